Background: an optimization exercise with open tools, aiming at small area. Do not read the settings as production practice.
RTL that was checked went through simulation tests only; none was proved equivalent to the original.
Order is by start time. A run may have started before the one above it ended, and the first run may already hold edits.
Not every run is shown, and edits may drop behaviour that the tests do not exercise.
No functional check of the RTL was part of runs 2 to 4, 6, 12, 13, 15, 23 and 37.
Power and IR drop assume default switching activity.

`flow/config.mk`:
```
export PLATFORM = sky130hd
export DESIGN_NAME = WaveGenerator
export DESIGN_NICKNAME = WaveGenerator
export VERILOG_FILES = /design/flow/design.v
export SDC_FILE = /design/flow/constraint.sdc
export NUM_CORES = 4
export LEC_CHECK = 0
export CAP_MARGIN = 20
export CORE_MARGIN = 2
export CORE_UTILIZATION = 40
export SLEW_MARGIN = 20
```
`flow/constraint.sdc`:
```
create_clock -name core_clock -period 6.0 [get_ports {clk}]
set_input_delay 1.2000 -clock core_clock [delete_from_list [all_inputs] [get_ports {clk}]]
set_output_delay 1.2000 -clock core_clock [all_outputs]
set_load 0.01 [all_outputs]
```
`flow/design.v`:
```
module NCO #(N = 32)(
  input clk,                  
  input rst,                  
  input [N-1:0] ctrl,         
  output reg [15:0] sin_out   
);
reg [N-1:0] phase;
always @(posedge clk) begin
  if (rst)
    phase <= {N{1'b0}};
  else
    phase <= phase + ctrl;
end
reg [5:0] sin_lut_sel;
reg [15:0] sin_lut_val;
always @(*) begin
  sin_lut_sel <= phase[N-2] ? ~(phase[N-3:N-8]-1'b1) : phase[N-3:N-8];
  if (phase[N-2] & ~|phase[N-3:N-8]) begin
    sin_out <= phase[N-1] ? 16'b10000000_00000001 : 16'b01111111_11111111;
  end else begin
    sin_out <= phase[N-1] ? (~sin_lut_val+1'b1) : sin_lut_val;    
  end
  case(sin_lut_sel)
    6'h00 : sin_lut_val <= 16'h0000;
    6'h01 : sin_lut_val <= 16'h0324;
    6'h02 : sin_lut_val <= 16'h0648;
    6'h03 : sin_lut_val <= 16'h096A;
    6'h04 : sin_lut_val <= 16'h0C8C;
    6'h05 : sin_lut_val <= 16'h0FAB;
    6'h06 : sin_lut_val <= 16'h12C8;
    6'h07 : sin_lut_val <= 16'h15E2;
    6'h08 : sin_lut_val <= 16'h18F9;
    6'h09 : sin_lut_val <= 16'h1C0B;
    6'h0A : sin_lut_val <= 16'h1F1A;
    6'h0B : sin_lut_val <= 16'h2223;
    6'h0C : sin_lut_val <= 16'h2528;
    6'h0D : sin_lut_val <= 16'h2826;
    6'h0E : sin_lut_val <= 16'h2B1F;
    6'h0F : sin_lut_val <= 16'h2E11;
    6'h10 : sin_lut_val <= 16'h30FB;
    6'h11 : sin_lut_val <= 16'h33DF;
    6'h12 : sin_lut_val <= 16'h36BA;
    6'h13 : sin_lut_val <= 16'h398C;
    6'h14 : sin_lut_val <= 16'h3C56;
    6'h15 : sin_lut_val <= 16'h3F17;
    6'h16 : sin_lut_val <= 16'h41CE;
    6'h17 : sin_lut_val <= 16'h447A;
    6'h18 : sin_lut_val <= 16'h471C;
    6'h19 : sin_lut_val <= 16'h49B4;
    6'h1A : sin_lut_val <= 16'h4C3F;
    6'h1B : sin_lut_val <= 16'h4EBF;
    6'h1C : sin_lut_val <= 16'h5133;
    6'h1D : sin_lut_val <= 16'h539B;
    6'h1E : sin_lut_val <= 16'h55F5;
    6'h1F : sin_lut_val <= 16'h5842;
    6'h20 : sin_lut_val <= 16'h5A82;
    6'h21 : sin_lut_val <= 16'h5CB3;
    6'h22 : sin_lut_val <= 16'h5ED7;
    6'h23 : sin_lut_val <= 16'h60EB;
    6'h24 : sin_lut_val <= 16'h62F1;
    6'h25 : sin_lut_val <= 16'h64E8;
    6'h26 : sin_lut_val <= 16'h66CF;
    6'h27 : sin_lut_val <= 16'h68A6;
    6'h28 : sin_lut_val <= 16'h6A6D;
    6'h29 : sin_lut_val <= 16'h6C23;
    6'h2A : sin_lut_val <= 16'h6DC9;
    6'h2B : sin_lut_val <= 16'h6F5E;
    6'h2C : sin_lut_val <= 16'h70E2;
    6'h2D : sin_lut_val <= 16'h7254;
    6'h2E : sin_lut_val <= 16'h73B5;
    6'h2F : sin_lut_val <= 16'h7504;
    6'h30 : sin_lut_val <= 16'h7641;
    6'h31 : sin_lut_val <= 16'h776B;
    6'h32 : sin_lut_val <= 16'h7884;
    6'h33 : sin_lut_val <= 16'h7989;
    6'h34 : sin_lut_val <= 16'h7A7C;
    6'h35 : sin_lut_val <= 16'h7B5C;
    6'h36 : sin_lut_val <= 16'h7C29;
    6'h37 : sin_lut_val <= 16'h7CE3;
    6'h38 : sin_lut_val <= 16'h7D89;
    6'h39 : sin_lut_val <= 16'h7E1D;
    6'h3A : sin_lut_val <= 16'h7E9C;
    6'h3B : sin_lut_val <= 16'h7F09;
    6'h3C : sin_lut_val <= 16'h7F61;
    6'h3D : sin_lut_val <= 16'h7FA6;
    6'h3E : sin_lut_val <= 16'h7FD8;
    6'h3F : sin_lut_val <= 16'h7FF5;
  endcase
end
endmodule
module Chirp #(N = 32)(
  input clk,
  input rst,
  input [7:0] delay,           
  input reverse,               
  input [N-1:0] min_ctrl,      
  input [N-1:0] max_ctrl,      
  input [N-1:0] inc_rate,      
  input [N-1:0] div_rate,      
  output reg nco_reset,        
  output reg [N-1:0] nco_ctrl  
);
wire [N-1:0] stt_ctrl;
wire [N-1:0] end_ctrl;
wire end_flag;
assign stt_ctrl = reverse ? max_ctrl : min_ctrl;
assign end_ctrl = reverse ? min_ctrl : max_ctrl;
assign end_flag = reverse ? (nco_ctrl <= end_ctrl) : (nco_ctrl >= end_ctrl);
reg [N-1:0] rate_count;
reg [7:0] delay_count;
always @(posedge clk) begin
  if (rst) begin
    rate_count <= {N{1'b0}};
    delay_count <= 4'b0;
    nco_reset <= 1'b1;
    nco_ctrl <= {N{1'b0}};
  end else begin
    if (end_flag) begin
      nco_ctrl <= stt_ctrl;
      rate_count <= rate_count + 1'b1;
    end else if (rate_count >= div_rate) begin
      nco_ctrl <= reverse ? nco_ctrl - inc_rate : nco_ctrl + inc_rate;
      rate_count <= {N{1'b0}};
    end else
      rate_count <= rate_count + 1'b1;
    if (end_flag) begin
      if (delay_count >= delay)
        delay_count <= 8'b0;
      else
        delay_count <= delay_count + 1'b1;
    end
    nco_reset <= |delay_count;
  end
end
endmodule
module WaveGenerator #(N = 32, M = 16)(
  input clk,
  input rst,
  input chirp_reverse,             
  input [7:0] chirp_delay,         
  input [N-1:0] chirp_min_ctrl,    
  input [N-1:0] chirp_max_ctrl,    
  input [N-1:0] chirp_inc_rate,    
  input [N-1:0] chirp_div_rate,    
  output reg [M-1:0] waveform     
);
reg nco_reset;
reg [N-1:0] nco_ctrl;
wire chirp_nco_reset;
wire [N-1:0] chirp_nco_ctrl;
wire [15:0] sin_out;
always @(posedge clk) begin
  nco_ctrl <= chirp_nco_ctrl;
  nco_reset <= chirp_nco_reset;
  waveform <= sin_out;
end
NCO #(.N(N)) NCO0 (
  .clk     ( clk       ),  
  .rst     ( nco_reset ),  
  .ctrl    ( nco_ctrl  ),  
  .sin_out ( sin_out   )  
);
Chirp #(.N(N)) Chirp0 (
  .clk       ( clk             ),  
  .rst       ( rst             ),  
  .delay     ( chirp_delay     ),  
  .reverse   ( chirp_reverse   ),  
  .min_ctrl  ( chirp_min_ctrl  ),  
  .max_ctrl  ( chirp_max_ctrl  ),  
  .inc_rate  ( chirp_inc_rate  ),  
  .div_rate  ( chirp_div_rate  ),  
  .nco_reset ( chirp_nco_reset ),  
  .nco_ctrl  ( chirp_nco_ctrl  )   
);
endmodule
```
`flow/run.sh`:
```
#!/bin/bash
# synth_recipe.tcl (not shown) runs the flow's synth.tcl, then flattens the netlist and writes it again
# the make line also repeats each setting of config.mk as NAME=value (left out here)
make -C /OpenROAD-flow-scripts/flow DESIGN_CONFIG=/design/flow/config.mk WORK_HOME=/design/flow/orfs CLKGATE_MAP_FILE= SYNTH_SCRIPT=/design/flow/synth_recipe.tcl finish
```
==> summary.md, run 1 <==
| Metric | Value |
|---|---|
| Largest net degree at the start of global routing | `62` |
| CTS tree | `done` |
| Overall Global Routing Usage | `20.8%` |
| Synthesized instance count | `1686` |
| First-pass GRT wire length | `60700 microns` |
| Post-Synthesis Mean Instance Area | `7.98 sq um` |
| Hold EP | `nco_reset$_DFF_P_` |
| Starting density of the core | `40.3%` |
| Hold buffers post-CTS | `0` |
| Worst-path clk slew | `0.06 ns` |
| R2r setup slk | `1.12 ns` |
| Minimum clock period after layout | `5.25 ns` |
| Largest area contributor in the netlist | `dfxtp_1` |
| TritonRoute pass-1 iters | `8` |
| Final Hold Viols | `0` |
| Critical Path Start | `chirp_inc_rate[9]` |
| Most frequent cell after synthesis | `nor2_1` |
| CP Max Fanout | `5` |
| Final TNS setup | `0 ns` |
| Kind of critical path | `in -> reg` |
| WL/cell | `16.3 microns` |
| Synth warn | `3` |
| Power share of the combinational group | `47.1%` |
| Critical path cell sequence | `clkdlybuf4s50_1 -> or4_1 -> nor3_1 -> nand3_1 -> nor2_1 -> a31oi_1 -> xnor2_1 -> ha_1 -> a21o_1 -> a31o_2 -> a221oi_1 -> a31oi_1 -> or2_2 -> o311ai_0 -> mux2i_1 -> o211a_1` |
| Core area | `0.0334 sq mm` |
| Root Buffer | `clkbuf_16` |
| Mapped Area | `0.0135 sq mm` |
| Max clock buf depth | `2` |
| Initial antenna violation count | `0` |
| Reg2reg path depth | `17` |
| Post-synth EDFFs | `0` |
| CTS Buf Count | `17` |
| Gr ovfl total | `0` |
| Setup violators final | `0` |
| Post-CTS setup buffers | `0` |
| Power Dens Cells | `292 mW/mm^2` |
| Share of Yosys cell area claimed by the top area cell type | `22.9%` |
| FMAX | `191 MHz` |
| Crit path DAT | `5.57 ns` |
| Die width | `187 microns` |
| Prevailing post-synth register cell | `dfxtp_1` |
| Synth top cells by count | `nor2_1, ha_1, dfxtp_1` |
| Syn_nets | `1982` |
| Final antenna-violating net count | `0` |
| CP required | `6.32 ns` |
| Yosys reg bits | `154` |
| Sequential share of the synthesized area | `22.9%` |
| Worst Skew | `0.0111 ns` |
| Dpl hpwl | `28400 microns` |
| HP Start | `Chirp0.nco_reset$_SDFF_PP1_` |
| Worst-margin pin slew | `0.951 ns` |
| CP max stage delay | `0.58 ns` |
| Fin nets | `2104` |
| Reg-to-Reg End | `waveform[13]$_DFF_P_` |
| DR iter-0 viols | `1044` |
| Post-synth ARST share | `0%` |
| Layout fillers | `3302` |
| Maximum Capacitance Violations | `0` |
| CP Capture Type | `register` |
| Sw frac | `38.7%` |
| Core Util, Final | `48.2%` |
| Most used cell, CP | `a31oi_1` |
| Setup crit start kind | `input port` |
| Multi-input logic area | `0.00967 sq mm` |
| Synth top area cells | `dfxtp_1, ha_1, mux2i_1` |
| Post-synthesis cell type count | `86` |
| Rows | `67` |
| Max transition margin | `36.6%` |
| Drt total wl | `36900 microns` |
| Via density | `5.60` |
| Layout cells sized above 1 | `5.11%` |
| Worst-skew pair later-pin latency | `0.43 ns` |
| P_leak | `0.00679 uW` |
| Crit-path slowest cell | `or4_1` |
| Sequential Power Share | `27.7%` |
| Diode count | `0` |
| Number of global-route vias before repair | `12100` |
| HP Class | `reg -> reg` |
| Hold Crit Depth | `0` |
| Via count | `12700` |
| DRC | `0` |
| Die height | `187 microns` |
| GPL Wtd Cong | `0.907` |
| Sink Count | `154` |
| H-tree depth | `4` |
| Reg-to-Reg Start | `NCO0.phase[25]$_SDFF_PP0_` |
| Die area | `0.0351 sq mm` |
| Internal | `2880 uW` |
| # IOs | `155` |
| Max VDD drop | `216 uV` |
| RSZ-0062 raised after global routing | `no` |
| WHS | `0.333 ns` |
| Max-slew violation count | `0` |
| Area Overhead vs Synth | `19.4%` |
| Final worst path period share | `87.4%` |
| P_sw | `1810 uW` |
| Reg area | `0.00308 sq mm` |
| Resized Gates After CTS | `0` |
| Outcome | `timing/DRC/antenna clean` |
| Clock power share | `25.2%` |
| IO Port Bufs | `154` |
critical path: cells and delay by family:
family	cells	cell delay [ns]
buf+inv	1	0.46
simple gates	5	1.43
mux	1	0.15
fa+ha+maj	1	0.35
compound gates	7	1.81
xor+xnor	1	0.16
cell usage in the layout (no fill, tap or decap), types with 24 or more instances in the layout:
cell type and n:
nor2_1 163, ha_1 155, dfxtp_1 154, clkdlybuf4s50_1 153, nand2_1 115, a21oi_1 109, inv_1 90, a211oi_1 77
xnor2_1 75, o21ai_0 68, mux2i_1 67, nand3_1 51, nor3_1 49, a21o_1 44, nor2b_1 40, xor2_1 40
buf_4 25, a31oi_1 24
area by class of cell:
type,instances,area share [%]
sequential,154,19.2
clock inverter,13,1.34
inverter,94,2.20
multi-input combinational,1361,60.1
clock buffer,19,2.69
tap,448,3.49
timing repair buffer,180,10.9
cell families after synthesis:
group | synth area share [%]
XOR/XNOR | 7.79
buffers and inverters | 5.42
AND/OR/NAND/NOR | 19.3
multiplexers | 5.40
AO/OA/AOI/OAI | 24.4
flip-flops | 22.9
adder cells (fa/ha/maj) | 14.7
per-layer routing:
| metal | GRT usage (%) | up-vias | wire [microns] |
|---|---|---|---|
| met1 | 29.0 | 5859 | 18000 |
| met2 | 34.0 | 374 | 16600 |
| met4 | 5.69 | 0 | 669 |
| met5 | 0 | - | 0 |
| li1 | - | 6423 | - |
| met3 | 2.53 | 45 | 1640 |
worst max-delay path by stage:
| stage | slack [ns] | to |
|---|---|---|
| after floorplan | 0.67 | Chirp0.nco_ctrl[9]$_SDFFE_PP0P_ |
| after global placement | 0.41 | Chirp0.nco_ctrl[29]$_SDFFE_PP0P_ |
| after detailed placement | 0.34 | Chirp0.nco_ctrl[29]$_SDFFE_PP0P_ |
| after CTS | 0.79 | Chirp0.nco_ctrl[29]$_SDFFE_PP0P_ |
| after global routing | 0.38 | Chirp0.nco_ctrl[29]$_SDFFE_PP0P_ |
| final | 0.75 | Chirp0.nco_ctrl[29]$_SDFFE_PP0P_ |
flip-flops by register name, summed over array words and instances, names as in the netlist:
| name | flops |
|---|---|
| Chirp0.delay_count | 8 |
| Chirp0.nco_ctrl | 32 |
| Chirp0.nco_reset | 1 |
| Chirp0.rate_count | 32 |
| NCO0.phase | 32 |
| nco_ctrl | 32 |
| nco_reset | 1 |
| waveform | 16 |
through the flow:
stage,worst slack [ns],cell area [sq um],std cells,total power [uW]
after floorplan,0.672,13500,1686,2890
after global placement,0.414,15400,2237,3470
after detailed placement,0.340,15400,2237,3500
after CTS,0.793,16100,2269,4690
after global routing,0.379,16100,2269,5010
final,0.755,16100,2269,4690
power groups by stage:
stage	Sequential, uW	Clock [uW]	Combinational (uW)
floorplan	1290	0	1600
CTS	1300	1210	2180
finish	1300	1180	2210
detailed placement	1320	0	2170
global route	1320	1250	2440
global placement	1320	0	2150
==> inputs of run 2 (changes only) <==
==> flow/design.v (replaced) <==
module NCO #(N = 32)(
  input clk,
  input rst,                  
  input [N-1:0] ctrl,         
  output reg [15:0] sin_out   
);
reg [N-1:0] phase;
reg [7:0] ph1, ph2;
always @(posedge clk) begin
  if (rst)
    phase <= {N{1'b0}};
  else
    phase <= phase + ctrl;
  ph1 <= phase[N-1:N-8];
  ph2 <= ph1;
end
reg [5:0] sin_lut_sel;
reg [15:0] sin_lut_val;
always @(*) begin
  sin_lut_sel = ph2[6] ? ~(ph2[5:0]-1'b1) : ph2[5:0];
  if (ph2[6] & ~|ph2[5:0]) begin
    sin_out = ph2[7] ? 16'b10000000_00000001 : 16'b01111111_11111111;
  end else begin
    sin_out = ph2[7] ? (~sin_lut_val+1'b1) : sin_lut_val;
  end
  case(sin_lut_sel)
    6'h00 : sin_lut_val = 16'h0000;
    6'h01 : sin_lut_val = 16'h0324;
    6'h02 : sin_lut_val = 16'h0648;
    6'h03 : sin_lut_val = 16'h096A;
    6'h04 : sin_lut_val = 16'h0C8C;
    6'h05 : sin_lut_val = 16'h0FAB;
    6'h06 : sin_lut_val = 16'h12C8;
    6'h07 : sin_lut_val = 16'h15E2;
    6'h08 : sin_lut_val = 16'h18F9;
    6'h09 : sin_lut_val = 16'h1C0B;
    6'h0A : sin_lut_val = 16'h1F1A;
    6'h0B : sin_lut_val = 16'h2223;
    6'h0C : sin_lut_val = 16'h2528;
    6'h0D : sin_lut_val = 16'h2826;
    6'h0E : sin_lut_val = 16'h2B1F;
    6'h0F : sin_lut_val = 16'h2E11;
    6'h10 : sin_lut_val = 16'h30FB;
    6'h11 : sin_lut_val = 16'h33DF;
    6'h12 : sin_lut_val = 16'h36BA;
    6'h13 : sin_lut_val = 16'h398C;
    6'h14 : sin_lut_val = 16'h3C56;
    6'h15 : sin_lut_val = 16'h3F17;
    6'h16 : sin_lut_val = 16'h41CE;
    6'h17 : sin_lut_val = 16'h447A;
    6'h18 : sin_lut_val = 16'h471C;
    6'h19 : sin_lut_val = 16'h49B4;
    6'h1A : sin_lut_val = 16'h4C3F;
    6'h1B : sin_lut_val = 16'h4EBF;
    6'h1C : sin_lut_val = 16'h5133;
    6'h1D : sin_lut_val = 16'h539B;
    6'h1E : sin_lut_val = 16'h55F5;
    6'h1F : sin_lut_val = 16'h5842;
    6'h20 : sin_lut_val = 16'h5A82;
    6'h21 : sin_lut_val = 16'h5CB3;
    6'h22 : sin_lut_val = 16'h5ED7;
    6'h23 : sin_lut_val = 16'h60EB;
    6'h24 : sin_lut_val = 16'h62F1;
    6'h25 : sin_lut_val = 16'h64E8;
    6'h26 : sin_lut_val = 16'h66CF;
    6'h27 : sin_lut_val = 16'h68A6;
    6'h28 : sin_lut_val = 16'h6A6D;
    6'h29 : sin_lut_val = 16'h6C23;
    6'h2A : sin_lut_val = 16'h6DC9;
    6'h2B : sin_lut_val = 16'h6F5E;
    6'h2C : sin_lut_val = 16'h70E2;
    6'h2D : sin_lut_val = 16'h7254;
    6'h2E : sin_lut_val = 16'h73B5;
    6'h2F : sin_lut_val = 16'h7504;
    6'h30 : sin_lut_val = 16'h7641;
    6'h31 : sin_lut_val = 16'h776B;
    6'h32 : sin_lut_val = 16'h7884;
    6'h33 : sin_lut_val = 16'h7989;
    6'h34 : sin_lut_val = 16'h7A7C;
    6'h35 : sin_lut_val = 16'h7B5C;
    6'h36 : sin_lut_val = 16'h7C29;
    6'h37 : sin_lut_val = 16'h7CE3;
    6'h38 : sin_lut_val = 16'h7D89;
    6'h39 : sin_lut_val = 16'h7E1D;
    6'h3A : sin_lut_val = 16'h7E9C;
    6'h3B : sin_lut_val = 16'h7F09;
    6'h3C : sin_lut_val = 16'h7F61;
    6'h3D : sin_lut_val = 16'h7FA6;
    6'h3E : sin_lut_val = 16'h7FD8;
    6'h3F : sin_lut_val = 16'h7FF5;
  endcase
end
endmodule
module Chirp #(N = 32)(
  input clk,
  input rst,
  input [7:0] delay,           
  input reverse,               
  input [N-1:0] min_ctrl,      
  input [N-1:0] max_ctrl,      
  input [N-1:0] inc_rate,      
  input [N-1:0] div_rate,      
  output reg nco_reset,        
  output reg [N-1:0] nco_ctrl  
);
wire [N-1:0] stt_ctrl;
wire [N-1:0] end_ctrl;
wire end_flag;
assign stt_ctrl = reverse ? max_ctrl : min_ctrl;
assign end_ctrl = reverse ? min_ctrl : max_ctrl;
assign end_flag = reverse ? (nco_ctrl <= end_ctrl) : (nco_ctrl >= end_ctrl);
reg [N-1:0] rate_count;
reg [7:0] delay_count;
always @(posedge clk) begin
  if (rst) begin
    rate_count <= {N{1'b0}};
    delay_count <= 4'b0;
    nco_reset <= 1'b1;
    nco_ctrl <= {N{1'b0}};
  end else begin
    if (end_flag) begin
      nco_ctrl <= stt_ctrl;
      rate_count <= rate_count + 1'b1;
    end else if (rate_count >= div_rate) begin
      nco_ctrl <= reverse ? nco_ctrl - inc_rate : nco_ctrl + inc_rate;
      rate_count <= {N{1'b0}};
    end else
      rate_count <= rate_count + 1'b1;
    if (end_flag) begin
      if (delay_count >= delay)
        delay_count <= 8'b0;
      else
        delay_count <= delay_count + 1'b1;
    end
    nco_reset <= |delay_count;
  end
end
endmodule
module WaveGenerator #(N = 32, M = 16)(
  input clk,
  input rst,
  input chirp_reverse,             
  input [7:0] chirp_delay,         
  input [N-1:0] chirp_min_ctrl,    
  input [N-1:0] chirp_max_ctrl,    
  input [N-1:0] chirp_inc_rate,    
  input [N-1:0] chirp_div_rate,    
  output [M-1:0] waveform          
);
wire chirp_nco_reset;
wire [N-1:0] chirp_nco_ctrl;
NCO #(.N(N)) NCO0 (
  .clk     ( clk             ),
  .rst     ( chirp_nco_reset ),
  .ctrl    ( chirp_nco_ctrl  ),
  .sin_out ( waveform        )
);
Chirp #(.N(N)) Chirp0 (
  .clk       ( clk             ),
  .rst       ( rst             ),
  .delay     ( chirp_delay     ),
  .reverse   ( chirp_reverse   ),
  .min_ctrl  ( chirp_min_ctrl  ),
  .max_ctrl  ( chirp_max_ctrl  ),
  .inc_rate  ( chirp_inc_rate  ),
  .div_rate  ( chirp_div_rate  ),
  .nco_reset ( chirp_nco_reset ),
  .nco_ctrl  ( chirp_nco_ctrl  )
);
endmodule
==> flow/flow/run.sh (new file) <==
#!/bin/bash
# Standard layout flow, unchanged.
bash standard.sh > standard.log 2>&1
==> flow/standard.sh (new file) <==
#!/bin/bash
# synth_recipe.tcl (not shown) runs the flow's synth.tcl, then flattens the netlist and writes it again
# the make line also repeats each setting of config.mk as NAME=value (left out here)
make -C /OpenROAD-flow-scripts/flow DESIGN_CONFIG=/design/flow/config.mk WORK_HOME=/design/flow/orfs CLKGATE_MAP_FILE= SYNTH_SCRIPT=/design/flow/synth_recipe.tcl "${@:-finish}"
removed: flow/run.sh
==> summary.md, run 2 <==
| Metric | Value |
|---|---|
| Gr busiest metal | `met2 (unchanged)` |
| Adder-Cell Fraction of Synth Area | `14.4% (was 14.7%)` |
| Most frequent cells in the layout | `clkdlybuf4s50_1, ha_1, nor2_1 (was nor2_1, ha_1, dfxtp_1)` |
| Reg-to-Reg Start | `Chirp0.nco_ctrl[1]$_SDFFE_PP0P_ (was NCO0.phase[25]$_SDFF_PP0_)` |
| Placed Area | `0.0156 sq mm (was 0.0154 sq mm)` |
| Met1 usage | `30.1% (was 29.0%)` |
| R2r setup slk | `2.51 ns (was 1.12 ns)` |
| Largest family of logic cells by synthesized area | `compound AO/OA/AOI/OAI gates (unchanged)` |
| IO Port Bufs | `154 (unchanged)` |
| Synth Area in Simple Gates | `21.3% (was 19.3%)` |
| Final Hold Viols | `0 (unchanged)` |
| Max VDD drop | `191 uV (was 216 uV)` |
| DRC | `0 (unchanged)` |
| Top flop regs | `Chirp0.nco_ctrl: 32 flops, Chirp0.rate_count: 32 flops, NCO0.phase: 32 flops` |
| Prevailing post-synth register cell | `dfxtp_1 (unchanged)` |
| Final WS setup | `0.274 ns (was 0.755 ns)` |
| Post-synth ARST share | `0% (unchanged)` |
| Setup crit start kind | `register (was input port)` |
| Die area | `0.0351 sq mm (about the same)` |
| Multi-input logic area | `0.0103 sq mm (was 0.00967 sq mm)` |
| Sequential share of the synthesized area | `18.0% (was 22.9%)` |
| Max transition margin | `39.7% (was 36.6%)` |
| Hold EP | `NCO0.ph2[0]$_DFF_P_ (was nco_reset$_DFF_P_)` |
| Drt total wl | `40000 microns (was 36900 microns)` |
| Overall Global Routing Usage | `22.4% (was 20.8%)` |
| Placed insts | `2306 (was 2237)` |
| Number of global-route vias before repair | `12600 (was 12100)` |
| Met2 usage | `37.5% (was 34.0%)` |
| Largest area contributor in the netlist | `dfxtp_1 (unchanged)` |
| Minimum clock period after layout | `5.73 ns (was 5.25 ns)` |
| Synthesized instance count | `1740 (was 1686)` |
| HP Start | `NCO0.ph1[0]$_DFF_P_ (was Chirp0.nco_reset$_SDFF_PP1_)` |
| TritonRoute pass-1 iters | `5 (was 8)` |
| Die width | `187 microns (about the same)` |
| Met3 Usage GRT | `2.78% (was 2.53%)` |
| Fin nets | `2180 (was 2104)` |
| Gr ovfl total | `0 (unchanged)` |
| CP Max Fanout | `9 (was 5)` |
| First-pass GRT wire length | `64600 microns (was 60700 microns)` |
| Hold Crit Depth | `0 (unchanged)` |
| Post-synthesis cell type count | `104 (was 86)` |
| Sink Count | `121 (was 154)` |
| Syn_nets | `2033 (was 1982)` |
| CTS tree | `done (unchanged)` |
| Max-slew violation count | `0 (unchanged)` |
| RSZ-0062 raised after global routing | `yes (was no)` |
| Fraction of synthesized area in multiplexers | `5.48% (was 5.40%)` |
| Final antenna-violating net count | `0 (unchanged)` |
| Outcome | `timing/DRC/antenna clean (unchanged)` |
| Worst-margin pin slew | `0.903 ns (was 0.951 ns)` |
| Crit path DAT | `4.53 ns (was 5.57 ns)` |
| Commonest non-fill, non-tap cell in the layout | `clkdlybuf4s50_1 (was nor2_1)` |
| Reg-to-Reg End | `Chirp0.nco_ctrl[31]$_SDFFE_PP0P_ (was waveform[13]$_DFF_P_)` |
| Reg area | `0.00242 sq mm (was 0.00308 sq mm)` |
| Yosys reg bits | `121 (was 154)` |
| WL/cell | `17.0 microns (was 16.3 microns)` |
| Core area | `0.0334 sq mm (unchanged)` |
| Synth top area cells | `dfxtp_1, ha_1, xnor2_1 (was dfxtp_1, ha_1, mux2i_1)` |
| Worst-skew pair later-pin latency | `0.43 ns (about the same)` |
| Post-Synth XOR/XNOR Area | `7.17% (was 7.79%)` |
| P_leak | `0.00703 uW (was 0.00679 uW)` |
| Reg2reg path depth | `12 (was 17)` |
| Starting density of the core | `40.4% (was 40.3%)` |
| Maximum Capacitance Violations | `0 (unchanged)` |
| Synth Area in Compound Gates | `27.9% (was 24.4%)` |
| GPL Wtd Cong | `0.924 (was 0.907)` |
| Max clock buf depth | `2 (unchanged)` |
| Layout fillers | `3368 (was 3302)` |
| Diode count | `0 (unchanged)` |
| Final worst path period share | `95.4% (was 87.4%)` |
| DR iter-0 viols | `969 (was 1044)` |
| WHS | `0.325 ns (was 0.333 ns)` |
| Largest net degree at the start of global routing | `49 (was 62)` |
| Layout cells sized above 1 | `7.74% (was 5.11%)` |
| Synth warn | `2 (was 3)` |
| Via density | `5.72 (was 5.60)` |
| Rows | `67 (unchanged)` |
| CP required | `4.80 ns (was 6.32 ns)` |
| Kind of critical path | `reg -> out (was in -> reg)` |
| Post-synth EDFFs | `0 (unchanged)` |
| Mapped Area | `0.0135 sq mm (about the same)` |
| Post-Synthesis Mean Instance Area | `7.74 sq um (was 7.98 sq um)` |
| H-tree depth | `4 (unchanged)` |
| Synth top cells by count | `ha_1, nor2_1, a21oi_1 (was nor2_1, ha_1, dfxtp_1)` |
| # IOs | `155 (unchanged)` |
| Place WS | `0.318 ns (was 0.340 ns)` |
| CTS Buf Count | `17 (unchanged)` |
| Die height | `187 microns (about the same)` |
| Share of Yosys cell area claimed by the top area cell type | `18.0% (was 22.9%)` |
| Non-filler cells, final | `2347 (was 2269)` |
| Initial antenna violation count | `0 (unchanged)` |
| Final Cell Area | `0.0163 sq mm (was 0.0161 sq mm)` |
| HP Class | `reg -> reg (unchanged)` |
| Worst Skew | `0.0178 ns (was 0.0111 ns)` |
| CP Capture Type | `output port (was register)` |
| Setup violators final | `0 (unchanged)` |
| Worst-path clk slew | `0.05 ns (was 0.06 ns)` |
| Dpl hpwl | `31100 microns (was 28400 microns)` |
| Power Dens Cells | `331 mW/mm^2 (was 292 mW/mm^2)` |
| FMAX | `175 MHz (was 191 MHz)` |
| Via count | `13400 (was 12700)` |
| Most frequent cell after synthesis | `ha_1 (was nor2_1)` |
| Area Overhead vs Synth | `20.9% (was 19.4%)` |
| Root Buffer | `clkbuf_16 (unchanged)` |
[run 2: final cells by class]
type                            count  share of cell area, %
Timing Repair Buffer              218                   12.5
Tap cell                          448                   3.44
Multi-Input combinational cell   1430                   63.3
Sequential cell                   121                   14.9
Clock inverter                      8                  0.569
Clock buffer                       23                   3.06
Inverter                           99                   2.28
[run 2: how the worst max path moves through the flow]
| stage | start | to | slack [ns] | cells after the start |
|---|---|---|---|---|
| finish | NCO0.ph2[0]$_DFF_P_ | waveform[7] | 0.27 | 16 |
| global route | NCO0.ph2[0]$_DFF_P_ | waveform[7] | -0.02 | 16 |
| CTS | NCO0.ph2[0]$_DFF_P_ | waveform[14] | 0.14 | 16 |
| detailed placement | chirp_inc_rate[2] | Chirp0.nco_ctrl[27]$_SDFFE_PP0P_ | 0.32 | 20 |
| global placement | chirp_inc_rate[2] | Chirp0.nco_ctrl[30]$_SDFFE_PP0P_ | 0.42 | 17 |
| floorplan | chirp_reverse | Chirp0.nco_ctrl[14]$_SDFFE_PP0P_ | 0.67 | 16 |
[run 2: metal layers]
metal	part of all wire, %	vias up
met3	5.2	49
met1	47	6253
met4	1.6	0
met5	0	-
met2	46	379
li1	-	6745
[run 2: timing repair]
action	4_1_cts	5_1_grt
buffers inserted	0	10
hold endpoints to repair	0	0
endpoints found under the setup margin	0	10
hold buffers	0	0
resized for setup	0	7
[run 2: logic make-up (layout without fill, tap and decap cells)]
kind of cell    after synthesis  in the layout
compound gates              532            532
xor+xnor                    108            108
fa+ha+maj                   154            154
buf+inv                     189            348
flops                       121            121
mux                          73             73
simple gates                563            563
[run 2: critical path, cell delays in order (launching register included)]
cell             delay [ns]
dfxtp_1                0.32
inv_1                  0.11
ha_1                   0.39
nand2_1                0.06
o21ai_0                0.22
inv_1                  0.13
ha_2                   0.27
or2_2                  0.39
nor3_1                 0.17
a311oi_1               0.09
o2111ai_1              0.23
nand3_1                0.15
a31oi_4                0.30
nand2_2                0.14
o41ai_2                0.38
xnor2_1                0.17
clkdlybuf4s50_1        0.56
[run 2: power breakdown]
part	internal (uW)	total (uW)	switching (uW)
logic	1470	3360	1890
registers	904	1000	99.8
clock network	660	1030	368
[run 2: per-stage QoR]
step	total power (uW)	utilization [%]	TNS [ns]
final	5390	48.8	0
after global placement	4210	46.6	0
after global routing	5780	48.8	-0.0234
after CTS	5290	48.4	0
after detailed placement	4240	46.6	0
after floorplan	3250	-	0
==> inputs of run 3 (changes only) <==
--- a/flow/design.v
+++ b/flow/design.v
@@ -6,2 +6,14 @@
 );
+function automatic [N-1:0] add;
+  input [N-1:0] a, b;
+  integer i;
+  reg c;
+  begin
+    c = 1'b0;
+    for (i = 0; i < N; i = i + 1) begin
+      add[i] = a[i] ^ b[i] ^ c;
+      c = (a[i] & b[i]) | (c & (a[i] ^ b[i]));
+    end
+  end
+endfunction
 reg [N-1:0] phase;
@@ -12,3 +24,3 @@
   else
-    phase <= phase + ctrl;
+    phase <= add(phase, ctrl);
   ph1 <= phase[N-1:N-8];
@@ -105,10 +117,44 @@
 );
-wire [N-1:0] stt_ctrl;
-wire [N-1:0] end_ctrl;
-wire end_flag;
-assign stt_ctrl = reverse ? max_ctrl : min_ctrl;
-assign end_ctrl = reverse ? min_ctrl : max_ctrl;
-assign end_flag = reverse ? (nco_ctrl <= end_ctrl) : (nco_ctrl >= end_ctrl);
+function automatic ge;
+  input [N-1:0] a, b;
+  integer i;
+  reg c;
+  begin
+    c = 1'b1;
+    for (i = 0; i < N; i = i + 1)
+      c = (a[i] & ~b[i]) | (c & ~(a[i] ^ b[i]));
+    ge = c;
+  end
+endfunction
+function automatic [N-1:0] add;
+  input [N-1:0] a, b;
+  input ci;
+  integer i;
+  reg c;
+  begin
+    c = ci;
+    for (i = 0; i < N; i = i + 1) begin
+      add[i] = a[i] ^ b[i] ^ c;
+      c = (a[i] & b[i]) | (c & (a[i] ^ b[i]));
+    end
+  end
+endfunction
+function automatic [N-1:0] inc;
+  input [N-1:0] a;
+  integer i;
+  reg c;
+  begin
+    c = 1'b1;
+    for (i = 0; i < N; i = i + 1) begin
+      inc[i] = a[i] ^ c;
+      c = c & a[i];
+    end
+  end
+endfunction
+wire [N-1:0] stt_ctrl = reverse ? max_ctrl : min_ctrl;
+wire end_flag = reverse ? ge(min_ctrl, nco_ctrl) : ge(nco_ctrl, max_ctrl);
 reg [N-1:0] rate_count;
 reg [7:0] delay_count;
+wire step = ge(rate_count, div_rate);
+wire [N-1:0] nco_step = add(nco_ctrl, inc_rate ^ {N{reverse}}, reverse);
 always @(posedge clk) begin
@@ -116,3 +162,3 @@
     rate_count <= {N{1'b0}};
-    delay_count <= 4'b0;
+    delay_count <= 8'b0;
     nco_reset <= 1'b1;
@@ -122,8 +168,8 @@
       nco_ctrl <= stt_ctrl;
-      rate_count <= rate_count + 1'b1;
-    end else if (rate_count >= div_rate) begin
-      nco_ctrl <= reverse ? nco_ctrl - inc_rate : nco_ctrl + inc_rate;
+      rate_count <= inc(rate_count);
+    end else if (step) begin
+      nco_ctrl <= nco_step;
       rate_count <= {N{1'b0}};
     end else
-      rate_count <= rate_count + 1'b1;
+      rate_count <= inc(rate_count);
     if (end_flag) begin
==> flow/flow/run.sh (replaced) <==
#!/bin/bash
# Standard ORFS layout, with two changes:
#  - synthesis maps logic with an area-oriented ABC script (flow/abc.script)
#    and leaves adders as plain logic (no full/half-adder cells); registers
#    are the standard synthesis's (same passes up to mapping, same names)
#  - ports are buffered with the smallest buffer
set -u
W=$(pwd)
export MY_ABC_SCRIPT=$W/flow/abc.script
export MY_ABC_D=${MY_ABC_D:-4000}
export MY_NO_FA=1
bash standard.sh SYNTH_SCRIPT=$W/flow/my_synth.tcl \
  BUFFER_PORTS_ARGS="-buffer_cell sky130_fd_sc_hd__buf_1" finish > standard.log 2>&1
==> flow/flow/abc.script (new file) <==
strash
dch
map {D}
topo
stime -c
==> flow/flow/my_synth.tcl (new file) <==
proc synth {args} { yosys synth -nofsm -noshare {*}$args }
if { [info exists ::env(MY_ABC_SCRIPT)] && $::env(MY_ABC_SCRIPT) ne "" } {
  proc abc {args} {
    set i [lsearch -exact $args -script]
    if { $i >= 0 } { set args [lreplace $args $i [expr {$i + 1}] -script $::env(MY_ABC_SCRIPT)] }
    set i [lsearch -exact $args -D]
    if { $i >= 0 && [info exists ::env(MY_ABC_D)] } { set args [lreplace $args $i [expr {$i + 1}] -D $::env(MY_ABC_D)] }
    puts "my abc: $args"
    yosys abc {*}$args
  }
}
if { [info exists ::env(MY_NO_FA)] && $::env(MY_NO_FA) eq "1" } {
  proc extract_fa {args} { puts "extract_fa skipped" }
}
source $::env(SCRIPTS_DIR)/synth.tcl
# left out here: clear keep_hierarchy, flatten, clean up, hide names made inside functions, write 1_2_yosys.v
==> summary.md, run 3 <==
| Metric | Value |
|---|---|
| WL/cell | `14.3 microns (was 17.0 microns)` |
| WHS | `0.324 ns (was 0.325 ns)` |
| Synthesized instance count | `1344 (was 1740)` |
| Core area | `0.0212 sq mm (was 0.0334 sq mm)` |
| Dpl hpwl | `20000 microns (was 31100 microns)` |
| Yosys reg bits | `121 (unchanged)` |
| Prevailing post-synth register cell | `dfxtp_1 (unchanged)` |
| CP required | `6.35 ns (was 4.80 ns)` |
| Gr busiest metal | `met2 (unchanged)` |
| Share of Yosys cell area claimed by the top area cell type | `27.9% (was 18.0%)` |
| CP Max Fanout | `7 (was 9)` |
| Setup crit end | `Chirp0.nco_ctrl[6]$_SDFFE_PP0P_ (was waveform[7])` |
| R2r setup slk | `0.35 ns (was 2.51 ns)` |
| Max VDD drop | `177 uV (was 191 uV)` |
| Post-synth ARST share | `0% (unchanged)` |
| Initial antenna violation count | `3 (was 0)` |
| Met2 usage | `41.5% (was 37.5%)` |
| CP max stage delay | `0.17 ns (was 0.56 ns)` |
| Via density | `5.29 (was 5.72)` |
| Layout cells sized above 1 | `17.5% (was 7.74%)` |
| Via count | `10500 (was 13400)` |
| Final Hold Viols | `0 (unchanged)` |
| Reg area | `0.00242 sq mm (unchanged)` |
| Drt total wl | `28200 microns (was 40000 microns)` |
| Worst-path clk slew | `0.06 ns (was 0.05 ns)` |
| Synth top area cells | `dfxtp_1, nor2_1, clkinv_1 (was dfxtp_1, ha_1, xnor2_1)` |
| Met3 Usage GRT | `4.67% (was 2.78%)` |
| Reg-to-Reg Start | `Chirp0.nco_ctrl[1]$_SDFFE_PP0P_ (unchanged)` |
| Sequential share of the synthesized area | `27.9% (was 18.0%)` |
| Synth top cells by count | `nor2_1, clkinv_1, nand2_1 (was ha_1, nor2_1, a21oi_1)` |
| Synth warn | `2 (unchanged)` |
| Final antenna-violating net count | `0 (unchanged)` |
| Max clock buf depth | `2 (unchanged)` |
| Critical Path Start | `chirp_reverse (was NCO0.ph2[0]$_DFF_P_)` |
| First-pass GRT wire length | `44200 microns (was 64600 microns)` |
| Multi-input logic area | `0.00588 sq mm (was 0.0103 sq mm)` |
| H-tree depth | `4 (unchanged)` |
| Hold buffers post-CTS | `0 (unchanged)` |
| Rows | `53 (was 67)` |
| FMAX | `171 MHz (was 175 MHz)` |
| HP Class | `reg -> reg (unchanged)` |
| Sink Count | `121 (unchanged)` |
| Maximum Capacitance Violations | `0 (unchanged)` |
| Minimum clock period after layout | `5.85 ns (was 5.73 ns)` |
| Most frequent cells in the layout | `nor2_1, clkinv_1, buf_4 (was clkdlybuf4s50_1, ha_1, nor2_1)` |
| Final WS setup | `0.154 ns (was 0.274 ns)` |
| Starting density of the core | `41.1% (was 40.4%)` |
| Overall Global Routing Usage | `24.2% (was 22.4%)` |
| Layout fillers | `2095 (was 3368)` |
| Place WS | `-0.682 ns (was 0.318 ns)` |
| Post-synthesis cell type count | `33 (was 104)` |
| P_leak | `0.00445 uW (was 0.00703 uW)` |
| Worst-skew pair later-pin latency | `0.42 ns (was 0.43 ns)` |
| Most used cell, CP | `buf_4 (was inv_1)` |
| Syn_nets | `1483 (was 2033)` |
| Core Util, Final | `56.1% (was 48.8%)` |
| Worst-margin pin slew | `0.886 ns (was 0.903 ns)` |
| CTS Buf Count | `17 (unchanged)` |
| Post-synth EDFFs | `0 (unchanged)` |
| Top flop regs | `Chirp0.nco_ctrl: 32 flops, Chirp0.rate_count: 32 flops, NCO0.phase: 32 flops (unchanged)` |
| Die area | `0.0229 sq mm (was 0.0351 sq mm)` |
| Kind of critical path | `in -> reg (was reg -> out)` |
| TritonRoute pass-1 iters | `7 (was 5)` |
| Reg2reg path depth | `40 (was 12)` |
| Die width | `151 microns (was 187 microns)` |
| Largest area contributor in the netlist | `dfxtp_1 (unchanged)` |
| CP Capture Type | `register (was output port)` |
| Crit-path slowest cell | `o21ai_4 (was clkdlybuf4s50_1)` |
| DR iter-0 viols | `585 (was 969)` |
| Final worst path period share | `97.4% (was 95.4%)` |
| DRC | `0 (unchanged)` |
| Number of global-route vias before repair | `9447 (was 12600)` |
| Worst Skew | `0.0122 ns (was 0.0178 ns)` |
| Root Buffer | `clkbuf_16 (unchanged)` |
| Setup violators final | `0 (unchanged)` |
| Post-Synthesis Mean Instance Area | `6.47 sq um (was 7.74 sq um)` |
| CTS tree | `done (unchanged)` |
| Outcome | `timing/DRC/antenna clean (unchanged)` |
| Final Cell Area | `0.0119 sq mm (was 0.0163 sq mm)` |
| Die height | `151 microns (was 187 microns)` |
| Gr ovfl total | `0 (unchanged)` |
| Fin nets | `1827 (was 2180)` |
| Most frequent cell after synthesis | `nor2_1 (was ha_1)` |
| Crit path DAT | `6.20 ns (was 4.53 ns)` |
| GPL Wtd Cong | `0.939 (was 0.924)` |
| Power Dens Cells | `271 mW/mm^2 (was 331 mW/mm^2)` |
| Setup crit start kind | `input port (was register)` |
| Largest net degree at the start of global routing | `35 (was 49)` |
| Max transition margin | `40.6% (was 39.7%)` |
| Reg-to-Reg End | `Chirp0.nco_ctrl[6]$_SDFFE_PP0P_ (was Chirp0.nco_ctrl[31]$_SDFFE_PP0P_)` |
| Max-slew violation count | `0 (unchanged)` |
| Met1 usage | `29.2% (was 30.1%)` |
| Placed Area | `0.0104 sq mm (was 0.0156 sq mm)` |
| IO Port Bufs | `154 (unchanged)` |
| Commonest non-fill, non-tap cell in the layout | `nor2_1 (was clkdlybuf4s50_1)` |
| Mapped Area | `0.00869 sq mm (was 0.0135 sq mm)` |
| Area Overhead vs Synth | `36.6% (was 20.9%)` |
| # IOs | `155 (unchanged)` |
==> run 3: cell count changes after synthesis, sizes merged, moves of 47 or more <==
cell,before,now
a21o,54,6
inv,98,0
ha,152,0
mux2i,67,0
clkinv,1,199
clkbuf,51,0
nor2,145,219
and2,47,0
==> run 3: layout make-up <==
| class | instances | area share (%) |
|---|---|---|
| Antenna cell | 1 | 0.0211 |
| Multi-Input combinational cell | 1024 | 49.5 |
| Tap cell | 275 | 2.90 |
| Inverter | 199 | 6.45 |
| Timing Repair Buffer | 325 | 16.1 |
| Sequential cell | 121 | 20.4 |
| Clock inverter | 15 | 0.970 |
| Clock buffer | 17 | 3.58 |
==> run 3: per-stage QoR <==
stage | instances | setup TNS [ns] | total power, uW
after global routing | 1976 | -0.463 | 3410
after detailed placement | 1868 | -17.32 | 2060
after CTS | 1971 | -0.00405 | 3140
final | 1977 | 0 | 3220
after floorplan | 1344 | -6.08 | 1650
after global placement | 1868 | -16.98 | 2050
==> run 3: worst min path at each step <==
| stage | to | slack (ns) | startpoint | cells after the start |
|---|---|---|---|---|
| 3_3_place_gp | NCO0.ph2[5]$_DFF_P_ | 0.31 | NCO0.ph1[5]$_DFF_P_ | 0 |
| 2_1_floorplan | NCO0.ph2[0]$_DFF_P_ | 0.31 | NCO0.ph1[0]$_DFF_P_ | 0 |
| 6_report | NCO0.ph2[6]$_DFF_P_ | 0.32 | NCO0.ph1[6]$_DFF_P_ | 0 |
| 3_5_place_dp | NCO0.ph2[0]$_DFF_P_ | 0.31 | NCO0.ph1[0]$_DFF_P_ | 0 |
| 5_1_grt | NCO0.ph2[6]$_DFF_P_ | 0.33 | NCO0.ph1[6]$_DFF_P_ | 0 |
| 4_1_cts | NCO0.ph2[0]$_DFF_P_ | 0.33 | NCO0.ph1[0]$_DFF_P_ | 0 |
==> run 3: repair_timing <==
action,in CTS,in global routing
setup buffers,71,10
resized for setup,24,76
pin swaps,17,45
endpoints found under the setup margin,8,77
==> run 3: metal layers <==
metal / up-vias / part of all wire (%)
met5: - / 0.092
met1: 4705 / 42
met3: 70 / 6.5
li1: 5325 / -
met2: 358 / 48
met4: 4 / 3.1
==> run 3: critical path: cells and delay by family <==
kind | cells | cell delay [ns]
buf+inv | 32 | 3.87
compound gates | 7 | 0.87
xor+xnor | 1 | 0.14
simple gates | 1 | 0.06
==> run 3: logic make-up (layout without fill, tap and decap cells) <==
group	after synthesis	count (layout)	share of synthesized area, %
AND/OR/NAND/NOR	459	459	21.2
AO/OA/AOI/OAI	457	457	31.4
buffers and inverters	199	556	8.60
flip-flops	121	121	27.9
XOR/XNOR	107	107	10.8
adder cells (fa/ha/maj)	1	1	0.115
other	0	1	0
==> run 3: report_power, final <==
part	total, uW	switching [uW]	internal, uW
logic	1330	757	577
clock network	940	406	534
registers	941	65.6	875
total	3220	1230	1990
==> inputs of run 4 (changes only) <==
==> flow/run.sh (new file) <==
#!/bin/bash
# synth_recipe.tcl (not shown) runs the flow's synth.tcl, then flattens the netlist and writes it again
# the make line also repeats each setting of config.mk as NAME=value (left out here)
make -C /OpenROAD-flow-scripts/flow DESIGN_CONFIG=/design/flow/config.mk WORK_HOME=/design/flow/orfs CLKGATE_MAP_FILE= SYNTH_SCRIPT=/design/flow/synth_recipe.tcl finish
removed: flow/flow/run.sh
removed: flow/flow/abc.script
removed: flow/flow/my_synth.tcl
removed: flow/standard.sh
==> summary.md, run 4 <==
| Metric | Value |
|---|---|
| Synth top cells by count | `ha_1, inv_1, dfxtp_1 (was nor2_1, clkinv_1, nand2_1)` |
| Final Power | `5270 uW (was 3220 uW)` |
| Fin nets | `1836 (was 1827)` |
| Mapped Area | `0.0115 sq mm (was 0.00869 sq mm)` |
| Maximum Capacitance Violations | `0 (unchanged)` |
| Number of global-route vias before repair | `10300 (was 9447)` |
| Max clock buf depth | `2 (unchanged)` |
| P_leak | `0.00631 uW (was 0.00445 uW)` |
| Post-synth EDFFs | `0 (unchanged)` |
| DRC | `0 (unchanged)` |
| HP Start | `NCO0.ph1[5]$_DFF_P_ (was NCO0.ph1[6]$_DFF_P_)` |
| Yosys reg bits | `121 (unchanged)` |
| Initial antenna violation count | `0 (was 3)` |
| Layout cells sized above 1 | `17.9% (was 17.5%)` |
| Prevailing post-synth register cell | `dfxtp_1 (unchanged)` |
| GPL Wtd Cong | `0.891 (was 0.939)` |
| HP Class | `reg -> reg (unchanged)` |
| Drt total wl | `31300 microns (was 28200 microns)` |
| Worst-path clk slew | `0.06 ns (about the same)` |
| Via count | `10200 (was 10500)` |
| Most used cell, CP | `fa_2 (was buf_4)` |
| Non-filler cells, final | `1884 (was 1977)` |
| Hold buffers post-CTS | `0 (unchanged)` |
| Layout check faults | `setup timing` |
| Max-slew violation count | `0 (unchanged)` |
| CP Capture Type | `register (unchanged)` |
| Starting density of the core | `40.4% (was 41.1%)` |
| Diode count | `0 (was 1)` |
| Syn_nets | `1667 (was 1483)` |
| CTS tree | `done (unchanged)` |
| Post-synthesis cell type count | `82 (was 33)` |
| Worst Skew | `0.0107 ns (was 0.0122 ns)` |
| Kind of critical path | `reg -> reg (was in -> reg)` |
| Layout fillers | `2679 (was 2095)` |
| Final WS setup | `-6.23 ns (was 0.154 ns)` |
| Setup crit start kind | `register (was input port)` |
| Minimum clock period after layout | `12.23 ns (was 5.85 ns)` |
| Overall Global Routing Usage | `21.1% (was 24.2%)` |
| WL/cell | `16.6 microns (was 14.3 microns)` |
| Worst-skew pair later-pin latency | `0.41 ns (was 0.42 ns)` |
| Hold Crit Depth | `0 (unchanged)` |
| CTS Buf Count | `17 (unchanged)` |
| IO Port Bufs | `154 (unchanged)` |
| Reg-to-Reg End | `NCO0.phase[31]$_SDFF_PP0_ (was Chirp0.nco_ctrl[6]$_SDFFE_PP0P_)` |
| Core area | `0.0285 sq mm (was 0.0212 sq mm)` |
| Dpl hpwl | `23900 microns (was 20000 microns)` |
| H-tree depth | `4 (unchanged)` |
| Share of Yosys cell area claimed by the top area cell type | `21.1% (was 27.9%)` |
| Outcome | `failed layout checks (was timing/DRC/antenna clean)` |
| CP required | `6.28 ns (was 6.35 ns)` |
| Largest area contributor in the netlist | `dfxtp_1 (unchanged)` |
| CP max stage delay | `0.39 ns (was 0.17 ns)` |
| Crit-path slowest cell | `fa_2 (was o21ai_4)` |
| Final worst path period share | `204% (was 97.4%)` |
| Rows | `62 (was 53)` |
| Synth top area cells | `dfxtp_1, ha_1, fa_1 (was dfxtp_1, nor2_1, clkinv_1)` |
| Post-Synthesis Mean Instance Area | `8.72 sq um (was 6.47 sq um)` |
| Post-synth ARST share | `0% (unchanged)` |
| Sink Count | `121 (unchanged)` |
| Most frequent cell after synthesis | `ha_1 (was nor2_1)` |
| Synth warn | `2 (unchanged)` |
| Commonest non-fill, non-tap cell in the layout | `clkdlybuf4s50_1 (was nor2_1)` |
| Max VDD drop | `193 uV (was 177 uV)` |
| FMAX | `81.8 MHz (was 171 MHz)` |
| Via density | `5.43 (was 5.29)` |
| TritonRoute pass-1 iters | `5 (was 7)` |
| Die width | `174 microns (was 151 microns)` |
| Die height | `174 microns (was 151 microns)` |
| Top flop regs | `Chirp0.nco_ctrl: 32 flops, Chirp0.rate_count: 32 flops, NCO0.phase: 32 flops (unchanged)` |
| Largest net degree at the start of global routing | `65 (was 35)` |
| # IOs | `155 (unchanged)` |
| CP Max Fanout | `2 (was 7)` |
| Synthesized instance count | `1318 (was 1344)` |
| Max transition margin | `35.0% (was 40.6%)` |
| DR iter-0 viols | `859 (was 585)` |
| Crit path DAT | `12.50 ns (was 6.20 ns)` |
| Most frequent cells in the layout | `clkdlybuf4s50_1, inv_1, dfxtp_1 (was nor2_1, clkinv_1, buf_4)` |
| First-pass GRT wire length | `52400 microns (was 44200 microns)` |
| Hold EP | `NCO0.ph2[5]$_DFF_P_ (was NCO0.ph2[6]$_DFF_P_)` |
| Setup violators final | `37 (was 0)` |
| Sequential share of the synthesized area | `21.1% (was 27.9%)` |
| Reg2reg path depth | `34 (was 40)` |
| Final antenna-violating net count | `0 (unchanged)` |
| Gr ovfl total | `0 (unchanged)` |
| Placed insts | `1851 (was 1868)` |
| Worst-margin pin slew | `0.974 ns (was 0.886 ns)` |
| Area Overhead vs Synth | `30.2% (was 36.6%)` |
| RSZ-0062 raised after global routing | `yes` |
| R2r setup slk | `-6.23 ns (was 0.35 ns)` |
| Final Hold Viols | `0 (unchanged)` |
| Die area | `0.0301 sq mm (was 0.0229 sq mm)` |
| Reg-to-Reg Start | `Chirp0.nco_ctrl[0]$_SDFFE_PP0P_ (was Chirp0.nco_ctrl[1]$_SDFFE_PP0P_)` |
| Power Dens Cells | `352 mW/mm^2 (was 271 mW/mm^2)` |
| Root Buffer | `clkbuf_16 (unchanged)` |
[run 4: changes by cell type after synthesis, moves of 64 or more]
| cell | change |
|---|---|
| clkinv_1 | -199 |
| ha_1 | +150 |
| nor2_1 | -145 |
| inv_1 | +123 |
| a21oi_1 | -82 |
| o21ai_0 | -64 |
| a211oi_1 | +70 |
| nand2_1 | -131 |
[run 4: timing repair]
| item | CTS | global route |
|---|---|---|
| cloned | 0 | 0 |
| gates resized for setup | 28 | 36 |
| setup endpoints to repair | 44 | 45 |
| buffers inserted | 0 | 1 |
| pin swaps | 5 | 2 |
[run 4: through the flow]
stage | area [sq um] | TNS, ns | hold WS, ns | worst slack, ns | utilization [%]
4_1_cts | 14700 | -123.38 | 0.323 | -6.33 | 51.7
5_1_grt | 15000 | -131.11 | 0.334 | -6.61 | 52.6
2_1_floorplan | 11800 | -127.31 | 0.310 | -6.42 | -
6_report | 15000 | -122.49 | 0.323 | -6.23 | 52.6
3_3_place_gp | 14000 | -137.12 | 0.313 | -6.83 | 49.3
3_5_place_dp | 14000 | -139.41 | 0.312 | -6.93 | 49.3
[run 4: metal layers]
metal	routed length (microns)	part of all wire (%)	global-route usage, %
met5	0	0	0
met1	14600	47	28.7
met3	1490	4.8	3.33
met4	546	1.7	5.90
met2	14700	47	34.9
[run 4: worst max-delay path by stage]
stage | cells past startpoint | to | from | slack [ns]
2_1_floorplan | 40 | Chirp0.nco_ctrl[31]$_SDFFE_PP0P_ | chirp_reverse | -6.42
3_3_place_gp | 38 | Chirp0.nco_ctrl[31]$_SDFFE_PP0P_ | chirp_inc_rate[0] | -6.83
3_5_place_dp | 37 | Chirp0.nco_ctrl[30]$_SDFFE_PP0P_ | chirp_inc_rate[0] | -6.93
4_1_cts | 34 | NCO0.phase[31]$_SDFF_PP0_ | Chirp0.nco_ctrl[0]$_SDFFE_PP0P_ | -6.33
5_1_grt | 34 | NCO0.phase[31]$_SDFF_PP0_ | Chirp0.nco_ctrl[0]$_SDFFE_PP0P_ | -6.61
6_report | 34 | NCO0.phase[31]$_SDFF_PP0_ | Chirp0.nco_ctrl[0]$_SDFFE_PP0P_ | -6.23
[run 4: final cells by class]
class                      count  area (sq um)  share of cell area (%)
clock buffer                  17           425                    2.84
timing repair buffer         237          2170                    14.5
tap                          384           480                    3.21
inverter                     126           475                    3.18
multi-input combinational    984          8750                    58.5
sequential                   121          2430                    16.2
clock inverter                15           235                    1.57
[run 4: worst max-delay path, delay by kind of cell, from the launching register on]
family / cells / cell delay [ns]
adder cells (fa/ha/maj): 31 / 11.40
flip-flops: 1 / 0.33
AND/OR/NAND/NOR: 1 / 0.05
XOR/XNOR: 2 / 0.28
[run 4: cells by family (layout without fill, tap and decap cells)]
logic type	after synthesis	after routing	synth area share (%)
compound gates	360	360	21.9
simple gates	317	317	14.9
buf+inv	213	395	7.27
fa+ha+maj	210	210	26.8
flops	121	121	21.1
xor+xnor	53	53	4.10
mux	44	44	3.97
[run 4: power breakdown]
| group | leakage, uW | switching (uW) | internal, uW | total [uW] |
|---|---|---|---|---|
| registers | 0.000990 | 143 | 924 | 1070 |
| logic | 0.00500 | 1650 | 1410 | 3060 |
| clock network | 0.000316 | 398 | 746 | 1140 |
| total | 0.00631 | 2190 | 3080 | 5270 |
==> inputs of run 5 (changes only) <==
--- a/flow/design.v
+++ b/flow/design.v
@@ -1,2 +1,2 @@
-module NCO #(N = 32)(
+module NCO #(N = 32, B = 8)(
   input clk,
@@ -8,9 +8,20 @@
   input [N-1:0] a, b;
-  integer i;
-  reg c;
-  begin
+  integer i, k;
+  reg c, G, P;
+  reg [N-1:0] g, p;
+  begin
+    g = a & b;
+    p = a ^ b;
     c = 1'b0;
-    for (i = 0; i < N; i = i + 1) begin
-      add[i] = a[i] ^ b[i] ^ c;
-      c = (a[i] & b[i]) | (c & (a[i] ^ b[i]));
+    for (k = 0; k < N; k = k + B) begin
+      G = 1'b0; P = 1'b1;
+      for (i = k; i < k + B; i = i + 1) begin
+        G = g[i] | (p[i] & G);
+        P = P & p[i];
+      end
+      for (i = k; i < k + B; i = i + 1) begin
+        add[i] = p[i] ^ c;
+        c = g[i] | (p[i] & c);
+      end
+      c = G | (P & c);
     end
@@ -105,3 +116,3 @@
 endmodule
-module Chirp #(N = 32)(
+module Chirp #(N = 32, B = 8)(
   input clk,
@@ -119,8 +130,14 @@
   input [N-1:0] a, b;
-  integer i;
-  reg c;
+  integer i, k;
+  reg c, G, T;
   begin
     c = 1'b1;
-    for (i = 0; i < N; i = i + 1)
-      c = (a[i] & ~b[i]) | (c & ~(a[i] ^ b[i]));
+    for (k = 0; k < N; k = k + B) begin
+      G = 1'b0; T = 1'b1;
+      for (i = k; i < k + B; i = i + 1) begin
+        G = (a[i] & ~b[i]) | ((a[i] | ~b[i]) & G);
+        T = T & (a[i] | ~b[i]);
+      end
+      c = G | (T & c);
+    end
     ge = c;
@@ -131,9 +148,20 @@
   input ci;
-  integer i;
-  reg c;
-  begin
+  integer i, k;
+  reg c, G, P;
+  reg [N-1:0] g, p;
+  begin
+    g = a & b;
+    p = a ^ b;
     c = ci;
-    for (i = 0; i < N; i = i + 1) begin
-      add[i] = a[i] ^ b[i] ^ c;
-      c = (a[i] & b[i]) | (c & (a[i] ^ b[i]));
+    for (k = 0; k < N; k = k + B) begin
+      G = 1'b0; P = 1'b1;
+      for (i = k; i < k + B; i = i + 1) begin
+        G = g[i] | (p[i] & G);
+        P = P & p[i];
+      end
+      for (i = k; i < k + B; i = i + 1) begin
+        add[i] = p[i] ^ c;
+        c = g[i] | (p[i] & c);
+      end
+      c = G | (P & c);
     end
@@ -143,9 +171,13 @@
   input [N-1:0] a;
-  integer i;
-  reg c;
+  integer i, k;
+  reg c, P;
   begin
     c = 1'b1;
-    for (i = 0; i < N; i = i + 1) begin
-      inc[i] = a[i] ^ c;
-      c = c & a[i];
+    for (k = 0; k < N; k = k + B) begin
+      P = &a[k +: B];
+      for (i = k; i < k + B; i = i + 1) begin
+        inc[i] = a[i] ^ c;
+        c = c & a[i];
+      end
+      c = P & c;
     end
==> flow/flow/run.sh (new file) <==
#!/bin/bash
# Standard ORFS layout, with these changes:
#  - synthesis maps logic with an area-oriented ABC script (flow/abc.script)
#    and leaves adders as plain logic (no full/half-adder cells); registers
#    are the standard synthesis's (same passes up to mapping, same names)
#  - ports are buffered with the smallest buffer
set -u
W=$(pwd)
export MY_ABC_SCRIPT=$W/flow/abc.script
export MY_NO_FA=1
bash standard.sh SYNTH_SCRIPT=$W/flow/my_synth.tcl \
  BUFFER_PORTS_ARGS="-buffer_cell sky130_fd_sc_hd__buf_1" finish > standard.log 2>&1
==> flow/flow/abc.script (new file) <==
strash
dch
amap
topo
stime -c
==> flow/flow/my_synth.tcl (new file) <==
proc synth {args} { yosys synth -nofsm -noshare {*}$args }
if { [info exists ::env(MY_ABC_SCRIPT)] && $::env(MY_ABC_SCRIPT) ne "" } {
  proc abc {args} {
    set i [lsearch -exact $args -script]
    if { $i >= 0 } { set args [lreplace $args $i [expr {$i + 1}] -script $::env(MY_ABC_SCRIPT)] }
    set i [lsearch -exact $args -D]
    if { $i >= 0 && [info exists ::env(MY_ABC_D)] } { set args [lreplace $args $i [expr {$i + 1}] -D $::env(MY_ABC_D)] }
    puts "my abc: $args"
    yosys abc {*}$args
  }
}
if { [info exists ::env(MY_NO_FA)] && $::env(MY_NO_FA) eq "1" } {
  proc extract_fa {args} { puts "extract_fa skipped" }
}
source $::env(SCRIPTS_DIR)/synth.tcl
# left out here: clear keep_hierarchy, flatten, clean up, hide names made inside functions, write 1_2_yosys.v
==> flow/standard.sh (new file) <==
#!/bin/bash
# synth_recipe.tcl (not shown) runs the flow's synth.tcl, then flattens the netlist and writes it again
# the make line also repeats each setting of config.mk as NAME=value (left out here)
make -C /OpenROAD-flow-scripts/flow DESIGN_CONFIG=/design/flow/config.mk WORK_HOME=/design/flow/orfs CLKGATE_MAP_FILE= SYNTH_SCRIPT=/design/flow/synth_recipe.tcl "${@:-finish}"
removed: flow/run.sh
==> summary.md, run 5 <==
| Metric | Value |
|---|---|
| Outcome | `failed layout checks (unchanged)` |
| Layout check faults | `setup timing (unchanged)` |
| Hold EP | `NCO0.ph2[2]$_DFF_P_ (was NCO0.ph2[5]$_DFF_P_)` |
| Commonest non-fill, non-tap cell in the layout | `buf_4 (was clkdlybuf4s50_1)` |
| TritonRoute pass-1 iters | `6 (was 5)` |
| Met3 WL post-DR | `4870 microns (was 1490 microns)` |
| Reg-to-Reg End | `NCO0.phase[2]$_SDFF_PP0_ (was NCO0.phase[31]$_SDFF_PP0_)` |
| Prevailing post-synth register cell | `dfxtp_1 (unchanged)` |
| Hold buffers post-CTS | `0 (unchanged)` |
| Max clock buf depth | `2 (unchanged)` |
| Starting density of the core | `40.8% (was 40.4%)` |
| Syn_nets | `1401 (was 1667)` |
| Post-Synthesis Mean Instance Area | `6.56 sq um (was 8.72 sq um)` |
| Core area | `0.0203 sq mm (was 0.0285 sq mm)` |
| Via count | `13500 (was 10200)` |
| HP Start | `NCO0.ph1[2]$_DFF_P_ (was NCO0.ph1[5]$_DFF_P_)` |
| Worst Skew | `0.0208 ns (was 0.0107 ns)` |
| Kind of critical path | `reg -> reg (unchanged)` |
| Most used cell, CP | `buf_4 (was fa_2)` |
| CP Max Fanout | `3 (was 2)` |
| Reg2reg path depth | `58 (was 34)` |
| Hold Crit Depth | `0 (unchanged)` |
| Most frequent cell after synthesis | `nor2_1 (was ha_1)` |
| Setup crit start kind | `register (unchanged)` |
| Most frequent cells in the layout | `buf_4, nor2_1, buf_1 (was clkdlybuf4s50_1, inv_1, dfxtp_1)` |
| Minimum clock period after layout | `7.93 ns (was 12.23 ns)` |
| Synth warn | `2 (unchanged)` |
| CP max stage delay | `0.37 ns (was 0.39 ns)` |
| Mapped Area | `0.00828 sq mm (was 0.0115 sq mm)` |
| Area Overhead vs Synth | `70.3% (was 30.2%)` |
| First-pass GRT wire length | `67100 microns (was 52400 microns)` |
| Setup violators final | `26 (was 37)` |
| Worst-margin pin slew | `0.726 ns (was 0.974 ns)` |
| Critical Path Start | `Chirp0.nco_ctrl[1]$_SDFFE_PP0P_ (was Chirp0.nco_ctrl[0]$_SDFFE_PP0P_)` |
| Gr ovfl total | `0 (unchanged)` |
| Synth top area cells | `dfxtp_1, nor2_1, a21oi_1 (was dfxtp_1, ha_1, fa_1)` |
| FMAX | `126 MHz (was 81.8 MHz)` |
| Max VDD drop | `166 uV (was 193 uV)` |
| Root Buffer | `clkbuf_16 (unchanged)` |
| CP required | `6.32 ns (was 6.28 ns)` |
| Initial antenna violation count | `1 (was 0)` |
| Final worst path period share | `132% (was 204%)` |
| Die height | `148 microns (was 174 microns)` |
| Non-filler cells, final | `2199 (was 1884)` |
| Yosys reg bits | `121 (unchanged)` |
| Placed insts | `1816 (was 1851)` |
| Overall Global Routing Usage | `38.1% (was 21.1%)` |
| Fin nets | `2054 (was 1836)` |
| Metal-1 WL | `15500 microns (was 14600 microns)` |
| Via density | `6.12 (was 5.43)` |
| Maximum Capacitance Violations | `0 (unchanged)` |
| H-tree depth | `4 (unchanged)` |
| R2r setup slk | `-1.93 ns (was -6.23 ns)` |
| Post-synthesis cell type count | `51 (was 82)` |
| Sink Count | `121 (unchanged)` |
| Post-synth ARST share | `0% (unchanged)` |
| Largest net degree at the start of global routing | `33 (was 65)` |
| Drt total wl | `42500 microns (was 31300 microns)` |
| GPL Wtd Cong | `0.912 (was 0.891)` |
| Met2 WL post-DR | `18600 microns (was 14700 microns)` |
| CTS Buf Count | `17 (unchanged)` |
| Final WS setup | `-1.93 ns (was -6.23 ns)` |
| Max transition margin | `51.3% (was 35.0%)` |
| Layout cells sized above 1 | `34.8% (was 17.9%)` |
| RSZ-0062 raised after global routing | `yes (unchanged)` |
| DRC | `0 (unchanged)` |
| Post-synth EDFFs | `0 (unchanged)` |
| Worst-path clk slew | `0.07 ns (was 0.06 ns)` |
| Max-slew violation count | `0 (unchanged)` |
| Crit-path slowest cell | `dfxtp_4 (was fa_2)` |
| Share of Yosys cell area claimed by the top area cell type | `29.3% (was 21.1%)` |
| Reg-to-Reg Start | `Chirp0.nco_ctrl[1]$_SDFFE_PP0P_ (was Chirp0.nco_ctrl[0]$_SDFFE_PP0P_)` |
| IO Port Bufs | `154 (unchanged)` |
| Synth top cells by count | `nor2_1, a21oi_1, clkinv_1 (was ha_1, inv_1, dfxtp_1)` |
| Final Hold Viols | `0 (unchanged)` |
| Largest area contributor in the netlist | `dfxtp_1 (unchanged)` |
| # IOs | `155 (unchanged)` |
| DR iter-0 viols | `1407 (was 859)` |
| Sequential share of the synthesized area | `29.3% (was 21.1%)` |
| Number of global-route vias before repair | `13500 (was 10300)` |
| Core Util, Final | `69.4% (was 52.6%)` |
| P_leak | `0.00568 uW (was 0.00631 uW)` |
| Top flop regs | `Chirp0.nco_ctrl: 32 flops, Chirp0.rate_count: 32 flops, NCO0.phase: 32 flops (unchanged)` |
| Final antenna-violating net count | `0 (unchanged)` |
| CTS tree | `done (unchanged)` |
| WL/cell | `19.3 microns (was 16.6 microns)` |
| Die width | `148 microns (was 174 microns)` |
| Worst-skew pair later-pin latency | `0.45 ns (was 0.41 ns)` |
| Rows | `52 (was 62)` |
| Dpl hpwl | `19900 microns (was 23900 microns)` |
| Crit path DAT | `8.25 ns (was 12.50 ns)` |
| Power Dens Cells | `234 mW/mm^2 (was 352 mW/mm^2)` |
| HP Class | `reg -> reg (unchanged)` |
| CP Capture Type | `register (unchanged)` |
| Top sig layer | `met4 (unchanged)` |
| Die area | `0.0219 sq mm (was 0.0301 sq mm)` |
| Synthesized instance count | `1262 (was 1318)` |
run 5: cell types whose count changed after synthesis, sizes merged, moves of 62 or more:
cell	delta
a21oi	+71
clkinv	+131
ha	-150
clkbuf	-62
inv	-126
nand2	+82
nor2	+202
run 5: kinds of logic (layout without fill, tap and decap cells):
| family | after synthesis | count (layout) | share of synthesized area, % |
|---|---|---|---|
| AOI/OAI and AO/OA | 527 | 527 | 40.6 |
| and+or+nand+nor | 483 | 483 | 24.2 |
| buffers and inverters | 131 | 797 | 5.94 |
| other | 0 | 1 | 0 |
| DFF | 121 | 121 | 29.3 |
run 5: where the power goes:
part           switching, uW  internal, uW  leakage (uW)
Clock                    471           600      0.000289
Combinational            776           500       0.00440
Sequential              76.8           871      0.000989
run 5: layout make-up:
type	instances	area, sq um
clock buffers	18	439
multi-input cells	1010	5910
well taps	270	338
repair buffers	634	4300
fillers	1594	6200
diodes	1	2.50
flip-flops and latches	121	2430
inverters	131	523
clock inverters	14	150
run 5: critical path, delay by kind of cell (launching register included):
| kind | cells | cell delay, ns |
|---|---|---|
| buffers and inverters | 53 | 6.67 |
| AOI/OAI and AO/OA | 3 | 0.64 |
| DFF | 1 | 0.37 |
| and+or+nand+nor | 2 | 0.12 |
run 5: stage by stage:
step                hold slack (ns)  total power [uW]  instance area, sq um  TNS (ns)  setup slack (ns)
floorplan                     0.310              1570                  8370     -6.32             -1.09
global placement              0.310              1930                 10300    -18.66             -1.74
detailed placement            0.312              1940                 10300    -22.30             -1.86
CTS                           0.328              3100                 14200    -19.86             -1.23
global route                  0.333              3430                 14100    -33.80             -2.09
finish                        0.325              3300                 14100    -25.40             -1.93
run 5: what timing repair did:
item / 4_1_cts / 5_1_grt
cloned: 0 / 0
resized for setup: 69 / 135
setup endpoints to repair: 25 / 46
setup buffers: 430 / 65
pin swaps: 37 / 58
run 5: worst max-delay path by stage:
stage	slack, ns	endpoint
floorplan	-1.09	Chirp0.nco_ctrl[31]$_SDFFE_PP0P_
global placement	-1.74	Chirp0.nco_ctrl[31]$_SDFFE_PP0P_
detailed placement	-1.86	Chirp0.nco_ctrl[31]$_SDFFE_PP0P_
CTS	-1.23	Chirp0.nco_ctrl[31]$_SDFFE_PP0P_
global route	-2.09	NCO0.phase[31]$_SDFF_PP0_
finish	-1.93	NCO0.phase[2]$_SDFF_PP0_
run 5: metal layers:
layer	global-route usage [%]	up-vias
li1	-	5995
met1	43.2	5934
met2	61.5	1124
met3	11.2	409
met4	26.9	0
met5	0	-
==> inputs of run 6 (changes only) <==
--- a/flow/design.v
+++ b/flow/design.v
@@ -1,2 +1,2 @@
-module NCO #(N = 32, B = 8)(
+module NCO #(N = 32)(
   input clk,
@@ -8,20 +8,9 @@
   input [N-1:0] a, b;
-  integer i, k;
-  reg c, G, P;
-  reg [N-1:0] g, p;
-  begin
-    g = a & b;
-    p = a ^ b;
+  integer i;
+  reg c;
+  begin
     c = 1'b0;
-    for (k = 0; k < N; k = k + B) begin
-      G = 1'b0; P = 1'b1;
-      for (i = k; i < k + B; i = i + 1) begin
-        G = g[i] | (p[i] & G);
-        P = P & p[i];
-      end
-      for (i = k; i < k + B; i = i + 1) begin
-        add[i] = p[i] ^ c;
-        c = g[i] | (p[i] & c);
-      end
-      c = G | (P & c);
+    for (i = 0; i < N; i = i + 1) begin
+      add[i] = a[i] ^ b[i] ^ c;
+      c = (a[i] & b[i]) | (c & (a[i] ^ b[i]));
     end
@@ -116,3 +105,3 @@
 endmodule
-module Chirp #(N = 32, B = 8)(
+module Chirp #(N = 32)(
   input clk,
@@ -130,14 +119,8 @@
   input [N-1:0] a, b;
-  integer i, k;
-  reg c, G, T;
+  integer i;
+  reg c;
   begin
     c = 1'b1;
-    for (k = 0; k < N; k = k + B) begin
-      G = 1'b0; T = 1'b1;
-      for (i = k; i < k + B; i = i + 1) begin
-        G = (a[i] & ~b[i]) | ((a[i] | ~b[i]) & G);
-        T = T & (a[i] | ~b[i]);
-      end
-      c = G | (T & c);
-    end
+    for (i = 0; i < N; i = i + 1)
+      c = (a[i] & ~b[i]) | (c & ~(a[i] ^ b[i]));
     ge = c;
@@ -148,20 +131,9 @@
   input ci;
-  integer i, k;
-  reg c, G, P;
-  reg [N-1:0] g, p;
-  begin
-    g = a & b;
-    p = a ^ b;
+  integer i;
+  reg c;
+  begin
     c = ci;
-    for (k = 0; k < N; k = k + B) begin
-      G = 1'b0; P = 1'b1;
-      for (i = k; i < k + B; i = i + 1) begin
-        G = g[i] | (p[i] & G);
-        P = P & p[i];
-      end
-      for (i = k; i < k + B; i = i + 1) begin
-        add[i] = p[i] ^ c;
-        c = g[i] | (p[i] & c);
-      end
-      c = G | (P & c);
+    for (i = 0; i < N; i = i + 1) begin
+      add[i] = a[i] ^ b[i] ^ c;
+      c = (a[i] & b[i]) | (c & (a[i] ^ b[i]));
     end
@@ -171,13 +143,9 @@
   input [N-1:0] a;
-  integer i, k;
-  reg c, P;
+  integer i;
+  reg c;
   begin
     c = 1'b1;
-    for (k = 0; k < N; k = k + B) begin
-      P = &a[k +: B];
-      for (i = k; i < k + B; i = i + 1) begin
-        inc[i] = a[i] ^ c;
-        c = c & a[i];
-      end
-      c = P & c;
+    for (i = 0; i < N; i = i + 1) begin
+      inc[i] = a[i] ^ c;
+      c = c & a[i];
     end
==> summary.md, run 6 <==
| Metric | Value |
|---|---|
| Outcome | `failed layout checks (unchanged)` |
| Layout check faults | `setup timing (unchanged)` |
| Synthesized instance count | `1295 (was 1262)` |
| IO Port Bufs | `154 (unchanged)` |
| WL/cell | `14.5 microns (was 19.3 microns)` |
| Largest area contributor in the netlist | `dfxtp_1 (unchanged)` |
| Top flop regs | `Chirp0.nco_ctrl: 32 flops, Chirp0.rate_count: 32 flops, NCO0.phase: 32 flops (unchanged)` |
| Most frequent cell after synthesis | `nor2_1 (unchanged)` |
| Die height | `148 microns (about the same)` |
| Worst-path clk slew | `0.06 ns (was 0.07 ns)` |
| Top sig layer | `met4 (unchanged)` |
| Max-slew violation count | `0 (unchanged)` |
| DRC | `0 (unchanged)` |
| FMAX | `126 MHz (about the same)` |
| Metal-1 WL | `13000 microns (was 15500 microns)` |
| Synth top area cells | `dfxtp_1, nor2_1, a21oi_1 (unchanged)` |
| Synth warn | `2 (unchanged)` |
| Starting density of the core | `40.9% (was 40.8%)` |
| Die width | `148 microns (about the same)` |
| CP max stage delay | `0.25 ns (was 0.37 ns)` |
| Yosys reg bits | `121 (unchanged)` |
| Core Util, Final | `66.8% (was 69.4%)` |
| Via density | `5.42 (was 6.12)` |
| First-pass GRT wire length | `47300 microns (was 67100 microns)` |
| Met2 WL post-DR | `15100 microns (was 18600 microns)` |
| Synth top cells by count | `nor2_1, a21oi_1, clkinv_1 (unchanged)` |
| Share of Yosys cell area claimed by the top area cell type | `29.1% (was 29.3%)` |
| RSZ-0062 raised after global routing | `yes (unchanged)` |
| Most used cell, CP | `a21oi_1 (was buf_4)` |
| Sequential share of the synthesized area | `29.1% (was 29.3%)` |
| GPL Wtd Cong | `0.918 (was 0.912)` |
| Worst-skew pair later-pin latency | `0.42 ns (was 0.45 ns)` |
| Max VDD drop | `178 uV (was 166 uV)` |
| Worst-margin pin slew | `1.00 ns (was 0.726 ns)` |
| # IOs | `155 (unchanged)` |
| Placed insts | `1942 (was 1816)` |
| Power Dens Cells | `242 mW/mm^2 (was 234 mW/mm^2)` |
| Setup violators final | `81 (was 26)` |
| Drt total wl | `30100 microns (was 42500 microns)` |
| Crit path DAT | `8.30 ns (was 8.25 ns)` |
| DR iter-0 viols | `540 (was 1407)` |
| Final antenna-violating net count | `0 (unchanged)` |
| Core area | `0.0204 sq mm (was 0.0203 sq mm)` |
| Post-synth EDFFs | `0 (unchanged)` |
| Maximum Capacitance Violations | `0 (unchanged)` |
| Final WS setup | `-1.96 ns (was -1.93 ns)` |
| P_leak | `0.00490 uW (was 0.00568 uW)` |
| Max clock buf depth | `2 (unchanged)` |
| Hold buffers post-CTS | `0 (unchanged)` |
| Prevailing post-synth register cell | `dfxtp_1 (unchanged)` |
| Area Overhead vs Synth | `63.2% (was 70.3%)` |
| Met3 WL post-DR | `1500 microns (was 4870 microns)` |
| CTS Buf Count | `17 (unchanged)` |
| Final Cell Area | `0.0136 sq mm (was 0.0141 sq mm)` |
| WHS | `0.320 ns (was 0.325 ns)` |
| Number of global-route vias before repair | `10400 (was 13500)` |
| Mapped Area | `0.00834 sq mm (was 0.00828 sq mm)` |
| Final TNS setup | `-143.56 ns (was -25.40 ns)` |
| Most frequent cells in the layout | `buf_4, nor2_1, buf_1 (unchanged)` |
| Post-synthesis cell type count | `40 (was 51)` |
| Diode count | `0 (was 1)` |
| Max transition margin | `32.9% (was 51.3%)` |
| Largest net degree at the start of global routing | `50 (was 33)` |
| CP Capture Type | `register (unchanged)` |
| Commonest non-fill, non-tap cell in the layout | `buf_4 (unchanged)` |
| Crit-path slowest cell | `a221o_1 (was dfxtp_4)` |
| Post-Synthesis Mean Instance Area | `6.44 sq um (was 6.56 sq um)` |
| TritonRoute pass-1 iters | `6 (unchanged)` |
| Dpl hpwl | `19600 microns (was 19900 microns)` |
| Kind of critical path | `in -> reg (was reg -> reg)` |
| Fin nets | `1933 (was 2054)` |
| CP Max Fanout | `3 (unchanged)` |
| Final worst path period share | `133% (was 132%)` |
| CP required | `6.35 ns (was 6.32 ns)` |
| Die area | `0.0220 sq mm (was 0.0219 sq mm)` |
| Sink Count | `121 (unchanged)` |
| Via count | `11200 (was 13500)` |
| CTS tree | `done (unchanged)` |
| Setup crit start kind | `input port (was register)` |
| Worst Skew | `0.0152 ns (was 0.0208 ns)` |
| Non-filler cells, final | `2076 (was 2199)` |
| Final Hold Viols | `0 (unchanged)` |
| HP Class | `reg -> reg (unchanged)` |
| Placed Area | `0.0113 sq mm (was 0.0103 sq mm)` |
| Post-synth ARST share | `0% (unchanged)` |
| Syn_nets | `1434 (was 1401)` |
| Layout cells sized above 1 | `32.7% (was 34.8%)` |
| Initial antenna violation count | `0 (was 1)` |
| Overall Global Routing Usage | `26.1% (was 38.1%)` |
| Gr ovfl total | `0 (unchanged)` |
| Root Buffer | `clkbuf_16 (unchanged)` |
| Minimum clock period after layout | `7.96 ns (was 7.93 ns)` |
| H-tree depth | `4 (unchanged)` |
| Rows | `52 (unchanged)` |
==> run 6: cell types whose count changed after synthesis, moves of 7 or more <==
cell      before  now
a211oi_1      55   77
a21oi_1      133  162
a22oi_1       20    9
nor2_1       276  306
nor2b_1       14    6
nor3_1        23   16
o211ai_1      14   28
o21bai_1       3   11
o22ai_1       44   29
o32ai_1       12    5
or2_0         18    7
or3_1          9    1
==> run 6: repair_timing <==
action                                  in CTS  in global routing
pin swaps                                   16                 23
endpoints found under the setup margin      91                100
gates resized for setup                    109                130
buffers inserted                            78                 27
cloned                                       5                  1
==> run 6: path summary, 6_finish.rpt <==
check,end,start,cells after the start,slack [ns]
worst min-delay path,NCO0.ph2[2]$_DFF_P_,NCO0.ph1[2]$_DFF_P_,0,0.32
worst max register to register,NCO0.phase[31]$_SDFF_PP0_,Chirp0.nco_ctrl[1]$_SDFFE_PP0P_,64,-1.88
worst max-delay path,Chirp0.delay_count[7]$_SDFFE_PP0P_,chirp_min_ctrl[0],61,-1.96
worst min register to register,NCO0.ph2[2]$_DFF_P_,NCO0.ph1[2]$_DFF_P_,0,0.32
==> run 6: routing by layer <==
layer,global-route usage [%],vias up
li1,-,5776
met1,32.0,5114
met2,46.8,307
met3,4.29,49
met4,8.00,0
met5,0,-
==> run 6: power by group <==
group          total, uW  internal (uW)  leakage [uW]  switching (uW)
Combinational       1320            571       0.00363             750
Sequential           944            874      0.000990            69.8
Clock               1020            630      0.000274             392
Total               3290           2080       0.00490            1210
==> run 6: critical path: cells and delay by family <==
family	cells	cell delay (ns)
buf+inv	1	0.07
simple gates	19	1.96
compound gates	41	5.07
==> run 6: final cells by class <==
| cell class | instances | area (sq um) |
|---|---|---|
| repair inverters | 2 | 46.3 |
| fillers | 1840 | 6760 |
| inverters | 136 | 584 |
| clock inverters | 11 | 123 |
| flip-flops and latches | 121 | 2430 |
| repair buffers | 475 | 3160 |
| well taps | 270 | 338 |
| multi-input cells | 1041 | 6460 |
| clock buffers | 20 | 457 |
==> run 6: cell families after synthesis <==
logic type	count (synthesis)	share of synthesized area [%]
AOI/OAI and AO/OA	562	42.4
and+or+nand+nor	476	22.4
DFF	121	29.1
buffers and inverters	136	6.12
==> run 6: stage by stage <==
step	power, uW	worst slack (ns)
after floorplan	1610	-1.97
after global routing	3480	-2.62
after global placement	2050	-2.49
final	3290	-1.96
after CTS	3210	-1.97
after detailed placement	2070	-2.52
==> inputs of run 7 (changes only) <==
--- a/flow/design.v
+++ b/flow/design.v
@@ -1,2 +1,2 @@
-module NCO #(N = 32)(
+module NCO #(N = 32, B = 8)(
   input clk,
@@ -8,9 +8,20 @@
   input [N-1:0] a, b;
-  integer i;
-  reg c;
-  begin
+  integer i, k;
+  reg c, G, P;
+  reg [N-1:0] g, p;
+  begin
+    g = a & b;
+    p = a ^ b;
     c = 1'b0;
-    for (i = 0; i < N; i = i + 1) begin
-      add[i] = a[i] ^ b[i] ^ c;
-      c = (a[i] & b[i]) | (c & (a[i] ^ b[i]));
+    for (k = 0; k < N; k = k + B) begin
+      G = 1'b0; P = 1'b1;
+      for (i = k; i < k + B; i = i + 1) begin
+        G = g[i] | (p[i] & G);
+        P = P & p[i];
+      end
+      for (i = k; i < k + B; i = i + 1) begin
+        add[i] = p[i] ^ c;
+        c = g[i] | (p[i] & c);
+      end
+      c = G | (P & c);
     end
@@ -105,3 +116,3 @@
 endmodule
-module Chirp #(N = 32)(
+module Chirp #(N = 32, B = 8)(
   input clk,
@@ -119,8 +130,14 @@
   input [N-1:0] a, b;
-  integer i;
-  reg c;
+  integer i, k;
+  reg c, G, T;
   begin
     c = 1'b1;
-    for (i = 0; i < N; i = i + 1)
-      c = (a[i] & ~b[i]) | (c & ~(a[i] ^ b[i]));
+    for (k = 0; k < N; k = k + B) begin
+      G = 1'b0; T = 1'b1;
+      for (i = k; i < k + B; i = i + 1) begin
+        G = (a[i] & ~b[i]) | ((a[i] | ~b[i]) & G);
+        T = T & (a[i] | ~b[i]);
+      end
+      c = G | (T & c);
+    end
     ge = c;
@@ -131,9 +148,20 @@
   input ci;
-  integer i;
-  reg c;
-  begin
+  integer i, k;
+  reg c, G, P;
+  reg [N-1:0] g, p;
+  begin
+    g = a & b;
+    p = a ^ b;
     c = ci;
-    for (i = 0; i < N; i = i + 1) begin
-      add[i] = a[i] ^ b[i] ^ c;
-      c = (a[i] & b[i]) | (c & (a[i] ^ b[i]));
+    for (k = 0; k < N; k = k + B) begin
+      G = 1'b0; P = 1'b1;
+      for (i = k; i < k + B; i = i + 1) begin
+        G = g[i] | (p[i] & G);
+        P = P & p[i];
+      end
+      for (i = k; i < k + B; i = i + 1) begin
+        add[i] = p[i] ^ c;
+        c = g[i] | (p[i] & c);
+      end
+      c = G | (P & c);
     end
@@ -143,9 +171,13 @@
   input [N-1:0] a;
-  integer i;
-  reg c;
+  integer i, k;
+  reg c, P;
   begin
     c = 1'b1;
-    for (i = 0; i < N; i = i + 1) begin
-      inc[i] = a[i] ^ c;
-      c = c & a[i];
+    for (k = 0; k < N; k = k + B) begin
+      P = &a[k +: B];
+      for (i = k; i < k + B; i = i + 1) begin
+        inc[i] = a[i] ^ c;
+        c = c & a[i];
+      end
+      c = P & c;
     end
==> flow/flow/abc.script (replaced) <==
strash
dch
map -D 5000
topo
stime -c
==> summary.md, run 7 <==
| Metric | Value |
|---|---|
| Sequential share of the synthesized area | `27.1% (was 29.1%)` |
| Layout fillers | `2359 (was 1840)` |
| Syn_nets | `1583 (was 1434)` |
| CP Max Fanout | `3 (unchanged)` |
| Setup violators final | `0 (was 81)` |
| Max-slew violation count | `0 (unchanged)` |
| Root Buffer | `clkbuf_16 (unchanged)` |
| Reg-to-Reg End | `NCO0.phase[31]$_SDFF_PP0_ (unchanged)` |
| Top flop regs | `Chirp0.nco_ctrl: 32 flops, Chirp0.rate_count: 32 flops, NCO0.phase: 32 flops (unchanged)` |
| Kind of critical path | `in -> reg (unchanged)` |
| CTS Buf Count | `17 (unchanged)` |
| Crit path DAT | `5.93 ns (was 8.30 ns)` |
| Final worst path period share | `93.0% (was 133%)` |
| Rows | `54 (was 52)` |
| Final Cell Area | `0.0112 sq mm (was 0.0136 sq mm)` |
| Hold EP | `NCO0.ph2[0]$_DFF_P_ (was NCO0.ph2[2]$_DFF_P_)` |
| Drt total wl | `26800 microns (was 30100 microns)` |
| Fin nets | `1817 (was 1933)` |
| CP Capture Type | `register (unchanged)` |
| Max transition margin | `42.2% (was 32.9%)` |
| Multi-input logic area | `0.00597 sq mm (was 0.00646 sq mm)` |
| R2r setup slk | `0.68 ns (was -1.88 ns)` |
| Synth top cells by count | `nand2_1, nor2_1, clkinv_1 (was nor2_1, a21oi_1, clkinv_1)` |
| Share of Yosys cell area claimed by the top area cell type | `27.1% (was 29.1%)` |
| Synthesized instance count | `1444 (was 1295)` |
| P_leak | `0.00430 uW (was 0.00490 uW)` |
| Core area | `0.0219 sq mm (was 0.0204 sq mm)` |
| Final TNS setup | `0 ns (was -143.56 ns)` |
| Minimum clock period after layout | `5.58 ns (was 7.96 ns)` |
| Overall Global Routing Usage | `22.3% (was 26.1%)` |
| HP Class | `reg -> reg (unchanged)` |
| Final Hold Viols | `0 (unchanged)` |
| IO Port Bufs | `154 (unchanged)` |
| Largest area contributor in the netlist | `dfxtp_1 (unchanged)` |
| Starting density of the core | `40.8% (was 40.9%)` |
| Via count | `10300 (was 11200)` |
| Post-synth ARST share | `0% (unchanged)` |
| Mapped Area | `0.00893 sq mm (was 0.00834 sq mm)` |
| Post-synthesis cell type count | `34 (was 40)` |
| Die height | `153 microns (was 148 microns)` |
| Crit-path slowest cell | `a21o_2 (was a221o_1)` |
| Die width | `153 microns (was 148 microns)` |
| Synth top area cells | `dfxtp_1, nand2_1, nor2_1 (was dfxtp_1, nor2_1, a21oi_1)` |
| Post-synth EDFFs | `0 (unchanged)` |
| Via density | `5.20 (was 5.42)` |
| Commonest non-fill, non-tap cell in the layout | `nand2_1 (was buf_4)` |
| FMAX | `179 MHz (was 126 MHz)` |
| TritonRoute pass-1 iters | `8 (was 6)` |
| HP Start | `NCO0.ph1[0]$_DFF_P_ (was NCO0.ph1[2]$_DFF_P_)` |
| Worst-path clk slew | `0.06 ns (about the same)` |
| Worst Skew | `0.00749 ns (was 0.0152 ns)` |
| Sink Count | `121 (unchanged)` |
| Post-Synthesis Mean Instance Area | `6.19 sq um (was 6.44 sq um)` |
| CTS tree | `done (unchanged)` |
| Area Overhead vs Synth | `25.1% (was 63.2%)` |
| Reg2reg path depth | `62 (was 64)` |
| Worst Path Buf+Inv | `1 (unchanged)` |
| CP delay by family, top | `simple AND/OR/NAND/NOR gates (was compound AO/OA/AOI/OAI gates)` |
| # IOs | `155 (unchanged)` |
| Most used cell, CP | `nand2_1 (was a21oi_1)` |
| Outcome | `timing/DRC/antenna clean (was failed layout checks)` |
| CP required | `6.35 ns (about the same)` |
| Synth warn | `2 (unchanged)` |
| WL/cell | `13.6 microns (was 14.5 microns)` |
| Most frequent cell after synthesis | `nand2_1 (was nor2_1)` |
| DRC | `0 (unchanged)` |
| GPL Wtd Cong | `0.927 (was 0.918)` |
| Reg-to-Reg Start | `NCO0.phase[1]$_SDFF_PP0_ (was Chirp0.nco_ctrl[1]$_SDFFE_PP0P_)` |
| Largest net degree at the start of global routing | `49 (was 50)` |
| Setup crit start kind | `input port (unchanged)` |
| Reg area | `0.00243 sq mm (about the same)` |
| Gr ovfl total | `0 (unchanged)` |
| Most frequent cells in the layout | `nand2_1, nor2_1, clkinv_1 (was buf_4, nor2_1, buf_1)` |
| Hold Crit Depth | `0 (unchanged)` |
| Prevailing post-synth register cell | `dfxtp_1 (unchanged)` |
| Dpl hpwl | `20200 microns (was 19600 microns)` |
| H-tree depth | `4 (unchanged)` |
| Yosys reg bits | `121 (unchanged)` |
| CP max stage delay | `0.24 ns (was 0.25 ns)` |
| Layout cells sized above 1 | `11.4% (was 32.7%)` |
| Die area | `0.0235 sq mm (was 0.0220 sq mm)` |
| Initial antenna violation count | `4 (was 0)` |
| Max VDD drop | `177 uV (was 178 uV)` |
| Power Dens Cells | `281 mW/mm^2 (was 242 mW/mm^2)` |
| Number of global-route vias before repair | `9313 (was 10400)` |
| Final antenna-violating net count | `0 (unchanged)` |
| Maximum Capacitance Violations | `0 (unchanged)` |
| First-pass GRT wire length | `43800 microns (was 47300 microns)` |
| Max clock buf depth | `2 (unchanged)` |
| Worst-skew pair later-pin latency | `0.42 ns (about the same)` |
| Worst-margin pin slew | `0.857 ns (was 1.00 ns)` |
| Placed Area | `0.0103 sq mm (was 0.0113 sq mm)` |
| DR iter-0 viols | `429 (was 540)` |
## run 7: cell count changes in the layout (fill, tap and decap cells not counted), moves of 32 or more
| cell | delta |
|---|---|
| clkinv_1 | +84 |
| nand3_1 | +59 |
| buf_4 | -242 |
| nand2_2 | +33 |
| a21oi_2 | -38 |
| xnor2_1 | +34 |
| a211oi_2 | -45 |
| nand2_1 | +138 |
| nor2_2 | -41 |
| nor3b_1 | +32 |
| xor2_1 | +51 |
## run 7: worst max-delay path by stage
stage / end / slack, ns / depth (start not counted) / from
after global routing: Chirp0.nco_ctrl[31]$_SDFFE_PP0P_ / -0.08 / 63 / chirp_inc_rate[1]
final: Chirp0.nco_ctrl[31]$_SDFFE_PP0P_ / 0.42 / 62 / chirp_inc_rate[1]
after CTS: NCO0.phase[31]$_SDFF_PP0_ / 0.008 / 63 / Chirp0.nco_ctrl[0]$_SDFFE_PP0P_
after global placement: Chirp0.nco_ctrl[31]$_SDFFE_PP0P_ / -0.09 / 62 / chirp_reverse
after floorplan: Chirp0.rate_count[31]$_SDFF_PP0_ / 0.27 / 17 / chirp_min_ctrl[1]
after detailed placement: Chirp0.nco_ctrl[31]$_SDFFE_PP0P_ / -0.18 / 62 / chirp_reverse
## run 7: routing by layer
metal | GRT usage, % | up-vias | share of wire [%]
li1 | - | 5359 | -
met1 | 28.1 | 4526 | 44
met2 | 38.2 | 313 | 47
met3 | 4.99 | 49 | 6.4
met4 | 6.42 | 4 | 2.0
met5 | 0 | - | 0.10
## run 7: layout make-up
class / instances / area share (%)
multi-input cells: 1113 / 53.4
clock buffers: 17 / 3.81
flip-flops and latches: 121 / 21.7
diodes: 2 / 0.0448
repair buffers: 215 / 9.45
well taps: 280 / 3.14
inverters: 210 / 7.05
clock inverters: 15 / 1.35
## run 7: cell families after synthesis
logic type	synth area share (%)
AND/OR/NAND/NOR	33.1
AO/OA/AOI/OAI	22.4
buffers and inverters	8.82
flip-flops	27.1
XOR/XNOR	8.63
## run 7: what timing repair did
| action | 4_1_cts | 5_1_grt |
|---|---|---|
| pin swaps | 0 | 40 |
| gates resized for setup | 2 | 97 |
| buffers inserted | 0 | 7 |
| hold buffers | 0 | 0 |
| setup endpoints to repair | 1 | 15 |
## run 7: per-stage QoR
| stage | instances | hold slack, ns | total power (uW) | worst slack (ns) | utilization [%] |
|---|---|---|---|---|---|
| after floorplan | 1444 | 0.310 | 1720 | 0.267 | - |
| after global placement | 1932 | 0.310 | 2100 | -0.0861 | 47.0 |
| after detailed placement | 1932 | 0.312 | 2100 | -0.175 | 47.0 |
| after CTS | 1964 | 0.325 | 3110 | 0.00800 | 49.6 |
| after global routing | 1972 | 0.329 | 3360 | -0.0803 | 51.0 |
| final | 1973 | 0.324 | 3140 | 0.420 | 51.0 |
## run 7: power breakdown
part	switching [uW]	internal [uW]
Sequential	75.6	882
Combinational	734	448
Clock	388	610
Total	1200	1940
==> inputs of run 8 (changes only) <==
--- a/flow/design.v
+++ b/flow/design.v
@@ -169,3 +169,3 @@
 endfunction
-function automatic [N-1:0] inc;
+function automatic [N-1:0] dec;
   input [N-1:0] a;
@@ -176,6 +176,6 @@
     for (k = 0; k < N; k = k + B) begin
-      P = &a[k +: B];
-      for (i = k; i < k + B; i = i + 1) begin
-        inc[i] = a[i] ^ c;
-        c = c & a[i];
+      P = ~|a[k +: B];
+      for (i = k; i < k + B; i = i + 1) begin
+        dec[i] = a[i] ^ c;
+        c = c & ~a[i];
       end
@@ -187,5 +187,5 @@
 wire end_flag = reverse ? ge(min_ctrl, nco_ctrl) : ge(nco_ctrl, max_ctrl);
-reg [N-1:0] rate_count;
+reg [N-1:0] rate_count_n;     
 reg [7:0] delay_count;
-wire step = ge(rate_count, div_rate);
+wire step = ge(~div_rate, rate_count_n);
 wire [N-1:0] nco_step = add(nco_ctrl, inc_rate ^ {N{reverse}}, reverse);
@@ -193,3 +193,3 @@
   if (rst) begin
-    rate_count <= {N{1'b0}};
+    rate_count_n <= {N{1'b1}};
     delay_count <= 8'b0;
@@ -200,8 +200,8 @@
       nco_ctrl <= stt_ctrl;
-      rate_count <= inc(rate_count);
+      rate_count_n <= dec(rate_count_n);
     end else if (step) begin
       nco_ctrl <= nco_step;
-      rate_count <= {N{1'b0}};
+      rate_count_n <= {N{1'b1}};
     end else
-      rate_count <= inc(rate_count);
+      rate_count_n <= dec(rate_count_n);
     if (end_flag) begin
==> flow/flow/abc.script (replaced) <==
strash
ifraig
dch
map -D 5000
topo
stime -c
--- a/flow/config.mk
+++ b/flow/config.mk
@@ -10,2 +10,3 @@
 export CORE_UTILIZATION = 40
+export CTS_BUF_LIST = sky130_fd_sc_hd__clkbuf_4 sky130_fd_sc_hd__clkbuf_8
 export SLEW_MARGIN = 20
==> summary.md, run 8 <==
| Metric | Value |
|---|---|
| Outcome | `timing/DRC/antenna clean (unchanged)` |
| Minimum clock period after layout | `5.63 ns (was 5.58 ns)` |
| Core area | `0.0216 sq mm (was 0.0219 sq mm)` |
| DR iter-0 viols | `416 (was 429)` |
| DRC | `0 (unchanged)` |
| CP delay by family, top | `simple AND/OR/NAND/NOR gates (unchanged)` |
| Largest net degree at the start of global routing | `51 (was 49)` |
| Setup violators final | `0 (unchanged)` |
| GPL Wtd Cong | `0.951 (was 0.927)` |
| Post-synth EDFFs | `0 (unchanged)` |
| Post-Synth XOR/XNOR Area | `6.92% (was 8.63%)` |
| Multi-input logic area | `0.00586 sq mm (was 0.00597 sq mm)` |
| Worst-margin pin slew | `0.863 ns (was 0.857 ns)` |
| Worst Path Buf+Inv | `3 (was 1)` |
| First-pass GRT wire length | `42000 microns (was 43800 microns)` |
| Via density | `5.26 (was 5.20)` |
| Reg-to-Reg Start | `Chirp0.rate_count_n[1]$_SDFF_PP1_ (was NCO0.phase[1]$_SDFF_PP0_)` |
| CP Capture Type | `register (unchanged)` |
| Non-filler cells, final | `1930 (was 1973)` |
| Fraction of synthesized area in multiplexers | `0% (unchanged)` |
| Commonest non-fill, non-tap cell in the layout | `nand2_1 (unchanged)` |
| Synth top area cells | `dfxtp_1, nand2_1, clkinv_1 (was dfxtp_1, nand2_1, nor2_1)` |
| Prevailing post-synth register cell | `dfxtp_1 (unchanged)` |
| Synth Area in Simple Gates | `30.5% (was 33.1%)` |
| CTS tree | `done (unchanged)` |
| WHS | `0.328 ns (was 0.324 ns)` |
| Die area | `0.0230 sq mm (was 0.0235 sq mm)` |
| TritonRoute pass-1 iters | `5 (was 8)` |
| Die height | `152 microns (was 153 microns)` |
| Layout fillers | `2278 (was 2359)` |
| Syn_nets | `1540 (was 1583)` |
| CP required | `6.37 ns (was 6.35 ns)` |
| HP Start | `NCO0.ph1[2]$_DFF_P_ (was NCO0.ph1[0]$_DFF_P_)` |
| Most frequent cell after synthesis | `nand2_1 (unchanged)` |
| Max transition margin | `42.1% (was 42.2%)` |
| Worst Skew | `0.0209 ns (was 0.00749 ns)` |
| Via count | `10200 (was 10300)` |
| IO Port Bufs | `154 (unchanged)` |
| P_leak | `0.00428 uW (was 0.00430 uW)` |
| CTS Buf Count | `17 (unchanged)` |
| Final antenna-violating net count | `0 (unchanged)` |
| RSZ-0062 raised after global routing | `yes` |
| Kind of critical path | `in -> reg (unchanged)` |
| Hold Crit Depth | `0 (unchanged)` |
| Most frequent cells in the layout | `nand2_1, clkinv_1, buf_1 (was nand2_1, nor2_1, clkinv_1)` |
| Reg2reg path depth | `44 (was 62)` |
| Placed insts | `1886 (was 1932)` |
| Maximum Capacitance Violations | `0 (unchanged)` |
| Power Dens Cells | `246 mW/mm^2 (was 281 mW/mm^2)` |
| Starting density of the core | `40.4% (was 40.8%)` |
| Share of Yosys cell area claimed by the top area cell type | `27.7% (was 27.1%)` |
| Adder-Cell Fraction of Synth Area | `0.344% (was 0%)` |
| Post-Synthesis Mean Instance Area | `6.24 sq um (was 6.19 sq um)` |
| Synthesized instance count | `1401 (was 1444)` |
| Layout cells sized above 1 | `12.0% (was 11.4%)` |
| Post-synthesis cell type count | `36 (was 34)` |
| Crit path depth | `60 (was 62)` |
| Top flop regs | `Chirp0.nco_ctrl: 32 flops, Chirp0.rate_count_n: 32 flops, NCO0.phase: 32 flops (was Chirp0.nco_ctrl: 32 flops, Chirp0.rate_count: 32 flops, NCO0.phase: 32 flops)` |
| Max clock buf depth | `2 (unchanged)` |
| # IOs | `155 (unchanged)` |
| Reg area | `0.00243 sq mm (about the same)` |
| Area Overhead vs Synth | `23.6% (was 25.1%)` |
| Sink Count | `121 (unchanged)` |
| CP Max Fanout | `7 (was 3)` |
| Rows | `54 (unchanged)` |
| Crit path DAT | `6.00 ns (was 5.93 ns)` |
| Initial antenna violation count | `2 (was 4)` |
| CP max stage delay | `0.21 ns (was 0.24 ns)` |
| Root Buffer | `clkbuf_8 (was clkbuf_16)` |
| HP Class | `reg -> reg (unchanged)` |
| Reg-to-Reg End | `Chirp0.rate_count_n[31]$_SDFF_PP1_ (was NCO0.phase[31]$_SDFF_PP0_)` |
| Post-synth ARST share | `0% (unchanged)` |
| Hold buffers post-CTS | `0 (unchanged)` |
| R2r setup slk | `0.68 ns (about the same)` |
| Die width | `152 microns (was 153 microns)` |
| WL/cell | `13.6 microns (about the same)` |
| Overall Global Routing Usage | `22.6% (was 22.3%)` |
| Worst-skew pair later-pin latency | `0.44 ns (was 0.42 ns)` |
| Max VDD drop | `127 uV (was 177 uV)` |
| Sequential share of the synthesized area | `27.7% (was 27.1%)` |
| Max-slew violation count | `0 (unchanged)` |
| Synth warn | `2 (unchanged)` |
| Fin nets | `1774 (was 1817)` |
| Hold EP | `NCO0.ph2[2]$_DFF_P_ (was NCO0.ph2[0]$_DFF_P_)` |
| Drt total wl | `26200 microns (was 26800 microns)` |
| FMAX | `178 MHz (was 179 MHz)` |
| Yosys reg bits | `121 (unchanged)` |
| Largest area contributor in the netlist | `dfxtp_1 (unchanged)` |
| Mapped Area | `0.00874 sq mm (was 0.00893 sq mm)` |
| Number of global-route vias before repair | `9093 (was 9313)` |
| Synth Area in Compound Gates | `26.7% (was 22.4%)` |
| Synth top cells by count | `nand2_1, clkinv_1, nor2_1 (was nand2_1, nor2_1, clkinv_1)` |
| Final worst path period share | `93.8% (was 93.0%)` |
| Most used cell, CP | `nand2_1 (unchanged)` |
| Dpl hpwl | `19700 microns (was 20200 microns)` |
| Final Cell Area | `0.0108 sq mm (was 0.0112 sq mm)` |
| Setup crit start kind | `input port (unchanged)` |
| Largest family of logic cells by synthesized area | `simple AND/OR/NAND/NOR gates (unchanged)` |
| Worst-path clk slew | `0.09 ns (was 0.06 ns)` |
| Crit-path slowest cell | `a21o_2 (unchanged)` |
| H-tree depth | `4 (unchanged)` |
| Placed Area | `0.0101 sq mm (was 0.0103 sq mm)` |
| Gr ovfl total | `0 (unchanged)` |
| Final Hold Viols | `0 (unchanged)` |
[run 8: cell count changes after synthesis, sizes merged, moves of 19 or more]
cell    previous run  this run
a21oi            100        81
clkinv           210       181
nand2            293       355
nand3             63        92
nor2             231       144
nor3              47        16
nor3b             33         0
o21ai             76       110
[run 8: per-stage QoR]
stage / setup TNS, ns / utilization, % / power, uW / worst slack, ns
CTS: 0 / 48.5 / 2640 / 0.0275
global placement: -0.0469 / 46.5 / 1860 / -0.0469
floorplan: 0 / - / 1540 / 0.111
finish: 0 / 49.9 / 2650 / 0.375
detailed placement: -0.187 / 46.5 / 1860 / -0.126
global route: -0.391 / 49.9 / 2850 / -0.167
[run 8: kinds of logic (layout without fill, tap and decap cells)]
family	count (synthesis)	after routing
compound gates	381	381
flops	121	121
other cells	0	2
buf+inv	181	428
simple gates	646	646
xor+xnor	69	69
fa+ha+maj	3	3
[run 8: layer usage]
layer / part of all wire [%] / vias to the layer above / GRT usage (%)
met5: 0 / - / 0
met4: 2.3 / 0 / 8.61
met3: 5.3 / 47 / 3.77
met2: 47 / 258 / 38.7
met1: 45 / 4549 / 28.3
li1: - / 5305 / -
[run 8: cell type report]
type	count	share of cell area, %
Multi-Input combinational cell	1099	54.2
Timing Repair Buffer	215	9.89
Inverter	181	6.29
Antenna cell	2	0.0464
Sequential cell	121	22.5
Tap cell	280	3.24
Clock inverter	15	1.63
Clock buffer	17	2.17
[run 8: power breakdown]
group,switching [uW],total (uW),internal [uW]
Combinational,596,962,365
Clock,377,763,386
Sequential,65.1,930,865
Total,1040,2650,1620
[run 8: worst reg2reg max path, delay by kind of cell, from the launching register on]
kind / cells / cell delay, ns
and+or+nand+nor: 30 / 3.83
buffers and inverters: 12 / 0.84
DFF: 1 / 0.35
AOI/OAI and AO/OA: 2 / 0.20
[run 8: worst max-delay path by stage]
stage / from / to / slack, ns
2_1_floorplan: chirp_reverse / Chirp0.nco_ctrl[31]$_SDFFE_PP0P_ / 0.11
3_3_place_gp: chirp_reverse / Chirp0.nco_ctrl[31]$_SDFFE_PP0P_ / -0.05
3_5_place_dp: chirp_reverse / Chirp0.nco_ctrl[31]$_SDFFE_PP0P_ / -0.13
4_1_cts: Chirp0.rate_count_n[1]$_SDFF_PP1_ / Chirp0.rate_count_n[31]$_SDFF_PP1_ / 0.03
5_1_grt: chirp_inc_rate[1] / Chirp0.nco_ctrl[31]$_SDFFE_PP0P_ / -0.17
6_report: chirp_reverse / Chirp0.nco_ctrl[31]$_SDFFE_PP0P_ / 0.37
[run 8: what timing repair did]
item / in CTS / in global routing
pin swaps: 1 / 23
setup endpoints to repair: 1 / 14
gates cloned: 0 / 0
gates resized for setup: 1 / 92
buffers inserted: 1 / 9
==> inputs of run 9 (changes only) <==
--- a/flow/config.mk
+++ b/flow/config.mk
@@ -7,3 +7,3 @@
 export LEC_CHECK = 0
-export CAP_MARGIN = 20
+export CAP_MARGIN = 0
 export CORE_MARGIN = 2
@@ -11,2 +11,2 @@
 export CTS_BUF_LIST = sky130_fd_sc_hd__clkbuf_4 sky130_fd_sc_hd__clkbuf_8
-export SLEW_MARGIN = 20
+export SLEW_MARGIN = 0
==> summary.md, run 9 <==
| Metric | Value |
|---|---|
| Met2 usage | `38.7% (unchanged)` |
| DR iter-0 viols | `415 (was 416)` |
| Starting density of the core | `40.4% (unchanged)` |
| CTS Buf Count | `17 (unchanged)` |
| Minimum clock period after layout | `5.63 ns (about the same)` |
| HP Start | `NCO0.ph1[2]$_DFF_P_ (unchanged)` |
| RSZ-0062 raised after global routing | `yes (unchanged)` |
| Largest area contributor in the netlist | `dfxtp_1 (unchanged)` |
| Area Overhead vs Synth | `23.6% (about the same)` |
| Sequential Power Share | `35.0% (about the same)` |
| Reg2reg path depth | `44 (unchanged)` |
| Worst-skew pair later-pin latency | `0.44 ns (about the same)` |
| Setup crit start kind | `input port (unchanged)` |
| Final worst path period share | `93.8% (about the same)` |
| Synth top cells by count | `nand2_1, clkinv_1, nor2_1 (unchanged)` |
| P_sw | `1040 uW (about the same)` |
| Power share of the combinational group | `36.2% (about the same)` |
| Dpl hpwl | `19700 microns (unchanged)` |
| # IOs | `155 (unchanged)` |
| CP max stage delay | `0.21 ns (about the same)` |
| Maximum Capacitance Violations | `0 (unchanged)` |
| Prevailing post-synth register cell | `dfxtp_1 (unchanged)` |
| Met3 Usage GRT | `3.77% (unchanged)` |
| Worst Skew | `0.0210 ns (was 0.0209 ns)` |
| Die width | `152 microns (unchanged)` |
| First-pass GRT wire length | `42000 microns (unchanged)` |
| Placed Area | `0.0101 sq mm (unchanged)` |
| WL/cell | `13.6 microns (about the same)` |
| Number of global-route vias before repair | `9093 (unchanged)` |
| Outcome | `timing/DRC/antenna clean (unchanged)` |
| CP Max Fanout | `7 (unchanged)` |
| TritonRoute pass-1 iters | `5 (unchanged)` |
| Synth top area cells | `dfxtp_1, nand2_1, clkinv_1 (unchanged)` |
| Mapped Area | `0.00874 sq mm (unchanged)` |
| FMAX | `178 MHz (about the same)` |
| Drt total wl | `26200 microns (about the same)` |
| Most frequent cells in the layout | `nand2_1, clkinv_1, buf_1 (unchanged)` |
| Yosys reg bits | `121 (unchanged)` |
| Initial antenna violation count | `2 (unchanged)` |
| Clock power share | `28.8% (was 28.7%)` |
| Gr ovfl total | `0 (unchanged)` |
| Met1 usage | `28.3% (unchanged)` |
| Fin nets | `1774 (unchanged)` |
| Max-slew violation count | `0 (unchanged)` |
| Synthesized instance count | `1401 (unchanged)` |
| Die height | `152 microns (unchanged)` |
| Hold EP | `NCO0.ph2[2]$_DFF_P_ (unchanged)` |
| Via density | `5.27 (was 5.26)` |
| Overall Global Routing Usage | `22.6% (unchanged)` |
| Root Buffer | `clkbuf_8 (unchanged)` |
| Final antenna-violating net count | `0 (unchanged)` |
| HP Class | `reg -> reg (unchanged)` |
| Max clock buf depth | `2 (unchanged)` |
| Internal | `1620 uW (about the same)` |
| Post-synthesis cell type count | `36 (unchanged)` |
| CTS tree | `done (unchanged)` |
| Final Cell Area | `0.0108 sq mm (about the same)` |
| Top flop regs | `Chirp0.nco_ctrl: 32 flops, Chirp0.rate_count_n: 32 flops, NCO0.phase: 32 flops (unchanged)` |
| Sequential share of the synthesized area | `27.7% (unchanged)` |
| CP Capture Type | `register (unchanged)` |
| Most used cell, CP | `nand2_1 (unchanged)` |
| Commonest non-fill, non-tap cell in the layout | `nand2_1 (unchanged)` |
| Max transition margin | `33.7% (was 42.1%)` |
| DRC | `0 (unchanged)` |
| Syn_nets | `1540 (unchanged)` |
| CP required | `6.37 ns (about the same)` |
| Post-synth ARST share | `0% (unchanged)` |
| Rows | `54 (unchanged)` |
| Post-Synthesis Mean Instance Area | `6.24 sq um (unchanged)` |
| Via count | `10200 (about the same)` |
| Sink Count | `121 (unchanged)` |
| Die area | `0.0230 sq mm (unchanged)` |
| P_leak | `0.00428 uW (unchanged)` |
| GPL Wtd Cong | `0.951 (unchanged)` |
| Final Hold Viols | `0 (unchanged)` |
| Worst-path clk slew | `0.09 ns (about the same)` |
| Crit-path slowest cell | `a21o_2 (unchanged)` |
| Sw frac | `39.1% (about the same)` |
| Most frequent cell after synthesis | `nand2_1 (unchanged)` |
| Core area | `0.0216 sq mm (unchanged)` |
| Synth warn | `2 (unchanged)` |
| Hold buffers post-CTS | `0 (unchanged)` |
| IO Port Bufs | `154 (unchanged)` |
| H-tree depth | `4 (unchanged)` |
| Final Power | `2650 uW (about the same)` |
| Worst-margin pin slew | `0.970 ns (was 0.863 ns)` |
| Reg-to-Reg End | `Chirp0.rate_count_n[31]$_SDFF_PP1_ (unchanged)` |
| Hold Crit Depth | `0 (unchanged)` |
| R2r setup slk | `0.67 ns (was 0.68 ns)` |
| Share of Yosys cell area claimed by the top area cell type | `27.7% (unchanged)` |
| Reg-to-Reg Start | `Chirp0.rate_count_n[1]$_SDFF_PP1_ (unchanged)` |
| Max VDD drop | `128 uV (was 127 uV)` |
| Crit path DAT | `6.00 ns (about the same)` |
| Kind of critical path | `in -> reg (unchanged)` |
| Gr busiest metal | `met2 (unchanged)` |
| Power Dens Cells | `246 mW/mm^2 (about the same)` |
| Post-synth EDFFs | `0 (unchanged)` |
| Setup violators final | `0 (unchanged)` |
| Layout cells sized above 1 | `12.0% (unchanged)` |
| Largest net degree at the start of global routing | `51 (unchanged)` |
[run 9: area by class of cell]
class                           count  area (sq um)
Antenna cell                        2          5.00
Tap cell                          280           350
Fill cell                        2279         10800
Inverter                          181           679
Clock inverter                     15           176
Clock buffer                       17           234
Multi-Input combinational cell   1099          5850
Sequential cell                   121          2430
Timing Repair Buffer              215          1070
[run 9: worst max-delay path by stage]
stage / start / end / slack, ns / cells after the start
floorplan: chirp_reverse / Chirp0.nco_ctrl[31]$_SDFFE_PP0P_ / 0.11 / 59
global placement: chirp_reverse / Chirp0.nco_ctrl[31]$_SDFFE_PP0P_ / -0.05 / 61
detailed placement: chirp_reverse / Chirp0.nco_ctrl[31]$_SDFFE_PP0P_ / -0.13 / 61
CTS: Chirp0.rate_count_n[1]$_SDFF_PP1_ / Chirp0.rate_count_n[31]$_SDFF_PP1_ / 0.03 / 44
global route: chirp_inc_rate[1] / Chirp0.nco_ctrl[31]$_SDFFE_PP0P_ / -0.17 / 61
finish: chirp_reverse / Chirp0.nco_ctrl[31]$_SDFFE_PP0P_ / 0.37 / 60
[run 9: per-stage QoR]
stage               worst slack, ns  setup TNS, ns  util, %  hold slack (ns)  std cells
floorplan                     0.111              0        -            0.310       1401
global placement            -0.0469        -0.0469     46.5            0.311       1886
detailed placement           -0.126         -0.187     46.5            0.312       1886
CTS                          0.0275              0     48.5            0.328       1919
global route                 -0.167         -0.391     49.9            0.336       1929
finish                        0.372              0     49.9            0.328       1930
[run 9: repair_timing]
action                     CTS  global route
hold endpoints to repair     0             0
resized for setup            1            92
setup endpoints to repair    1            14
setup buffers                1             9
pin swaps                    1            23
[run 9: cell families (layout without fill, tap and decap cells)]
| group | count (synthesis) | after routing | synth area share, % |
|---|---|---|---|
| xor+xnor | 69 | 69 | 6.92 |
| fa+ha+maj | 3 | 3 | 0.344 |
| buf+inv | 181 | 428 | 7.78 |
| compound gates | 381 | 381 | 26.7 |
| simple gates | 646 | 646 | 30.5 |
| other cells | 0 | 2 | 0 |
| flops | 121 | 121 | 27.7 |
[run 9: power by group through the flow]
stage / Sequential [uW] / Clock (uW) / Combinational [uW]
finish: 930 / 764 / 961
floorplan: 930 / 0 / 614
CTS: 929 / 788 / 920
global placement: 946 / 0 / 913
detailed placement: 947 / 0 / 916
global route: 941 / 824 / 1090
[run 9: worst max-delay path, delay by kind of cell]
kind | cells | cell delay, ns
simple gates | 49 | 3.05
compound gates | 6 | 0.96
buf+inv | 3 | 0.41
xor+xnor | 2 | 0.37
[run 9: metal layers]
metal	wire (microns)	vias to the layer above
met5	0	-
met4	578	0
met3	1400	44
met2	12500	263
met1	11800	4554
li1	-	5304
==> inputs of run 10 (changes only) <==
==> flow/flow/abc.script (replaced) <==
strash
ifraig
dch
map -D 4500
topo
stime -c
--- a/flow/config.mk
+++ b/flow/config.mk
@@ -7,3 +7,3 @@
 export LEC_CHECK = 0
-export CAP_MARGIN = 0
+export CAP_MARGIN = 20
 export CORE_MARGIN = 2
@@ -11,2 +11,2 @@
 export CTS_BUF_LIST = sky130_fd_sc_hd__clkbuf_4 sky130_fd_sc_hd__clkbuf_8
-export SLEW_MARGIN = 0
+export SLEW_MARGIN = 20
==> summary.md, run 10 <==
| Metric | Value |
|---|---|
| Outcome | `timing/DRC/antenna clean (unchanged)` |
| Hold EP | `NCO0.ph2[1]$_DFF_P_ (was NCO0.ph2[2]$_DFF_P_)` |
| Worst-margin pin slew | `1.01 ns (was 0.970 ns)` |
| Largest net degree at the start of global routing | `51 (unchanged)` |
| Share of Yosys cell area claimed by the top area cell type | `27.8% (was 27.7%)` |
| Via density | `5.35 (was 5.27)` |
| Placed Area | `0.0101 sq mm (about the same)` |
| Sink Count | `121 (unchanged)` |
| Final TNS setup | `0 ns (unchanged)` |
| Rows | `53 (was 54)` |
| GPL Wtd Cong | `0.911 (was 0.951)` |
| Fin nets | `1767 (was 1774)` |
| HP Start | `NCO0.ph1[1]$_DFF_P_ (was NCO0.ph1[2]$_DFF_P_)` |
| Sw frac | `38.7% (was 39.1%)` |
| Reg-to-Reg End | `Chirp0.nco_ctrl[7]$_SDFFE_PP0P_ (was Chirp0.rate_count_n[31]$_SDFF_PP1_)` |
| Clock power share | `29.4% (was 28.8%)` |
| Reg-to-Reg Start | `Chirp0.nco_ctrl[1]$_SDFFE_PP0P_ (was Chirp0.rate_count_n[1]$_SDFF_PP1_)` |
| DRC | `0 (unchanged)` |
| Power Dens Cells | `250 mW/mm^2 (was 246 mW/mm^2)` |
| Maximum Capacitance Violations | `0 (unchanged)` |
| Overall Global Routing Usage | `23.2% (was 22.6%)` |
| Reg2reg path depth | `45 (was 44)` |
| Die width | `152 microns (about the same)` |
| Mapped Area | `0.00871 sq mm (was 0.00874 sq mm)` |
| First-pass GRT wire length | `43000 microns (was 42000 microns)` |
| Sequential share of the synthesized area | `27.8% (was 27.7%)` |
| Yosys reg bits | `121 (unchanged)` |
| Core area | `0.0212 sq mm (was 0.0216 sq mm)` |
| CP Capture Type | `register (unchanged)` |
| Number of global-route vias before repair | `9135 (was 9093)` |
| Layout fillers | `2189 (was 2279)` |
| Most used cell, CP | `buf_4 (was nand2_1)` |
| Worst-path clk slew | `0.09 ns (about the same)` |
| IO Port Bufs | `154 (unchanged)` |
| Worst Path Buf+Inv | `28 (was 3)` |
| CP Max Fanout | `3 (was 7)` |
| Final Hold Viols | `0 (unchanged)` |
| Synthesized instance count | `1349 (was 1401)` |
| Synth top area cells | `dfxtp_1, nand2_1, o21ai_0 (was dfxtp_1, nand2_1, clkinv_1)` |
| Commonest non-fill, non-tap cell in the layout | `nand2_1 (unchanged)` |
| Max-slew violation count | `0 (unchanged)` |
| Starting density of the core | `41.0% (was 40.4%)` |
| Minimum clock period after layout | `5.83 ns (was 5.63 ns)` |
| DR iter-0 viols | `569 (was 415)` |
| Drt total wl | `26800 microns (was 26200 microns)` |
| Area Overhead vs Synth | `28.5% (was 23.6%)` |
| Synth warn | `2 (unchanged)` |
| Top flop regs | `Chirp0.nco_ctrl: 32 flops, Chirp0.rate_count_n: 32 flops, NCO0.phase: 32 flops (unchanged)` |
| # IOs | `155 (unchanged)` |
| Synth top cells by count | `nand2_1, clkinv_1, nor2_1 (unchanged)` |
| Largest area contributor in the netlist | `dfxtp_1 (unchanged)` |
| Final antenna-violating net count | `0 (unchanged)` |
| Crit-path slowest cell | `xor2_1 (was a21o_2)` |
| Max transition margin | `31.1% (was 33.7%)` |
| Dpl hpwl | `19600 microns (was 19700 microns)` |
| Max clock buf depth | `2 (unchanged)` |
| Post-synthesis cell type count | `36 (unchanged)` |
| Gr ovfl total | `0 (unchanged)` |
| Worst Skew | `0.0203 ns (was 0.0210 ns)` |
| Hold buffers post-CTS | `0 (unchanged)` |
| Root Buffer | `clkbuf_8 (unchanged)` |
| Most frequent cell after synthesis | `nand2_1 (unchanged)` |
| H-tree depth | `4 (unchanged)` |
| Syn_nets | `1488 (was 1540)` |
| P_leak | `0.00427 uW (was 0.00428 uW)` |
| Die height | `152 microns (about the same)` |
| Worst-skew pair later-pin latency | `0.46 ns (was 0.44 ns)` |
| Power share of the combinational group | `37.6% (was 36.2%)` |
| Sequential Power Share | `33.0% (was 35.0%)` |
| Prevailing post-synth register cell | `dfxtp_1 (unchanged)` |
| Setup crit start kind | `input port (unchanged)` |
| CP max stage delay | `0.17 ns (was 0.21 ns)` |
| Internal | `1720 uW (was 1620 uW)` |
| Final Cell Area | `0.0112 sq mm (was 0.0108 sq mm)` |
| P_sw | `1080 uW (was 1040 uW)` |
| WL/cell | `14.0 microns (was 13.6 microns)` |
| HP Class | `reg -> reg (unchanged)` |
| Crit path DAT | `6.20 ns (was 6.00 ns)` |
| Core Util, Final | `52.7% (was 49.9%)` |
| Die area | `0.0230 sq mm (about the same)` |
| Post-synth EDFFs | `0 (unchanged)` |
| Kind of critical path | `in -> reg (unchanged)` |
| CTS Buf Count | `17 (unchanged)` |
| Hold Crit Depth | `0 (unchanged)` |
| FMAX | `172 MHz (was 178 MHz)` |
| R2r setup slk | `0.59 ns (was 0.67 ns)` |
| Setup violators final | `0 (unchanged)` |
| Final worst path period share | `97.1% (was 93.8%)` |
| CTS tree | `done (unchanged)` |
| Max VDD drop | `128 uV (about the same)` |
| Layout cells sized above 1 | `15.1% (was 12.0%)` |
| Via count | `10200 (about the same)` |
| Post-Synthesis Mean Instance Area | `6.46 sq um (was 6.24 sq um)` |
| Post-synth ARST share | `0% (unchanged)` |
| Initial antenna violation count | `1 (was 2)` |
| CP required | `6.37 ns (about the same)` |
| TritonRoute pass-1 iters | `5 (unchanged)` |
| CP delay by family, top | `buffers and inverters (was simple AND/OR/NAND/NOR gates)` |
| Most frequent cells in the layout | `nand2_1, clkinv_1, nor2_1 (was nand2_1, clkinv_1, buf_1)` |
-- run 10: changes by cell type in the layout (fill, tap and decap cells not counted), moves of 6 or more --
| cell | delta |
|---|---|
| o21bai_2 | +7 |
| a21oi_2 | +17 |
| nor2_1 | +28 |
| nand2_1 | -93 |
| xor2_1 | +15 |
| o21ai_0 | +17 |
| a21boi_0 | +11 |
| a21o_2 | +6 |
| nand3_1 | -41 |
| nand2_2 | -20 |
| buf_4 | +46 |
-- run 10: timing repair --
action,4_1_cts,5_1_grt
resized for setup,26,68
setup buffers,43,5
endpoints found under the setup margin,7,18
pin swaps,28,39
-- run 10: power by group through the flow --
stage          Clock [uW]  Sequential, uW  Combinational, uW
6_report              822             925               1050
5_1_grt               882             935               1170
4_1_cts               846             924               1010
3_5_place_dp            0             942                920
3_3_place_gp            0             942                916
2_1_floorplan           0             929                608
-- run 10: worst max path at each step --
stage	to	startpoint	slack, ns	depth (start not counted)
after floorplan	Chirp0.nco_ctrl[31]$_SDFFE_PP0P_	chirp_reverse	0.02	40
after global placement	Chirp0.nco_ctrl[31]$_SDFFE_PP0P_	chirp_reverse	-0.64	41
after detailed placement	Chirp0.nco_ctrl[31]$_SDFFE_PP0P_	chirp_reverse	-0.87	41
after CTS	Chirp0.nco_ctrl[31]$_SDFFE_PP0P_	chirp_reverse	-0.1	41
after global routing	Chirp0.nco_ctrl[31]$_SDFFE_PP0P_	chirp_reverse	-0.02	42
final	Chirp0.nco_ctrl[7]$_SDFFE_PP0P_	chirp_reverse	0.17	45
-- run 10: routing by layer --
| layer | vias up | routed length (microns) | global-route usage [%] |
|---|---|---|---|
| li1 | 5264 | - | - |
| met1 | 4608 | 11900 | 29.8 |
| met2 | 322 | 12500 | 39.0 |
| met3 | 53 | 1570 | 3.98 |
| met4 | 0 | 756 | 8.80 |
| met5 | - | 0 | 0 |
-- run 10: per-stage QoR --
stage / setup WS, ns / power [uW] / std cells / hold WS [ns]
after global routing: -0.0238 / 2990 / 1916 / 0.336
final: 0.174 / 2800 / 1917 / 0.329
after detailed placement: -0.866 / 1860 / 1841 / 0.312
after CTS: -0.0958 / 2780 / 1916 / 0.330
after global placement: -0.643 / 1860 / 1841 / 0.310
after floorplan: 0.0206 / 1540 / 1349 / 0.310
-- run 10: logic make-up after synthesis --
group / synth area share, %
adders and majority gates: 0.345
DFF: 27.8
and+or+nand+nor: 24.1
AOI/OAI and AO/OA: 31.5
buffers and inverters: 7.59
xor gates and xnor gates: 8.65
-- run 10: layout make-up --
| cell class | count | area (sq um) | area share (%) |
|---|---|---|---|
| Multi-Input combinational cell | 1052 | 5910 | 52.8 |
| Inverter | 176 | 661 | 5.90 |
| Antenna cell | 1 | 2.50 | 0.0224 |
| Timing Repair Buffer | 260 | 1410 | 12.6 |
| Sequential cell | 121 | 2420 | 21.7 |
| Clock buffer | 17 | 234 | 2.09 |
| Tap cell | 275 | 344 | 3.07 |
| Clock inverter | 15 | 205 | 1.83 |
==> inputs of run 11 (changes only) <==
==> flow/flow/abc.script (replaced) <==
strash
ifraig
dch
map -D 5000
topo
stime -c
--- a/flow/config.mk
+++ b/flow/config.mk
@@ -11,2 +11,3 @@
 export CTS_BUF_LIST = sky130_fd_sc_hd__clkbuf_4 sky130_fd_sc_hd__clkbuf_8
+export GPL_TIMING_DRIVEN = 0
 export SLEW_MARGIN = 20
==> summary.md, run 11 <==
| Metric | Value |
|---|---|
| Area Overhead vs Synth | `29.2% (was 28.5%)` |
| CP Capture Type | `register (unchanged)` |
| CTS Buf Count | `17 (unchanged)` |
| Largest net degree at the start of global routing | `52 (was 51)` |
| Most frequent cells in the layout | `nand2_1, clkinv_1, buf_1 (was nand2_1, clkinv_1, nor2_1)` |
| Sink Count | `121 (unchanged)` |
| Layout cells sized above 1 | `16.4% (was 15.1%)` |
| Core Util, Final | `52.2% (was 52.7%)` |
| Final Power | `2730 uW (was 2800 uW)` |
| DR iter-0 viols | `455 (was 569)` |
| Gr ovfl total | `0 (unchanged)` |
| Most used cell, CP | `buf_4 (unchanged)` |
| Initial antenna violation count | `2 (was 1)` |
| Yosys reg bits | `121 (unchanged)` |
| Max transition margin | `32.7% (was 31.1%)` |
| Final worst path period share | `97.6% (was 97.1%)` |
| Outcome | `timing/DRC/antenna clean (unchanged)` |
| CP max stage delay | `0.15 ns (was 0.17 ns)` |
| Fin nets | `1811 (was 1767)` |
| Via count | `10500 (was 10200)` |
| GPL Wtd Cong | `0.915 (was 0.911)` |
| H-tree depth | `4 (unchanged)` |
| CP Max Fanout | `6 (was 3)` |
| Die height | `152 microns (about the same)` |
| Prevailing post-synth register cell | `dfxtp_1 (unchanged)` |
| Largest area contributor in the netlist | `dfxtp_1 (unchanged)` |
| Post-synth ARST share | `0% (unchanged)` |
| Worst-margin pin slew | `0.999 ns (was 1.01 ns)` |
| Reg-to-Reg End | `Chirp0.nco_ctrl[2]$_SDFFE_PP0P_ (was Chirp0.nco_ctrl[7]$_SDFFE_PP0P_)` |
| Hold buffers post-CTS | `0 (unchanged)` |
| Post-Synthesis Mean Instance Area | `6.24 sq um (was 6.46 sq um)` |
| Top flop regs | `Chirp0.nco_ctrl: 32 flops, Chirp0.rate_count_n: 32 flops, NCO0.phase: 32 flops (unchanged)` |
| Worst Skew | `0.0142 ns (was 0.0203 ns)` |
| Dpl hpwl | `19200 microns (was 19600 microns)` |
| # IOs | `155 (unchanged)` |
| Final antenna-violating net count | `0 (unchanged)` |
| Metal-1 WL | `12300 microns (was 11900 microns)` |
| Most frequent cell after synthesis | `nand2_1 (unchanged)` |
| WL/cell | `14.2 microns (was 14.0 microns)` |
| Worst-path clk slew | `0.07 ns (was 0.09 ns)` |
| First-pass GRT wire length | `45000 microns (was 43000 microns)` |
| Placed Area | `0.00980 sq mm (was 0.0101 sq mm)` |
| IO Port Bufs | `154 (unchanged)` |
| Post-synthesis cell type count | `36 (unchanged)` |
| DRC | `0 (unchanged)` |
| Commonest non-fill, non-tap cell in the layout | `nand2_1 (unchanged)` |
| Top sig layer | `met4 (unchanged)` |
| Overall Global Routing Usage | `24.3% (was 23.2%)` |
| Met2 WL post-DR | `13500 microns (was 12500 microns)` |
| R2r setup slk | `0.52 ns (was 0.59 ns)` |
| CTS tree | `done (unchanged)` |
| Starting density of the core | `40.4% (was 41.0%)` |
| Mapped Area | `0.00874 sq mm (was 0.00871 sq mm)` |
| Synth warn | `2 (unchanged)` |
| Layout fillers | `2256 (was 2189)` |
| Core area | `0.0216 sq mm (was 0.0212 sq mm)` |
| Reg2reg path depth | `41 (was 45)` |
| Reg-to-Reg Start | `Chirp0.nco_ctrl[1]$_SDFFE_PP0P_ (unchanged)` |
| Critical Path Start | `chirp_reverse (unchanged)` |
| Max-slew violation count | `0 (unchanged)` |
| Kind of critical path | `in -> reg (unchanged)` |
| CP required | `6.30 ns (was 6.37 ns)` |
| TritonRoute pass-1 iters | `5 (unchanged)` |
| FMAX | `171 MHz (was 172 MHz)` |
| Minimum clock period after layout | `5.85 ns (was 5.83 ns)` |
| Drt total wl | `28000 microns (was 26800 microns)` |
| Via density | `5.34 (was 5.35)` |
| P_leak | `0.00450 uW (was 0.00427 uW)` |
| Synth top cells by count | `nand2_1, clkinv_1, nor2_1 (unchanged)` |
| Final WS setup | `0.145 ns (was 0.174 ns)` |
| Setup crit end | `Chirp0.nco_ctrl[2]$_SDFFE_PP0P_ (was Chirp0.nco_ctrl[7]$_SDFFE_PP0P_)` |
| HP Class | `reg -> reg (unchanged)` |
| Die width | `152 microns (about the same)` |
| Sequential share of the synthesized area | `27.7% (was 27.8%)` |
| Post-synth EDFFs | `0 (unchanged)` |
| Met3 WL post-DR | `1390 microns (was 1570 microns)` |
| Power Dens Cells | `241 mW/mm^2 (was 250 mW/mm^2)` |
| Syn_nets | `1540 (was 1488)` |
| Synthesized instance count | `1401 (was 1349)` |
| Setup crit start kind | `input port (unchanged)` |
| Maximum Capacitance Violations | `0 (unchanged)` |
| Die area | `0.0230 sq mm (about the same)` |
| Setup violators final | `0 (unchanged)` |
| Final Cell Area | `0.0113 sq mm (was 0.0112 sq mm)` |
| Worst-skew pair later-pin latency | `0.43 ns (was 0.46 ns)` |
| Place WS | `-1.55 ns (was -0.866 ns)` |
| Crit-path slowest cell | `o21ai_2 (was xor2_1)` |
| Number of global-route vias before repair | `9595 (was 9135)` |
| Max clock buf depth | `2 (unchanged)` |
| Final TNS setup | `0 ns (unchanged)` |
| Root Buffer | `clkbuf_8 (unchanged)` |
| Max VDD drop | `114 uV (was 128 uV)` |
| Synth top area cells | `dfxtp_1, nand2_1, clkinv_1 (was dfxtp_1, nand2_1, o21ai_0)` |
| Share of Yosys cell area claimed by the top area cell type | `27.7% (was 27.8%)` |
| Final Hold Viols | `0 (unchanged)` |
| Rows | `54 (was 53)` |
| RSZ-0062 raised after global routing | `yes` |
| Crit path DAT | `6.16 ns (was 6.20 ns)` |
[run 11: changes by cell type after synthesis, sizes merged, moves of 10 or more]
cell	before	now
nand2	242	355
o21ai	134	110
nand3	49	92
nor2	172	144
a21oi	103	81
a21boi	12	2
xor2	54	37
[run 11: report_power, final]
| group | switching [uW] | internal [uW] | total [uW] |
|---|---|---|---|
| Sequential | 65.8 | 865 | 931 |
| Clock | 334 | 393 | 727 |
| Combinational | 638 | 430 | 1070 |
[run 11: per-stage QoR]
step	cells	hold WS, ns
3_5_place_dp	1842	0.312
4_1_cts	1959	0.325
3_3_place_gp	1835	0.312
5_1_grt	1966	0.329
6_report	1967	0.329
2_1_floorplan	1401	0.310
[run 11: area by class of cell]
| type | instances | area (sq um) | area share (%) |
|---|---|---|---|
| Multi-Input combinational cell | 1099 | 5980 | 53.0 |
| Sequential cell | 121 | 2430 | 21.5 |
| Tap cell | 280 | 350 | 3.10 |
| Inverter | 181 | 687 | 6.08 |
| Timing Repair Buffer | 252 | 1450 | 12.8 |
| Clock inverter | 12 | 125 | 1.11 |
| Clock buffer | 20 | 269 | 2.38 |
| Antenna cell | 2 | 5.00 | 0.0443 |
[run 11: kinds of logic after synthesis]
group | after synthesis | synth area share [%]
and+or+nand+nor | 646 | 30.5
AOI/OAI and AO/OA | 381 | 26.7
buffers and inverters | 181 | 7.78
DFF | 121 | 27.7
xor gates and xnor gates | 69 | 6.92
adders and majority gates | 3 | 0.344
[run 11: critical path, delay by kind of cell]
kind | cells | cell delay (ns)
buf+inv | 37 | 4.47
simple gates | 2 | 0.14
compound gates | 2 | 0.23
xor+xnor | 1 | 0.14
[run 11: worst min path at each step]
stage / startpoint / to / cells past startpoint
2_1_floorplan: NCO0.ph1[0]$_DFF_P_ / NCO0.ph2[0]$_DFF_P_ / 0
3_3_place_gp: NCO0.ph1[6]$_DFF_P_ / NCO0.ph2[6]$_DFF_P_ / 0
3_5_place_dp: NCO0.ph1[0]$_DFF_P_ / NCO0.ph2[0]$_DFF_P_ / 0
4_1_cts: NCO0.ph1[0]$_DFF_P_ / NCO0.ph2[0]$_DFF_P_ / 0
5_1_grt: NCO0.ph1[1]$_DFF_P_ / NCO0.ph2[1]$_DFF_P_ / 0
6_report: NCO0.ph1[7]$_DFF_P_ / NCO0.ph2[7]$_DFF_P_ / 0
[run 11: per-layer routing]
layer  global-route usage [%]  vias up
met2                     41.8      290
met1                     29.9     4767
met5                        0        -
met3                     4.31       64
li1                         -     5386
met4                     10.0        0
[run 11: what timing repair did]
action | 4_1_cts | 5_1_grt
cloned | 2 | 0
pin swaps | 14 | 25
resized for setup | 35 | 98
endpoints found under the setup margin | 15 | 29
buffers inserted | 84 | 17
==> inputs of run 12 (changes only) <==
--- a/flow/design.v
+++ b/flow/design.v
@@ -39,77 +39,74 @@
 end
-reg [5:0] sin_lut_sel;
-reg [15:0] sin_lut_val;
+wire [6:0] sin_lut_sel = ph2[6] ? (7'd64 - {1'b0, ph2[5:0]}) : {1'b0, ph2[5:0]};
+reg [14:0] sin_lut_val;
 always @(*) begin
-  sin_lut_sel = ph2[6] ? ~(ph2[5:0]-1'b1) : ph2[5:0];
-  if (ph2[6] & ~|ph2[5:0]) begin
-    sin_out = ph2[7] ? 16'b10000000_00000001 : 16'b01111111_11111111;
-  end else begin
-    sin_out = ph2[7] ? (~sin_lut_val+1'b1) : sin_lut_val;
-  end
   case(sin_lut_sel)
-    6'h00 : sin_lut_val = 16'h0000;
-    6'h01 : sin_lut_val = 16'h0324;
-    6'h02 : sin_lut_val = 16'h0648;
-    6'h03 : sin_lut_val = 16'h096A;
-    6'h04 : sin_lut_val = 16'h0C8C;
-    6'h05 : sin_lut_val = 16'h0FAB;
-    6'h06 : sin_lut_val = 16'h12C8;
-    6'h07 : sin_lut_val = 16'h15E2;
-    6'h08 : sin_lut_val = 16'h18F9;
-    6'h09 : sin_lut_val = 16'h1C0B;
-    6'h0A : sin_lut_val = 16'h1F1A;
-    6'h0B : sin_lut_val = 16'h2223;
-    6'h0C : sin_lut_val = 16'h2528;
-    6'h0D : sin_lut_val = 16'h2826;
-    6'h0E : sin_lut_val = 16'h2B1F;
-    6'h0F : sin_lut_val = 16'h2E11;
-    6'h10 : sin_lut_val = 16'h30FB;
-    6'h11 : sin_lut_val = 16'h33DF;
-    6'h12 : sin_lut_val = 16'h36BA;
-    6'h13 : sin_lut_val = 16'h398C;
-    6'h14 : sin_lut_val = 16'h3C56;
-    6'h15 : sin_lut_val = 16'h3F17;
-    6'h16 : sin_lut_val = 16'h41CE;
-    6'h17 : sin_lut_val = 16'h447A;
-    6'h18 : sin_lut_val = 16'h471C;
-    6'h19 : sin_lut_val = 16'h49B4;
-    6'h1A : sin_lut_val = 16'h4C3F;
-    6'h1B : sin_lut_val = 16'h4EBF;
-    6'h1C : sin_lut_val = 16'h5133;
-    6'h1D : sin_lut_val = 16'h539B;
-    6'h1E : sin_lut_val = 16'h55F5;
-    6'h1F : sin_lut_val = 16'h5842;
-    6'h20 : sin_lut_val = 16'h5A82;
-    6'h21 : sin_lut_val = 16'h5CB3;
-    6'h22 : sin_lut_val = 16'h5ED7;
-    6'h23 : sin_lut_val = 16'h60EB;
-    6'h24 : sin_lut_val = 16'h62F1;
-    6'h25 : sin_lut_val = 16'h64E8;
-    6'h26 : sin_lut_val = 16'h66CF;
-    6'h27 : sin_lut_val = 16'h68A6;
-    6'h28 : sin_lut_val = 16'h6A6D;
-    6'h29 : sin_lut_val = 16'h6C23;
-    6'h2A : sin_lut_val = 16'h6DC9;
-    6'h2B : sin_lut_val = 16'h6F5E;
-    6'h2C : sin_lut_val = 16'h70E2;
-    6'h2D : sin_lut_val = 16'h7254;
-    6'h2E : sin_lut_val = 16'h73B5;
-    6'h2F : sin_lut_val = 16'h7504;
-    6'h30 : sin_lut_val = 16'h7641;
-    6'h31 : sin_lut_val = 16'h776B;
-    6'h32 : sin_lut_val = 16'h7884;
-    6'h33 : sin_lut_val = 16'h7989;
-    6'h34 : sin_lut_val = 16'h7A7C;
-    6'h35 : sin_lut_val = 16'h7B5C;
-    6'h36 : sin_lut_val = 16'h7C29;
-    6'h37 : sin_lut_val = 16'h7CE3;
-    6'h38 : sin_lut_val = 16'h7D89;
-    6'h39 : sin_lut_val = 16'h7E1D;
-    6'h3A : sin_lut_val = 16'h7E9C;
-    6'h3B : sin_lut_val = 16'h7F09;
-    6'h3C : sin_lut_val = 16'h7F61;
-    6'h3D : sin_lut_val = 16'h7FA6;
-    6'h3E : sin_lut_val = 16'h7FD8;
-    6'h3F : sin_lut_val = 16'h7FF5;
+    7'd0 : sin_lut_val = 15'h0000;
+    7'd1 : sin_lut_val = 15'h0324;
+    7'd2 : sin_lut_val = 15'h0648;
+    7'd3 : sin_lut_val = 15'h096A;
+    7'd4 : sin_lut_val = 15'h0C8C;
+    7'd5 : sin_lut_val = 15'h0FAB;
+    7'd6 : sin_lut_val = 15'h12C8;
+    7'd7 : sin_lut_val = 15'h15E2;
+    7'd8 : sin_lut_val = 15'h18F9;
+    7'd9 : sin_lut_val = 15'h1C0B;
+    7'd10 : sin_lut_val = 15'h1F1A;
+    7'd11 : sin_lut_val = 15'h2223;
+    7'd12 : sin_lut_val = 15'h2528;
+    7'd13 : sin_lut_val = 15'h2826;
+    7'd14 : sin_lut_val = 15'h2B1F;
+    7'd15 : sin_lut_val = 15'h2E11;
+    7'd16 : sin_lut_val = 15'h30FB;
+    7'd17 : sin_lut_val = 15'h33DF;
+    7'd18 : sin_lut_val = 15'h36BA;
+    7'd19 : sin_lut_val = 15'h398C;
+    7'd20 : sin_lut_val = 15'h3C56;
+    7'd21 : sin_lut_val = 15'h3F17;
+    7'd22 : sin_lut_val = 15'h41CE;
+    7'd23 : sin_lut_val = 15'h447A;
+    7'd24 : sin_lut_val = 15'h471C;
+    7'd25 : sin_lut_val = 15'h49B4;
+    7'd26 : sin_lut_val = 15'h4C3F;
+    7'd27 : sin_lut_val = 15'h4EBF;
+    7'd28 : sin_lut_val = 15'h5133;
+    7'd29 : sin_lut_val = 15'h539B;
+    7'd30 : sin_lut_val = 15'h55F5;
+    7'd31 : sin_lut_val = 15'h5842;
+    7'd32 : sin_lut_val = 15'h5A82;
+    7'd33 : sin_lut_val = 15'h5CB3;
+    7'd34 : sin_lut_val = 15'h5ED7;
+    7'd35 : sin_lut_val = 15'h60EB;
+    7'd36 : sin_lut_val = 15'h62F1;
+    7'd37 : sin_lut_val = 15'h64E8;
+    7'd38 : sin_lut_val = 15'h66CF;
+    7'd39 : sin_lut_val = 15'h68A6;
+    7'd40 : sin_lut_val = 15'h6A6D;
+    7'd41 : sin_lut_val = 15'h6C23;
+    7'd42 : sin_lut_val = 15'h6DC9;
+    7'd43 : sin_lut_val = 15'h6F5E;
+    7'd44 : sin_lut_val = 15'h70E2;
+    7'd45 : sin_lut_val = 15'h7254;
+    7'd46 : sin_lut_val = 15'h73B5;
+    7'd47 : sin_lut_val = 15'h7504;
+    7'd48 : sin_lut_val = 15'h7641;
+    7'd49 : sin_lut_val = 15'h776B;
+    7'd50 : sin_lut_val = 15'h7884;
+    7'd51 : sin_lut_val = 15'h7989;
+    7'd52 : sin_lut_val = 15'h7A7C;
+    7'd53 : sin_lut_val = 15'h7B5C;
+    7'd54 : sin_lut_val = 15'h7C29;
+    7'd55 : sin_lut_val = 15'h7CE3;
+    7'd56 : sin_lut_val = 15'h7D89;
+    7'd57 : sin_lut_val = 15'h7E1D;
+    7'd58 : sin_lut_val = 15'h7E9C;
+    7'd59 : sin_lut_val = 15'h7F09;
+    7'd60 : sin_lut_val = 15'h7F61;
+    7'd61 : sin_lut_val = 15'h7FA6;
+    7'd62 : sin_lut_val = 15'h7FD8;
+    7'd63 : sin_lut_val = 15'h7FF5;
+    7'd64 : sin_lut_val = 15'h7FFF;
+    default : sin_lut_val = 15'h0000;
   endcase
+  sin_out = ph2[7] ? -{1'b0, sin_lut_val} : {1'b0, sin_lut_val};
 end
@@ -169,2 +166,24 @@
 endfunction
+function automatic [N-1:0] add_cs;
+  input [N-1:0] a, b;
+  input ci;
+  integer i;
+  reg c, c0, c1;
+  reg [N-1:0] g, p;
+  begin
+    g = a & b;
+    p = a ^ b;
+    c = ci;
+    for (i = 0; i < N/2; i = i + 1) begin
+      add_cs[i] = p[i] ^ c;
+      c = g[i] | (p[i] & c);
+    end
+    c0 = 1'b0; c1 = 1'b1;
+    for (i = N/2; i < N; i = i + 1) begin
+      add_cs[i] = p[i] ^ (c ? c1 : c0);
+      c0 = g[i] | (p[i] & c0);
+      c1 = g[i] | (p[i] & c1);
+    end
+  end
+endfunction
 function automatic [N-1:0] dec;
@@ -190,3 +209,3 @@
 wire step = ge(~div_rate, rate_count_n);
-wire [N-1:0] nco_step = add(nco_ctrl, inc_rate ^ {N{reverse}}, reverse);
+wire [N-1:0] nco_step = add_cs(nco_ctrl, inc_rate ^ {N{reverse}}, reverse);
 always @(posedge clk) begin
--- a/flow/config.mk
+++ b/flow/config.mk
@@ -11,3 +11,2 @@
 export CTS_BUF_LIST = sky130_fd_sc_hd__clkbuf_4 sky130_fd_sc_hd__clkbuf_8
-export GPL_TIMING_DRIVEN = 0
 export SLEW_MARGIN = 20
==> summary.md, run 12 <==
| Metric | Value |
|---|---|
| Max transition margin | `36.6% (was 32.7%)` |
| Top flop regs | `Chirp0.nco_ctrl: 32 flops, Chirp0.rate_count_n: 32 flops, NCO0.phase: 32 flops (unchanged)` |
| Largest area contributor in the netlist | `dfxtp_1 (unchanged)` |
| Setup violators final | `8 (was 0)` |
| FMAX | `148 MHz (was 171 MHz)` |
| Internal | `1800 uW (was 1690 uW)` |
| Commonest non-fill, non-tap cell in the layout | `nand2_1 (unchanged)` |
| Worst Skew | `0.0157 ns (was 0.0142 ns)` |
| Outcome | `failed layout checks (was timing/DRC/antenna clean)` |
| Hold EP | `NCO0.ph2[2]$_DFF_P_ (was NCO0.ph2[7]$_DFF_P_)` |
| Place WS | `-1.24 ns (was -1.55 ns)` |
| Overall Global Routing Usage | `28.3% (was 24.3%)` |
| Worst Path Buf+Inv | `32 (was 37)` |
| First-pass GRT wire length | `51600 microns (was 45000 microns)` |
| Number of global-route vias before repair | `10700 (was 9595)` |
| Crit path DAT | `7.08 ns (was 6.16 ns)` |
| Maximum Capacitance Violations | `0 (unchanged)` |
| Kind of critical path | `in -> reg (unchanged)` |
| Synth top cells by count | `nand2_1, clkinv_1, nor2_1 (unchanged)` |
| Most frequent cells in the layout | `nand2_1, buf_4, clkinv_1 (was nand2_1, clkinv_1, buf_1)` |
| HP Start | `NCO0.ph1[2]$_DFF_P_ (was NCO0.ph1[7]$_DFF_P_)` |
| Post-synth ARST share | `0% (unchanged)` |
| Setup crit start kind | `input port (unchanged)` |
| CTS Buf Count | `17 (unchanged)` |
| R2r setup slk | `-0.16 ns (was 0.52 ns)` |
| Die height | `151 microns (was 152 microns)` |
| Worst-skew pair later-pin latency | `0.45 ns (was 0.43 ns)` |
| CP delay by family, top | `buffers and inverters (unchanged)` |
| Layout check faults | `setup timing` |
| Final Hold Viols | `0 (unchanged)` |
| Max clock buf depth | `2 (unchanged)` |
| Post-synthesis cell type count | `35 (was 36)` |
| Met3 WL post-DR | `2400 microns (was 1390 microns)` |
| Drt total wl | `31800 microns (was 28000 microns)` |
| P_sw | `1090 uW (was 1040 uW)` |
| DRC | `0 (unchanged)` |
| Final worst path period share | `113% (was 97.6%)` |
| Prevailing post-synth register cell | `dfxtp_1 (unchanged)` |
| Via density | `5.45 (was 5.34)` |
| Dpl hpwl | `19600 microns (was 19200 microns)` |
| Worst-path clk slew | `0.08 ns (was 0.07 ns)` |
| HP Class | `reg -> reg (unchanged)` |
| CP max stage delay | `0.20 ns (was 0.15 ns)` |
| Sink Count | `121 (unchanged)` |
| Placed Area | `0.0102 sq mm (was 0.00980 sq mm)` |
| Core area | `0.0212 sq mm (was 0.0216 sq mm)` |
| CTS tree | `done (unchanged)` |
| Final Cell Area | `0.0123 sq mm (was 0.0113 sq mm)` |
| H-tree depth | `4 (unchanged)` |
| RSZ-0062 raised after global routing | `yes (unchanged)` |
| Minimum clock period after layout | `6.76 ns (was 5.85 ns)` |
| CP required | `6.32 ns (was 6.30 ns)` |
| Worst-margin pin slew | `0.945 ns (was 0.999 ns)` |
| WL/cell | `15.5 microns (was 14.2 microns)` |
| TritonRoute pass-1 iters | `5 (unchanged)` |
| Final WS setup | `-0.763 ns (was 0.145 ns)` |
| Rows | `53 (was 54)` |
| Syn_nets | `1501 (was 1540)` |
| Reg2reg path depth | `48 (was 41)` |
| DR iter-0 viols | `628 (was 455)` |
| Final Power | `2890 uW (was 2730 uW)` |
| Met2 WL post-DR | `14900 microns (was 13500 microns)` |
| Reg-to-Reg End | `Chirp0.nco_ctrl[8]$_SDFFE_PP0P_ (was Chirp0.nco_ctrl[2]$_SDFFE_PP0P_)` |
| Critical Path Start | `chirp_reverse (unchanged)` |
| Final antenna-violating net count | `0 (unchanged)` |
| Most used cell, CP | `buf_4 (unchanged)` |
| Post-synth EDFFs | `0 (unchanged)` |
| IO Port Bufs | `154 (unchanged)` |
| Sequential Power Share | `31.8% (was 34.1%)` |
| Synth warn | `2 (unchanged)` |
| Area Overhead vs Synth | `41.2% (was 29.2%)` |
| Max-slew violation count | `0 (unchanged)` |
| Power share of the combinational group | `40.6% (was 39.2%)` |
| Hold Crit Depth | `0 (unchanged)` |
| Layout cells sized above 1 | `23.7% (was 16.4%)` |
| Mapped Area | `0.00868 sq mm (was 0.00874 sq mm)` |
| Yosys reg bits | `121 (unchanged)` |
| Synthesized instance count | `1362 (was 1401)` |
| Starting density of the core | `41.0% (was 40.4%)` |
| Sequential share of the synthesized area | `27.9% (was 27.7%)` |
| Sw frac | `37.8% (was 38.1%)` |
| Gr ovfl total | `0 (unchanged)` |
| Fin nets | `1906 (was 1811)` |
| CP Capture Type | `register (unchanged)` |
| Initial antenna violation count | `2 (unchanged)` |
| Die area | `0.0229 sq mm (was 0.0230 sq mm)` |
| # IOs | `155 (unchanged)` |
| Share of Yosys cell area claimed by the top area cell type | `27.9% (was 27.7%)` |
| P_leak | `0.00500 uW (was 0.00450 uW)` |
| Max VDD drop | `178 uV (was 114 uV)` |
| Post-Synthesis Mean Instance Area | `6.37 sq um (was 6.24 sq um)` |
| Reg-to-Reg Start | `Chirp0.nco_ctrl[1]$_SDFFE_PP0P_ (unchanged)` |
| Root Buffer | `clkbuf_8 (unchanged)` |
| Power Dens Cells | `236 mW/mm^2 (was 241 mW/mm^2)` |
| Synth top area cells | `dfxtp_1, nand2_1, clkinv_1 (unchanged)` |
| Hold buffers post-CTS | `0 (unchanged)` |
| Largest net degree at the start of global routing | `52 (unchanged)` |
| Clock power share | `27.6% (was 26.7%)` |
| Top sig layer | `met4 (unchanged)` |
| Non-filler cells, final | `2057 (was 1967)` |
| Most frequent cell after synthesis | `nand2_1 (unchanged)` |
| Metal-1 WL | `13000 microns (was 12300 microns)` |
| Via count | `11200 (was 10500)` |
| Crit-path slowest cell | `xor2_2 (was o21ai_2)` |
| GPL Wtd Cong | `0.919 (was 0.915)` |
| CP Max Fanout | `5 (was 6)` |
| Placed insts | `1861 (was 1842)` |
| Final TNS setup | `-3.55 ns (was 0 ns)` |
| Die width | `151 microns (was 152 microns)` |
## run 12: cell types whose count changed after synthesis, moves of 12 or more
cell | previous run | this run
a21oi_1 | 81 | 115
a22oi_1 | 26 | 39
a31oi_1 | 38 | 21
clkinv_1 | 181 | 164
nand2_1 | 355 | 304
nand3_1 | 92 | 74
o211ai_1 | 37 | 19
xor2_1 | 37 | 49
## run 12: what timing repair did
item	4_1_cts	5_1_grt
pin swaps	22	60
buffers inserted	179	28
resized for setup	24	112
setup endpoints to repair	6	39
## run 12: layout make-up
type                            count  area, sq um
Antenna cell                        2         5.00
Fill cell                        2064         8900
Sequential cell                   121         2420
Clock buffer                       18          248
Tap cell                          275          344
Inverter                          164          619
Multi-Input combinational cell   1077         6040
Clock inverter                     14          174
Timing Repair Buffer              386         2390
## run 12: logic make-up (layout without fill, tap and decap cells)
logic type	Yosys count	after routing	synth area share [%]
buffers and inverters	164	582	7.09
other	0	2	0
flip-flops	121	121	27.9
XOR/XNOR	82	82	8.27
AND/OR/NAND/NOR	595	595	28.8
AO/OA/AOI/OAI	395	395	27.3
multiplexers	2	2	0.259
adder cells (fa/ha/maj)	3	3	0.346
## run 12: layer usage
metal / up-vias / global-route usage [%]
li1: 5537 / -
met1: 5049 / 33.2
met2: 491 / 47.1
met3: 137 / 6.75
met4: 0 / 16.2
met5: - / 0
## run 12: worst max path at each step
| stage | endpoint | cells after the start |
|---|---|---|
| after global placement | Chirp0.nco_ctrl[31]$_SDFFE_PP0P_ | 54 |
| final | Chirp0.nco_ctrl[8]$_SDFFE_PP0P_ | 49 |
| after CTS | Chirp0.nco_ctrl[8]$_SDFFE_PP0P_ | 50 |
| after global routing | Chirp0.nco_ctrl[31]$_SDFFE_PP0P_ | 54 |
| after floorplan | Chirp0.nco_ctrl[31]$_SDFFE_PP0P_ | 53 |
| after detailed placement | Chirp0.nco_ctrl[31]$_SDFFE_PP0P_ | 54 |
## run 12: metrics by stage
stage | hold slack [ns] | util (%)
global placement | 0.310 | 48.2
finish | 0.326 | 57.9
CTS | 0.325 | 57.0
global route | 0.343 | 57.9
floorplan | 0.310 | -
detailed placement | 0.312 | 48.2
## run 12: power by group through the flow
stage | Combinational (uW) | Sequential, uW | Clock (uW)
after floorplan | 581 | 924 | 0
after global placement | 876 | 934 | 0
after detailed placement | 879 | 936 | 0
after CTS | 1110 | 918 | 806
after global routing | 1290 | 929 | 845
final | 1170 | 920 | 797
==> inputs of run 13 (changes only) <==
--- a/flow/design.v
+++ b/flow/design.v
@@ -166,24 +166,2 @@
 endfunction
-function automatic [N-1:0] add_cs;
-  input [N-1:0] a, b;
-  input ci;
-  integer i;
-  reg c, c0, c1;
-  reg [N-1:0] g, p;
-  begin
-    g = a & b;
-    p = a ^ b;
-    c = ci;
-    for (i = 0; i < N/2; i = i + 1) begin
-      add_cs[i] = p[i] ^ c;
-      c = g[i] | (p[i] & c);
-    end
-    c0 = 1'b0; c1 = 1'b1;
-    for (i = N/2; i < N; i = i + 1) begin
-      add_cs[i] = p[i] ^ (c ? c1 : c0);
-      c0 = g[i] | (p[i] & c0);
-      c1 = g[i] | (p[i] & c1);
-    end
-  end
-endfunction
 function automatic [N-1:0] dec;
@@ -209,3 +187,3 @@
 wire step = ge(~div_rate, rate_count_n);
-wire [N-1:0] nco_step = add_cs(nco_ctrl, inc_rate ^ {N{reverse}}, reverse);
+wire [N-1:0] nco_step = add(nco_ctrl, inc_rate ^ {N{reverse}}, reverse);
 always @(posedge clk) begin
==> summary.md, run 13 <==
| Metric | Value |
|---|---|
| TritonRoute pass-1 iters | `7 (was 5)` |
| Reg2reg path depth | `48 (unchanged)` |
| DRC | `0 (unchanged)` |
| Outcome | `failed layout checks (unchanged)` |
| Most frequent cell after synthesis | `nand2_1 (unchanged)` |
| Layout cells sized above 1 | `22.0% (was 23.7%)` |
| Most used cell, CP | `buf_4 (unchanged)` |
| Gr ovfl total | `0 (unchanged)` |
| HP Start | `NCO0.ph1[1]$_DFF_P_ (was NCO0.ph1[2]$_DFF_P_)` |
| Post-synth EDFFs | `0 (unchanged)` |
| Largest family of logic cells by synthesized area | `simple AND/OR/NAND/NOR gates (unchanged)` |
| Die area | `0.0229 sq mm (about the same)` |
| Minimum clock period after layout | `6.77 ns (was 6.76 ns)` |
| First-pass GRT wire length | `50300 microns (was 51600 microns)` |
| Overall Global Routing Usage | `27.4% (was 28.3%)` |
| Starting density of the core | `41.1% (was 41.0%)` |
| Synth top cells by count | `nand2_1, clkinv_1, nor2_1 (unchanged)` |
| Adder-Cell Fraction of Synth Area | `0.345% (was 0.346%)` |
| Largest area contributor in the netlist | `dfxtp_1 (unchanged)` |
| Hold buffers post-CTS | `0 (unchanged)` |
| Largest net degree at the start of global routing | `45 (was 52)` |
| Crit path DAT | `7.11 ns (was 7.08 ns)` |
| CP Max Fanout | `4 (was 5)` |
| Non-filler cells, final | `2094 (was 2057)` |
| Max clock buf depth | `2 (unchanged)` |
| Syn_nets | `1507 (was 1501)` |
| Maximum Capacitance Violations | `0 (unchanged)` |
| Synth top area cells | `dfxtp_1, nand2_1, clkinv_1 (unchanged)` |
| GPL Wtd Cong | `0.923 (was 0.919)` |
| P_leak | `0.00517 uW (was 0.00500 uW)` |
| Commonest non-fill, non-tap cell in the layout | `nand2_1 (unchanged)` |
| Synth Area in Simple Gates | `29.1% (was 28.8%)` |
| Synthesized instance count | `1368 (was 1362)` |
| CTS Buf Count | `17 (unchanged)` |
| Initial antenna violation count | `2 (unchanged)` |
| WL/cell | `15.3 microns (was 15.5 microns)` |
| CTS tree | `done (unchanged)` |
| # IOs | `155 (unchanged)` |
| Max transition margin | `32.8% (was 36.6%)` |
| Core area | `0.0212 sq mm (unchanged)` |
| Dpl hpwl | `19600 microns (about the same)` |
| Power Dens Cells | `250 mW/mm^2 (was 236 mW/mm^2)` |
| Top flop regs | `Chirp0.nco_ctrl: 32 flops, Chirp0.rate_count_n: 32 flops, NCO0.phase: 32 flops (unchanged)` |
| Die width | `151 microns (about the same)` |
| Setup violators final | `11 (was 8)` |
| Via count | `11300 (was 11200)` |
| Placed insts | `1852 (was 1861)` |
| Final worst path period share | `113% (about the same)` |
| Post-synth ARST share | `0% (unchanged)` |
| Max-slew violation count | `0 (unchanged)` |
| Worst-path clk slew | `0.10 ns (was 0.08 ns)` |
| Drt total wl | `32000 microns (was 31800 microns)` |
| Post-synthesis cell type count | `36 (was 35)` |
| Hold Crit Depth | `0 (unchanged)` |
| Final antenna-violating net count | `0 (unchanged)` |
| Die height | `151 microns (about the same)` |
| Setup crit start kind | `input port (unchanged)` |
| DR iter-0 viols | `574 (was 628)` |
| Worst Skew | `0.0189 ns (was 0.0157 ns)` |
| Final Power | `3100 uW (was 2890 uW)` |
| Post-Synth XOR/XNOR Area | `8.66% (was 8.27%)` |
| Via density | `5.42 (was 5.45)` |
| Kind of critical path | `in -> reg (unchanged)` |
| Share of Yosys cell area claimed by the top area cell type | `27.8% (was 27.9%)` |
| Rows | `53 (unchanged)` |
| Reg-to-Reg Start | `Chirp0.nco_ctrl[1]$_SDFFE_PP0P_ (unchanged)` |
| Sink Count | `121 (unchanged)` |
| Post-Synthesis Mean Instance Area | `6.36 sq um (was 6.37 sq um)` |
| R2r setup slk | `-0.25 ns (was -0.16 ns)` |
| Fraction of synthesized area in multiplexers | `0.360% (was 0.259%)` |
| H-tree depth | `4 (unchanged)` |
| Final WS setup | `-0.770 ns (was -0.763 ns)` |
| Sequential share of the synthesized area | `27.8% (was 27.9%)` |
| RSZ-0062 raised after global routing | `yes (unchanged)` |
| Prevailing post-synth register cell | `dfxtp_1 (unchanged)` |
| CP Capture Type | `register (unchanged)` |
| Hold EP | `NCO0.ph2[1]$_DFF_P_ (was NCO0.ph2[2]$_DFF_P_)` |
| Layout check faults | `setup timing (unchanged)` |
| Most frequent cells in the layout | `nand2_1, buf_4, clkinv_1 (unchanged)` |
| Worst-skew pair later-pin latency | `0.46 ns (was 0.45 ns)` |
| Area Overhead vs Synth | `42.8% (was 41.2%)` |
| Synth Area in Compound Gates | `26.4% (was 27.3%)` |
| Root Buffer | `clkbuf_8 (unchanged)` |
| IO Port Bufs | `154 (unchanged)` |
| Yosys reg bits | `121 (unchanged)` |
| Crit-path slowest cell | `xor2_2 (unchanged)` |
| Max VDD drop | `142 uV (was 178 uV)` |
| Number of global-route vias before repair | `10900 (was 10700)` |
| HP Class | `reg -> reg (unchanged)` |
| Final Hold Viols | `0 (unchanged)` |
| Mapped Area | `0.00870 sq mm (was 0.00868 sq mm)` |
| Synth warn | `2 (unchanged)` |
| Reg-to-Reg End | `Chirp0.nco_ctrl[4]$_SDFFE_PP0P_ (was Chirp0.nco_ctrl[8]$_SDFFE_PP0P_)` |
| Fin nets | `1943 (was 1906)` |
| CP max stage delay | `0.20 ns (about the same)` |
| CP required | `6.34 ns (was 6.32 ns)` |
| Core Util, Final | `58.7% (was 57.9%)` |
| FMAX | `148 MHz (about the same)` |
| Worst-margin pin slew | `0.983 ns (was 0.945 ns)` |
run 13: area by class of cell:
class                   count  area (sq um)
fillers                  2020          8730
clock inverters            15           150
flip-flops and latches    121          2420
inverters                 169           634
clock buffers              17           234
multi-input cells        1078          5970
repair buffers            417          2660
diodes                      2          5.00
well taps                 275           344
run 13: cell families (layout without fill, tap and decap cells):
family,count (synthesis),in the layout
AND/OR/NAND/NOR,604,604
multiplexers,3,3
other,0,2
flip-flops,121,121
AO/OA/AOI/OAI,382,382
XOR/XNOR,86,86
adder cells (fa/ha/maj),3,3
buffers and inverters,169,618
run 13: repair_timing:
action,4_1_cts,5_1_grt
setup endpoints to repair,6,25
pin swaps,25,43
setup buffers,214,37
gates resized for setup,26,85
run 13: worst max path at each step:
stage / startpoint / to / slack, ns
finish: chirp_reverse / Chirp0.nco_ctrl[4]$_SDFFE_PP0P_ / -0.77
global route: chirp_reverse / Chirp0.nco_ctrl[31]$_SDFFE_PP0P_ / -1.04
CTS: chirp_inc_rate[1] / Chirp0.nco_ctrl[12]$_SDFFE_PP0P_ / -0.24
detailed placement: chirp_reverse / Chirp0.nco_ctrl[31]$_SDFFE_PP0P_ / -1.21
global placement: chirp_reverse / Chirp0.nco_ctrl[31]$_SDFFE_PP0P_ / -1.08
floorplan: chirp_reverse / Chirp0.nco_ctrl[31]$_SDFFE_PP0P_ / -0.31
run 13: worst max-delay path, delay by kind of cell:
family                    cells  cell delay [ns]
xor gates and xnor gates      2             0.35
buffers and inverters        38             4.69
and+or+nand+nor               5             0.49
AOI/OAI and AO/OA             4             0.36
run 13: metrics by stage:
step                      hold slack (ns)  setup WS (ns)  TNS, ns  cell area (sq um)
after CTS                           0.331         -0.244    -1.81              12200
after global placement              0.311          -1.08    -4.86              10100
final                               0.329         -0.770    -5.28              12400
after detailed placement            0.313          -1.21    -5.78              10100
after floorplan                     0.310         -0.313   -0.600               8740
after global routing                0.334          -1.04    -7.79              12400
run 13: metal layers:
metal	vias to the layer above	track usage [%]	wire length [microns]
li1	5594	-	-
met2	468	47.7	15400
met5	-	0	0
met1	5136	31.2	12900
met3	150	5.51	2130
met4	0	15.7	1600
run 13: power by group:
group	switching [uW]	leakage, uW	internal, uW	total [uW]
clock network	414	0.000188	310	724
logic	792	0.00399	649	1440
registers	65.8	0.000990	870	936
total	1270	0.00517	1830	3100
==> inputs of run 14 (changes only) <==
==> flow/design.v: back to that of run 8 <==
--- a/flow/flow/run.sh
+++ b/flow/flow/run.sh
@@ -11,2 +11,4 @@
 bash standard.sh SYNTH_SCRIPT=$W/flow/my_synth.tcl \
-  BUFFER_PORTS_ARGS="-buffer_cell sky130_fd_sc_hd__buf_1" finish > standard.log 2>&1
+  BUFFER_PORTS_ARGS="-buffer_cell sky130_fd_sc_hd__buf_1" \
+  SETUP_MOVE_SEQUENCE=unbuffer,sizeup,swap,clone \
+  RECOVER_POWER=100 finish > standard.log 2>&1
--- a/flow/flow/my_synth.tcl
+++ b/flow/flow/my_synth.tcl
@@ -8,3 +8,13 @@
     puts "my abc: $args"
-    yosys abc {*}$args
+    if { [info exists ::env(MY_ABC_KEEP_SCRIPT)] && [info exists ::env(SYNTH_KEEP_MODULES)] } {
+      set kargs $args
+      set i [lsearch -exact $kargs -script]
+      set kargs [lreplace $kargs $i [expr {$i + 1}] -script $::env(MY_ABC_KEEP_SCRIPT)]
+      foreach m $::env(SYNTH_KEEP_MODULES) {
+        yosys abc {*}$kargs $m
+      }
+      yosys abc {*}$args $::env(DESIGN_NAME)
+    } else {
+      yosys abc {*}$args
+    }
   }
==> summary.md, run 14 <==
| Metric | Value |
|---|---|
| Crit path DAT | `5.97 ns (was 7.11 ns)` |
| Top flop regs | `Chirp0.nco_ctrl: 32 flops, Chirp0.rate_count_n: 32 flops, NCO0.phase: 32 flops (unchanged)` |
| TritonRoute pass-1 iters | `5 (was 7)` |
| Maximum Capacitance Violations | `0 (unchanged)` |
| Die width | `152 microns (was 151 microns)` |
| Drt total wl | `26100 microns (was 32000 microns)` |
| Area Overhead vs Synth | `22.8% (was 42.8%)` |
| CP max stage delay | `0.20 ns (about the same)` |
| RSZ-0062 raised after global routing | `yes (unchanged)` |
| Most frequent cell after synthesis | `nand2_1 (unchanged)` |
| Most frequent cells in the layout | `nand2_1, clkinv_1, buf_1 (was nand2_1, buf_4, clkinv_1)` |
| CP delay by family, top | `simple AND/OR/NAND/NOR gates (was buffers and inverters)` |
| Final Hold Viols | `0 (unchanged)` |
| Worst-margin pin slew | `0.874 ns (was 0.983 ns)` |
| Max VDD drop | `127 uV (was 142 uV)` |
| Reg-to-Reg End | `Chirp0.rate_count_n[31]$_SDFF_PP1_ (was Chirp0.nco_ctrl[4]$_SDFFE_PP0P_)` |
| Post-synthesis cell type count | `36 (unchanged)` |
| H-tree depth | `4 (unchanged)` |
| CP required | `6.38 ns (was 6.34 ns)` |
| Power Dens Cells | `246 mW/mm^2 (was 250 mW/mm^2)` |
| CTS Buf Count | `17 (unchanged)` |
| Largest net degree at the start of global routing | `51 (was 45)` |
| Starting density of the core | `40.4% (was 41.1%)` |
| Layout cells sized above 1 | `11.7% (was 22.0%)` |
| Post-synth ARST share | `0% (unchanged)` |
| DRC | `0 (unchanged)` |
| Final worst path period share | `93.2% (was 113%)` |
| Crit-path slowest cell | `xor2_1 (was xor2_2)` |
| Prevailing post-synth register cell | `dfxtp_1 (unchanged)` |
| Reg-to-Reg Start | `Chirp0.rate_count_n[1]$_SDFF_PP1_ (was Chirp0.nco_ctrl[1]$_SDFFE_PP0P_)` |
| Max-slew violation count | `0 (unchanged)` |
| Final TNS setup | `0 ns (was -5.28 ns)` |
| Synth top area cells | `dfxtp_1, nand2_1, clkinv_1 (unchanged)` |
| Reg2reg path depth | `44 (was 48)` |
| Sink Count | `121 (unchanged)` |
| Die area | `0.0230 sq mm (was 0.0229 sq mm)` |
| Final antenna-violating net count | `0 (unchanged)` |
| Share of Yosys cell area claimed by the top area cell type | `27.7% (was 27.8%)` |
| Commonest non-fill, non-tap cell in the layout | `nand2_1 (unchanged)` |
| Worst Path Buf+Inv | `3 (was 38)` |
| Worst Skew | `0.0208 ns (was 0.0189 ns)` |
| Synth warn | `2 (unchanged)` |
| Fin nets | `1764 (was 1943)` |
| WL/cell | `13.6 microns (was 15.3 microns)` |
| HP Class | `reg -> reg (unchanged)` |
| CP Capture Type | `register (unchanged)` |
| Via count | `10100 (was 11300)` |
| Overall Global Routing Usage | `22.6% (was 27.4%)` |
| Syn_nets | `1540 (was 1507)` |
| Hold Crit Depth | `0 (unchanged)` |
| Worst-path clk slew | `0.09 ns (was 0.10 ns)` |
| Largest area contributor in the netlist | `dfxtp_1 (unchanged)` |
| IO Port Bufs | `154 (unchanged)` |
| Max clock buf depth | `2 (unchanged)` |
| Mapped Area | `0.00874 sq mm (was 0.00870 sq mm)` |
| Worst-skew pair later-pin latency | `0.44 ns (was 0.46 ns)` |
| Root Buffer | `clkbuf_8 (unchanged)` |
| FMAX | `179 MHz (was 148 MHz)` |
| First-pass GRT wire length | `42000 microns (was 50300 microns)` |
| Synth top cells by count | `nand2_1, clkinv_1, nor2_1 (unchanged)` |
| Dpl hpwl | `19700 microns (was 19600 microns)` |
| CP Max Fanout | `7 (was 4)` |
| Minimum clock period after layout | `5.59 ns (was 6.77 ns)` |
| Hold EP | `NCO0.ph2[2]$_DFF_P_ (was NCO0.ph2[1]$_DFF_P_)` |
| Via density | `5.28 (was 5.42)` |
| CTS tree | `done (unchanged)` |
| R2r setup slk | `0.68 ns (was -0.25 ns)` |
| Yosys reg bits | `121 (unchanged)` |
| Most used cell, CP | `nand2_1 (was buf_4)` |
| Initial antenna violation count | `2 (unchanged)` |
| Post-CTS setup buffers | `0 (was 214)` |
| Kind of critical path | `in -> reg (unchanged)` |
| DR iter-0 viols | `421 (was 574)` |
| HP Start | `NCO0.ph1[2]$_DFF_P_ (was NCO0.ph1[1]$_DFF_P_)` |
| Post-synth EDFFs | `0 (unchanged)` |
| Number of global-route vias before repair | `9074 (was 10900)` |
| Setup violators final | `0 (was 11)` |
| Post-Synthesis Mean Instance Area | `6.24 sq um (was 6.36 sq um)` |
| Die height | `152 microns (was 151 microns)` |
| Sequential share of the synthesized area | `27.7% (was 27.8%)` |
| Synthesized instance count | `1401 (was 1368)` |
| Placed Area | `0.0101 sq mm (about the same)` |
| Gr ovfl total | `0 (unchanged)` |
| Rows | `54 (was 53)` |
| Max transition margin | `41.4% (was 32.8%)` |
| Setup crit start kind | `input port (unchanged)` |
| Critical Path Start | `chirp_reverse (unchanged)` |
| Core area | `0.0216 sq mm (was 0.0212 sq mm)` |
| # IOs | `155 (unchanged)` |
| Final Cell Area | `0.0107 sq mm (was 0.0124 sq mm)` |
| P_leak | `0.00424 uW (was 0.00517 uW)` |
| Outcome | `timing/DRC/antenna clean (was failed layout checks)` |
| GPL Wtd Cong | `0.951 (was 0.923)` |
[run 14: cell count changes in the layout (fill, tap and decap cells not counted), moves of 12 or more]
cell and change:
a21oi_1 -12, buf_4 -194, buf_6 -19, nand2_1 +43, nand3_1 +35, nand3b_1 -18, nor2_1 -22, xor2_1 -13
[run 14: cell type report]
cell class	count	area (sq um)
well taps	280	350
flip-flops and latches	121	2430
clock inverters	15	176
repair buffers	205	992
diodes	2	5.00
multi-input cells	1099	5870
fillers	2280	10900
clock buffers	17	234
inverters	181	679
[run 14: per-stage QoR]
stage	util, %	power (uW)	worst slack [ns]	hold WS (ns)	std cells
CTS	48.5	2640	0.0152	0.328	1918
detailed placement	46.5	1860	-0.126	0.312	1886
floorplan	-	1540	0.111	0.310	1401
finish	49.6	2640	0.406	0.328	1920
global route	49.6	2840	-0.193	0.336	1919
global placement	46.5	1860	-0.0469	0.311	1886
[run 14: logic make-up after synthesis]
group	synth area share, %
AO/OA/AOI/OAI	26.7
XOR/XNOR	6.92
adder cells (fa/ha/maj)	0.344
buffers and inverters	7.78
flip-flops	27.7
AND/OR/NAND/NOR	30.5
[run 14: per-layer routing]
metal	wire length [microns]	GRT usage, %	part of all wire, %	vias up
met5	0	0	0	-
met4	637	8.61	2.4	0
met3	1400	3.77	5.4	49
met2	12300	38.8	47	285
met1	11700	28.3	45	4514
li1	-	-	-	5291
[run 14: timing repair]
item	in CTS	in global routing
hold buffers	0	0
setup endpoints to repair	1	14
gates resized for setup	2	95
pin swaps	1	24
[run 14: worst reg2reg max path, delay by kind of cell, from the launching register on]
family	cells	cell delay, ns
buffers and inverters	12	0.83
and+or+nand+nor	30	3.82
AOI/OAI and AO/OA	2	0.20
DFF	1	0.35
[run 14: where the power goes]
part / internal (uW) / switching (uW)
registers: 865 / 65.1
clock network: 385 / 378
logic: 357 / 593
total: 1610 / 1040
[run 14: worst max path at each step]
| stage | slack (ns) | cells after the start | endpoint |
|---|---|---|---|
| after floorplan | 0.11 | 59 | Chirp0.nco_ctrl[31]$_SDFFE_PP0P_ |
| after CTS | 0.02 | 44 | Chirp0.rate_count_n[31]$_SDFF_PP1_ |
| after global placement | -0.05 | 61 | Chirp0.nco_ctrl[31]$_SDFFE_PP0P_ |
| final | 0.41 | 60 | Chirp0.nco_ctrl[31]$_SDFFE_PP0P_ |
| after global routing | -0.19 | 61 | Chirp0.nco_ctrl[31]$_SDFFE_PP0P_ |
| after detailed placement | -0.13 | 61 | Chirp0.nco_ctrl[31]$_SDFFE_PP0P_ |
==> inputs of run 15 (changes only) <==
==> flow/design.v: back to that of run 13 <==
==> summary.md, run 15 <==
| Metric | Value |
|---|---|
| Largest area contributor in the netlist | `dfxtp_1 (unchanged)` |
| Worst-skew pair later-pin latency | `0.46 ns (was 0.44 ns)` |
| Layout cells sized above 1 | `10.3% (was 11.7%)` |
| Worst-margin pin slew | `1.08 ns (was 0.874 ns)` |
| Setup crit start kind | `input port (unchanged)` |
| Outcome | `failed layout checks (was timing/DRC/antenna clean)` |
| Largest net degree at the start of global routing | `45 (was 51)` |
| Yosys reg bits | `121 (unchanged)` |
| Power Dens Cells | `255 mW/mm^2 (was 246 mW/mm^2)` |
| Max transition margin | `27.7% (was 41.4%)` |
| Overall Global Routing Usage | `22.5% (was 22.6%)` |
| Via count | `9959 (was 10100)` |
| CTS Buf Count | `17 (unchanged)` |
| Post-synth ARST share | `0% (unchanged)` |
| Sink Count | `121 (unchanged)` |
| Die height | `151 microns (was 152 microns)` |
| Worst Skew | `0.0196 ns (was 0.0208 ns)` |
| Commonest non-fill, non-tap cell in the layout | `nand2_1 (unchanged)` |
| Place WS | `-1.21 ns (was -0.126 ns)` |
| Minimum clock period after layout | `6.12 ns (was 5.59 ns)` |
| Reg-to-Reg End | `NCO0.phase[31]$_SDFF_PP0_ (was Chirp0.rate_count_n[31]$_SDFF_PP1_)` |
| Crit-path slowest cell | `xnor2_4 (was xor2_1)` |
| HP Class | `reg -> reg (unchanged)` |
| Final WS setup | `-0.121 ns (was 0.406 ns)` |
| Final Hold Viols | `0 (unchanged)` |
| Post-synth EDFFs | `0 (unchanged)` |
| Most frequent cells in the layout | `nand2_1, clkinv_1, nor2_1 (was nand2_1, clkinv_1, buf_1)` |
| GPL Wtd Cong | `0.923 (was 0.951)` |
| WL/cell | `13.7 microns (was 13.6 microns)` |
| Worst-path clk slew | `0.07 ns (was 0.09 ns)` |
| # IOs | `155 (unchanged)` |
| Power share of the combinational group | `39.3% (was 35.9%)` |
| Internal | `1580 uW (was 1610 uW)` |
| Via density | `5.28 (about the same)` |
| Setup crit end | `Chirp0.nco_ctrl[31]$_SDFFE_PP0P_ (unchanged)` |
| Final TNS setup | `-0.168 ns (was 0 ns)` |
| Most used cell, CP | `nand2_2 (was nand2_1)` |
| Layout check faults | `setup timing` |
| Final antenna-violating net count | `0 (unchanged)` |
| CP required | `6.38 ns (about the same)` |
| Post-synthesis cell type count | `36 (unchanged)` |
| P_leak | `0.00416 uW (was 0.00424 uW)` |
| First-pass GRT wire length | `41700 microns (was 42000 microns)` |
| Core Util, Final | `50.6% (was 49.6%)` |
| Drt total wl | `25800 microns (was 26100 microns)` |
| Maximum Capacitance Violations | `0 (unchanged)` |
| Hold buffers post-CTS | `0 (unchanged)` |
| Die area | `0.0229 sq mm (was 0.0230 sq mm)` |
| Top flop regs | `Chirp0.nco_ctrl: 32 flops, Chirp0.rate_count_n: 32 flops, NCO0.phase: 32 flops (unchanged)` |
| Reg2reg path depth | `61 (was 44)` |
| Kind of critical path | `in -> reg (unchanged)` |
| Prevailing post-synth register cell | `dfxtp_1 (unchanged)` |
| Core area | `0.0212 sq mm (was 0.0216 sq mm)` |
| Die width | `151 microns (was 152 microns)` |
| CP Capture Type | `register (unchanged)` |
| Mapped Area | `0.00870 sq mm (was 0.00874 sq mm)` |
| Synth warn | `2 (unchanged)` |
| Post-Synthesis Mean Instance Area | `6.36 sq um (was 6.24 sq um)` |
| FMAX | `163 MHz (was 179 MHz)` |
| CP max stage delay | `0.20 ns (about the same)` |
| Syn_nets | `1507 (was 1540)` |
| P_sw | `1140 uW (was 1040 uW)` |
| CP Max Fanout | `4 (was 7)` |
| Synthesized instance count | `1368 (was 1401)` |
| TritonRoute pass-1 iters | `5 (unchanged)` |
| Most frequent cell after synthesis | `nand2_1 (unchanged)` |
| Dpl hpwl | `19600 microns (was 19700 microns)` |
| Reg-to-Reg Start | `Chirp0.nco_ctrl[1]$_SDFFE_PP0P_ (was Chirp0.rate_count_n[1]$_SDFF_PP1_)` |
| Crit path DAT | `6.50 ns (was 5.97 ns)` |
| Sequential share of the synthesized area | `27.8% (was 27.7%)` |
| Initial antenna violation count | `2 (unchanged)` |
| Starting density of the core | `41.1% (was 40.4%)` |
| R2r setup slk | `0.38 ns (was 0.68 ns)` |
| Root Buffer | `clkbuf_8 (unchanged)` |
| H-tree depth | `4 (unchanged)` |
| Setup violators final | `2 (was 0)` |
| CTS tree | `done (unchanged)` |
| Clock power share | `26.5% (was 28.9%)` |
| DRC | `0 (unchanged)` |
| DR iter-0 viols | `409 (was 421)` |
| Area Overhead vs Synth | `23.0% (was 22.8%)` |
| Final worst path period share | `102% (was 93.2%)` |
| Synth top cells by count | `nand2_1, clkinv_1, nor2_1 (unchanged)` |
| Sw frac | `41.9% (was 39.2%)` |
| Rows | `53 (was 54)` |
| Gr ovfl total | `0 (unchanged)` |
| IO Port Bufs | `154 (unchanged)` |
| Number of global-route vias before repair | `9189 (was 9074)` |
| Max-slew violation count | `0 (unchanged)` |
| Sequential Power Share | `34.2% (was 35.2%)` |
| Synth top area cells | `dfxtp_1, nand2_1, clkinv_1 (unchanged)` |
| HP Start | `NCO0.ph1[1]$_DFF_P_ (was NCO0.ph1[2]$_DFF_P_)` |
| Max clock buf depth | `2 (unchanged)` |
| Layout fillers | `2272 (was 2280)` |
| Fin nets | `1735 (was 1764)` |
| RSZ-0062 raised after global routing | `yes (unchanged)` |
| Share of Yosys cell area claimed by the top area cell type | `27.8% (was 27.7%)` |
| Critical Path Start | `chirp_reverse (unchanged)` |
| Max VDD drop | `139 uV (was 127 uV)` |
## run 15: final cells by class
| cell class | instances | area [sq um] | area share, % |
|---|---|---|---|
| well taps | 275 | 344 | 3.22 |
| clock buffers | 17 | 234 | 2.19 |
| repair buffers | 209 | 1000 | 9.37 |
| multi-input cells | 1078 | 5900 | 55.2 |
| clock inverters | 15 | 150 | 1.40 |
| diodes | 1 | 2.50 | 0.0234 |
| inverters | 169 | 634 | 5.93 |
| flip-flops and latches | 121 | 2420 | 22.7 |
## run 15: cell families after synthesis
logic type               Yosys count  share of synthesized area (%)
AND/OR/NAND/NOR                  604                           29.1
AO/OA/AOI/OAI                    382                           26.4
buffers and inverters            169                           7.29
flip-flops                       121                           27.8
XOR/XNOR                          86                           8.66
multiplexers                       3                          0.360
adder cells (fa/ha/maj)            3                          0.345
## run 15: power by group through the flow
stage	Sequential (uW)	Clock, uW	Combinational [uW]
after floorplan	939	0	680
after global placement	951	0	1020
after detailed placement	953	0	1020
after CTS	935	742	1040
after global routing	946	770	1200
final	934	722	1070
## run 15: routing by layer
| metal | vias to the layer above | part of all wire [%] | track usage, % | routed length [microns] |
|---|---|---|---|---|
| met1 | 4470 | 44 | 27.0 | 11300 |
| met4 | 0 | 2.6 | 8.13 | 677 |
| met3 | 49 | 5.6 | 4.13 | 1460 |
| met2 | 258 | 48 | 40.1 | 12400 |
| met5 | - | 0 | 0 | 0 |
| li1 | 5182 | - | - | - |
## run 15: what timing repair did
item                                    in CTS  in global routing
endpoints found under the setup margin       6                 13
gates resized for setup                     18                 63
pin swaps                                   23                 26
buffers inserted                             0                  0
endpoints found under the hold margin        0                  0
## run 15: critical path, delay by kind of cell
family | cells | cell delay (ns)
and+or+nand+nor | 35 | 2.99
xor gates and xnor gates | 2 | 0.36
AOI/OAI and AO/OA | 18 | 1.84
buffers and inverters | 1 | 0.11
## run 15: through the flow
stage | hold WS [ns] | std cells | cell area (sq um) | total power [uW]
2_1_floorplan | 0.310 | 1368 | 8740 | 1620
3_3_place_gp | 0.311 | 1852 | 10100 | 1970
3_5_place_dp | 0.313 | 1852 | 10100 | 1980
4_1_cts | 0.331 | 1884 | 10500 | 2720
5_1_grt | 0.334 | 1884 | 10700 | 2920
6_report | 0.329 | 1885 | 10700 | 2730
## run 15: worst min path at each step
stage | cells after the start | slack [ns] | end
after floorplan | 0 | 0.31 | NCO0.ph2[0]$_DFF_P_
after global placement | 0 | 0.31 | NCO0.ph2[1]$_DFF_P_
after detailed placement | 0 | 0.31 | NCO0.ph2[1]$_DFF_P_
after CTS | 0 | 0.33 | NCO0.ph2[1]$_DFF_P_
after global routing | 0 | 0.33 | NCO0.ph2[0]$_DFF_P_
final | 0 | 0.33 | NCO0.ph2[1]$_DFF_P_
==> inputs of run 16 (changes only) <==
==> flow/design.v: back to that of run 8 <==
==> flow/flow/abc.script (replaced) <==
strash
ifraig
dch
map -D 5000
topo
upsize -c
dnsize -c
topo
stime -c
==> summary.md, run 16 <==
| Metric | Value |
|---|---|
| Outcome | `timing/DRC/antenna clean (was failed layout checks)` |
| Dpl hpwl | `19700 microns (was 19600 microns)` |
| Overall Global Routing Usage | `22.1% (was 22.5%)` |
| WL/cell | `13.9 microns (was 13.7 microns)` |
| Final Hold Viols | `0 (unchanged)` |
| Sequential Power Share | `35.9% (was 34.2%)` |
| Kind of critical path | `in -> reg (unchanged)` |
| Post-CTS setup buffers | `0 (unchanged)` |
| Final antenna-violating net count | `0 (unchanged)` |
| CTS tree | `done (unchanged)` |
| Met3 WL post-DR | `1420 microns (was 1460 microns)` |
| Via density | `5.30 (was 5.28)` |
| Core area | `0.0218 sq mm (was 0.0212 sq mm)` |
| R2r setup slk | `0.63 ns (was 0.38 ns)` |
| Synth top cells by count | `nand2_1, clkinv_1, nor2_1 (unchanged)` |
| Synth top area cells | `dfxtp_1, nand2_1, clkinv_1 (unchanged)` |
| Syn_nets | `1540 (was 1507)` |
| Area Overhead vs Synth | `19.3% (was 23.0%)` |
| Internal | `1540 uW (was 1580 uW)` |
| FMAX | `181 MHz (was 163 MHz)` |
| Worst Skew | `0.0187 ns (was 0.0196 ns)` |
| Initial antenna violation count | `1 (was 2)` |
| Post-synth EDFFs | `0 (unchanged)` |
| Layout cells sized above 1 | `13.6% (was 10.3%)` |
| CP Capture Type | `register (unchanged)` |
| Die width | `153 microns (was 151 microns)` |
| Top flop regs | `Chirp0.nco_ctrl: 32 flops, Chirp0.rate_count_n: 32 flops, NCO0.phase: 32 flops (unchanged)` |
| Sw frac | `40.6% (was 41.9%)` |
| Rows | `54 (was 53)` |
| Yosys reg bits | `121 (unchanged)` |
| Crit-path slowest cell | `xor2_1 (was xnor2_4)` |
| WHS | `0.328 ns (was 0.329 ns)` |
| Worst-margin pin slew | `0.902 ns (was 1.08 ns)` |
| Max clock buf depth | `2 (unchanged)` |
| H-tree depth | `4 (unchanged)` |
| Minimum clock period after layout | `5.53 ns (was 6.12 ns)` |
| Final TNS setup | `0 ns (was -0.168 ns)` |
| DRC | `0 (unchanged)` |
| Setup violators final | `0 (was 2)` |
| Synthesized instance count | `1401 (was 1368)` |
| Commonest non-fill, non-tap cell in the layout | `nand2_1 (unchanged)` |
| Root Buffer | `clkbuf_8 (unchanged)` |
| Sequential share of the synthesized area | `27.2% (was 27.8%)` |
| Die area | `0.0234 sq mm (was 0.0229 sq mm)` |
| IO Port Bufs | `154 (unchanged)` |
| Worst-path clk slew | `0.08 ns (was 0.07 ns)` |
| Top sig layer | `met4 (unchanged)` |
| CP max stage delay | `0.22 ns (was 0.20 ns)` |
| DR iter-0 viols | `473 (was 409)` |
| Clock power share | `27.9% (was 26.5%)` |
| Max transition margin | `39.5% (was 27.7%)` |
| Power Dens Cells | `244 mW/mm^2 (was 255 mW/mm^2)` |
| Gr ovfl total | `0 (unchanged)` |
| Post-Synthesis Mean Instance Area | `6.35 sq um (was 6.36 sq um)` |
| Starting density of the core | `40.8% (was 41.1%)` |
| CP required | `6.38 ns (about the same)` |
| Max-slew violation count | `0 (unchanged)` |
| Metal-1 WL | `11900 microns (was 11300 microns)` |
| Met2 WL post-DR | `12300 microns (was 12400 microns)` |
| Sink Count | `121 (unchanged)` |
| Post-synth ARST share | `0% (unchanged)` |
| Drt total wl | `26200 microns (was 25800 microns)` |
| Maximum Capacitance Violations | `0 (unchanged)` |
| P_leak | `0.00411 uW (was 0.00416 uW)` |
| Most frequent cell after synthesis | `nand2_1 (unchanged)` |
| Die height | `153 microns (was 151 microns)` |
| Via count | `10000 (was 9959)` |
| First-pass GRT wire length | `43500 microns (was 41700 microns)` |
| Final worst path period share | `92.2% (was 102%)` |
| CP Max Fanout | `9 (was 4)` |
| Number of global-route vias before repair | `9294 (was 9189)` |
| HP Class | `reg -> reg (unchanged)` |
| Max VDD drop | `129 uV (was 139 uV)` |
| Worst-skew pair later-pin latency | `0.45 ns (was 0.46 ns)` |
| GPL Wtd Cong | `0.957 (was 0.923)` |
| Power share of the combinational group | `36.2% (was 39.3%)` |
| Mapped Area | `0.00889 sq mm (was 0.00870 sq mm)` |
| Most frequent cells in the layout | `nand2_1, clkinv_1, buf_1 (was nand2_1, clkinv_1, nor2_1)` |
| Post-synthesis cell type count | `43 (was 36)` |
| Crit path DAT | `5.91 ns (was 6.50 ns)` |
| Fin nets | `1734 (was 1735)` |
| CTS Buf Count | `17 (unchanged)` |
| # IOs | `155 (unchanged)` |
| Largest area contributor in the netlist | `dfxtp_1 (unchanged)` |
| P_sw | `1050 uW (was 1140 uW)` |
| Share of Yosys cell area claimed by the top area cell type | `27.2% (was 27.8%)` |
| Most used cell, CP | `nand2_2 (unchanged)` |
| Synth warn | `2 (unchanged)` |
| Largest net degree at the start of global routing | `51 (was 45)` |
| Prevailing post-synth register cell | `dfxtp_1 (unchanged)` |
| Setup crit start kind | `input port (unchanged)` |
| TritonRoute pass-1 iters | `5 (unchanged)` |
## run 16: cell types whose count changed after synthesis, moves of 6 or more
| cell | delta |
|---|---|
| a21oi_1 | -18 |
| a22oi_1 | -7 |
| a31oi_1 | +9 |
| clkinv_1 | +12 |
| nand2_1 | -9 |
| nand2_2 | +45 |
| nand3_1 | +30 |
| nand3b_1 | -18 |
| nor2_1 | -11 |
| o211ai_1 | +8 |
| o21ai_0 | -8 |
| o22ai_1 | +7 |
| or2_2 | +6 |
| xor2_1 | -14 |
## run 16: final timing paths
kind                                                      start                          endpoint  cells past startpoint
worst max-delay path                              chirp_reverse  Chirp0.nco_ctrl[31]$_SDFFE_PP0P_                     59
worst min-delay path                        NCO0.ph1[3]$_DFF_P_               NCO0.ph2[3]$_DFF_P_                      0
worst max register to register  Chirp0.nco_ctrl[0]$_SDFFE_PP0P_         NCO0.phase[31]$_SDFF_PP0_                     62
worst min register to register              NCO0.ph1[3]$_DFF_P_               NCO0.ph2[3]$_DFF_P_                      0
## run 16: critical path: cells and delay by family
family	cells	cell delay (ns)
and+or+nand+nor	49	3.07
AOI/OAI and AO/OA	6	0.95
xor gates and xnor gates	2	0.41
buffers and inverters	2	0.29
## run 16: per-layer routing
metal	up-vias	global-route usage [%]
li1	5220	-
met1	4456	28.1
met2	285	37.6
met3	43	4.08
met4	0	7.41
met5	-	0
## run 16: kinds of logic (layout without fill, tap and decap cells)
kind of cell	after synthesis	after routing	share of synthesized area [%]
adder cells (fa/ha/maj)	3	3	0.338
AND/OR/NAND/NOR	646	646	31.5
flip-flops	121	121	27.2
AO/OA/AOI/OAI	381	381	26.5
other	0	1	0
buffers and inverters	181	388	7.64
XOR/XNOR	69	69	6.80
## run 16: area by class of cell
cell class                      count  area, sq um
Antenna cell                        1         2.50
Clock buffer                       17          234
Clock inverter                     15          151
Fill cell                        2295        11200
Inverter                          181          682
Multi-Input combinational cell   1099         6010
Sequential cell                   121         2430
Tap cell                          280          350
Timing Repair Buffer              175          743
## run 16: stage by stage
stage	total power (uW)	setup WS (ns)	std cells	area, sq um	utilization (%)
after floorplan	1580	0.471	1401	8890	-
after global placement	1860	0.0981	1856	9990	45.8
after detailed placement	1860	-0.0493	1856	9990	45.8
after CTS	2590	0.0699	1888	10400	47.6
after global routing	2790	-0.0711	1889	10600	48.6
final	2590	0.467	1889	10600	48.6
## run 16: timing repair
| item | CTS | global route |
|---|---|---|
| pin swaps | 7 | 38 |
| cloned | 0 | 0 |
| setup endpoints to repair | 2 | 12 |
| gates resized for setup | 8 | 89 |
| hold buffers | 0 | 0 |
## run 16: power groups by stage
stage                     sequential, uW  clock [uW]  combinational [uW]
after floorplan                      930           0                 645
after global placement               946           0                 913
after detailed placement             948           0                 915
after CTS                            929         745                 920
after global routing                 942         784                1060
final                                930         724                 937
==> inputs of run 17 (changes only) <==
--- a/flow/flow/run.sh
+++ b/flow/flow/run.sh
@@ -11,4 +11,2 @@
 bash standard.sh SYNTH_SCRIPT=$W/flow/my_synth.tcl \
-  BUFFER_PORTS_ARGS="-buffer_cell sky130_fd_sc_hd__buf_1" \
-  SETUP_MOVE_SEQUENCE=unbuffer,sizeup,swap,clone \
-  RECOVER_POWER=100 finish > standard.log 2>&1
+  BUFFER_PORTS_ARGS="-buffer_cell sky130_fd_sc_hd__buf_1" finish > standard.log 2>&1
==> summary.md, run 17 <==
| Metric | Value |
|---|---|
| DR iter-0 viols | `475 (was 473)` |
| CP Max Fanout | `9 (unchanged)` |
| Via count | `10000 (about the same)` |
| Worst-margin pin slew | `0.897 ns (was 0.902 ns)` |
| First-pass GRT wire length | `43500 microns (unchanged)` |
| WHS | `0.328 ns (about the same)` |
| Synth warn | `2 (unchanged)` |
| Setup crit start kind | `input port (unchanged)` |
| Largest area contributor in the netlist | `dfxtp_1 (unchanged)` |
| Post-synthesis cell type count | `43 (unchanged)` |
| Post-synth ARST share | `0% (unchanged)` |
| Most frequent cells in the layout | `nand2_1, clkinv_1, buf_1 (unchanged)` |
| HP Start | `NCO0.ph1[3]$_DFF_P_ (unchanged)` |
| WL/cell | `13.9 microns (about the same)` |
| Synth top area cells | `dfxtp_1, nand2_1, clkinv_1 (unchanged)` |
| Final Hold Viols | `0 (unchanged)` |
| Number of global-route vias before repair | `9305 (was 9294)` |
| Overall Global Routing Usage | `22.1% (unchanged)` |
| Die height | `153 microns (unchanged)` |
| Syn_nets | `1540 (unchanged)` |
| Most frequent cell after synthesis | `nand2_1 (unchanged)` |
| Max VDD drop | `128 uV (was 129 uV)` |
| Critical Path Start | `chirp_reverse (unchanged)` |
| Worst-skew pair later-pin latency | `0.45 ns (about the same)` |
| Outcome | `timing/DRC/antenna clean (unchanged)` |
| RSZ-0062 raised after global routing | `yes` |
| Kind of critical path | `in -> reg (unchanged)` |
| Synthesized instance count | `1401 (unchanged)` |
| Non-filler cells, final | `1893 (was 1889)` |
| H-tree depth | `4 (unchanged)` |
| Sequential share of the synthesized area | `27.2% (unchanged)` |
| Dpl hpwl | `19700 microns (unchanged)` |
| Max clock buf depth | `2 (unchanged)` |
| Maximum Capacitance Violations | `0 (unchanged)` |
| # IOs | `155 (unchanged)` |
| CP required | `6.37 ns (was 6.38 ns)` |
| Crit-path slowest cell | `xor2_1 (unchanged)` |
| Drt total wl | `26200 microns (about the same)` |
| Placed insts | `1856 (unchanged)` |
| Power Dens Cells | `245 mW/mm^2 (was 244 mW/mm^2)` |
| Die area | `0.0234 sq mm (unchanged)` |
| Crit path DAT | `5.93 ns (was 5.91 ns)` |
| Mapped Area | `0.00889 sq mm (unchanged)` |
| DRC | `0 (unchanged)` |
| Reg area | `0.00243 sq mm (unchanged)` |
| Minimum clock period after layout | `5.56 ns (was 5.53 ns)` |
| Max transition margin | `39.8% (was 39.5%)` |
| Rows | `54 (unchanged)` |
| Area Overhead vs Synth | `18.9% (was 19.3%)` |
| Root Buffer | `clkbuf_8 (unchanged)` |
| Final antenna-violating net count | `0 (unchanged)` |
| Top flop regs | `Chirp0.nco_ctrl: 32 flops, Chirp0.rate_count_n: 32 flops, NCO0.phase: 32 flops (unchanged)` |
| Hold buffers post-CTS | `0 (unchanged)` |
| Largest net degree at the start of global routing | `51 (unchanged)` |
| Gr ovfl total | `0 (unchanged)` |
| Setup violators final | `0 (unchanged)` |
| Fin nets | `1738 (was 1734)` |
| CP max stage delay | `0.22 ns (about the same)` |
| Share of Yosys cell area claimed by the top area cell type | `27.2% (unchanged)` |
| P_leak | `0.00410 uW (was 0.00411 uW)` |
| Via density | `5.30 (about the same)` |
| GPL Wtd Cong | `0.957 (unchanged)` |
| CTS Buf Count | `17 (unchanged)` |
| CTS tree | `done (unchanged)` |
| Die width | `153 microns (unchanged)` |
| Final worst path period share | `92.6% (was 92.2%)` |
| Worst-path clk slew | `0.08 ns (about the same)` |
| Yosys reg bits | `121 (unchanged)` |
| HP Class | `reg -> reg (unchanged)` |
| Most used cell, CP | `nand2_2 (unchanged)` |
| Prevailing post-synth register cell | `dfxtp_1 (unchanged)` |
| Initial antenna violation count | `1 (unchanged)` |
| Worst Skew | `0.0181 ns (was 0.0187 ns)` |
| Post-synth EDFFs | `0 (unchanged)` |
| FMAX | `180 MHz (was 181 MHz)` |
| Max-slew violation count | `0 (unchanged)` |
| Multi-input logic area | `0.00596 sq mm (was 0.00601 sq mm)` |
| CP Capture Type | `register (unchanged)` |
| Core area | `0.0218 sq mm (unchanged)` |
| Commonest non-fill, non-tap cell in the layout | `nand2_1 (unchanged)` |
| IO Port Bufs | `154 (unchanged)` |
| Reg-to-Reg Start | `Chirp0.rate_count_n[0]$_SDFF_PP1_ (was Chirp0.nco_ctrl[0]$_SDFFE_PP0P_)` |
| Post-Synthesis Mean Instance Area | `6.35 sq um (unchanged)` |
| Synth top cells by count | `nand2_1, clkinv_1, nor2_1 (unchanged)` |
| Starting density of the core | `40.8% (unchanged)` |
| Layout cells sized above 1 | `12.4% (was 13.6%)` |
| Layout fillers | `2294 (was 2295)` |
| Sink Count | `121 (unchanged)` |
| TritonRoute pass-1 iters | `5 (unchanged)` |
-- run 17: cell counts after synthesis --
No cell type changed its count.
-- run 17: cell type report --
| cell class | count | share of cell area, % |
|---|---|---|
| diodes | 1 | 0.0237 |
| repair buffers | 179 | 7.30 |
| well taps | 280 | 3.31 |
| multi-input cells | 1099 | 56.3 |
| clock buffers | 17 | 2.21 |
| flip-flops and latches | 121 | 23.0 |
| inverters | 181 | 6.42 |
| clock inverters | 15 | 1.43 |
-- run 17: repair_timing --
item / CTS / global route
endpoints found under the hold margin: 0 / 0
setup endpoints to repair: 2 / 12
setup buffers: 1 / 3
gates resized for setup: 3 / 68
pin swaps: 2 / 13
-- run 17: kinds of logic (layout without fill, tap and decap cells) --
family / Yosys count / count (layout) / synth area share (%)
buffers and inverters: 181 / 392 / 7.64
flip-flops: 121 / 121 / 27.2
other: 0 / 1 / 0
AO/OA/AOI/OAI: 381 / 381 / 26.5
AND/OR/NAND/NOR: 646 / 646 / 31.5
adder cells (fa/ha/maj): 3 / 3 / 0.338
XOR/XNOR: 69 / 69 / 6.80
-- run 17: metrics by stage --
| step | setup TNS (ns) | power [uW] | cell area, sq um | utilization, % | setup slack, ns |
|---|---|---|---|---|---|
| after CTS | 0 | 2590 | 10400 | 47.6 | 0.000137 |
| after global placement | 0 | 1860 | 9990 | 45.8 | 0.0981 |
| after global routing | -0.201 | 2780 | 10600 | 48.5 | -0.126 |
| after floorplan | 0 | 1580 | 8890 | - | 0.471 |
| after detailed placement | -0.0731 | 1860 | 9990 | 45.8 | -0.0493 |
| final | 0 | 2590 | 10600 | 48.5 | 0.443 |
-- run 17: final timing paths --
check                                       endpoint  slack, ns  cells past startpoint
setup / recovery    Chirp0.nco_ctrl[31]$_SDFFE_PP0P_       0.44                     59
setup reg to reg  Chirp0.rate_count_n[31]$_SDFF_PP1_       0.69                     44
hold / removal                   NCO0.ph2[3]$_DFF_P_       0.33                      0
hold reg to reg                  NCO0.ph2[3]$_DFF_P_       0.33                      0
-- run 17: critical path: cells and delay by family --
kind	cells	cell delay [ns]
and+or+nand+nor	49	3.07
AOI/OAI and AO/OA	6	0.96
xor gates and xnor gates	2	0.41
buffers and inverters	2	0.29
-- run 17: power breakdown --
group	leakage (uW)	internal, uW	switching [uW]
registers	0.000990	865	65.1
clock network	0.000187	341	382
logic	0.00292	334	601
total	0.00410	1540	1050
-- run 17: per-layer routing --
metal	vias to the layer above	GRT usage, %	routed length, microns
li1	5226	-	-
met3	39	4.08	1360
met4	0	7.41	569
met1	4477	28.1	12000
met5	-	0	0
met2	298	37.6	12300
==> inputs of run 18 (changes only) <==
--- a/flow/flow/run.sh
+++ b/flow/flow/run.sh
@@ -11,2 +11,3 @@
 bash standard.sh SYNTH_SCRIPT=$W/flow/my_synth.tcl \
-  BUFFER_PORTS_ARGS="-buffer_cell sky130_fd_sc_hd__buf_1" finish > standard.log 2>&1
+  BUFFER_PORTS_ARGS="-buffer_cell sky130_fd_sc_hd__buf_1" \
+  CTS_ARGS="-sink_clustering_enable -repair_clock_nets -dont_use_dummy_load -buf_list sky130_fd_sc_hd__clkbuf_8" finish > standard.log 2>&1
==> summary.md, run 18 <==
| Metric | Value |
|---|---|
| Most frequent cells in the layout | `nand2_1, clkinv_1, buf_1 (unchanged)` |
| H-tree depth | `4 (unchanged)` |
| Setup violators final | `0 (unchanged)` |
| Largest family of logic cells by synthesized area | `simple AND/OR/NAND/NOR gates (unchanged)` |
| CTS Buf Count | `17 (unchanged)` |
| CP Capture Type | `register (unchanged)` |
| Kind of critical path | `in -> reg (unchanged)` |
| Commonest non-fill, non-tap cell in the layout | `nand2_1 (unchanged)` |
| Max transition margin | `41.2% (was 39.8%)` |
| Syn_nets | `1540 (unchanged)` |
| Fin nets | `1739 (was 1738)` |
| Max VDD drop | `127 uV (was 128 uV)` |
| Gr ovfl total | `0 (unchanged)` |
| Max clock buf depth | `2 (unchanged)` |
| WL/cell | `13.8 microns (was 13.9 microns)` |
| Met2 usage | `37.2% (was 37.6%)` |
| Final Hold Viols | `0 (unchanged)` |
| Met1 usage | `28.1% (about the same)` |
| Max-slew violation count | `0 (unchanged)` |
| Final antenna-violating net count | `0 (unchanged)` |
| FMAX | `179 MHz (was 180 MHz)` |
| Synth warn | `2 (unchanged)` |
| Number of global-route vias before repair | `9218 (was 9305)` |
| Die height | `153 microns (unchanged)` |
| Place WS | `-0.0493 ns (unchanged)` |
| Most used cell, CP | `nand2_2 (unchanged)` |
| GPL Wtd Cong | `0.957 (unchanged)` |
| Synthesized instance count | `1401 (unchanged)` |
| Maximum Capacitance Violations | `0 (unchanged)` |
| Drt total wl | `26000 microns (was 26200 microns)` |
| Final Cell Area | `0.0104 sq mm (was 0.0106 sq mm)` |
| Synth top cells by count | `nand2_1, clkinv_1, nor2_1 (unchanged)` |
| CTS tree | `done (unchanged)` |
| DRC | `0 (unchanged)` |
| Prevailing post-synth register cell | `dfxtp_1 (unchanged)` |
| Post-synth EDFFs | `0 (unchanged)` |
| Mapped Area | `0.00889 sq mm (unchanged)` |
| Core Util, Final | `47.8% (was 48.5%)` |
| Yosys reg bits | `121 (unchanged)` |
| Rows | `54 (unchanged)` |
| Crit path DAT | `5.93 ns (about the same)` |
| Reg2reg path depth | `44 (unchanged)` |
| Synth top area cells | `dfxtp_1, nand2_1, clkinv_1 (unchanged)` |
| Overall Global Routing Usage | `22.0% (was 22.1%)` |
| Worst-path clk slew | `0.06 ns (was 0.08 ns)` |
| Worst-skew pair later-pin latency | `0.45 ns (about the same)` |
| RSZ-0062 raised after global routing | `yes (unchanged)` |
| Post-synth ARST share | `0% (unchanged)` |
| First-pass GRT wire length | `43200 microns (was 43500 microns)` |
| Hold buffers post-CTS | `0 (unchanged)` |
| Sequential share of the synthesized area | `27.2% (unchanged)` |
| Setup crit start kind | `input port (unchanged)` |
| Top flop regs | `Chirp0.nco_ctrl: 32 flops, Chirp0.rate_count_n: 32 flops, NCO0.phase: 32 flops (unchanged)` |
| P_leak | `0.00404 uW (was 0.00410 uW)` |
| Largest net degree at the start of global routing | `51 (unchanged)` |
| Final WS setup | `0.416 ns (was 0.443 ns)` |
| # IOs | `155 (unchanged)` |
| Placed Area | `0.00999 sq mm (unchanged)` |
| Root Buffer | `clkbuf_8 (unchanged)` |
| Via density | `5.30 (about the same)` |
| Sink Count | `121 (unchanged)` |
| Largest area contributor in the netlist | `dfxtp_1 (unchanged)` |
| Core area | `0.0218 sq mm (unchanged)` |
| Synth Area in Compound Gates | `26.5% (unchanged)` |
| CP max stage delay | `0.22 ns (about the same)` |
| Die width | `153 microns (unchanged)` |
| HP Class | `reg -> reg (unchanged)` |
| Most frequent cell after synthesis | `nand2_1 (unchanged)` |
| Dpl hpwl | `19700 microns (unchanged)` |
| DR iter-0 viols | `458 (was 475)` |
| Area Overhead vs Synth | `17.2% (was 18.9%)` |
| Post-Synthesis Mean Instance Area | `6.35 sq um (unchanged)` |
| IO Port Bufs | `154 (unchanged)` |
| CP required | `6.35 ns (was 6.37 ns)` |
| Power Dens Cells | `229 mW/mm^2 (was 245 mW/mm^2)` |
| Worst Skew | `0.0388 ns (was 0.0181 ns)` |
| Gr busiest metal | `met2 (unchanged)` |
| Minimum clock period after layout | `5.58 ns (was 5.56 ns)` |
| Final worst path period share | `93.1% (was 92.6%)` |
| Post-synthesis cell type count | `43 (unchanged)` |
| Post-Synth XOR/XNOR Area | `6.80% (unchanged)` |
| TritonRoute pass-1 iters | `4 (was 5)` |
| CP Max Fanout | `9 (unchanged)` |
| Crit-path slowest cell | `xor2_1 (unchanged)` |
| Outcome | `timing/DRC/antenna clean (unchanged)` |
| Worst-margin pin slew | `0.877 ns (was 0.897 ns)` |
| WHS | `0.323 ns (was 0.328 ns)` |
| Layout cells sized above 1 | `11.4% (was 12.4%)` |
| Initial antenna violation count | `1 (unchanged)` |
| Share of Yosys cell area claimed by the top area cell type | `27.2% (unchanged)` |
| Synth Area in Simple Gates | `31.5% (unchanged)` |
| Via count | `9963 (was 10000)` |
| Met3 Usage GRT | `3.88% (was 4.08%)` |
| Adder-Cell Fraction of Synth Area | `0.338% (unchanged)` |
| Fraction of synthesized area in multiplexers | `0% (unchanged)` |
| Final TNS setup | `0 ns (unchanged)` |
| Die area | `0.0234 sq mm (unchanged)` |
| Hold Crit Depth | `0 (unchanged)` |
| Starting density of the core | `40.8% (unchanged)` |
==> run 18: final cells by class <==
class                   instances  area [sq um]
inverters                     181           679
multi-input cells            1099          5950
flip-flops and latches        121          2430
fillers                      2303         11400
diodes                          1          2.50
clock buffers                  17           234
repair buffers                180           779
well taps                     280           350
==> run 18: where the power goes <==
| group | internal [uW] | switching, uW |
|---|---|---|
| sequential | 866 | 65.1 |
| clock | 248 | 278 |
| combinational | 335 | 599 |
==> run 18: per-stage QoR <==
step,instances,power [uW]
6_report,1879,2390
5_1_grt,1879,2580
4_1_cts,1874,2400
3_5_place_dp,1856,1860
3_3_place_gp,1856,1860
2_1_floorplan,1401,1580
==> run 18: path summary, 6_finish.rpt <==
path / slack, ns / to / start
worst max-delay path: 0.42 / Chirp0.nco_ctrl[31]$_SDFFE_PP0P_ / chirp_reverse
worst min-delay path: 0.32 / NCO0.ph2[5]$_DFF_P_ / NCO0.ph1[5]$_DFF_P_
worst max register to register: 0.68 / Chirp0.rate_count_n[31]$_SDFF_PP1_ / Chirp0.rate_count_n[0]$_SDFF_PP1_
worst min register to register: 0.32 / NCO0.ph2[5]$_DFF_P_ / NCO0.ph1[5]$_DFF_P_
==> run 18: logic make-up after synthesis <==
group           after synthesis
simple gates                646
compound gates              381
buf+inv                     181
flops                       121
xor+xnor                     69
fa+ha+maj                     3
==> run 18: what timing repair did <==
action                     CTS  global route
gates resized for setup      3            64
pin swaps                    2            12
setup endpoints to repair    1            12
buffers inserted             1             4
==> run 18: critical path, delay by kind of cell <==
family,cells,cell delay [ns]
buffers and inverters,2,0.29
AO/OA/AOI/OAI,6,0.96
XOR/XNOR,2,0.41
AND/OR/NAND/NOR,49,3.08
==> run 18: routing by layer <==
metal,share of wire [%],vias to the layer above
met1,46,4427
met5,0,-
met2,47,282
met4,2.2,0
met3,5.4,47
li1,-,5207
==> inputs of run 19 (changes only) <==
--- a/flow/flow/run.sh
+++ b/flow/flow/run.sh
@@ -12,2 +12,2 @@
   BUFFER_PORTS_ARGS="-buffer_cell sky130_fd_sc_hd__buf_1" \
-  CTS_ARGS="-sink_clustering_enable -repair_clock_nets -dont_use_dummy_load -buf_list sky130_fd_sc_hd__clkbuf_8" finish > standard.log 2>&1
+  CTS_ARGS="-sink_clustering_enable -repair_clock_nets -dont_use_dummy_load -buf_list sky130_fd_sc_hd__clkbuf_8 -sink_clustering_size 30 -sink_clustering_max_diameter 200" finish > standard.log 2>&1
==> summary.md, run 19 <==
| Metric | Value |
|---|---|
| # IOs | `155 (unchanged)` |
| GPL Wtd Cong | `0.957 (unchanged)` |
| Die area | `0.0234 sq mm (unchanged)` |
| Die width | `153 microns (unchanged)` |
| Crit-path slowest cell | `xor2_1 (unchanged)` |
| Post-synth ARST share | `0% (unchanged)` |
| Most frequent cell after synthesis | `nand2_1 (unchanged)` |
| Initial antenna violation count | `1 (unchanged)` |
| CP max stage delay | `0.22 ns (about the same)` |
| Gr ovfl total | `0 (unchanged)` |
| FMAX | `179 MHz (unchanged)` |
| Clock power share | `22.0% (about the same)` |
| Max clock buf depth | `2 (unchanged)` |
| Most used cell, CP | `nand2_2 (unchanged)` |
| Core Util, Final | `47.8% (unchanged)` |
| Layout fillers | `2303 (unchanged)` |
| Final worst path period share | `93.1% (unchanged)` |
| Fin nets | `1739 (unchanged)` |
| Setup crit start kind | `input port (unchanged)` |
| DRC | `0 (unchanged)` |
| Post-synthesis cell type count | `43 (unchanged)` |
| Max VDD drop | `127 uV (unchanged)` |
| Largest net degree at the start of global routing | `51 (unchanged)` |
| CP Max Fanout | `9 (unchanged)` |
| Rows | `54 (unchanged)` |
| Top flop regs | `Chirp0.nco_ctrl: 32 flops, Chirp0.rate_count_n: 32 flops, NCO0.phase: 32 flops (unchanged)` |
| Number of global-route vias before repair | `9218 (unchanged)` |
| CP required | `6.35 ns (about the same)` |
| Synth warn | `2 (unchanged)` |
| Setup violators final | `0 (unchanged)` |
| Power share of the combinational group | `39.0% (about the same)` |
| Layout cells sized above 1 | `11.4% (unchanged)` |
| Final Cell Area | `0.0104 sq mm (unchanged)` |
| Via density | `5.30 (unchanged)` |
| CTS tree | `done (unchanged)` |
| IO Port Bufs | `154 (unchanged)` |
| Drt total wl | `26000 microns (unchanged)` |
| CTS Buf Count | `17 (unchanged)` |
| Final Hold Viols | `0 (unchanged)` |
| Met2 usage | `37.2% (unchanged)` |
| Power Dens Cells | `229 mW/mm^2 (unchanged)` |
| Max-slew violation count | `0 (unchanged)` |
| First-pass GRT wire length | `43200 microns (unchanged)` |
| Internal | `1450 uW (unchanged)` |
| Final antenna-violating net count | `0 (unchanged)` |
| Overall Global Routing Usage | `22.0% (unchanged)` |
| Die height | `153 microns (unchanged)` |
| Crit path DAT | `5.93 ns (about the same)` |
| TritonRoute pass-1 iters | `4 (unchanged)` |
| Sequential share of the synthesized area | `27.2% (unchanged)` |
| Outcome | `timing/DRC/antenna clean (unchanged)` |
| Gr busiest metal | `met2 (unchanged)` |
| Via count | `9963 (unchanged)` |
| R2r setup slk | `0.68 ns (about the same)` |
| P_sw | `941 uW (unchanged)` |
| Hold buffers post-CTS | `0 (unchanged)` |
| Sw frac | `39.4% (unchanged)` |
| Met1 usage | `28.1% (unchanged)` |
| Most frequent cells in the layout | `nand2_1, clkinv_1, buf_1 (unchanged)` |
| Maximum Capacitance Violations | `0 (unchanged)` |
| Commonest non-fill, non-tap cell in the layout | `nand2_1 (unchanged)` |
| Placed Area | `0.00999 sq mm (unchanged)` |
| Post-synth EDFFs | `0 (unchanged)` |
| Starting density of the core | `40.8% (unchanged)` |
| Worst-skew pair later-pin latency | `0.45 ns (about the same)` |
| CP Capture Type | `register (unchanged)` |
| Minimum clock period after layout | `5.58 ns (unchanged)` |
| Core area | `0.0218 sq mm (unchanged)` |
| Met3 Usage GRT | `3.88% (unchanged)` |
| Mapped Area | `0.00889 sq mm (unchanged)` |
| Synth top area cells | `dfxtp_1, nand2_1, clkinv_1 (unchanged)` |
| Area Overhead vs Synth | `17.2% (unchanged)` |
| P_leak | `0.00404 uW (unchanged)` |
| WHS | `0.323 ns (unchanged)` |
| Synthesized instance count | `1401 (unchanged)` |
| RSZ-0062 raised after global routing | `yes (unchanged)` |
| Sink Count | `121 (unchanged)` |
| Kind of critical path | `in -> reg (unchanged)` |
| DR iter-0 viols | `458 (unchanged)` |
| Worst Skew | `0.0388 ns (unchanged)` |
| Root Buffer | `clkbuf_8 (unchanged)` |
| Dpl hpwl | `19700 microns (unchanged)` |
| Largest area contributor in the netlist | `dfxtp_1 (unchanged)` |
| Share of Yosys cell area claimed by the top area cell type | `27.2% (unchanged)` |
| Sequential Power Share | `39.0% (about the same)` |
| H-tree depth | `4 (unchanged)` |
| Worst-margin pin slew | `0.877 ns (unchanged)` |
| Syn_nets | `1540 (unchanged)` |
| WL/cell | `13.8 microns (unchanged)` |
| Prevailing post-synth register cell | `dfxtp_1 (unchanged)` |
| Synth top cells by count | `nand2_1, clkinv_1, nor2_1 (unchanged)` |
| Post-Synthesis Mean Instance Area | `6.35 sq um (unchanged)` |
| Worst-path clk slew | `0.06 ns (about the same)` |
| Yosys reg bits | `121 (unchanged)` |
| HP Class | `reg -> reg (unchanged)` |
| Max transition margin | `41.2% (unchanged)` |
[run 19: cell counts in the layout (fill, tap and decap cells not counted)]
Identical to the previous run, type by type.
[run 19: path summary, 6_finish.rpt]
path,from,endpoint,cells past startpoint
worst max register to register,Chirp0.rate_count_n[0]$_SDFF_PP1_,Chirp0.rate_count_n[31]$_SDFF_PP1_,44
worst min register to register,NCO0.ph1[5]$_DFF_P_,NCO0.ph2[5]$_DFF_P_,0
worst min-delay path,NCO0.ph1[5]$_DFF_P_,NCO0.ph2[5]$_DFF_P_,0
worst max-delay path,chirp_reverse,Chirp0.nco_ctrl[31]$_SDFFE_PP0P_,59
[run 19: kinds of logic after synthesis]
family / after synthesis / synth area share (%)
compound gates: 381 / 26.5
xor+xnor: 69 / 6.80
fa+ha+maj: 3 / 0.338
buf+inv: 181 / 7.64
flops: 121 / 27.2
simple gates: 646 / 31.5
[run 19: layout make-up]
type                       count  area [sq um]  share of cell area (%)
tap                          280           350                    3.36
timing repair buffer         180           779                    7.48
antenna                        1          2.50                  0.0240
inverter                     181           679                    6.52
sequential                   121          2430                    23.3
clock buffer                  17           234                    2.24
multi-input combinational   1099          5950                    57.1
[run 19: repair_timing]
action	in CTS	in global routing
endpoints found under the hold margin	0	0
endpoints found under the setup margin	1	12
gates resized for setup	3	64
pin swaps	2	12
setup buffers	1	4
[run 19: layer usage]
metal / up-vias / part of all wire (%)
li1: 5207 / -
met1: 4427 / 46
met2: 282 / 47
met3: 47 / 5.4
met4: 0 / 2.2
met5: - / 0
[run 19: stage by stage]
stage	instances	power [uW]	worst slack, ns	setup TNS [ns]
2_1_floorplan	1401	1580	0.471	0
3_3_place_gp	1856	1860	0.0981	0
6_report	1879	2390	0.416	0
4_1_cts	1874	2400	0.0289	0
5_1_grt	1879	2580	-0.0713	-0.124
3_5_place_dp	1856	1860	-0.0493	-0.0731
[run 19: power by group through the flow]
stage	sequential (uW)	clock (uW)	combinational [uW]
2_1_floorplan	930	0	645
3_3_place_gp	946	0	913
3_5_place_dp	948	0	915
4_1_cts	931	550	918
5_1_grt	942	582	1060
6_report	931	526	934
[run 19: critical path: cells and delay by family]
family / cells / cell delay, ns
AND/OR/NAND/NOR: 49 / 3.08
XOR/XNOR: 2 / 0.41
buffers and inverters: 2 / 0.29
AO/OA/AOI/OAI: 6 / 0.96
==> inputs of run 20 (changes only) <==
--- a/flow/flow/run.sh
+++ b/flow/flow/run.sh
@@ -12,2 +12,2 @@
   BUFFER_PORTS_ARGS="-buffer_cell sky130_fd_sc_hd__buf_1" \
-  CTS_ARGS="-sink_clustering_enable -repair_clock_nets -dont_use_dummy_load -buf_list sky130_fd_sc_hd__clkbuf_8 -sink_clustering_size 30 -sink_clustering_max_diameter 200" finish > standard.log 2>&1
+  CTS_ARGS="-sink_clustering_enable -repair_clock_nets -dont_use_dummy_load -buf_list sky130_fd_sc_hd__clkbuf_8 -sink_buffer_max_cap_derate 1.0" finish > standard.log 2>&1
==> summary.md, run 20 <==
| Metric | Value |
|---|---|
| Worst Skew | `0.0388 ns (unchanged)` |
| CTS Buf Count | `17 (unchanged)` |
| IO Port Bufs | `154 (unchanged)` |
| Post-synth EDFFs | `0 (unchanged)` |
| Reg2reg path depth | `44 (unchanged)` |
| Sw frac | `39.4% (unchanged)` |
| FMAX | `179 MHz (unchanged)` |
| Final antenna-violating net count | `0 (unchanged)` |
| Max-slew violation count | `0 (unchanged)` |
| Place WS | `-0.0493 ns (unchanged)` |
| Reg-to-Reg End | `Chirp0.rate_count_n[31]$_SDFF_PP1_ (unchanged)` |
| P_leak | `0.00404 uW (unchanged)` |
| CP max stage delay | `0.22 ns (about the same)` |
| R2r setup slk | `0.68 ns (about the same)` |
| Initial antenna violation count | `1 (unchanged)` |
| Drt total wl | `26000 microns (unchanged)` |
| Root Buffer | `clkbuf_8 (unchanged)` |
| Setup crit start kind | `input port (unchanged)` |
| CP Max Fanout | `9 (unchanged)` |
| Maximum Capacitance Violations | `0 (unchanged)` |
| Final worst path period share | `93.1% (unchanged)` |
| Die area | `0.0234 sq mm (unchanged)` |
| Power share of the combinational group | `39.0% (about the same)` |
| Metal-1 WL | `11900 microns (unchanged)` |
| Via density | `5.30 (unchanged)` |
| Syn_nets | `1540 (unchanged)` |
| CTS tree | `done (unchanged)` |
| Synth warn | `2 (unchanged)` |
| HP Start | `NCO0.ph1[5]$_DFF_P_ (unchanged)` |
| Commonest non-fill, non-tap cell in the layout | `nand2_1 (unchanged)` |
| Area Overhead vs Synth | `17.2% (unchanged)` |
| Reg area | `0.00243 sq mm (unchanged)` |
| Starting density of the core | `40.8% (unchanged)` |
| Most frequent cell after synthesis | `nand2_1 (unchanged)` |
| Power Dens Cells | `229 mW/mm^2 (unchanged)` |
| H-tree depth | `4 (unchanged)` |
| Layout cells sized above 1 | `11.4% (unchanged)` |
| Max VDD drop | `127 uV (unchanged)` |
| DR iter-0 viols | `458 (unchanged)` |
| Mapped Area | `0.00889 sq mm (unchanged)` |
| Synthesized instance count | `1401 (unchanged)` |
| Final Hold Viols | `0 (unchanged)` |
| Most used cell, CP | `nand2_2 (unchanged)` |
| Minimum clock period after layout | `5.58 ns (unchanged)` |
| Worst-skew pair later-pin latency | `0.45 ns (about the same)` |
| Synth top area cells | `dfxtp_1, nand2_1, clkinv_1 (unchanged)` |
| Core area | `0.0218 sq mm (unchanged)` |
| Layout fillers | `2303 (unchanged)` |
| Most frequent cells in the layout | `nand2_1, clkinv_1, buf_1 (unchanged)` |
| Fin nets | `1739 (unchanged)` |
| Synth top cells by count | `nand2_1, clkinv_1, nor2_1 (unchanged)` |
| Dpl hpwl | `19700 microns (unchanged)` |
| Kind of critical path | `in -> reg (unchanged)` |
| TritonRoute pass-1 iters | `4 (unchanged)` |
| Placed Area | `0.00999 sq mm (unchanged)` |
| Setup violators final | `0 (unchanged)` |
| Multi-input logic area | `0.00595 sq mm (unchanged)` |
| Post-synthesis cell type count | `43 (unchanged)` |
| Hold EP | `NCO0.ph2[5]$_DFF_P_ (unchanged)` |
| Final WS setup | `0.416 ns (unchanged)` |
| Sink Count | `121 (unchanged)` |
| Die height | `153 microns (unchanged)` |
| GPL Wtd Cong | `0.957 (unchanged)` |
| Crit-path slowest cell | `xor2_1 (unchanged)` |
| RSZ-0062 raised after global routing | `yes (unchanged)` |
| Overall Global Routing Usage | `22.0% (unchanged)` |
| # IOs | `155 (unchanged)` |
| Sequential Power Share | `39.0% (about the same)` |
| Met3 WL post-DR | `1410 microns (unchanged)` |
| Worst-margin pin slew | `0.877 ns (unchanged)` |
| Outcome | `timing/DRC/antenna clean (unchanged)` |
| Crit path DAT | `5.93 ns (about the same)` |
| Die width | `153 microns (unchanged)` |
| Met2 WL post-DR | `12200 microns (unchanged)` |
| Worst-path clk slew | `0.06 ns (about the same)` |
| Share of Yosys cell area claimed by the top area cell type | `27.2% (unchanged)` |
| Max transition margin | `41.2% (unchanged)` |
| Internal | `1450 uW (unchanged)` |
| WHS | `0.323 ns (unchanged)` |
| Largest net degree at the start of global routing | `51 (unchanged)` |
| DRC | `0 (unchanged)` |
| Reg-to-Reg Start | `Chirp0.rate_count_n[0]$_SDFF_PP1_ (unchanged)` |
| Hold Crit Depth | `0 (unchanged)` |
| Clock power share | `22.0% (about the same)` |
| First-pass GRT wire length | `43200 microns (unchanged)` |
| Prevailing post-synth register cell | `dfxtp_1 (unchanged)` |
| Largest area contributor in the netlist | `dfxtp_1 (unchanged)` |
| CP Capture Type | `register (unchanged)` |
| Max clock buf depth | `2 (unchanged)` |
| Gr ovfl total | `0 (unchanged)` |
| Via count | `9963 (unchanged)` |
| Final Cell Area | `0.0104 sq mm (unchanged)` |
| P_sw | `941 uW (unchanged)` |
| Rows | `54 (unchanged)` |
| Yosys reg bits | `121 (unchanged)` |
| HP Class | `reg -> reg (unchanged)` |
| Number of global-route vias before repair | `9218 (unchanged)` |
| CP required | `6.35 ns (about the same)` |
| Top sig layer | `met4 (unchanged)` |
| WL/cell | `13.8 microns (unchanged)` |
| Post-Synthesis Mean Instance Area | `6.35 sq um (unchanged)` |
| Post-synth ARST share | `0% (unchanged)` |
| Sequential share of the synthesized area | `27.2% (unchanged)` |
| Top flop regs | `Chirp0.nco_ctrl: 32 flops, Chirp0.rate_count_n: 32 flops, NCO0.phase: 32 flops (unchanged)` |
==> run 20: cell counts after synthesis <==
Identical to the previous run, type by type.
==> run 20: layer usage <==
| metal | up-vias | GRT usage [%] |
|---|---|---|
| met3 | 47 | 3.88 |
| met2 | 282 | 37.2 |
| met4 | 0 | 7.67 |
| met5 | - | 0 |
| li1 | 5207 | - |
| met1 | 4427 | 28.1 |
==> run 20: critical path: cells and delay by family <==
kind,cells,cell delay (ns)
xor gates and xnor gates,2,0.41
buffers and inverters,2,0.29
AOI/OAI and AO/OA,6,0.96
and+or+nand+nor,49,3.08
==> run 20: logic make-up (layout without fill, tap and decap cells) <==
logic type                 after synthesis  after routing  share of synthesized area [%]
and+or+nand+nor                        646            646                           31.5
adders and majority gates                3              3                          0.338
xor gates and xnor gates                69             69                           6.80
buffers and inverters                  181            378                           7.64
other                                    0              1                              0
DFF                                    121            121                           27.2
AOI/OAI and AO/OA                      381            381                           26.5
==> run 20: what timing repair did <==
action,CTS,global route
gates resized for setup,3,64
setup buffers,1,4
pin swaps,2,12
hold buffers,0,0
setup endpoints to repair,1,12
endpoints found under the hold margin,0,0
==> run 20: through the flow <==
stage	util [%]	TNS (ns)	power, uW	cells
2_1_floorplan	-	0	1580	1401
3_3_place_gp	45.8	0	1860	1856
3_5_place_dp	45.8	-0.0731	1860	1856
4_1_cts	46.9	0	2400	1874
5_1_grt	47.8	-0.124	2580	1879
6_report	47.8	0	2390	1879
==> run 20: area by class of cell <==
| class | instances | share of cell area [%] |
|---|---|---|
| multi-input cells | 1099 | 57.1 |
| repair buffers | 180 | 7.48 |
| well taps | 280 | 3.36 |
| inverters | 181 | 6.52 |
| clock buffers | 17 | 2.24 |
| flip-flops and latches | 121 | 23.3 |
| diodes | 1 | 0.0240 |
==> run 20: power by group through the flow <==
stage          Clock, uW  Sequential [uW]  Combinational (uW)
6_report             526              931                 934
5_1_grt              582              942                1060
4_1_cts              550              931                 918
3_5_place_dp           0              948                 915
2_1_floorplan          0              930                 645
3_3_place_gp           0              946                 913
==> run 20: worst max path at each step <==
| stage | startpoint | to | cells past startpoint | slack (ns) |
|---|---|---|---|---|
| 3_3_place_gp | chirp_reverse | Chirp0.nco_ctrl[31]$_SDFFE_PP0P_ | 59 | 0.1 |
| 4_1_cts | Chirp0.rate_count_n[1]$_SDFF_PP1_ | Chirp0.rate_count_n[31]$_SDFF_PP1_ | 44 | 0.03 |
| 6_report | chirp_reverse | Chirp0.nco_ctrl[31]$_SDFFE_PP0P_ | 59 | 0.42 |
| 5_1_grt | Chirp0.nco_ctrl[0]$_SDFFE_PP0P_ | NCO0.phase[31]$_SDFF_PP0_ | 62 | -0.07 |
| 2_1_floorplan | chirp_reverse | Chirp0.nco_ctrl[31]$_SDFFE_PP0P_ | 59 | 0.47 |
| 3_5_place_dp | chirp_reverse | Chirp0.nco_ctrl[31]$_SDFFE_PP0P_ | 59 | -0.05 |
==> inputs of run 21 (changes only) <==
--- a/flow/flow/run.sh
+++ b/flow/flow/run.sh
@@ -12,2 +12,3 @@
   BUFFER_PORTS_ARGS="-buffer_cell sky130_fd_sc_hd__buf_1" \
-  CTS_ARGS="-sink_clustering_enable -repair_clock_nets -dont_use_dummy_load -buf_list sky130_fd_sc_hd__clkbuf_8 -sink_buffer_max_cap_derate 1.0" finish > standard.log 2>&1
+  CTS_ARGS="-sink_clustering_enable -repair_clock_nets -dont_use_dummy_load -buf_list sky130_fd_sc_hd__clkbuf_8" \
+  RECOVER_POWER=100 finish > standard.log 2>&1
==> summary.md, run 21 <==
| Metric | Value |
|---|---|
| Mapped Area | `0.00889 sq mm (unchanged)` |
| Area Overhead vs Synth | `17.2% (unchanged)` |
| Setup crit start kind | `input port (unchanged)` |
| TritonRoute pass-1 iters | `4 (unchanged)` |
| Rows | `54 (unchanged)` |
| FMAX | `179 MHz (unchanged)` |
| WL/cell | `13.8 microns (unchanged)` |
| Overall Global Routing Usage | `22.0% (unchanged)` |
| Synth top cells by count | `nand2_1, clkinv_1, nor2_1 (unchanged)` |
| CP Capture Type | `register (unchanged)` |
| CTS Buf Count | `17 (unchanged)` |
| Crit-path slowest cell | `xor2_1 (unchanged)` |
| CP max stage delay | `0.22 ns (about the same)` |
| Setup violators final | `0 (unchanged)` |
| Root Buffer | `clkbuf_8 (unchanged)` |
| Synthesized instance count | `1401 (unchanged)` |
| Post-synthesis cell type count | `43 (unchanged)` |
| CP required | `6.35 ns (about the same)` |
| Fin nets | `1739 (unchanged)` |
| HP Class | `reg -> reg (unchanged)` |
| Most frequent cells in the layout | `nand2_1, clkinv_1, buf_1 (unchanged)` |
| CTS tree | `done (unchanged)` |
| Worst-path clk slew | `0.06 ns (about the same)` |
| Final Hold Viols | `0 (unchanged)` |
| RSZ-0062 raised after global routing | `yes (unchanged)` |
| Worst Skew | `0.0388 ns (unchanged)` |
| Worst-margin pin slew | `0.877 ns (unchanged)` |
| Max-slew violation count | `0 (unchanged)` |
| Crit path DAT | `5.93 ns (about the same)` |
| Layout cells sized above 1 | `11.4% (unchanged)` |
| GPL Wtd Cong | `0.957 (unchanged)` |
| Yosys reg bits | `121 (unchanged)` |
| Die width | `153 microns (unchanged)` |
| Prevailing post-synth register cell | `dfxtp_1 (unchanged)` |
| Syn_nets | `1540 (unchanged)` |
| DR iter-0 viols | `458 (unchanged)` |
| DRC | `0 (unchanged)` |
| Final TNS setup | `0 ns (unchanged)` |
| Power Dens Cells | `229 mW/mm^2 (unchanged)` |
| Worst Path Buf+Inv | `2 (unchanged)` |
| Max VDD drop | `127 uV (unchanged)` |
| Most used cell, CP | `nand2_2 (unchanged)` |
| Die height | `153 microns (unchanged)` |
| Outcome | `timing/DRC/antenna clean (unchanged)` |
| Post-synth ARST share | `0% (unchanged)` |
| Synth warn | `2 (unchanged)` |
| Dpl hpwl | `19700 microns (unchanged)` |
| Post-synth EDFFs | `0 (unchanged)` |
| Via density | `5.30 (unchanged)` |
| H-tree depth | `4 (unchanged)` |
| Commonest non-fill, non-tap cell in the layout | `nand2_1 (unchanged)` |
| Via count | `9963 (unchanged)` |
| Most frequent cell after synthesis | `nand2_1 (unchanged)` |
| Core area | `0.0218 sq mm (unchanged)` |
| Placed Area | `0.00999 sq mm (unchanged)` |
| Hold buffers post-CTS | `0 (unchanged)` |
| Largest area contributor in the netlist | `dfxtp_1 (unchanged)` |
| Share of Yosys cell area claimed by the top area cell type | `27.2% (unchanged)` |
| Sequential share of the synthesized area | `27.2% (unchanged)` |
| Maximum Capacitance Violations | `0 (unchanged)` |
| CP Max Fanout | `9 (unchanged)` |
| Placed insts | `1856 (unchanged)` |
| Max clock buf depth | `2 (unchanged)` |
| IO Port Bufs | `154 (unchanged)` |
| Layout fillers | `2303 (unchanged)` |
| Max transition margin | `41.2% (unchanged)` |
| Minimum clock period after layout | `5.58 ns (unchanged)` |
| Worst-skew pair later-pin latency | `0.45 ns (about the same)` |
| Final antenna-violating net count | `0 (unchanged)` |
| Gr ovfl total | `0 (unchanged)` |
| # IOs | `155 (unchanged)` |
| Final worst path period share | `93.1% (unchanged)` |
| Number of global-route vias before repair | `9218 (unchanged)` |
| Top flop regs | `Chirp0.nco_ctrl: 32 flops, Chirp0.rate_count_n: 32 flops, NCO0.phase: 32 flops (unchanged)` |
| Synth top area cells | `dfxtp_1, nand2_1, clkinv_1 (unchanged)` |
| CP delay by family, top | `simple AND/OR/NAND/NOR gates (unchanged)` |
| First-pass GRT wire length | `43200 microns (unchanged)` |
| Die area | `0.0234 sq mm (unchanged)` |
| WHS | `0.323 ns (unchanged)` |
| Largest net degree at the start of global routing | `51 (unchanged)` |
| Non-filler cells, final | `1879 (unchanged)` |
| Final Cell Area | `0.0104 sq mm (unchanged)` |
| Sink Count | `121 (unchanged)` |
| Starting density of the core | `40.8% (unchanged)` |
| Drt total wl | `26000 microns (unchanged)` |
| Kind of critical path | `in -> reg (unchanged)` |
| Initial antenna violation count | `1 (unchanged)` |
| P_leak | `0.00404 uW (unchanged)` |
| Post-Synthesis Mean Instance Area | `6.35 sq um (unchanged)` |
## run 21: cell counts after synthesis
No cell type changed its count.
## run 21: path summary, 6_finish.rpt
check,end,from,cells past startpoint,slack (ns)
min,NCO0.ph2[5]$_DFF_P_,NCO0.ph1[5]$_DFF_P_,0,0.32
max reg2reg,Chirp0.rate_count_n[31]$_SDFF_PP1_,Chirp0.rate_count_n[0]$_SDFF_PP1_,44,0.68
min reg2reg,NCO0.ph2[5]$_DFF_P_,NCO0.ph1[5]$_DFF_P_,0,0.32
max,Chirp0.nco_ctrl[31]$_SDFFE_PP0P_,chirp_reverse,59,0.42
## run 21: per-layer routing
metal | vias to the layer above | GRT usage [%] | routed length [microns]
met5 | - | 0 | 0
met4 | 0 | 7.67 | 564
met3 | 47 | 3.88 | 1410
met2 | 282 | 37.2 | 12200
met1 | 4427 | 28.1 | 11900
li1 | 5207 | - | -
## run 21: power breakdown
part / switching (uW) / internal (uW)
logic: 599 / 335
registers: 65.1 / 866
clock network: 278 / 248
total: 941 / 1450
## run 21: kinds of logic (layout without fill, tap and decap cells)
kind of cell / Yosys count / after routing / share of synthesized area, %
adder cells (fa/ha/maj): 3 / 3 / 0.338
AO/OA/AOI/OAI: 381 / 381 / 26.5
AND/OR/NAND/NOR: 646 / 646 / 31.5
other: 0 / 1 / 0
buffers and inverters: 181 / 378 / 7.64
flip-flops: 121 / 121 / 27.2
XOR/XNOR: 69 / 69 / 6.80
## run 21: timing repair
item	4_1_cts	5_1_grt
buffers inserted	1	4
endpoints found under the setup margin	1	12
pin swaps	2	12
gates resized for setup	3	64
gates cloned	0	0
## run 21: area by class of cell
type	instances	area, sq um	area share (%)
clock buffer	17	234	2.24
timing repair buffer	180	779	7.48
tap	280	350	3.36
antenna	1	2.50	0.0240
sequential	121	2430	23.3
multi-input combinational	1099	5950	57.1
inverter	181	679	6.52
## run 21: stage by stage
stage / util (%) / power [uW] / setup WS [ns]
floorplan: - / 1580 / 0.471
global placement: 45.8 / 1860 / 0.0981
detailed placement: 45.8 / 1860 / -0.0493
CTS: 46.9 / 2400 / 0.0289
global route: 47.8 / 2580 / -0.0713
finish: 47.8 / 2390 / 0.416
==> inputs of run 22 (changes only) <==
--- a/flow/flow/run.sh
+++ b/flow/flow/run.sh
@@ -12,3 +12,2 @@
   BUFFER_PORTS_ARGS="-buffer_cell sky130_fd_sc_hd__buf_1" \
-  CTS_ARGS="-sink_clustering_enable -repair_clock_nets -dont_use_dummy_load -buf_list sky130_fd_sc_hd__clkbuf_8" \
-  RECOVER_POWER=100 finish > standard.log 2>&1
+  CTS_ARGS="-sink_clustering_enable -repair_clock_nets -dont_use_dummy_load -buf_list sky130_fd_sc_hd__clkbuf_8" finish > standard.log 2>&1
--- a/flow/config.mk
+++ b/flow/config.mk
@@ -10,3 +10,3 @@
 export CORE_UTILIZATION = 40
-export CTS_BUF_LIST = sky130_fd_sc_hd__clkbuf_4 sky130_fd_sc_hd__clkbuf_8
+export GPL_TIMING_DRIVEN = 0
 export SLEW_MARGIN = 20
==> summary.md, run 22 <==
| Metric | Value |
|---|---|
| Outcome | `timing/DRC/antenna clean (unchanged)` |
| CP Max Fanout | `8 (was 9)` |
| Max transition margin | `27.7% (was 41.2%)` |
| Crit path DAT | `6.10 ns (was 5.93 ns)` |
| Number of global-route vias before repair | `9267 (was 9218)` |
| Largest family of logic cells by synthesized area | `simple AND/OR/NAND/NOR gates (unchanged)` |
| CP Capture Type | `register (unchanged)` |
| Setup crit start kind | `input port (unchanged)` |
| Fraction of synthesized area in multiplexers | `0% (unchanged)` |
| Max VDD drop | `127 uV (about the same)` |
| First-pass GRT wire length | `42900 microns (was 43200 microns)` |
| Synth top area cells | `dfxtp_1, nand2_1, clkinv_1 (unchanged)` |
| Worst Path Buf+Inv | `1 (was 2)` |
| Top flop regs | `Chirp0.nco_ctrl: 32 flops, Chirp0.rate_count_n: 32 flops, NCO0.phase: 32 flops (unchanged)` |
| CP required | `6.36 ns (was 6.35 ns)` |
| Die height | `153 microns (unchanged)` |
| Synthesized instance count | `1401 (unchanged)` |
| Core area | `0.0218 sq mm (unchanged)` |
| Crit-path slowest cell | `a21o_4 (was xor2_1)` |
| Power Dens Cells | `227 mW/mm^2 (was 229 mW/mm^2)` |
| Final TNS setup | `0 ns (unchanged)` |
| Largest area contributor in the netlist | `dfxtp_1 (unchanged)` |
| Final antenna-violating net count | `0 (unchanged)` |
| Most used cell, CP | `nand2_2 (unchanged)` |
| Kind of critical path | `in -> reg (unchanged)` |
| Final worst path period share | `95.6% (was 93.1%)` |
| Adder-Cell Fraction of Synth Area | `0.338% (unchanged)` |
| Rows | `54 (unchanged)` |
| HP Class | `reg -> reg (unchanged)` |
| Via density | `5.39 (was 5.30)` |
| Placed insts | `1841 (was 1856)` |
| Synth Area in Simple Gates | `31.5% (unchanged)` |
| Commonest non-fill, non-tap cell in the layout | `nand2_1 (unchanged)` |
| WL/cell | `14.1 microns (was 13.8 microns)` |
| Most frequent cells in the layout | `nand2_1, clkinv_1, buf_1 (unchanged)` |
| Prevailing post-synth register cell | `dfxtp_1 (unchanged)` |
| Mapped Area | `0.00889 sq mm (unchanged)` |
| Post-synthesis cell type count | `43 (unchanged)` |
| Layout cells sized above 1 | `12.3% (was 11.4%)` |
| CTS tree | `done (unchanged)` |
| Overall Global Routing Usage | `21.7% (was 22.0%)` |
| Worst Skew | `0.0397 ns (was 0.0388 ns)` |
| Final Power | `2430 uW (was 2390 uW)` |
| Worst-skew pair later-pin latency | `0.45 ns (about the same)` |
| Gr ovfl total | `0 (unchanged)` |
| GPL Wtd Cong | `0.924 (was 0.957)` |
| Max clock buf depth | `2 (unchanged)` |
| Place WS | `-0.897 ns (was -0.0493 ns)` |
| RSZ-0062 raised after global routing | `yes (unchanged)` |
| Most frequent cell after synthesis | `nand2_1 (unchanged)` |
| Max-slew violation count | `0 (unchanged)` |
| IO Port Bufs | `154 (unchanged)` |
| Post-Synthesis Mean Instance Area | `6.35 sq um (unchanged)` |
| Final WS setup | `0.264 ns (was 0.416 ns)` |
| Post-Synth XOR/XNOR Area | `6.80% (unchanged)` |
| Synth warn | `2 (unchanged)` |
| Yosys reg bits | `121 (unchanged)` |
| Worst-margin pin slew | `1.07 ns (was 0.877 ns)` |
| Synth Area in Compound Gates | `26.5% (unchanged)` |
| Final Hold Viols | `0 (unchanged)` |
| Syn_nets | `1540 (unchanged)` |
| Layout fillers | `2357 (was 2303)` |
| Post-synth ARST share | `0% (unchanged)` |
| Core Util, Final | `49.0% (was 47.8%)` |
| Sink Count | `121 (unchanged)` |
| Maximum Capacitance Violations | `0 (unchanged)` |
| H-tree depth | `4 (unchanged)` |
| CTS Buf Count | `17 (unchanged)` |
| Setup violators final | `0 (unchanged)` |
| Hold buffers post-CTS | `0 (unchanged)` |
| Worst-path clk slew | `0.07 ns (was 0.06 ns)` |
| Post-synth EDFFs | `0 (unchanged)` |
| DR iter-0 viols | `517 (was 458)` |
| Dpl hpwl | `19500 microns (was 19700 microns)` |
| # IOs | `155 (unchanged)` |
| Die width | `153 microns (unchanged)` |
| Area Overhead vs Synth | `20.1% (was 17.2%)` |
| Largest net degree at the start of global routing | `52 (was 51)` |
| Sequential share of the synthesized area | `27.2% (unchanged)` |
| Drt total wl | `26600 microns (was 26000 microns)` |
| CP max stage delay | `0.22 ns (about the same)` |
| Root Buffer | `clkbuf_8 (unchanged)` |
| DRC | `0 (unchanged)` |
| TritonRoute pass-1 iters | `5 (was 4)` |
| Share of Yosys cell area claimed by the top area cell type | `27.2% (unchanged)` |
| Die area | `0.0234 sq mm (unchanged)` |
| Fin nets | `1749 (was 1739)` |
| FMAX | `174 MHz (was 179 MHz)` |
| Initial antenna violation count | `1 (unchanged)` |
| Starting density of the core | `40.8% (unchanged)` |
| P_leak | `0.00418 uW (was 0.00404 uW)` |
| Non-filler cells, final | `1889 (was 1879)` |
| CP delay by family, top | `simple AND/OR/NAND/NOR gates (unchanged)` |
| Minimum clock period after layout | `5.74 ns (was 5.58 ns)` |
| Via count | `10200 (was 9963)` |
| Synth top cells by count | `nand2_1, clkinv_1, nor2_1 (unchanged)` |
==> run 22: cell types whose count changed in the layout (fill, tap and decap cells not counted), sizes merged <==
| cell | delta |
|---|---|
| bufbuf | +1 |
| inv | +1 |
| clkinv | -3 |
| buf | +9 |
| clkinvlp | +2 |
==> run 22: per-stage QoR <==
stage               hold WS [ns]  instance area [sq um]
floorplan                  0.310                   8890
global placement           0.310                   9820
detailed placement         0.312                   9940
CTS                        0.320                  10200
global route               0.328                  10700
finish                     0.321                  10700
==> run 22: path summary, 6_finish.rpt <==
check	start	endpoint	slack [ns]	cells past startpoint
setup / recovery	chirp_reverse	Chirp0.nco_ctrl[31]$_SDFFE_PP0P_	0.26	60
hold / removal	NCO0.ph1[1]$_DFF_P_	NCO0.ph2[1]$_DFF_P_	0.32	0
setup reg to reg	Chirp0.nco_ctrl[1]$_SDFFE_PP0P_	Chirp0.nco_ctrl[31]$_SDFFE_PP0P_	0.63	59
hold reg to reg	NCO0.ph1[1]$_DFF_P_	NCO0.ph2[1]$_DFF_P_	0.32	0
==> run 22: timing repair <==
action                     4_1_cts  5_1_grt
resized for setup                8       76
gates cloned                     1        2
pin swaps                        0       21
setup buffers                    0       28
setup endpoints to repair       15       27
hold endpoints to repair         0        0
==> run 22: logic make-up (layout without fill, tap and decap cells) <==
| logic type | after synthesis | after routing |
|---|---|---|
| buffers and inverters | 181 | 388 |
| other | 0 | 1 |
| AO/OA/AOI/OAI | 381 | 381 |
| AND/OR/NAND/NOR | 646 | 646 |
| flip-flops | 121 | 121 |
| XOR/XNOR | 69 | 69 |
| adder cells (fa/ha/maj) | 3 | 3 |
==> run 22: report_power, final <==
part	switching [uW]	internal [uW]	total (uW)
combinational	614	354	969
clock	280	248	528
sequential	64.2	866	930
==> run 22: area by class of cell <==
| class | count | area, sq um | share of cell area (%) |
|---|---|---|---|
| antenna | 1 | 2.50 | 0.0234 |
| clock buffer | 17 | 234 | 2.19 |
| inverter | 181 | 692 | 6.48 |
| multi-input combinational | 1099 | 6000 | 56.1 |
| sequential | 121 | 2430 | 22.7 |
| tap | 280 | 350 | 3.28 |
| timing repair buffer | 190 | 981 | 9.18 |
==> run 22: routing by layer <==
metal  global-route usage (%)  routed length (microns)  up-vias
li1                         -                        -     5239
met1                     27.2                    11900     4622
met2                     37.7                    12700      269
met3                     3.86                     1430       49
met4                     7.36                      627        0
met5                        0                        0        -
==> run 22: worst register-to-register path: cells and delay by family (launching register included) <==
family / cells / cell delay [ns]
DFF: 1 / 0.42
xor gates and xnor gates: 1 / 0.22
and+or+nand+nor: 50 / 3.28
AOI/OAI and AO/OA: 7 / 1.13
buffers and inverters: 1 / 0.26
==> inputs of run 23 (changes only) <==
--- a/flow/design.v
+++ b/flow/design.v
@@ -1,2 +1,2 @@
-module NCO #(N = 32, B = 8)(
+module NCO #(N = 32, B = 4)(
   input clk,
@@ -116,3 +116,3 @@
 endmodule
-module Chirp #(N = 32, B = 8)(
+module Chirp #(N = 32, B = 4)(
   input clk,
--- a/flow/config.mk
+++ b/flow/config.mk
@@ -10,3 +10,3 @@
 export CORE_UTILIZATION = 40
-export GPL_TIMING_DRIVEN = 0
+export CTS_BUF_LIST = sky130_fd_sc_hd__clkbuf_4 sky130_fd_sc_hd__clkbuf_8
 export SLEW_MARGIN = 20
==> summary.md, run 23 <==
| Metric | Value |
|---|---|
| HP Class | `reg -> reg (unchanged)` |
| CTS Buf Count | `17 (unchanged)` |
| Synth top area cells | `dfxtp_1, nand2_1, clkinv_1 (unchanged)` |
| DR iter-0 viols | `538 (was 517)` |
| Final TNS setup | `-0.0316 ns (was 0 ns)` |
| Die area | `0.0231 sq mm (was 0.0234 sq mm)` |
| Final antenna-violating net count | `0 (unchanged)` |
| Die width | `152 microns (was 153 microns)` |
| Initial antenna violation count | `2 (was 1)` |
| Die height | `152 microns (was 153 microns)` |
| Gr ovfl total | `0 (unchanged)` |
| Metal-1 WL | `11900 microns (about the same)` |
| Most frequent cell after synthesis | `nand2_1 (unchanged)` |
| FMAX | `166 MHz (was 174 MHz)` |
| RSZ-0062 raised after global routing | `yes (unchanged)` |
| Fin nets | `1760 (was 1749)` |
| Final worst path period share | `101% (was 95.6%)` |
| Crit-path slowest cell | `xor2_1 (was a21o_4)` |
| Via count | `10000 (was 10200)` |
| Kind of critical path | `in -> reg (unchanged)` |
| GPL Wtd Cong | `0.955 (was 0.924)` |
| Max VDD drop | `95.4 uV (was 127 uV)` |
| CP required | `6.34 ns (was 6.36 ns)` |
| Sequential share of the synthesized area | `27.6% (was 27.2%)` |
| Maximum Capacitance Violations | `0 (unchanged)` |
| Post-synth ARST share | `0% (unchanged)` |
| Prevailing post-synth register cell | `dfxtp_1 (unchanged)` |
| Commonest non-fill, non-tap cell in the layout | `nand2_1 (unchanged)` |
| Area Overhead vs Synth | `22.9% (was 20.1%)` |
| Most frequent cells in the layout | `nand2_1, clkinv_1, buf_1 (unchanged)` |
| Core Util, Final | `49.7% (was 49.0%)` |
| Final Hold Viols | `0 (unchanged)` |
| Critical Path Start | `chirp_reverse (unchanged)` |
| Setup violators final | `1 (was 0)` |
| Met2 WL post-DR | `11900 microns (was 12700 microns)` |
| Top sig layer | `met4 (unchanged)` |
| Layout cells sized above 1 | `12.5% (was 12.3%)` |
| CTS tree | `done (unchanged)` |
| TritonRoute pass-1 iters | `6 (was 5)` |
| Starting density of the core | `40.5% (was 40.8%)` |
| Max transition margin | `41.8% (was 27.7%)` |
| Setup crit start kind | `input port (unchanged)` |
| Reg-to-Reg Start | `Chirp0.nco_ctrl[1]$_SDFFE_PP0P_ (unchanged)` |
| Largest net degree at the start of global routing | `38 (was 52)` |
| Worst-skew pair later-pin latency | `0.44 ns (was 0.45 ns)` |
| CP Max Fanout | `4 (was 8)` |
| HP Start | `NCO0.ph1[3]$_DFF_P_ (was NCO0.ph1[1]$_DFF_P_)` |
| Layout fillers | `2246 (was 2357)` |
| Root Buffer | `clkbuf_8 (unchanged)` |
| Synthesized instance count | `1359 (was 1401)` |
| Synth top cells by count | `nand2_1, clkinv_1, nor2_1 (unchanged)` |
| P_leak | `0.00412 uW (was 0.00418 uW)` |
| Yosys reg bits | `121 (unchanged)` |
| Met3 WL post-DR | `1740 microns (was 1430 microns)` |
| Max clock buf depth | `2 (unchanged)` |
| Top flop regs | `Chirp0.nco_ctrl: 32 flops, Chirp0.rate_count_n: 32 flops, NCO0.phase: 32 flops (unchanged)` |
| CP Capture Type | `register (unchanged)` |
| WL/cell | `13.7 microns (was 14.1 microns)` |
| Layout check faults | `setup timing` |
| Syn_nets | `1498 (was 1540)` |
| Power Dens Cells | `222 mW/mm^2 (was 227 mW/mm^2)` |
| Worst Skew | `0.0401 ns (was 0.0397 ns)` |
| # IOs | `155 (unchanged)` |
| Share of Yosys cell area claimed by the top area cell type | `27.6% (was 27.2%)` |
| Sink Count | `121 (unchanged)` |
| H-tree depth | `4 (unchanged)` |
| Via density | `5.28 (was 5.39)` |
| Mapped Area | `0.00878 sq mm (was 0.00889 sq mm)` |
| Most used cell, CP | `nand2_2 (unchanged)` |
| Rows | `54 (unchanged)` |
| First-pass GRT wire length | `43100 microns (was 42900 microns)` |
| Drt total wl | `26100 microns (was 26600 microns)` |
| Worst-margin pin slew | `0.868 ns (was 1.07 ns)` |
| Number of global-route vias before repair | `9289 (was 9267)` |
| Outcome | `failed layout checks (was timing/DRC/antenna clean)` |
| Overall Global Routing Usage | `22.1% (was 21.7%)` |
| Synth warn | `2 (unchanged)` |
| Max-slew violation count | `0 (unchanged)` |
| IO Port Bufs | `154 (unchanged)` |
| Minimum clock period after layout | `6.03 ns (was 5.74 ns)` |
| Hold buffers post-CTS | `0 (unchanged)` |
| Worst-path clk slew | `0.06 ns (was 0.07 ns)` |
| Dpl hpwl | `19200 microns (was 19500 microns)` |
| Post-synth EDFFs | `0 (unchanged)` |
| Largest area contributor in the netlist | `dfxtp_1 (unchanged)` |
| Crit path DAT | `6.37 ns (was 6.10 ns)` |
| Core area | `0.0217 sq mm (was 0.0218 sq mm)` |
| DRC | `0 (unchanged)` |
| Post-synthesis cell type count | `43 (unchanged)` |
| CP max stage delay | `0.23 ns (was 0.22 ns)` |
| Final WS setup | `-0.0316 ns (was 0.264 ns)` |
| Post-Synthesis Mean Instance Area | `6.46 sq um (was 6.35 sq um)` |
run 23: cell types whose count changed in the layout (fill, tap and decap cells not counted), sizes merged, moves of 7 or more:
cell / change
buf: +54
nand3: -36
o21ai: +12
nand2: -44
nor2: +10
a21oi: +8
nand3b: +15
inv: -8
xor2: +13
clkinv: -7
run 23: kinds of logic (layout without fill, tap and decap cells):
family,count (synthesis),after routing,synth area share (%)
buffers and inverters,164,424,7.01
xor gates and xnor gates,82,82,8.18
and+or+nand+nor,590,590,28.6
adders and majority gates,2,2,0.228
AOI/OAI and AO/OA,400,400,28.3
other,0,2,0
DFF,121,121,27.6
run 23: metrics by stage:
| step | setup WS (ns) | instance area, sq um | hold WS [ns] | power [uW] | cells |
|---|---|---|---|---|---|
| 3_3_place_gp | -0.425 | 10100 | 0.311 | 1780 | 1837 |
| 6_report | -0.0316 | 10800 | 0.317 | 2400 | 1901 |
| 4_1_cts | -0.0143 | 10600 | 0.315 | 2380 | 1892 |
| 5_1_grt | -0.392 | 10800 | 0.329 | 2560 | 1900 |
| 3_5_place_dp | -0.564 | 10100 | 0.312 | 1790 | 1837 |
| 2_1_floorplan | -0.0878 | 8790 | 0.310 | 1500 | 1359 |
run 23: path summary, 6_finish.rpt:
check | cells after the start | slack, ns | endpoint
hold / removal | 0 | 0.32 | NCO0.ph2[3]$_DFF_P_
hold reg to reg | 0 | 0.32 | NCO0.ph2[3]$_DFF_P_
setup / recovery | 51 | -0.03 | Chirp0.nco_ctrl[31]$_SDFFE_PP0P_
setup reg to reg | 50 | 0.40 | Chirp0.nco_ctrl[31]$_SDFFE_PP0P_
run 23: critical path: cells and delay by family:
family / cells / cell delay (ns)
buf+inv: 1 / 0.12
xor+xnor: 2 / 0.39
compound gates: 22 / 2.53
simple gates: 26 / 2.10
run 23: timing repair:
| action | CTS | global route |
|---|---|---|
| setup endpoints to repair | 2 | 12 |
| resized for setup | 7 | 38 |
| pin swaps | 7 | 12 |
| gates cloned | 0 | 0 |
| setup buffers | 38 | 12 |
run 23: layout make-up:
| type | instances | area [sq um] | share of cell area, % |
|---|---|---|---|
| Multi-Input combinational cell | 1074 | 5890 | 54.6 |
| Clock buffer | 17 | 234 | 2.17 |
| Inverter | 164 | 616 | 5.71 |
| Timing Repair Buffer | 243 | 1260 | 11.7 |
| Tap cell | 280 | 350 | 3.25 |
| Sequential cell | 121 | 2430 | 22.5 |
| Antenna cell | 2 | 5.00 | 0.0464 |
run 23: metal layers:
layer	track usage, %	up-vias
met5	0	-
met4	7.65	0
met3	5.29	50
met2	36.9	320
met1	27.8	4461
li1	-	5207
run 23: power breakdown:
group | switching (uW) | internal [uW]
sequential | 62.0 | 862
combinational | 568 | 377
clock | 281 | 248
==> inputs of run 24 (changes only) <==
--- a/flow/design.v
+++ b/flow/design.v
@@ -1,2 +1,2 @@
-module NCO #(N = 32, B = 4)(
+module NCO #(N = 32, B = 8)(
   input clk,
@@ -116,3 +116,3 @@
 endmodule
-module Chirp #(N = 32, B = 4)(
+module Chirp #(N = 32, B = 8)(
   input clk,
--- a/flow/config.mk
+++ b/flow/config.mk
@@ -10,3 +10,2 @@
 export CORE_UTILIZATION = 40
-export CTS_BUF_LIST = sky130_fd_sc_hd__clkbuf_4 sky130_fd_sc_hd__clkbuf_8
 export SLEW_MARGIN = 20
==> summary.md, run 24 <==
| Metric | Value |
|---|---|
| Placed Area | `0.00999 sq mm (was 0.0101 sq mm)` |
| Final Hold Viols | `0 (unchanged)` |
| Synth Area in Simple Gates | `31.5% (was 28.6%)` |
| WHS | `0.323 ns (was 0.317 ns)` |
| Reg-to-Reg Start | `Chirp0.rate_count_n[0]$_SDFF_PP1_ (was Chirp0.nco_ctrl[1]$_SDFFE_PP0P_)` |
| Via density | `5.30 (was 5.28)` |
| Worst-skew pair later-pin latency | `0.45 ns (was 0.44 ns)` |
| Area Overhead vs Synth | `17.2% (was 22.9%)` |
| CTS Buf Count | `17 (unchanged)` |
| Multi-input logic area | `0.00595 sq mm (was 0.00589 sq mm)` |
| Most used cell, CP | `nand2_2 (unchanged)` |
| Most frequent cells in the layout | `nand2_1, clkinv_1, buf_1 (unchanged)` |
| Via count | `9963 (was 10000)` |
| Syn_nets | `1540 (was 1498)` |
| FMAX | `179 MHz (was 166 MHz)` |
| Commonest non-fill, non-tap cell in the layout | `nand2_1 (unchanged)` |
| Power Dens Cells | `229 mW/mm^2 (was 222 mW/mm^2)` |
| Max clock buf depth | `2 (unchanged)` |
| Post-synth EDFFs | `0 (unchanged)` |
| Largest net degree at the start of global routing | `51 (was 38)` |
| Final Power | `2390 uW (was 2400 uW)` |
| Yosys reg bits | `121 (unchanged)` |
| HP Class | `reg -> reg (unchanged)` |
| Outcome | `timing/DRC/antenna clean (was failed layout checks)` |
| Layout cells sized above 1 | `11.4% (was 12.5%)` |
| Reg area | `0.00243 sq mm (about the same)` |
| Critical Path Start | `chirp_reverse (unchanged)` |
| H-tree depth | `4 (unchanged)` |
| Synth warn | `2 (unchanged)` |
| Final worst path period share | `93.1% (was 101%)` |
| TritonRoute pass-1 iters | `4 (was 6)` |
| Synthesized instance count | `1401 (was 1359)` |
| Synth top cells by count | `nand2_1, clkinv_1, nor2_1 (unchanged)` |
| Place WS | `-0.0493 ns (was -0.564 ns)` |
| Number of global-route vias before repair | `9218 (was 9289)` |
| Post-Synth XOR/XNOR Area | `6.80% (was 8.18%)` |
| CP required | `6.35 ns (was 6.34 ns)` |
| RSZ-0062 raised after global routing | `yes (unchanged)` |
| Drt total wl | `26000 microns (was 26100 microns)` |
| CP max stage delay | `0.22 ns (was 0.23 ns)` |
| IO Port Bufs | `154 (unchanged)` |
| Final antenna-violating net count | `0 (unchanged)` |
| Prevailing post-synth register cell | `dfxtp_1 (unchanged)` |
| Initial antenna violation count | `1 (was 2)` |
| Synth top area cells | `dfxtp_1, nand2_1, clkinv_1 (unchanged)` |
| Post-synthesis cell type count | `43 (unchanged)` |
| Final Cell Area | `0.0104 sq mm (was 0.0108 sq mm)` |
| Adder-Cell Fraction of Synth Area | `0.338% (was 0.228%)` |
| Post-synth ARST share | `0% (unchanged)` |
| Core area | `0.0218 sq mm (was 0.0217 sq mm)` |
| CP Capture Type | `register (unchanged)` |
| P_leak | `0.00404 uW (was 0.00412 uW)` |
| Die height | `153 microns (was 152 microns)` |
| Fin nets | `1739 (was 1760)` |
| Maximum Capacitance Violations | `0 (unchanged)` |
| Top flop regs | `Chirp0.nco_ctrl: 32 flops, Chirp0.rate_count_n: 32 flops, NCO0.phase: 32 flops (unchanged)` |
| DRC | `0 (unchanged)` |
| Worst Skew | `0.0388 ns (was 0.0401 ns)` |
| GPL Wtd Cong | `0.957 (was 0.955)` |
| Most frequent cell after synthesis | `nand2_1 (unchanged)` |
| CTS tree | `done (unchanged)` |
| Sequential share of the synthesized area | `27.2% (was 27.6%)` |
| Setup violators final | `0 (was 1)` |
| Post-Synthesis Mean Instance Area | `6.35 sq um (was 6.46 sq um)` |
| Fraction of synthesized area in multiplexers | `0% (unchanged)` |
| Crit path DAT | `5.93 ns (was 6.37 ns)` |
| Largest area contributor in the netlist | `dfxtp_1 (unchanged)` |
| Final WS setup | `0.416 ns (was -0.0316 ns)` |
| Minimum clock period after layout | `5.58 ns (was 6.03 ns)` |
| Max transition margin | `41.2% (was 41.8%)` |
| Setup crit start kind | `input port (unchanged)` |
| Max-slew violation count | `0 (unchanged)` |
| Final TNS setup | `0 ns (was -0.0316 ns)` |
| Largest family of logic cells by synthesized area | `simple AND/OR/NAND/NOR gates (unchanged)` |
| Max VDD drop | `127 uV (was 95.4 uV)` |
| Synth Area in Compound Gates | `26.5% (was 28.3%)` |
| # IOs | `155 (unchanged)` |
| Layout fillers | `2303 (was 2246)` |
| Kind of critical path | `in -> reg (unchanged)` |
| Die width | `153 microns (was 152 microns)` |
| Sink Count | `121 (unchanged)` |
| First-pass GRT wire length | `43200 microns (was 43100 microns)` |
| Overall Global Routing Usage | `22.0% (was 22.1%)` |
| Root Buffer | `clkbuf_8 (unchanged)` |
| Gr ovfl total | `0 (unchanged)` |
| DR iter-0 viols | `458 (was 538)` |
| Die area | `0.0234 sq mm (was 0.0231 sq mm)` |
| Starting density of the core | `40.8% (was 40.5%)` |
| CP Max Fanout | `9 (was 4)` |
| WL/cell | `13.8 microns (was 13.7 microns)` |
| Share of Yosys cell area claimed by the top area cell type | `27.2% (was 27.6%)` |
| Worst-path clk slew | `0.06 ns (about the same)` |
| Worst-margin pin slew | `0.877 ns (was 0.868 ns)` |
| Dpl hpwl | `19700 microns (was 19200 microns)` |
| Crit-path slowest cell | `xor2_1 (unchanged)` |
| Hold buffers post-CTS | `0 (unchanged)` |
| Rows | `54 (unchanged)` |
| Mapped Area | `0.00889 sq mm (was 0.00878 sq mm)` |
| HP Start | `NCO0.ph1[5]$_DFF_P_ (was NCO0.ph1[3]$_DFF_P_)` |
[run 24: cell types whose count changed after synthesis, moves of 13 or more]
cell	delta
nand3_1	+36
nand2_2	+29
clkinv_1	+17
nand3b_1	-14
nand2_1	+13
xor2_1	-13
[run 24: critical path: cells and delay by family]
kind,cells,cell delay (ns)
and+or+nand+nor,49,3.08
AOI/OAI and AO/OA,6,0.96
xor gates and xnor gates,2,0.41
buffers and inverters,2,0.29
[run 24: per-stage QoR]
stage          util, %  cells
2_1_floorplan        -   1401
3_3_place_gp      45.8   1856
3_5_place_dp      45.8   1856
4_1_cts           46.9   1874
5_1_grt           47.8   1879
6_report          47.8   1879
[run 24: layout make-up]
class | count | share of cell area, %
Antenna cell | 1 | 0.0240
Clock buffer | 17 | 2.24
Inverter | 181 | 6.52
Multi-Input combinational cell | 1099 | 57.1
Sequential cell | 121 | 23.3
Tap cell | 280 | 3.36
Timing Repair Buffer | 180 | 7.48
[run 24: final timing paths]
kind / cells past startpoint / slack (ns) / end
hold / removal: 0 / 0.32 / NCO0.ph2[5]$_DFF_P_
setup reg to reg: 44 / 0.68 / Chirp0.rate_count_n[31]$_SDFF_PP1_
setup / recovery: 59 / 0.42 / Chirp0.nco_ctrl[31]$_SDFFE_PP0P_
hold reg to reg: 0 / 0.32 / NCO0.ph2[5]$_DFF_P_
[run 24: metal layers]
| layer | vias up | global-route usage, % | share of wire [%] |
|---|---|---|---|
| met5 | - | 0 | 0 |
| met4 | 0 | 7.67 | 2.2 |
| met3 | 47 | 3.88 | 5.4 |
| li1 | 5207 | - | - |
| met1 | 4427 | 28.1 | 46 |
| met2 | 282 | 37.2 | 47 |
[run 24: report_power, final]
group | switching (uW) | total (uW) | leakage (uW) | internal (uW)
clock | 278 | 526 | 0.000122 | 248
combinational | 599 | 934 | 0.00293 | 335
sequential | 65.1 | 931 | 0.000989 | 866
total | 941 | 2390 | 0.00404 | 1450
[run 24: timing repair]
item | CTS | global route
setup buffers | 1 | 4
gates resized for setup | 3 | 64
pin swaps | 2 | 12
endpoints found under the setup margin | 1 | 12
[run 24: cells by family (layout without fill, tap and decap cells)]
logic type,Yosys count,in the layout
AOI/OAI and AO/OA,381,381
DFF,121,121
and+or+nand+nor,646,646
buffers and inverters,181,378
adders and majority gates,3,3
xor gates and xnor gates,69,69
other,0,1
==> inputs of run 25 (changes only) <==
--- a/flow/config.mk
+++ b/flow/config.mk
@@ -9,3 +9,3 @@
 export CORE_MARGIN = 2
-export CORE_UTILIZATION = 40
+export CORE_UTILIZATION = 52
 export SLEW_MARGIN = 20
==> summary.md, run 25 <==
| Metric | Value |
|---|---|
| CTS tree | `done (unchanged)` |
| Fin nets | `1744 (was 1739)` |
| Largest family of logic cells by synthesized area | `simple AND/OR/NAND/NOR gates (unchanged)` |
| Final worst path period share | `94.2% (was 93.1%)` |
| Internal | `1460 uW (was 1450 uW)` |
| Die width | `135 microns (was 153 microns)` |
| Post-synth EDFFs | `0 (unchanged)` |
| Power share of the combinational group | `39.4% (was 39.0%)` |
| Sequential share of the synthesized area | `27.2% (unchanged)` |
| Top flop regs | `Chirp0.nco_ctrl: 32 flops, Chirp0.rate_count_n: 32 flops, NCO0.phase: 32 flops (unchanged)` |
| Outcome | `timing/DRC/antenna clean (unchanged)` |
| WHS | `0.323 ns (about the same)` |
| Max clock buf depth | `2 (unchanged)` |
| Worst-path clk slew | `0.05 ns (was 0.06 ns)` |
| Reg-to-Reg End | `Chirp0.rate_count_n[31]$_SDFF_PP1_ (unchanged)` |
| Layout fillers | `1721 (was 2303)` |
| Overall Global Routing Usage | `26.8% (was 22.0%)` |
| Placed Area | `0.00987 sq mm (was 0.00999 sq mm)` |
| Layout cells sized above 1 | `10.9% (was 11.4%)` |
| Synth top area cells | `dfxtp_1, nand2_1, clkinv_1 (unchanged)` |
| Commonest non-fill, non-tap cell in the layout | `nand2_1 (unchanged)` |
| CP Max Fanout | `3 (was 9)` |
| Clock power share | `21.7% (was 22.0%)` |
| Synth Area in Simple Gates | `31.5% (unchanged)` |
| FMAX | `177 MHz (was 179 MHz)` |
| Starting density of the core | `53.4% (was 40.8%)` |
| Adder-Cell Fraction of Synth Area | `0.338% (unchanged)` |
| Largest net degree at the start of global routing | `51 (unchanged)` |
| Worst-margin pin slew | `0.908 ns (was 0.877 ns)` |
| Setup crit start kind | `input port (unchanged)` |
| Setup violators final | `0 (unchanged)` |
| DRC | `0 (unchanged)` |
| Syn_nets | `1540 (unchanged)` |
| Worst Path Buf+Inv | `1 (was 2)` |
| Crit-path slowest cell | `a21o_4 (was xor2_1)` |
| Die area | `0.0182 sq mm (was 0.0234 sq mm)` |
| Synth Area in Compound Gates | `26.5% (unchanged)` |
| Final Cell Area | `0.0104 sq mm (about the same)` |
| Reg-to-Reg Start | `Chirp0.rate_count_n[0]$_SDFF_PP1_ (unchanged)` |
| Mapped Area | `0.00889 sq mm (unchanged)` |
| Crit path DAT | `5.99 ns (was 5.93 ns)` |
| CP required | `6.33 ns (was 6.35 ns)` |
| Final Hold Viols | `0 (unchanged)` |
| HP Start | `NCO0.ph1[3]$_DFF_P_ (was NCO0.ph1[5]$_DFF_P_)` |
| Most frequent cell after synthesis | `nand2_1 (unchanged)` |
| Synth warn | `2 (unchanged)` |
| Hold EP | `NCO0.ph2[3]$_DFF_P_ (was NCO0.ph2[5]$_DFF_P_)` |
| Final antenna-violating net count | `0 (unchanged)` |
| Yosys reg bits | `121 (unchanged)` |
| CTS Buf Count | `17 (unchanged)` |
| Post-Synth XOR/XNOR Area | `6.80% (unchanged)` |
| Synth top cells by count | `nand2_1, clkinv_1, nor2_1 (unchanged)` |
| Dpl hpwl | `18700 microns (was 19700 microns)` |
| Sw frac | `39.1% (was 39.4%)` |
| Synthesized instance count | `1401 (unchanged)` |
| Post-synthesis cell type count | `43 (unchanged)` |
| Gr ovfl total | `0 (unchanged)` |
| CP delay by family, top | `simple AND/OR/NAND/NOR gates (unchanged)` |
| CP Capture Type | `register (unchanged)` |
| H-tree depth | `4 (unchanged)` |
| Core area | `0.0166 sq mm (was 0.0218 sq mm)` |
| Max VDD drop | `154 uV (was 127 uV)` |
| IO Port Bufs | `154 (unchanged)` |
| Maximum Capacitance Violations | `0 (unchanged)` |
| P_sw | `938 uW (was 941 uW)` |
| Most used cell, CP | `nand2_2 (unchanged)` |
| Post-synth ARST share | `0% (unchanged)` |
| # IOs | `155 (unchanged)` |
| Root Buffer | `clkbuf_8 (unchanged)` |
| Worst-skew pair later-pin latency | `0.44 ns (was 0.45 ns)` |
| GPL Wtd Cong | `0.963 (was 0.957)` |
| Initial antenna violation count | `1 (unchanged)` |
| Max transition margin | `39.5% (was 41.2%)` |
| Reg2reg path depth | `44 (unchanged)` |
| P_leak | `0.00408 uW (was 0.00404 uW)` |
| First-pass GRT wire length | `40200 microns (was 43200 microns)` |
| HP Class | `reg -> reg (unchanged)` |
| Post-Synthesis Mean Instance Area | `6.35 sq um (unchanged)` |
| Largest area contributor in the netlist | `dfxtp_1 (unchanged)` |
| Fraction of synthesized area in multiplexers | `0% (unchanged)` |
| Worst Skew | `0.0359 ns (was 0.0388 ns)` |
| TritonRoute pass-1 iters | `5 (was 4)` |
| Via count | `9994 (was 9963)` |
| Most frequent cells in the layout | `nand2_1, clkinv_1, buf_1 (unchanged)` |
| CP max stage delay | `0.21 ns (was 0.22 ns)` |
| Max-slew violation count | `0 (unchanged)` |
| Die height | `135 microns (was 153 microns)` |
| Sequential Power Share | `38.9% (was 39.0%)` |
| Final Power | `2400 uW (was 2390 uW)` |
| DR iter-0 viols | `755 (was 458)` |
| Sink Count | `121 (unchanged)` |
| Drt total wl | `24900 microns (was 26000 microns)` |
| Number of global-route vias before repair | `8757 (was 9218)` |
| Minimum clock period after layout | `5.65 ns (was 5.58 ns)` |
| Area Overhead vs Synth | `17.1% (was 17.2%)` |
| R2r setup slk | `0.52 ns (was 0.68 ns)` |
| Power Dens Cells | `230 mW/mm^2 (was 229 mW/mm^2)` |
| WL/cell | `13.7 microns (was 13.8 microns)` |
| RSZ-0062 raised after global routing | `yes (unchanged)` |
| Hold Crit Depth | `0 (unchanged)` |
| Rows | `47 (was 54)` |
| Via density | `5.48 (was 5.30)` |
| Prevailing post-synth register cell | `dfxtp_1 (unchanged)` |
| Share of Yosys cell area claimed by the top area cell type | `27.2% (unchanged)` |
| Kind of critical path | `in -> reg (unchanged)` |
| Core Util, Final | `62.6% (was 47.8%)` |
run 25: layer usage:
metal | GRT usage [%] | wire length (microns) | vias to the layer above
met5 | 0 | 0 | -
met1 | 34.2 | 11100 | 4401
li1 | - | - | 5212
met3 | 3.90 | 1380 | 52
met4 | 9.82 | 603 | 0
met2 | 46.1 | 11900 | 329
run 25: stage by stage:
stage	std cells	setup WS (ns)	setup TNS [ns]
finish	1824	0.347	0
global route	1823	-0.0844	-0.152
CTS	1807	0.00681	0
detailed placement	1790	-0.107	-0.187
global placement	1790	0.0606	0
floorplan	1401	0.471	0
run 25: cells by family after synthesis:
logic type,after synthesis
adder cells (fa/ha/maj),3
flip-flops,121
XOR/XNOR,69
AND/OR/NAND/NOR,646
AO/OA/AOI/OAI,381
buffers and inverters,181
run 25: power groups by stage:
| stage | clock, uW | sequential (uW) | combinational, uW |
|---|---|---|---|
| after floorplan | 0 | 930 | 645 |
| after global placement | 0 | 947 | 893 |
| after detailed placement | 0 | 949 | 898 |
| after CTS | 538 | 933 | 902 |
| after global routing | 571 | 945 | 1050 |
| final | 520 | 934 | 946 |
run 25: area by class of cell:
type,instances,area (sq um),share of cell area [%]
Clock buffer,17,234,2.25
Antenna cell,1,2.50,0.0240
Multi-Input combinational cell,1099,5960,57.3
Inverter,181,679,6.52
Sequential cell,121,2430,23.3
Timing Repair Buffer,185,835,8.01
Tap cell,220,275,2.64
run 25: worst max-delay path by stage:
| stage | start | endpoint | slack [ns] | cells after the start |
|---|---|---|---|---|
| finish | chirp_inc_rate[1] | Chirp0.nco_ctrl[31]$_SDFFE_PP0P_ | 0.35 | 60 |
| global route | chirp_inc_rate[1] | Chirp0.nco_ctrl[31]$_SDFFE_PP0P_ | -0.08 | 60 |
| CTS | Chirp0.rate_count_n[1]$_SDFF_PP1_ | Chirp0.rate_count_n[31]$_SDFF_PP1_ | 0.007 | 44 |
| detailed placement | chirp_reverse | Chirp0.nco_ctrl[31]$_SDFFE_PP0P_ | -0.11 | 60 |
| global placement | chirp_reverse | Chirp0.nco_ctrl[31]$_SDFFE_PP0P_ | 0.06 | 60 |
| floorplan | chirp_reverse | Chirp0.nco_ctrl[31]$_SDFFE_PP0P_ | 0.47 | 59 |
run 25: timing repair:
item / 4_1_cts / 5_1_grt
pin swaps: 1 / 20
hold buffers: 0 / 0
buffers inserted: 0 / 16
gates resized for setup: 2 / 62
endpoints found under the setup margin: 1 / 11
endpoints found under the hold margin: 0 / 0
==> inputs of run 26 (changes only) <==
--- a/flow/config.mk
+++ b/flow/config.mk
@@ -9,3 +9,3 @@
 export CORE_MARGIN = 2
-export CORE_UTILIZATION = 52
+export CORE_UTILIZATION = 30
 export SLEW_MARGIN = 20
==> summary.md, run 26 <==
| Metric | Value |
|---|---|
| Worst Path Buf+Inv | `2 (was 1)` |
| Number of global-route vias before repair | `9068 (was 8757)` |
| Root Buffer | `clkbuf_8 (unchanged)` |
| Die height | `176 microns (was 135 microns)` |
| Worst-margin pin slew | `1.01 ns (was 0.908 ns)` |
| Worst-skew pair later-pin latency | `0.43 ns (was 0.44 ns)` |
| First-pass GRT wire length | `43400 microns (was 40200 microns)` |
| Final Cell Area | `0.0107 sq mm (was 0.0104 sq mm)` |
| Mapped Area | `0.00889 sq mm (unchanged)` |
| Reg-to-Reg Start | `Chirp0.rate_count_n[0]$_SDFF_PP1_ (unchanged)` |
| CP Capture Type | `register (unchanged)` |
| Max clock buf depth | `2 (unchanged)` |
| Hold EP | `NCO0.ph2[3]$_DFF_P_ (unchanged)` |
| HP Class | `reg -> reg (unchanged)` |
| Fin nets | `1750 (was 1744)` |
| Core Util, Final | `36.3% (was 62.6%)` |
| Most frequent cells in the layout | `nand2_1, clkinv_1, buf_1 (unchanged)` |
| Synth top area cells | `dfxtp_1, nand2_1, clkinv_1 (unchanged)` |
| Placed insts | `1963 (was 1790)` |
| Layout cells sized above 1 | `11.4% (was 10.9%)` |
| FMAX | `175 MHz (was 177 MHz)` |
| Syn_nets | `1540 (unchanged)` |
| Worst Skew | `0.0274 ns (was 0.0359 ns)` |
| Minimum clock period after layout | `5.72 ns (was 5.65 ns)` |
| Worst-path clk slew | `0.07 ns (was 0.05 ns)` |
| Rows | `63 (was 47)` |
| CP Max Fanout | `3 (unchanged)` |
| Maximum Capacitance Violations | `0 (unchanged)` |
| HP Start | `NCO0.ph1[3]$_DFF_P_ (unchanged)` |
| WHS | `0.301 ns (was 0.323 ns)` |
| Gr ovfl total | `0 (unchanged)` |
| Dpl hpwl | `20800 microns (was 18700 microns)` |
| TritonRoute pass-1 iters | `6 (was 5)` |
| Max transition margin | `31.2% (was 39.5%)` |
| DR iter-0 viols | `498 (was 755)` |
| DRC | `0 (unchanged)` |
| Sink Count | `121 (unchanged)` |
| Setup violators final | `0 (unchanged)` |
| CP required | `6.28 ns (was 6.33 ns)` |
| Max VDD drop | `87.6 uV (was 154 uV)` |
| Largest area contributor in the netlist | `dfxtp_1 (unchanged)` |
| RSZ-0062 raised after global routing | `yes (unchanged)` |
| Via density | `5.01 (was 5.48)` |
| Yosys reg bits | `121 (unchanged)` |
| Kind of critical path | `in -> reg (unchanged)` |
| Synth top cells by count | `nand2_1, clkinv_1, nor2_1 (unchanged)` |
| # IOs | `155 (unchanged)` |
| GPL Wtd Cong | `0.910 (was 0.963)` |
| IO Port Bufs | `154 (unchanged)` |
| Area Overhead vs Synth | `20.1% (was 17.1%)` |
| Final worst path period share | `95.3% (was 94.2%)` |
| CP delay by family, top | `simple AND/OR/NAND/NOR gates (unchanged)` |
| CTS Buf Count | `17 (unchanged)` |
| Crit-path slowest cell | `xor2_1 (was a21o_4)` |
| Most used cell, CP | `nand2_2 (unchanged)` |
| Max-slew violation count | `0 (unchanged)` |
| CP max stage delay | `0.22 ns (was 0.21 ns)` |
| Final TNS setup | `0 ns (unchanged)` |
| Synthesized instance count | `1401 (unchanged)` |
| P_leak | `0.00411 uW (was 0.00408 uW)` |
| Share of Yosys cell area claimed by the top area cell type | `27.2% (unchanged)` |
| Largest net degree at the start of global routing | `51 (unchanged)` |
| Top flop regs | `Chirp0.nco_ctrl: 32 flops, Chirp0.rate_count_n: 32 flops, NCO0.phase: 32 flops (unchanged)` |
| Crit path DAT | `6.00 ns (was 5.99 ns)` |
| Reg-to-Reg End | `Chirp0.rate_count_n[31]$_SDFF_PP1_ (unchanged)` |
| Final Hold Viols | `0 (unchanged)` |
| Most frequent cell after synthesis | `nand2_1 (unchanged)` |
| Via count | `10000 (was 9994)` |
| Drt total wl | `27000 microns (was 24900 microns)` |
| Setup crit start kind | `input port (unchanged)` |
| CTS tree | `done (unchanged)` |
| Synth warn | `2 (unchanged)` |
| Non-filler cells, final | `2001 (was 1824)` |
| Sequential share of the synthesized area | `27.2% (unchanged)` |
| Initial antenna violation count | `3 (was 1)` |
| Post-synth EDFFs | `0 (unchanged)` |
| Commonest non-fill, non-tap cell in the layout | `nand2_1 (unchanged)` |
| R2r setup slk | `0.56 ns (was 0.52 ns)` |
| Post-synth ARST share | `0% (unchanged)` |
| Post-synthesis cell type count | `43 (unchanged)` |
| H-tree depth | `4 (unchanged)` |
| Power Dens Cells | `228 mW/mm^2 (was 230 mW/mm^2)` |
| Post-Synthesis Mean Instance Area | `6.35 sq um (unchanged)` |
| WL/cell | `13.5 microns (was 13.7 microns)` |
| Die area | `0.0310 sq mm (was 0.0182 sq mm)` |
| Core area | `0.0294 sq mm (was 0.0166 sq mm)` |
| Overall Global Routing Usage | `17.0% (was 26.8%)` |
| Outcome | `timing/DRC/antenna clean (unchanged)` |
| Final antenna-violating net count | `0 (unchanged)` |
| Starting density of the core | `30.2% (was 53.4%)` |
| Placed Area | `0.0101 sq mm (was 0.00987 sq mm)` |
| Prevailing post-synth register cell | `dfxtp_1 (unchanged)` |
| Hold Crit Depth | `0 (unchanged)` |
| Reg2reg path depth | `44 (unchanged)` |
| Die width | `176 microns (was 135 microns)` |
[run 26: cell counts after synthesis]
Identical to the previous run, type by type.
[run 26: layout make-up]
cell class / instances / area [sq um]
flip-flops and latches: 121 / 2430
inverters: 181 / 679
diodes: 2 / 5.00
well taps: 390 / 488
multi-input cells: 1099 / 5960
clock buffers: 17 / 234
repair buffers: 191 / 886
fillers: 3208 / 18700
[run 26: cells by family after synthesis]
family / share of synthesized area, %
buf+inv: 7.64
flops: 27.2
fa+ha+maj: 0.338
compound gates: 26.5
xor+xnor: 6.80
simple gates: 31.5
[run 26: how the worst max path moves through the flow]
stage | slack, ns | endpoint | depth (start not counted) | from
after floorplan | 0.47 | Chirp0.nco_ctrl[31]$_SDFFE_PP0P_ | 59 | chirp_reverse
after CTS | 0.02 | NCO0.phase[31]$_SDFF_PP0_ | 61 | Chirp0.nco_ctrl[0]$_SDFFE_PP0P_
final | 0.28 | Chirp0.nco_ctrl[30]$_SDFFE_PP0P_ | 60 | chirp_inc_rate[1]
after detailed placement | -0.07 | Chirp0.nco_ctrl[31]$_SDFFE_PP0P_ | 59 | chirp_reverse
after global placement | 0.11 | Chirp0.nco_ctrl[31]$_SDFFE_PP0P_ | 57 | chirp_reverse
after global routing | -0.11 | Chirp0.nco_ctrl[31]$_SDFFE_PP0P_ | 60 | chirp_inc_rate[1]
[run 26: metal layers]
metal	track usage (%)	vias up	part of all wire (%)
li1	-	5240	-
met1	22.4	4458	47
met2	28.0	275	45
met3	3.23	47	5.6
met4	5.65	2	2.1
met5	0	-	0.041
[run 26: report_power, final]
| group | switching, uW | internal (uW) | leakage, uW |
|---|---|---|---|
| Combinational | 614 | 353 | 0.00300 |
| Sequential | 64.9 | 866 | 0.000990 |
| Clock | 286 | 249 | 0.000122 |
[run 26: timing repair]
item | 4_1_cts | 5_1_grt
endpoints found under the hold margin | 0 | 0
gates resized for setup | 2 | 66
buffers inserted | 2 | 17
hold buffers | 0 | 0
pin swaps | 8 | 38
endpoints found under the setup margin | 1 | 11
[run 26: stage by stage]
step / power (uW) / setup slack [ns]
final: 2430 / 0.283
after global routing: 2620 / -0.113
after CTS: 2410 / 0.0219
after detailed placement: 1870 / -0.0697
after global placement: 1860 / 0.114
after floorplan: 1580 / 0.471
==> inputs of run 27 (changes only) <==
--- a/flow/flow/run.sh
+++ b/flow/flow/run.sh
@@ -12,2 +12,3 @@
   BUFFER_PORTS_ARGS="-buffer_cell sky130_fd_sc_hd__buf_1" \
-  CTS_ARGS="-sink_clustering_enable -repair_clock_nets -dont_use_dummy_load -buf_list sky130_fd_sc_hd__clkbuf_8" finish > standard.log 2>&1
+  CTS_ARGS="-sink_clustering_enable -repair_clock_nets -dont_use_dummy_load -buf_list sky130_fd_sc_hd__clkbuf_8" \
+  GPL_KEEP_OVERFLOW=0 finish > standard.log 2>&1
--- a/flow/config.mk
+++ b/flow/config.mk
@@ -9,3 +9,3 @@
 export CORE_MARGIN = 2
-export CORE_UTILIZATION = 30
+export CORE_UTILIZATION = 40
 export SLEW_MARGIN = 20
==> summary.md, run 27 <==
| Metric | Value |
|---|---|
| Outcome | `timing/DRC/antenna clean (unchanged)` |
| DR iter-0 viols | `475 (was 498)` |
| Hold Crit Depth | `0 (unchanged)` |
| Minimum clock period after layout | `5.83 ns (was 5.72 ns)` |
| P_leak | `0.00415 uW (was 0.00411 uW)` |
| Root Buffer | `clkbuf_8 (unchanged)` |
| Core area | `0.0218 sq mm (was 0.0294 sq mm)` |
| Most frequent cells in the layout | `nand2_1, clkinv_1, buf_1 (unchanged)` |
| Metal-1 WL | `12100 microns (was 12800 microns)` |
| Final Cell Area | `0.0107 sq mm (about the same)` |
| WL/cell | `14.0 microns (was 13.5 microns)` |
| Sequential share of the synthesized area | `27.2% (unchanged)` |
| Synthesized instance count | `1401 (unchanged)` |
| Dpl hpwl | `19500 microns (was 20800 microns)` |
| Multi-input logic area | `0.00596 sq mm (about the same)` |
| Area Overhead vs Synth | `20.0% (was 20.1%)` |
| Synth top cells by count | `nand2_1, clkinv_1, nor2_1 (unchanged)` |
| Prevailing post-synth register cell | `dfxtp_1 (unchanged)` |
| Synth warn | `2 (unchanged)` |
| CTS tree | `done (unchanged)` |
| Die height | `153 microns (was 176 microns)` |
| Starting density of the core | `40.8% (was 30.2%)` |
| Post-synthesis cell type count | `43 (unchanged)` |
| Hold EP | `NCO0.ph2[0]$_DFF_P_ (was NCO0.ph2[3]$_DFF_P_)` |
| Number of global-route vias before repair | `9274 (was 9068)` |
| Met2 WL post-DR | `12600 microns (was 12100 microns)` |
| Worst-skew pair later-pin latency | `0.44 ns (was 0.43 ns)` |
| Final antenna-violating net count | `0 (unchanged)` |
| CP Capture Type | `register (unchanged)` |
| Kind of critical path | `in -> reg (unchanged)` |
| WHS | `0.325 ns (was 0.301 ns)` |
| Top sig layer | `met4 (was met5)` |
| Power Dens Cells | `227 mW/mm^2 (was 228 mW/mm^2)` |
| Placed Area | `0.00995 sq mm (was 0.0101 sq mm)` |
| Syn_nets | `1540 (unchanged)` |
| Max-slew violation count | `0 (unchanged)` |
| Via density | `5.30 (was 5.01)` |
| Power share of the combinational group | `39.7% (was 39.8%)` |
| Max transition margin | `29.4% (was 31.2%)` |
| Initial antenna violation count | `0 (was 3)` |
| Synth top area cells | `dfxtp_1, nand2_1, clkinv_1 (unchanged)` |
| Diode count | `0 (was 2)` |
| Yosys reg bits | `121 (unchanged)` |
| Internal | `1470 uW (about the same)` |
| Max clock buf depth | `2 (unchanged)` |
| Setup violators final | `0 (unchanged)` |
| Rows | `54 (was 63)` |
| Reg area | `0.00243 sq mm (unchanged)` |
| Clock power share | `21.8% (was 22.0%)` |
| Reg2reg path depth | `44 (unchanged)` |
| CP max stage delay | `0.23 ns (was 0.22 ns)` |
| Max VDD drop | `118 uV (was 87.6 uV)` |
| Post-synth ARST share | `0% (unchanged)` |
| Crit path DAT | `6.13 ns (was 6.00 ns)` |
| Mapped Area | `0.00889 sq mm (unchanged)` |
| Hold buffers post-CTS | `0 (unchanged)` |
| IO Port Bufs | `154 (unchanged)` |
| Most used cell, CP | `nand2_2 (unchanged)` |
| Drt total wl | `26500 microns (was 27000 microns)` |
| Overall Global Routing Usage | `21.7% (was 17.0%)` |
| Worst-margin pin slew | `1.03 ns (was 1.01 ns)` |
| Via count | `10000 (about the same)` |
| DRC | `0 (unchanged)` |
| Commonest non-fill, non-tap cell in the layout | `nand2_1 (unchanged)` |
| Share of Yosys cell area claimed by the top area cell type | `27.2% (unchanged)` |
| Post-synth EDFFs | `0 (unchanged)` |
| Reg-to-Reg Start | `Chirp0.rate_count_n[0]$_SDFF_PP1_ (unchanged)` |
| GPL Wtd Cong | `0.956 (was 0.910)` |
| Die area | `0.0234 sq mm (was 0.0310 sq mm)` |
| HP Start | `NCO0.ph1[0]$_DFF_P_ (was NCO0.ph1[3]$_DFF_P_)` |
| Post-Synthesis Mean Instance Area | `6.35 sq um (unchanged)` |
| Final Hold Viols | `0 (unchanged)` |
| Setup crit start kind | `input port (unchanged)` |
| TritonRoute pass-1 iters | `7 (was 6)` |
| Sequential Power Share | `38.5% (was 38.3%)` |
| R2r setup slk | `0.64 ns (was 0.56 ns)` |
| H-tree depth | `4 (unchanged)` |
| Most frequent cell after synthesis | `nand2_1 (unchanged)` |
| Largest area contributor in the netlist | `dfxtp_1 (unchanged)` |
| CP required | `6.29 ns (was 6.28 ns)` |
| Sink Count | `121 (unchanged)` |
| Layout fillers | `2349 (was 3208)` |
| Sw frac | `39.4% (was 39.6%)` |
| Layout cells sized above 1 | `12.0% (was 11.4%)` |
| Worst Skew | `0.0399 ns (was 0.0274 ns)` |
| Maximum Capacitance Violations | `0 (unchanged)` |
| Fin nets | `1751 (was 1750)` |
| FMAX | `171 MHz (was 175 MHz)` |
| Crit-path slowest cell | `a21o_4 (was xor2_1)` |
| CP Max Fanout | `7 (was 3)` |
| Met3 WL post-DR | `1260 microns (was 1520 microns)` |
| First-pass GRT wire length | `42800 microns (was 43400 microns)` |
| CTS Buf Count | `17 (unchanged)` |
| HP Class | `reg -> reg (unchanged)` |
| Final worst path period share | `97.2% (was 95.3%)` |
| Reg-to-Reg End | `Chirp0.rate_count_n[31]$_SDFF_PP1_ (unchanged)` |
| Largest net degree at the start of global routing | `52 (was 51)` |
| P_sw | `953 uW (was 965 uW)` |
| RSZ-0062 raised after global routing | `yes (unchanged)` |
| Worst-path clk slew | `0.05 ns (was 0.07 ns)` |
| Top flop regs | `Chirp0.nco_ctrl: 32 flops, Chirp0.rate_count_n: 32 flops, NCO0.phase: 32 flops (unchanged)` |
| Die width | `153 microns (was 176 microns)` |
| # IOs | `155 (unchanged)` |
| Gr ovfl total | `0 (unchanged)` |
## run 27: cell counts after synthesis
No cell type changed its count.
## run 27: layout make-up
type | instances | share of cell area, %
Clock buffer | 17 | 2.19
Inverter | 181 | 6.47
Multi-Input combinational cell | 1099 | 55.9
Sequential cell | 121 | 22.7
Tap cell | 280 | 3.28
Timing Repair Buffer | 192 | 9.42
## run 27: per-layer routing
layer / vias to the layer above / track usage (%)
met5: - / 0
met4: 0 / 7.50
met3: 44 / 3.54
met2: 262 / 36.7
met1: 4480 / 27.9
li1: 5227 / -
## run 27: cells by family after synthesis
logic type / count (synthesis) / share of synthesized area [%]
simple gates: 646 / 31.5
compound gates: 381 / 26.5
buf+inv: 181 / 7.64
flops: 121 / 27.2
xor+xnor: 69 / 6.80
fa+ha+maj: 3 / 0.338
## run 27: power by group through the flow
stage	clock (uW)	combinational (uW)	sequential, uW
3_5_place_dp	0	902	947
2_1_floorplan	0	645	930
3_3_place_gp	0	893	947
5_1_grt	581	1080	942
4_1_cts	551	908	930
6_report	528	960	931
## run 27: what timing repair did
| action | 4_1_cts | 5_1_grt |
|---|---|---|
| resized for setup | 7 | 67 |
| setup buffers | 0 | 29 |
| endpoints found under the hold margin | 0 | 0 |
| gates cloned | 0 | 3 |
| setup endpoints to repair | 14 | 23 |
| pin swaps | 0 | 30 |
## run 27: how the worst max path moves through the flow
| stage | cells after the start | slack [ns] | startpoint | to |
|---|---|---|---|---|
| 2_1_floorplan | 59 | 0.47 | chirp_reverse | Chirp0.nco_ctrl[31]$_SDFFE_PP0P_ |
| 3_3_place_gp | 9 | -4.51 | chirp_reverse | Chirp0.rate_count_n[31]$_SDFF_PP1_ |
| 3_5_place_dp | 61 | -0.69 | chirp_reverse | Chirp0.nco_ctrl[31]$_SDFFE_PP0P_ |
| 4_1_cts | 44 | 0.01 | Chirp0.rate_count_n[1]$_SDFF_PP1_ | Chirp0.rate_count_n[31]$_SDFF_PP1_ |
| 5_1_grt | 61 | -0.23 | chirp_reverse | Chirp0.nco_ctrl[31]$_SDFFE_PP0P_ |
| 6_report | 61 | 0.17 | chirp_reverse | Chirp0.nco_ctrl[30]$_SDFFE_PP0P_ |
## run 27: critical path, delay by kind of cell
family / cells / cell delay [ns]
and+or+nand+nor: 49 / 3.16
xor gates and xnor gates: 2 / 0.37
AOI/OAI and AO/OA: 7 / 1.02
buffers and inverters: 3 / 0.38
## run 27: per-stage QoR
stage | cells | power (uW) | setup WS (ns) | util [%] | setup TNS [ns]
6_report | 1890 | 2420 | 0.167 | 48.9 | 0
3_3_place_gp | 1835 | 1840 | -4.51 | 45.0 | -271.59
4_1_cts | 1858 | 2390 | 0.0145 | 46.7 | 0
3_5_place_dp | 1841 | 1850 | -0.692 | 45.6 | -4.28
5_1_grt | 1890 | 2600 | -0.229 | 48.9 | -0.600
2_1_floorplan | 1401 | 1580 | 0.471 | - | 0
==> inputs of run 28 (changes only) <==
==> flow/flow/abc.script (replaced) <==
strash
ifraig
dch
map -D 4900
topo
upsize -c
dnsize -c
topo
stime -c
==> summary.md, run 28 <==
| Metric | Value |
|---|---|
| Synthesized instance count | `1387 (was 1401)` |
| Most frequent cell after synthesis | `nand2_1 (unchanged)` |
| Crit-path slowest cell | `o21ai_2 (was a21o_4)` |
| Fin nets | `1730 (was 1751)` |
| DRC | `0 (unchanged)` |
| Gr ovfl total | `0 (unchanged)` |
| RSZ-0062 raised after global routing | `yes (unchanged)` |
| Largest net degree at the start of global routing | `52 (unchanged)` |
| Max clock buf depth | `2 (unchanged)` |
| Sequential share of the synthesized area | `27.3% (was 27.2%)` |
| Root Buffer | `clkbuf_8 (unchanged)` |
| Crit path DAT | `5.89 ns (was 6.13 ns)` |
| First-pass GRT wire length | `41900 microns (was 42800 microns)` |
| Top sig layer | `met5 (was met4)` |
| IO Port Bufs | `154 (unchanged)` |
| Drt total wl | `25800 microns (was 26500 microns)` |
| Core Util, Final | `48.5% (was 48.9%)` |
| Number of global-route vias before repair | `8816 (was 9274)` |
| Die height | `153 microns (about the same)` |
| Worst-path clk slew | `0.05 ns (about the same)` |
| Met2 WL post-DR | `11900 microns (was 12600 microns)` |
| Synth warn | `2 (unchanged)` |
| Minimum clock period after layout | `5.55 ns (was 5.83 ns)` |
| H-tree depth | `4 (unchanged)` |
| TritonRoute pass-1 iters | `5 (was 7)` |
| Worst Skew | `0.0286 ns (was 0.0399 ns)` |
| Hold buffers post-CTS | `0 (unchanged)` |
| CTS Buf Count | `17 (unchanged)` |
| Area Overhead vs Synth | `19.2% (was 20.0%)` |
| Final TNS setup | `0 ns (unchanged)` |
| Post-synth EDFFs | `0 (unchanged)` |
| Overall Global Routing Usage | `21.4% (was 21.7%)` |
| Final Cell Area | `0.0106 sq mm (was 0.0107 sq mm)` |
| Kind of critical path | `in -> reg (unchanged)` |
| # IOs | `155 (unchanged)` |
| Final worst path period share | `92.5% (was 97.2%)` |
| Layout cells sized above 1 | `10.9% (was 12.0%)` |
| Power Dens Cells | `227 mW/mm^2 (about the same)` |
| Top flop regs | `Chirp0.nco_ctrl: 32 flops, Chirp0.rate_count_n: 32 flops, NCO0.phase: 32 flops (unchanged)` |
| Die width | `153 microns (about the same)` |
| Rows | `54 (unchanged)` |
| Placed Area | `0.00993 sq mm (was 0.00995 sq mm)` |
| CTS tree | `done (unchanged)` |
| Max VDD drop | `122 uV (was 118 uV)` |
| Die area | `0.0234 sq mm (about the same)` |
| Final Hold Viols | `0 (unchanged)` |
| Post-synth ARST share | `0% (unchanged)` |
| Most frequent cells in the layout | `nand2_1, clkinv_1, buf_1 (unchanged)` |
| Maximum Capacitance Violations | `0 (unchanged)` |
| Share of Yosys cell area claimed by the top area cell type | `27.3% (was 27.2%)` |
| Mapped Area | `0.00888 sq mm (was 0.00889 sq mm)` |
| Worst-margin pin slew | `0.847 ns (was 1.03 ns)` |
| Diode count | `0 (unchanged)` |
| Via count | `9846 (was 10000)` |
| CP required | `6.34 ns (was 6.29 ns)` |
| Setup crit start kind | `input port (unchanged)` |
| WL/cell | `13.8 microns (was 14.0 microns)` |
| Outcome | `timing/DRC/antenna clean (unchanged)` |
| Setup violators final | `0 (unchanged)` |
| Largest area contributor in the netlist | `dfxtp_1 (unchanged)` |
| DR iter-0 viols | `469 (was 475)` |
| Via density | `5.27 (was 5.30)` |
| Max transition margin | `43.1% (was 29.4%)` |
| HP Class | `reg -> reg (unchanged)` |
| Sink Count | `121 (unchanged)` |
| GPL Wtd Cong | `0.910 (was 0.956)` |
| Post-synthesis cell type count | `45 (was 43)` |
| P_leak | `0.00411 uW (was 0.00415 uW)` |
| Met3 WL post-DR | `1070 microns (was 1260 microns)` |
| Synth top area cells | `dfxtp_1, nand2_1, clkinv_1 (unchanged)` |
| Yosys reg bits | `121 (unchanged)` |
| Final antenna-violating net count | `0 (unchanged)` |
| Core area | `0.0218 sq mm (unchanged)` |
| Most used cell, CP | `nand2_2 (unchanged)` |
| FMAX | `180 MHz (was 171 MHz)` |
| Starting density of the core | `40.7% (was 40.8%)` |
| Dpl hpwl | `19300 microns (was 19500 microns)` |
| Prevailing post-synth register cell | `dfxtp_1 (unchanged)` |
| CP Capture Type | `register (unchanged)` |
| Max-slew violation count | `0 (unchanged)` |
| Synth top cells by count | `nand2_1, clkinv_1, nor2_1 (unchanged)` |
| CP Max Fanout | `7 (unchanged)` |
| Commonest non-fill, non-tap cell in the layout | `nand2_1 (unchanged)` |
| CP max stage delay | `0.20 ns (was 0.23 ns)` |
| Metal-1 WL | `12300 microns (was 12100 microns)` |
| Initial antenna violation count | `1 (was 0)` |
| Worst-skew pair later-pin latency | `0.44 ns (about the same)` |
| Syn_nets | `1526 (was 1540)` |
| Post-Synthesis Mean Instance Area | `6.40 sq um (was 6.35 sq um)` |
==> run 28: cell types whose count changed in the layout (fill, tap and decap cells not counted), sizes merged, moves of 2 or more <==
cell	delta
nor2	+2
a21boi	+2
o21ai	+4
inv	+3
buf	-8
a21oi	+5
clkinv	-7
xor2	+5
nand3	-12
nand2	-18
==> run 28: worst paths after layout <==
kind,startpoint,endpoint,slack (ns),cells past startpoint
setup / recovery,chirp_reverse,Chirp0.nco_ctrl[31]$_SDFFE_PP0P_,0.45,58
hold / removal,NCO0.ph1[0]$_DFF_P_,NCO0.ph2[0]$_DFF_P_,0.32,0
setup reg to reg,Chirp0.rate_count_n[1]$_SDFF_PP1_,Chirp0.rate_count_n[31]$_SDFF_PP1_,0.64,44
hold reg to reg,NCO0.ph1[0]$_DFF_P_,NCO0.ph2[0]$_DFF_P_,0.32,0
==> run 28: critical path, delay by kind of cell <==
kind	cells	cell delay, ns
compound gates	9	1.27
simple gates	45	2.79
buf+inv	2	0.25
xor+xnor	2	0.34
==> run 28: repair_timing <==
item / CTS / global route
gates cloned: 0 / 3
hold endpoints to repair: 0 / 0
setup buffers: 0 / 21
pin swaps: 2 / 18
resized for setup: 5 / 54
endpoints found under the setup margin: 13 / 20
==> run 28: layout make-up <==
type | count | area (sq um)
fill | 2281 | 11200
multi-input combinational | 1090 | 5940
sequential | 121 | 2420
timing repair buffer | 185 | 957
inverter | 176 | 669
tap | 280 | 350
clock buffer | 17 | 234
==> run 28: logic make-up after synthesis <==
group                      after synthesis  share of synthesized area [%]
AOI/OAI and AO/OA                      392                           27.4
xor gates and xnor gates                74                           7.30
adders and majority gates                4                          0.451
buffers and inverters                  176                           7.44
DFF                                    121                           27.3
and+or+nand+nor                        620                           30.2
==> run 28: report_power, final <==
group | leakage, uW | switching, uW | internal (uW)
clock network | 0.000122 | 279 | 248
logic | 0.00300 | 601 | 341
registers | 0.000989 | 66.4 | 866
total | 0.00411 | 946 | 1460
==> run 28: through the flow <==
stage               setup WS [ns]  power (uW)  hold WS [ns]  instances
CTS                        0.0131        2380         0.325       1844
floorplan                   0.589        1570         0.310       1387
global placement            -4.38        1830         0.310       1821
global route               -0.122        2580         0.330       1869
finish                      0.451        2400         0.324       1869
detailed placement         -0.587        1840         0.312       1827
==> run 28: layer usage <==
metal	up-vias	GRT usage [%]
li1	5197	-
met1	4397	28.1
met2	213	35.9
met3	37	3.60
met4	2	6.61
met5	-	0
==> inputs of run 29 (changes only) <==
--- a/flow/flow/run.sh
+++ b/flow/flow/run.sh
@@ -12,3 +12,2 @@
   BUFFER_PORTS_ARGS="-buffer_cell sky130_fd_sc_hd__buf_1" \
-  CTS_ARGS="-sink_clustering_enable -repair_clock_nets -dont_use_dummy_load -buf_list sky130_fd_sc_hd__clkbuf_8" \
-  GPL_KEEP_OVERFLOW=0 finish > standard.log 2>&1
+  CTS_ARGS="-sink_clustering_enable -repair_clock_nets -dont_use_dummy_load -buf_list sky130_fd_sc_hd__clkbuf_8 -sink_clustering_buffer sky130_fd_sc_hd__clkbuf_4" finish > standard.log 2>&1
==> flow/flow/abc.script (replaced) <==
strash
ifraig
dch
map -D 5000
topo
upsize -c
dnsize -c
topo
stime -c
==> summary.md, run 29 <==
| Metric | Value |
|---|---|
| CTS tree | `done (unchanged)` |
| Die width | `153 microns (about the same)` |
| Most frequent cell after synthesis | `nand2_1 (unchanged)` |
| Most frequent cells in the layout | `nand2_1, clkinv_1, buf_1 (unchanged)` |
| GPL Wtd Cong | `0.957 (was 0.910)` |
| Final worst path period share | `93.1% (was 92.5%)` |
| Hold buffers post-CTS | `0 (unchanged)` |
| Post-synth EDFFs | `0 (unchanged)` |
| Largest net degree at the start of global routing | `51 (was 52)` |
| Sequential share of the synthesized area | `27.2% (was 27.3%)` |
| DR iter-0 viols | `458 (was 469)` |
| Max VDD drop | `127 uV (was 122 uV)` |
| Most used cell, CP | `nand2_2 (unchanged)` |
| Final TNS setup | `0 ns (unchanged)` |
| Fin nets | `1739 (was 1730)` |
| Setup violators final | `0 (unchanged)` |
| Via count | `9963 (was 9846)` |
| TritonRoute pass-1 iters | `4 (was 5)` |
| Synth warn | `2 (unchanged)` |
| RSZ-0062 raised after global routing | `yes (unchanged)` |
| Post-Synthesis Mean Instance Area | `6.35 sq um (was 6.40 sq um)` |
| Kind of critical path | `in -> reg (unchanged)` |
| Initial antenna violation count | `1 (unchanged)` |
| Gr ovfl total | `0 (unchanged)` |
| DRC | `0 (unchanged)` |
| Reg2reg path depth | `44 (unchanged)` |
| CTS Buf Count | `17 (unchanged)` |
| Die height | `153 microns (about the same)` |
| Worst Skew | `0.0388 ns (was 0.0286 ns)` |
| Reg-to-Reg Start | `Chirp0.rate_count_n[0]$_SDFF_PP1_ (was Chirp0.rate_count_n[1]$_SDFF_PP1_)` |
| Root Buffer | `clkbuf_8 (unchanged)` |
| HP Class | `reg -> reg (unchanged)` |
| CP delay by family, top | `simple AND/OR/NAND/NOR gates (unchanged)` |
| Max clock buf depth | `2 (unchanged)` |
| Number of global-route vias before repair | `9218 (was 8816)` |
| Starting density of the core | `40.8% (was 40.7%)` |
| Hold EP | `NCO0.ph2[5]$_DFF_P_ (was NCO0.ph2[0]$_DFF_P_)` |
| H-tree depth | `4 (unchanged)` |
| WHS | `0.323 ns (was 0.324 ns)` |
| # IOs | `155 (unchanged)` |
| CP max stage delay | `0.22 ns (was 0.20 ns)` |
| Outcome | `timing/DRC/antenna clean (unchanged)` |
| Synth top cells by count | `nand2_1, clkinv_1, nor2_1 (unchanged)` |
| First-pass GRT wire length | `43200 microns (was 41900 microns)` |
| Synth top area cells | `dfxtp_1, nand2_1, clkinv_1 (unchanged)` |
| Synthesized instance count | `1401 (was 1387)` |
| Commonest non-fill, non-tap cell in the layout | `nand2_1 (unchanged)` |
| Share of Yosys cell area claimed by the top area cell type | `27.2% (was 27.3%)` |
| Via density | `5.30 (was 5.27)` |
| Maximum Capacitance Violations | `0 (unchanged)` |
| Power Dens Cells | `229 mW/mm^2 (was 227 mW/mm^2)` |
| CP Capture Type | `register (unchanged)` |
| Minimum clock period after layout | `5.58 ns (was 5.55 ns)` |
| R2r setup slk | `0.68 ns (was 0.64 ns)` |
| CP required | `6.35 ns (was 6.34 ns)` |
| FMAX | `179 MHz (was 180 MHz)` |
| Prevailing post-synth register cell | `dfxtp_1 (unchanged)` |
| Die area | `0.0234 sq mm (about the same)` |
| Reg-to-Reg End | `Chirp0.rate_count_n[31]$_SDFF_PP1_ (unchanged)` |
| HP Start | `NCO0.ph1[5]$_DFF_P_ (was NCO0.ph1[0]$_DFF_P_)` |
| Final antenna-violating net count | `0 (unchanged)` |
| Worst-path clk slew | `0.06 ns (was 0.05 ns)` |
| Worst Path Buf+Inv | `2 (unchanged)` |
| Final Hold Viols | `0 (unchanged)` |
| Largest area contributor in the netlist | `dfxtp_1 (unchanged)` |
| P_leak | `0.00404 uW (was 0.00411 uW)` |
| Overall Global Routing Usage | `22.0% (was 21.4%)` |
| CP Max Fanout | `9 (was 7)` |
| Max transition margin | `41.2% (was 43.1%)` |
| Mapped Area | `0.00889 sq mm (was 0.00888 sq mm)` |
| Crit path DAT | `5.93 ns (was 5.89 ns)` |
| Sink Count | `121 (unchanged)` |
| Yosys reg bits | `121 (unchanged)` |
| Top flop regs | `Chirp0.nco_ctrl: 32 flops, Chirp0.rate_count_n: 32 flops, NCO0.phase: 32 flops (unchanged)` |
| Worst-margin pin slew | `0.877 ns (was 0.847 ns)` |
| Crit-path slowest cell | `xor2_1 (was o21ai_2)` |
| Max-slew violation count | `0 (unchanged)` |
| Post-synth ARST share | `0% (unchanged)` |
| Setup crit start kind | `input port (unchanged)` |
| Core area | `0.0218 sq mm (unchanged)` |
| Drt total wl | `26000 microns (was 25800 microns)` |
| Area Overhead vs Synth | `17.2% (was 19.2%)` |
| Post-synthesis cell type count | `43 (was 45)` |
| WL/cell | `13.8 microns (about the same)` |
| Rows | `54 (unchanged)` |
| Syn_nets | `1540 (was 1526)` |
| Layout cells sized above 1 | `11.4% (was 10.9%)` |
| Dpl hpwl | `19700 microns (was 19300 microns)` |
| Hold Crit Depth | `0 (unchanged)` |
| IO Port Bufs | `154 (unchanged)` |
| Worst-skew pair later-pin latency | `0.45 ns (was 0.44 ns)` |
-- run 29: cell types whose count changed after synthesis, moves of 5 or more --
cell,previous run,this run
nand2_2,40,45
nand2_1,295,308
nand3_1,80,92
clkinv_1,174,181
xor2_1,42,37
-- run 29: area by class of cell --
| cell class | count | area [sq um] |
|---|---|---|
| repair buffers | 180 | 779 |
| inverters | 181 | 679 |
| clock buffers | 17 | 234 |
| well taps | 280 | 350 |
| flip-flops and latches | 121 | 2430 |
| multi-input cells | 1099 | 5950 |
| fillers | 2303 | 11400 |
| diodes | 1 | 2.50 |
-- run 29: stage by stage --
| step | power (uW) | util (%) | setup slack (ns) | std cells | area, sq um |
|---|---|---|---|---|---|
| after floorplan | 1580 | - | 0.471 | 1401 | 8890 |
| after global placement | 1860 | 45.8 | 0.0981 | 1856 | 9990 |
| after detailed placement | 1860 | 45.8 | -0.0493 | 1856 | 9990 |
| after CTS | 2400 | 46.9 | 0.0289 | 1874 | 10200 |
| after global routing | 2580 | 47.8 | -0.0713 | 1879 | 10400 |
| final | 2390 | 47.8 | 0.416 | 1879 | 10400 |
-- run 29: worst reg2reg max path, delay by kind of cell, from the launching register on --
kind | cells | cell delay (ns)
buffers and inverters | 12 | 0.88
and+or+nand+nor | 30 | 3.77
AOI/OAI and AO/OA | 2 | 0.20
DFF | 1 | 0.34
-- run 29: cells by family (layout without fill, tap and decap cells) --
family,after synthesis,after routing,share of synthesized area [%]
buf+inv,181,378,7.64
fa+ha+maj,3,3,0.338
flops,121,121,27.2
compound gates,381,381,26.5
xor+xnor,69,69,6.80
other cells,0,1,0
simple gates,646,646,31.5
-- run 29: worst max-delay path by stage --
stage	cells after the start	from	endpoint
6_report	59	chirp_reverse	Chirp0.nco_ctrl[31]$_SDFFE_PP0P_
2_1_floorplan	59	chirp_reverse	Chirp0.nco_ctrl[31]$_SDFFE_PP0P_
5_1_grt	62	Chirp0.nco_ctrl[0]$_SDFFE_PP0P_	NCO0.phase[31]$_SDFF_PP0_
3_3_place_gp	59	chirp_reverse	Chirp0.nco_ctrl[31]$_SDFFE_PP0P_
3_5_place_dp	59	chirp_reverse	Chirp0.nco_ctrl[31]$_SDFFE_PP0P_
4_1_cts	44	Chirp0.rate_count_n[1]$_SDFF_PP1_	Chirp0.rate_count_n[31]$_SDFF_PP1_
-- run 29: where the power goes --
part	total [uW]	switching (uW)	leakage [uW]	internal (uW)
registers	931	65.1	0.000989	866
clock network	526	278	0.000122	248
logic	934	599	0.00293	335
-- run 29: timing repair --
action / 4_1_cts / 5_1_grt
setup buffers: 1 / 4
gates resized for setup: 3 / 64
setup endpoints to repair: 1 / 12
pin swaps: 2 / 12
-- run 29: per-layer routing --
layer	routed length [microns]	up-vias	track usage (%)
met5	0	-	0
met4	564	0	7.67
met3	1410	47	3.88
met2	12200	282	37.2
met1	11900	4427	28.1
li1	-	5207	-
==> inputs of run 30 (changes only) <==
--- a/flow/flow/run.sh
+++ b/flow/flow/run.sh
@@ -12,2 +12,2 @@
   BUFFER_PORTS_ARGS="-buffer_cell sky130_fd_sc_hd__buf_1" \
-  CTS_ARGS="-sink_clustering_enable -repair_clock_nets -dont_use_dummy_load -buf_list sky130_fd_sc_hd__clkbuf_8 -sink_clustering_buffer sky130_fd_sc_hd__clkbuf_4" finish > standard.log 2>&1
+  CTS_ARGS="-sink_clustering_enable -repair_clock_nets -dont_use_dummy_load -buf_list sky130_fd_sc_hd__clkbuf_8" finish > standard.log 2>&1
==> flow/flow/abc.script (replaced) <==
strash
ifraig
dch
map -D 4900
topo
upsize -c
dnsize -c
topo
stime -c
==> summary.md, run 30 <==
| Metric | Value |
|---|---|
| Outcome | `timing/DRC/antenna clean (unchanged)` |
| Area Overhead vs Synth | `17.6% (was 17.2%)` |
| Overall Global Routing Usage | `21.6% (was 22.0%)` |
| Sequential share of the synthesized area | `27.3% (was 27.2%)` |
| Layout fillers | `2278 (was 2303)` |
| Kind of critical path | `in -> reg (unchanged)` |
| Synth warn | `2 (unchanged)` |
| Final WS setup | `0.454 ns (was 0.416 ns)` |
| Share of Yosys cell area claimed by the top area cell type | `27.3% (was 27.2%)` |
| Max-slew violation count | `0 (unchanged)` |
| H-tree depth | `4 (unchanged)` |
| Root Buffer | `clkbuf_8 (unchanged)` |
| Synthesized instance count | `1387 (was 1401)` |
| CP Capture Type | `register (unchanged)` |
| TritonRoute pass-1 iters | `5 (was 4)` |
| GPL Wtd Cong | `0.923 (was 0.957)` |
| Initial antenna violation count | `1 (unchanged)` |
| Place WS | `0.0176 ns (was -0.0493 ns)` |
| Most used cell, CP | `nand2_2 (unchanged)` |
| Most frequent cell after synthesis | `nand2_1 (unchanged)` |
| Via count | `9950 (was 9963)` |
| Largest area contributor in the netlist | `dfxtp_1 (unchanged)` |
| Commonest non-fill, non-tap cell in the layout | `nand2_1 (unchanged)` |
| Top flop regs | `Chirp0.nco_ctrl: 32 flops, Chirp0.rate_count_n: 32 flops, NCO0.phase: 32 flops (unchanged)` |
| Worst Skew | `0.0347 ns (was 0.0388 ns)` |
| WL/cell | `13.7 microns (was 13.8 microns)` |
| HP Class | `reg -> reg (unchanged)` |
| WHS | `0.321 ns (was 0.323 ns)` |
| Worst-margin pin slew | `0.834 ns (was 0.877 ns)` |
| Via density | `5.33 (was 5.30)` |
| Worst-path clk slew | `0.08 ns (was 0.06 ns)` |
| Final antenna-violating net count | `0 (unchanged)` |
| Hold buffers post-CTS | `0 (unchanged)` |
| Die area | `0.0234 sq mm (about the same)` |
| Post-Synthesis Mean Instance Area | `6.40 sq um (was 6.35 sq um)` |
| Core area | `0.0218 sq mm (unchanged)` |
| Crit-path slowest cell | `o21ai_2 (was xor2_1)` |
| Largest net degree at the start of global routing | `51 (unchanged)` |
| Power Dens Cells | `230 mW/mm^2 (was 229 mW/mm^2)` |
| Die height | `153 microns (about the same)` |
| Synth top cells by count | `nand2_1, clkinv_1, nor2_1 (unchanged)` |
| CTS Buf Count | `17 (unchanged)` |
| Final TNS setup | `0 ns (unchanged)` |
| Layout cells sized above 1 | `11.0% (was 11.4%)` |
| Yosys reg bits | `121 (unchanged)` |
| Post-synth ARST share | `0% (unchanged)` |
| Drt total wl | `25500 microns (was 26000 microns)` |
| CP max stage delay | `0.21 ns (was 0.22 ns)` |
| Number of global-route vias before repair | `8935 (was 9218)` |
| CTS tree | `done (unchanged)` |
| Fin nets | `1728 (was 1739)` |
| Most frequent cells in the layout | `nand2_1, clkinv_1, buf_1 (unchanged)` |
| DR iter-0 viols | `429 (was 458)` |
| Setup crit start kind | `input port (unchanged)` |
| CP required | `6.37 ns (was 6.35 ns)` |
| Starting density of the core | `40.7% (was 40.8%)` |
| # IOs | `155 (unchanged)` |
| Crit path DAT | `5.92 ns (was 5.93 ns)` |
| Reg area | `0.00242 sq mm (was 0.00243 sq mm)` |
| Multi-input logic area | `0.00596 sq mm (was 0.00595 sq mm)` |
| Final worst path period share | `92.4% (was 93.1%)` |
| Gr ovfl total | `0 (unchanged)` |
| DRC | `0 (unchanged)` |
| Final Hold Viols | `0 (unchanged)` |
| Maximum Capacitance Violations | `0 (unchanged)` |
| P_leak | `0.00403 uW (was 0.00404 uW)` |
| Synth top area cells | `dfxtp_1, nand2_1, clkinv_1 (unchanged)` |
| Diode count | `0 (was 1)` |
| IO Port Bufs | `154 (unchanged)` |
| Setup violators final | `0 (unchanged)` |
| Worst-skew pair later-pin latency | `0.45 ns (about the same)` |
| Post-synthesis cell type count | `45 (was 43)` |
| Max clock buf depth | `2 (unchanged)` |
| CP Max Fanout | `5 (was 9)` |
| First-pass GRT wire length | `42200 microns (was 43200 microns)` |
| Die width | `153 microns (about the same)` |
| Max VDD drop | `112 uV (was 127 uV)` |
| Max transition margin | `44.0% (was 41.2%)` |
| Sink Count | `121 (unchanged)` |
| Prevailing post-synth register cell | `dfxtp_1 (unchanged)` |
| Post-synth EDFFs | `0 (unchanged)` |
| FMAX | `180 MHz (was 179 MHz)` |
| Minimum clock period after layout | `5.55 ns (was 5.58 ns)` |
| Rows | `54 (unchanged)` |
| Dpl hpwl | `19400 microns (was 19700 microns)` |
| Mapped Area | `0.00888 sq mm (was 0.00889 sq mm)` |
| Syn_nets | `1526 (was 1540)` |
## run 30: worst paths after layout
| check | from | endpoint | slack [ns] | depth (start not counted) |
|---|---|---|---|---|
| worst min-delay path | NCO0.ph1[5]$_DFF_P_ | NCO0.ph2[5]$_DFF_P_ | 0.32 | 0 |
| worst max register to register | Chirp0.rate_count_n[1]$_SDFF_PP1_ | Chirp0.rate_count_n[31]$_SDFF_PP1_ | 0.59 | 44 |
| worst max-delay path | chirp_reverse | Chirp0.nco_ctrl[31]$_SDFFE_PP0P_ | 0.45 | 57 |
| worst min register to register | NCO0.ph1[5]$_DFF_P_ | NCO0.ph2[5]$_DFF_P_ | 0.32 | 0 |
## run 30: layout make-up
cell class	instances	area share [%]
clock buffers	17	2.24
repair buffers	183	7.71
flip-flops and latches	121	23.2
multi-input cells	1090	57.1
well taps	280	3.36
inverters	176	6.33
## run 30: metal layers
metal  routed length [microns]  global-route usage (%)  share of wire, %
met4                       587                    7.63               2.3
met1                     11600                    27.4                46
met3                      1320                    3.91               5.2
met2                     12000                    36.7                47
met5                        13                       0             0.051
## run 30: critical path: cells and delay by family
kind	cells	cell delay, ns
and+or+nand+nor	45	2.86
AOI/OAI and AO/OA	9	1.37
xor gates and xnor gates	2	0.36
buffers and inverters	1	0.15
## run 30: cell families after synthesis
logic type                 count (synthesis)  share of synthesized area, %
DFF                                      121                          27.3
buffers and inverters                    176                          7.44
xor gates and xnor gates                  74                          7.30
AOI/OAI and AO/OA                        392                          27.4
and+or+nand+nor                          620                          30.2
adders and majority gates                  4                         0.451
## run 30: metrics by stage
stage	instances	total power, uW	utilization (%)	area, sq um
floorplan	1387	1570	-	8880
global placement	1843	1860	45.7	9980
finish	1867	2400	47.8	10400
detailed placement	1843	1860	45.7	9980
global route	1867	2580	47.8	10400
CTS	1862	2400	46.9	10200
## run 30: what timing repair did
item                                    4_1_cts  5_1_grt
endpoints found under the setup margin        1       10
pin swaps                                     6       21
cloned                                        0        0
setup buffers                                 2        5
gates resized for setup                       2       59
endpoints found under the hold margin         0        0
## run 30: power by group
| part | internal (uW) | switching, uW |
|---|---|---|
| sequential | 866 | 66.4 |
| clock | 248 | 277 |
| combinational | 339 | 598 |
==> inputs of run 31 (changes only) <==
==> flow/flow/abc.script (replaced) <==
strash
ifraig
dch
map -D 5000
topo
dnsize -c
upsize -c
topo
stime -c
==> summary.md, run 31 <==
| Metric | Value |
|---|---|
| Outcome | `timing/DRC/antenna clean (unchanged)` |
| Non-filler cells, final | `1894 (was 1867)` |
| Most used cell, CP | `nand2_2 (unchanged)` |
| Synth warn | `2 (unchanged)` |
| Initial antenna violation count | `1 (unchanged)` |
| Internal | `1470 uW (was 1450 uW)` |
| Placed Area | `0.00997 sq mm (was 0.00998 sq mm)` |
| Sw frac | `39.2% (was 39.3%)` |
| Core area | `0.0218 sq mm (unchanged)` |
| Max transition margin | `39.0% (was 44.0%)` |
| Gr ovfl total | `0 (unchanged)` |
| Post-Synthesis Mean Instance Area | `6.35 sq um (was 6.40 sq um)` |
| Dpl hpwl | `19600 microns (was 19400 microns)` |
| Clock power share | `21.7% (was 21.9%)` |
| Met2 usage | `37.3% (was 36.7%)` |
| # IOs | `155 (unchanged)` |
| Minimum clock period after layout | `5.70 ns (was 5.55 ns)` |
| Die width | `153 microns (about the same)` |
| Max clock buf depth | `2 (unchanged)` |
| Worst Path Buf+Inv | `3 (was 1)` |
| RSZ-0062 raised after global routing | `yes` |
| Worst-skew pair later-pin latency | `0.44 ns (was 0.45 ns)` |
| H-tree depth | `4 (unchanged)` |
| Synthesized instance count | `1401 (was 1387)` |
| Die area | `0.0234 sq mm (about the same)` |
| Crit-path slowest cell | `a21o_4 (was o21ai_2)` |
| Post-synth ARST share | `0% (unchanged)` |
| Final antenna-violating net count | `0 (unchanged)` |
| Layout cells sized above 1 | `11.8% (was 11.0%)` |
| FMAX | `175 MHz (was 180 MHz)` |
| Final worst path period share | `95.0% (was 92.4%)` |
| Yosys reg bits | `121 (unchanged)` |
| Hold buffers post-CTS | `0 (unchanged)` |
| DR iter-0 viols | `509 (was 429)` |
| Largest area contributor in the netlist | `dfxtp_1 (unchanged)` |
| P_leak | `0.00412 uW (was 0.00403 uW)` |
| Drt total wl | `26300 microns (was 25500 microns)` |
| R2r setup slk | `0.56 ns (was 0.59 ns)` |
| Crit path DAT | `5.98 ns (was 5.92 ns)` |
| Overall Global Routing Usage | `21.9% (was 21.6%)` |
| Kind of critical path | `in -> reg (unchanged)` |
| Reg-to-Reg Start | `Chirp0.rate_count_n[0]$_SDFF_PP1_ (was Chirp0.rate_count_n[1]$_SDFF_PP1_)` |
| Final Cell Area | `0.0106 sq mm (was 0.0104 sq mm)` |
| Maximum Capacitance Violations | `0 (unchanged)` |
| Syn_nets | `1540 (was 1526)` |
| Max VDD drop | `117 uV (was 112 uV)` |
| Commonest non-fill, non-tap cell in the layout | `nand2_1 (unchanged)` |
| HP Class | `reg -> reg (unchanged)` |
| Final WS setup | `0.300 ns (was 0.454 ns)` |
| WL/cell | `13.9 microns (was 13.7 microns)` |
| HP Start | `NCO0.ph1[5]$_DFF_P_ (unchanged)` |
| CP required | `6.28 ns (was 6.37 ns)` |
| GPL Wtd Cong | `0.892 (was 0.923)` |
| Share of Yosys cell area claimed by the top area cell type | `27.2% (was 27.3%)` |
| Met1 usage | `28.4% (was 27.4%)` |
| Prevailing post-synth register cell | `dfxtp_1 (unchanged)` |
| Final TNS setup | `0 ns (unchanged)` |
| Largest net degree at the start of global routing | `51 (unchanged)` |
| Starting density of the core | `40.8% (was 40.7%)` |
| Number of global-route vias before repair | `9148 (was 8935)` |
| IO Port Bufs | `154 (unchanged)` |
| Die height | `153 microns (about the same)` |
| CP delay by family, top | `simple AND/OR/NAND/NOR gates (unchanged)` |
| Worst Skew | `0.0352 ns (was 0.0347 ns)` |
| CTS Buf Count | `17 (unchanged)` |
| Final Hold Viols | `0 (unchanged)` |
| Setup violators final | `0 (unchanged)` |
| CP Max Fanout | `6 (was 5)` |
| Rows | `54 (unchanged)` |
| Power Dens Cells | `228 mW/mm^2 (was 230 mW/mm^2)` |
| CP Capture Type | `register (unchanged)` |
| Placed insts | `1853 (was 1843)` |
| Power share of the combinational group | `39.7% (was 39.1%)` |
| Synth top cells by count | `nand2_1, clkinv_1, nor2_1 (unchanged)` |
| Top flop regs | `Chirp0.nco_ctrl: 32 flops, Chirp0.rate_count_n: 32 flops, NCO0.phase: 32 flops (unchanged)` |
| First-pass GRT wire length | `43100 microns (was 42200 microns)` |
| Worst-margin pin slew | `0.906 ns (was 0.834 ns)` |
| Critical Path Start | `chirp_reverse (unchanged)` |
| CP max stage delay | `0.23 ns (was 0.21 ns)` |
| Sequential Power Share | `38.6% (was 38.9%)` |
| Setup crit start kind | `input port (unchanged)` |
| Most frequent cell after synthesis | `nand2_1 (unchanged)` |
| Sink Count | `121 (unchanged)` |
| Met3 Usage GRT | `3.74% (was 3.91%)` |
| P_sw | `946 uW (was 942 uW)` |
| Max-slew violation count | `0 (unchanged)` |
| WHS | `0.316 ns (was 0.321 ns)` |
| Post-synthesis cell type count | `44 (was 45)` |
| Worst-path clk slew | `0.06 ns (was 0.08 ns)` |
| Post-synth EDFFs | `0 (unchanged)` |
| CTS tree | `done (unchanged)` |
| Fin nets | `1754 (was 1728)` |
| Sequential share of the synthesized area | `27.2% (was 27.3%)` |
| DRC | `0 (unchanged)` |
| Gr busiest metal | `met2 (unchanged)` |
| Via density | `5.33 (about the same)` |
| Mapped Area | `0.00890 sq mm (was 0.00888 sq mm)` |
| TritonRoute pass-1 iters | `5 (unchanged)` |
| Most frequent cells in the layout | `nand2_1, clkinv_1, buf_1 (unchanged)` |
| Root Buffer | `clkbuf_8 (unchanged)` |
| Place WS | `-0.0771 ns (was 0.0176 ns)` |
| Layout fillers | `2307 (was 2278)` |
| Area Overhead vs Synth | `18.8% (was 17.6%)` |
| Via count | `10100 (was 9950)` |
| Synth top area cells | `dfxtp_1, nand2_1, clkinv_1 (unchanged)` |
-- run 31: changes by cell type in the layout (fill, tap and decap cells not counted), moves of 3 or more --
cell / delta
clkinv_1: +5
nand2_1: +14
nand2_2: +4
xor2_1: -5
nand3_1: +11
a21oi_2: -3
buf_4: +10
nor2_1: -3
-- run 31: cell type report --
class                   count  area, sq um  area share (%)
diodes                      1         2.50          0.0237
clock buffers              17          234            2.21
inverters                 181          679            6.43
multi-input cells        1099         5960            56.4
flip-flops and latches    121         2430            23.0
well taps                 280          350            3.31
repair buffers            195          913            8.64
-- run 31: power groups by stage --
stage | clock network (uW) | registers [uW] | logic (uW)
6_report | 523 | 931 | 958
5_1_grt | 580 | 944 | 1080
3_3_place_gp | 0 | 947 | 909
2_1_floorplan | 0 | 930 | 646
4_1_cts | 543 | 931 | 914
3_5_place_dp | 0 | 948 | 910
-- run 31: logic make-up after synthesis --
family	synth area share [%]
adders and majority gates	0.338
AOI/OAI and AO/OA	26.5
xor gates and xnor gates	6.79
buffers and inverters	7.64
DFF	27.2
and+or+nand+nor	31.5
-- run 31: per-layer routing --
layer | vias to the layer above | part of all wire (%)
met1 | 4524 | 45
met4 | 0 | 2.1
met2 | 271 | 47
met5 | - | 0
li1 | 5251 | -
met3 | 43 | 5.6
-- run 31: worst paths after layout --
check | endpoint | cells after the start
worst max-delay path | Chirp0.nco_ctrl[30]$_SDFFE_PP0P_ | 59
worst min-delay path | NCO0.ph2[5]$_DFF_P_ | 0
worst max register to register | Chirp0.rate_count_n[31]$_SDFF_PP1_ | 44
worst min register to register | NCO0.ph2[5]$_DFF_P_ | 0
-- run 31: timing repair --
action	CTS	global route
pin swaps	6	35
setup endpoints to repair	1	11
resized for setup	3	66
setup buffers	3	20
-- run 31: worst reg2reg max path, delay by kind of cell (launching register included) --
kind / cells / cell delay (ns)
flip-flops: 1 / 0.34
AND/OR/NAND/NOR: 30 / 3.84
buffers and inverters: 12 / 0.90
AO/OA/AOI/OAI: 2 / 0.24
-- run 31: per-stage QoR --
step / total power (uW) / utilization, %
detailed placement: 1860 / 45.7
floorplan: 1580 / -
finish: 2410 / 48.4
global placement: 1860 / 45.7
global route: 2600 / 48.4
CTS: 2390 / 46.9
==> inputs of run 32 (changes only) <==
==> flow/flow/abc.script (replaced) <==
strash
ifraig
dch
map -D 5000
topo
upsize -c
dnsize -c
topo
stime -c
--- a/flow/config.mk
+++ b/flow/config.mk
@@ -10,2 +10,3 @@
 export CORE_UTILIZATION = 40
+export SETUP_SLACK_MARGIN = -0.15
 export SLEW_MARGIN = 20
==> summary.md, run 32 <==
| Metric | Value |
|---|---|
| Top flop regs | `Chirp0.nco_ctrl: 32 flops, Chirp0.rate_count_n: 32 flops, NCO0.phase: 32 flops (unchanged)` |
| Synth top area cells | `dfxtp_1, nand2_1, clkinv_1 (unchanged)` |
| Drt total wl | `25900 microns (was 26300 microns)` |
| Worst Skew | `0.0392 ns (was 0.0352 ns)` |
| Largest area contributor in the netlist | `dfxtp_1 (unchanged)` |
| CTS Buf Count | `17 (unchanged)` |
| Max transition margin | `41.0% (was 39.0%)` |
| WL/cell | `13.8 microns (was 13.9 microns)` |
| Via density | `5.29 (was 5.33)` |
| Hold buffers post-CTS | `0 (unchanged)` |
| Number of global-route vias before repair | `9185 (was 9148)` |
| Prevailing post-synth register cell | `dfxtp_1 (unchanged)` |
| Max-slew violation count | `0 (unchanged)` |
| Power Dens Cells | `230 mW/mm^2 (was 228 mW/mm^2)` |
| Die height | `153 microns (about the same)` |
| Synth top cells by count | `nand2_1, clkinv_1, nor2_1 (unchanged)` |
| Via count | `9916 (was 10100)` |
| Final worst path period share | `94.5% (was 95.0%)` |
| Most used cell, CP | `nand2_2 (unchanged)` |
| Post-Synthesis Mean Instance Area | `6.35 sq um (about the same)` |
| Syn_nets | `1540 (unchanged)` |
| CP Capture Type | `register (unchanged)` |
| FMAX | `176 MHz (was 175 MHz)` |
| P_leak | `0.00401 uW (was 0.00412 uW)` |
| Worst-skew pair later-pin latency | `0.45 ns (was 0.44 ns)` |
| Synth warn | `2 (unchanged)` |
| Placed Area | `0.00999 sq mm (was 0.00997 sq mm)` |
| R2r setup slk | `0.57 ns (was 0.56 ns)` |
| Reg2reg path depth | `44 (unchanged)` |
| Die width | `153 microns (about the same)` |
| H-tree depth | `4 (unchanged)` |
| Setup violators final | `0 (unchanged)` |
| First-pass GRT wire length | `43100 microns (about the same)` |
| Outcome | `timing/DRC/antenna clean (unchanged)` |
| Setup crit start kind | `input port (unchanged)` |
| Met2 WL post-DR | `12100 microns (was 12400 microns)` |
| Kind of critical path | `in -> reg (unchanged)` |
| CTS tree | `done (unchanged)` |
| TritonRoute pass-1 iters | `6 (was 5)` |
| Commonest non-fill, non-tap cell in the layout | `nand2_1 (unchanged)` |
| Starting density of the core | `40.8% (about the same)` |
| CP max stage delay | `0.27 ns (was 0.23 ns)` |
| Mapped Area | `0.00889 sq mm (was 0.00890 sq mm)` |
| Yosys reg bits | `121 (unchanged)` |
| Fin nets | `1735 (was 1754)` |
| GPL Wtd Cong | `0.957 (was 0.892)` |
| HP Class | `reg -> reg (unchanged)` |
| Max VDD drop | `127 uV (was 117 uV)` |
| Layout fillers | `2311 (was 2307)` |
| Post-synthesis cell type count | `43 (was 44)` |
| Minimum clock period after layout | `5.67 ns (was 5.70 ns)` |
| IO Port Bufs | `154 (unchanged)` |
| Core Util, Final | `47.4% (was 48.4%)` |
| Post-synth EDFFs | `0 (unchanged)` |
| Sequential share of the synthesized area | `27.2% (about the same)` |
| Worst-margin pin slew | `0.880 ns (was 0.906 ns)` |
| DRC | `0 (unchanged)` |
| CP Max Fanout | `9 (was 6)` |
| Overall Global Routing Usage | `21.9% (about the same)` |
| Dpl hpwl | `19700 microns (was 19600 microns)` |
| Most frequent cell after synthesis | `nand2_1 (unchanged)` |
| Final Cell Area | `0.0104 sq mm (was 0.0106 sq mm)` |
| Synthesized instance count | `1401 (unchanged)` |
| Crit path DAT | `6.02 ns (was 5.98 ns)` |
| WHS | `0.323 ns (was 0.316 ns)` |
| Share of Yosys cell area claimed by the top area cell type | `27.2% (about the same)` |
| Sink Count | `121 (unchanged)` |
| Reg-to-Reg End | `Chirp0.rate_count_n[31]$_SDFF_PP1_ (unchanged)` |
| Post-synth ARST share | `0% (unchanged)` |
| CP required | `6.35 ns (was 6.28 ns)` |
| Top sig layer | `met4 (unchanged)` |
| Metal-1 WL | `11800 microns (was 11900 microns)` |
| Maximum Capacitance Violations | `0 (unchanged)` |
| Met3 WL post-DR | `1370 microns (was 1460 microns)` |
| Final Hold Viols | `0 (unchanged)` |
| Max clock buf depth | `2 (unchanged)` |
| Gr ovfl total | `0 (unchanged)` |
| DR iter-0 viols | `478 (was 509)` |
| Die area | `0.0234 sq mm (about the same)` |
| Core area | `0.0218 sq mm (unchanged)` |
| Largest net degree at the start of global routing | `51 (unchanged)` |
| # IOs | `155 (unchanged)` |
| HP Start | `NCO0.ph1[3]$_DFF_P_ (was NCO0.ph1[5]$_DFF_P_)` |
| Crit-path slowest cell | `xnor2_1 (was a21o_4)` |
| Hold Crit Depth | `0 (unchanged)` |
| Area Overhead vs Synth | `16.4% (was 18.8%)` |
| Most frequent cells in the layout | `nand2_1, clkinv_1, buf_1 (unchanged)` |
| Worst-path clk slew | `0.06 ns (about the same)` |
| Layout cells sized above 1 | `10.5% (was 11.8%)` |
| Rows | `54 (unchanged)` |
| Final antenna-violating net count | `0 (unchanged)` |
| Root Buffer | `clkbuf_8 (unchanged)` |
| Reg-to-Reg Start | `Chirp0.rate_count_n[0]$_SDFF_PP1_ (unchanged)` |
| Hold EP | `NCO0.ph2[3]$_DFF_P_ (was NCO0.ph2[5]$_DFF_P_)` |
| Initial antenna violation count | `1 (unchanged)` |
[run 32: layout make-up]
type / count / area (sq um) / share of cell area, %
Multi-Input combinational cell: 1099 / 5920 / 57.1
Sequential cell: 121 / 2430 / 23.4
Timing Repair Buffer: 176 / 746 / 7.20
Inverter: 181 / 679 / 6.56
Tap cell: 280 / 350 / 3.38
Clock buffer: 17 / 234 / 2.26
Antenna cell: 1 / 2.50 / 0.0242
[run 32: kinds of logic after synthesis]
family	share of synthesized area [%]
compound gates	26.5
buf+inv	7.64
flops	27.2
simple gates	31.5
fa+ha+maj	0.338
xor+xnor	6.80
[run 32: report_power, final]
| group | leakage (uW) | total (uW) | internal, uW | switching (uW) |
|---|---|---|---|---|
| Clock | 0.000122 | 525 | 248 | 276 |
| Sequential | 0.000989 | 931 | 866 | 65.0 |
| Combinational | 0.00290 | 927 | 331 | 596 |
| Total | 0.00401 | 2380 | 1440 | 937 |
[run 32: stage by stage]
step                      setup TNS (ns)  power (uW)  std cells  setup WS (ns)
after floorplan                        0        1580       1401          0.471
after global placement                 0        1860       1856         0.0981
after detailed placement         -0.0731        1860       1856        -0.0493
after CTS                        -0.0849        2400       1873        -0.0849
after global routing              -0.536        2570       1875         -0.155
final                                  0        2380       1875          0.332
[run 32: repair_timing]
item / in CTS / in global routing
gates resized for setup: 0 / 53
setup buffers: 0 / 1
endpoints found under the setup margin: 0 / 10
[run 32: worst max path at each step]
stage,slack [ns],endpoint,from
after floorplan,0.47,Chirp0.nco_ctrl[31]$_SDFFE_PP0P_,chirp_reverse
after global placement,0.1,Chirp0.nco_ctrl[31]$_SDFFE_PP0P_,chirp_reverse
after detailed placement,-0.05,Chirp0.nco_ctrl[31]$_SDFFE_PP0P_,chirp_reverse
after CTS,-0.08,Chirp0.rate_count_n[31]$_SDFF_PP1_,Chirp0.rate_count_n[1]$_SDFF_PP1_
after global routing,-0.16,NCO0.phase[31]$_SDFF_PP0_,Chirp0.nco_ctrl[0]$_SDFFE_PP0P_
final,0.33,Chirp0.nco_ctrl[31]$_SDFFE_PP0P_,chirp_reverse
[run 32: worst max-delay path: cells and delay by family]
kind | cells | cell delay, ns
AOI/OAI and AO/OA | 6 | 0.94
xor gates and xnor gates | 2 | 0.50
buffers and inverters | 2 | 0.31
and+or+nand+nor | 49 | 3.07
[run 32: metal layers]
| metal | vias to the layer above | global-route usage, % |
|---|---|---|
| met5 | - | 0 |
| met4 | 0 | 7.67 |
| met3 | 54 | 3.88 |
| met2 | 274 | 37.1 |
| met1 | 4390 | 28.1 |
| li1 | 5198 | - |
==> inputs of run 33 (changes only) <==
--- a/flow/config.mk
+++ b/flow/config.mk
@@ -10,3 +10,3 @@
 export CORE_UTILIZATION = 40
-export SETUP_SLACK_MARGIN = -0.15
+export SETUP_SLACK_MARGIN = -0.3
 export SLEW_MARGIN = 20
==> summary.md, run 33 <==
| Metric | Value |
|---|---|
| Sequential share of the synthesized area | `27.2% (unchanged)` |
| H-tree depth | `4 (unchanged)` |
| Kind of critical path | `in -> reg (unchanged)` |
| Clock power share | `22.1% (was 22.0%)` |
| TritonRoute pass-1 iters | `5 (was 6)` |
| Synth top cells by count | `nand2_1, clkinv_1, nor2_1 (unchanged)` |
| Synth warn | `2 (unchanged)` |
| CTS Buf Count | `17 (unchanged)` |
| Area Overhead vs Synth | `16.1% (was 16.4%)` |
| Outcome | `timing/DRC/antenna clean (unchanged)` |
| Rows | `54 (unchanged)` |
| Internal | `1440 uW (about the same)` |
| Final Hold Viols | `0 (unchanged)` |
| Most frequent cell after synthesis | `nand2_1 (unchanged)` |
| Setup violators final | `0 (unchanged)` |
| Crit-path slowest cell | `xnor2_1 (unchanged)` |
| Initial antenna violation count | `1 (unchanged)` |
| Max clock buf depth | `2 (unchanged)` |
| Synthesized instance count | `1401 (unchanged)` |
| Number of global-route vias before repair | `9185 (unchanged)` |
| Final Power | `2380 uW (about the same)` |
| CP Capture Type | `register (unchanged)` |
| Max-slew violation count | `0 (unchanged)` |
| Share of Yosys cell area claimed by the top area cell type | `27.2% (unchanged)` |
| Maximum Capacitance Violations | `0 (unchanged)` |
| Yosys reg bits | `121 (unchanged)` |
| Syn_nets | `1540 (unchanged)` |
| DR iter-0 viols | `486 (was 478)` |
| Sink Count | `121 (unchanged)` |
| # IOs | `155 (unchanged)` |
| Post-Synthesis Mean Instance Area | `6.35 sq um (unchanged)` |
| Gr busiest metal | `met2 (unchanged)` |
| Power share of the combinational group | `38.8% (was 38.9%)` |
| Post-synthesis cell type count | `43 (unchanged)` |
| Largest area contributor in the netlist | `dfxtp_1 (unchanged)` |
| Final WS setup | `0.392 ns (was 0.332 ns)` |
| Overall Global Routing Usage | `21.9% (unchanged)` |
| Max VDD drop | `127 uV (about the same)` |
| Post-synth ARST share | `0% (unchanged)` |
| Dpl hpwl | `19700 microns (unchanged)` |
| Gr ovfl total | `0 (unchanged)` |
| P_sw | `938 uW (was 937 uW)` |
| Die width | `153 microns (unchanged)` |
| DRC | `0 (unchanged)` |
| Die height | `153 microns (unchanged)` |
| Top flop regs | `Chirp0.nco_ctrl: 32 flops, Chirp0.rate_count_n: 32 flops, NCO0.phase: 32 flops (unchanged)` |
| Met1 usage | `28.1% (unchanged)` |
| Minimum clock period after layout | `5.61 ns (was 5.67 ns)` |
| Commonest non-fill, non-tap cell in the layout | `nand2_1 (unchanged)` |
| Met3 Usage GRT | `3.88% (unchanged)` |
| Starting density of the core | `40.8% (unchanged)` |
| Core area | `0.0218 sq mm (unchanged)` |
| Synth top area cells | `dfxtp_1, nand2_1, clkinv_1 (unchanged)` |
| Largest net degree at the start of global routing | `51 (unchanged)` |
| Worst Skew | `0.0380 ns (was 0.0392 ns)` |
| Most used cell, CP | `nand2_2 (unchanged)` |
| Worst-margin pin slew | `0.876 ns (was 0.880 ns)` |
| Drt total wl | `25900 microns (about the same)` |
| Prevailing post-synth register cell | `dfxtp_1 (unchanged)` |
| CP max stage delay | `0.23 ns (was 0.27 ns)` |
| Mapped Area | `0.00889 sq mm (unchanged)` |
| Via count | `9917 (was 9916)` |
| IO Port Bufs | `154 (unchanged)` |
| Via density | `5.29 (about the same)` |
| Die area | `0.0234 sq mm (unchanged)` |
| Worst-skew pair later-pin latency | `0.44 ns (was 0.45 ns)` |
| HP Class | `reg -> reg (unchanged)` |
| GPL Wtd Cong | `0.957 (unchanged)` |
| CTS tree | `done (unchanged)` |
| Met2 usage | `37.1% (unchanged)` |
| Layout cells sized above 1 | `9.79% (was 10.5%)` |
| Root Buffer | `clkbuf_8 (unchanged)` |
| WL/cell | `13.8 microns (about the same)` |
| Sequential Power Share | `39.1% (about the same)` |
| CP required | `6.35 ns (about the same)` |
| Setup crit start kind | `input port (unchanged)` |
| Worst-path clk slew | `0.06 ns (about the same)` |
| Power Dens Cells | `231 mW/mm^2 (was 230 mW/mm^2)` |
| P_leak | `0.00401 uW (about the same)` |
| Sw frac | `39.4% (about the same)` |
| Fin nets | `1735 (unchanged)` |
| Final antenna-violating net count | `0 (unchanged)` |
| Final worst path period share | `93.5% (was 94.5%)` |
| Crit path DAT | `5.96 ns (was 6.02 ns)` |
| CP Max Fanout | `3 (was 9)` |
| Post-synth EDFFs | `0 (unchanged)` |
| First-pass GRT wire length | `43100 microns (unchanged)` |
| Hold buffers post-CTS | `0 (unchanged)` |
| Place WS | `-0.0493 ns (unchanged)` |
| Max transition margin | `41.2% (was 41.0%)` |
| Most frequent cells in the layout | `nand2_1, clkinv_1, buf_1 (unchanged)` |
| FMAX | `178 MHz (was 176 MHz)` |
[run 33: per-stage QoR]
step	cell area [sq um]	hold slack, ns	instances	setup TNS (ns)	utilization, %
after floorplan	8890	0.310	1401	0	-
after global placement	9990	0.311	1856	0	45.8
after detailed placement	9990	0.312	1856	-0.0731	45.8
after CTS	10200	0.324	1873	-0.0849	46.9
after global routing	10300	0.327	1875	-1.10	47.3
final	10300	0.323	1875	0	47.3
[run 33: what timing repair did]
item / CTS / global route
gates resized for setup: 0 / 41
endpoints found under the setup margin: 0 / 7
buffers inserted: 0 / 1
[run 33: worst max-delay path: cells and delay by family]
family | cells | cell delay [ns]
compound gates | 7 | 1.05
xor+xnor | 2 | 0.46
buf+inv | 1 | 0.12
simple gates | 50 | 3.13
[run 33: final timing paths]
check | from | to | slack, ns | depth (start not counted)
min reg2reg | NCO0.ph1[3]$_DFF_P_ | NCO0.ph2[3]$_DFF_P_ | 0.32 | 0
max | chirp_reverse | Chirp0.nco_ctrl[31]$_SDFFE_PP0P_ | 0.39 | 60
max reg2reg | Chirp0.rate_count_n[0]$_SDFF_PP1_ | Chirp0.rate_count_n[31]$_SDFF_PP1_ | 0.44 | 44
min | NCO0.ph1[3]$_DFF_P_ | NCO0.ph2[3]$_DFF_P_ | 0.32 | 0
[run 33: logic make-up (layout without fill, tap and decap cells)]
| family | count (synthesis) | after routing | share of synthesized area [%] |
|---|---|---|---|
| and+or+nand+nor | 646 | 646 | 31.5 |
| AOI/OAI and AO/OA | 381 | 381 | 26.5 |
| buffers and inverters | 181 | 374 | 7.64 |
| DFF | 121 | 121 | 27.2 |
| xor gates and xnor gates | 69 | 69 | 6.80 |
| adders and majority gates | 3 | 3 | 0.338 |
| other | 0 | 1 | 0 |
[run 33: power by group through the flow]
stage / logic, uW / registers, uW / clock network (uW)
final: 925 / 931 / 526
after global routing: 1050 / 941 / 582
after CTS: 918 / 931 / 550
after detailed placement: 915 / 948 / 0
after global placement: 913 / 946 / 0
after floorplan: 645 / 930 / 0
[run 33: cell type report]
type,instances,area [sq um]
Tap cell,280,350
Clock buffer,17,234
Inverter,181,679
Sequential cell,121,2430
Multi-Input combinational cell,1099,5890
Antenna cell,1,2.50
Timing Repair Buffer,176,746
Fill cell,2316,11500
[run 33: metal layers]
| layer | vias to the layer above | wire length (microns) |
|---|---|---|
| met4 | 0 | 645 |
| li1 | 5201 | - |
| met5 | - | 0 |
| met3 | 52 | 1350 |
| met2 | 260 | 12100 |
| met1 | 4404 | 11800 |
==> inputs of run 34 (changes only) <==
--- a/flow/config.mk
+++ b/flow/config.mk
@@ -10,3 +10,3 @@
 export CORE_UTILIZATION = 40
-export SETUP_SLACK_MARGIN = -0.3
+export SETUP_SLACK_MARGIN = -1.0
 export SLEW_MARGIN = 20
==> summary.md, run 34 <==
| Metric | Value |
|---|---|
| Share of Yosys cell area claimed by the top area cell type | `27.2% (unchanged)` |
| Minimum clock period after layout | `6.01 ns (was 5.61 ns)` |
| Yosys reg bits | `121 (unchanged)` |
| Largest family of logic cells by synthesized area | `simple AND/OR/NAND/NOR gates (unchanged)` |
| Met1 usage | `28.1% (unchanged)` |
| First-pass GRT wire length | `43100 microns (unchanged)` |
| Max-slew violation count | `0 (unchanged)` |
| Gr busiest metal | `met2 (unchanged)` |
| Critical Path Start | `Chirp0.rate_count_n[1]$_SDFF_PP1_ (was chirp_reverse)` |
| Power Dens Cells | `233 mW/mm^2 (was 231 mW/mm^2)` |
| DR iter-0 viols | `509 (was 486)` |
| Mapped Area | `0.00889 sq mm (unchanged)` |
| Core Util, Final | `46.9% (was 47.3%)` |
| Gr ovfl total | `0 (unchanged)` |
| WL/cell | `13.8 microns (about the same)` |
| Synth top area cells | `dfxtp_1, nand2_1, clkinv_1 (unchanged)` |
| Worst-margin pin slew | `0.878 ns (was 0.876 ns)` |
| Dpl hpwl | `19700 microns (unchanged)` |
| Crit path DAT | `6.33 ns (was 5.96 ns)` |
| Fraction of synthesized area in multiplexers | `0% (unchanged)` |
| Worst-skew pair later-pin latency | `0.45 ns (was 0.44 ns)` |
| Die area | `0.0234 sq mm (unchanged)` |
| Prevailing post-synth register cell | `dfxtp_1 (unchanged)` |
| Hold buffers post-CTS | `0 (unchanged)` |
| Rows | `54 (unchanged)` |
| Drt total wl | `25800 microns (was 25900 microns)` |
| Max clock buf depth | `2 (unchanged)` |
| FMAX | `166 MHz (was 178 MHz)` |
| Die width | `153 microns (unchanged)` |
| Final worst path period share | `100% (was 93.5%)` |
| Kind of critical path | `reg -> reg (was in -> reg)` |
| Area Overhead vs Synth | `15.1% (was 16.1%)` |
| Reg2reg path depth | `44 (unchanged)` |
| Via count | `9922 (was 9917)` |
| Worst Skew | `0.0391 ns (was 0.0380 ns)` |
| Max VDD drop | `128 uV (was 127 uV)` |
| Die height | `153 microns (unchanged)` |
| Layout check faults | `setup timing` |
| Post-synth ARST share | `0% (unchanged)` |
| Worst-path clk slew | `0.07 ns (was 0.06 ns)` |
| Max transition margin | `41.1% (was 41.2%)` |
| Largest area contributor in the netlist | `dfxtp_1 (unchanged)` |
| Root Buffer | `clkbuf_8 (unchanged)` |
| Post-synthesis cell type count | `43 (unchanged)` |
| P_leak | `0.00399 uW (was 0.00401 uW)` |
| Crit-path slowest cell | `dfxtp_1 (was xnor2_1)` |
| IO Port Bufs | `154 (unchanged)` |
| Top flop regs | `Chirp0.nco_ctrl: 32 flops, Chirp0.rate_count_n: 32 flops, NCO0.phase: 32 flops (unchanged)` |
| Sequential share of the synthesized area | `27.2% (unchanged)` |
| Final Hold Viols | `0 (unchanged)` |
| Maximum Capacitance Violations | `0 (unchanged)` |
| Layout cells sized above 1 | `7.72% (was 9.79%)` |
| Via density | `5.29 (about the same)` |
| Met2 usage | `37.1% (unchanged)` |
| Setup crit start kind | `register (was input port)` |
| Final antenna-violating net count | `0 (unchanged)` |
| Starting density of the core | `40.8% (unchanged)` |
| Reg-to-Reg Start | `Chirp0.rate_count_n[1]$_SDFF_PP1_ (was Chirp0.rate_count_n[0]$_SDFF_PP1_)` |
| Layout fillers | `2322 (was 2316)` |
| Most frequent cell after synthesis | `nand2_1 (unchanged)` |
| TritonRoute pass-1 iters | `5 (unchanged)` |
| Post-Synthesis Mean Instance Area | `6.35 sq um (unchanged)` |
| CP Capture Type | `register (unchanged)` |
| Most frequent cells in the layout | `nand2_1, clkinv_1, buf_1 (unchanged)` |
| Met3 Usage GRT | `3.88% (unchanged)` |
| CTS Buf Count | `17 (unchanged)` |
| Core area | `0.0218 sq mm (unchanged)` |
| Final Power | `2380 uW (about the same)` |
| Most used cell, CP | `nor2_1 (was nand2_2)` |
| Overall Global Routing Usage | `21.9% (unchanged)` |
| # IOs | `155 (unchanged)` |
| Placed Area | `0.00999 sq mm (unchanged)` |
| Commonest non-fill, non-tap cell in the layout | `nand2_1 (unchanged)` |
| Largest net degree at the start of global routing | `51 (unchanged)` |
| Final WS setup | `-0.0118 ns (was 0.392 ns)` |
| HP Class | `reg -> reg (unchanged)` |
| CP required | `6.31 ns (was 6.35 ns)` |
| H-tree depth | `4 (unchanged)` |
| Sink Count | `121 (unchanged)` |
| Final Cell Area | `0.0102 sq mm (was 0.0103 sq mm)` |
| Synth Area in Compound Gates | `26.5% (unchanged)` |
| Syn_nets | `1540 (unchanged)` |
| Synth top cells by count | `nand2_1, clkinv_1, nor2_1 (unchanged)` |
| GPL Wtd Cong | `0.957 (unchanged)` |
| Adder-Cell Fraction of Synth Area | `0.338% (unchanged)` |
| R2r setup slk | `-0.01 ns (was 0.44 ns)` |
| Synth Area in Simple Gates | `31.5% (unchanged)` |
| Reg-to-Reg End | `Chirp0.rate_count_n[31]$_SDFF_PP1_ (unchanged)` |
| CTS tree | `done (unchanged)` |
| Setup violators final | `1 (was 0)` |
| Number of global-route vias before repair | `9185 (unchanged)` |
| Initial antenna violation count | `1 (unchanged)` |
| Post-Synth XOR/XNOR Area | `6.80% (unchanged)` |
| DRC | `0 (unchanged)` |
| CP Max Fanout | `5 (was 3)` |
| Synth warn | `2 (unchanged)` |
| Synthesized instance count | `1401 (unchanged)` |
| Fin nets | `1734 (was 1735)` |
| Post-synth EDFFs | `0 (unchanged)` |
| Outcome | `failed layout checks (was timing/DRC/antenna clean)` |
| Setup crit end | `Chirp0.rate_count_n[31]$_SDFF_PP1_ (was Chirp0.nco_ctrl[31]$_SDFFE_PP0P_)` |
| CP max stage delay | `0.34 ns (was 0.23 ns)` |
## run 34: per-layer routing
layer | up-vias | share of wire [%]
met3 | 51 | 5.5
met1 | 4374 | 46
met2 | 300 | 46
met5 | - | 0
li1 | 5197 | -
met4 | 0 | 2.5
## run 34: critical path, delay by kind of cell (launching register included)
kind                   cells  cell delay, ns
and+or+nand+nor           30            4.15
buffers and inverters     12            1.18
DFF                        1            0.34
AOI/OAI and AO/OA          2            0.20
## run 34: metrics by stage
step	hold slack (ns)	cells	setup TNS, ns	setup WS (ns)
after floorplan	0.310	1401	0	0.471
after global placement	0.311	1856	0	0.0981
after detailed placement	0.312	1856	-0.0731	-0.0493
after CTS	0.324	1873	-0.0849	-0.0849
after global routing	0.327	1874	-5.27	-0.970
final	0.323	1874	-0.0118	-0.0118
## run 34: repair_timing
action / in CTS / in global routing
resized for setup: 0 / 5
buffers inserted: 0 / 0
endpoints found under the setup margin: 0 / 3
## run 34: worst min-delay path by stage
| stage | from | end | depth (start not counted) |
|---|---|---|---|
| after CTS | NCO0.ph1[5]$_DFF_P_ | NCO0.ph2[5]$_DFF_P_ | 0 |
| after global routing | NCO0.ph1[3]$_DFF_P_ | NCO0.ph2[3]$_DFF_P_ | 0 |
| after global placement | NCO0.ph1[6]$_DFF_P_ | NCO0.ph2[6]$_DFF_P_ | 0 |
| final | NCO0.ph1[3]$_DFF_P_ | NCO0.ph2[3]$_DFF_P_ | 0 |
| after detailed placement | NCO0.ph1[4]$_DFF_P_ | NCO0.ph2[4]$_DFF_P_ | 0 |
| after floorplan | NCO0.ph1[0]$_DFF_P_ | NCO0.ph2[0]$_DFF_P_ | 0 |
## run 34: cell type report
cell class	instances	area, sq um	share of cell area [%]
antenna	1	2.50	0.0244
multi-input combinational	1099	5810	56.8
clock buffer	17	234	2.29
inverter	181	679	6.64
sequential	121	2420	23.7
timing repair buffer	175	738	7.21
tap	280	350	3.42
## run 34: report_power, final
| group | switching (uW) | internal [uW] | total (uW) |
|---|---|---|---|
| sequential | 64.4 | 866 | 930 |
| combinational | 594 | 329 | 923 |
| clock | 279 | 248 | 527 |
## run 34: logic make-up after synthesis
family | after synthesis
flip-flops | 121
XOR/XNOR | 69
buffers and inverters | 181
AND/OR/NAND/NOR | 646
AO/OA/AOI/OAI | 381
adder cells (fa/ha/maj) | 3
==> inputs of run 35 (changes only) <==
--- a/flow/config.mk
+++ b/flow/config.mk
@@ -10,3 +10,3 @@
 export CORE_UTILIZATION = 40
-export SETUP_SLACK_MARGIN = -1.0
+export SETUP_SLACK_MARGIN = -0.6
 export SLEW_MARGIN = 20
==> summary.md, run 35 <==
| Metric | Value |
|---|---|
| HP Class | `reg -> reg (unchanged)` |
| CTS Buf Count | `17 (unchanged)` |
| Max clock buf depth | `2 (unchanged)` |
| P_sw | `938 uW (about the same)` |
| GPL Wtd Cong | `0.957 (unchanged)` |
| Reg-to-Reg Start | `Chirp0.rate_count_n[1]$_SDFF_PP1_ (unchanged)` |
| Adder-Cell Fraction of Synth Area | `0.338% (unchanged)` |
| Mapped Area | `0.00889 sq mm (unchanged)` |
| Most frequent cell after synthesis | `nand2_1 (unchanged)` |
| Worst Skew | `0.0370 ns (was 0.0391 ns)` |
| DRC | `0 (unchanged)` |
| Synth top area cells | `dfxtp_1, nand2_1, clkinv_1 (unchanged)` |
| Fraction of synthesized area in multiplexers | `0% (unchanged)` |
| Sw frac | `39.4% (about the same)` |
| WL/cell | `13.8 microns (about the same)` |
| Post-synthesis cell type count | `43 (unchanged)` |
| Area Overhead vs Synth | `15.5% (was 15.1%)` |
| Die area | `0.0234 sq mm (unchanged)` |
| Syn_nets | `1540 (unchanged)` |
| Power Dens Cells | `232 mW/mm^2 (was 233 mW/mm^2)` |
| CP max stage delay | `0.35 ns (was 0.34 ns)` |
| Initial antenna violation count | `1 (unchanged)` |
| Synth top cells by count | `nand2_1, clkinv_1, nor2_1 (unchanged)` |
| Prevailing post-synth register cell | `dfxtp_1 (unchanged)` |
| Reg-to-Reg End | `Chirp0.rate_count_n[31]$_SDFF_PP1_ (unchanged)` |
| Gr ovfl total | `0 (unchanged)` |
| Worst-skew pair later-pin latency | `0.45 ns (about the same)` |
| Post-synth EDFFs | `0 (unchanged)` |
| First-pass GRT wire length | `43100 microns (unchanged)` |
| Yosys reg bits | `121 (unchanged)` |
| Commonest non-fill, non-tap cell in the layout | `nand2_1 (unchanged)` |
| Kind of critical path | `reg -> reg (unchanged)` |
| Number of global-route vias before repair | `9185 (unchanged)` |
| CP Max Fanout | `5 (unchanged)` |
| Final Power | `2380 uW (about the same)` |
| Die height | `153 microns (unchanged)` |
| Worst-path clk slew | `0.07 ns (about the same)` |
| Via count | `9908 (was 9922)` |
| Crit path DAT | `6.03 ns (was 6.33 ns)` |
| Crit-path slowest cell | `dfxtp_1 (unchanged)` |
| Starting density of the core | `40.8% (unchanged)` |
| Worst-margin pin slew | `0.876 ns (was 0.878 ns)` |
| Clock power share | `22.2% (was 22.1%)` |
| Post-Synthesis Mean Instance Area | `6.35 sq um (unchanged)` |
| Final worst path period share | `95.2% (was 100%)` |
| Largest area contributor in the netlist | `dfxtp_1 (unchanged)` |
| Reg2reg path depth | `44 (unchanged)` |
| Placed insts | `1856 (unchanged)` |
| R2r setup slk | `0.29 ns (was -0.01 ns)` |
| Sequential share of the synthesized area | `27.2% (unchanged)` |
| CP Capture Type | `register (unchanged)` |
| Setup crit start kind | `register (unchanged)` |
| H-tree depth | `4 (unchanged)` |
| TritonRoute pass-1 iters | `5 (unchanged)` |
| Drt total wl | `25800 microns (about the same)` |
| Final antenna-violating net count | `0 (unchanged)` |
| Share of Yosys cell area claimed by the top area cell type | `27.2% (unchanged)` |
| Non-filler cells, final | `1874 (unchanged)` |
| Max transition margin | `41.2% (was 41.1%)` |
| Post-synth ARST share | `0% (unchanged)` |
| Synthesized instance count | `1401 (unchanged)` |
| Synth Area in Simple Gates | `31.5% (unchanged)` |
| Sink Count | `121 (unchanged)` |
| Dpl hpwl | `19700 microns (unchanged)` |
| Max-slew violation count | `0 (unchanged)` |
| P_leak | `0.00400 uW (was 0.00399 uW)` |
| CP required | `6.31 ns (about the same)` |
| Via density | `5.29 (about the same)` |
| Hold Crit Depth | `0 (unchanged)` |
| Final Hold Viols | `0 (unchanged)` |
| DR iter-0 viols | `529 (was 509)` |
| Most frequent cells in the layout | `nand2_1, clkinv_1, buf_1 (unchanged)` |
| Outcome | `timing/DRC/antenna clean (was failed layout checks)` |
| CTS tree | `done (unchanged)` |
| # IOs | `155 (unchanged)` |
| Post-Synth XOR/XNOR Area | `6.80% (unchanged)` |
| Die width | `153 microns (unchanged)` |
| FMAX | `175 MHz (was 166 MHz)` |
| Power share of the combinational group | `38.8% (about the same)` |
| Internal | `1440 uW (about the same)` |
| Top flop regs | `Chirp0.nco_ctrl: 32 flops, Chirp0.rate_count_n: 32 flops, NCO0.phase: 32 flops (unchanged)` |
| Fin nets | `1734 (unchanged)` |
| Layout cells sized above 1 | `8.60% (was 7.72%)` |
| Minimum clock period after layout | `5.71 ns (was 6.01 ns)` |
| Synth warn | `2 (unchanged)` |
| Largest family of logic cells by synthesized area | `simple AND/OR/NAND/NOR gates (unchanged)` |
| Root Buffer | `clkbuf_8 (unchanged)` |
| Rows | `54 (unchanged)` |
| Synth Area in Compound Gates | `26.5% (unchanged)` |
| Sequential Power Share | `39.1% (about the same)` |
| Core area | `0.0218 sq mm (unchanged)` |
| Maximum Capacitance Violations | `0 (unchanged)` |
| Max VDD drop | `128 uV (about the same)` |
| Largest net degree at the start of global routing | `51 (unchanged)` |
| Setup violators final | `0 (was 1)` |
| Hold EP | `NCO0.ph2[3]$_DFF_P_ (unchanged)` |
| IO Port Bufs | `154 (unchanged)` |
| HP Start | `NCO0.ph1[3]$_DFF_P_ (unchanged)` |
| Overall Global Routing Usage | `21.9% (unchanged)` |
## run 35: per-stage QoR
stage | setup TNS (ns) | utilization (%) | cell area [sq um] | hold WS [ns] | setup slack (ns)
after floorplan | 0 | - | 8890 | 0.310 | 0.471
after global placement | 0 | 45.8 | 9990 | 0.311 | 0.0981
after detailed placement | -0.0731 | 45.8 | 9990 | 0.312 | -0.0493
after CTS | -0.0849 | 46.9 | 10200 | 0.324 | -0.0849
after global routing | -2.56 | 47.1 | 10300 | 0.327 | -0.607
final | 0 | 47.1 | 10300 | 0.323 | 0.285
## run 35: logic make-up after synthesis
logic type / Yosys count
buffers and inverters: 181
flip-flops: 121
adder cells (fa/ha/maj): 3
AND/OR/NAND/NOR: 646
AO/OA/AOI/OAI: 381
XOR/XNOR: 69
## run 35: power by group through the flow
stage / Sequential [uW] / Combinational [uW] / Clock, uW
global placement: 946 / 913 / 0
detailed placement: 948 / 915 / 0
CTS: 931 / 918 / 550
global route: 941 / 1050 / 582
finish: 931 / 923 / 528
floorplan: 930 / 645 / 0
## run 35: layout make-up
cell class | instances | area (sq um)
Antenna cell | 1 | 2.50
Tap cell | 280 | 350
Multi-Input combinational cell | 1099 | 5840
Fill cell | 2321 | 11600
Sequential cell | 121 | 2420
Clock buffer | 17 | 234
Timing Repair Buffer | 175 | 738
Inverter | 181 | 679
## run 35: how the worst max path moves through the flow
stage	start	endpoint	slack [ns]	depth (start not counted)
6_report	Chirp0.rate_count_n[1]$_SDFF_PP1_	Chirp0.rate_count_n[31]$_SDFF_PP1_	0.29	44
5_1_grt	Chirp0.rate_count_n[1]$_SDFF_PP1_	Chirp0.rate_count_n[31]$_SDFF_PP1_	-0.61	44
3_3_place_gp	chirp_reverse	Chirp0.nco_ctrl[31]$_SDFFE_PP0P_	0.1	59
3_5_place_dp	chirp_reverse	Chirp0.nco_ctrl[31]$_SDFFE_PP0P_	-0.05	59
2_1_floorplan	chirp_reverse	Chirp0.nco_ctrl[31]$_SDFFE_PP0P_	0.47	59
4_1_cts	Chirp0.rate_count_n[1]$_SDFF_PP1_	Chirp0.rate_count_n[31]$_SDFF_PP1_	-0.08	44
## run 35: critical path: cells and delay by family (launching register included)
family	cells	cell delay (ns)
AOI/OAI and AO/OA	2	0.20
buffers and inverters	12	1.14
DFF	1	0.35
and+or+nand+nor	30	3.88
## run 35: what timing repair did
action,4_1_cts,5_1_grt
buffers inserted,0,0
setup endpoints to repair,0,5
hold buffers,0,0
gates resized for setup,0,21
## run 35: metal layers
layer | track usage (%) | wire [microns] | vias up
li1 | - | - | 5193
met4 | 7.67 | 643 | 0
met5 | 0 | 0 | -
met1 | 28.1 | 11700 | 4371
met3 | 3.88 | 1490 | 52
met2 | 37.1 | 12000 | 292
==> inputs of run 36 (changes only) <==
==> flow/flow/abc.script (replaced) <==
strash
ifraig
dch
map -D 4900
topo
upsize -c
dnsize -c
topo
stime -c
==> summary.md, run 36 <==
| Metric | Value |
|---|---|
| Layout cells sized above 1 | `8.35% (was 8.60%)` |
| CP delay by family, top | `simple AND/OR/NAND/NOR gates (unchanged)` |
| Post-synth EDFFs | `0 (unchanged)` |
| Initial antenna violation count | `1 (unchanged)` |
| Rows | `54 (unchanged)` |
| Drt total wl | `25500 microns (was 25800 microns)` |
| Via count | `9930 (was 9908)` |
| Root Buffer | `clkbuf_8 (unchanged)` |
| Power Dens Cells | `232 mW/mm^2 (about the same)` |
| Share of Yosys cell area claimed by the top area cell type | `27.3% (was 27.2%)` |
| Final antenna-violating net count | `0 (unchanged)` |
| Minimum clock period after layout | `5.78 ns (was 5.71 ns)` |
| Core area | `0.0218 sq mm (unchanged)` |
| Layout fillers | `2305 (was 2321)` |
| Final TNS setup | `0 ns (unchanged)` |
| Hold EP | `NCO0.ph2[5]$_DFF_P_ (was NCO0.ph2[3]$_DFF_P_)` |
| DR iter-0 viols | `429 (was 529)` |
| Reg2reg path depth | `44 (unchanged)` |
| Overall Global Routing Usage | `21.6% (was 21.9%)` |
| Max transition margin | `44.9% (was 41.2%)` |
| Most frequent cells in the layout | `nand2_1, clkinv_1, buf_1 (unchanged)` |
| Yosys reg bits | `121 (unchanged)` |
| P_leak | `0.00396 uW (was 0.00400 uW)` |
| Largest area contributor in the netlist | `dfxtp_1 (unchanged)` |
| Die width | `153 microns (about the same)` |
| Number of global-route vias before repair | `8931 (was 9185)` |
| Crit path DAT | `6.08 ns (was 6.03 ns)` |
| Gr ovfl total | `0 (unchanged)` |
| Post-Synthesis Mean Instance Area | `6.40 sq um (was 6.35 sq um)` |
| Synthesized instance count | `1387 (was 1401)` |
| Die area | `0.0234 sq mm (about the same)` |
| IO Port Bufs | `154 (unchanged)` |
| Fin nets | `1721 (was 1734)` |
| Reg-to-Reg End | `Chirp0.rate_count_n[31]$_SDFF_PP1_ (unchanged)` |
| R2r setup slk | `0.22 ns (was 0.29 ns)` |
| Synth top cells by count | `nand2_1, clkinv_1, nor2_1 (unchanged)` |
| FMAX | `173 MHz (was 175 MHz)` |
| Most frequent cell after synthesis | `nand2_1 (unchanged)` |
| CP required | `6.30 ns (was 6.31 ns)` |
| Diode count | `0 (was 1)` |
| First-pass GRT wire length | `42200 microns (was 43100 microns)` |
| GPL Wtd Cong | `0.923 (was 0.957)` |
| Top flop regs | `Chirp0.nco_ctrl: 32 flops, Chirp0.rate_count_n: 32 flops, NCO0.phase: 32 flops (unchanged)` |
| Maximum Capacitance Violations | `0 (unchanged)` |
| Max VDD drop | `112 uV (was 128 uV)` |
| Kind of critical path | `reg -> reg (unchanged)` |
| Worst Skew | `0.0338 ns (was 0.0370 ns)` |
| Crit path depth | `44 (unchanged)` |
| Area Overhead vs Synth | `15.5% (about the same)` |
| Synth top area cells | `dfxtp_1, nand2_1, clkinv_1 (unchanged)` |
| Post-synthesis cell type count | `45 (was 43)` |
| WL/cell | `13.7 microns (was 13.8 microns)` |
| CTS tree | `done (unchanged)` |
| Hold Crit Depth | `0 (unchanged)` |
| Reg-to-Reg Start | `Chirp0.rate_count_n[1]$_SDFF_PP1_ (unchanged)` |
| Core Util, Final | `47.0% (was 47.1%)` |
| Syn_nets | `1526 (was 1540)` |
| Final Hold Viols | `0 (unchanged)` |
| Synth warn | `2 (unchanged)` |
| Worst Path Buf+Inv | `12 (unchanged)` |
| Post-synth ARST share | `0% (unchanged)` |
| HP Start | `NCO0.ph1[5]$_DFF_P_ (was NCO0.ph1[3]$_DFF_P_)` |
| CP Capture Type | `register (unchanged)` |
| CP Max Fanout | `5 (unchanged)` |
| Commonest non-fill, non-tap cell in the layout | `nand2_1 (unchanged)` |
| Worst-margin pin slew | `0.822 ns (was 0.876 ns)` |
| Via density | `5.34 (was 5.29)` |
| Mapped Area | `0.00888 sq mm (was 0.00889 sq mm)` |
| Sequential share of the synthesized area | `27.3% (was 27.2%)` |
| Starting density of the core | `40.7% (was 40.8%)` |
| Max-slew violation count | `0 (unchanged)` |
| Die height | `153 microns (about the same)` |
| DRC | `0 (unchanged)` |
| Final Power | `2380 uW (about the same)` |
| CTS Buf Count | `17 (unchanged)` |
| Outcome | `timing/DRC/antenna clean (unchanged)` |
| CP max stage delay | `0.35 ns (about the same)` |
| Worst-path clk slew | `0.07 ns (about the same)` |
| Final WS setup | `0.221 ns (was 0.285 ns)` |
| TritonRoute pass-1 iters | `5 (unchanged)` |
| Max clock buf depth | `2 (unchanged)` |
| Final worst path period share | `96.3% (was 95.2%)` |
| H-tree depth | `4 (unchanged)` |
| Prevailing post-synth register cell | `dfxtp_1 (unchanged)` |
| Dpl hpwl | `19400 microns (was 19700 microns)` |
| # IOs | `155 (unchanged)` |
| HP Class | `reg -> reg (unchanged)` |
| Setup violators final | `0 (unchanged)` |
| Setup crit start kind | `register (unchanged)` |
| Sink Count | `121 (unchanged)` |
| Worst-skew pair later-pin latency | `0.44 ns (was 0.45 ns)` |
| Crit-path slowest cell | `dfxtp_1 (unchanged)` |
| Largest net degree at the start of global routing | `51 (unchanged)` |
| Place WS | `0.0176 ns (was -0.0493 ns)` |
[run 36: per-stage QoR]
step | hold WS, ns | area [sq um] | cells
floorplan | 0.310 | 8880 | 1387
global placement | 0.311 | 9980 | 1843
detailed placement | 0.312 | 9980 | 1843
CTS | 0.325 | 10200 | 1860
global route | 0.323 | 10200 | 1860
finish | 0.321 | 10200 | 1860
[run 36: cells by family (layout without fill, tap and decap cells)]
family	after synthesis	in the layout	share of synthesized area (%)
buffers and inverters	176	369	7.44
DFF	121	121	27.3
xor gates and xnor gates	74	74	7.30
and+or+nand+nor	620	620	30.2
adders and majority gates	4	4	0.451
AOI/OAI and AO/OA	392	392	27.4
[run 36: how the worst max path moves through the flow]
stage	startpoint	endpoint
2_1_floorplan	chirp_reverse	Chirp0.nco_ctrl[31]$_SDFFE_PP0P_
3_3_place_gp	Chirp0.rate_count_n[1]$_SDFF_PP1_	Chirp0.rate_count_n[31]$_SDFF_PP1_
3_5_place_dp	Chirp0.rate_count_n[1]$_SDFF_PP1_	Chirp0.rate_count_n[31]$_SDFF_PP1_
4_1_cts	Chirp0.rate_count_n[1]$_SDFF_PP1_	Chirp0.rate_count_n[31]$_SDFF_PP1_
5_1_grt	Chirp0.nco_ctrl[0]$_SDFFE_PP0P_	NCO0.phase[31]$_SDFF_PP0_
6_report	Chirp0.rate_count_n[1]$_SDFF_PP1_	Chirp0.rate_count_n[31]$_SDFF_PP1_
[run 36: power breakdown]
group | internal (uW) | switching (uW)
combinational | 330 | 593
sequential | 866 | 66.8
clock | 248 | 277
[run 36: layer usage]
metal,vias up,global-route usage (%),wire length [microns]
met2,274,36.7,11800
li1,5166,-,-
met1,4437,27.4,11700
met5,-,0,13
met4,2,7.63,635
met3,51,3.91,1260
[run 36: cell type report]
class / instances / area [sq um] / area share, %
clock buffer: 17 / 234 / 2.28
inverter: 176 / 661 / 6.45
multi-input combinational: 1090 / 5840 / 56.9
sequential: 121 / 2420 / 23.6
tap: 280 / 350 / 3.42
timing repair buffer: 176 / 746 / 7.28
[run 36: repair_timing]
item                                    in CTS  in global routing
buffers inserted                             0                  0
endpoints found under the setup margin       0                  4
endpoints found under the hold margin        0                  0
resized for setup                            0                 15
hold buffers                                 0                  0
==> inputs of run 37 (changes only) <==
--- a/flow/design.v
+++ b/flow/design.v
@@ -1,2 +1,2 @@
-module NCO #(N = 32, B = 8)(
+module NCO #(N = 32, B = 4)(
   input clk,
@@ -116,3 +116,3 @@
 endmodule
-module Chirp #(N = 32, B = 8)(
+module Chirp #(N = 32, B = 4)(
   input clk,
==> flow/flow/abc.script (replaced) <==
strash
ifraig
dch
map -D 5000
topo
upsize -c
dnsize -c
topo
stime -c
--- a/flow/config.mk
+++ b/flow/config.mk
@@ -10,3 +10,3 @@
 export CORE_UTILIZATION = 40
-export SETUP_SLACK_MARGIN = -0.6
+export SETUP_SLACK_MARGIN = -0.3
 export SLEW_MARGIN = 20
==> summary.md, run 37 <==
| Metric | Value |
|---|---|
| Crit path DAT | `6.51 ns (was 6.08 ns)` |
| IO Port Bufs | `154 (unchanged)` |
| Reg2reg path depth | `50 (was 44)` |
| Worst-margin pin slew | `0.836 ns (was 0.822 ns)` |
| Largest family of logic cells by synthesized area | `simple AND/OR/NAND/NOR gates (unchanged)` |
| WHS | `0.313 ns (was 0.321 ns)` |
| Share of Yosys cell area claimed by the top area cell type | `27.6% (was 27.3%)` |
| Die width | `152 microns (was 153 microns)` |
| Largest net degree at the start of global routing | `44 (was 51)` |
| Max transition margin | `43.9% (was 44.9%)` |
| DRC | `0 (unchanged)` |
| Power Dens Cells | `223 mW/mm^2 (was 232 mW/mm^2)` |
| Worst Path Buf+Inv | `4 (was 12)` |
| FMAX | `161 MHz (was 173 MHz)` |
| Most used cell, CP | `nand2_2` |
| Synth top cells by count | `nand2_1, clkinv_1, nor2_1 (unchanged)` |
| CP max stage delay | `0.20 ns (was 0.35 ns)` |
| Worst Skew | `0.0303 ns (was 0.0338 ns)` |
| DR iter-0 viols | `485 (was 429)` |
| Initial antenna violation count | `0 (was 1)` |
| Outcome | `failed layout checks (was timing/DRC/antenna clean)` |
| Starting density of the core | `40.5% (was 40.7%)` |
| Rows | `54 (unchanged)` |
| CP delay by family, top | `compound AO/OA/AOI/OAI gates (was simple AND/OR/NAND/NOR gates)` |
| Area Overhead vs Synth | `19.4% (was 15.5%)` |
| WL/cell | `13.4 microns (was 13.7 microns)` |
| Drt total wl | `25100 microns (was 25500 microns)` |
| HP Class | `reg -> reg (unchanged)` |
| Setup violators final | `3 (was 0)` |
| Via density | `5.23 (was 5.34)` |
| Root Buffer | `clkbuf_8 (unchanged)` |
| Core Util, Final | `48.3% (was 47.0%)` |
| Fraction of synthesized area in multiplexers | `0% (unchanged)` |
| R2r setup slk | `0.17 ns (was 0.22 ns)` |
| Dpl hpwl | `19100 microns (was 19400 microns)` |
| Overall Global Routing Usage | `21.2% (was 21.6%)` |
| Synthesized instance count | `1359 (was 1387)` |
| Largest area contributor in the netlist | `dfxtp_1 (unchanged)` |
| Crit-path slowest cell | `a21o_1 (was dfxtp_1)` |
| Final Hold Viols | `0 (unchanged)` |
| RSZ-0062 raised after global routing | `yes` |
| Max clock buf depth | `2 (unchanged)` |
| Met3 Usage GRT | `4.32% (was 3.91%)` |
| Number of global-route vias before repair | `8926 (was 8931)` |
| Adder-Cell Fraction of Synth Area | `0.228% (was 0.451%)` |
| Crit path depth | `51 (was 44)` |
| Max VDD drop | `107 uV (was 112 uV)` |
| CP Capture Type | `register (unchanged)` |
| Post-synth ARST share | `0% (unchanged)` |
| Worst-skew pair later-pin latency | `0.43 ns (was 0.44 ns)` |
| CP required | `6.29 ns (was 6.30 ns)` |
| Gr ovfl total | `0 (unchanged)` |
| Synth top area cells | `dfxtp_1, nand2_1, clkinv_1 (unchanged)` |
| Post-synthesis cell type count | `43 (was 45)` |
| CP Max Fanout | `4 (was 5)` |
| Top flop regs | `Chirp0.nco_ctrl: 32 flops, Chirp0.rate_count_n: 32 flops, NCO0.phase: 32 flops (unchanged)` |
| Place WS | `-0.637 ns (was 0.0176 ns)` |
| P_leak | `0.00398 uW (was 0.00396 uW)` |
| Post-Synthesis Mean Instance Area | `6.46 sq um (was 6.40 sq um)` |
| Setup crit start kind | `input port (was register)` |
| Die area | `0.0231 sq mm (was 0.0234 sq mm)` |
| Sink Count | `121 (unchanged)` |
| Most frequent cells in the layout | `nand2_1, clkinv_1, buf_1 (unchanged)` |
| Via count | `9769 (was 9930)` |
| Most frequent cell after synthesis | `nand2_1 (unchanged)` |
| TritonRoute pass-1 iters | `5 (unchanged)` |
| Syn_nets | `1498 (was 1526)` |
| Final antenna-violating net count | `0 (unchanged)` |
| Met1 usage | `28.0% (was 27.4%)` |
| Post-synth EDFFs | `0 (unchanged)` |
| Post-Synth XOR/XNOR Area | `8.18% (was 7.30%)` |
| Met2 usage | `35.7% (was 36.7%)` |
| Kind of critical path | `in -> reg (was reg -> reg)` |
| Final Cell Area | `0.0105 sq mm (was 0.0102 sq mm)` |
| H-tree depth | `4 (unchanged)` |
| Fin nets | `1728 (was 1721)` |
| Core area | `0.0217 sq mm (was 0.0218 sq mm)` |
| Final WS setup | `-0.224 ns (was 0.221 ns)` |
| # IOs | `155 (unchanged)` |
| Mapped Area | `0.00878 sq mm (was 0.00888 sq mm)` |
| Diode count | `0 (unchanged)` |
| First-pass GRT wire length | `41600 microns (was 42200 microns)` |
| Worst-path clk slew | `0.06 ns (was 0.07 ns)` |
| CTS tree | `done (unchanged)` |
| Die height | `152 microns (was 153 microns)` |
| Minimum clock period after layout | `6.22 ns (was 5.78 ns)` |
| Gr busiest metal | `met2 (unchanged)` |
| Placed Area | `0.0101 sq mm (was 0.00998 sq mm)` |
| Synth warn | `2 (unchanged)` |
| CTS Buf Count | `17 (unchanged)` |
| Yosys reg bits | `121 (unchanged)` |
| Commonest non-fill, non-tap cell in the layout | `nand2_1 (unchanged)` |
| Final TNS setup | `-0.524 ns (was 0 ns)` |
| Prevailing post-synth register cell | `dfxtp_1 (unchanged)` |
| Layout cells sized above 1 | `9.51% (was 8.35%)` |
| Maximum Capacitance Violations | `0 (unchanged)` |
| Final worst path period share | `104% (was 96.3%)` |
| Sequential share of the synthesized area | `27.6% (was 27.3%)` |
| GPL Wtd Cong | `0.890 (was 0.923)` |
| Synth Area in Simple Gates | `28.6% (was 30.2%)` |
| Layout check faults | `setup timing` |
| Synth Area in Compound Gates | `28.3% (was 27.4%)` |
| Hold Crit Depth | `0 (unchanged)` |
| Max-slew violation count | `0 (unchanged)` |
==> run 37: cell types whose count changed after synthesis, moves of 4 or more <==
cell      previous run  this run
a221oi_1             3         7
xor2_1              42        50
nand3b_1             8        21
o221ai_1            12         7
nand2_2             40        16
o211ai_1            37        42
a21oi_1             82        87
a22oi_1             26        20
o22ai_1             38        32
nor2_1             146       154
nand3_1             80        56
o21ai_2              3        11
clkinv_1           174       164
==> run 37: path summary, 6_finish.rpt <==
path	startpoint	end
worst max-delay path	chirp_reverse	Chirp0.nco_ctrl[30]$_SDFFE_PP0P_
worst min-delay path	NCO0.ph1[6]$_DFF_P_	NCO0.ph2[6]$_DFF_P_
worst max register to register	Chirp0.nco_ctrl[1]$_SDFFE_PP0P_	Chirp0.nco_ctrl[30]$_SDFFE_PP0P_
worst min register to register	NCO0.ph1[6]$_DFF_P_	NCO0.ph2[6]$_DFF_P_
==> run 37: cell families (layout without fill, tap and decap cells) <==
logic type / Yosys count / count (layout)
simple gates: 590 / 590
fa+ha+maj: 2 / 2
xor+xnor: 82 / 82
flops: 121 / 121
buf+inv: 164 / 392
compound gates: 400 / 400
==> run 37: report_power, final <==
part           switching [uW]  leakage (uW)  internal [uW]
sequential               61.8      0.000988            862
combinational             543       0.00287            344
clock                     277      0.000122            248
==> run 37: what timing repair did <==
action,CTS,global route
hold buffers,0,0
setup buffers,0,12
resized for setup,0,28
endpoints found under the setup margin,0,7
==> run 37: layer usage <==
metal  vias up  part of all wire, %  routed length, microns
met3        20                  5.5                    1370
met5         -                    0                       0
met2       222                   46                   11500
met4         0                  1.0                     250
met1      4373                   48                   11900
li1       5154                    -                       -
==> run 37: through the flow <==
| step | instances | total power (uW) |
|---|---|---|
| 6_report | 1867 | 2340 |
| 5_1_grt | 1867 | 2510 |
| 4_1_cts | 1855 | 2320 |
| 3_5_place_dp | 1838 | 1790 |
| 3_3_place_gp | 1838 | 1780 |
| 2_1_floorplan | 1359 | 1500 |
==> run 37: area by class of cell <==
cell class,count,area (sq um)
clock buffers,17,234
fillers,2318,11200
flip-flops and latches,121,2420
repair buffers,211,1030
multi-input cells,1074,5830
well taps,280,350
inverters,164,616
==> inputs of run 38 (changes only) <==
--- a/flow/design.v
+++ b/flow/design.v
@@ -1,2 +1,2 @@
-module NCO #(N = 32, B = 4)(
+module NCO #(N = 32, B = 8)(
   input clk,
@@ -116,3 +116,3 @@
 endmodule
-module Chirp #(N = 32, B = 4)(
+module Chirp #(N = 32, B = 8)(
   input clk,
==> flow/flow/abc.script (replaced) <==
strash
ifraig
dch
map -D 5300
topo
upsize -c
dnsize -c
topo
stime -c
==> summary.md, run 38 <==
| Metric | Value |
|---|---|
| Outcome | `timing/DRC/antenna clean (was failed layout checks)` |
| Largest net degree at the start of global routing | `51 (was 44)` |
| Most used cell, CP | `nand2_2 (unchanged)` |
| Top flop regs | `Chirp0.nco_ctrl: 32 flops, Chirp0.rate_count_n: 32 flops, NCO0.phase: 32 flops (unchanged)` |
| Maximum Capacitance Violations | `0 (unchanged)` |
| WHS | `0.316 ns (was 0.313 ns)` |
| Synth top cells by count | `nand2_1, clkinv_1, nor2_1 (unchanged)` |
| HP Class | `reg -> reg (unchanged)` |
| CTS tree | `done (unchanged)` |
| Post-Synthesis Mean Instance Area | `6.37 sq um (was 6.46 sq um)` |
| Sink Count | `121 (unchanged)` |
| WL/cell | `13.6 microns (was 13.4 microns)` |
| # IOs | `155 (unchanged)` |
| Hold buffers post-CTS | `0 (unchanged)` |
| Via density | `5.29 (was 5.23)` |
| Starting density of the core | `40.6% (was 40.5%)` |
| RSZ-0062 raised after global routing | `yes (unchanged)` |
| Placed Area | `0.0103 sq mm (was 0.0101 sq mm)` |
| Number of global-route vias before repair | `9261 (was 8926)` |
| Kind of critical path | `in -> reg (unchanged)` |
| Syn_nets | `1525 (was 1498)` |
| CP required | `6.36 ns (was 6.29 ns)` |
| Power Dens Cells | `228 mW/mm^2 (was 223 mW/mm^2)` |
| Setup crit start kind | `input port (unchanged)` |
| Area Overhead vs Synth | `20.9% (was 19.4%)` |
| Crit-path slowest cell | `or2_4 (was a21o_1)` |
| Layout fillers | `2301 (was 2318)` |
| Post-synthesis cell type count | `46 (was 43)` |
| TritonRoute pass-1 iters | `4 (was 5)` |
| H-tree depth | `4 (unchanged)` |
| Post-synth ARST share | `0% (unchanged)` |
| Initial antenna violation count | `0 (unchanged)` |
| Die width | `153 microns (was 152 microns)` |
| FMAX | `171 MHz (was 161 MHz)` |
| Gr ovfl total | `0 (unchanged)` |
| Yosys reg bits | `121 (unchanged)` |
| Post-synth EDFFs | `0 (unchanged)` |
| Synth warn | `2 (unchanged)` |
| CP Max Fanout | `4 (unchanged)` |
| Max-slew violation count | `0 (unchanged)` |
| Share of Yosys cell area claimed by the top area cell type | `27.4% (was 27.6%)` |
| Drt total wl | `26000 microns (was 25100 microns)` |
| Final Cell Area | `0.0107 sq mm (was 0.0105 sq mm)` |
| Prevailing post-synth register cell | `dfxtp_1 (unchanged)` |
| Core area | `0.0218 sq mm (was 0.0217 sq mm)` |
| Mapped Area | `0.00883 sq mm (was 0.00878 sq mm)` |
| Max clock buf depth | `2 (unchanged)` |
| Reg area | `0.00242 sq mm (about the same)` |
| Die height | `153 microns (was 152 microns)` |
| Worst-skew pair later-pin latency | `0.45 ns (was 0.43 ns)` |
| DRC | `0 (unchanged)` |
| Layout cells sized above 1 | `11.7% (was 9.51%)` |
| Multi-input logic area | `0.00587 sq mm (was 0.00583 sq mm)` |
| Final worst path period share | `97.7% (was 104%)` |
| Synthesized instance count | `1386 (was 1359)` |
| Worst-path clk slew | `0.07 ns (was 0.06 ns)` |
| Synth top area cells | `dfxtp_1, nand2_1, clkinv_1 (unchanged)` |
| GPL Wtd Cong | `0.947 (was 0.890)` |
| Fin nets | `1766 (was 1728)` |
| Die area | `0.0233 sq mm (was 0.0231 sq mm)` |
| Max VDD drop | `105 uV (was 107 uV)` |
| IO Port Bufs | `154 (unchanged)` |
| P_leak | `0.00417 uW (was 0.00398 uW)` |
| Worst-margin pin slew | `0.754 ns (was 0.836 ns)` |
| Final Hold Viols | `0 (unchanged)` |
| Non-filler cells, final | `1905 (was 1867)` |
| Diode count | `0 (unchanged)` |
| Dpl hpwl | `19900 microns (was 19100 microns)` |
| Via count | `10100 (was 9769)` |
| First-pass GRT wire length | `43000 microns (was 41600 microns)` |
| Minimum clock period after layout | `5.86 ns (was 6.22 ns)` |
| Setup violators final | `0 (was 3)` |
| Placed insts | `1883 (was 1838)` |
| CTS Buf Count | `17 (unchanged)` |
| Commonest non-fill, non-tap cell in the layout | `nand2_1 (unchanged)` |
| Max transition margin | `49.6% (was 43.9%)` |
| Final antenna-violating net count | `0 (unchanged)` |
| Crit path DAT | `6.22 ns (was 6.51 ns)` |
| Place WS | `-0.393 ns (was -0.637 ns)` |
| Most frequent cells in the layout | `nand2_1, clkinv_1, nor2_1 (was nand2_1, clkinv_1, buf_1)` |
| Root Buffer | `clkbuf_8 (unchanged)` |
| CP Capture Type | `register (unchanged)` |
| Overall Global Routing Usage | `21.9% (was 21.2%)` |
| Worst Skew | `0.0408 ns (was 0.0303 ns)` |
| CP max stage delay | `0.23 ns (was 0.20 ns)` |
| Most frequent cell after synthesis | `nand2_1 (unchanged)` |
| DR iter-0 viols | `490 (was 485)` |
| Rows | `54 (unchanged)` |
| Final WS setup | `0.136 ns (was -0.224 ns)` |
| Largest area contributor in the netlist | `dfxtp_1 (unchanged)` |
| Sequential share of the synthesized area | `27.4% (was 27.6%)` |
run 38: critical path: cells and delay by family:
family          cells  cell delay (ns)
simple gates       40             2.67
compound gates     11             1.50
xor+xnor            3             0.54
buf+inv             2             0.24
run 38: area by class of cell:
cell class	instances	share of cell area, %
Inverter	179	6.29
Clock buffer	17	2.19
Sequential cell	121	22.7
Timing Repair Buffer	222	10.6
Multi-Input combinational cell	1086	55.0
Tap cell	280	3.28
run 38: power breakdown:
part	switching (uW)	internal (uW)
clock network	285	249
logic	597	376
registers	64.6	866
total	947	1490
run 38: kinds of logic after synthesis:
family,Yosys count,synth area share [%]
AO/OA/AOI/OAI,335,24.1
XOR/XNOR,70,7.03
adder cells (fa/ha/maj),1,0.113
buffers and inverters,179,7.61
flip-flops,121,27.4
AND/OR/NAND/NOR,680,33.7
run 38: final timing paths:
| check | start | endpoint | slack (ns) | depth (start not counted) |
|---|---|---|---|---|
| setup / recovery | chirp_reverse | Chirp0.nco_ctrl[31]$_SDFFE_PP0P_ | 0.14 | 56 |
| hold / removal | NCO0.ph1[0]$_DFF_P_ | NCO0.ph2[0]$_DFF_P_ | 0.32 | 0 |
| setup reg to reg | Chirp0.rate_count_n[1]$_SDFF_PP1_ | Chirp0.rate_count_n[31]$_SDFF_PP1_ | 0.46 | 44 |
| hold reg to reg | NCO0.ph1[0]$_DFF_P_ | NCO0.ph2[0]$_DFF_P_ | 0.32 | 0 |
run 38: per-stage QoR:
step / utilization (%) / total power [uW] / setup TNS [ns]
floorplan: - / 1570 / 0
global placement: 47.1 / 1890 / -0.437
detailed placement: 47.1 / 1900 / -0.985
CTS: 48.2 / 2430 / -0.248
global route: 49.1 / 2620 / -1.38
finish: 49.1 / 2440 / 0
run 38: timing repair:
action | CTS | global route
resized for setup | 0 | 66
setup buffers | 0 | 5
setup endpoints to repair | 0 | 11
run 38: layer usage:
metal / track usage, % / vias to the layer above / wire length [microns]
li1: - / 5238 / -
met1: 27.6 / 4536 / 11600
met2: 38.2 / 264 / 12500
met3: 3.30 / 47 / 1260
met4: 7.36 / 0 / 614
met5: 0 / - / 0
==> inputs of run 39 (changes only) <==
==> flow/flow/abc.script (replaced) <==
strash
ifraig
dch
map -D 5000
topo
upsize -c
dnsize -c
topo
stime -c
--- a/flow/config.mk
+++ b/flow/config.mk
@@ -10,3 +10,3 @@
 export CORE_UTILIZATION = 40
-export SETUP_SLACK_MARGIN = -0.3
+export SETUP_SLACK_MARGIN = -0.45
 export SLEW_MARGIN = 20
==> summary.md, run 39 <==
| Metric | Value |
|---|---|
| Layout cells sized above 1 | `9.10% (was 11.7%)` |
| Top flop regs | `Chirp0.nco_ctrl: 32 flops, Chirp0.rate_count_n: 32 flops, NCO0.phase: 32 flops (unchanged)` |
| Final Hold Viols | `0 (unchanged)` |
| CP Max Fanout | `5 (was 4)` |
| Max transition margin | `41.7% (was 49.6%)` |
| Commonest non-fill, non-tap cell in the layout | `nand2_1 (unchanged)` |
| GPL Wtd Cong | `0.957 (was 0.947)` |
| Layout fillers | `2315 (was 2301)` |
| DR iter-0 viols | `539 (was 490)` |
| WHS | `0.323 ns (was 0.316 ns)` |
| Fin nets | `1734 (was 1766)` |
| Mapped Area | `0.00889 sq mm (was 0.00883 sq mm)` |
| # IOs | `155 (unchanged)` |
| Drt total wl | `25800 microns (was 26000 microns)` |
| Crit path DAT | `5.95 ns (was 6.22 ns)` |
| Post-CTS setup buffers | `0 (unchanged)` |
| Die width | `153 microns (about the same)` |
| IO Port Bufs | `154 (unchanged)` |
| Via count | `9914 (was 10100)` |
| Setup crit start kind | `register (was input port)` |
| HP Start | `NCO0.ph1[3]$_DFF_P_ (was NCO0.ph1[0]$_DFF_P_)` |
| FMAX | `177 MHz (was 171 MHz)` |
| Hold Crit Depth | `0 (unchanged)` |
| Core area | `0.0218 sq mm (about the same)` |
| Post-synth EDFFs | `0 (unchanged)` |
| Worst-path clk slew | `0.07 ns (about the same)` |
| Number of global-route vias before repair | `9185 (was 9261)` |
| Resized Gates After CTS | `0 (unchanged)` |
| Max-slew violation count | `0 (unchanged)` |
| Most frequent cell after synthesis | `nand2_1 (unchanged)` |
| Initial antenna violation count | `1 (was 0)` |
| CTS Buf Count | `17 (unchanged)` |
| Starting density of the core | `40.8% (was 40.6%)` |
| Max VDD drop | `127 uV (was 105 uV)` |
| Post-Synthesis Mean Instance Area | `6.35 sq um (was 6.37 sq um)` |
| Die height | `153 microns (about the same)` |
| CP Capture Type | `register (unchanged)` |
| Setup violators final | `0 (unchanged)` |
| Power Dens Cells | `231 mW/mm^2 (was 228 mW/mm^2)` |
| Overall Global Routing Usage | `21.9% (about the same)` |
| Rows | `54 (unchanged)` |
| Sequential share of the synthesized area | `27.2% (was 27.4%)` |
| Sink Count | `121 (unchanged)` |
| First-pass GRT wire length | `43100 microns (was 43000 microns)` |
| Max clock buf depth | `2 (unchanged)` |
| Largest net degree at the start of global routing | `51 (unchanged)` |
| Reg-to-Reg End | `Chirp0.rate_count_n[31]$_SDFF_PP1_ (unchanged)` |
| Most frequent cells in the layout | `nand2_1, clkinv_1, buf_1 (was nand2_1, clkinv_1, nor2_1)` |
| R2r setup slk | `0.36 ns (was 0.46 ns)` |
| Share of Yosys cell area claimed by the top area cell type | `27.2% (was 27.4%)` |
| Syn_nets | `1540 (was 1525)` |
| P_leak | `0.00401 uW (was 0.00417 uW)` |
| Reg-to-Reg Start | `Chirp0.rate_count_n[0]$_SDFF_PP1_ (was Chirp0.rate_count_n[1]$_SDFF_PP1_)` |
| Maximum Capacitance Violations | `0 (unchanged)` |
| Worst-skew pair later-pin latency | `0.45 ns (about the same)` |
| CP required | `6.31 ns (was 6.36 ns)` |
| Gr ovfl total | `0 (unchanged)` |
| Area Overhead vs Synth | `15.7% (was 20.9%)` |
| HP Class | `reg -> reg (unchanged)` |
| Reg2reg path depth | `44 (unchanged)` |
| Final TNS setup | `0 ns (unchanged)` |
| Hold buffers post-CTS | `0 (unchanged)` |
| TritonRoute pass-1 iters | `5 (was 4)` |
| H-tree depth | `4 (unchanged)` |
| Crit-path slowest cell | `dfxtp_1 (was or2_4)` |
| Synthesized instance count | `1401 (was 1386)` |
| Die area | `0.0234 sq mm (was 0.0233 sq mm)` |
| Outcome | `timing/DRC/antenna clean (unchanged)` |
| Most used cell, CP | `clkinv_1 (was nand2_2)` |
| Final worst path period share | `94.0% (was 97.7%)` |
| Synth top area cells | `dfxtp_1, nand2_1, clkinv_1 (unchanged)` |
| Post-synth ARST share | `0% (unchanged)` |
| Via density | `5.29 (about the same)` |
| Worst-margin pin slew | `0.870 ns (was 0.754 ns)` |
| Worst Skew | `0.0380 ns (was 0.0408 ns)` |
| Synth top cells by count | `nand2_1, clkinv_1, nor2_1 (unchanged)` |
| Largest area contributor in the netlist | `dfxtp_1 (unchanged)` |
| Final WS setup | `0.359 ns (was 0.136 ns)` |
| Yosys reg bits | `121 (unchanged)` |
| Synth warn | `2 (unchanged)` |
| WL/cell | `13.8 microns (was 13.6 microns)` |
| Minimum clock period after layout | `5.64 ns (was 5.86 ns)` |
| Prevailing post-synth register cell | `dfxtp_1 (unchanged)` |
| Place WS | `-0.0493 ns (was -0.393 ns)` |
| CP max stage delay | `0.35 ns (was 0.23 ns)` |
| Kind of critical path | `reg -> reg (was in -> reg)` |
| Final antenna-violating net count | `0 (unchanged)` |
| Dpl hpwl | `19700 microns (was 19900 microns)` |
| CTS tree | `done (unchanged)` |
| Hold EP | `NCO0.ph2[3]$_DFF_P_ (was NCO0.ph2[0]$_DFF_P_)` |
| DRC | `0 (unchanged)` |
| Post-synthesis cell type count | `43 (was 46)` |
| Root Buffer | `clkbuf_8 (unchanged)` |
| Final Power | `2380 uW (was 2440 uW)` |
run 39: changes by cell type after synthesis, sizes merged, moves of 4 or more:
cell   change
nand3      +6
nor3b     -28
a21o       -4
nand2     +24
nor2      -30
a21oi     +28
o21ai     +25
run 39: power by group:
group	switching [uW]	total (uW)	leakage, uW	internal (uW)
Sequential	64.7	931	0.000989	866
Clock	277	525	0.000122	248
Combinational	595	925	0.00289	329
Total	937	2380	0.00401	1440
run 39: final cells by class:
cell class	instances	area [sq um]	share of cell area, %
Antenna cell	1	2.50	0.0243
Clock buffer	17	234	2.27
Inverter	181	679	6.60
Multi-Input combinational cell	1099	5860	57.0
Sequential cell	121	2420	23.5
Tap cell	280	350	3.40
Timing Repair Buffer	175	738	7.17
run 39: per-layer routing:
metal,GRT usage (%),wire length [microns],part of all wire (%),vias to the layer above
li1,-,-,-,5188
met1,28.1,11800,46,4394
met2,37.1,11900,46,279
met3,3.88,1390,5.4,53
met4,7.67,697,2.7,0
met5,0,0,0,-
run 39: cells by family after synthesis:
group           Yosys count  synth area share [%]
compound gates          381                  26.5
flops                   121                  27.2
fa+ha+maj                 3                 0.338
buf+inv                 181                  7.64
simple gates            646                  31.5
xor+xnor                 69                  6.80
run 39: worst max-delay path by stage:
stage,slack [ns],from,end,depth (start not counted)
finish,0.36,Chirp0.rate_count_n[0]$_SDFF_PP1_,Chirp0.rate_count_n[31]$_SDFF_PP1_,44
global route,-0.48,Chirp0.rate_count_n[0]$_SDFF_PP1_,Chirp0.rate_count_n[31]$_SDFF_PP1_,44
CTS,-0.08,Chirp0.rate_count_n[1]$_SDFF_PP1_,Chirp0.rate_count_n[31]$_SDFF_PP1_,44
detailed placement,-0.05,chirp_reverse,Chirp0.nco_ctrl[31]$_SDFFE_PP0P_,59
global placement,0.1,chirp_reverse,Chirp0.nco_ctrl[31]$_SDFFE_PP0P_,59
floorplan,0.47,chirp_reverse,Chirp0.nco_ctrl[31]$_SDFFE_PP0P_,59
run 39: metrics by stage:
step                      util (%)  cells  area, sq um
after floorplan                  -   1401         8890
after global placement        45.8   1856         9990
after detailed placement      45.8   1856         9990
after CTS                     46.9   1873        10200
after global routing          47.2   1874        10300
final                         47.2   1874        10300
run 39: critical path: cells and delay by family (launching register included):
kind / cells / cell delay, ns
flip-flops: 1 / 0.35
AND/OR/NAND/NOR: 30 / 3.86
buffers and inverters: 12 / 1.11
AO/OA/AOI/OAI: 2 / 0.20

## separate check: timing with driven ports
In the flow no input, the clock included, has a driving cell. The finished layouts below were timed again as built, in two steps. Step 1 (the two cells are an assumption about what drives the block):
set clk [get_ports {clk}]
set_driving_cell -lib_cell sky130_fd_sc_hd__clkbuf_16 $clk
set_driving_cell -lib_cell sky130_fd_sc_hd__buf_2 [delete_from_list [all_inputs] $clk]
Step 2, shift: input delay + t, output delay - t, t = (earliest + latest rising clock arrival at the registers) / 2. This alone moves slack from input paths to output paths. Slacks: ideal ports / drivers / drivers and shift; pairs: ideal ports / drivers.
run | t, ns | setup slack, ns | worst hold slack (ns) | worst slew at a driven data input, ns | cell pins on the clock port's net
run 1 | 0.475 | 0.755 / 0.785 / 0.310 | 0.333 / 0.333 / 0.333 | 0.06 | 1
run 2 | 0.467 | 0.274 / 0.226 / 0.198 | 0.325 / 0.325 / 0.325 | 0.05 | 1
run 3 | 0.462 | 0.154 / 0.138 / -0.324 | 0.324 / 0.324 / 0.324 | 0.08 | 1
run 4 | 0.455 | -6.225 / -6.225 / -6.642 | 0.323 / 0.323 / 0.323 | 0.12 | 1
run 5 | 0.486 | -1.933 / -1.933 / -2.221 | 0.325 / 0.325 / 0.325 | 0.10 | 1
run 6 | 0.466 | -1.956 / -1.944 / -2.409 | 0.320 / 0.320 / 0.320 | 0.07 | 1
run 7 | 0.459 | 0.420 / 0.411 / -0.048 | 0.324 / 0.324 / 0.324 | 0.08 | 1
run 8 | 0.475 | 0.375 / 0.346 / -0.129 | 0.328 / 0.328 / 0.328 | 0.10 | 1
run 9 | 0.475 | 0.372 / 0.343 / -0.132 | 0.328 / 0.328 / 0.328 | 0.10 | 1
run 10 | 0.486 | 0.174 / 0.175 / -0.312 | 0.329 / 0.329 / 0.329 | 0.07 | 1
run 11 | 0.474 | 0.145 / 0.099 / -0.375 | 0.329 / 0.329 / 0.329 | 0.13 | 1
run 12 | 0.484 | -0.763 / -0.788 / -1.272 | 0.326 / 0.326 / 0.326 | 0.09 | 1
run 13 | 0.491 | -0.770 / -0.767 / -1.258 | 0.329 / 0.329 / 0.329 | 0.09 | 1
run 14 | 0.476 | 0.406 / 0.376 / -0.100 | 0.328 / 0.328 / 0.328 | 0.10 | 1
run 15 | 0.488 | -0.121 / -0.126 / -0.615 | 0.329 / 0.329 / 0.329 | 0.07 | 1
run 16 | 0.487 | 0.467 / 0.424 / -0.063 | 0.328 / 0.328 / 0.328 | 0.11 | 1
run 17 | 0.482 | 0.443 / 0.401 / -0.081 | 0.328 / 0.328 / 0.328 | 0.11 | 1
run 18 | 0.469 | 0.416 / 0.366 / -0.103 | 0.323 / 0.323 / 0.323 | 0.12 | 1
run 19 | 0.469 | 0.416 / 0.366 / -0.103 | 0.323 / 0.323 / 0.323 | 0.12 | 1
run 20 | 0.469 | 0.416 / 0.366 / -0.103 | 0.323 / 0.323 / 0.323 | 0.12 | 1
run 21 | 0.469 | 0.416 / 0.366 / -0.103 | 0.323 / 0.323 / 0.323 | 0.12 | 1
run 22 | 0.468 | 0.264 / 0.127 / -0.341 | 0.321 / 0.321 / 0.321 | 0.23 | 1
run 23 | 0.464 | -0.032 / -0.077 / -0.541 | 0.317 / 0.317 / 0.317 | 0.12 | 1
run 24 | 0.469 | 0.416 / 0.366 / -0.103 | 0.323 / 0.323 / 0.323 | 0.12 | 1
run 25 | 0.469 | 0.347 / 0.340 / -0.129 | 0.323 / 0.323 / 0.323 | 0.06 | 1
run 26 | 0.455 | 0.283 / 0.242 / -0.213 | 0.301 / 0.301 / 0.301 | 0.13 | 1
run 27 | 0.467 | 0.167 / 0.100 / -0.367 | 0.325 / 0.325 / 0.325 | 0.17 | 1
run 28 | 0.463 | 0.451 / 0.388 / -0.075 | 0.324 / 0.324 / 0.324 | 0.16 | 1
run 29 | 0.469 | 0.416 / 0.366 / -0.103 | 0.323 / 0.323 / 0.323 | 0.12 | 1
run 30 | 0.472 | 0.454 / 0.444 / -0.028 | 0.321 / 0.321 / 0.321 | 0.07 | 1
run 31 | 0.468 | 0.300 / 0.243 / -0.225 | 0.316 / 0.315 / 0.315 | 0.12 | 1
run 32 | 0.469 | 0.332 / 0.294 / -0.175 | 0.323 / 0.323 / 0.323 | 0.11 | 1
run 33 | 0.468 | 0.392 / 0.329 / -0.139 | 0.323 / 0.323 / 0.323 | 0.12 | 1
run 34 | 0.471 | -0.012 / -0.012 / -0.151 | 0.323 / 0.323 / 0.323 | 0.12 | 1
run 35 | 0.471 | 0.285 / 0.285 / -0.157 | 0.323 / 0.323 / 0.323 | 0.12 | 1
run 36 | 0.471 | 0.221 / 0.221 / -0.008 | 0.321 / 0.321 / 0.321 | 0.07 | 1
run 37 | 0.461 | -0.224 / -0.279 / -0.740 | 0.313 / 0.313 / 0.313 | 0.13 | 1
run 38 | 0.470 | 0.136 / 0.103 / -0.367 | 0.316 / 0.316 / 0.316 | 0.11 | 1
run 39 | 0.468 | 0.359 / 0.334 / -0.134 | 0.323 / 0.323 / 0.323 | 0.12 | 1
With both steps, setup timing fails in 28 of these runs, where it was met with ideal ports. The setup slack of run 22, which loses most, moves by -0.137 ns with the drivers and by -0.605 ns with both steps.
